Background: an optimization exercise with open tools, aiming at small area, a short achievable clock period and few clock cycles per item. Do not read the settings as production practice. In this exercise RTL edits were held to simulation tests only and were not proved equivalent to the original. Order is by start time. A run may have started before the one above it ended, and the first run may already hold edits. The series may have gaps, and a smaller design here may also do less where the tests do not look.

## flow/design.v

```verilog
module neuro (input clk, input rst, input load, input [24:0] din, input start,
              output [24:0] state, output ready);
  reg [24:0] neuros;
  wire signed [7:0] links[624:0];
  reg signed [7:0] sum;
assign links[0] = 8'sd0;
assign links[1] = 8'sd0;
assign links[2] = 8'sd0;
assign links[3] = 8'sd0;
assign links[4] = 8'sd0;
assign links[5] = -8'sd2;
assign links[6] = 8'sd2;
assign links[7] = -8'sd2;
assign links[8] = 8'sd2;
assign links[9] = 8'sd2;
assign links[10] = -8'sd2;
assign links[11] = 8'sd0;
assign links[12] = 8'sd0;
assign links[13] = 8'sd0;
assign links[14] = 8'sd2;
assign links[15] = 8'sd0;
assign links[16] = 8'sd0;
assign links[17] = -8'sd2;
assign links[18] = 8'sd0;
assign links[19] = 8'sd2;
assign links[20] = 8'sd2;
assign links[21] = 8'sd0;
assign links[22] = 8'sd0;
assign links[23] = -8'sd2;
assign links[24] = -8'sd2;
assign links[25] = 8'sd0;
assign links[26] = 8'sd0;
assign links[27] = 8'sd4;
assign links[28] = 8'sd4;
assign links[29] = 8'sd0;
assign links[30] = -8'sd2;
assign links[31] = -8'sd2;
assign links[32] = -8'sd2;
assign links[33] = -8'sd2;
assign links[34] = -8'sd2;
assign links[35] = -8'sd2;
assign links[36] = 8'sd0;
assign links[37] = -8'sd4;
assign links[38] = 8'sd0;
assign links[39] = -8'sd2;
assign links[40] = 8'sd0;
assign links[41] = 8'sd0;
assign links[42] = -8'sd2;
assign links[43] = 8'sd0;
assign links[44] = -8'sd2;
assign links[45] = -8'sd2;
assign links[46] = 8'sd4;
assign links[47] = 8'sd4;
assign links[48] = 8'sd2;
assign links[49] = -8'sd2;
assign links[50] = 8'sd0;
assign links[51] = 8'sd4;
assign links[52] = 8'sd0;
assign links[53] = 8'sd4;
assign links[54] = 8'sd0;
assign links[55] = -8'sd2;
assign links[56] = -8'sd2;
assign links[57] = -8'sd2;
assign links[58] = -8'sd2;
assign links[59] = -8'sd2;
assign links[60] = -8'sd2;
assign links[61] = 8'sd0;
assign links[62] = -8'sd4;
assign links[63] = 8'sd0;
assign links[64] = -8'sd2;
assign links[65] = 8'sd0;
assign links[66] = 8'sd0;
assign links[67] = -8'sd2;
assign links[68] = 8'sd0;
assign links[69] = -8'sd2;
assign links[70] = -8'sd2;
assign links[71] = 8'sd4;
assign links[72] = 8'sd4;
assign links[73] = 8'sd2;
assign links[74] = -8'sd2;
assign links[75] = 8'sd0;
assign links[76] = 8'sd4;
assign links[77] = 8'sd4;
assign links[78] = 8'sd0;
assign links[79] = 8'sd0;
assign links[80] = -8'sd2;
assign links[81] = -8'sd2;
assign links[82] = -8'sd2;
assign links[83] = -8'sd2;
assign links[84] = -8'sd2;
assign links[85] = -8'sd2;
assign links[86] = 8'sd0;
assign links[87] = -8'sd4;
assign links[88] = 8'sd0;
assign links[89] = -8'sd2;
assign links[90] = 8'sd0;
assign links[91] = 8'sd0;
assign links[92] = -8'sd2;
assign links[93] = 8'sd0;
assign links[94] = -8'sd2;
assign links[95] = -8'sd2;
assign links[96] = 8'sd4;
assign links[97] = 8'sd4;
assign links[98] = 8'sd2;
assign links[99] = -8'sd2;
assign links[100] = 8'sd0;
assign links[101] = 8'sd0;
assign links[102] = 8'sd0;
assign links[103] = 8'sd0;
assign links[104] = 8'sd0;
assign links[105] = 8'sd2;
assign links[106] = -8'sd2;
assign links[107] = -8'sd2;
assign links[108] = 8'sd2;
assign links[109] = -8'sd2;
assign links[110] = 8'sd2;
assign links[111] = -8'sd4;
assign links[112] = 8'sd0;
assign links[113] = 8'sd0;
assign links[114] = -8'sd2;
assign links[115] = 8'sd4;
assign links[116] = -8'sd4;
assign links[117] = -8'sd2;
assign links[118] = 8'sd0;
assign links[119] = -8'sd2;
assign links[120] = 8'sd2;
assign links[121] = 8'sd0;
assign links[122] = 8'sd0;
assign links[123] = -8'sd2;
assign links[124] = 8'sd2;
assign links[125] = -8'sd2;
assign links[126] = -8'sd2;
assign links[127] = -8'sd2;
assign links[128] = -8'sd2;
assign links[129] = 8'sd2;
assign links[130] = 8'sd0;
assign links[131] = 8'sd0;
assign links[132] = 8'sd0;
assign links[133] = 8'sd0;
assign links[134] = 8'sd0;
assign links[135] = 8'sd4;
assign links[136] = -8'sd2;
assign links[137] = 8'sd2;
assign links[138] = -8'sd2;
assign links[139] = 8'sd0;
assign links[140] = 8'sd2;
assign links[141] = -8'sd2;
assign links[142] = 8'sd0;
assign links[143] = -8'sd2;
assign links[144] = 8'sd0;
assign links[145] = 8'sd0;
assign links[146] = -8'sd2;
assign links[147] = -8'sd2;
assign links[148] = 8'sd0;
assign links[149] = 8'sd4;
assign links[150] = 8'sd2;
assign links[151] = -8'sd2;
assign links[152] = -8'sd2;
assign links[153] = -8'sd2;
assign links[154] = -8'sd2;
assign links[155] = 8'sd0;
assign links[156] = 8'sd0;
assign links[157] = 8'sd0;
assign links[158] = 8'sd0;
assign links[159] = 8'sd4;
assign links[160] = 8'sd0;
assign links[161] = 8'sd2;
assign links[162] = 8'sd2;
assign links[163] = -8'sd2;
assign links[164] = 8'sd4;
assign links[165] = -8'sd2;
assign links[166] = 8'sd2;
assign links[167] = 8'sd0;
assign links[168] = -8'sd2;
assign links[169] = 8'sd4;
assign links[170] = 8'sd0;
assign links[171] = -8'sd2;
assign links[172] = -8'sd2;
assign links[173] = 8'sd0;
assign links[174] = 8'sd0;
assign links[175] = -8'sd2;
assign links[176] = -8'sd2;
assign links[177] = -8'sd2;
assign links[178] = -8'sd2;
assign links[179] = -8'sd2;
assign links[180] = 8'sd0;
assign links[181] = 8'sd0;
assign links[182] = 8'sd0;
assign links[183] = 8'sd0;
assign links[184] = 8'sd0;
assign links[185] = 8'sd0;
assign links[186] = 8'sd2;
assign links[187] = 8'sd2;
assign links[188] = 8'sd2;
assign links[189] = 8'sd0;
assign links[190] = -8'sd2;
assign links[191] = 8'sd2;
assign links[192] = 8'sd4;
assign links[193] = 8'sd2;
assign links[194] = 8'sd0;
assign links[195] = 8'sd0;
assign links[196] = -8'sd2;
assign links[197] = -8'sd2;
assign links[198] = 8'sd0;
assign links[199] = 8'sd0;
assign links[200] = 8'sd2;
assign links[201] = -8'sd2;
assign links[202] = -8'sd2;
assign links[203] = -8'sd2;
assign links[204] = 8'sd2;
assign links[205] = 8'sd0;
assign links[206] = 8'sd0;
assign links[207] = 8'sd0;
assign links[208] = 8'sd0;
assign links[209] = 8'sd0;
assign links[210] = 8'sd0;
assign links[211] = -8'sd2;
assign links[212] = 8'sd2;
assign links[213] = 8'sd2;
assign links[214] = 8'sd0;
assign links[215] = 8'sd2;
assign links[216] = -8'sd2;
assign links[217] = 8'sd0;
assign links[218] = 8'sd2;
assign links[219] = 8'sd0;
assign links[220] = 8'sd4;
assign links[221] = -8'sd2;
assign links[222] = -8'sd2;
assign links[223] = -8'sd4;
assign links[224] = 8'sd0;
assign links[225] = 8'sd2;
assign links[226] = -8'sd2;
assign links[227] = -8'sd2;
assign links[228] = -8'sd2;
assign links[229] = -8'sd2;
assign links[230] = 8'sd0;
assign links[231] = 8'sd4;
assign links[232] = 8'sd0;
assign links[233] = 8'sd0;
assign links[234] = 8'sd0;
assign links[235] = 8'sd0;
assign links[236] = 8'sd2;
assign links[237] = 8'sd2;
assign links[238] = -8'sd2;
assign links[239] = 8'sd4;
assign links[240] = -8'sd2;
assign links[241] = 8'sd2;
assign links[242] = 8'sd0;
assign links[243] = -8'sd2;
assign links[244] = 8'sd4;
assign links[245] = 8'sd0;
assign links[246] = -8'sd2;
assign links[247] = -8'sd2;
assign links[248] = 8'sd0;
assign links[249] = 8'sd0;
assign links[250] = -8'sd2;
assign links[251] = -8'sd2;
assign links[252] = -8'sd2;
assign links[253] = -8'sd2;
assign links[254] = 8'sd2;
assign links[255] = 8'sd4;
assign links[256] = 8'sd0;
assign links[257] = 8'sd0;
assign links[258] = 8'sd0;
assign links[259] = 8'sd0;
assign links[260] = 8'sd0;
assign links[261] = -8'sd2;
assign links[262] = 8'sd2;
assign links[263] = -8'sd2;
assign links[264] = 8'sd0;
assign links[265] = 8'sd2;
assign links[266] = -8'sd2;
assign links[267] = 8'sd0;
assign links[268] = -8'sd2;
assign links[269] = 8'sd0;
assign links[270] = 8'sd0;
assign links[271] = -8'sd2;
assign links[272] = -8'sd2;
assign links[273] = 8'sd0;
assign links[274] = 8'sd4;
assign links[275] = 8'sd0;
assign links[276] = 8'sd0;
assign links[277] = 8'sd0;
assign links[278] = 8'sd0;
assign links[279] = -8'sd4;
assign links[280] = -8'sd2;
assign links[281] = 8'sd2;
assign links[282] = 8'sd2;
assign links[283] = -8'sd2;
assign links[284] = 8'sd2;
assign links[285] = -8'sd2;
assign links[286] = 8'sd0;
assign links[287] = 8'sd0;
assign links[288] = 8'sd0;
assign links[289] = 8'sd2;
assign links[290] = -8'sd4;
assign links[291] = 8'sd4;
assign links[292] = 8'sd2;
assign links[293] = 8'sd0;
assign links[294] = 8'sd2;
assign links[295] = -8'sd2;
assign links[296] = 8'sd0;
assign links[297] = 8'sd0;
assign links[298] = 8'sd2;
assign links[299] = -8'sd2;
assign links[300] = 8'sd0;
assign links[301] = -8'sd4;
assign links[302] = -8'sd4;
assign links[303] = -8'sd4;
assign links[304] = 8'sd0;
assign links[305] = 8'sd2;
assign links[306] = 8'sd2;
assign links[307] = 8'sd2;
assign links[308] = 8'sd2;
assign links[309] = 8'sd2;
assign links[310] = 8'sd2;
assign links[311] = 8'sd0;
assign links[312] = 8'sd0;
assign links[313] = 8'sd0;
assign links[314] = 8'sd2;
assign links[315] = 8'sd0;
assign links[316] = 8'sd0;
assign links[317] = 8'sd2;
assign links[318] = 8'sd0;
assign links[319] = 8'sd2;
assign links[320] = 8'sd2;
assign links[321] = -8'sd4;
assign links[322] = -8'sd4;
assign links[323] = -8'sd2;
assign links[324] = 8'sd2;
assign links[325] = 8'sd0;
assign links[326] = 8'sd0;
assign links[327] = 8'sd0;
assign links[328] = 8'sd0;
assign links[329] = 8'sd0;
assign links[330] = -8'sd2;
assign links[331] = -8'sd2;
assign links[332] = 8'sd2;
assign links[333] = 8'sd2;
assign links[334] = -8'sd2;
assign links[335] = -8'sd2;
assign links[336] = 8'sd0;
assign links[337] = 8'sd0;
assign links[338] = 8'sd0;
assign links[339] = -8'sd2;
assign links[340] = 8'sd0;
assign links[341] = 8'sd0;
assign links[342] = 8'sd2;
assign links[343] = 8'sd4;
assign links[344] = -8'sd2;
assign links[345] = 8'sd2;
assign links[346] = 8'sd0;
assign links[347] = 8'sd0;
assign links[348] = -8'sd2;
assign links[349] = -8'sd2;
assign links[350] = 8'sd2;
assign links[351] = -8'sd2;
assign links[352] = -8'sd2;
assign links[353] = -8'sd2;
assign links[354] = -8'sd2;
assign links[355] = 8'sd0;
assign links[356] = 8'sd4;
assign links[357] = 8'sd0;
assign links[358] = 8'sd0;
assign links[359] = 8'sd4;
assign links[360] = 8'sd0;
assign links[361] = 8'sd2;
assign links[362] = 8'sd2;
assign links[363] = -8'sd2;
assign links[364] = 8'sd0;
assign links[365] = -8'sd2;
assign links[366] = 8'sd2;
assign links[367] = 8'sd0;
assign links[368] = -8'sd2;
assign links[369] = 8'sd4;
assign links[370] = 8'sd0;
assign links[371] = -8'sd2;
assign links[372] = -8'sd2;
assign links[373] = 8'sd0;
assign links[374] = 8'sd0;
assign links[375] = 8'sd0;
assign links[376] = 8'sd0;
assign links[377] = 8'sd0;
assign links[378] = 8'sd0;
assign links[379] = 8'sd4;
assign links[380] = 8'sd2;
assign links[381] = -8'sd2;
assign links[382] = -8'sd2;
assign links[383] = 8'sd2;
assign links[384] = -8'sd2;
assign links[385] = 8'sd2;
assign links[386] = -8'sd4;
assign links[387] = 8'sd0;
assign links[388] = 8'sd0;
assign links[389] = -8'sd2;
assign links[390] = 8'sd0;
assign links[391] = -8'sd4;
assign links[392] = -8'sd2;
assign links[393] = 8'sd0;
assign links[394] = -8'sd2;
assign links[395] = 8'sd2;
assign links[396] = 8'sd0;
assign links[397] = 8'sd0;
assign links[398] = -8'sd2;
assign links[399] = 8'sd2;
assign links[400] = 8'sd0;
assign links[401] = 8'sd0;
assign links[402] = 8'sd0;
assign links[403] = 8'sd0;
assign links[404] = -8'sd4;
assign links[405] = -8'sd2;
assign links[406] = 8'sd2;
assign links[407] = 8'sd2;
assign links[408] = -8'sd2;
assign links[409] = 8'sd2;
assign links[410] = -8'sd2;
assign links[411] = 8'sd4;
assign links[412] = 8'sd0;
assign links[413] = 8'sd0;
assign links[414] = 8'sd2;
assign links[415] = -8'sd4;
assign links[416] = 8'sd0;
assign links[417] = 8'sd2;
assign links[418] = 8'sd0;
assign links[419] = 8'sd2;
assign links[420] = -8'sd2;
assign links[421] = 8'sd0;
assign links[422] = 8'sd0;
assign links[423] = 8'sd2;
assign links[424] = -8'sd2;
assign links[425] = -8'sd2;
assign links[426] = -8'sd2;
assign links[427] = -8'sd2;
assign links[428] = -8'sd2;
assign links[429] = -8'sd2;
assign links[430] = 8'sd0;
assign links[431] = 8'sd0;
assign links[432] = 8'sd4;
assign links[433] = 8'sd0;
assign links[434] = 8'sd0;
assign links[435] = 8'sd0;
assign links[436] = 8'sd2;
assign links[437] = 8'sd2;
assign links[438] = 8'sd2;
assign links[439] = 8'sd0;
assign links[440] = -8'sd2;
assign links[441] = 8'sd2;
assign links[442] = 8'sd0;
assign links[443] = 8'sd2;
assign links[444] = 8'sd0;
assign links[445] = 8'sd0;
assign links[446] = -8'sd2;
assign links[447] = -8'sd2;
assign links[448] = 8'sd0;
assign links[449] = 8'sd0;
assign links[450] = 8'sd0;
assign links[451] = 8'sd0;
assign links[452] = 8'sd0;
assign links[453] = 8'sd0;
assign links[454] = 8'sd0;
assign links[455] = -8'sd2;
assign links[456] = -8'sd2;
assign links[457] = 8'sd2;
assign links[458] = 8'sd2;
assign links[459] = -8'sd2;
assign links[460] = -8'sd2;
assign links[461] = 8'sd0;
assign links[462] = 8'sd0;
assign links[463] = 8'sd4;
assign links[464] = -8'sd2;
assign links[465] = 8'sd0;
assign links[466] = 8'sd0;
assign links[467] = 8'sd2;
assign links[468] = 8'sd0;
assign links[469] = -8'sd2;
assign links[470] = 8'sd2;
assign links[471] = 8'sd0;
assign links[472] = 8'sd0;
assign links[473] = -8'sd2;
assign links[474] = -8'sd2;
assign links[475] = 8'sd2;
assign links[476] = -8'sd2;
assign links[477] = -8'sd2;
assign links[478] = -8'sd2;
assign links[479] = -8'sd2;
assign links[480] = 8'sd0;
assign links[481] = 8'sd4;
assign links[482] = 8'sd0;
assign links[483] = 8'sd0;
assign links[484] = 8'sd4;
assign links[485] = 8'sd0;
assign links[486] = 8'sd2;
assign links[487] = 8'sd2;
assign links[488] = -8'sd2;
assign links[489] = 8'sd4;
assign links[490] = -8'sd2;
assign links[491] = 8'sd2;
assign links[492] = 8'sd0;
assign links[493] = -8'sd2;
assign links[494] = 8'sd0;
assign links[495] = 8'sd0;
assign links[496] = -8'sd2;
assign links[497] = -8'sd2;
assign links[498] = 8'sd0;
assign links[499] = 8'sd0;
assign links[500] = 8'sd2;
assign links[501] = -8'sd2;
assign links[502] = -8'sd2;
assign links[503] = -8'sd2;
assign links[504] = 8'sd2;
assign links[505] = 8'sd0;
assign links[506] = 8'sd0;
assign links[507] = 8'sd0;
assign links[508] = 8'sd4;
assign links[509] = 8'sd0;
assign links[510] = 8'sd0;
assign links[511] = -8'sd2;
assign links[512] = 8'sd2;
assign links[513] = 8'sd2;
assign links[514] = 8'sd0;
assign links[515] = 8'sd2;
assign links[516] = -8'sd2;
assign links[517] = 8'sd0;
assign links[518] = 8'sd2;
assign links[519] = 8'sd0;
assign links[520] = 8'sd0;
assign links[521] = -8'sd2;
assign links[522] = -8'sd2;
assign links[523] = -8'sd4;
assign links[524] = 8'sd0;
assign links[525] = 8'sd0;
assign links[526] = 8'sd4;
assign links[527] = 8'sd4;
assign links[528] = 8'sd4;
assign links[529] = 8'sd0;
assign links[530] = -8'sd2;
assign links[531] = -8'sd2;
assign links[532] = -8'sd2;
assign links[533] = -8'sd2;
assign links[534] = -8'sd2;
assign links[535] = -8'sd2;
assign links[536] = 8'sd0;
assign links[537] = -8'sd4;
assign links[538] = 8'sd0;
assign links[539] = -8'sd2;
assign links[540] = 8'sd0;
assign links[541] = 8'sd0;
assign links[542] = -8'sd2;
assign links[543] = 8'sd0;
assign links[544] = -8'sd2;
assign links[545] = -8'sd2;
assign links[546] = 8'sd0;
assign links[547] = 8'sd4;
assign links[548] = 8'sd2;
assign links[549] = -8'sd2;
assign links[550] = 8'sd0;
assign links[551] = 8'sd4;
assign links[552] = 8'sd4;
assign links[553] = 8'sd4;
assign links[554] = 8'sd0;
assign links[555] = -8'sd2;
assign links[556] = -8'sd2;
assign links[557] = -8'sd2;
assign links[558] = -8'sd2;
assign links[559] = -8'sd2;
assign links[560] = -8'sd2;
assign links[561] = 8'sd0;
assign links[562] = -8'sd4;
assign links[563] = 8'sd0;
assign links[564] = -8'sd2;
assign links[565] = 8'sd0;
assign links[566] = 8'sd0;
assign links[567] = -8'sd2;
assign links[568] = 8'sd0;
assign links[569] = -8'sd2;
assign links[570] = -8'sd2;
assign links[571] = 8'sd4;
assign links[572] = 8'sd0;
assign links[573] = 8'sd2;
assign links[574] = -8'sd2;
assign links[575] = -8'sd2;
assign links[576] = 8'sd2;
assign links[577] = 8'sd2;
assign links[578] = 8'sd2;
assign links[579] = -8'sd2;
assign links[580] = 8'sd0;
assign links[581] = 8'sd0;
assign links[582] = 8'sd0;
assign links[583] = -8'sd4;
assign links[584] = 8'sd0;
assign links[585] = 8'sd0;
assign links[586] = 8'sd2;
assign links[587] = -8'sd2;
assign links[588] = -8'sd2;
assign links[589] = 8'sd0;
assign links[590] = -8'sd2;
assign links[591] = 8'sd2;
assign links[592] = 8'sd0;
assign links[593] = -8'sd2;
assign links[594] = 8'sd0;
assign links[595] = -8'sd4;
assign links[596] = 8'sd2;
assign links[597] = 8'sd2;
assign links[598] = 8'sd0;
assign links[599] = 8'sd0;
assign links[600] = -8'sd2;
assign links[601] = -8'sd2;
assign links[602] = -8'sd2;
assign links[603] = -8'sd2;
assign links[604] = 8'sd2;
assign links[605] = 8'sd4;
assign links[606] = 8'sd0;
assign links[607] = 8'sd0;
assign links[608] = 8'sd0;
assign links[609] = 8'sd0;
assign links[610] = 8'sd4;
assign links[611] = -8'sd2;
assign links[612] = 8'sd2;
assign links[613] = -8'sd2;
assign links[614] = 8'sd0;
assign links[615] = 8'sd2;
assign links[616] = -8'sd2;
assign links[617] = 8'sd0;
assign links[618] = -8'sd2;
assign links[619] = 8'sd0;
assign links[620] = 8'sd0;
assign links[621] = -8'sd2;
assign links[622] = -8'sd2;
assign links[623] = 8'sd0;
assign links[624] = 8'sd0;
  assign state = neuros;
  assign ready = 1'b1;
  integer k,m;
  always @(posedge(clk))begin
	if (rst==0) neuros = 25'b0111010011100100001001110;
	else if (load) neuros = din;
	else if (start) begin
        for (k=0;k<25;k=k+1) begin
            sum=0;
            for (m=0;m<25;m=m+1)
                sum = sum + ((neuros[m]==1)?links[(k<<4)+(k<<3)+k+m]:(-links[(k<<4)+(k<<3)+k+m]));
        neuros[k]=(sum>0)?1:0;
        end
	end
  end
endmodule
```

## flow/run.sh

```bash
#!/bin/bash
# synth_recipe.tcl (not shown) runs the flow's synth.tcl, then flattens the netlist and writes it again
# the make line also repeats each setting of config.mk as NAME=value (left out here)
make -C /OpenROAD-flow-scripts/flow DESIGN_CONFIG=/design/flow/config.mk WORK_HOME=/design/flow/orfs CLKGATE_MAP_FILE= SYNTH_SCRIPT=/design/flow/synth_recipe.tcl finish
```

## flow/config.mk

```make
export PLATFORM = sky130hd
export DESIGN_NAME = neuro
export DESIGN_NICKNAME = neuro
export VERILOG_FILES = /design/flow/design.v
export SDC_FILE = /design/flow/constraint.sdc
export NUM_CORES = 4
export LEC_CHECK = 0
export CAP_MARGIN = 20
export CORE_MARGIN = 2
export CORE_UTILIZATION = 40
export PLACE_DENSITY = 0.6
export SLEW_MARGIN = 20
```

## flow/constraint.sdc

```tcl
create_clock -name core_clock -period 90.0 [get_ports {clk}]
set_input_delay 18.0000 -clock core_clock [delete_from_list [all_inputs] [get_ports {clk}]]
set_output_delay 18.0000 -clock core_clock [all_outputs]
set_load 0.01 [all_outputs]
```

==> results.sh, run 1 <==
export IMPL_synthSimpleGateAreaFrac_pct=2.14
export IMPL_initial_core_util_pct=40.5
export IMPL_syn_area_per_cell_um2=10.5
export IMPL_synth_warnings=1
export IMPL_synth_xor_area_share_pct=11.5
export IMPL_cts_root_buffer="clkbuf_16"
export IMPL_fin_crit_sh_pct=83.8
export IMPL_synthDistinctLibCells=56
export IMPL_crit_arrival_ps=75590
export IMPL_synthTopCellsByCount="inv_1 (875), fa_1 (708), ha_1 (360)"
export IMPL_crit_required_ps=90180
export IMPL_netlist_area_um2=27300
export IMPL_crit_path_max_fanout=17
export IMPL_cts_tree="done"
export IMPL_antenna_found_initial=2
export IMPL_fillers=6330
export IMPL_place_port_buffers=53
export IMPL_postCtsSetupBuffers=0
export IMPL_ios=55
export IMPL_start_kind="flip-flop"
export IMPL_synth_fp_nets=3691
export IMPL_die_area_um2=70400
export IMPL_clock_sinks=25
export IMPL_holdCritPathClass="flip-flop to flip-flop"
export IMPL_max_cap_violations=0
export IMPL_cts_resized=0
export IMPL_rows=95
export IMPL_h_tree_depth=1
export IMPL_synth_top_area_share_pct=51.9
export IMPL_layout_setup_ws_ps=14600
export IMPL_drt_iter0_markers=819
export IMPL_insertion_delay_ps=310
export IMPL_status="timing/DRC/antenna clean"
export IMPL_area_growth_pct=7.44
export IMPL_yosysSeqAreaShare_pct=1.83
export IMPL_rsz0062_at_grt="false"
export IMPL_r2r_setup_slack_ps=14600
export IMPL_cts_hold_buf=0
export IMPL_synthMuxAreaShare_pct=0.339
export IMPL_dieWidth_um=265
export IMPL_vias_per_cell=4.78
export IMPL_antennaDiodeCount=0
export IMPL_netlist_instances=2594
export IMPL_grt_first_pass_wirelength_mm=117
export IMPL_worstSetupEndpointType="flip-flop"
export IMPL_tns_ps=0
export IMPL_clk_pin_slew_ps=100
export IMPL_yosysMostFrequentCell="inv_1"
export IMPL_ys_flop_type="dfxtp_1"
export IMPL_critPathKind="flip-flop to flip-flop"
export IMPL_largest_reg_flops=25
export IMPL_final_net_count=3778
export IMPL_clock_fmax_ghz=0.0133
export IMPL_gp_congestion=0.942
export IMPL_synth_top_family_by_area="adder cells"
export IMPL_first_pass_iters=5
export IMPL_routed_wl_mm=73.8
export IMPL_synth_seq_cells=25
export IMPL_synth_edf_count=0
export IMPL_grt_max_degree=42
export IMPL_synth_compound_area_share_pct=3.44
export IMPL_finalSetupViolCount=0
export IMPL_synth_async_sr_flop_share_pct=0
export IMPL_via_count=17000
export IMPL_drive_gt1_share_pct=3.21
export IMPL_clk_path_buf_depth=2
export IMPL_slew_headroom_pct=32.9
export IMPL_drc=0
export IMPL_grt_overflow=0
export IMPL_fp_coreArea_um2=67400
export IMPL_cp_slowest_stage_delay_ps=800
export IMPL_ant_nets=0
export IMPL_fin_skew_ps=19.7
export IMPL_critPathMostFrequentCell="fa_1"
export IMPL_period_minus_slack_ps=75400
export IMPL_maxSlewViolCount=0
export IMPL_cts_buffers=3
export IMPL_synthTopCellsByArea="fa_1 (52%), ha_1 (16%), inv_1 (12%), xnor2_1 (8.6%), dfxtp_1 (1.8%)"
export IMPL_place_worst_setup_slack_ps=14550
export IMPL_place_hpwl_mm=64.7
export IMPL_critPathSlowestCell="a31oi_4"
export IMPL_die_y_um=265
export IMPL_yosys_area_top_type="fa_1"
export IMPL_grt_use_total_pct=22.3
export IMPL_hold_viol=0
export IMPL_synth_fa_ha_area_share_pct=68.4
export IMPL_wire_per_inst_um=20.8
export IMPL_tightest_slew_ps=1010
export IMPL_grt_pass1_vias=19700
cells by family (layout without fill, tap and decap cells):
| group | after synthesis | in the layout |
|---|---|---|
| buf+inv | 896 | 982 |
| flops | 25 | 25 |
| fa+ha+maj | 1068 | 1068 |
| other cells | 1 | 1 |
| xor+xnor | 332 | 332 |
| simple gates | 119 | 119 |
| mux | 9 | 9 |
| compound gates | 144 | 144 |
critical path, delay by kind of cell, from the launching register on:
kind | cells | cell delay [ps]
multiplexers | 1 | 220
adder cells (fa/ha/maj) | 113 | 49020
AND/OR/NAND/NOR | 16 | 3220
flip-flops | 1 | 330
AO/OA/AOI/OAI | 27 | 5870
XOR/XNOR | 49 | 9130
buffers and inverters | 74 | 7300
final timing paths:
| kind | start | to | cells past startpoint |
|---|---|---|---|
| worst max-delay path | neuros[20] | neuros[23] | 280 |
| worst max register to register | neuros[20] | neuros[23] | 280 |
| worst min register to register | neuros[0] | neuros[0] | 2 |
| worst min-delay path | neuros[0] | neuros[0] | 2 |
layer usage:
metal	wire [um]	up-vias	GRT usage, %
li1	-	7619	-
met4	2470	0	5.83
met3	4940	94	4.58
met2	35200	409	37.0
met1	31200	8857	29.8
met5	0	-	0
final cells by class:
cell class                      instances  area [um2]  share of cell area [%]
Multi-Input combinational cell       1673       23500                    80.0
Inverter                              878        3300                    11.2
Timing Repair Buffer                  100         878                    2.99
Clock buffer                            3        75.1                   0.256
Clock inverter                          1        7.51                  0.0256
Sequential cell                        25         507                    1.73
Tap cell                              873        1090                    3.72
cells in the final DEF, fill, tap and decap left out, drive strengths merged, types with 2 or more instances in the layout:
cell	instances
buf	48
mux2	2
nand3	3
mux2i	7
nand2b	2
a21oi	50
nor2	57
nor3	2
a211o	5
and2	2
a21o	28
or2	10
xor3	2
clkdlybuf4s50	52
o21bai	8
nor4bb	2
inv	877
xnor2	273
xnor3	11
a31oi	4
a211oi	14
a41oi	4
nor2b	7
nand4b	3
xor2	46
nor4	7
o21ai	20
ha	360
o41a	2
fa	708
nand2	18
nor4b	3
clkbuf	3
dfxtp	25
through the flow:
step           cells  instance area [um2]  hold slack, ps  utilization [%]
6_report        3553                29300             568             43.5
5_1_grt         3553                29300             612             43.5
4_1_cts         3553                29300             576             43.5
3_5_place_dp    3549                29300             550             43.4
3_3_place_gp    3549                29300             555             43.4
2_1_floorplan   2594                27300             566                -
Testbench counts, summed over its fixed seeds: cycles 3,649, sweeps 2,449.
Power of run 1 is not shown: default switching activity piles up to over one toggle a cycle in this logic, so the estimate is an artifact.
==> inputs of run 2 (changes only) <==
==> flow/design.v (replaced) <==
module neuro (input clk, input rst, input load, input [24:0] din, input start,
              output [24:0] state, output ready);
  reg [24:0] x;
  wire [24:0] nx;
  assign state = x;
  assign ready = 1'b1;
  sweepc u_sweep (.x(x), .nx(nx));
  always @(posedge clk) begin
    if (!rst) x <= 25'd15321166;
    else if (load) x <= din;
    else if (start) x <= nx;
  end
endmodule
module sweepc(x, nx);
  input [24:0] x;
  wire [24:0] x;
  output [24:0] nx;
  wire [24:0] nx;
  wire _0000_;
  wire _0001_;
  wire _0002_;
  wire _0003_;
  wire _0004_;
  wire _0005_;
  wire _0006_;
  wire _0007_;
  wire _0008_;
  wire _0009_;
  wire _0010_;
  wire _0011_;
  wire _0012_;
  wire _0013_;
  wire _0014_;
  wire _0015_;
  wire _0016_;
  wire _0017_;
  wire _0018_;
  wire _0019_;
  wire _0020_;
  wire _0021_;
  wire _0022_;
  wire _0023_;
  wire _0024_;
  wire _0025_;
  wire _0026_;
  wire _0027_;
  wire _0028_;
  wire _0029_;
  wire _0030_;
  wire _0031_;
  wire _0032_;
  wire _0033_;
  wire _0034_;
  wire _0035_;
  wire _0036_;
  wire _0037_;
  wire _0038_;
  wire _0039_;
  wire _0040_;
  wire _0041_;
  wire _0042_;
  wire _0043_;
  wire _0044_;
  wire _0045_;
  wire _0046_;
  wire _0047_;
  wire _0048_;
  wire _0049_;
  wire _0050_;
  wire _0051_;
  wire _0052_;
  wire _0053_;
  wire _0054_;
  wire _0055_;
  wire _0056_;
  wire _0057_;
  wire _0058_;
  wire _0059_;
  wire _0060_;
  wire _0061_;
  wire _0062_;
  wire _0063_;
  wire _0064_;
  wire _0065_;
  wire _0066_;
  wire _0067_;
  wire _0068_;
  wire _0069_;
  wire _0070_;
  wire _0071_;
  wire _0072_;
  wire _0073_;
  wire _0074_;
  wire _0075_;
  wire _0076_;
  wire _0077_;
  wire _0078_;
  wire _0079_;
  wire _0080_;
  wire _0081_;
  wire _0082_;
  wire _0083_;
  wire _0084_;
  wire _0085_;
  wire _0086_;
  wire _0087_;
  wire _0088_;
  wire _0089_;
  wire _0090_;
  wire _0091_;
  wire _0092_;
  wire _0093_;
  wire _0094_;
  wire _0095_;
  wire _0096_;
  wire _0097_;
  wire _0098_;
  wire _0099_;
  wire _0100_;
  wire _0101_;
  wire _0102_;
  wire _0103_;
  wire _0104_;
  wire _0105_;
  wire _0106_;
  wire _0107_;
  wire _0108_;
  wire _0109_;
  wire _0110_;
  wire _0111_;
  wire _0112_;
  wire _0113_;
  wire _0114_;
  wire _0115_;
  wire _0116_;
  wire _0117_;
  wire _0118_;
  wire _0119_;
  wire _0120_;
  wire _0121_;
  wire _0122_;
  wire _0123_;
  wire _0124_;
  wire _0125_;
  wire _0126_;
  wire _0127_;
  wire _0128_;
  wire _0129_;
  wire _0130_;
  wire _0131_;
  wire _0132_;
  wire _0133_;
  wire _0134_;
  wire _0135_;
  wire _0136_;
  wire _0137_;
  wire _0138_;
  wire _0139_;
  wire _0140_;
  wire _0141_;
  wire _0142_;
  wire _0143_;
  wire _0144_;
  wire _0145_;
  wire _0146_;
  wire _0147_;
  wire _0148_;
  wire _0149_;
  wire _0150_;
  wire _0151_;
  wire _0152_;
  wire _0153_;
  wire _0154_;
  wire _0155_;
  wire _0156_;
  wire _0157_;
  wire _0158_;
  wire _0159_;
  wire _0160_;
  wire _0161_;
  wire _0162_;
  wire _0163_;
  wire _0164_;
  wire _0165_;
  wire _0166_;
  wire _0167_;
  wire _0168_;
  wire _0169_;
  wire _0170_;
  wire _0171_;
  wire _0172_;
  wire _0173_;
  wire _0174_;
  wire _0175_;
  wire _0176_;
  wire _0177_;
  wire _0178_;
  wire _0179_;
  wire _0180_;
  wire _0181_;
  wire _0182_;
  wire _0183_;
  wire _0184_;
  wire _0185_;
  wire _0186_;
  wire _0187_;
  wire _0188_;
  wire _0189_;
  wire _0190_;
  wire _0191_;
  wire _0192_;
  wire _0193_;
  wire _0194_;
  wire _0195_;
  wire _0196_;
  wire _0197_;
  wire _0198_;
  wire _0199_;
  wire _0200_;
  wire _0201_;
  wire _0202_;
  wire _0203_;
  wire _0204_;
  wire _0205_;
  wire _0206_;
  wire _0207_;
  wire _0208_;
  wire _0209_;
  wire _0210_;
  wire _0211_;
  wire _0212_;
  wire _0213_;
  wire _0214_;
  wire _0215_;
  wire _0216_;
  wire _0217_;
  wire _0218_;
  wire _0219_;
  wire _0220_;
  wire _0221_;
  wire _0222_;
  wire _0223_;
  wire _0224_;
  wire _0225_;
  wire _0226_;
  wire _0227_;
  wire _0228_;
  wire _0229_;
  wire _0230_;
  wire _0231_;
  wire _0232_;
  wire _0233_;
  wire _0234_;
  wire _0235_;
  wire _0236_;
  wire _0237_;
  wire _0238_;
  wire _0239_;
  wire _0240_;
  wire _0241_;
  wire _0242_;
  wire _0243_;
  wire _0244_;
  wire _0245_;
  wire _0246_;
  wire _0247_;
  wire _0248_;
  wire _0249_;
  wire _0250_;
  wire _0251_;
  wire _0252_;
  wire _0253_;
  wire _0254_;
  wire _0255_;
  wire _0256_;
  wire _0257_;
  wire _0258_;
  wire _0259_;
  wire _0260_;
  wire _0261_;
  wire _0262_;
  wire _0263_;
  wire _0264_;
  wire _0265_;
  wire _0266_;
  wire _0267_;
  wire _0268_;
  wire _0269_;
  wire _0270_;
  wire _0271_;
  wire _0272_;
  wire _0273_;
  wire _0274_;
  wire _0275_;
  wire _0276_;
  wire _0277_;
  wire _0278_;
  wire _0279_;
  wire _0280_;
  wire _0281_;
  wire _0282_;
  wire _0283_;
  wire _0284_;
  wire _0285_;
  wire _0286_;
  wire _0287_;
  wire _0288_;
  wire _0289_;
  wire _0290_;
  wire _0291_;
  wire _0292_;
  wire _0293_;
  wire _0294_;
  wire _0295_;
  wire _0296_;
  wire _0297_;
  wire _0298_;
  wire _0299_;
  wire _0300_;
  wire _0301_;
  wire _0302_;
  wire _0303_;
  wire _0304_;
  wire _0305_;
  wire _0306_;
  wire _0307_;
  wire _0308_;
  wire _0309_;
  wire _0310_;
  wire _0311_;
  wire _0312_;
  wire _0313_;
  wire _0314_;
  wire _0315_;
  wire _0316_;
  wire _0317_;
  wire _0318_;
  wire _0319_;
  wire _0320_;
  wire _0321_;
  wire _0322_;
  wire _0323_;
  wire _0324_;
  wire _0325_;
  wire _0326_;
  wire _0327_;
  wire _0328_;
  wire _0329_;
  wire _0330_;
  wire _0331_;
  wire _0332_;
  wire _0333_;
  wire _0334_;
  wire _0335_;
  wire _0336_;
  wire _0337_;
  wire _0338_;
  wire _0339_;
  wire _0340_;
  wire _0341_;
  wire _0342_;
  wire _0343_;
  wire _0344_;
  wire _0345_;
  wire _0346_;
  wire _0347_;
  wire _0348_;
  wire _0349_;
  wire _0350_;
  wire _0351_;
  wire _0352_;
  wire _0353_;
  wire _0354_;
  wire _0355_;
  wire _0356_;
  wire _0357_;
  wire _0358_;
  wire _0359_;
  wire _0360_;
  wire _0361_;
  wire _0362_;
  wire _0363_;
  wire _0364_;
  wire _0365_;
  wire _0366_;
  wire _0367_;
  wire _0368_;
  wire _0369_;
  wire _0370_;
  wire _0371_;
  wire _0372_;
  wire _0373_;
  wire _0374_;
  wire _0375_;
  wire _0376_;
  wire _0377_;
  wire _0378_;
  wire _0379_;
  wire _0380_;
  wire _0381_;
  wire _0382_;
  wire _0383_;
  wire _0384_;
  wire _0385_;
  wire _0386_;
  wire _0387_;
  wire _0388_;
  wire _0389_;
  wire _0390_;
  wire _0391_;
  wire _0392_;
  wire _0393_;
  wire _0394_;
  wire _0395_;
  wire _0396_;
  wire _0397_;
  wire _0398_;
  wire _0399_;
  wire _0400_;
  wire _0401_;
  wire _0402_;
  wire _0403_;
  wire _0404_;
  wire _0405_;
  wire _0406_;
  wire _0407_;
  wire _0408_;
  wire _0409_;
  wire _0410_;
  wire _0411_;
  wire _0412_;
  wire _0413_;
  wire _0414_;
  wire _0415_;
  wire _0416_;
  wire _0417_;
  wire _0418_;
  wire _0419_;
  wire _0420_;
  wire _0421_;
  wire _0422_;
  wire _0423_;
  wire _0424_;
  wire _0425_;
  wire _0426_;
  wire _0427_;
  wire _0428_;
  wire _0429_;
  wire _0430_;
  wire _0431_;
  wire _0432_;
  wire _0433_;
  wire _0434_;
  wire _0435_;
  wire _0436_;
  wire _0437_;
  wire _0438_;
  wire _0439_;
  wire _0440_;
  wire _0441_;
  wire _0442_;
  wire _0443_;
  wire _0444_;
  wire _0445_;
  wire _0446_;
  wire _0447_;
  wire _0448_;
  wire _0449_;
  wire _0450_;
  wire _0451_;
  wire _0452_;
  wire _0453_;
  wire _0454_;
  wire _0455_;
  wire _0456_;
  wire _0457_;
  wire _0458_;
  wire _0459_;
  wire _0460_;
  wire _0461_;
  wire _0462_;
  wire _0463_;
  wire _0464_;
  wire _0465_;
  wire _0466_;
  wire _0467_;
  wire _0468_;
  wire _0469_;
  wire _0470_;
  wire _0471_;
  wire _0472_;
  wire _0473_;
  wire _0474_;
  wire _0475_;
  wire _0476_;
  wire _0477_;
  wire _0478_;
  wire _0479_;
  wire _0480_;
  wire _0481_;
  wire _0482_;
  wire _0483_;
  wire _0484_;
  wire _0485_;
  wire _0486_;
  wire _0487_;
  wire _0488_;
  wire _0489_;
  wire _0490_;
  wire _0491_;
  wire _0492_;
  wire _0493_;
  wire _0494_;
  wire _0495_;
  wire _0496_;
  wire _0497_;
  wire _0498_;
  wire _0499_;
  wire _0500_;
  wire _0501_;
  wire _0502_;
  wire _0503_;
  wire _0504_;
  wire _0505_;
  wire _0506_;
  wire _0507_;
  wire _0508_;
  wire _0509_;
  wire _0510_;
  wire _0511_;
  wire _0512_;
  wire _0513_;
  wire _0514_;
  wire _0515_;
  wire _0516_;
  wire _0517_;
  wire _0518_;
  wire _0519_;
  wire _0520_;
  wire _0521_;
  wire _0522_;
  wire _0523_;
  wire _0524_;
  wire _0525_;
  wire _0526_;
  wire _0527_;
  wire _0528_;
  wire _0529_;
  wire _0530_;
  wire _0531_;
  wire _0532_;
  wire _0533_;
  wire _0534_;
  wire _0535_;
  wire _0536_;
  wire _0537_;
  wire _0538_;
  wire _0539_;
  wire _0540_;
  wire _0541_;
  wire _0542_;
  wire _0543_;
  wire _0544_;
  wire _0545_;
  wire _0546_;
  wire _0547_;
  wire _0548_;
  wire _0549_;
  wire _0550_;
  wire _0551_;
  wire _0552_;
  wire _0553_;
  wire _0554_;
  wire _0555_;
  wire _0556_;
  wire _0557_;
  wire _0558_;
  wire _0559_;
  wire _0560_;
  wire _0561_;
  wire _0562_;
  wire _0563_;
  wire _0564_;
  wire _0565_;
  wire _0566_;
  wire _0567_;
  wire _0568_;
  wire _0569_;
  wire _0570_;
  wire _0571_;
  wire _0572_;
  wire _0573_;
  wire _0574_;
  wire _0575_;
  wire _0576_;
  wire _0577_;
  wire _0578_;
  wire _0579_;
  wire _0580_;
  wire _0581_;
  wire _0582_;
  wire _0583_;
  wire _0584_;
  wire _0585_;
  wire _0586_;
  wire _0587_;
  wire _0588_;
  wire _0589_;
  wire _0590_;
  wire _0591_;
  wire _0592_;
  wire _0593_;
  wire _0594_;
  wire _0595_;
  wire _0596_;
  wire _0597_;
  wire _0598_;
  wire _0599_;
  wire _0600_;
  wire _0601_;
  wire _0602_;
  wire _0603_;
  wire _0604_;
  wire _0605_;
  wire _0606_;
  wire _0607_;
  wire _0608_;
  wire _0609_;
  wire _0610_;
  wire _0611_;
  wire _0612_;
  wire _0613_;
  wire _0614_;
  wire _0615_;
  wire _0616_;
  wire _0617_;
  wire _0618_;
  wire _0619_;
  wire _0620_;
  wire _0621_;
  wire _0622_;
  wire _0623_;
  wire _0624_;
  wire _0625_;
  wire _0626_;
  wire _0627_;
  wire _0628_;
  wire _0629_;
  wire _0630_;
  wire _0631_;
  wire _0632_;
  wire _0633_;
  wire _0634_;
  wire _0635_;
  wire _0636_;
  wire _0637_;
  wire _0638_;
  wire _0639_;
  wire _0640_;
  wire _0641_;
  wire _0642_;
  wire _0643_;
  wire _0644_;
  wire _0645_;
  wire _0646_;
  wire _0647_;
  wire _0648_;
  wire _0649_;
  wire _0650_;
  wire _0651_;
  wire _0652_;
  wire _0653_;
  wire _0654_;
  wire _0655_;
  wire _0656_;
  wire _0657_;
  wire _0658_;
  wire _0659_;
  wire _0660_;
  wire _0661_;
  wire _0662_;
  wire _0663_;
  wire _0664_;
  wire _0665_;
  wire _0666_;
  wire _0667_;
  wire _0668_;
  wire _0669_;
  wire _0670_;
  wire _0671_;
  wire _0672_;
  wire _0673_;
  wire _0674_;
  wire _0675_;
  wire _0676_;
  wire _0677_;
  wire _0678_;
  wire _0679_;
  wire _0680_;
  wire _0681_;
  wire _0682_;
  wire _0683_;
  wire _0684_;
  wire _0685_;
  wire _0686_;
  wire _0687_;
  wire _0688_;
  wire _0689_;
  wire _0690_;
  wire _0691_;
  wire _0692_;
  wire _0693_;
  wire _0694_;
  wire _0695_;
  wire _0696_;
  wire _0697_;
  wire _0698_;
  wire _0699_;
  wire _0700_;
  wire _0701_;
  wire _0702_;
  wire _0703_;
  wire _0704_;
  wire _0705_;
  wire _0706_;
  wire _0707_;
  wire _0708_;
  wire _0709_;
  wire _0710_;
  wire _0711_;
  wire _0712_;
  wire _0713_;
  wire _0714_;
  wire _0715_;
  wire _0716_;
  wire _0717_;
  wire _0718_;
  wire _0719_;
  wire _0720_;
  wire _0721_;
  wire _0722_;
  wire _0723_;
  wire _0724_;
  wire _0725_;
  wire _0726_;
  wire _0727_;
  wire _0728_;
  wire _0729_;
  wire _0730_;
  wire _0731_;
  wire _0732_;
  wire _0733_;
  wire _0734_;
  wire _0735_;
  wire _0736_;
  wire _0737_;
  wire _0738_;
  wire _0739_;
  wire _0740_;
  wire _0741_;
  wire _0742_;
  wire _0743_;
  wire _0744_;
  wire _0745_;
  wire _0746_;
  wire _0747_;
  wire _0748_;
  wire _0749_;
  wire _0750_;
  wire _0751_;
  wire _0752_;
  wire _0753_;
  wire _0754_;
  wire _0755_;
  wire _0756_;
  wire _0757_;
  wire _0758_;
  wire _0759_;
  wire _0760_;
  wire _0761_;
  wire _0762_;
  wire _0763_;
  wire _0764_;
  wire _0765_;
  wire _0766_;
  wire _0767_;
  wire _0768_;
  wire _0769_;
  wire _0770_;
  wire _0771_;
  wire _0772_;
  wire _0773_;
  wire _0774_;
  wire _0775_;
  wire _0776_;
  wire _0777_;
  wire _0778_;
  wire _0779_;
  wire _0780_;
  wire _0781_;
  wire _0782_;
  wire _0783_;
  wire _0784_;
  wire _0785_;
  wire _0786_;
  wire _0787_;
  wire _0788_;
  wire _0789_;
  wire _0790_;
  wire _0791_;
  wire _0792_;
  wire _0793_;
  wire _0794_;
  wire _0795_;
  wire _0796_;
  wire _0797_;
  wire _0798_;
  wire _0799_;
  wire _0800_;
  wire _0801_;
  wire _0802_;
  wire _0803_;
  wire _0804_;
  wire _0805_;
  wire _0806_;
  wire _0807_;
  wire _0808_;
  wire _0809_;
  wire _0810_;
  wire _0811_;
  wire _0812_;
  wire _0813_;
  wire _0814_;
  wire _0815_;
  wire _0816_;
  wire _0817_;
  wire _0818_;
  wire _0819_;
  wire _0820_;
  wire _0821_;
  wire _0822_;
  wire _0823_;
  wire _0824_;
  wire _0825_;
  wire _0826_;
  wire _0827_;
  wire _0828_;
  wire _0829_;
  wire _0830_;
  wire _0831_;
  wire _0832_;
  wire _0833_;
  wire _0834_;
  wire _0835_;
  wire _0836_;
  wire _0837_;
  wire _0838_;
  wire _0839_;
  wire _0840_;
  wire _0841_;
  wire _0842_;
  wire _0843_;
  wire _0844_;
  wire _0845_;
  wire _0846_;
  wire _0847_;
  wire _0848_;
  wire _0849_;
  wire _0850_;
  wire _0851_;
  wire _0852_;
  wire _0853_;
  wire _0854_;
  wire _0855_;
  wire _0856_;
  wire _0857_;
  wire _0858_;
  wire _0859_;
  wire _0860_;
  wire _0861_;
  wire _0862_;
  wire _0863_;
  wire _0864_;
  wire _0865_;
  wire _0866_;
  wire _0867_;
  wire _0868_;
  wire _0869_;
  wire _0870_;
  wire _0871_;
  wire _0872_;
  wire _0873_;
  wire _0874_;
  wire _0875_;
  wire _0876_;
  wire _0877_;
  wire _0878_;
  wire _0879_;
  wire _0880_;
  wire _0881_;
  wire _0882_;
  wire _0883_;
  wire _0884_;
  wire _0885_;
  wire _0886_;
  wire _0887_;
  wire _0888_;
  wire _0889_;
  wire _0890_;
  wire _0891_;
  wire _0892_;
  wire _0893_;
  wire _0894_;
  wire _0895_;
  wire _0896_;
  wire _0897_;
  wire _0898_;
  wire _0899_;
  wire _0900_;
  wire _0901_;
  wire _0902_;
  wire _0903_;
  wire _0904_;
  wire _0905_;
  wire _0906_;
  wire _0907_;
  wire _0908_;
  wire _0909_;
  wire _0910_;
  wire _0911_;
  wire _0912_;
  wire _0913_;
  wire _0914_;
  wire _0915_;
  wire _0916_;
  wire _0917_;
  wire _0918_;
  wire _0919_;
  wire _0920_;
  wire _0921_;
  wire _0922_;
  wire _0923_;
  wire _0924_;
  wire _0925_;
  wire _0926_;
  wire _0927_;
  wire _0928_;
  wire _0929_;
  wire _0930_;
  wire _0931_;
  wire _0932_;
  wire _0933_;
  wire _0934_;
  wire _0935_;
  wire _0936_;
  wire _0937_;
  wire _0938_;
  wire _0939_;
  wire _0940_;
  wire _0941_;
  wire _0942_;
  wire _0943_;
  wire _0944_;
  wire _0945_;
  wire _0946_;
  wire _0947_;
  wire _0948_;
  wire _0949_;
  wire _0950_;
  wire _0951_;
  wire _0952_;
  wire _0953_;
  wire _0954_;
  wire _0955_;
  wire _0956_;
  wire _0957_;
  wire _0958_;
  wire _0959_;
  wire _0960_;
  wire _0961_;
  wire _0962_;
  wire _0963_;
  wire _0964_;
  wire _0965_;
  wire _0966_;
  wire _0967_;
  wire _0968_;
  wire _0969_;
  wire _0970_;
  wire _0971_;
  wire _0972_;
  wire _0973_;
  wire _0974_;
  wire _0975_;
  wire _0976_;
  wire _0977_;
  wire _0978_;
  wire _0979_;
  wire _0980_;
  wire _0981_;
  wire _0982_;
  wire _0983_;
  wire _0984_;
  wire _0985_;
  wire _0986_;
  wire _0987_;
  wire _0988_;
  wire _0989_;
  wire _0990_;
  wire _0991_;
  wire _0992_;
  wire _0993_;
  wire _0994_;
  wire _0995_;
  wire _0996_;
  wire _0997_;
  wire _0998_;
  wire _0999_;
  wire _1000_;
  wire _1001_;
  wire _1002_;
  wire _1003_;
  wire _1004_;
  wire _1005_;
  wire _1006_;
  wire _1007_;
  wire _1008_;
  wire _1009_;
  wire _1010_;
  wire _1011_;
  wire _1012_;
  wire _1013_;
  wire _1014_;
  wire _1015_;
  wire _1016_;
  wire _1017_;
  wire _1018_;
  wire _1019_;
  wire _1020_;
  wire _1021_;
  wire _1022_;
  wire _1023_;
  wire _1024_;
  wire _1025_;
  wire _1026_;
  wire _1027_;
  wire _1028_;
  wire _1029_;
  wire _1030_;
  wire _1031_;
  wire _1032_;
  wire _1033_;
  wire _1034_;
  wire _1035_;
  wire _1036_;
  wire _1037_;
  wire _1038_;
  wire _1039_;
  wire _1040_;
  wire _1041_;
  wire _1042_;
  wire _1043_;
  wire _1044_;
  wire _1045_;
  wire _1046_;
  wire _1047_;
  wire _1048_;
  wire _1049_;
  wire _1050_;
  wire _1051_;
  wire _1052_;
  wire _1053_;
  wire _1054_;
  wire _1055_;
  wire _1056_;
  wire _1057_;
  wire _1058_;
  wire _1059_;
  wire _1060_;
  wire _1061_;
  wire _1062_;
  wire _1063_;
  wire _1064_;
  wire _1065_;
  wire _1066_;
  wire _1067_;
  wire _1068_;
  wire _1069_;
  wire _1070_;
  wire _1071_;
  wire _1072_;
  wire _1073_;
  wire _1074_;
  wire _1075_;
  wire _1076_;
  wire _1077_;
  wire _1078_;
  wire _1079_;
  wire _1080_;
  wire _1081_;
  wire _1082_;
  wire _1083_;
  wire _1084_;
  wire _1085_;
  wire _1086_;
  wire _1087_;
  wire _1088_;
  wire _1089_;
  wire _1090_;
  wire _1091_;
  wire _1092_;
  wire _1093_;
  wire _1094_;
  wire _1095_;
  wire _1096_;
  wire _1097_;
  wire _1098_;
  wire _1099_;
  wire _1100_;
  wire _1101_;
  wire _1102_;
  wire _1103_;
  wire _1104_;
  wire _1105_;
  wire _1106_;
  wire _1107_;
  wire _1108_;
  wire _1109_;
  wire _1110_;
  wire _1111_;
  wire _1112_;
  wire _1113_;
  wire _1114_;
  wire _1115_;
  wire _1116_;
  wire _1117_;
  wire _1118_;
  wire _1119_;
  wire _1120_;
  wire _1121_;
  wire _1122_;
  wire _1123_;
  wire _1124_;
  wire _1125_;
  wire _1126_;
  wire _1127_;
  wire _1128_;
  wire _1129_;
  wire _1130_;
  wire _1131_;
  wire _1132_;
  wire _1133_;
  wire _1134_;
  wire _1135_;
  wire _1136_;
  wire _1137_;
  wire _1138_;
  wire _1139_;
  wire _1140_;
  wire _1141_;
  wire _1142_;
  wire _1143_;
  wire _1144_;
  wire _1145_;
  wire _1146_;
  wire _1147_;
  wire _1148_;
  wire _1149_;
  wire _1150_;
  wire _1151_;
  wire _1152_;
  wire _1153_;
  wire _1154_;
  wire _1155_;
  wire _1156_;
  wire _1157_;
  wire _1158_;
  wire _1159_;
  wire _1160_;
  wire _1161_;
  wire _1162_;
  wire _1163_;
  wire _1164_;
  wire _1165_;
  wire _1166_;
  wire _1167_;
  wire _1168_;
  wire _1169_;
  wire _1170_;
  wire _1171_;
  wire _1172_;
  wire _1173_;
  wire _1174_;
  wire _1175_;
  wire _1176_;
  wire _1177_;
  wire _1178_;
  wire _1179_;
  wire _1180_;
  wire _1181_;
  wire _1182_;
  wire _1183_;
  wire _1184_;
  wire _1185_;
  wire _1186_;
  wire _1187_;
  wire _1188_;
  wire _1189_;
  wire _1190_;
  wire _1191_;
  wire _1192_;
  wire _1193_;
  wire _1194_;
  wire _1195_;
  wire _1196_;
  wire _1197_;
  wire _1198_;
  wire _1199_;
  wire _1200_;
  wire _1201_;
  wire _1202_;
  wire _1203_;
  wire _1204_;
  wire _1205_;
  wire _1206_;
  wire _1207_;
  wire _1208_;
  wire _1209_;
  wire _1210_;
  wire _1211_;
  wire _1212_;
  wire _1213_;
  wire _1214_;
  wire _1215_;
  wire _1216_;
  wire _1217_;
  wire _1218_;
  wire _1219_;
  wire _1220_;
  wire _1221_;
  wire _1222_;
  wire _1223_;
  wire _1224_;
  wire _1225_;
  wire _1226_;
  wire _1227_;
  wire _1228_;
  wire _1229_;
  wire _1230_;
  wire _1231_;
  wire _1232_;
  wire _1233_;
  wire _1234_;
  wire _1235_;
  wire _1236_;
  wire _1237_;
  wire _1238_;
  wire _1239_;
  wire _1240_;
  wire _1241_;
  wire _1242_;
  wire _1243_;
  wire _1244_;
  wire _1245_;
  wire _1246_;
  wire _1247_;
  wire _1248_;
  wire _1249_;
  wire _1250_;
  wire _1251_;
  wire _1252_;
  wire _1253_;
  wire _1254_;
  wire _1255_;
  wire _1256_;
  wire _1257_;
  wire _1258_;
  wire _1259_;
  wire _1260_;
  wire _1261_;
  wire _1262_;
  wire _1263_;
  assign _0205_ = ~(_0182_ | _0179_);
  assign _0206_ = _0185_ & _0183_;
  assign _0207_ = ~(_0206_ | _0205_);
  assign _0208_ = _0207_ & ~(_0204_);
  assign _0209_ = _0201_ & ~(_0202_);
  assign _0210_ = _0207_ & ~(_0209_);
  assign _0212_ = _0204_ & ~(_0210_);
  assign _0213_ = _0199_ & ~(_0209_);
  assign _0214_ = _0213_ | _0212_;
  assign _0215_ = _0214_ | _0208_;
  assign _0216_ = ~(_0215_ | _0187_);
  assign _0217_ = _0198_ & _0193_;
  assign _0218_ = _0212_ | _0217_;
  assign _0219_ = ~(_0218_ | _0216_);
  assign _0220_ = _0157_ | ~(_0183_);
  assign _0221_ = _0220_ | _0215_;
  assign _0223_ = ~x[22];
  assign _0224_ = _0218_ | _0223_;
  assign _0225_ = _0221_ & ~(_0224_);
  assign _1245_ = ~(_0225_ | _0219_);
  assign _1262_ = ~_0544_;
  assign _1248_ = _0049_ & ~(_0057_);
  assign _0226_ = _0223_ & ~(_0219_);
  assign _0227_ = _0226_ | _0225_;
  assign _0228_ = ~(_0184_ & x[22]);
  assign _0229_ = _0184_ | x[22];
  assign _0231_ = _0182_ ? _0228_ : _0229_;
  assign _0232_ = _0227_ & ~(_0231_);
  assign _0233_ = _0202_ ^ _0182_;
  assign _0234_ = _0232_ & ~(_0233_);
  assign _0235_ = _0234_ ^ _0193_;
  assign _0236_ = _1201_ | _0252_;
  assign _0237_ = ~(_1201_ & _0252_);
  assign _0238_ = _1196_ ? _0236_ : _0237_;
  assign _0239_ = ~(_0238_ | _0016_);
  assign _0240_ = _0239_ & _1222_;
  assign _0242_ = ~(_0240_ ^ _1224_);
  assign _0243_ = ~_0242_;
  assign _0244_ = ~(_0243_ & _0235_);
  assign _0245_ = _0232_ ^ _0202_;
  assign _0246_ = _0239_ ^ _1229_;
  assign _0247_ = _0246_ ^ _0245_;
  assign _0248_ = ~(_0016_ ^ _1201_);
  assign _0249_ = ~(_0227_ ^ _0184_);
  assign _0250_ = ~(_0249_ | _0248_);
  assign _0251_ = _0237_ & _0236_;
  assign _0253_ = ~(_0251_ | _0016_);
  assign _0254_ = _0253_ ^ _1196_;
  assign _0255_ = ~(_0254_ | _0250_);
  assign _0256_ = _0254_ ^ _0250_;
  assign _0257_ = _0229_ & _0228_;
  assign _0258_ = _0227_ & ~(_0257_);
  assign _0259_ = _0258_ ^ _0182_;
  assign _0260_ = _0256_ & ~(_0259_);
  assign _0261_ = ~(_0260_ | _0255_);
  assign _0262_ = _0247_ | ~(_0261_);
  assign _0264_ = _0245_ & ~(_0246_);
  assign _0265_ = _0264_ ^ _0243_;
  assign _0266_ = ~(_0265_ | _0235_);
  assign _0267_ = _0266_ | _0264_;
  assign _0268_ = _0262_ & ~(_0267_);
  assign _0269_ = _0244_ & ~(_0268_);
  assign _0270_ = _0380_ & ~(_0266_);
  assign _0271_ = ~(_0259_ ^ _0256_);
  assign _0272_ = _0265_ & _0235_;
  assign _0273_ = _0272_ | _0271_;
  assign _0275_ = _0270_ & ~(_0273_);
  assign _0276_ = _0261_ ^ _0247_;
  assign _0277_ = _0275_ & ~(_0276_);
  assign _1243_ = _0277_ | _0269_;
  assign _1263_ = ~(_0489_ | _0493_);
  assign _0278_ = _0173_ ^ _0124_;
  assign _0279_ = _0278_ ^ _0223_;
  assign _0280_ = _0227_ & ~(_0279_);
  assign _0281_ = _0179_ | x[22];
  assign _0282_ = ~(_0179_ & x[22]);
  assign _0284_ = _0201_ ? _0281_ : _0282_;
  assign _0285_ = _0280_ & ~(_0284_);
  assign _0286_ = _0285_ ^ _0198_;
  assign _0287_ = x[20] & ~(_0109_);
  assign _0288_ = _0090_ ? _0287_ : _0169_;
  assign _0289_ = ~(_0086_ & _0807_);
  assign _0290_ = _0086_ | _0807_;
  assign _0291_ = _0082_ ? _0290_ : _0289_;
  assign _0292_ = _0288_ & ~(_0291_);
  assign _0293_ = _0292_ ^ _0073_;
  assign _0295_ = _0286_ | ~(_0293_);
  assign _0296_ = _0282_ & _0281_;
  assign _0297_ = _0280_ & ~(_0296_);
  assign _0298_ = ~(_0297_ ^ _0201_);
  assign _0299_ = _0290_ & _0289_;
  assign _0300_ = _0299_ | ~(_0288_);
  assign _0301_ = _0300_ ^ _0082_;
  assign _0302_ = _0301_ ^ _0298_;
  assign _0303_ = ~(_0288_ ^ _0086_);
  assign _0304_ = ~(_0280_ ^ _0179_);
  assign _0306_ = ~(_0304_ & _0303_);
  assign _0307_ = _0304_ ^ _0303_;
  assign _0308_ = _0110_ ^ _0090_;
  assign _0309_ = _0278_ ^ _0227_;
  assign _0310_ = _0308_ | ~(_0309_);
  assign _0311_ = _0307_ & ~(_0310_);
  assign _0312_ = _0306_ & ~(_0311_);
  assign _0313_ = _0312_ | ~(_0302_);
  assign _0314_ = ~(_0301_ | _0298_);
  assign _0315_ = _0286_ & ~(_0293_);
  assign _0317_ = _0315_ | _0314_;
  assign _0318_ = _0313_ & ~(_0317_);
  assign _0319_ = _0295_ & ~(_0318_);
  assign _0320_ = _0308_ & ~(_0309_);
  assign _0321_ = _0433_ & ~(_0320_);
  assign _0322_ = _0321_ | _0307_;
  assign _0323_ = _0320_ & ~(_0433_);
  assign _0324_ = _0323_ | _0311_;
  assign _0325_ = _0322_ & ~(_0324_);
  assign _0326_ = _0315_ | ~(_0295_);
  assign _0328_ = _0326_ ^ _0314_;
  assign _0329_ = _0325_ & ~(_0328_);
  assign _0330_ = _0312_ ^ _0302_;
  assign _0331_ = _0329_ & ~(_0330_);
  assign _1244_ = _0331_ | _0319_;
  assign _0708_ = x[14] & x[6];
  assign _0719_ = ~(x[14] | x[6]);
  assign _0730_ = ~(_0719_ | _0708_);
  assign _0741_ = _0730_ ^ x[9];
  assign _0752_ = x[19] & ~(x[8]);
  assign _0763_ = x[19] | ~(x[8]);
  assign _0774_ = _0752_ | ~(_0763_);
  assign _0785_ = _0774_ ^ x[4];
  assign _0796_ = ~(_0785_ | _0741_);
  assign _0807_ = ~x[20];
  assign _0818_ = _0785_ ^ _0741_;
  assign _0829_ = _0818_ & ~(_0807_);
  assign _0840_ = _0829_ | _0796_;
  assign _0851_ = x[13] | x[15];
  assign _0862_ = ~(x[13] & x[15]);
  assign _0872_ = _0818_ ^ x[20];
  assign _0883_ = _0862_ & ~(_0872_);
  assign _0894_ = _0851_ & ~(_0883_);
  assign _0905_ = ~(_0894_ | _0840_);
  assign _0916_ = ~x[9];
  assign _0927_ = _0730_ & ~(_0916_);
  assign _0937_ = _0927_ | _0708_;
  assign _0948_ = x[4] & ~(_0752_);
  assign _0959_ = _0763_ & ~(_0948_);
  assign _0970_ = ~(_0959_ & _0937_);
  assign _0981_ = _0905_ & ~(_0970_);
  assign _0991_ = _0959_ | _0937_;
  assign _1002_ = _0991_ & _0970_;
  assign _1013_ = _0894_ ^ _0840_;
  assign _1024_ = _1002_ & ~(_1013_);
  assign _1035_ = _0991_ & ~(_1024_);
  assign _1046_ = _0905_ ? _0970_ : _1035_;
  assign _1057_ = _1013_ ^ _1002_;
  assign _1068_ = x[23] | ~(x[18]);
  assign _1079_ = ~(x[23] ^ x[18]);
  assign _1090_ = ~(_0862_ & _0851_);
  assign _1100_ = _1090_ ^ _0872_;
  assign _1111_ = _1079_ & ~(_1100_);
  assign _1122_ = _1068_ & ~(_1111_);
  assign _1133_ = _1122_ | _1057_;
  assign _1144_ = _1122_ ^ _1057_;
  assign _1155_ = ~(x[16] & x[11]);
  assign _1166_ = _1100_ ^ _1079_;
  assign _1177_ = x[16] ^ x[11];
  assign _1188_ = _1177_ & _1166_;
  assign _1199_ = _1155_ & ~(_1188_);
  assign _1210_ = _1199_ & _1144_;
  assign _1221_ = _1133_ & ~(_1210_);
  assign _1232_ = _1221_ & _1046_;
  assign _0000_ = ~(_1232_ | _0981_);
  assign _0008_ = ~_0000_;
  assign _0019_ = x[5] & x[4];
  assign _0030_ = ~x[15];
  assign _0041_ = x[5] ^ x[4];
  assign _0052_ = _0041_ & ~(_0030_);
  assign _0063_ = ~(_0052_ | _0019_);
  assign _0074_ = ~(x[13] & x[11]);
  assign _0085_ = ~x[7];
  assign _0096_ = x[13] ^ x[11];
  assign _0107_ = _0096_ & ~(_0085_);
  assign _0118_ = _0074_ & ~(_0107_);
  assign _0129_ = _0063_ & ~(_0118_);
  assign _0140_ = ~(_0118_ ^ _0063_);
  assign _0151_ = _0096_ ^ x[7];
  assign _0162_ = _0041_ ^ x[15];
  assign _0170_ = _0151_ | ~(_0162_);
  assign _0178_ = ~(_0162_ ^ _0151_);
  assign _0189_ = _0178_ & ~(x[18]);
  assign _0200_ = _0170_ & ~(_0189_);
  assign _0211_ = _0200_ & _0140_;
  assign _0222_ = _0211_ | _0129_;
  assign _0230_ = _0200_ ^ _0140_;
  assign _0241_ = ~(x[17] | x[16]);
  assign _0252_ = ~x[18];
  assign _0263_ = _0178_ ^ _0252_;
  assign _0274_ = x[17] ^ x[16];
  assign _0283_ = _0274_ & _0263_;
  assign _0294_ = ~(_0283_ | _0241_);
  assign _0305_ = ~(_0294_ & _0230_);
  assign _0316_ = ~(x[10] | x[24]);
  assign _0327_ = ~(_0274_ ^ _0263_);
  assign _0332_ = x[10] ^ x[24];
  assign _0333_ = _0332_ & _0327_;
  assign _0334_ = _0333_ | _0316_;
  assign _0335_ = _0294_ ^ _0230_;
  assign _0336_ = _0335_ & _0334_;
  assign _0337_ = _0305_ & ~(_0336_);
  assign _0338_ = _0222_ & ~(_0337_);
  assign _0339_ = _1221_ ^ _1046_;
  assign _0340_ = _0222_ | ~(_0337_);
  assign _0341_ = _0340_ & ~(_0338_);
  assign _0342_ = _0341_ & _0339_;
  assign _0343_ = ~(_0342_ | _0338_);
  assign _0344_ = _0343_ & ~(_0008_);
  assign _0345_ = _0343_ | _0000_;
  assign _0346_ = _1177_ ^ _1166_;
  assign _0347_ = _0332_ ^ _0327_;
  assign _0348_ = ~(_0347_ | _0346_);
  assign _0349_ = _0335_ ^ _0334_;
  assign _0350_ = _0348_ & ~(_0349_);
  assign _0351_ = _1199_ ^ _1144_;
  assign _0352_ = ~(_0349_ ^ _0348_);
  assign _0353_ = ~_0352_;
  assign _0354_ = _0353_ & ~(_0351_);
  assign _0355_ = _0354_ | x[4];
  assign _0356_ = _0355_ | ~(_0350_);
  assign _0357_ = ~(_0341_ ^ _0339_);
  assign _0358_ = _0356_ & ~(_0357_);
  assign _0359_ = _0351_ & ~(_0353_);
  assign _0360_ = _0359_ | _0350_;
  assign _0361_ = _0355_ & ~(_0360_);
  assign _0362_ = _0361_ | _0358_;
  assign _0363_ = _0345_ & ~(_0362_);
  assign _0364_ = ~(_0363_ | _0344_);
  assign _1261_ = ~_0364_;
  assign _0365_ = ~x[1];
  assign _0366_ = x[2] ^ x[21];
  assign _0367_ = x[3] ^ x[0];
  assign _0368_ = _0367_ ^ x[1];
  assign _0369_ = ~x[17];
  assign _0370_ = ~x[10];
  assign _0371_ = x[22] & ~(x[12]);
  assign _0372_ = x[22] | ~(x[12]);
  assign _0373_ = _0372_ & ~(_0371_);
  assign _0374_ = _0373_ ^ _0370_;
  assign _0375_ = _0374_ ^ _0369_;
  assign _0376_ = _0375_ ^ _0368_;
  assign _0377_ = x[5] ^ x[7];
  assign _0378_ = ~(_0377_ ^ _0376_);
  assign _0379_ = _0378_ | x[24];
  assign _0380_ = ~x[24];
  assign _0381_ = _0378_ & ~(_0380_);
  assign _0382_ = _0381_ | ~(_0379_);
  assign _0383_ = _0382_ ^ _0366_;
  assign _0384_ = x[3] & x[0];
  assign _0385_ = _0367_ & ~(_0365_);
  assign _0386_ = ~(_0385_ | _0384_);
  assign _0387_ = ~_0386_;
  assign _0388_ = _0374_ & ~(x[17]);
  assign _0389_ = ~(_0375_ & _0368_);
  assign _0390_ = _0389_ & ~(_0388_);
  assign _0391_ = _0387_ & ~(_0390_);
  assign _0392_ = _0383_ & x[2];
  assign _0393_ = x[21] & ~(_0381_);
  assign _0394_ = _0379_ & ~(_0393_);
  assign _0395_ = _0392_ | ~(_0394_);
  assign _0396_ = ~(_0394_ ^ _0392_);
  assign _0397_ = x[5] & x[7];
  assign _0398_ = _0377_ & ~(_0376_);
  assign _0399_ = ~(_0398_ | _0397_);
  assign _0400_ = _0390_ ^ _0387_;
  assign _0401_ = x[10] & ~(_0371_);
  assign _0402_ = _0372_ & ~(_0401_);
  assign _0403_ = _0400_ & ~(_0402_);
  assign _0404_ = _0402_ & ~(_0400_);
  assign _0405_ = ~(_0404_ | _0403_);
  assign _0406_ = _0405_ ^ _0399_;
  assign _0407_ = _0396_ & ~(_0406_);
  assign _0408_ = _0395_ & ~(_0407_);
  assign _0409_ = ~_0391_;
  assign _0410_ = _0399_ & ~(_0403_);
  assign _0411_ = _0410_ | _0409_;
  assign _0412_ = ~(_0410_ & _0409_);
  assign _0413_ = _0404_ | ~(_0412_);
  assign _0414_ = _0411_ & ~(_0413_);
  assign _0415_ = _0414_ ? _0391_ : _0408_;
  assign _0416_ = x[12] & x[19];
  assign _0417_ = x[12] ^ x[19];
  assign _0418_ = _0417_ & ~(_0807_);
  assign _0419_ = ~(_0418_ | _0416_);
  assign _0420_ = _0417_ ^ x[20];
  assign _0421_ = _0916_ & ~(_0420_);
  assign _0422_ = ~(_0420_ & x[9]);
  assign _0423_ = _0366_ ^ x[1];
  assign _0424_ = _0730_ ^ x[23];
  assign _0425_ = _0424_ ^ _0423_;
  assign _0426_ = _0425_ ^ x[8];
  assign _0427_ = _0422_ & ~(_0426_);
  assign _0428_ = ~(_0427_ | _0421_);
  assign _0429_ = _0428_ & ~(_0419_);
  assign _0430_ = x[2] & x[21];
  assign _0431_ = _0366_ & ~(_0365_);
  assign _0432_ = ~(_0431_ | _0430_);
  assign _0433_ = ~x[23];
  assign _0434_ = _0730_ & ~(_0433_);
  assign _0435_ = ~(_0434_ | _0719_);
  assign _0436_ = _0435_ ^ _0432_;
  assign _0437_ = _0424_ | _0423_;
  assign _0438_ = ~x[8];
  assign _0439_ = _0425_ & ~(_0438_);
  assign _0440_ = _0437_ & ~(_0439_);
  assign _0441_ = ~(_0440_ ^ _0436_);
  assign _0442_ = ~(_0428_ ^ _0419_);
  assign _0443_ = _0442_ & _0441_;
  assign _0444_ = ~(_0443_ | _0429_);
  assign _0445_ = _0435_ & _0432_;
  assign _0446_ = _0436_ & ~(_0440_);
  assign _0447_ = ~(_0446_ | _0445_);
  assign _0448_ = _0447_ & _0444_;
  assign _0449_ = _0442_ ^ _0441_;
  assign _0450_ = x[0] & ~(x[22]);
  assign _0451_ = ~(x[22] ^ x[0]);
  assign _0452_ = _0421_ | ~(_0422_);
  assign _0453_ = _0452_ ^ _0426_;
  assign _0454_ = _0451_ & ~(_0453_);
  assign _0455_ = ~(_0454_ | _0450_);
  assign _0456_ = _0455_ & ~(_0449_);
  assign _0457_ = ~(_0453_ ^ _0451_);
  assign _0458_ = x[3] & ~(_0457_);
  assign _0459_ = ~(_0455_ ^ _0449_);
  assign _0460_ = _0459_ & _0458_;
  assign _0461_ = ~(_0460_ | _0456_);
  assign _0462_ = _0447_ ^ _0444_;
  assign _0463_ = _0462_ & ~(_0461_);
  assign _0464_ = ~(_0463_ | _0448_);
  assign _0465_ = _0464_ | _0415_;
  assign _0466_ = ~(_0464_ & _0415_);
  assign _0467_ = _0414_ ^ _0408_;
  assign _0468_ = ~_0467_;
  assign _0469_ = _0459_ ^ _0458_;
  assign _0470_ = ~(_0406_ ^ _0396_);
  assign _0471_ = ~(_0470_ & _0469_);
  assign _0472_ = ~(_0457_ ^ x[3]);
  assign _0473_ = _0472_ | _0383_;
  assign _0474_ = _0470_ ^ _0469_;
  assign _0475_ = _0474_ & _0473_;
  assign _0476_ = _0471_ & ~(_0475_);
  assign _0477_ = _0476_ | _0468_;
  assign _0478_ = _0476_ ^ _0468_;
  assign _0479_ = ~(_0462_ ^ _0461_);
  assign _0480_ = _0479_ & _0478_;
  assign _0481_ = _0477_ & ~(_0480_);
  assign _0482_ = _0466_ & ~(_0481_);
  assign _0483_ = _0465_ & ~(_0482_);
  assign _0484_ = _0481_ | _0465_;
  assign _0485_ = _0474_ ^ _0473_;
  assign _0486_ = _0479_ ^ _0478_;
  assign _0487_ = _0486_ | _0485_;
  assign _0488_ = _0484_ & ~(_0487_);
  assign _0489_ = ~(_0488_ | _0483_);
  assign _0490_ = x[0] ? _0483_ : _0489_;
  assign _0491_ = _0490_ ^ _0383_;
  assign _0492_ = _0491_ ^ _0365_;
  assign _0493_ = x[0] & ~(_0483_);
  assign _0494_ = ~_0493_;
  assign _0495_ = ~x[0];
  assign _0496_ = _0495_ & ~(_0489_);
  assign _0497_ = ~_0496_;
  assign _0498_ = _0383_ ? _0494_ : _0497_;
  assign _0499_ = _0470_ ^ _0495_;
  assign _0500_ = _0499_ & ~(_0498_);
  assign _0501_ = _0470_ ^ _0467_;
  assign _0502_ = _0500_ & ~(_0501_);
  assign _0503_ = _0502_ ^ _0415_;
  assign _0504_ = _0472_ ? _0494_ : _0497_;
  assign _0505_ = ~(_0469_ & x[0]);
  assign _0506_ = _0469_ | x[0];
  assign _0507_ = _0479_ ? _0505_ : _0506_;
  assign _0508_ = ~(_0507_ | _0504_);
  assign _0509_ = ~(_0508_ ^ _0464_);
  assign _0510_ = ~_0509_;
  assign _0511_ = _0510_ & ~(_0503_);
  assign _0512_ = ~(_0506_ & _0505_);
  assign _0513_ = _0512_ & ~(_0504_);
  assign _0514_ = _0513_ ^ _0479_;
  assign _0515_ = _0500_ ^ _0467_;
  assign _0516_ = _0515_ & ~(_0514_);
  assign _0517_ = ~(_0504_ ^ _0469_);
  assign _0518_ = _0498_ ^ _0470_;
  assign _0519_ = ~(_0518_ & _0517_);
  assign _0520_ = _0518_ ^ _0517_;
  assign _0521_ = ~(_0490_ ^ _0472_);
  assign _0522_ = _0521_ & _0491_;
  assign _0523_ = _0522_ & _0520_;
  assign _0524_ = _0519_ & ~(_0523_);
  assign _0525_ = _0524_ | _0516_;
  assign _0526_ = _0510_ ^ _0503_;
  assign _0527_ = _0514_ & ~(_0515_);
  assign _0528_ = _0527_ | _0526_;
  assign _0529_ = _0525_ & ~(_0528_);
  assign _0530_ = _0529_ | _0511_;
  assign _0531_ = _0527_ & _0526_;
  assign _0532_ = _0531_ | _0529_;
  assign _0533_ = ~(_0527_ | _0516_);
  assign _0534_ = _0524_ & ~(_0533_);
  assign _0535_ = ~(_0521_ | _0491_);
  assign _0536_ = _0520_ ? _0522_ : _0535_;
  assign _0537_ = _0536_ | _0534_;
  assign _0538_ = _0532_ & ~(_0537_);
  assign _0539_ = _0530_ & ~(_0538_);
  assign _0540_ = _0365_ & ~(_0539_);
  assign _0541_ = _0520_ & ~(_0535_);
  assign _0542_ = _0530_ & ~(_0541_);
  assign _0543_ = ~(_0542_ | _0539_);
  assign _0544_ = ~(_0543_ | _0540_);
  assign _0545_ = _0544_ ^ x[2];
  assign _0546_ = _0492_ & ~(_0545_);
  assign _0547_ = _0365_ ? _0539_ : _0543_;
  assign _0548_ = ~(_0547_ | _0492_);
  assign _0549_ = ~(_0548_ ^ _0518_);
  assign _0550_ = x[2] & ~(_0549_);
  assign _0551_ = _0550_ | ~(_0546_);
  assign _0552_ = _0549_ & ~(x[2]);
  assign _0553_ = ~(_0552_ | _0551_);
  assign _0554_ = _0546_ ? _0518_ : _0549_;
  assign _0555_ = _0544_ | x[3];
  assign _0556_ = _0492_ ^ x[2];
  assign _0557_ = _0556_ | _0555_;
  assign _0558_ = ~(_0557_ | _0554_);
  assign _0559_ = ~(_0544_ & x[3]);
  assign _0560_ = _0559_ | ~(_0556_);
  assign _0561_ = _0554_ & ~(_0560_);
  assign _0562_ = _0561_ | _0558_;
  assign _0563_ = ~(_0562_ | _0553_);
  assign _0564_ = _0518_ ^ _0365_;
  assign _0565_ = _0548_ & ~(_0564_);
  assign _0566_ = _0565_ ^ _0515_;
  assign _0567_ = _0566_ ^ _0563_;
  assign _0568_ = _0559_ & _0555_;
  assign _0569_ = ~(_0568_ ^ _0556_);
  assign _0570_ = ~_0569_;
  assign _0571_ = _0515_ ^ x[1];
  assign _0572_ = _0565_ & ~(_0571_);
  assign _0573_ = _0572_ ^ _0503_;
  assign _0574_ = _0573_ | _0553_;
  assign _0575_ = x[2] & ~(_0551_);
  assign _0576_ = _0575_ | _0561_;
  assign _0577_ = _0574_ & ~(_0576_);
  assign _0578_ = ~(_0577_ | _0558_);
  assign _0579_ = ~(_0364_ & x[4]);
  assign _0580_ = _0579_ | ~(_0347_);
  assign _0581_ = _0349_ & ~(_0580_);
  assign _0582_ = _0364_ | x[4];
  assign _0583_ = _0582_ | _0347_;
  assign _0584_ = _0349_ ? _0580_ : _0583_;
  assign _0585_ = _0341_ & ~(_0584_);
  assign _0586_ = _0340_ & ~(_0585_);
  assign _0587_ = ~(_0586_ | _0581_);
  assign _0588_ = _0587_ | _0578_;
  assign _0589_ = ~(_0587_ & _0578_);
  assign _0590_ = ~(_0584_ ^ _0341_);
  assign _0591_ = _0590_ & ~(_0567_);
  assign _0592_ = _0556_ ? _0559_ : _0555_;
  assign _0593_ = _0592_ ^ _0554_;
  assign _0594_ = _0582_ & _0579_;
  assign _0595_ = ~(_0594_ ^ _0347_);
  assign _0596_ = _0569_ & ~(_0595_);
  assign _0597_ = _0347_ ? _0579_ : _0582_;
  assign _0598_ = ~(_0597_ ^ _0349_);
  assign _0599_ = _0596_ & ~(_0598_);
  assign _0600_ = _0593_ & ~(_0599_);
  assign _0601_ = _0598_ & ~(_0596_);
  assign _0602_ = ~_0590_;
  assign _0603_ = _0602_ ^ _0567_;
  assign _0604_ = _0603_ & ~(_0601_);
  assign _0605_ = _0604_ & ~(_0600_);
  assign _0606_ = _0605_ | _0591_;
  assign _0607_ = _0589_ & ~(_0606_);
  assign _0608_ = _0588_ & ~(_0607_);
  assign _0609_ = x[5] & ~(_0608_);
  assign _0610_ = _0606_ | _0588_;
  assign _0611_ = _0603_ | _0599_;
  assign _0612_ = ~_0593_;
  assign _0613_ = _0604_ ? _0600_ : _0612_;
  assign _0614_ = ~(_0613_ & _0611_);
  assign _0615_ = _0610_ & ~(_0614_);
  assign _0616_ = ~(_0615_ | _0608_);
  assign _0617_ = ~(_0616_ | x[5]);
  assign _0618_ = _0570_ ? _0609_ : _0617_;
  assign _0619_ = _0593_ ^ x[5];
  assign _0620_ = _0618_ & ~(_0619_);
  assign _0621_ = ~(_0620_ ^ _0567_);
  assign _0622_ = _0618_ ^ _0593_;
  assign _0623_ = _0622_ ^ _0621_;
  assign _0624_ = _0623_ & _0620_;
  assign _0625_ = ~(_0624_ ^ _0578_);
  assign _0626_ = _0595_ ? _0609_ : _0617_;
  assign _0627_ = _0598_ | x[5];
  assign _0628_ = ~(_0598_ & x[5]);
  assign _0629_ = _0590_ ? _0627_ : _0628_;
  assign _0630_ = _0626_ & ~(_0629_);
  assign _0631_ = ~(_0630_ ^ _0587_);
  assign _0632_ = _0631_ & ~(_0625_);
  assign _0633_ = _0625_ & ~(_0631_);
  assign _0634_ = ~(_0633_ | _0632_);
  assign _0635_ = ~_0621_;
  assign _0636_ = x[5] ? _0608_ : _0616_;
  assign _0637_ = _0636_ ^ _0570_;
  assign _0638_ = ~(_0626_ ^ _0598_);
  assign _0639_ = ~(_0636_ ^ _0595_);
  assign _0640_ = _0639_ ^ _0638_;
  assign _0641_ = _0637_ ? _0640_ : _0638_;
  assign _0642_ = ~(_0641_ | _0622_);
  assign _0643_ = _0638_ | ~(_0639_);
  assign _0644_ = _0637_ & ~(_0643_);
  assign _0645_ = ~(_0644_ | _0642_);
  assign _0646_ = _0628_ & _0627_;
  assign _0647_ = _0626_ & ~(_0646_);
  assign _0648_ = _0647_ ^ _0602_;
  assign _0649_ = _0645_ & ~(_0648_);
  assign _0650_ = _0648_ & ~(_0645_);
  assign _0651_ = _0635_ ? _0649_ : _0650_;
  assign _0652_ = _0651_ ^ _0634_;
  assign _0653_ = ~(_0652_ & x[7]);
  assign _0654_ = ~(_0641_ ^ _0622_);
  assign _0655_ = ~(_0654_ & _0652_);
  assign _0656_ = _0649_ | _0635_;
  assign _0657_ = _0650_ | _0632_;
  assign _0658_ = _0656_ & ~(_0657_);
  assign _0659_ = _0633_ | x[7];
  assign _0660_ = _0659_ | _0658_;
  assign _0661_ = _0655_ & ~(_0660_);
  assign _0662_ = _0653_ & ~(_0661_);
  assign _0663_ = _0637_ ^ _0085_;
  assign _0664_ = ~(_0663_ | _0662_);
  assign _0665_ = _0622_ ^ x[7];
  assign _0666_ = _0664_ & ~(_0665_);
  assign _0667_ = _0666_ ^ _0621_;
  assign _0668_ = _0666_ & _0623_;
  assign _0669_ = ~(_0668_ ^ _0625_);
  assign _0670_ = ~(_0664_ ^ _0622_);
  assign _1257_ = ~(_0616_ | _0609_);
  assign _0671_ = _1257_ | _0370_;
  assign _0672_ = _0662_ ^ _0637_;
  assign _0673_ = _0671_ | ~(_0672_);
  assign _0674_ = _0673_ | _0670_;
  assign _0675_ = _0669_ ? x[10] : _0674_;
  assign _0676_ = ~(_0675_ | _0667_);
  assign _0677_ = ~(_1257_ & _0370_);
  assign _0678_ = _0677_ | _0672_;
  assign _0679_ = _0670_ ? _0678_ : _0673_;
  assign _0680_ = _0679_ | _0667_;
  assign _0681_ = _0678_ | ~(_0670_);
  assign _0682_ = _0681_ & ~(_0669_);
  assign _0683_ = _0680_ & ~(_0682_);
  assign _0684_ = ~(_0683_ | _0676_);
  assign _0685_ = _0521_ ^ _0365_;
  assign _0686_ = ~(_0685_ | _0547_);
  assign _0687_ = _0517_ ^ _0365_;
  assign _0688_ = _0686_ & ~(_0687_);
  assign _0689_ = _0685_ & ~(_0545_);
  assign _0690_ = ~(_0686_ ^ _0517_);
  assign _0691_ = _0690_ ^ x[2];
  assign _0692_ = _0691_ | ~(_0689_);
  assign _0693_ = _0689_ ? _0517_ : _0690_;
  assign _0694_ = _0685_ ^ x[2];
  assign _0695_ = _0694_ & ~(_0559_);
  assign _0696_ = ~_0694_;
  assign _0697_ = _0696_ & ~(_0555_);
  assign _0698_ = _0693_ ? _0695_ : _0697_;
  assign _0699_ = _0692_ & ~(_0698_);
  assign _0700_ = _0699_ ^ _0514_;
  assign _0701_ = _0688_ ? _0514_ : _0700_;
  assign _0702_ = _0696_ ^ _0568_;
  assign _0703_ = ~_0702_;
  assign _0704_ = _0695_ & _0693_;
  assign _0705_ = _0692_ | x[2];
  assign _0706_ = _0510_ & ~(_0688_);
  assign _0707_ = _0517_ | ~(_0686_);
  assign _0709_ = x[1] & ~(_0707_);
  assign _0710_ = _0709_ | _0706_;
  assign _0711_ = _0692_ & ~(_0710_);
  assign _0712_ = _0711_ | _0698_;
  assign _0713_ = _0705_ & ~(_0712_);
  assign _0714_ = ~(_0713_ | _0704_);
  assign _0715_ = ~(_0582_ | _0346_);
  assign _0716_ = _0346_ & ~(_0579_);
  assign _0717_ = _0351_ ? _0715_ : _0716_;
  assign _0718_ = _0346_ ? _0579_ : _0582_;
  assign _0720_ = _0718_ ^ _0351_;
  assign _0721_ = ~_0720_;
  assign _0722_ = _0717_ ^ _0339_;
  assign _0723_ = _0722_ ^ _0721_;
  assign _0724_ = _0723_ & _0717_;
  assign _0725_ = _0724_ ^ _0008_;
  assign _0726_ = ~_0725_;
  assign _0727_ = ~(_0726_ & _0714_);
  assign _0728_ = _0726_ | _0714_;
  assign _0729_ = ~_0722_;
  assign _0731_ = _0729_ & ~(_0701_);
  assign _0732_ = _0701_ & ~(_0729_);
  assign _0733_ = _0594_ ^ _0346_;
  assign _0734_ = _0702_ & ~(_0733_);
  assign _0735_ = _0721_ & ~(_0734_);
  assign _0736_ = _0735_ & ~(_0732_);
  assign _0737_ = _0736_ | _0731_;
  assign _0738_ = ~(_0737_ & _0728_);
  assign _0739_ = ~(_0738_ & _0727_);
  assign _0740_ = _0696_ ? _0555_ : _0559_;
  assign _0742_ = ~(_0740_ ^ _0693_);
  assign _0743_ = _0734_ & ~(_0721_);
  assign _0744_ = _0743_ | _0742_;
  assign _0745_ = _0744_ | _0732_;
  assign _0746_ = _0728_ & ~(_0745_);
  assign _0747_ = ~(_0746_ | _0739_);
  assign _0748_ = x[6] & ~(_0747_);
  assign _0749_ = ~x[6];
  assign _0750_ = _0743_ & _0732_;
  assign _0751_ = _0750_ | _0727_;
  assign _0753_ = _0743_ | ~(_0731_);
  assign _0754_ = ~(_0753_ & _0742_);
  assign _0755_ = _0751_ & ~(_0754_);
  assign _0756_ = _0739_ & ~(_0755_);
  assign _0757_ = _0749_ & ~(_0756_);
  assign _0758_ = _0703_ ? _0748_ : _0757_;
  assign _0759_ = _0742_ ^ _0749_;
  assign _0760_ = _0758_ & ~(_0759_);
  assign _0761_ = _0760_ ^ _0701_;
  assign _0762_ = ~_0761_;
  assign _0764_ = x[6] ? _0747_ : _0756_;
  assign _0765_ = _0764_ ^ _0703_;
  assign _0766_ = _0758_ ^ _0742_;
  assign _0767_ = ~_0766_;
  assign _0768_ = _0767_ ^ _0761_;
  assign _0769_ = _0768_ & _0760_;
  assign _0770_ = _0769_ ^ _0714_;
  assign _0771_ = _0733_ ? _0748_ : _0757_;
  assign _0772_ = _0720_ ^ _0749_;
  assign _0773_ = _0771_ & ~(_0772_);
  assign _0775_ = _0773_ & _0723_;
  assign _0776_ = _0775_ ^ _0725_;
  assign _0777_ = _0776_ & _0770_;
  assign _0778_ = _0776_ | _0770_;
  assign _0779_ = _0771_ ^ _0721_;
  assign _0780_ = ~(_0779_ | _0766_);
  assign _0781_ = _0764_ ^ _0733_;
  assign _0782_ = _0765_ & ~(_0781_);
  assign _0783_ = _0779_ ^ _0766_;
  assign _0784_ = _0783_ & ~(_0782_);
  assign _0786_ = ~(_0784_ | _0780_);
  assign _0787_ = _0786_ & ~(_0762_);
  assign _0788_ = _0786_ ^ _0761_;
  assign _0789_ = _0773_ ^ _0722_;
  assign _0790_ = _0788_ & ~(_0789_);
  assign _0791_ = ~(_0790_ | _0787_);
  assign _0792_ = _0791_ & _0778_;
  assign _0793_ = _0792_ | _0777_;
  assign _0794_ = _0438_ & ~(_0793_);
  assign _0795_ = ~_0794_;
  assign _0797_ = _0791_ | _0778_;
  assign _0798_ = ~_0789_;
  assign _0799_ = _0798_ ^ _0788_;
  assign _0800_ = _0783_ ^ _0782_;
  assign _0801_ = _0800_ | _0799_;
  assign _0802_ = _0797_ & ~(_0801_);
  assign _0803_ = ~(_0802_ | _0793_);
  assign _0804_ = x[8] & ~(_0803_);
  assign _0805_ = ~_0804_;
  assign _0806_ = _0765_ ? _0795_ : _0805_;
  assign _0808_ = _0766_ ^ _0438_;
  assign _0809_ = ~(_0808_ | _0806_);
  assign _0810_ = _0809_ ^ _0762_;
  assign _0811_ = x[9] & ~(_0810_);
  assign _0812_ = _0806_ ^ _0767_;
  assign _0813_ = ~(_0757_ | _0747_);
  assign _0814_ = ~(_0813_ & x[9]);
  assign _0815_ = _0438_ ? _0793_ : _0803_;
  assign _0816_ = _0815_ ^ _0765_;
  assign _0817_ = _0814_ | ~(_0816_);
  assign _0819_ = _0817_ | _0812_;
  assign _0820_ = _0813_ | x[9];
  assign _0821_ = _0820_ | _0816_;
  assign _0822_ = _0812_ ? _0821_ : _0817_;
  assign _0823_ = ~(_0822_ | _0810_);
  assign _0824_ = _0819_ & ~(_0823_);
  assign _0825_ = ~(_0824_ | _0811_);
  assign _0826_ = _0809_ & _0768_;
  assign _0827_ = _0826_ ^ _0770_;
  assign _0828_ = _0827_ ^ _0825_;
  assign _0830_ = _0828_ | _0684_;
  assign _0831_ = _0672_ ? _0671_ : _0677_;
  assign _0832_ = ~(_0831_ ^ _0670_);
  assign _0833_ = _0816_ ? _0814_ : _0820_;
  assign _0834_ = ~(_0833_ ^ _0812_);
  assign _0835_ = _0834_ & _0832_;
  assign _0836_ = ~_0835_;
  assign _0837_ = _0679_ ^ _0667_;
  assign _0838_ = _0822_ ^ _0810_;
  assign _0839_ = ~(_0838_ ^ _0837_);
  assign _0841_ = _0839_ ^ _0836_;
  assign _0842_ = _0834_ | _0832_;
  assign _0843_ = ~x[12];
  assign _0844_ = _0677_ & _0671_;
  assign _0845_ = _0844_ ^ _0672_;
  assign _0846_ = _0820_ & _0814_;
  assign _0847_ = _0846_ ^ _0816_;
  assign _0848_ = ~(_0847_ | _0845_);
  assign _0849_ = _0848_ & ~(_0843_);
  assign _0850_ = _0849_ | _0835_;
  assign _0852_ = _0842_ & ~(_0850_);
  assign _0853_ = _0843_ & ~(_0848_);
  assign _0854_ = _0853_ | _0852_;
  assign _0855_ = _0841_ & ~(_0854_);
  assign _0856_ = ~(_0855_ | _0830_);
  assign _0857_ = _0838_ & ~(_0837_);
  assign _0858_ = _0839_ & ~(_0836_);
  assign _0859_ = _0858_ | _0857_;
  assign _0860_ = _0859_ | _0856_;
  assign _0861_ = _0828_ & _0684_;
  assign _0863_ = ~(_0861_ | _0855_);
  assign _0864_ = _0830_ & ~(_0863_);
  assign _1255_ = _0860_ & ~(_0864_);
  assign _0865_ = ~x[11];
  assign _0866_ = _0781_ ? _0805_ : _0795_;
  assign _0867_ = _0779_ ^ x[8];
  assign _0868_ = _0867_ & ~(_0866_);
  assign _0869_ = _0868_ ^ _0798_;
  assign _0870_ = x[9] & ~(_0869_);
  assign _0871_ = _0815_ ^ _0781_;
  assign _0873_ = _0814_ | ~(_0871_);
  assign _0874_ = ~(_0866_ ^ _0779_);
  assign _0875_ = _0873_ | ~(_0874_);
  assign _0876_ = _0871_ | _0820_;
  assign _0877_ = _0874_ ? _0873_ : _0876_;
  assign _0878_ = ~(_0877_ | _0869_);
  assign _0879_ = _0875_ & ~(_0878_);
  assign _0880_ = ~(_0879_ | _0870_);
  assign _0881_ = _0789_ ^ x[8];
  assign _0882_ = _0868_ & ~(_0881_);
  assign _0884_ = _0882_ ^ _0776_;
  assign _0885_ = _0884_ ^ _0880_;
  assign _0886_ = _0639_ ^ _0085_;
  assign _0887_ = ~(_0886_ | _0662_);
  assign _0888_ = _0887_ & _0640_;
  assign _0889_ = _0648_ ^ _0085_;
  assign _0890_ = _0888_ & ~(_0889_);
  assign _0891_ = _0890_ ^ _0631_;
  assign _0892_ = _0887_ ^ _0638_;
  assign _0893_ = ~(_0662_ ^ _0639_);
  assign _0895_ = ~(_0893_ | _0677_);
  assign _0896_ = _0893_ & ~(_0671_);
  assign _0897_ = _0892_ ? _0895_ : _0896_;
  assign _0898_ = ~(_0888_ ^ _0648_);
  assign _0899_ = _0898_ ^ _0370_;
  assign _0900_ = _0897_ & ~(_0899_);
  assign _0901_ = ~(_0900_ ^ _0891_);
  assign _0902_ = _0885_ & ~(_0901_);
  assign _0903_ = _0885_ | ~(_0901_);
  assign _0904_ = _0877_ ^ _0869_;
  assign _0906_ = ~(_0898_ ^ _0897_);
  assign _0907_ = ~(_0906_ & _0904_);
  assign _0908_ = _0906_ | _0904_;
  assign _0909_ = _0871_ ? _0814_ : _0820_;
  assign _0910_ = _0909_ ^ _0874_;
  assign _0911_ = _0893_ ? _0671_ : _0677_;
  assign _0912_ = ~(_0911_ ^ _0892_);
  assign _0913_ = _0910_ & ~(_0912_);
  assign _0914_ = _0912_ & ~(_0910_);
  assign _0915_ = ~(_0871_ ^ _0846_);
  assign _0917_ = ~_0915_;
  assign _0918_ = _0893_ ^ _0844_;
  assign _0919_ = _0917_ & ~(_0918_);
  assign _0920_ = _0919_ & ~(_0914_);
  assign _0921_ = ~(_0920_ | _0913_);
  assign _0922_ = _0908_ & ~(_0921_);
  assign _0923_ = _0907_ & ~(_0922_);
  assign _0924_ = _0923_ | ~(_0903_);
  assign _0925_ = _0924_ & ~(_0902_);
  assign _0926_ = _0865_ & ~(_0925_);
  assign _0928_ = _0902_ & ~(_0923_);
  assign _0929_ = _0908_ & _0907_;
  assign _0930_ = ~_0919_;
  assign _0931_ = _0913_ ? _0930_ : _0920_;
  assign _0932_ = _0914_ & ~(_0919_);
  assign _0933_ = _0929_ ? _0931_ : _0932_;
  assign _0934_ = ~(_0933_ | _0925_);
  assign _0935_ = _0934_ | _0928_;
  assign _1256_ = _0935_ | _0926_;
  assign _0936_ = x[11] & ~(_0935_);
  assign _0938_ = _0917_ ? _0926_ : _0936_;
  assign _0939_ = ~(_0910_ & _0865_);
  assign _0940_ = _0910_ | _0865_;
  assign _0941_ = _0940_ & _0939_;
  assign _0942_ = _0938_ & ~(_0941_);
  assign _0943_ = ~(_0942_ ^ _0904_);
  assign _0944_ = _0865_ ? _0925_ : _0935_;
  assign _0945_ = _0944_ ^ _0917_;
  assign _0946_ = ~(_0918_ & x[11]);
  assign _0947_ = _0918_ | x[11];
  assign _0949_ = _0912_ ? _0946_ : _0947_;
  assign _0950_ = ~(_0949_ | _0944_);
  assign _0951_ = _0906_ ^ _0865_;
  assign _0952_ = _0950_ & ~(_0951_);
  assign _0953_ = _0952_ ^ _0901_;
  assign _0954_ = _0904_ ? _0939_ : _0940_;
  assign _0955_ = _0938_ & ~(_0954_);
  assign _0956_ = ~(_0955_ ^ _0885_);
  assign _0957_ = _0953_ | ~(_0956_);
  assign _0958_ = _0947_ & _0946_;
  assign _0960_ = ~(_0958_ | _0944_);
  assign _0961_ = _0960_ ^ _0912_;
  assign _0962_ = _0938_ ^ _0910_;
  assign _0963_ = _0962_ & _0961_;
  assign _0964_ = _0944_ ^ _0918_;
  assign _0965_ = ~(_0964_ & _0945_);
  assign _0966_ = _0962_ ^ _0961_;
  assign _0967_ = _0966_ & _0965_;
  assign _0968_ = ~(_0967_ | _0963_);
  assign _0969_ = _0968_ ^ _0943_;
  assign _0971_ = _0950_ ^ _0906_;
  assign _0972_ = ~_0971_;
  assign _0973_ = _0972_ ^ _0969_;
  assign _0974_ = ~x[13];
  assign _0975_ = _0966_ ^ _0965_;
  assign _0976_ = _0974_ & ~(_0975_);
  assign _0977_ = _0973_ & ~(_0976_);
  assign _0978_ = ~(_0977_ | _0957_);
  assign _0979_ = _0968_ & _0943_;
  assign _0980_ = _0969_ & ~(_0972_);
  assign _0982_ = _0980_ | _0979_;
  assign _0983_ = _0982_ | _0978_;
  assign _0984_ = _0953_ & ~(_0956_);
  assign _0985_ = ~(_0984_ | _0977_);
  assign _0986_ = _0957_ & ~(_0985_);
  assign _1254_ = _0983_ & ~(_0986_);
  assign _0987_ = _1254_ & ~(x[13]);
  assign _0988_ = ~_0987_;
  assign _0989_ = x[13] & ~(_1254_);
  assign _0990_ = ~_0989_;
  assign _0992_ = _0945_ ? _0988_ : _0990_;
  assign _0993_ = ~(_0962_ & x[13]);
  assign _0994_ = _0962_ | x[13];
  assign _0995_ = ~(_0994_ & _0993_);
  assign _0996_ = _0995_ & ~(_0992_);
  assign _0997_ = _0996_ ^ _0943_;
  assign _0998_ = ~(_0989_ | _0987_);
  assign _0999_ = ~(_0998_ ^ _0945_);
  assign _1000_ = _0943_ ? _0994_ : _0993_;
  assign _1001_ = ~(_1000_ | _0992_);
  assign _1003_ = _1001_ ^ _0956_;
  assign _1004_ = x[12] & ~(_1255_);
  assign _1005_ = _1255_ & ~(x[12]);
  assign _1006_ = _0847_ ? _1005_ : _1004_;
  assign _1007_ = ~(_0834_ & _0843_);
  assign _1008_ = _0834_ | _0843_;
  assign _1009_ = _0838_ ? _1007_ : _1008_;
  assign _1010_ = _1006_ & ~(_1009_);
  assign _1011_ = _1010_ ^ _0828_;
  assign _1012_ = ~(_1011_ & _1003_);
  assign _1014_ = _1011_ | _1003_;
  assign _1015_ = ~_0838_;
  assign _1016_ = _1008_ & _1007_;
  assign _1017_ = _1006_ & ~(_1016_);
  assign _1018_ = _1017_ ^ _1015_;
  assign _1019_ = ~(_1018_ | _0997_);
  assign _1020_ = ~(_1018_ & _0997_);
  assign _1021_ = ~(_1005_ | _1004_);
  assign _1022_ = _1021_ ^ _0847_;
  assign _1023_ = _1022_ | _0999_;
  assign _1025_ = _0992_ ^ _0962_;
  assign _1026_ = ~_0834_;
  assign _1027_ = _1006_ ^ _1026_;
  assign _1028_ = ~_1027_;
  assign _1029_ = _1025_ & ~(_1028_);
  assign _1030_ = ~(_1029_ | _1023_);
  assign _1031_ = _1028_ & ~(_1025_);
  assign _1032_ = ~_1031_;
  assign _1033_ = _1032_ & ~(_1030_);
  assign _1034_ = _1020_ & ~(_1033_);
  assign _1036_ = _1034_ | _1019_;
  assign _1037_ = _1014_ & ~(_1036_);
  assign _1038_ = _1012_ & ~(_1037_);
  assign _1039_ = x[14] & ~(_1038_);
  assign _1040_ = ~_1039_;
  assign _1041_ = ~x[14];
  assign _1042_ = _1036_ | _1012_;
  assign _1043_ = ~(_1031_ | _1029_);
  assign _1044_ = _1023_ & ~(_1043_);
  assign _1045_ = _1020_ & ~(_1019_);
  assign _1047_ = _1045_ ? _1030_ : _1032_;
  assign _1048_ = _1047_ | _1044_;
  assign _1049_ = _1042_ & ~(_1048_);
  assign _1050_ = ~(_1049_ | _1038_);
  assign _1051_ = _1041_ & ~(_1050_);
  assign _1052_ = ~_1051_;
  assign _1053_ = _0999_ ? _1040_ : _1052_;
  assign _1054_ = ~(_1053_ ^ _1025_);
  assign _1055_ = x[14] ? _1038_ : _1050_;
  assign _1056_ = ~(_1055_ ^ _0999_);
  assign _1058_ = _1056_ ^ _1054_;
  assign _1059_ = ~(_1058_ | _1053_);
  assign _1060_ = ~(_1059_ ^ _0997_);
  assign _1061_ = _0974_ & ~(_0964_);
  assign _1062_ = ~(_1061_ | _0998_);
  assign _1063_ = _0961_ ? _0964_ : x[13];
  assign _1064_ = _1062_ & ~(_1063_);
  assign _1065_ = _1064_ ^ _0972_;
  assign _1066_ = ~_1065_;
  assign _1067_ = ~(_1066_ & _1060_);
  assign _1069_ = _0971_ ^ _0974_;
  assign _1070_ = _1064_ & ~(_1069_);
  assign _1071_ = _1070_ ^ _0953_;
  assign _1072_ = ~(_1060_ ^ _1054_);
  assign _1073_ = _1059_ & ~(_1072_);
  assign _1074_ = ~(_1073_ ^ _1003_);
  assign _1075_ = _1074_ & ~(_1071_);
  assign _1076_ = _1067_ & ~(_1075_);
  assign _1077_ = _1066_ | _1060_;
  assign _1078_ = ~(_0998_ ^ _0964_);
  assign _1080_ = _1056_ & ~(_1078_);
  assign _1081_ = _0964_ ? _0988_ : _0990_;
  assign _1082_ = _1081_ ^ _0961_;
  assign _1083_ = _1082_ & ~(_1054_);
  assign _1084_ = _1080_ & ~(_1083_);
  assign _1085_ = _1054_ & ~(_1082_);
  assign _1086_ = _1085_ | _1084_;
  assign _1087_ = _1077_ & ~(_1086_);
  assign _1088_ = _1087_ | ~(_1076_);
  assign _1089_ = _1071_ & ~(_1074_);
  assign _1091_ = _1089_ | _0030_;
  assign _1092_ = _1088_ & ~(_1091_);
  assign _1252_ = ~(_1092_ | _1256_);
  assign _1093_ = ~_1082_;
  assign _1094_ = _0030_ & ~(_1256_);
  assign _1095_ = _1078_ ? _1092_ : _1094_;
  assign _1096_ = _1095_ ^ _1093_;
  assign _1097_ = ~x[16];
  assign _1098_ = ~(_1094_ | _1092_);
  assign _1099_ = _1056_ ^ _0030_;
  assign _1101_ = ~(_1099_ | _1098_);
  assign _1102_ = _1101_ & ~(_1058_);
  assign _1103_ = _1102_ & ~(_1072_);
  assign _1104_ = _1103_ ^ _1074_;
  assign _1105_ = _1082_ | x[15];
  assign _1106_ = ~(_1082_ & x[15]);
  assign _1107_ = _1065_ ? _1105_ : _1106_;
  assign _1108_ = _1095_ & ~(_1107_);
  assign _1109_ = ~(_1108_ ^ _1071_);
  assign _1110_ = ~(_1109_ | _1104_);
  assign _1112_ = _1106_ & _1105_;
  assign _1113_ = _1095_ & ~(_1112_);
  assign _1114_ = _1113_ ^ _1066_;
  assign _1115_ = ~(_1102_ ^ _1060_);
  assign _1116_ = _1114_ & ~(_1115_);
  assign _1117_ = _1252_ & ~(_1116_);
  assign _1118_ = _1117_ | _1110_;
  assign _1119_ = _1097_ & ~(_1118_);
  assign _1120_ = ~_1119_;
  assign _1121_ = ~(_1098_ ^ _1078_);
  assign _1123_ = ~(_1109_ & _1104_);
  assign _1124_ = _1115_ & ~(_1114_);
  assign _1125_ = _1124_ | _1252_;
  assign _1126_ = _1125_ & ~(_1116_);
  assign _1127_ = _1126_ | _1123_;
  assign _1128_ = _1101_ ^ _1054_;
  assign _1129_ = _1128_ | ~(_1076_);
  assign _1130_ = _1129_ & ~(_1096_);
  assign _1131_ = _1098_ ^ _1056_;
  assign _1132_ = _1131_ & _1121_;
  assign _1134_ = _1096_ & ~(_1128_);
  assign _1135_ = _1134_ | _1132_;
  assign _1136_ = _1135_ | _1130_;
  assign _1137_ = _1127_ & ~(_1136_);
  assign _1138_ = ~(_1137_ | _1118_);
  assign _1139_ = x[16] & ~(_1138_);
  assign _1140_ = ~_1139_;
  assign _1141_ = _1121_ ? _1120_ : _1140_;
  assign _1142_ = _1141_ ^ _1096_;
  assign _1143_ = _1097_ ? _1118_ : _1138_;
  assign _1145_ = ~(_1143_ ^ _1121_);
  assign _1146_ = ~(_1145_ & _0369_);
  assign _1147_ = _1145_ | _0369_;
  assign _1148_ = ~(_1147_ & _1146_);
  assign _1149_ = _1097_ & ~(_1096_);
  assign _1150_ = _1096_ & ~(_1097_);
  assign _1151_ = _1114_ ? _1149_ : _1150_;
  assign _1152_ = _1151_ & ~(_1141_);
  assign _1153_ = _1152_ ^ _1109_;
  assign _1154_ = ~_0845_;
  assign _1156_ = _1154_ ? _1004_ : _1005_;
  assign _1157_ = ~(_0832_ & _0843_);
  assign _1158_ = _0832_ | _0843_;
  assign _1159_ = _0837_ ? _1158_ : _1157_;
  assign _1160_ = _1156_ & ~(_1159_);
  assign _1161_ = _1160_ ^ _0684_;
  assign _1162_ = _1153_ & ~(_1161_);
  assign _1163_ = _1150_ | _1149_;
  assign _1164_ = _1163_ & ~(_1141_);
  assign _1165_ = _1164_ ^ _1114_;
  assign _1167_ = _1158_ & _1157_;
  assign _1168_ = _1156_ & ~(_1167_);
  assign _1169_ = _1168_ ^ _0837_;
  assign _1170_ = _1165_ & ~(_1169_);
  assign _1171_ = _1156_ ^ _0832_;
  assign _1172_ = _1171_ | _1142_;
  assign _1173_ = _1021_ ^ _1154_;
  assign _1174_ = ~(_1173_ & _1145_);
  assign _1175_ = _1171_ ^ _1142_;
  assign _1176_ = _1175_ & _1174_;
  assign _1178_ = _1172_ & ~(_1176_);
  assign _1179_ = ~_1169_;
  assign _1180_ = _1179_ ^ _1165_;
  assign _1181_ = _1180_ & _1178_;
  assign _1182_ = ~(_1181_ | _1170_);
  assign _1183_ = _1162_ & ~(_1182_);
  assign _1184_ = _1162_ | ~(_1182_);
  assign _1185_ = _1175_ ^ _1174_;
  assign _1186_ = _1185_ | x[17];
  assign _1187_ = _1180_ ^ _1178_;
  assign _1189_ = _1186_ & ~(_1187_);
  assign _1190_ = _1161_ & ~(_1153_);
  assign _1191_ = _1190_ | _1189_;
  assign _1192_ = _1184_ & ~(_1191_);
  assign _1193_ = ~(_1192_ | _1183_);
  assign _1194_ = _1193_ ^ _0369_;
  assign _1195_ = _1194_ & _1148_;
  assign _1196_ = ~(_1195_ ^ _1142_);
  assign _1197_ = _1131_ ? _1120_ : _1140_;
  assign _1198_ = _1197_ ^ _1128_;
  assign _1200_ = ~(_1198_ | _1196_);
  assign _1201_ = _1194_ ^ _1145_;
  assign _1202_ = _1143_ ^ _1131_;
  assign _1203_ = ~_1202_;
  assign _1204_ = _1201_ & ~(_1203_);
  assign _1205_ = _1198_ ^ _1196_;
  assign _1206_ = _1205_ & _1204_;
  assign _1207_ = ~(_1206_ | _1200_);
  assign _1208_ = _1128_ | x[16];
  assign _1209_ = ~(_1128_ & x[16]);
  assign _1211_ = ~(_1209_ & _1208_);
  assign _1212_ = _1197_ | ~(_1211_);
  assign _1213_ = _1212_ ^ _1115_;
  assign _1214_ = ~(_1213_ & _1207_);
  assign _1215_ = _1115_ ? _1209_ : _1208_;
  assign _1216_ = ~(_1215_ | _1197_);
  assign _1217_ = _1216_ ^ _1104_;
  assign _1218_ = _1142_ ? _1146_ : _1147_;
  assign _1219_ = _1194_ & ~(_1218_);
  assign _1220_ = ~(_1219_ ^ _1165_);
  assign _1222_ = ~(_1220_ ^ _1196_);
  assign _1223_ = _1222_ & _1219_;
  assign _1224_ = _1223_ ^ _1153_;
  assign _1225_ = _1217_ & ~(_1224_);
  assign _1226_ = _1217_ | ~(_1224_);
  assign _1227_ = _1226_ & ~(_1225_);
  assign _1228_ = _1214_ & ~(_1227_);
  assign _1229_ = ~_1220_;
  assign _1230_ = ~(_1213_ | _1207_);
  assign _1231_ = _1214_ & ~(_1230_);
  assign _1233_ = _1229_ & ~(_1231_);
  assign _1234_ = _1220_ & ~(_1230_);
  assign _1235_ = _1234_ & _1227_;
  assign _1236_ = _1235_ | _1233_;
  assign _1237_ = _1236_ | _1228_;
  assign _1238_ = _1214_ & ~(_1234_);
  assign _1239_ = _1226_ & ~(_1238_);
  assign _1240_ = _1239_ | _1225_;
  assign _1241_ = _1237_ & ~(_1240_);
  assign _1242_ = _1205_ ^ _1204_;
  assign _0001_ = _1242_ | _1237_;
  assign _0002_ = _1240_ | x[18];
  assign _0003_ = _0001_ & ~(_0002_);
  assign _1249_ = _0003_ | _1241_;
  assign _1253_ = ~(_1050_ | _1039_);
  assign _1251_ = _1138_ | _1119_;
  assign _0004_ = _1022_ ? _1040_ : _1052_;
  assign _0005_ = _0004_ ^ _1027_;
  assign _0006_ = ~(_1055_ ^ _1022_);
  assign _0007_ = ~x[19];
  assign _0009_ = _1027_ & ~(_1041_);
  assign _0010_ = _1041_ & ~(_1027_);
  assign _0011_ = _1018_ ? _0009_ : _0010_;
  assign _0012_ = _0011_ & ~(_0004_);
  assign _0013_ = _0012_ ^ _1011_;
  assign _0014_ = ~_0013_;
  assign _0015_ = x[18] & ~(_1241_);
  assign _0016_ = ~(_0015_ | _0003_);
  assign _0017_ = ~(_1202_ & _0252_);
  assign _0018_ = _1202_ | _0252_;
  assign _0020_ = _1198_ ? _0018_ : _0017_;
  assign _0021_ = ~(_0020_ | _0016_);
  assign _0022_ = _1213_ ^ x[18];
  assign _0023_ = _0021_ & ~(_0022_);
  assign _0024_ = _0023_ ^ _1217_;
  assign _0025_ = _0024_ | _0014_;
  assign _0026_ = _0010_ | _0009_;
  assign _0027_ = _0026_ & ~(_0004_);
  assign _0028_ = _0027_ ^ _1018_;
  assign _0029_ = ~_0028_;
  assign _0031_ = ~(_0021_ ^ _1213_);
  assign _0032_ = _0031_ & ~(_0029_);
  assign _0033_ = _0018_ & _0017_;
  assign _0034_ = ~(_0033_ | _0016_);
  assign _0035_ = _0034_ ^ _1198_;
  assign _0036_ = ~(_0035_ & _0005_);
  assign _0037_ = _0031_ ^ _0029_;
  assign _0038_ = _0016_ ^ _1203_;
  assign _0039_ = ~(_0038_ | _0006_);
  assign _0040_ = ~(_0035_ | _0005_);
  assign _0042_ = _0039_ & ~(_0040_);
  assign _0043_ = _0042_ | _0037_;
  assign _0044_ = _0036_ & ~(_0043_);
  assign _0045_ = ~(_0044_ | _0032_);
  assign _0046_ = ~(_0024_ & _0014_);
  assign _0047_ = _0046_ & ~(_0045_);
  assign _0048_ = _0025_ & ~(_0047_);
  assign _0049_ = _0048_ | _0007_;
  assign _0050_ = _0045_ | _0025_;
  assign _0051_ = _0040_ | ~(_0036_);
  assign _0053_ = _0051_ & ~(_0039_);
  assign _0054_ = _0037_ ? _0036_ : _0042_;
  assign _0055_ = _0054_ | _0053_;
  assign _0056_ = _0050_ & ~(_0055_);
  assign _0057_ = ~(_0056_ | _0048_);
  assign _0058_ = _0007_ & ~(_0057_);
  assign _0059_ = ~_0058_;
  assign _0060_ = _0006_ ? _0049_ : _0059_;
  assign _0061_ = _0060_ ^ _0005_;
  assign _0062_ = ~(_0005_ & _0007_);
  assign _0064_ = _0005_ | _0007_;
  assign _0065_ = _0028_ ? _0064_ : _0062_;
  assign _0066_ = ~(_0065_ | _0060_);
  assign _0067_ = _0066_ ^ _0013_;
  assign _0068_ = _0038_ ? _0049_ : _0059_;
  assign _0069_ = _0035_ | _0007_;
  assign _0070_ = ~(_0035_ & _0007_);
  assign _0071_ = _0031_ ? _0069_ : _0070_;
  assign _0072_ = ~(_0071_ | _0068_);
  assign _0073_ = ~(_0072_ ^ _0024_);
  assign _0075_ = _0067_ & ~(_0073_);
  assign _0076_ = _0067_ | ~(_0073_);
  assign _0077_ = _0064_ & _0062_;
  assign _0078_ = ~(_0077_ | _0060_);
  assign _0079_ = _0078_ ^ _0028_;
  assign _0080_ = _0070_ & _0069_;
  assign _0081_ = ~(_0080_ | _0068_);
  assign _0082_ = ~(_0081_ ^ _0031_);
  assign _0083_ = _0082_ | _0079_;
  assign _0084_ = ~(_0082_ & _0079_);
  assign _0086_ = _0068_ ^ _0035_;
  assign _0087_ = _0061_ | ~(_0086_);
  assign _0088_ = _0086_ | ~(_0061_);
  assign _0089_ = x[19] ? _0048_ : _0057_;
  assign _0090_ = _0089_ ^ _0038_;
  assign _0091_ = _0089_ ^ _0006_;
  assign _0092_ = _0090_ | ~(_0091_);
  assign _0093_ = _0088_ & ~(_0092_);
  assign _0094_ = _0087_ & ~(_0093_);
  assign _0095_ = _0084_ & ~(_0094_);
  assign _0097_ = _0083_ & ~(_0095_);
  assign _0098_ = _0097_ & _0076_;
  assign _0099_ = _0098_ | _0075_;
  assign _0100_ = ~(_0097_ | _0076_);
  assign _0101_ = ~(_0084_ & _0083_);
  assign _0102_ = _0101_ | _0094_;
  assign _0103_ = _0087_ & ~(_0102_);
  assign _0104_ = _0101_ ? _0088_ : _0094_;
  assign _0105_ = _0092_ & ~(_0104_);
  assign _0106_ = _0105_ | _0103_;
  assign _0108_ = ~(_0106_ | _0099_);
  assign _0109_ = _0108_ | _0100_;
  assign _0110_ = _0807_ ? _0099_ : _0109_;
  assign _0111_ = ~(_0091_ & _0807_);
  assign _0112_ = _0091_ | _0807_;
  assign _0113_ = _0112_ & _0111_;
  assign _0114_ = ~(_0113_ | _0110_);
  assign _0115_ = _0114_ ^ _0061_;
  assign _0116_ = _1173_ | _0369_;
  assign _0117_ = ~(_1173_ & _0369_);
  assign _0119_ = _0117_ & _0116_;
  assign _0120_ = _1194_ & ~(_0119_);
  assign _0121_ = _0120_ ^ _1171_;
  assign _0122_ = _0115_ & ~(_0121_);
  assign _0123_ = ~(_0121_ ^ _0115_);
  assign _0124_ = ~(_0110_ ^ _0091_);
  assign _0125_ = _0119_ ^ _1193_;
  assign _0126_ = ~(_0125_ | _0124_);
  assign _0127_ = _0126_ & _0123_;
  assign _0128_ = ~(_0127_ | _0122_);
  assign _0130_ = _1171_ ? _0117_ : _0116_;
  assign _0131_ = _1194_ & ~(_0130_);
  assign _0132_ = _0131_ ^ _1179_;
  assign _0133_ = ~_0132_;
  assign _0134_ = _0128_ & ~(_0133_);
  assign _0135_ = _0061_ ? _0112_ : _0111_;
  assign _0136_ = ~(_0135_ | _0110_);
  assign _0137_ = ~(_0136_ ^ _0079_);
  assign _0138_ = _0137_ | _0134_;
  assign _0139_ = _0079_ ^ x[20];
  assign _0141_ = _0136_ & ~(_0139_);
  assign _0142_ = _0141_ ^ _0067_;
  assign _0143_ = _1169_ ^ x[17];
  assign _0144_ = _0131_ & ~(_0143_);
  assign _0145_ = _0144_ ^ _1161_;
  assign _0146_ = _0145_ ^ _0142_;
  assign _0147_ = _0133_ & ~(_0128_);
  assign _0148_ = _0147_ | ~(_0146_);
  assign _0149_ = _0138_ & ~(_0148_);
  assign _0150_ = _0137_ & _0134_;
  assign _0152_ = _0149_ & ~(_0150_);
  assign _0153_ = _0146_ | _0137_;
  assign _0154_ = _0147_ & ~(_0153_);
  assign _0155_ = _0154_ | _0152_;
  assign _0156_ = _0125_ & _0124_;
  assign _0157_ = _0156_ | _0126_;
  assign _0158_ = _0157_ | ~(_0123_);
  assign _0159_ = _0155_ & ~(_0158_);
  assign _0160_ = ~x[21];
  assign _0161_ = ~(_0145_ | _0142_);
  assign _0163_ = ~(_0149_ | _0161_);
  assign _0164_ = _0163_ | _0160_;
  assign _0165_ = _0164_ | _0159_;
  assign _0166_ = _0123_ ? _0126_ : _0156_;
  assign _0167_ = _0166_ | ~(_0155_);
  assign _0168_ = _0167_ & ~(_0163_);
  assign _1246_ = _0165_ & ~(_0168_);
  assign _1260_ = ~_0813_;
  assign _1258_ = _0803_ | _0794_;
  assign _0169_ = _0807_ & ~(_0099_);
  assign _1247_ = _0169_ | _0109_;
  assign _1250_ = ~_1193_;
  assign _0171_ = x[7] & ~(_0652_);
  assign _1259_ = _0171_ | _0661_;
  assign _0172_ = _0160_ & ~(_0168_);
  assign _0173_ = _0165_ & ~(_0172_);
  assign _0174_ = _0124_ | x[21];
  assign _0175_ = ~(_0124_ & x[21]);
  assign _0176_ = ~(_0175_ & _0174_);
  assign _0177_ = _0176_ & ~(_0173_);
  assign _0179_ = ~(_0177_ ^ _0115_);
  assign _0180_ = _0125_ ^ _0160_;
  assign _0181_ = _0180_ & ~(_0173_);
  assign _0182_ = _0181_ ^ _0121_;
  assign _0183_ = _0182_ ^ _0179_;
  assign _0184_ = ~(_0173_ ^ _0125_);
  assign _0185_ = _0157_ & ~(_0184_);
  assign _0186_ = _0185_ ^ _0183_;
  assign _0187_ = _0157_ & ~(_0186_);
  assign _0188_ = _0121_ ^ x[21];
  assign _0190_ = _0181_ & ~(_0188_);
  assign _0191_ = _0132_ ^ _0121_;
  assign _0192_ = _0190_ & ~(_0191_);
  assign _0193_ = _0192_ ^ _0145_;
  assign _0194_ = _0115_ ? _0174_ : _0175_;
  assign _0195_ = ~(_0194_ | _0173_);
  assign _0196_ = _0137_ ^ x[21];
  assign _0197_ = _0195_ & ~(_0196_);
  assign _0198_ = _0197_ ^ _0142_;
  assign _0199_ = ~(_0198_ ^ _0193_);
  assign _0201_ = ~(_0195_ ^ _0137_);
  assign _0202_ = _0190_ ^ _0132_;
  assign _0203_ = _0202_ & ~(_0201_);
  assign _0204_ = ~(_0203_ | _0199_);
  assign nx = { _1243_, _1244_, _1245_, _1246_, _1247_, _1248_, _1249_, _1250_, _1251_, _1252_, _1253_, _1254_, _1255_, _1256_, _1257_, _1260_, _1258_, _1259_, _1260_, _1257_, _1261_, _1262_, _1262_, _1262_, _1263_ };
endmodule
--- a/flow/config.mk
+++ b/flow/config.mk
@@ -5,6 +5,7 @@
 export SDC_FILE = /design/flow/constraint.sdc
 export NUM_CORES = 4
 export LEC_CHECK = 0
+export ABC_AREA = 1
 export CAP_MARGIN = 20
 export CORE_MARGIN = 2
 export CORE_UTILIZATION = 40
==> results.sh, run 2 <==
export IMPL_dieWidth_um=161
export IMPL_clk_path_buf_depth=2
export IMPL_vias_per_cell=4.95
export IMPL_grt_use_total_pct=21.4
export IMPL_crit_arrival_ps=30590
export IMPL_synthTopCellsByArea="nand2_1 (17%), ha_1 (14%), inv_1 (10%), xor2_1 (9.1%), fa_1 (9.0%)"
export IMPL_synth_seq_cells=25
export IMPL_ios=55
export IMPL_tns_ps=0
export IMPL_grt_pass1_vias=9169
export IMPL_multiInputGateArea_um2=8190
export IMPL_antenna_found_initial=0
export IMPL_drc=0
export IMPL_fp_coreArea_um2=24200
export IMPL_yosys_area_top_type="nand2_1"
export IMPL_final_net_count=1818
export IMPL_drive_gt1_share_pct=10.5
export IMPL_fin_crit_sh_pct=33.8
export IMPL_clk_pin_slew_ps=90
export IMPL_h_tree_depth=1
export IMPL_grt_first_pass_wirelength_mm=45.4
export IMPL_cts_tree="done"
export IMPL_critPathKind="flip-flop to flip-flop"
export IMPL_hold_viol=0
export IMPL_placed_cells=1956
export IMPL_first_pass_iters=5
export IMPL_die_area_um2=25800
export IMPL_rows=57
export IMPL_period_minus_slack_ps=30410
export IMPL_cts_hold_buf=0
export IMPL_cts_resized=0
export IMPL_final_cell_mix="nand2_1 (436), inv_1 (270), nand3_1 (175)"
export IMPL_holdCritPathClass="flip-flop to flip-flop"
export IMPL_synth_top_area_share_pct=16.6
export IMPL_max_cap_violations=0
export IMPL_tightest_slew_ps=1070
export IMPL_status="timing/DRC/antenna clean"
export IMPL_regArea_um2=500
export IMPL_ant_nets=0
export IMPL_cp_slowest_stage_delay_ps=560
export IMPL_yosysSeqAreaShare_pct=5.09
export IMPL_netlist_area_um2=9830
export IMPL_via_count=9696
export IMPL_synth_fp_nets=1768
export IMPL_place_hpwl_mm=22.9
export IMPL_cts_buffers=3
export IMPL_slew_headroom_pct=28.5
export IMPL_initial_core_util_pct=40.5
export IMPL_ys_flop_type="dfxtp_1"
export IMPL_maxSlewViolCount=0
export IMPL_start_kind="flip-flop"
export IMPL_synth_warnings=1
export IMPL_worstSetupEndpointType="flip-flop"
export IMPL_synthDistinctLibCells=44
export IMPL_synthTopCellsByCount="nand2_1 (436), inv_1 (270), nand3_1 (175)"
export IMPL_place_port_buffers=53
export IMPL_yosysMostFrequentCell="nand2_1"
export IMPL_finalSetupViolCount=0
export IMPL_drt_iter0_markers=649
export IMPL_postLayoutCellArea_um2=10800
export IMPL_critPathMostFrequentCell="nand2_1"
export IMPL_postCtsSetupBuffers=0
export IMPL_grt_overflow=0
export IMPL_mostFrequentLayoutCell="nand2_1"
export IMPL_gp_congestion=0.879
export IMPL_largest_reg_flops=25
export IMPL_critical_path_top_delay_family="simple AND/OR/NAND/NOR gates"
export IMPL_synth_edf_count=0
export IMPL_syn_area_per_cell_um2=6.19
export IMPL_routed_wl_mm=27.5
export IMPL_crit_path_max_fanout=12
export IMPL_place_area_um2=10700
export IMPL_cts_root_buffer="clkbuf_16"
export IMPL_synth_async_sr_flop_share_pct=0
export IMPL_area_growth_pct=9.98
export IMPL_grt_max_degree=27
export IMPL_critPathSlowestCell="fa_1"
export IMPL_path_buf_inv=29
export IMPL_clock_fmax_ghz=0.0329
export IMPL_place_worst_setup_slack_ps=59710
export IMPL_netlist_instances=1587
export IMPL_rsz0062_at_grt="false"
export IMPL_final_cells=1960
export IMPL_layout_setup_ws_ps=59590
export IMPL_crit_required_ps=90180
export IMPL_r2r_setup_slack_ps=59590
export IMPL_insertion_delay_ps=280
export IMPL_die_y_um=161
export IMPL_fillers=2649
export IMPL_fin_skew_ps=2.86
export IMPL_clock_sinks=25
export IMPL_wire_per_inst_um=14.0
export IMPL_antennaDiodeCount=0
## run 2: worst paths after layout
kind                            startpoint     to  cells past startpoint
worst max register to register       x[22]  x[23]                    202
worst min register to register        x[0]   x[0]                      2
worst min-delay path                  x[0]   x[0]                      2
worst max-delay path                 x[22]  x[23]                    202
## run 2: per-stage QoR
step | hold WS (ps) | util (%)
after floorplan | 572 | -
after global placement | 643 | 44.3
after detailed placement | 647 | 44.3
after CTS | 660 | 44.6
after global routing | 686 | 44.6
final | 666 | 44.6
## run 2: kinds of logic (layout without fill, tap and decap cells)
group	after synthesis	after routing	synth area share, %
fa+ha+maj	152	152	22.7
other cells	1	1	0.0381
simple gates	851	851	40.5
buf+inv	300	349	11.6
flops	25	25	5.09
mux	7	7	0.764
compound gates	124	124	7.74
xor+xnor	127	127	11.5
## run 2: layout make-up
| class | count | share of cell area [%] |
|---|---|---|
| tap | 324 | 3.75 |
| multi-input combinational | 1262 | 75.7 |
| inverter | 289 | 10.0 |
| sequential | 25 | 4.63 |
| clock buffer | 3 | 0.694 |
| timing repair buffer | 56 | 5.12 |
| clock inverter | 1 | 0.0463 |
## run 2: metal layers
layer / up-vias / GRT usage, % / routed length (um)
met3: 32 / 1.83 / 870
met4: 0 / 4.55 / 538
met2: 146 / 37.3 / 12900
met1: 4434 / 28.9 / 13200
li1: 5084 / - / -
met5: - / 0 / 0
## run 2: worst reg2reg max path, delay by kind of cell (launching register included)
family                   cells  cell delay [ps]
AO/OA/AOI/OAI                6              930
XOR/XNOR                    19             5800
adder cells (fa/ha/maj)     24             8350
buffers and inverters       29             2640
flip-flops                   1              510
AND/OR/NAND/NOR            124            12190
Testbench counts for the RTL of run 2, summed over its fixed seeds: cycles 3,649, sweeps 2,449.
Power of run 2 is left out for the same reason.
==> inputs of run 3 (changes only) <==
==> flow/design.v (replaced) <==
module neuro (input clk, input rst, input load, input [24:0] din, input start,
              output [24:0] state, output ready);
  reg [24:0] x;
  wire [24:0] nx;
  assign state = x;
  assign ready = 1'b1;
  sweepc u_sweep (.x(x), .nx(nx));
  always @(posedge clk) begin
    if (!rst) x <= 25'd15321166;
    else if (load) x <= din;
    else if (start) x <= nx;
  end
endmodule
module sweepc(x, nx);
  input [24:0] x;
  wire [24:0] x;
  output [24:0] nx;
  wire [24:0] nx;
  wire _0000_;
  wire _0001_;
  wire _0002_;
  wire _0003_;
  wire _0004_;
  wire _0005_;
  wire _0006_;
  wire _0007_;
  wire _0008_;
  wire _0009_;
  wire _0010_;
  wire _0011_;
  wire _0012_;
  wire _0013_;
  wire _0014_;
  wire _0015_;
  wire _0016_;
  wire _0017_;
  wire _0018_;
  wire _0019_;
  wire _0020_;
  wire _0021_;
  wire _0022_;
  wire _0023_;
  wire _0024_;
  wire _0025_;
  wire _0026_;
  wire _0027_;
  wire _0028_;
  wire _0029_;
  wire _0030_;
  wire _0031_;
  wire _0032_;
  wire _0033_;
  wire _0034_;
  wire _0035_;
  wire _0036_;
  wire _0037_;
  wire _0038_;
  wire _0039_;
  wire _0040_;
  wire _0041_;
  wire _0042_;
  wire _0043_;
  wire _0044_;
  wire _0045_;
  wire _0046_;
  wire _0047_;
  wire _0048_;
  wire _0049_;
  wire _0050_;
  wire _0051_;
  wire _0052_;
  wire _0053_;
  wire _0054_;
  wire _0055_;
  wire _0056_;
  wire _0057_;
  wire _0058_;
  wire _0059_;
  wire _0060_;
  wire _0061_;
  wire _0062_;
  wire _0063_;
  wire _0064_;
  wire _0065_;
  wire _0066_;
  wire _0067_;
  wire _0068_;
  wire _0069_;
  wire _0070_;
  wire _0071_;
  wire _0072_;
  wire _0073_;
  wire _0074_;
  wire _0075_;
  wire _0076_;
  wire _0077_;
  wire _0078_;
  wire _0079_;
  wire _0080_;
  wire _0081_;
  wire _0082_;
  wire _0083_;
  wire _0084_;
  wire _0085_;
  wire _0086_;
  wire _0087_;
  wire _0088_;
  wire _0089_;
  wire _0090_;
  wire _0091_;
  wire _0092_;
  wire _0093_;
  wire _0094_;
  wire _0095_;
  wire _0096_;
  wire _0097_;
  wire _0098_;
  wire _0099_;
  wire _0100_;
  wire _0101_;
  wire _0102_;
  wire _0103_;
  wire _0104_;
  wire _0105_;
  wire _0106_;
  wire _0107_;
  wire _0108_;
  wire _0109_;
  wire _0110_;
  wire _0111_;
  wire _0112_;
  wire _0113_;
  wire _0114_;
  wire _0115_;
  wire _0116_;
  wire _0117_;
  wire _0118_;
  wire _0119_;
  wire _0120_;
  wire _0121_;
  wire _0122_;
  wire _0123_;
  wire _0124_;
  wire _0125_;
  wire _0126_;
  wire _0127_;
  wire _0128_;
  wire _0129_;
  wire _0130_;
  wire _0131_;
  wire _0132_;
  wire _0133_;
  wire _0134_;
  wire _0135_;
  wire _0136_;
  wire _0137_;
  wire _0138_;
  wire _0139_;
  wire _0140_;
  wire _0141_;
  wire _0142_;
  wire _0143_;
  wire _0144_;
  wire _0145_;
  wire _0146_;
  wire _0147_;
  wire _0148_;
  wire _0149_;
  wire _0150_;
  wire _0151_;
  wire _0152_;
  wire _0153_;
  wire _0154_;
  wire _0155_;
  wire _0156_;
  wire _0157_;
  wire _0158_;
  wire _0159_;
  wire _0160_;
  wire _0161_;
  wire _0162_;
  wire _0163_;
  wire _0164_;
  wire _0165_;
  wire _0166_;
  wire _0167_;
  wire _0168_;
  wire _0169_;
  wire _0170_;
  wire _0171_;
  wire _0172_;
  wire _0173_;
  wire _0174_;
  wire _0175_;
  wire _0176_;
  wire _0177_;
  wire _0178_;
  wire _0179_;
  wire _0180_;
  wire _0181_;
  wire _0182_;
  wire _0183_;
  wire _0184_;
  wire _0185_;
  wire _0186_;
  wire _0187_;
  wire _0188_;
  wire _0189_;
  wire _0190_;
  wire _0191_;
  wire _0192_;
  wire _0193_;
  wire _0194_;
  wire _0195_;
  wire _0196_;
  wire _0197_;
  wire _0198_;
  wire _0199_;
  wire _0200_;
  wire _0201_;
  wire _0202_;
  wire _0203_;
  wire _0204_;
  wire _0205_;
  wire _0206_;
  wire _0207_;
  wire _0208_;
  wire _0209_;
  wire _0210_;
  wire _0211_;
  wire _0212_;
  wire _0213_;
  wire _0214_;
  wire _0215_;
  wire _0216_;
  wire _0217_;
  wire _0218_;
  wire _0219_;
  wire _0220_;
  wire _0221_;
  wire _0222_;
  wire _0223_;
  wire _0224_;
  wire _0225_;
  wire _0226_;
  wire _0227_;
  wire _0228_;
  wire _0229_;
  wire _0230_;
  wire _0231_;
  wire _0232_;
  wire _0233_;
  wire _0234_;
  wire _0235_;
  wire _0236_;
  wire _0237_;
  wire _0238_;
  wire _0239_;
  wire _0240_;
  wire _0241_;
  wire _0242_;
  wire _0243_;
  wire _0244_;
  wire _0245_;
  wire _0246_;
  wire _0247_;
  wire _0248_;
  wire _0249_;
  wire _0250_;
  wire _0251_;
  wire _0252_;
  wire _0253_;
  wire _0254_;
  wire _0255_;
  wire _0256_;
  wire _0257_;
  wire _0258_;
  wire _0259_;
  wire _0260_;
  wire _0261_;
  wire _0262_;
  wire _0263_;
  wire _0264_;
  wire _0265_;
  wire _0266_;
  wire _0267_;
  wire _0268_;
  wire _0269_;
  wire _0270_;
  wire _0271_;
  wire _0272_;
  wire _0273_;
  wire _0274_;
  wire _0275_;
  wire _0276_;
  wire _0277_;
  wire _0278_;
  wire _0279_;
  wire _0280_;
  wire _0281_;
  wire _0282_;
  wire _0283_;
  wire _0284_;
  wire _0285_;
  wire _0286_;
  wire _0287_;
  wire _0288_;
  wire _0289_;
  wire _0290_;
  wire _0291_;
  wire _0292_;
  wire _0293_;
  wire _0294_;
  wire _0295_;
  wire _0296_;
  wire _0297_;
  wire _0298_;
  wire _0299_;
  wire _0300_;
  wire _0301_;
  wire _0302_;
  wire _0303_;
  wire _0304_;
  wire _0305_;
  wire _0306_;
  wire _0307_;
  wire _0308_;
  wire _0309_;
  wire _0310_;
  wire _0311_;
  wire _0312_;
  wire _0313_;
  wire _0314_;
  wire _0315_;
  wire _0316_;
  wire _0317_;
  wire _0318_;
  wire _0319_;
  wire _0320_;
  wire _0321_;
  wire _0322_;
  wire _0323_;
  wire _0324_;
  wire _0325_;
  wire _0326_;
  wire _0327_;
  wire _0328_;
  wire _0329_;
  wire _0330_;
  wire _0331_;
  wire _0332_;
  wire _0333_;
  wire _0334_;
  wire _0335_;
  wire _0336_;
  wire _0337_;
  wire _0338_;
  wire _0339_;
  wire _0340_;
  wire _0341_;
  wire _0342_;
  wire _0343_;
  wire _0344_;
  wire _0345_;
  wire _0346_;
  wire _0347_;
  wire _0348_;
  wire _0349_;
  wire _0350_;
  wire _0351_;
  wire _0352_;
  wire _0353_;
  wire _0354_;
  wire _0355_;
  wire _0356_;
  wire _0357_;
  wire _0358_;
  wire _0359_;
  wire _0360_;
  wire _0361_;
  wire _0362_;
  wire _0363_;
  wire _0364_;
  wire _0365_;
  wire _0366_;
  wire _0367_;
  wire _0368_;
  wire _0369_;
  wire _0370_;
  wire _0371_;
  wire _0372_;
  wire _0373_;
  wire _0374_;
  wire _0375_;
  wire _0376_;
  wire _0377_;
  wire _0378_;
  wire _0379_;
  wire _0380_;
  wire _0381_;
  wire _0382_;
  wire _0383_;
  wire _0384_;
  wire _0385_;
  wire _0386_;
  wire _0387_;
  wire _0388_;
  wire _0389_;
  wire _0390_;
  wire _0391_;
  wire _0392_;
  wire _0393_;
  wire _0394_;
  wire _0395_;
  wire _0396_;
  wire _0397_;
  wire _0398_;
  wire _0399_;
  wire _0400_;
  wire _0401_;
  wire _0402_;
  wire _0403_;
  wire _0404_;
  wire _0405_;
  wire _0406_;
  wire _0407_;
  wire _0408_;
  wire _0409_;
  wire _0410_;
  wire _0411_;
  wire _0412_;
  wire _0413_;
  wire _0414_;
  wire _0415_;
  wire _0416_;
  wire _0417_;
  wire _0418_;
  wire _0419_;
  wire _0420_;
  wire _0421_;
  wire _0422_;
  wire _0423_;
  wire _0424_;
  wire _0425_;
  wire _0426_;
  wire _0427_;
  wire _0428_;
  wire _0429_;
  wire _0430_;
  wire _0431_;
  wire _0432_;
  wire _0433_;
  wire _0434_;
  wire _0435_;
  wire _0436_;
  wire _0437_;
  wire _0438_;
  wire _0439_;
  wire _0440_;
  wire _0441_;
  wire _0442_;
  wire _0443_;
  wire _0444_;
  wire _0445_;
  wire _0446_;
  wire _0447_;
  wire _0448_;
  wire _0449_;
  wire _0450_;
  wire _0451_;
  wire _0452_;
  wire _0453_;
  wire _0454_;
  wire _0455_;
  wire _0456_;
  wire _0457_;
  wire _0458_;
  wire _0459_;
  wire _0460_;
  wire _0461_;
  wire _0462_;
  wire _0463_;
  wire _0464_;
  wire _0465_;
  wire _0466_;
  wire _0467_;
  wire _0468_;
  wire _0469_;
  wire _0470_;
  wire _0471_;
  wire _0472_;
  wire _0473_;
  wire _0474_;
  wire _0475_;
  wire _0476_;
  wire _0477_;
  wire _0478_;
  wire _0479_;
  wire _0480_;
  wire _0481_;
  wire _0482_;
  wire _0483_;
  wire _0484_;
  wire _0485_;
  wire _0486_;
  wire _0487_;
  wire _0488_;
  wire _0489_;
  wire _0490_;
  wire _0491_;
  wire _0492_;
  wire _0493_;
  wire _0494_;
  wire _0495_;
  wire _0496_;
  wire _0497_;
  wire _0498_;
  wire _0499_;
  wire _0500_;
  wire _0501_;
  wire _0502_;
  wire _0503_;
  wire _0504_;
  wire _0505_;
  wire _0506_;
  wire _0507_;
  wire _0508_;
  wire _0509_;
  wire _0510_;
  wire _0511_;
  wire _0512_;
  wire _0513_;
  wire _0514_;
  wire _0515_;
  wire _0516_;
  wire _0517_;
  wire _0518_;
  wire _0519_;
  wire _0520_;
  wire _0521_;
  wire _0522_;
  wire _0523_;
  wire _0524_;
  wire _0525_;
  wire _0526_;
  wire _0527_;
  wire _0528_;
  wire _0529_;
  wire _0530_;
  wire _0531_;
  wire _0532_;
  wire _0533_;
  wire _0534_;
  wire _0535_;
  wire _0536_;
  wire _0537_;
  wire _0538_;
  wire _0539_;
  wire _0540_;
  wire _0541_;
  wire _0542_;
  wire _0543_;
  wire _0544_;
  wire _0545_;
  wire _0546_;
  wire _0547_;
  wire _0548_;
  wire _0549_;
  wire _0550_;
  wire _0551_;
  wire _0552_;
  wire _0553_;
  wire _0554_;
  wire _0555_;
  wire _0556_;
  wire _0557_;
  wire _0558_;
  wire _0559_;
  wire _0560_;
  wire _0561_;
  wire _0562_;
  wire _0563_;
  wire _0564_;
  wire _0565_;
  wire _0566_;
  wire _0567_;
  wire _0568_;
  wire _0569_;
  wire _0570_;
  wire _0571_;
  wire _0572_;
  wire _0573_;
  wire _0574_;
  wire _0575_;
  wire _0576_;
  wire _0577_;
  wire _0578_;
  wire _0579_;
  wire _0580_;
  wire _0581_;
  wire _0582_;
  wire _0583_;
  wire _0584_;
  wire _0585_;
  wire _0586_;
  wire _0587_;
  wire _0588_;
  wire _0589_;
  wire _0590_;
  wire _0591_;
  wire _0592_;
  wire _0593_;
  wire _0594_;
  wire _0595_;
  wire _0596_;
  wire _0597_;
  wire _0598_;
  wire _0599_;
  wire _0600_;
  wire _0601_;
  wire _0602_;
  wire _0603_;
  wire _0604_;
  wire _0605_;
  wire _0606_;
  wire _0607_;
  wire _0608_;
  wire _0609_;
  wire _0610_;
  wire _0611_;
  wire _0612_;
  wire _0613_;
  wire _0614_;
  wire _0615_;
  wire _0616_;
  wire _0617_;
  wire _0618_;
  wire _0619_;
  wire _0620_;
  wire _0621_;
  wire _0622_;
  wire _0623_;
  wire _0624_;
  wire _0625_;
  wire _0626_;
  wire _0627_;
  wire _0628_;
  wire _0629_;
  wire _0630_;
  wire _0631_;
  wire _0632_;
  wire _0633_;
  wire _0634_;
  wire _0635_;
  wire _0636_;
  wire _0637_;
  wire _0638_;
  wire _0639_;
  wire _0640_;
  wire _0641_;
  wire _0642_;
  wire _0643_;
  wire _0644_;
  wire _0645_;
  wire _0646_;
  wire _0647_;
  wire _0648_;
  wire _0649_;
  wire _0650_;
  wire _0651_;
  wire _0652_;
  wire _0653_;
  wire _0654_;
  wire _0655_;
  wire _0656_;
  wire _0657_;
  wire _0658_;
  wire _0659_;
  wire _0660_;
  wire _0661_;
  wire _0662_;
  wire _0663_;
  wire _0664_;
  wire _0665_;
  wire _0666_;
  wire _0667_;
  wire _0668_;
  wire _0669_;
  wire _0670_;
  wire _0671_;
  wire _0672_;
  wire _0673_;
  wire _0674_;
  wire _0675_;
  wire _0676_;
  wire _0677_;
  wire _0678_;
  wire _0679_;
  wire _0680_;
  wire _0681_;
  wire _0682_;
  wire _0683_;
  wire _0684_;
  wire _0685_;
  wire _0686_;
  wire _0687_;
  wire _0688_;
  wire _0689_;
  wire _0690_;
  wire _0691_;
  wire _0692_;
  wire _0693_;
  wire _0694_;
  wire _0695_;
  wire _0696_;
  wire _0697_;
  wire _0698_;
  wire _0699_;
  wire _0700_;
  wire _0701_;
  wire _0702_;
  wire _0703_;
  wire _0704_;
  wire _0705_;
  wire _0706_;
  wire _0707_;
  wire _0708_;
  wire _0709_;
  wire _0710_;
  wire _0711_;
  wire _0712_;
  wire _0713_;
  wire _0714_;
  wire _0715_;
  wire _0716_;
  wire _0717_;
  wire _0718_;
  wire _0719_;
  wire _0720_;
  wire _0721_;
  wire _0722_;
  wire _0723_;
  wire _0724_;
  wire _0725_;
  wire _0726_;
  wire _0727_;
  wire _0728_;
  wire _0729_;
  wire _0730_;
  wire _0731_;
  wire _0732_;
  wire _0733_;
  wire _0734_;
  wire _0735_;
  wire _0736_;
  wire _0737_;
  wire _0738_;
  wire _0739_;
  wire _0740_;
  wire _0741_;
  wire _0742_;
  wire _0743_;
  wire _0744_;
  wire _0745_;
  wire _0746_;
  wire _0747_;
  wire _0748_;
  wire _0749_;
  wire _0750_;
  wire _0751_;
  wire _0752_;
  wire _0753_;
  wire _0754_;
  wire _0755_;
  wire _0756_;
  wire _0757_;
  wire _0758_;
  wire _0759_;
  wire _0760_;
  wire _0761_;
  wire _0762_;
  wire _0763_;
  wire _0764_;
  wire _0765_;
  wire _0766_;
  wire _0767_;
  wire _0768_;
  wire _0769_;
  wire _0770_;
  wire _0771_;
  wire _0772_;
  wire _0773_;
  wire _0774_;
  wire _0775_;
  wire _0776_;
  wire _0777_;
  wire _0778_;
  wire _0779_;
  wire _0780_;
  wire _0781_;
  wire _0782_;
  wire _0783_;
  wire _0784_;
  wire _0785_;
  wire _0786_;
  wire _0787_;
  wire _0788_;
  wire _0789_;
  wire _0790_;
  wire _0791_;
  wire _0792_;
  wire _0793_;
  wire _0794_;
  wire _0795_;
  wire _0796_;
  wire _0797_;
  wire _0798_;
  wire _0799_;
  wire _0800_;
  wire _0801_;
  wire _0802_;
  wire _0803_;
  wire _0804_;
  wire _0805_;
  wire _0806_;
  wire _0807_;
  wire _0808_;
  wire _0809_;
  wire _0810_;
  wire _0811_;
  wire _0812_;
  wire _0813_;
  wire _0814_;
  wire _0815_;
  wire _0816_;
  wire _0817_;
  wire _0818_;
  wire _0819_;
  wire _0820_;
  wire _0821_;
  wire _0822_;
  wire _0823_;
  wire _0824_;
  wire _0825_;
  wire _0826_;
  wire _0827_;
  wire _0828_;
  wire _0829_;
  wire _0830_;
  wire _0831_;
  wire _0832_;
  wire _0833_;
  wire _0834_;
  wire _0835_;
  wire _0836_;
  wire _0837_;
  wire _0838_;
  wire _0839_;
  wire _0840_;
  wire _0841_;
  wire _0842_;
  wire _0843_;
  wire _0844_;
  wire _0845_;
  wire _0846_;
  wire _0847_;
  wire _0848_;
  wire _0849_;
  wire _0850_;
  wire _0851_;
  wire _0852_;
  wire _0853_;
  wire _0854_;
  wire _0855_;
  wire _0856_;
  wire _0857_;
  wire _0858_;
  wire _0859_;
  wire _0860_;
  wire _0861_;
  wire _0862_;
  wire _0863_;
  wire _0864_;
  wire _0865_;
  wire _0866_;
  wire _0867_;
  wire _0868_;
  wire _0869_;
  wire _0870_;
  wire _0871_;
  wire _0872_;
  wire _0873_;
  wire _0874_;
  wire _0875_;
  wire _0876_;
  wire _0877_;
  wire _0878_;
  wire _0879_;
  wire _0880_;
  wire _0881_;
  wire _0882_;
  wire _0883_;
  wire _0884_;
  wire _0885_;
  wire _0886_;
  wire _0887_;
  wire _0888_;
  wire _0889_;
  wire _0890_;
  wire _0891_;
  wire _0892_;
  wire _0893_;
  wire _0894_;
  wire _0895_;
  wire _0896_;
  wire _0897_;
  wire _0898_;
  wire _0899_;
  wire _0900_;
  wire _0901_;
  wire _0902_;
  wire _0903_;
  wire _0904_;
  wire _0905_;
  wire _0906_;
  wire _0907_;
  wire _0908_;
  wire _0909_;
  wire _0910_;
  wire _0911_;
  wire _0912_;
  wire _0913_;
  wire _0914_;
  wire _0915_;
  wire _0916_;
  wire _0917_;
  wire _0918_;
  wire _0919_;
  wire _0920_;
  wire _0921_;
  wire _0922_;
  wire _0923_;
  wire _0924_;
  wire _0925_;
  wire _0926_;
  wire _0927_;
  wire _0928_;
  wire _0929_;
  wire _0930_;
  wire _0931_;
  wire _0932_;
  wire _0933_;
  wire _0934_;
  wire _0935_;
  wire _0936_;
  wire _0937_;
  wire _0938_;
  wire _0939_;
  wire _0940_;
  wire _0941_;
  wire _0942_;
  wire _0943_;
  wire _0944_;
  wire _0945_;
  wire _0946_;
  wire _0947_;
  wire _0948_;
  wire _0949_;
  wire _0950_;
  wire _0951_;
  wire _0952_;
  wire _0953_;
  wire _0954_;
  wire _0955_;
  wire _0956_;
  wire _0957_;
  wire _0958_;
  wire _0959_;
  wire _0960_;
  wire _0961_;
  wire _0962_;
  wire _0963_;
  wire _0964_;
  wire _0965_;
  wire _0966_;
  wire _0967_;
  wire _0968_;
  wire _0969_;
  wire _0970_;
  wire _0971_;
  wire _0972_;
  wire _0973_;
  wire _0974_;
  wire _0975_;
  wire _0976_;
  wire _0977_;
  wire _0978_;
  wire _0979_;
  wire _0980_;
  wire _0981_;
  wire _0982_;
  wire _0983_;
  wire _0984_;
  wire _0985_;
  wire _0986_;
  wire _0987_;
  wire _0988_;
  wire _0989_;
  wire _0990_;
  wire _0991_;
  wire _0992_;
  wire _0993_;
  wire _0994_;
  wire _0995_;
  wire _0996_;
  wire _0997_;
  wire _0998_;
  wire _0999_;
  wire _1000_;
  wire _1001_;
  wire _1002_;
  wire _1003_;
  wire _1004_;
  wire _1005_;
  wire _1006_;
  wire _1007_;
  wire _1008_;
  wire _1009_;
  wire _1010_;
  wire _1011_;
  wire _1012_;
  wire _1013_;
  wire _1014_;
  wire _1015_;
  wire _1016_;
  wire _1017_;
  wire _1018_;
  wire _1019_;
  wire _1020_;
  wire _1021_;
  wire _1022_;
  wire _1023_;
  wire _1024_;
  wire _1025_;
  wire _1026_;
  wire _1027_;
  wire _1028_;
  wire _1029_;
  wire _1030_;
  wire _1031_;
  wire _1032_;
  wire _1033_;
  wire _1034_;
  wire _1035_;
  wire _1036_;
  wire _1037_;
  wire _1038_;
  wire _1039_;
  wire _1040_;
  wire _1041_;
  wire _1042_;
  wire _1043_;
  wire _1044_;
  wire _1045_;
  wire _1046_;
  wire _1047_;
  wire _1048_;
  wire _1049_;
  wire _1050_;
  wire _1051_;
  wire _1052_;
  wire _1053_;
  wire _1054_;
  wire _1055_;
  wire _1056_;
  wire _1057_;
  wire _1058_;
  wire _1059_;
  wire _1060_;
  wire _1061_;
  wire _1062_;
  wire _1063_;
  wire _1064_;
  wire _1065_;
  wire _1066_;
  wire _1067_;
  wire _1068_;
  wire _1069_;
  wire _1070_;
  wire _1071_;
  wire _1072_;
  wire _1073_;
  wire _1074_;
  wire _1075_;
  wire _1076_;
  wire _1077_;
  wire _1078_;
  wire _1079_;
  wire _1080_;
  wire _1081_;
  wire _1082_;
  wire _1083_;
  wire _1084_;
  wire _1085_;
  wire _1086_;
  wire _1087_;
  wire _1088_;
  wire _1089_;
  wire _1090_;
  wire _1091_;
  wire _1092_;
  wire _1093_;
  wire _1094_;
  wire _1095_;
  wire _1096_;
  wire _1097_;
  wire _1098_;
  wire _1099_;
  wire _1100_;
  wire _1101_;
  wire _1102_;
  wire _1103_;
  wire _1104_;
  wire _1105_;
  wire _1106_;
  wire _1107_;
  wire _1108_;
  wire _1109_;
  wire _1110_;
  wire _1111_;
  wire _1112_;
  wire _1113_;
  wire _1114_;
  wire _1115_;
  wire _1116_;
  wire _1117_;
  wire _1118_;
  wire _1119_;
  wire _1120_;
  wire _1121_;
  wire _1122_;
  wire _1123_;
  wire _1124_;
  wire _1125_;
  wire _1126_;
  wire _1127_;
  wire _1128_;
  wire _1129_;
  wire _1130_;
  wire _1131_;
  wire _1132_;
  wire _1133_;
  wire _1134_;
  wire _1135_;
  wire _1136_;
  wire _1137_;
  wire _1138_;
  wire _1139_;
  wire _1140_;
  wire _1141_;
  wire _1142_;
  wire _1143_;
  wire _1144_;
  wire _1145_;
  wire _1146_;
  wire _1147_;
  wire _1148_;
  wire _1149_;
  wire _1150_;
  wire _1151_;
  wire _1152_;
  wire _1153_;
  wire _1154_;
  wire _1155_;
  wire _1156_;
  wire _1157_;
  wire _1158_;
  wire _1159_;
  wire _1160_;
  wire _1161_;
  wire _1162_;
  wire _1163_;
  wire _1164_;
  wire _1165_;
  wire _1166_;
  wire _1167_;
  wire _1168_;
  wire _1169_;
  wire _1170_;
  wire _1171_;
  wire _1172_;
  wire _1173_;
  wire _1174_;
  wire _1175_;
  wire _1176_;
  wire _1177_;
  wire _1178_;
  wire _1179_;
  wire _1180_;
  wire _1181_;
  wire _1182_;
  wire _1183_;
  wire _1184_;
  wire _1185_;
  wire _1186_;
  wire _1187_;
  wire _1188_;
  wire _1189_;
  assign _0637_ = ~(x[8] | x[4]);
  assign _0648_ = ~x[19];
  assign _0659_ = x[8] ^ x[4];
  assign _0670_ = _0659_ & ~(_0648_);
  assign _0680_ = ~(_0670_ | _0637_);
  assign _0691_ = ~(x[14] & x[6]);
  assign _0702_ = ~x[9];
  assign _0713_ = x[14] ^ x[6];
  assign _0724_ = _0713_ & ~(_0702_);
  assign _0735_ = _0691_ & ~(_0724_);
  assign _0746_ = ~(_0735_ | _0680_);
  assign _0757_ = ~_0746_;
  assign _0768_ = x[13] | x[15];
  assign _0778_ = _0713_ ^ x[9];
  assign _0789_ = ~x[20];
  assign _0800_ = _0659_ ^ x[19];
  assign _0811_ = _0800_ ^ _0789_;
  assign _0821_ = _0811_ ^ _0778_;
  assign _0832_ = x[13] ^ x[15];
  assign _0843_ = _0832_ & _0821_;
  assign _0854_ = _0768_ & ~(_0843_);
  assign _0865_ = _0800_ & ~(x[20]);
  assign _0876_ = ~(_0811_ & _0778_);
  assign _0886_ = _0876_ & ~(_0865_);
  assign _0897_ = ~(_0886_ | _0854_);
  assign _0908_ = _0897_ & ~(_0757_);
  assign _0919_ = ~(_0735_ & _0680_);
  assign _0930_ = _0919_ & ~(_0746_);
  assign _0941_ = _0886_ ^ _0854_;
  assign _0952_ = _0930_ & ~(_0941_);
  assign _0963_ = _0919_ & ~(_0952_);
  assign _0974_ = _0897_ ? _0757_ : _0963_;
  assign _0985_ = _0941_ ^ _0930_;
  assign _0995_ = x[23] | ~(x[18]);
  assign _1006_ = _0832_ ^ _0821_;
  assign _1017_ = ~(x[18] ^ x[23]);
  assign _1028_ = _1017_ & ~(_1006_);
  assign _1039_ = _0995_ & ~(_1028_);
  assign _1050_ = _1039_ | _0985_;
  assign _1061_ = _1039_ ^ _0985_;
  assign _1072_ = x[11] | x[16];
  assign _1082_ = ~(_1017_ ^ _1006_);
  assign _1093_ = x[11] ^ x[16];
  assign _1104_ = _1093_ & _1082_;
  assign _1115_ = _1072_ & ~(_1104_);
  assign _1126_ = _1061_ & ~(_1115_);
  assign _1136_ = _1050_ & ~(_1126_);
  assign _1147_ = _1136_ & _0974_;
  assign _1158_ = ~(_1147_ | _0908_);
  assign _0000_ = _1093_ ^ _1082_;
  assign _0010_ = x[5] & x[15];
  assign _0021_ = ~x[4];
  assign _0032_ = x[5] ^ x[15];
  assign _0043_ = _0032_ & ~(_0021_);
  assign _0054_ = ~(_0043_ | _0010_);
  assign _0065_ = ~(x[7] & x[11]);
  assign _0076_ = ~x[13];
  assign _0087_ = x[7] ^ x[11];
  assign _0098_ = _0087_ & ~(_0076_);
  assign _0108_ = _0065_ & ~(_0098_);
  assign _0119_ = _0054_ & ~(_0108_);
  assign _0130_ = ~(_0108_ ^ _0054_);
  assign _0141_ = _0032_ ^ _0021_;
  assign _0152_ = _0087_ ^ x[13];
  assign _0163_ = _0152_ | _0141_;
  assign _0174_ = _0152_ ^ _0141_;
  assign _0185_ = _0174_ & ~(x[18]);
  assign _0196_ = _0163_ & ~(_0185_);
  assign _0207_ = _0196_ & _0130_;
  assign _0214_ = _0207_ | _0119_;
  assign _0225_ = _0196_ ^ _0130_;
  assign _0236_ = ~(x[17] | x[16]);
  assign _0247_ = ~x[18];
  assign _0254_ = _0174_ ^ _0247_;
  assign _0255_ = x[17] ^ x[16];
  assign _0256_ = _0255_ & _0254_;
  assign _0257_ = ~(_0256_ | _0236_);
  assign _0258_ = ~(_0257_ & _0225_);
  assign _0259_ = _0257_ ^ _0225_;
  assign _0260_ = x[10] | x[24];
  assign _0261_ = ~(_0255_ ^ _0254_);
  assign _0262_ = x[10] ^ x[24];
  assign _0263_ = _0262_ & _0261_;
  assign _0264_ = _0260_ & ~(_0263_);
  assign _0265_ = _0259_ & ~(_0264_);
  assign _0266_ = _0258_ & ~(_0265_);
  assign _0267_ = _0266_ & ~(_0214_);
  assign _0268_ = _1136_ ^ _0974_;
  assign _0269_ = _0214_ & ~(_0266_);
  assign _0270_ = ~(_0269_ | _0267_);
  assign _0271_ = ~_0270_;
  assign _0272_ = _0271_ | _0268_;
  assign _0273_ = _0272_ & ~(_0267_);
  assign _0274_ = _1158_ & ~(_0273_);
  assign _0275_ = ~(_1115_ ^ _1061_);
  assign _0276_ = _0262_ ^ _0261_;
  assign _0277_ = _0000_ & ~(_0276_);
  assign _0278_ = ~(_0277_ & _0275_);
  assign _0279_ = ~(_0264_ ^ _0259_);
  assign _0280_ = _0279_ & ~(_0021_);
  assign _0281_ = ~(_0280_ & _0278_);
  assign _0282_ = _0021_ & ~(_0279_);
  assign _0283_ = _0282_ & ~(_0278_);
  assign _0284_ = _0271_ ^ _0268_;
  assign _0285_ = ~(_0284_ | _0283_);
  assign _0286_ = _0281_ & ~(_0285_);
  assign _0287_ = ~_1158_;
  assign _0288_ = ~(_0273_ & _0287_);
  assign _0289_ = _0282_ | _0277_;
  assign _0290_ = _0289_ | _0275_;
  assign _0291_ = ~(_0290_ & _0288_);
  assign _0292_ = _0286_ & ~(_0291_);
  assign _1187_ = _0292_ | _0274_;
  assign _0293_ = _1187_ & ~(x[4]);
  assign _0294_ = ~_0293_;
  assign _0295_ = x[4] & ~(_1187_);
  assign _0296_ = ~_0295_;
  assign _0297_ = _0000_ ? _0294_ : _0296_;
  assign _0298_ = _0275_ ^ x[4];
  assign _0299_ = _0298_ & ~(_0297_);
  assign _0300_ = _0268_ ^ x[4];
  assign _0301_ = _0299_ & ~(_0300_);
  assign _0302_ = _0301_ ^ _1158_;
  assign _0303_ = ~_0302_;
  assign _0304_ = ~(_0295_ | _0293_);
  assign _0305_ = _0304_ ^ _0000_;
  assign _0306_ = ~x[6];
  assign _0307_ = x[21] & x[2];
  assign _0308_ = ~x[1];
  assign _0309_ = x[21] ^ x[2];
  assign _0310_ = _0309_ & ~(_0308_);
  assign _0311_ = ~(_0310_ | _0307_);
  assign _0312_ = _0713_ & ~(x[23]);
  assign _0313_ = _0691_ & ~(_0312_);
  assign _0314_ = _0311_ & ~(_0313_);
  assign _0315_ = ~(_0313_ ^ _0311_);
  assign _0316_ = ~x[8];
  assign _0317_ = _0309_ ^ x[1];
  assign _0318_ = ~(_0317_ & _0316_);
  assign _0319_ = ~(_0713_ ^ x[23]);
  assign _0320_ = _0317_ ^ _0316_;
  assign _0321_ = _0320_ & ~(_0319_);
  assign _0322_ = _0318_ & ~(_0321_);
  assign _0323_ = _0322_ & _0315_;
  assign _0324_ = ~(_0323_ | _0314_);
  assign _0325_ = x[12] ^ x[19];
  assign _0326_ = _0325_ ^ x[20];
  assign _0327_ = _0702_ & ~(_0326_);
  assign _0328_ = _0326_ ^ x[9];
  assign _0329_ = ~_0328_;
  assign _0330_ = ~(_0320_ ^ _0319_);
  assign _0331_ = _0330_ & ~(_0329_);
  assign _0332_ = _0331_ | _0327_;
  assign _0333_ = ~(x[12] & x[19]);
  assign _0334_ = _0325_ & ~(_0789_);
  assign _0335_ = _0333_ & ~(_0334_);
  assign _0336_ = _0335_ | _0332_;
  assign _0337_ = _0322_ ^ _0315_;
  assign _0338_ = _0335_ ^ _0332_;
  assign _0339_ = _0338_ & _0337_;
  assign _0340_ = _0336_ & ~(_0339_);
  assign _0341_ = _0340_ ^ _0324_;
  assign _0342_ = _0338_ ^ _0337_;
  assign _0343_ = x[0] & ~(x[22]);
  assign _0344_ = _0330_ ^ _0329_;
  assign _0345_ = ~(x[0] ^ x[22]);
  assign _0346_ = _0345_ & _0344_;
  assign _0347_ = ~(_0346_ | _0343_);
  assign _0348_ = _0342_ | ~(_0347_);
  assign _0349_ = _0345_ ^ _0344_;
  assign _0350_ = x[3] & ~(_0349_);
  assign _0351_ = ~(_0347_ ^ _0342_);
  assign _0352_ = _0351_ & _0350_;
  assign _0353_ = _0348_ & ~(_0352_);
  assign _0354_ = _0353_ ^ _0341_;
  assign _0355_ = x[3] & x[0];
  assign _0356_ = x[3] ^ x[0];
  assign _0357_ = _0356_ & ~(_0308_);
  assign _0358_ = ~(_0357_ | _0355_);
  assign _0359_ = ~x[17];
  assign _0360_ = ~x[10];
  assign _0361_ = x[22] & ~(x[12]);
  assign _0362_ = x[22] | ~(x[12]);
  assign _0363_ = _0362_ & ~(_0361_);
  assign _0364_ = _0363_ ^ _0360_;
  assign _0365_ = ~(_0364_ & _0359_);
  assign _0366_ = _0364_ ^ _0359_;
  assign _0367_ = _0356_ ^ x[1];
  assign _0368_ = _0367_ & _0366_;
  assign _0369_ = _0365_ & ~(_0368_);
  assign _0370_ = _0369_ ^ _0358_;
  assign _0371_ = x[10] & ~(_0361_);
  assign _0372_ = _0362_ & ~(_0371_);
  assign _0373_ = _0372_ ^ _0370_;
  assign _0374_ = x[7] | x[5];
  assign _0375_ = _0367_ ^ _0366_;
  assign _0376_ = x[7] ^ x[5];
  assign _0377_ = _0376_ & _0375_;
  assign _0378_ = _0374_ & ~(_0377_);
  assign _0379_ = ~(_0378_ ^ _0373_);
  assign _0380_ = x[21] | ~(x[24]);
  assign _0381_ = _0376_ ^ _0375_;
  assign _0382_ = ~(x[21] ^ x[24]);
  assign _0383_ = _0382_ & ~(_0381_);
  assign _0384_ = _0380_ & ~(_0383_);
  assign _0385_ = ~(_0384_ | _0379_);
  assign _0386_ = _0384_ ^ _0379_;
  assign _0387_ = ~(_0382_ ^ _0381_);
  assign _0388_ = x[2] & ~(_0387_);
  assign _0389_ = _0386_ & ~(_0388_);
  assign _0390_ = _0389_ | _0385_;
  assign _0391_ = ~(_0369_ | _0358_);
  assign _0392_ = ~_0391_;
  assign _0393_ = _0373_ & ~(_0378_);
  assign _0394_ = _0372_ & _0370_;
  assign _0395_ = _0394_ | _0391_;
  assign _0396_ = _0393_ ? _0392_ : _0395_;
  assign _0397_ = _0396_ ^ _0390_;
  assign _0398_ = _0354_ & ~(_0397_);
  assign _0399_ = ~(_0340_ | _0324_);
  assign _0400_ = _0353_ & _0341_;
  assign _0401_ = ~(_0400_ | _0399_);
  assign _0402_ = ~(_0395_ | _0393_);
  assign _0403_ = _0396_ & _0390_;
  assign _0404_ = ~(_0403_ | _0402_);
  assign _0405_ = _0401_ & ~(_0404_);
  assign _0406_ = _0398_ & ~(_0405_);
  assign _0407_ = _0398_ | ~(_0405_);
  assign _0408_ = ~x[0];
  assign _0409_ = _0351_ ^ _0350_;
  assign _0410_ = _0409_ & ~(_0408_);
  assign _0411_ = ~(_0388_ ^ _0386_);
  assign _0412_ = ~x[3];
  assign _0413_ = _0349_ ^ _0412_;
  assign _0414_ = _0381_ ^ x[24];
  assign _0415_ = _0414_ ^ _0309_;
  assign _0416_ = ~(_0415_ | _0413_);
  assign _0417_ = _0411_ & ~(_0416_);
  assign _0418_ = _0417_ | _0410_;
  assign _0419_ = _0408_ & ~(_0409_);
  assign _0420_ = _0416_ & _0386_;
  assign _0421_ = _0420_ | _0419_;
  assign _0422_ = _0418_ & ~(_0421_);
  assign _0423_ = _0397_ ^ _0354_;
  assign _0424_ = _0423_ | _0422_;
  assign _0425_ = _0404_ & ~(_0401_);
  assign _0426_ = _0420_ & _0419_;
  assign _0427_ = _0426_ | _0425_;
  assign _0428_ = _0424_ & ~(_0427_);
  assign _0429_ = _0407_ & ~(_0428_);
  assign _1189_ = _0429_ | _0406_;
  assign _0430_ = _0356_ ^ _0349_;
  assign _0431_ = _0430_ ^ _1189_;
  assign _0432_ = _1189_ ^ x[0];
  assign _0433_ = _0415_ ^ x[0];
  assign _0434_ = _0432_ & ~(_0433_);
  assign _0435_ = ~(_0434_ ^ _0411_);
  assign _0436_ = x[1] & ~(_0435_);
  assign _0437_ = _0432_ & _0430_;
  assign _0438_ = ~(_0419_ | _0410_);
  assign _0439_ = _0437_ & ~(_0438_);
  assign _0440_ = _0439_ ^ _0354_;
  assign _0441_ = _0411_ ^ x[0];
  assign _0442_ = _0434_ & ~(_0441_);
  assign _0443_ = ~(_0442_ ^ _0397_);
  assign _0444_ = _0443_ ^ _0440_;
  assign _0445_ = _0435_ & ~(x[1]);
  assign _0446_ = _0437_ ^ _0409_;
  assign _0447_ = ~(_0433_ ^ _1189_);
  assign _0448_ = _0431_ & ~(_0447_);
  assign _0449_ = _0448_ & ~(_0446_);
  assign _0450_ = _0449_ & ~(_0445_);
  assign _0451_ = _0450_ | _0444_;
  assign _0452_ = ~(_0451_ | _0436_);
  assign _0453_ = _0446_ & ~(_0448_);
  assign _0454_ = _0444_ & ~(_0445_);
  assign _0455_ = _0453_ & ~(_0454_);
  assign _0456_ = ~(_0455_ | _0452_);
  assign _0457_ = _0440_ | ~(_0443_);
  assign _0458_ = _0354_ ? _0419_ : _0410_;
  assign _0459_ = _0458_ & _0437_;
  assign _0460_ = ~(_0459_ ^ _0401_);
  assign _0461_ = _0397_ ^ x[0];
  assign _0462_ = _0442_ & ~(_0461_);
  assign _0463_ = ~(_0462_ ^ _0404_);
  assign _0464_ = ~(_0463_ & _0460_);
  assign _0465_ = _0457_ & ~(_0464_);
  assign _0466_ = ~(_0465_ | _0456_);
  assign _0467_ = ~(_0463_ | _0460_);
  assign _0468_ = _0457_ & ~(_0467_);
  assign _0469_ = _0464_ & ~(_0468_);
  assign _0470_ = ~(_0469_ | _0466_);
  assign _0471_ = ~(_0470_ & x[2]);
  assign _0472_ = _0470_ | x[2];
  assign _0473_ = _0472_ & _0471_;
  assign _0474_ = _0473_ ^ x[1];
  assign _0475_ = _0474_ ^ _0431_;
  assign _0476_ = _0470_ | x[3];
  assign _0477_ = ~_0446_;
  assign _0478_ = _0431_ & ~(_0308_);
  assign _0479_ = _0308_ & ~(_0431_);
  assign _0480_ = _0470_ ? _0478_ : _0479_;
  assign _0481_ = _0480_ ^ _0477_;
  assign _0482_ = ~(_0470_ & x[3]);
  assign _0483_ = _0481_ ? _0482_ : _0476_;
  assign _0484_ = ~(_0483_ | _0475_);
  assign _0485_ = _0470_ & ~(_0478_);
  assign _0486_ = _0477_ ? _0470_ : _0479_;
  assign _0487_ = _0486_ & ~(_0485_);
  assign _0488_ = ~(_0487_ | _0484_);
  assign _0489_ = _0481_ ? _0471_ : _0472_;
  assign _0490_ = _0489_ | ~(_0475_);
  assign _0491_ = _0490_ ^ _0440_;
  assign _0492_ = _0491_ ^ _0488_;
  assign _0493_ = _0299_ ^ _0268_;
  assign _0494_ = ~_0493_;
  assign _0495_ = _0492_ & ~(_0494_);
  assign _0496_ = ~_0495_;
  assign _0497_ = _0481_ | _0472_;
  assign _0498_ = _0475_ & ~(_0497_);
  assign _0499_ = _0487_ | _0460_;
  assign _0500_ = ~(_0479_ & _0446_);
  assign _0501_ = ~(_0500_ | _0470_);
  assign _0502_ = _0499_ & ~(_0501_);
  assign _0503_ = _0490_ & ~(_0502_);
  assign _0504_ = ~(_0503_ | _0498_);
  assign _0505_ = _0484_ ? x[3] : _0504_;
  assign _0506_ = _0505_ | _0303_;
  assign _0507_ = _0496_ & ~(_0506_);
  assign _0508_ = _0494_ ^ _0492_;
  assign _0509_ = ~(_0297_ ^ _0275_);
  assign _0510_ = _0306_ & ~(_0509_);
  assign _0511_ = ~_0473_;
  assign _0512_ = _0482_ & _0476_;
  assign _0513_ = ~_0512_;
  assign _0514_ = _0475_ ? _0511_ : _0513_;
  assign _0515_ = _0514_ ^ _0481_;
  assign _0516_ = ~_0305_;
  assign _0517_ = _0475_ ^ _0412_;
  assign _0518_ = _0517_ & ~(_0516_);
  assign _0519_ = ~(_0518_ & _0515_);
  assign _0520_ = _0510_ & ~(_0519_);
  assign _0521_ = _0508_ & ~(_0520_);
  assign _0522_ = ~(_0509_ & x[6]);
  assign _0523_ = _0519_ & ~(_0522_);
  assign _0524_ = ~(_0518_ | _0510_);
  assign _0525_ = _0524_ & ~(_0515_);
  assign _0526_ = _0525_ | _0523_;
  assign _0527_ = _0526_ | _0521_;
  assign _0528_ = ~(_0527_ | _0507_);
  assign _0529_ = _0505_ & ~(_0302_);
  assign _0530_ = _0496_ & ~(_0529_);
  assign _0531_ = _0506_ & ~(_0530_);
  assign _0532_ = ~(_0531_ | _0528_);
  assign _0533_ = _0306_ & ~(_0532_);
  assign _0534_ = _0532_ & ~(_0306_);
  assign _0535_ = _0305_ ? _0533_ : _0534_;
  assign _0536_ = _0522_ & ~(_0510_);
  assign _0537_ = _0535_ & ~(_0536_);
  assign _0538_ = _0493_ ^ _0306_;
  assign _0539_ = _0537_ & ~(_0538_);
  assign _0540_ = _0539_ ^ _0303_;
  assign _0541_ = ~_0540_;
  assign _0542_ = ~(_0534_ | _0533_);
  assign _0543_ = _0517_ ^ x[6];
  assign _0544_ = _0543_ & ~(_0542_);
  assign _0545_ = _0515_ ^ _0306_;
  assign _0546_ = _0544_ & ~(_0545_);
  assign _0547_ = _0546_ ^ _0492_;
  assign _0548_ = _0544_ ^ _0515_;
  assign _0549_ = _0548_ ^ _0547_;
  assign _0550_ = _0546_ & ~(_0549_);
  assign _0551_ = ~(_0550_ ^ _0505_);
  assign _0552_ = _0541_ & ~(_0551_);
  assign _0553_ = ~(_0551_ & _0540_);
  assign _0554_ = _0537_ ^ _0494_;
  assign _0555_ = ~(_0554_ & _0547_);
  assign _0556_ = ~(_0554_ | _0547_);
  assign _0557_ = _0542_ ^ _0516_;
  assign _0558_ = _0543_ ^ _0532_;
  assign _0559_ = ~(_0558_ | _0557_);
  assign _0560_ = _0535_ ^ _0509_;
  assign _0561_ = ~_0560_;
  assign _0562_ = _0561_ & ~(_0559_);
  assign _0563_ = ~_0548_;
  assign _0564_ = _0559_ & ~(_0561_);
  assign _0565_ = _0563_ & ~(_0564_);
  assign _0566_ = ~(_0565_ | _0562_);
  assign _0567_ = _0566_ & ~(_0556_);
  assign _0568_ = _0555_ & ~(_0567_);
  assign _0569_ = _0553_ & ~(_0568_);
  assign _0570_ = ~(_0569_ | _0552_);
  assign _0571_ = _0553_ & ~(_0552_);
  assign _0572_ = _0571_ | _0556_;
  assign _0573_ = ~(_0562_ & _0563_);
  assign _0574_ = ~(_0564_ & _0548_);
  assign _0575_ = _0556_ | ~(_0555_);
  assign _0576_ = _0574_ & ~(_0575_);
  assign _0577_ = _0573_ & ~(_0576_);
  assign _0578_ = _0577_ | _0316_;
  assign _0579_ = _0572_ & ~(_0578_);
  assign _0580_ = _0579_ | _0570_;
  assign _1184_ = ~_0580_;
  assign _0581_ = ~(_0474_ ^ _0447_);
  assign _0582_ = _0581_ ? _0511_ : _0513_;
  assign _0583_ = x[1] & ~(_0447_);
  assign _0584_ = _0447_ & ~(x[1]);
  assign _0585_ = _0470_ ? _0583_ : _0584_;
  assign _0586_ = ~(_0585_ ^ _0435_);
  assign _0587_ = _0586_ ^ _0470_;
  assign _0588_ = _0582_ & ~(_0587_);
  assign _0589_ = ~(_0445_ | _0436_);
  assign _0590_ = _0585_ & ~(_0589_);
  assign _0591_ = _0590_ ^ _0443_;
  assign _0592_ = ~(_0591_ ^ _0588_);
  assign _0593_ = _0581_ ^ _0412_;
  assign _0594_ = ~_0593_;
  assign _0595_ = ~x[5];
  assign _0596_ = ~_0276_;
  assign _0597_ = _0596_ ? _0294_ : _0296_;
  assign _0598_ = ~(_0282_ | _0280_);
  assign _0599_ = ~(_0598_ | _0597_);
  assign _0600_ = _0021_ & ~(_0269_);
  assign _0601_ = _0599_ ? _0600_ : _0267_;
  assign _0602_ = ~_0601_;
  assign _0603_ = _0590_ | _0588_;
  assign _0604_ = ~(_0591_ ^ _0586_);
  assign _0605_ = _0603_ & ~(_0604_);
  assign _0606_ = _0605_ ^ _0463_;
  assign _0607_ = _0602_ & ~(_0606_);
  assign _0608_ = _0599_ ^ _0270_;
  assign _0609_ = ~_0608_;
  assign _0610_ = _0592_ & ~(_0609_);
  assign _0611_ = _0607_ & ~(_0610_);
  assign _0612_ = _0609_ ^ _0592_;
  assign _0613_ = ~(_0597_ ^ _0279_);
  assign _0614_ = _0595_ & ~(_0613_);
  assign _0615_ = ~(_0586_ ^ _0582_);
  assign _0616_ = _0304_ ^ _0596_;
  assign _0617_ = _0593_ & ~(_0616_);
  assign _0618_ = _0615_ | ~(_0617_);
  assign _0619_ = _0614_ & ~(_0618_);
  assign _0620_ = _0612_ & ~(_0619_);
  assign _0621_ = _0617_ | _0614_;
  assign _0622_ = _0615_ & ~(_0621_);
  assign _0623_ = ~(_0613_ & x[5]);
  assign _0624_ = _0618_ & ~(_0623_);
  assign _0625_ = _0624_ | _0622_;
  assign _0626_ = _0625_ | _0620_;
  assign _0627_ = ~(_0626_ | _0611_);
  assign _0628_ = _0606_ & ~(_0602_);
  assign _0629_ = _0610_ & ~(_0607_);
  assign _0630_ = _0629_ | _0628_;
  assign _0631_ = ~(_0630_ | _0627_);
  assign _0632_ = _0595_ & ~(_0631_);
  assign _0633_ = ~(_0632_ | _0594_);
  assign _0634_ = _0631_ & ~(_0595_);
  assign _0635_ = _0615_ ? _0634_ : _0593_;
  assign _0636_ = _0635_ & ~(_0633_);
  assign _0638_ = _0636_ ^ _0592_;
  assign _0639_ = ~(_0634_ | _0632_);
  assign _0640_ = _0616_ ^ x[5];
  assign _0641_ = ~(_0640_ | _0639_);
  assign _0642_ = _0623_ & ~(_0614_);
  assign _0643_ = _0641_ & ~(_0642_);
  assign _0644_ = _0643_ ^ _0608_;
  assign _0645_ = _0644_ | ~(_0638_);
  assign _0646_ = _0644_ & ~(_0638_);
  assign _0647_ = _0593_ ? _0632_ : _0634_;
  assign _0649_ = _0647_ ^ _0615_;
  assign _0650_ = ~(_0649_ | x[7]);
  assign _0651_ = _0641_ ^ _0613_;
  assign _0652_ = _0639_ ^ _0594_;
  assign _0653_ = _0640_ ^ _0631_;
  assign _0654_ = _0652_ & ~(_0653_);
  assign _0655_ = ~(_0654_ & _0651_);
  assign _0656_ = _0650_ & ~(_0655_);
  assign _0657_ = _0656_ | _0646_;
  assign _0658_ = _0645_ & ~(_0657_);
  assign _0660_ = ~(_0654_ | _0651_);
  assign _0661_ = _0660_ & ~(_0650_);
  assign _0662_ = ~(_0649_ & x[7]);
  assign _0663_ = _0655_ & ~(_0662_);
  assign _0664_ = _0663_ | _0661_;
  assign _0665_ = _0664_ | _0658_;
  assign _0666_ = ~(_0649_ ^ _0638_);
  assign _0667_ = _0636_ & ~(_0666_);
  assign _0668_ = _0667_ ^ _0606_;
  assign _0669_ = _0668_ | ~(_0665_);
  assign _0671_ = _0665_ | ~(_0668_);
  assign _0672_ = _0608_ ^ _0595_;
  assign _0673_ = _0643_ & ~(_0672_);
  assign _0674_ = _0673_ ^ _0601_;
  assign _0675_ = ~(_0674_ | _0646_);
  assign _0676_ = _0671_ & ~(_0675_);
  assign _1185_ = _0669_ & ~(_0676_);
  assign _0677_ = _0580_ ^ x[8];
  assign _0678_ = _0557_ ^ x[8];
  assign _0679_ = _0678_ | _0677_;
  assign _0681_ = _0560_ ^ x[8];
  assign _0682_ = _0681_ & ~(_0679_);
  assign _0683_ = _0682_ ^ _0554_;
  assign _0684_ = x[9] & ~(_0683_);
  assign _0685_ = _0532_ & ~(_0702_);
  assign _0686_ = _0677_ ^ _0557_;
  assign _0687_ = ~(_0686_ & _0685_);
  assign _0688_ = _0679_ ^ _0560_;
  assign _0689_ = _0688_ | _0687_;
  assign _0690_ = _0702_ & ~(_0532_);
  assign _0692_ = ~_0690_;
  assign _0693_ = _0692_ | _0686_;
  assign _0694_ = _0688_ ? _0693_ : _0687_;
  assign _0695_ = ~(_0694_ | _0683_);
  assign _0696_ = _0689_ & ~(_0695_);
  assign _0697_ = ~(_0696_ | _0684_);
  assign _0698_ = _0554_ ^ _0316_;
  assign _0699_ = _0682_ & ~(_0698_);
  assign _0700_ = _0699_ ^ _0541_;
  assign _0701_ = ~(_0700_ ^ _0697_);
  assign _0703_ = ~(_0690_ | _0685_);
  assign _0704_ = ~_0703_;
  assign _0705_ = _0704_ ^ _0686_;
  assign _0706_ = ~_0705_;
  assign _0707_ = ~x[11];
  assign _0708_ = _1185_ & ~(x[7]);
  assign _0709_ = x[7] & ~(_1185_);
  assign _0710_ = _0653_ ? _0709_ : _0708_;
  assign _0711_ = ~(_0710_ ^ _0651_);
  assign _0712_ = ~(_0709_ | _0708_);
  assign _0714_ = ~(_0712_ ^ _0653_);
  assign _0715_ = _0631_ | x[10];
  assign _0716_ = _0714_ & ~(_0715_);
  assign _0717_ = ~(_0631_ & x[10]);
  assign _0718_ = ~(_0717_ | _0714_);
  assign _0719_ = _0711_ ? _0716_ : _0718_;
  assign _0720_ = _0708_ | _0653_;
  assign _0721_ = ~_0709_;
  assign _0722_ = _0651_ ? _0653_ : _0721_;
  assign _0723_ = _0720_ & ~(_0722_);
  assign _0725_ = ~(_0723_ ^ _0644_);
  assign _0726_ = ~(_0725_ ^ _0719_);
  assign _0727_ = _0714_ ? _0715_ : _0717_;
  assign _0728_ = ~(_0727_ ^ _0711_);
  assign _0729_ = ~_0728_;
  assign _0730_ = _0729_ ^ _0726_;
  assign _0731_ = _0730_ & _0719_;
  assign _0732_ = _0644_ ^ x[7];
  assign _0733_ = _0732_ | ~(_0723_);
  assign _0734_ = _0733_ ^ _0674_;
  assign _0736_ = _0734_ ^ _0731_;
  assign _0737_ = ~(_0736_ & _0701_);
  assign _0738_ = _0736_ | _0701_;
  assign _0739_ = _0694_ ^ _0683_;
  assign _0740_ = ~_0739_;
  assign _0741_ = _0740_ | _0726_;
  assign _0742_ = _0726_ & ~(_0739_);
  assign _0743_ = _0717_ & _0715_;
  assign _0744_ = ~(_0743_ ^ _0714_);
  assign _0745_ = _0706_ & ~(_0744_);
  assign _0747_ = _0745_ & ~(_0728_);
  assign _0748_ = ~_0685_;
  assign _0749_ = _0686_ ? _0748_ : _0692_;
  assign _0750_ = ~(_0749_ ^ _0688_);
  assign _0751_ = _0728_ & ~(_0745_);
  assign _0752_ = _0750_ & ~(_0751_);
  assign _0753_ = _0752_ | _0747_;
  assign _0754_ = _0753_ & ~(_0742_);
  assign _0755_ = _0741_ & ~(_0754_);
  assign _0756_ = _0738_ & ~(_0755_);
  assign _0758_ = _0737_ & ~(_0756_);
  assign _0759_ = _0707_ & ~(_0758_);
  assign _0760_ = ~_0759_;
  assign _0761_ = _0738_ & _0737_;
  assign _0762_ = _0761_ | _0742_;
  assign _0763_ = ~_0750_;
  assign _0764_ = ~(_0751_ & _0763_);
  assign _0765_ = _0741_ & ~(_0742_);
  assign _0766_ = _0764_ & ~(_0765_);
  assign _0767_ = _0747_ & ~(_0763_);
  assign _0769_ = _0767_ | _0707_;
  assign _0770_ = _0769_ | _0766_;
  assign _0771_ = _0762_ & ~(_0770_);
  assign _1182_ = ~(_0771_ | _0758_);
  assign _0772_ = x[11] & ~(_1182_);
  assign _0773_ = ~_0772_;
  assign _0774_ = _0706_ ? _0760_ : _0773_;
  assign _0775_ = _0750_ ^ x[11];
  assign _0776_ = _0775_ & ~(_0774_);
  assign _0777_ = _0750_ ^ _0739_;
  assign _0779_ = _0776_ & ~(_0777_);
  assign _0780_ = ~(_0779_ ^ _0701_);
  assign _0781_ = _0744_ ? _0773_ : _0760_;
  assign _0782_ = _0728_ ^ x[11];
  assign _0783_ = ~(_0782_ | _0781_);
  assign _0784_ = _0783_ & _0730_;
  assign _0785_ = ~(_0784_ ^ _0736_);
  assign _0786_ = _0780_ & ~(_0785_);
  assign _0787_ = _0776_ ^ _0740_;
  assign _0788_ = ~(_0783_ ^ _0726_);
  assign _0790_ = ~(_0788_ | _0787_);
  assign _0791_ = _0780_ | ~(_0785_);
  assign _0792_ = _0791_ & ~(_0790_);
  assign _0793_ = ~(_0792_ | _0786_);
  assign _0794_ = _0790_ | ~(_0786_);
  assign _0795_ = _0707_ ? _0758_ : _1182_;
  assign _0796_ = _0795_ ^ _0706_;
  assign _0797_ = _0795_ ^ _0744_;
  assign _0798_ = ~(_0797_ & _0796_);
  assign _0799_ = _0076_ & ~(_0798_);
  assign _0801_ = _0781_ ^ _0729_;
  assign _0802_ = _0774_ ^ _0763_;
  assign _0803_ = _0802_ | _0801_;
  assign _0804_ = _0799_ & ~(_0803_);
  assign _0805_ = ~(_0788_ ^ _0787_);
  assign _0806_ = _0805_ | _0804_;
  assign _0807_ = _0802_ & _0801_;
  assign _0808_ = _0807_ & ~(_0799_);
  assign _0809_ = ~(_0798_ & x[13]);
  assign _0810_ = _0803_ & ~(_0809_);
  assign _0812_ = _0810_ | _0808_;
  assign _0813_ = _0806_ & ~(_0812_);
  assign _0814_ = _0794_ & ~(_0813_);
  assign _0815_ = _0814_ | _0793_;
  assign _1180_ = ~_0815_;
  assign _0816_ = _0662_ & ~(_0650_);
  assign _0817_ = ~_0708_;
  assign _0818_ = _0652_ ? _0817_ : _0721_;
  assign _0819_ = ~(_0818_ | _0816_);
  assign _0820_ = _0819_ ^ _0638_;
  assign _0822_ = _0360_ & ~(_0820_);
  assign _0823_ = ~(_0712_ ^ _0652_);
  assign _0824_ = _0715_ | ~(_0823_);
  assign _0825_ = _0818_ ^ _0649_;
  assign _0826_ = _0824_ | ~(_0825_);
  assign _0827_ = _0823_ | _0717_;
  assign _0828_ = _0825_ ? _0824_ : _0827_;
  assign _0829_ = ~(_0828_ | _0820_);
  assign _0830_ = _0826_ & ~(_0829_);
  assign _0831_ = ~(_0830_ | _0822_);
  assign _0833_ = _0819_ & ~(_0666_);
  assign _0834_ = ~(_0833_ ^ _0668_);
  assign _0835_ = _0834_ ^ _0831_;
  assign _0836_ = _0558_ ^ x[8];
  assign _0837_ = _0836_ ^ _0580_;
  assign _0838_ = _0837_ & ~(_0690_);
  assign _0839_ = ~(_0836_ | _0677_);
  assign _0840_ = _0839_ ^ _0548_;
  assign _0841_ = _0840_ ? _0837_ : _0685_;
  assign _0842_ = _0841_ & ~(_0838_);
  assign _0844_ = _0548_ ^ _0316_;
  assign _0845_ = _0839_ & ~(_0844_);
  assign _0846_ = ~(_0845_ ^ _0547_);
  assign _0847_ = ~(_0846_ ^ _0840_);
  assign _0848_ = _0842_ & ~(_0847_);
  assign _0849_ = _0845_ & ~(_0549_);
  assign _0850_ = ~(_0849_ ^ _0551_);
  assign _0851_ = _0850_ ^ _0848_;
  assign _0852_ = ~_0851_;
  assign _0853_ = ~(_0852_ & _0835_);
  assign _0855_ = _0828_ ^ _0820_;
  assign _0856_ = _0846_ ^ _0842_;
  assign _0857_ = _0856_ & _0855_;
  assign _0858_ = _0852_ ^ _0835_;
  assign _0859_ = ~x[12];
  assign _0860_ = _0837_ ? _0690_ : _0685_;
  assign _0861_ = ~(_0860_ ^ _0840_);
  assign _0862_ = _0859_ & ~(_0861_);
  assign _0863_ = _0837_ ^ _0704_;
  assign _0864_ = ~_0863_;
  assign _0866_ = ~(_0823_ ^ _0743_);
  assign _0867_ = _0864_ & ~(_0866_);
  assign _0868_ = _0823_ ? _0715_ : _0717_;
  assign _0869_ = ~(_0868_ ^ _0825_);
  assign _0870_ = _0867_ | ~(_0869_);
  assign _0871_ = _0862_ & ~(_0870_);
  assign _0872_ = _0858_ & ~(_0871_);
  assign _0873_ = _0872_ | _0857_;
  assign _0874_ = _0856_ | _0855_;
  assign _0875_ = ~(_0874_ & _0858_);
  assign _0877_ = ~(_0861_ & x[12]);
  assign _0878_ = _0870_ & ~(_0877_);
  assign _0879_ = ~_0862_;
  assign _0880_ = _0869_ | ~(_0867_);
  assign _0881_ = _0879_ & ~(_0880_);
  assign _0882_ = _0881_ | _0878_;
  assign _0883_ = _0875_ & ~(_0882_);
  assign _0884_ = _0873_ & ~(_0883_);
  assign _1181_ = _0853_ & ~(_0884_);
  assign _0885_ = _0076_ & ~(_0815_);
  assign _0887_ = ~_0885_;
  assign _0888_ = _0815_ & ~(_0076_);
  assign _0889_ = ~_0888_;
  assign _0890_ = _0797_ ? _0887_ : _0889_;
  assign _0891_ = _0890_ ^ _0801_;
  assign _0892_ = ~(_0888_ | _0885_);
  assign _0893_ = ~(_0892_ ^ _0797_);
  assign _0894_ = ~(_0893_ & x[15]);
  assign _0895_ = _0801_ ^ _0076_;
  assign _0896_ = _0895_ & ~(_0890_);
  assign _0898_ = ~(_0896_ ^ _0788_);
  assign _0899_ = _0796_ ? _0887_ : _0889_;
  assign _0900_ = _0802_ ^ _0076_;
  assign _0901_ = _0900_ & ~(_0899_);
  assign _0902_ = ~(_0901_ ^ _0787_);
  assign _0903_ = ~x[14];
  assign _0904_ = _0899_ ^ _0802_;
  assign _0905_ = _0903_ & ~(_0904_);
  assign _0906_ = _0904_ & ~(_0903_);
  assign _0907_ = ~(_0906_ | _0905_);
  assign _0909_ = ~_0856_;
  assign _0910_ = _0877_ & ~(_0862_);
  assign _0911_ = x[12] & ~(_1181_);
  assign _0912_ = _1181_ & ~(x[12]);
  assign _0913_ = _0864_ ? _0911_ : _0912_;
  assign _0914_ = _0913_ & ~(_0910_);
  assign _0915_ = _0914_ ^ _0909_;
  assign _0916_ = ~_0915_;
  assign _0917_ = _0902_ & ~(_0916_);
  assign _0918_ = _0856_ ? _0877_ : _0879_;
  assign _0920_ = _0913_ & ~(_0918_);
  assign _0921_ = _0920_ ^ _0851_;
  assign _0922_ = _0921_ | _0917_;
  assign _0923_ = _0915_ ^ _0902_;
  assign _0924_ = _0892_ ^ _0796_;
  assign _0925_ = ~(_0912_ | _0911_);
  assign _0926_ = ~(_0925_ ^ _0864_);
  assign _0927_ = _0924_ & ~(_0926_);
  assign _0928_ = _0913_ ^ _0861_;
  assign _0929_ = _0927_ & ~(_0928_);
  assign _0931_ = _0929_ & _0905_;
  assign _0932_ = _0931_ | _0923_;
  assign _0933_ = _0906_ & ~(_0929_);
  assign _0934_ = _0928_ & ~(_0927_);
  assign _0935_ = _0934_ & ~(_0905_);
  assign _0936_ = _0935_ | _0933_;
  assign _0937_ = _0932_ & ~(_0936_);
  assign _0938_ = ~(_0937_ | _0922_);
  assign _0939_ = _0904_ ^ _0902_;
  assign _0940_ = _0939_ & _0901_;
  assign _0942_ = ~(_0940_ ^ _0780_);
  assign _0943_ = _0942_ & ~(_0938_);
  assign _0944_ = _0921_ & _0917_;
  assign _0945_ = ~(_0944_ | _0937_);
  assign _0946_ = _0922_ & ~(_0945_);
  assign _0947_ = ~(_0946_ | _0943_);
  assign _0948_ = _0947_ & ~(_0903_);
  assign _0949_ = _0903_ & ~(_0947_);
  assign _0950_ = ~(_0949_ | _0948_);
  assign _0951_ = _0924_ ^ x[14];
  assign _0953_ = _0950_ | ~(_0951_);
  assign _0954_ = ~(_0953_ | _0907_);
  assign _0955_ = _0954_ ^ _0902_;
  assign _0956_ = _0898_ & ~(_0955_);
  assign _0957_ = _0898_ ^ _0891_;
  assign _0958_ = _0957_ & _0896_;
  assign _0959_ = ~(_0958_ ^ _0785_);
  assign _0960_ = _0954_ & _0939_;
  assign _0961_ = ~(_0960_ ^ _0942_);
  assign _0962_ = _0961_ | ~(_0959_);
  assign _0964_ = _1182_ | x[15];
  assign _0965_ = ~(_0955_ ^ _0898_);
  assign _0966_ = _0964_ & ~(_0965_);
  assign _0967_ = _0953_ ^ _0904_;
  assign _0968_ = ~x[15];
  assign _0969_ = _0891_ & ~(_0968_);
  assign _0970_ = _0969_ & _0967_;
  assign _0971_ = _0969_ | _0967_;
  assign _0972_ = _0951_ ^ _0947_;
  assign _0973_ = _0972_ & ~(_0893_);
  assign _0975_ = _0968_ & ~(_0891_);
  assign _0976_ = _0975_ | _0973_;
  assign _0977_ = _0971_ & ~(_0976_);
  assign _0978_ = _0977_ | _0970_;
  assign _0979_ = _0978_ | _0966_;
  assign _0980_ = _0979_ & ~(_0962_);
  assign _0981_ = _0956_ & ~(_0980_);
  assign _0982_ = _0961_ & ~(_0959_);
  assign _0983_ = _0979_ & ~(_0982_);
  assign _0984_ = _0962_ & ~(_0983_);
  assign _0986_ = ~(_0984_ | _0981_);
  assign _0987_ = _0893_ | x[15];
  assign _0988_ = _0986_ ? _0894_ : _0987_;
  assign _0989_ = ~(_0988_ ^ _0891_);
  assign _0990_ = _0986_ & ~(x[16]);
  assign _0991_ = ~(_0987_ & _0894_);
  assign _0992_ = _0991_ ^ _0986_;
  assign _1178_ = ~_0986_;
  assign _0993_ = ~(_0975_ | _0969_);
  assign _0994_ = ~(_0993_ | _0988_);
  assign _0996_ = _0994_ & _0957_;
  assign _0997_ = _0996_ ^ _0959_;
  assign _0998_ = _0967_ | x[15];
  assign _0999_ = ~(_0967_ & x[15]);
  assign _1000_ = ~(_0999_ & _0998_);
  assign _1001_ = _0972_ & ~(x[15]);
  assign _1002_ = x[15] & ~(_0972_);
  assign _1003_ = _0986_ ? _1002_ : _1001_;
  assign _1004_ = _1003_ & _1000_;
  assign _1005_ = _1004_ ^ _0955_;
  assign _1007_ = _0994_ ^ _0898_;
  assign _1008_ = _1007_ & ~(_1005_);
  assign _1009_ = _0955_ ? _0999_ : _0998_;
  assign _1010_ = _1003_ & ~(_1009_);
  assign _1011_ = _1010_ ^ _0961_;
  assign _1012_ = ~(_1011_ | _1008_);
  assign _1013_ = ~(_1012_ & _0997_);
  assign _1014_ = _1007_ ^ _1005_;
  assign _1015_ = _1003_ ^ _0967_;
  assign _1016_ = ~(_1015_ | _0989_);
  assign _1018_ = _1014_ & ~(_1016_);
  assign _1019_ = ~(_1002_ | _1001_);
  assign _1020_ = _1019_ ^ _0986_;
  assign _1021_ = _0992_ & ~(_1020_);
  assign _1022_ = _1021_ | _1018_;
  assign _1023_ = _1013_ & ~(_1022_);
  assign _1024_ = ~(_1023_ | _1178_);
  assign _1025_ = x[16] & ~(_1024_);
  assign _1026_ = _0992_ ? _0990_ : _1025_;
  assign _1027_ = _1026_ ^ _0989_;
  assign _1029_ = _1027_ & ~(x[17]);
  assign _1030_ = ~_0869_;
  assign _1031_ = _0866_ ? _0912_ : _0911_;
  assign _1032_ = _1031_ ^ _1030_;
  assign _1033_ = ~(_0925_ ^ _0866_);
  assign _1034_ = ~x[16];
  assign _1035_ = _1034_ ? _1178_ : _1024_;
  assign _1036_ = ~(_1035_ ^ _0992_);
  assign _1037_ = ~(_1036_ & _1033_);
  assign _1038_ = _1037_ & _1032_;
  assign _1040_ = _1038_ & ~(_1029_);
  assign _1041_ = _1037_ | _1032_;
  assign _1042_ = _1027_ | _0359_;
  assign _1043_ = _1041_ & ~(_1042_);
  assign _1044_ = _1043_ | _1040_;
  assign _1045_ = _0911_ & ~(_0866_);
  assign _1046_ = _0912_ & _0866_;
  assign _1047_ = _1030_ ? _1045_ : _1046_;
  assign _1048_ = _0855_ ^ x[12];
  assign _1049_ = _1047_ & ~(_1048_);
  assign _1051_ = ~(_1049_ ^ _0835_);
  assign _1052_ = ~_1051_;
  assign _1053_ = ~(_1052_ | _1044_);
  assign _1054_ = _0989_ | _1034_;
  assign _1055_ = ~(_0989_ & _1034_);
  assign _1056_ = _1055_ & _1054_;
  assign _1057_ = _1026_ & ~(_1056_);
  assign _1058_ = ~(_1057_ ^ _1007_);
  assign _1059_ = _1047_ ^ _0855_;
  assign _1060_ = _1058_ | ~(_1059_);
  assign _1062_ = _1060_ | _1053_;
  assign _1063_ = _1059_ | ~(_1058_);
  assign _1064_ = _1063_ | _1044_;
  assign _1065_ = _1007_ ? _1054_ : _1055_;
  assign _1066_ = _1026_ & ~(_1065_);
  assign _1067_ = _1066_ ^ _0997_;
  assign _1068_ = _1067_ & ~(_1052_);
  assign _1069_ = _1029_ & ~(_1041_);
  assign _1070_ = _1069_ | _1068_;
  assign _1071_ = _1064_ & ~(_1070_);
  assign _1073_ = _1052_ & ~(_1067_);
  assign _1074_ = _1073_ | _1071_;
  assign _1176_ = _1062_ & ~(_1074_);
  assign _1075_ = _1029_ | ~(_1042_);
  assign _1076_ = _1176_ & ~(x[17]);
  assign _1077_ = ~_1076_;
  assign _1078_ = x[17] & ~(_1176_);
  assign _1079_ = ~_1078_;
  assign _1080_ = _1036_ ? _1077_ : _1079_;
  assign _1081_ = _1075_ & ~(_1080_);
  assign _1083_ = ~(_1081_ ^ _1058_);
  assign _1084_ = _1020_ | x[16];
  assign _1085_ = ~(_1020_ & x[16]);
  assign _1086_ = _1015_ ? _1084_ : _1085_;
  assign _1087_ = ~(_1086_ | _1035_);
  assign _1088_ = ~(_1087_ ^ _1005_);
  assign _1089_ = _1083_ & ~(_1088_);
  assign _1090_ = ~_1029_;
  assign _1091_ = _1058_ ? _1090_ : _1042_;
  assign _1092_ = ~(_1091_ | _1080_);
  assign _1094_ = ~(_1092_ ^ _1067_);
  assign _1095_ = _1005_ ^ _1034_;
  assign _1096_ = _1087_ & ~(_1095_);
  assign _1097_ = _1096_ ^ _1011_;
  assign _1098_ = _1097_ & ~(_1094_);
  assign _1099_ = _1098_ & ~(_1089_);
  assign _1100_ = _1085_ & _1084_;
  assign _1101_ = ~(_1100_ | _1035_);
  assign _1102_ = ~(_1101_ ^ _1015_);
  assign _1103_ = _1102_ & ~(x[18]);
  assign _1105_ = ~(_1078_ | _1076_);
  assign _1106_ = _1105_ ^ _1036_;
  assign _1107_ = _1035_ ^ _1020_;
  assign _1108_ = ~(_1107_ | _1106_);
  assign _1109_ = _1080_ ^ _1027_;
  assign _1110_ = _1109_ | ~(_1108_);
  assign _1111_ = _1103_ & ~(_1110_);
  assign _1112_ = _1088_ ^ _1083_;
  assign _1113_ = _1112_ | _1111_;
  assign _1114_ = _1089_ & ~(_1098_);
  assign _1116_ = _1108_ | _1103_;
  assign _1117_ = _1109_ & ~(_1116_);
  assign _1118_ = _1102_ | _0247_;
  assign _1119_ = _1110_ & ~(_1118_);
  assign _1120_ = _1094_ & ~(_1097_);
  assign _1121_ = _1120_ | _1119_;
  assign _1122_ = _1121_ | _1117_;
  assign _1123_ = _1122_ | _1114_;
  assign _1124_ = _1113_ & ~(_1123_);
  assign _1125_ = ~(_1124_ | _1099_);
  assign _1175_ = ~_1125_;
  assign _1127_ = _0926_ ? _0948_ : _0949_;
  assign _1128_ = ~(_0928_ & x[14]);
  assign _1129_ = _0928_ | x[14];
  assign _1130_ = _0915_ ? _1129_ : _1128_;
  assign _1131_ = _1127_ & ~(_1130_);
  assign _1132_ = _1131_ ^ _0921_;
  assign _1133_ = _0950_ ^ _0926_;
  assign _1134_ = _1129_ & _1128_;
  assign _1135_ = _1127_ & ~(_1134_);
  assign _1137_ = _1135_ ^ _0916_;
  assign _1138_ = _1103_ | ~(_1118_);
  assign _1139_ = _1125_ & ~(_0247_);
  assign _1140_ = _0247_ & ~(_1125_);
  assign _1141_ = _1107_ ? _1139_ : _1140_;
  assign _1142_ = _1141_ & _1138_;
  assign _1143_ = ~(_1142_ ^ _1088_);
  assign _1144_ = _1143_ & ~(_1137_);
  assign _1145_ = ~_1103_;
  assign _1146_ = _1088_ ? _1145_ : _1118_;
  assign _1148_ = _1141_ & ~(_1146_);
  assign _1149_ = _1148_ ^ _1097_;
  assign _1150_ = _1149_ & ~(_1132_);
  assign _1151_ = _1144_ | ~(_1150_);
  assign _1152_ = _1143_ ^ _1137_;
  assign _1153_ = ~(_1140_ | _1139_);
  assign _1154_ = _1153_ ^ _1107_;
  assign _1155_ = _1133_ & ~(_1154_);
  assign _1156_ = ~(_1127_ ^ _0928_);
  assign _1157_ = ~_1156_;
  assign _1159_ = _1155_ & ~(_1157_);
  assign _1160_ = _1141_ ^ _1102_;
  assign _1161_ = _1160_ | x[19];
  assign _1162_ = _1159_ & ~(_1161_);
  assign _1163_ = _1152_ & ~(_1162_);
  assign _1164_ = _1160_ & ~(_0648_);
  assign _1165_ = _1164_ & ~(_1159_);
  assign _1166_ = _1156_ | _1155_;
  assign _1167_ = _1161_ & ~(_1166_);
  assign _1168_ = _1167_ | _1165_;
  assign _0001_ = _1168_ | _1163_;
  assign _0002_ = _1132_ & ~(_1149_);
  assign _0003_ = _1144_ & ~(_1150_);
  assign _0004_ = _0003_ | _0002_;
  assign _0005_ = _0001_ & ~(_0004_);
  assign _1174_ = _1151_ & ~(_0005_);
  assign _0006_ = ~(_1174_ & _0648_);
  assign _0007_ = _1174_ | _0648_;
  assign _0008_ = _1133_ ? _0006_ : _0007_;
  assign _0009_ = ~(_1156_ & _0648_);
  assign _0011_ = _1156_ | _0648_;
  assign _0012_ = _1137_ ? _0011_ : _0009_;
  assign _0013_ = ~(_0012_ | _0008_);
  assign _0014_ = _0013_ ^ _1132_;
  assign _0015_ = _1164_ | ~(_1161_);
  assign _0016_ = _1154_ ? _0007_ : _0006_;
  assign _0017_ = _0015_ & ~(_0016_);
  assign _0018_ = _0017_ ^ _1143_;
  assign _0019_ = _0016_ ^ _1160_;
  assign _0020_ = ~(_0019_ ^ _0018_);
  assign _0022_ = _0020_ & _0017_;
  assign _0023_ = ~(_0022_ ^ _1149_);
  assign _0024_ = _0023_ & ~(_0014_);
  assign _0025_ = _0023_ | ~(_0014_);
  assign _0026_ = _0011_ & _0009_;
  assign _0027_ = ~(_0026_ | _0008_);
  assign _0028_ = _0027_ ^ _1137_;
  assign _0029_ = ~(_0028_ | _0018_);
  assign _0030_ = _0025_ & ~(_0029_);
  assign _0031_ = _0007_ & _0006_;
  assign _0033_ = ~(_0031_ ^ _1133_);
  assign _0034_ = ~(_0031_ ^ _1154_);
  assign _0035_ = _0034_ & _0033_;
  assign _0036_ = _0008_ ^ _1157_;
  assign _0037_ = _0019_ & ~(_0036_);
  assign _0038_ = _0037_ & ~(_0035_);
  assign _0039_ = _0038_ | _0030_;
  assign _0040_ = _0028_ & _0018_;
  assign _0041_ = _0036_ & ~(_0019_);
  assign _0042_ = _0041_ & _0035_;
  assign _0044_ = _0042_ | ~(_0025_);
  assign _0045_ = _0044_ & ~(_0040_);
  assign _0046_ = _0045_ | ~(_0039_);
  assign _0047_ = _0046_ & ~(_0024_);
  assign _0048_ = x[20] & ~(_0047_);
  assign _0049_ = _0041_ | _0035_;
  assign _0050_ = _0040_ | _0037_;
  assign _0051_ = _0050_ | ~(_0049_);
  assign _0052_ = ~(_0051_ & _0030_);
  assign _0053_ = _0024_ | x[20];
  assign _0055_ = _0052_ & ~(_0053_);
  assign _0056_ = ~(_0055_ | _0048_);
  assign _0057_ = _0033_ & ~(x[20]);
  assign _0058_ = x[20] & ~(_0033_);
  assign _0059_ = _0036_ ? _0057_ : _0058_;
  assign _0060_ = _0059_ & ~(_0056_);
  assign _0061_ = _0028_ ^ x[20];
  assign _0062_ = _0060_ & ~(_0061_);
  assign _0063_ = _0062_ ^ _0014_;
  assign _0064_ = ~(_0056_ ^ _0033_);
  assign _0066_ = ~(_1032_ & x[17]);
  assign _0067_ = _1032_ | x[17];
  assign _0068_ = ~(_0067_ & _0066_);
  assign _0069_ = _1033_ ? _1076_ : _1078_;
  assign _0070_ = _0069_ & _0068_;
  assign _0071_ = _0070_ ^ _1059_;
  assign _0072_ = ~(_0060_ ^ _0028_);
  assign _0073_ = _0071_ & ~(_0072_);
  assign _0074_ = _1059_ ? _0066_ : _0067_;
  assign _0075_ = _0069_ & ~(_0074_);
  assign _0077_ = _0075_ ^ _1052_;
  assign _0078_ = _0063_ & ~(_0077_);
  assign _0079_ = _0073_ | ~(_0078_);
  assign _0080_ = _0072_ ^ _0071_;
  assign _0081_ = ~x[21];
  assign _0082_ = _0058_ | _0057_;
  assign _0083_ = _0082_ & ~(_0056_);
  assign _0084_ = _0083_ ^ _0036_;
  assign _0085_ = _0081_ & ~(_0084_);
  assign _0086_ = ~(_0069_ ^ _1032_);
  assign _0088_ = ~(_1105_ ^ _1033_);
  assign _0089_ = _0088_ & _0064_;
  assign _0090_ = _0089_ | _0086_;
  assign _0091_ = _0085_ & ~(_0090_);
  assign _0092_ = _0080_ & ~(_0091_);
  assign _0093_ = _0089_ & _0086_;
  assign _0094_ = _0093_ & ~(_0085_);
  assign _0095_ = ~(_0084_ & x[21]);
  assign _0096_ = _0090_ & ~(_0095_);
  assign _0097_ = _0096_ | _0094_;
  assign _0099_ = _0097_ | _0092_;
  assign _0100_ = _0077_ & ~(_0063_);
  assign _0101_ = _0073_ & ~(_0078_);
  assign _0102_ = _0101_ | _0100_;
  assign _0103_ = _0099_ & ~(_0102_);
  assign _1172_ = _0079_ & ~(_0103_);
  assign _0104_ = x[21] & ~(_1172_);
  assign _0105_ = _1172_ & ~(x[21]);
  assign _0106_ = _0064_ ? _0104_ : _0105_;
  assign _0107_ = ~_0085_;
  assign _0109_ = _0072_ ? _0095_ : _0107_;
  assign _0110_ = _0106_ & ~(_0109_);
  assign _0111_ = _0110_ ^ _0063_;
  assign _0112_ = ~(_0106_ ^ _0084_);
  assign _0113_ = ~(_0105_ | _0104_);
  assign _0114_ = _0113_ ^ _0064_;
  assign _0115_ = ~_0114_;
  assign _0116_ = _0095_ & ~(_0085_);
  assign _0117_ = _0106_ & ~(_0116_);
  assign _0118_ = ~(_0117_ ^ _0072_);
  assign _0120_ = _0088_ ? _0104_ : _0105_;
  assign _0121_ = ~(_0086_ & x[21]);
  assign _0122_ = _0086_ | x[21];
  assign _0123_ = _0122_ & _0121_;
  assign _0124_ = _0123_ | ~(_0120_);
  assign _0125_ = _0124_ ^ _0071_;
  assign _0126_ = ~(_0125_ ^ _0118_);
  assign _0127_ = _0120_ ^ _0086_;
  assign _0128_ = _0127_ & ~(_0112_);
  assign _0129_ = _0126_ & ~(_0128_);
  assign _0131_ = _0112_ & ~(_0127_);
  assign _0132_ = _0131_ | _0126_;
  assign _0133_ = _0113_ ^ _0088_;
  assign _0134_ = ~(_0133_ | _0114_);
  assign _0135_ = _0134_ | x[22];
  assign _0136_ = _0132_ & ~(_0135_);
  assign _0137_ = ~(_0136_ | _0129_);
  assign _0138_ = _0118_ & ~(_0125_);
  assign _0139_ = _0071_ ? _0122_ : _0121_;
  assign _0140_ = _0120_ & ~(_0139_);
  assign _0142_ = _0140_ ^ _0077_;
  assign _0143_ = _0111_ & ~(_0142_);
  assign _0144_ = _0143_ & ~(_0138_);
  assign _0145_ = ~x[22];
  assign _0146_ = _0134_ & ~(_0145_);
  assign _0147_ = _0146_ & ~(_0131_);
  assign _0148_ = _0147_ | _0144_;
  assign _0149_ = ~(_0148_ | _0137_);
  assign _0150_ = _0142_ & ~(_0111_);
  assign _0151_ = _0138_ & ~(_0143_);
  assign _0153_ = _0151_ | _0150_;
  assign _0154_ = ~(_0153_ | _0149_);
  assign _0155_ = _0154_ | x[22];
  assign _0156_ = _0155_ | _0115_;
  assign _0157_ = ~(_0154_ & x[22]);
  assign _0158_ = _0115_ & ~(_0157_);
  assign _0159_ = ~_0158_;
  assign _0160_ = _0112_ ? _0156_ : _0159_;
  assign _0161_ = _0118_ ^ _0145_;
  assign _0162_ = _0161_ | _0160_;
  assign _0164_ = _0162_ ^ _0111_;
  assign _0165_ = ~(_0034_ & _0789_);
  assign _0166_ = _0034_ | _0789_;
  assign _0167_ = _0019_ ? _0166_ : _0165_;
  assign _0168_ = ~(_0167_ | _0056_);
  assign _0169_ = _0168_ & _0020_;
  assign _0170_ = _0169_ ^ _0023_;
  assign _0171_ = ~(_0170_ | _0164_);
  assign _0172_ = ~(_0160_ ^ _0118_);
  assign _0173_ = ~(_0168_ ^ _0018_);
  assign _0175_ = _0172_ & ~(_0173_);
  assign _0176_ = _0170_ & _0164_;
  assign _0177_ = _0176_ | _0175_;
  assign _0178_ = _0177_ & ~(_0171_);
  assign _0179_ = ~(_0173_ ^ _0172_);
  assign _0180_ = ~(_0166_ & _0165_);
  assign _0181_ = _0180_ & ~(_0056_);
  assign _0182_ = ~(_0181_ ^ _0019_);
  assign _0183_ = _0114_ ? _0155_ : _0157_;
  assign _0184_ = _0183_ ^ _0112_;
  assign _0186_ = _0184_ & _0182_;
  assign _0187_ = _0157_ & _0155_;
  assign _0188_ = _0187_ & ~(_0115_);
  assign _0189_ = _0115_ & ~(_0187_);
  assign _0190_ = _0056_ ^ _0034_;
  assign _0191_ = _0190_ | _0189_;
  assign _0192_ = _0191_ | _0188_;
  assign _0193_ = _0186_ & ~(_0192_);
  assign _0194_ = _0179_ & ~(_0193_);
  assign _0195_ = _0184_ | _0182_;
  assign _0197_ = _0192_ & ~(_0195_);
  assign _0198_ = _0197_ | x[23];
  assign _0199_ = _0198_ | _0194_;
  assign _0200_ = _0171_ & ~(_0175_);
  assign _0201_ = _0195_ & ~(_0192_);
  assign _0202_ = _0201_ | _0186_;
  assign _0203_ = _0179_ & ~(_0202_);
  assign _0204_ = x[23] & ~(_0203_);
  assign _0205_ = _0204_ | _0200_;
  assign _0206_ = _0199_ & ~(_0205_);
  assign _1170_ = _0206_ | _0178_;
  assign _1186_ = ~_0532_;
  assign _1171_ = ~_0154_;
  assign _1183_ = ~_0631_;
  assign _0208_ = _0133_ ? _0155_ : _0157_;
  assign _0209_ = _0208_ ^ _0127_;
  assign _0210_ = _1106_ ? _1139_ : _1140_;
  assign _0211_ = _0210_ ^ _1109_;
  assign _0212_ = _0209_ & ~(_0211_);
  assign _0213_ = ~(_1153_ ^ _1106_);
  assign _0215_ = ~(_0187_ ^ _0133_);
  assign _0216_ = _0213_ & ~(_0215_);
  assign _0217_ = _0216_ | ~(_0212_);
  assign _0218_ = ~(_1109_ & x[18]);
  assign _0219_ = _1109_ | x[18];
  assign _0220_ = _0219_ & _0218_;
  assign _0221_ = _0210_ & ~(_0220_);
  assign _0222_ = _0221_ ^ _1083_;
  assign _0223_ = ~(_0157_ | _0133_);
  assign _0224_ = _0133_ & ~(_0155_);
  assign _0226_ = _0127_ ? _0223_ : _0224_;
  assign _0227_ = ~(_0226_ ^ _0125_);
  assign _0228_ = ~(_0227_ ^ _0222_);
  assign _0229_ = _0209_ | ~(_0211_);
  assign _0230_ = _0229_ | ~(_0216_);
  assign _0231_ = _0230_ & ~(_0228_);
  assign _0232_ = _0217_ & ~(_0231_);
  assign _0233_ = _0232_ | x[24];
  assign _0234_ = _0222_ & ~(_0227_);
  assign _0235_ = _0125_ ^ x[22];
  assign _0237_ = _0226_ & ~(_0235_);
  assign _0238_ = ~(_0237_ ^ _0142_);
  assign _0239_ = _1083_ ? _0218_ : _0219_;
  assign _0240_ = _0210_ & ~(_0239_);
  assign _0241_ = _0240_ ^ _1094_;
  assign _0242_ = ~(_0241_ | _0238_);
  assign _0243_ = _0242_ & ~(_0234_);
  assign _0244_ = _0229_ & ~(_0216_);
  assign _0245_ = _0244_ | _0212_;
  assign _0246_ = _0228_ & ~(_0245_);
  assign _0248_ = x[24] & ~(_0246_);
  assign _0249_ = _0248_ | _0243_;
  assign _0250_ = _0233_ & ~(_0249_);
  assign _0251_ = _0241_ & _0238_;
  assign _0252_ = _0234_ & ~(_0242_);
  assign _0253_ = _0252_ | _0251_;
  assign _1169_ = _0253_ | _0250_;
  assign _1179_ = ~_0947_;
  assign _1188_ = ~_0470_;
  assign _1177_ = _1024_ | _0990_;
  assign _1173_ = _0055_ | _0047_;
  assign nx = { _1169_, _1170_, _1171_, _1172_, _1173_, _1174_, _1175_, _1176_, _1177_, _1178_, _1179_, _1180_, _1181_, _1182_, _1183_, _1186_, _1184_, _1185_, _1186_, _1183_, _1187_, _1188_, _1188_, _1188_, _1189_ };
endmodule
==> flow/flow/run.sh (new file) <==
#!/bin/bash
# Own flow: the standard ORFS layout, with one change in synthesis: ABC maps the logic
# with an area-oriented script (flow/abc_my.script) and Yosys's full/half-adder extraction is
# skipped. Registers, flattening and renaming are exactly as in synth_recipe.tcl.
set -euo pipefail
W=$(pwd)
{
  echo 'proc abc {args} {'
  echo '  set i [lsearch -exact $args -script]'
  echo "  if { \$i >= 0 } { set args [lreplace \$args \$i [expr {\$i+1}] -script $W/flow/abc_my.script] }"
  echo '  yosys abc {*}$args'
  echo '}'
  echo 'proc extract_fa {args} {}'
  cat "$W/synth_recipe.tcl"
} > "$W/my_synth.tcl"
sed "s#SYNTH_SCRIPT=[^ ]*#SYNTH_SCRIPT=$W/my_synth.tcl#" "$W/standard.sh" > "$W/my_standard.sh"
grep -q "SYNTH_SCRIPT=$W/my_synth.tcl" "$W/my_standard.sh"
bash "$W/my_standard.sh" finish > "$W/flow_make.log" 2>&1
==> flow/flow/abc_my.script (new file) <==
strash
&get -n
&deepsyn -T 20
&put
dch -f
map -a
topo
stime -c
==> flow/standard.sh (new file) <==
#!/bin/bash
# synth_recipe.tcl (not shown) runs the flow's synth.tcl, then flattens the netlist and writes it again
# the make line also repeats each setting of config.mk as NAME=value (left out here)
make -C /OpenROAD-flow-scripts/flow DESIGN_CONFIG=/design/flow/config.mk WORK_HOME=/design/flow/orfs CLKGATE_MAP_FILE= SYNTH_SCRIPT=/design/flow/synth_recipe.tcl "${@:-finish}"
removed: flow/run.sh
==> results.sh, run 3 <==
export IMPL_netlist_instances=1329
export IMPL_rows=48
export IMPL_area_growth_pct=12.7
export IMPL_critPathMostFrequentCell="nand2_1"
export IMPL_holdCritPathClass="flip-flop to flip-flop"
export IMPL_finalSetupViolCount=0
export IMPL_start_kind="flip-flop"
export IMPL_clock_fmax_ghz=0.0327
export IMPL_final_util_pct=46.4
export IMPL_drive_gt1_share_pct=3.96
export IMPL_final_cells=1613
export IMPL_grt_first_pass_wirelength_mm=35.2
export IMPL_routed_wl_mm=22.0
export IMPL_fin_crit_sh_pct=34.0
export IMPL_slew_headroom_pct=52.6
export IMPL_clk_path_buf_depth=2
export IMPL_place_hpwl_mm=17.9
export IMPL_synth_warnings=1
export IMPL_first_pass_iters=5
export IMPL_largest_reg_flops=25
export IMPL_fin_skew_ps=6.24
export IMPL_period_minus_slack_ps=30620
export IMPL_ant_nets=0
export IMPL_crit_path_max_fanout=9
export IMPL_multiInputGateArea_um2=5960
export IMPL_cts_tree="done"
export IMPL_final_net_count=1418
export IMPL_final_cell_mix="nand2_1 (355), nor2_1 (208), clkinv_1 (188)"
export IMPL_fp_coreArea_um2=17400
export IMPL_yosysSeqAreaShare_pct=6.97
export IMPL_grt_max_degree=18
export IMPL_fillers=1915
export IMPL_r2r_setup_slack_ps=59380
export IMPL_gp_congestion=0.873
export IMPL_crit_arrival_ps=30820
export IMPL_postLayoutCellArea_um2=8090
export IMPL_via_count=8132
export IMPL_die_area_um2=19000
export IMPL_wire_per_inst_um=13.6
export IMPL_synth_top_area_share_pct=18.7
export IMPL_maxSlewViolCount=0
export IMPL_h_tree_depth=1
export IMPL_insertion_delay_ps=300
export IMPL_die_y_um=138
export IMPL_netlist_area_um2=7180
export IMPL_hold_viol=0
export IMPL_place_port_buffers=53
export IMPL_grt_pass1_vias=7072
export IMPL_initial_core_util_pct=41.2
export IMPL_synth_async_sr_flop_share_pct=0
export IMPL_dieWidth_um=138
export IMPL_antenna_found_initial=0
export IMPL_drt_iter0_markers=470
export IMPL_tightest_slew_ps=707
export IMPL_drc=0
export IMPL_cts_root_buffer="clkbuf_16"
export IMPL_critPathKind="flip-flop to flip-flop"
export IMPL_critPathSlowestCell="dfxtp_1"
export IMPL_vias_per_cell=5.04
export IMPL_postCtsSetupBuffers=0
export IMPL_synthTopCellsByCount="nand2_1 (355), nor2_1 (208), clkinv_1 (188)"
export IMPL_grt_use_total_pct=23.4
export IMPL_cp_slowest_stage_delay_ps=520
export IMPL_regArea_um2=500
export IMPL_tns_ps=0
export IMPL_cts_hold_buf=0
export IMPL_yosys_area_top_type="xor2_1"
export IMPL_placed_cells=1609
export IMPL_syn_area_per_cell_um2=5.40
export IMPL_status="timing/DRC/antenna clean"
export IMPL_synth_fp_nets=1358
export IMPL_mostFrequentLayoutCell="nand2_1"
export IMPL_antennaDiodeCount=0
export IMPL_cts_buffers=3
export IMPL_grt_overflow=0
export IMPL_rsz0062_at_grt="false"
export IMPL_cts_resized=0
export IMPL_place_area_um2=8010
export IMPL_synthDistinctLibCells=40
export IMPL_yosysMostFrequentCell="nand2_1"
export IMPL_crit_required_ps=90200
export IMPL_synthTopCellsByArea="xor2_1 (19%), nand2_1 (19%), nor2_1 (11%), clkinv_1 (9.8%), o21ai_0 (7.8%)"
export IMPL_synth_edf_count=0
export IMPL_clock_sinks=25
export IMPL_ys_flop_type="dfxtp_1"
export IMPL_max_cap_violations=0
export IMPL_synth_seq_cells=25
export IMPL_worstSetupEndpointType="flip-flop"
export IMPL_clk_pin_slew_ps=100
export IMPL_ios=55
==> run 3: cell count changes after synthesis, moves of 83 or more <==
cell / change
nor2_1: +139
ha_1: -108
inv_1: -270
o21ai_0: +83
clkinv_1: +185
nand3_1: -134
nand2_2: -88
==> run 3: cell type report <==
class	instances	share of cell area [%]
inverter	188	8.73
sequential	25	6.19
clock buffer	3	0.928
clock inverter	1	0.0928
multi-input combinational	1115	73.7
tap	225	3.48
timing repair buffer	56	6.84
==> run 3: critical path: cells and delay by family (launching register included) <==
family                     cells  cell delay [ps]
and+or+nand+nor               77            10030
buffers and inverters         25             3070
adders and majority gates      3             1070
DFF                            1              520
xor gates and xnor gates      26             6650
AOI/OAI and AO/OA             53             9190
==> run 3: logic make-up after synthesis <==
logic type	count (synthesis)	share of synthesized area, %
DFF	25	6.97
xor gates and xnor gates	200	24.4
AOI/OAI and AO/OA	245	20.5
other	1	0.0522
muxes	2	0.314
adders and majority gates	3	0.418
and+or+nand+nor	664	37.4
buffers and inverters	189	9.94
==> run 3: final timing paths <==
kind / startpoint / endpoint / cells after the start
min reg2reg: x[14] / x[14] / 2
max reg2reg: x[1] / x[24] / 184
max: x[1] / x[24] / 184
min: x[14] / x[14] / 2
==> run 3: through the flow <==
| step | hold slack (ps) | setup slack (ps) |
|---|---|---|
| 3_5_place_dp | 623 | 59670 |
| 5_1_grt | 684 | 55610 |
| 2_1_floorplan | 558 | 63770 |
| 3_3_place_gp | 618 | 59960 |
| 6_report | 647 | 59380 |
| 4_1_cts | 642 | 59520 |
==> run 3: layer usage <==
metal / vias up / routed length [um] / GRT usage (%)
li1: 4409 / - / -
met1: 3555 / 11100 / 33.1
met2: 151 / 9830 / 39.2
met3: 17 / 762 / 1.39
met4: 0 / 359 / 4.99
met5: - / 0 / 0
Testbench counts for the RTL of run 3, summed over its fixed seeds: cycles 3,649, sweeps 2,449.
Power of run 3 is left out for the same reason.
==> inputs of run 4 (changes only) <==
==> flow/flow/abc_my.script (replaced) <==
strash
&get -n
&deepsyn -T 20
&put
dch -f
map -a
buffer -p
upsize -D 18000
dnsize -D 18000
topo
stime -c
==> results.sh, run 4 <==
export IMPL_place_area_um2=8290
export IMPL_final_net_count=1419
export IMPL_synthTopCellsByArea="xor2_1 (17%), nand2_1 (17%), nor2_1 (10%), inv_1 (7.7%), dfxtp_1 (6.7%)"
export IMPL_min_from="x[14]"
export IMPL_ios=55
export IMPL_fp_coreArea_um2=18600
export IMPL_hold_end="x[14]"
export IMPL_synthDistinctLibCells=62
export IMPL_r2r_setup_slack_ps=63970
export IMPL_crit_required_ps=90220
export IMPL_drive_gt1_share_pct=8.57
export IMPL_cts_hold_buf=0
export IMPL_critPathKind="flip-flop to flip-flop"
export IMPL_status="timing/DRC/antenna clean"
export IMPL_synth_edf_count=0
export IMPL_antennaDiodeCount=0
export IMPL_ys_flop_type="dfxtp_1"
export IMPL_grt_use_total_pct=22.6
export IMPL_period_minus_slack_ps=26030
export IMPL_start_kind="flip-flop"
export IMPL_routed_wl_mm=22.9
export IMPL_crit_path_max_fanout=8
export IMPL_postCtsSetupBuffers=0
export IMPL_netlist_instances=1344
export IMPL_largest_reg_flops=25
export IMPL_place_port_buffers=53
export IMPL_wire_per_inst_um=14.1
export IMPL_holdCritPathClass="flip-flop to flip-flop"
export IMPL_fin_crit_sh_pct=28.9
export IMPL_grt_overflow=0
export IMPL_synth_async_sr_flop_share_pct=0
export IMPL_maxSlewViolCount=0
export IMPL_clock_fmax_ghz=0.0384
export IMPL_tightest_slew_ps=852
export IMPL_grt_max_degree=19
export IMPL_mostFrequentLayoutCell="nand2_1"
export IMPL_final_util_pct=45.0
export IMPL_yosys_area_top_type="xor2_1"
export IMPL_synthTopCellsByCount="nand2_1 (337), nor2_1 (200), inv_1 (155)"
export IMPL_critPathSlowestCell="dfxtp_1"
export IMPL_drt_iter0_markers=520
export IMPL_worstSetupEndpointType="flip-flop"
export IMPL_crit_arrival_ps=26240
export IMPL_rsz0062_at_grt="false"
export IMPL_cts_buffers=3
export IMPL_die_area_um2=19900
export IMPL_antenna_found_initial=0
export IMPL_ff2ff_path_depth=175
export IMPL_cts_tree="done"
export IMPL_cts_resized=0
export IMPL_hold_viol=0
export IMPL_yosysSeqAreaShare_pct=6.66
export IMPL_synth_fp_nets=1373
export IMPL_ant_nets=0
export IMPL_fin_skew_ps=5.09
export IMPL_max_cap_violations=0
export IMPL_via_count=8240
export IMPL_h_tree_depth=1
export IMPL_reg2reg_from="x[3]"
export IMPL_clk_path_buf_depth=2
export IMPL_cp_slowest_stage_delay_ps=540
export IMPL_area_growth_pct=11.4
export IMPL_syn_area_per_cell_um2=5.59
export IMPL_slew_headroom_pct=43.1
export IMPL_grt_first_pass_wirelength_mm=36.6
export IMPL_rows=50
export IMPL_yosysMostFrequentCell="nand2_1"
export IMPL_die_y_um=141
export IMPL_final_cells=1623
export IMPL_initial_core_util_pct=40.4
export IMPL_synth_seq_cells=25
export IMPL_gp_congestion=0.877
export IMPL_dieWidth_um=141
export IMPL_finalSetupViolCount=0
export IMPL_final_cell_mix="nand2_1 (337), nor2_1 (200), inv_1 (155)"
export IMPL_postLayoutCellArea_um2=8370
export IMPL_drc=0
export IMPL_whs_path_depth=2
export IMPL_clk_pin_slew_ps=100
export IMPL_synth_warnings=1
export IMPL_first_pass_iters=5
export IMPL_place_hpwl_mm=18.4
export IMPL_critPathMostFrequentCell="nand2_1"
export IMPL_netlist_area_um2=7510
export IMPL_synth_top_area_share_pct=16.9
export IMPL_tns_ps=0
export IMPL_worst_r2r_endpoint="x[24]"
export IMPL_cts_root_buffer="clkbuf_16"
export IMPL_vias_per_cell=5.08
export IMPL_insertion_delay_ps=290
export IMPL_grt_pass1_vias=7327
export IMPL_placed_cells=1619
export IMPL_clock_sinks=25
-- run 4: cell count changes after synthesis, sizes merged --
cell	previous run	this run
buf	1	7
inv	0	182
clkinv	188	6
clkbuf	0	9
-- run 4: cell families (layout without fill, tap and decap cells) --
family,count (synthesis),after routing,share of synthesized area [%]
fa+ha+maj,3,3,0.450
xor+xnor,200,200,24.5
compound gates,245,245,20.8
other cells,1,1,0.0499
flops,25,25,6.66
simple gates,664,664,36.8
mux,2,2,0.300
buf+inv,204,249,10.5
-- run 4: worst max path at each step --
stage / startpoint / end / slack [ps] / cells after the start
after global placement: x[3] / x[24] / 64550 / 177
after CTS: x[3] / x[24] / 64060 / 180
after floorplan: x[6] / x[24] / 67550 / 175
after global routing: x[3] / x[24] / 60900 / 185
final: x[3] / x[24] / 63970 / 175
after detailed placement: x[3] / x[24] / 64140 / 178
-- run 4: critical path, delay by kind of cell, from the launching register on --
family                     cells  cell delay, ps
DFF                            1             540
AOI/OAI and AO/OA             47            6780
adders and majority gates      3             860
xor gates and xnor gates      28            7200
and+or+nand+nor               80            9020
buffers and inverters         17            1510
-- run 4: cell type report --
class	instances	area, um2
Fill cell	2024	10200
Multi-Input combinational cell	1115	6230
Inverter	188	706
Timing Repair Buffer	57	561
Sequential cell	25	500
Tap cell	234	293
Clock buffer	3	75.1
Clock inverter	1	5.00
-- run 4: metrics by stage --
stage,hold slack (ps),setup slack [ps]
6_report,695,63970
5_1_grt,734,60900
4_1_cts,679,64060
3_5_place_dp,658,64140
3_3_place_gp,665,64550
2_1_floorplan,583,67550
-- run 4: layer usage --
layer	track usage, %	vias up	part of all wire, %
li1	-	4385	-
met1	31.4	3669	49
met2	38.6	161	45
met3	1.43	25	4.2
met4	5.16	0	1.9
met5	0	-	0
Power of run 4 is left out for the same reason.
==> inputs of run 5 (changes only) <==
--- a/flow/config.mk
+++ b/flow/config.mk
@@ -8,6 +8,6 @@
 export ABC_AREA = 1
 export CAP_MARGIN = 20
 export CORE_MARGIN = 2
-export CORE_UTILIZATION = 40
-export PLACE_DENSITY = 0.6
+export CORE_UTILIZATION = 65
+export PLACE_DENSITY = 0.75
 export SLEW_MARGIN = 20
==> results.sh, run 5 <==
export IMPL_yosysMostFrequentCell="nand2_1"
export IMPL_via_count=8528
export IMPL_final_net_count=1417
export IMPL_hold_end="x[3]"
export IMPL_synthTopCellsByCount="nand2_1 (337), nor2_1 (200), inv_1 (155)"
export IMPL_finalHoldWorstSlack_ps=699
export IMPL_final_cells=1530
export IMPL_ff2ff_path_depth=173
export IMPL_clk_pin_slew_ps=90
export IMPL_crit_path_max_fanout=7
export IMPL_die_y_um=112
export IMPL_ys_flop_type="dfxtp_1"
export IMPL_synth_async_sr_flop_share_pct=0
export IMPL_tightest_slew_ps=786
export IMPL_routed_wl_mm=21.3
export IMPL_critPathSlowestCell="dfxtp_1"
export IMPL_cts_buffers=3
export IMPL_wire_per_inst_um=13.9
export IMPL_synth_seq_cells=25
export IMPL_ant_nets=0
export IMPL_clock_fmax_ghz=0.0383
export IMPL_yosysSeqAreaShare_pct=6.66
export IMPL_synth_top_area_share_pct=16.9
export IMPL_place_port_buffers=53
export IMPL_crit_arrival_ps=26300
export IMPL_postLayoutCellArea_um2=8240
export IMPL_synthTopCellsByArea="xor2_1 (17%), nand2_1 (17%), nor2_1 (10%), inv_1 (7.7%), dfxtp_1 (6.7%)"
export IMPL_whs_path_depth=2
export IMPL_cts_tree="done"
export IMPL_met3_length_mm=1.32
export IMPL_first_pass_iters=5
export IMPL_m1WireLength_mm=9.70
export IMPL_cp_slowest_stage_delay_ps=470
export IMPL_synth_edf_count=0
export IMPL_h_tree_depth=1
export IMPL_drc=0
export IMPL_antennaDiodeCount=0
export IMPL_crit_required_ps=90190
export IMPL_drt_iter0_markers=593
export IMPL_die_area_um2=12400
export IMPL_postCtsSetupBuffers=0
export IMPL_start_kind="flip-flop"
export IMPL_insertion_delay_ps=290
export IMPL_final_cell_mix="nand2_1 (337), nor2_1 (200), inv_1 (155)"
export IMPL_antenna_found_initial=0
export IMPL_synth_warnings=1
export IMPL_grt_first_pass_wirelength_mm=35.3
export IMPL_vias_per_cell=5.57
export IMPL_initial_core_util_pct=66.1
export IMPL_fin_crit_sh_pct=29.0
export IMPL_place_hpwl_mm=17.1
export IMPL_maxSlewViolCount=0
export IMPL_rsz0062_at_grt="false"
export IMPL_max_cap_violations=0
export IMPL_rows=39
export IMPL_cts_hold_buf=0
export IMPL_worstSetupEndpointType="flip-flop"
export IMPL_holdCritPathClass="flip-flop to flip-flop"
export IMPL_grt_max_degree=19
export IMPL_placed_cells=1526
export IMPL_clock_sinks=25
export IMPL_reg2reg_from="x[14]"
export IMPL_grt_pass1_vias=7597
export IMPL_top_layer="met4"
export IMPL_fp_coreArea_um2=11400
export IMPL_ios=55
export IMPL_area_growth_pct=9.63
export IMPL_cp_num_cells=173
export IMPL_syn_area_per_cell_um2=5.59
export IMPL_clk_path_buf_depth=2
export IMPL_grt_overflow=0
export IMPL_wl_met2_mm=9.66
export IMPL_place_area_um2=8160
export IMPL_tns_ps=0
export IMPL_path_buf_inv=18
export IMPL_worst_r2r_endpoint="x[24]"
export IMPL_synth_fp_nets=1373
export IMPL_gp_congestion=0.937
export IMPL_fin_skew_ps=11.8
export IMPL_netlist_instances=1344
export IMPL_grt_use_total_pct=33.8
export IMPL_period_minus_slack_ps=26100
export IMPL_finalSetupViolCount=0
export IMPL_status="timing/DRC/antenna clean"
export IMPL_hold_viol=0
export IMPL_critical_path_top_delay_family="simple AND/OR/NAND/NOR gates"
export IMPL_largest_reg_flops=25
export IMPL_cts_resized=0
export IMPL_min_from="x[3]"
export IMPL_slew_headroom_pct=47.5
export IMPL_critPathMostFrequentCell="nand2_1"
export IMPL_mostFrequentLayoutCell="nand2_1"
export IMPL_cts_root_buffer="clkbuf_16"
export IMPL_dieWidth_um=112
export IMPL_critPathKind="flip-flop to flip-flop"
export IMPL_synthDistinctLibCells=62
export IMPL_netlist_area_um2=7510
export IMPL_yosys_area_top_type="xor2_1"
export IMPL_r2r_setup_slack_ps=63900
export IMPL_drive_gt1_share_pct=8.36
[run 5: cell types whose count changed in the layout (fill, tap and decap cells not counted)]
cell	before	now
buf_4	4	2
clkbuf_1	0	1
clkinv_2	1	0
[run 5: worst max-delay path by stage]
stage	startpoint	to	slack [ps]
global route	x[1]	x[24]	60830
global placement	x[6]	x[24]	64870
finish	x[14]	x[24]	63900
CTS	x[14]	x[24]	64260
detailed placement	x[1]	x[24]	64400
floorplan	x[6]	x[24]	67550
[run 5: kinds of logic after synthesis]
logic type,synth area share (%)
buffers and inverters,10.5
adders and majority gates,0.450
other,0.0499
xor gates and xnor gates,24.5
DFF,6.66
muxes,0.300
AOI/OAI and AO/OA,20.8
and+or+nand+nor,36.8
[run 5: layout make-up]
class,count,area [um2]
Tap cell,143,179
Timing Repair Buffer,55,546
Clock buffer,4,78.8
Fill cell,1073,3130
Sequential cell,25,500
Multi-Input combinational cell,1115,6230
Inverter,188,706
[run 5: metrics by stage]
| stage | setup slack, ps | utilization (%) |
|---|---|---|
| 3_5_place_dp | 64400 | 71.8 |
| 3_3_place_gp | 64870 | 71.8 |
| 4_1_cts | 64260 | 72.4 |
| 2_1_floorplan | 67550 | - |
| 5_1_grt | 60830 | 72.4 |
| 6_report | 63900 | 72.4 |
[run 5: layer usage]
layer  track usage [%]  vias up
met5                 0        -
met4              10.3        0
met3              2.78       46
met2              58.3      265
met1              45.0     3838
li1                  -     4379
[run 5: tightest hold or removal path, delay by kind of cell, from the launching register on]
kind	cells	cell delay, ps
AND/OR/NAND/NOR	1	50
flip-flops	1	400
AO/OA/AOI/OAI	1	210
Power of run 5 is left out for the same reason.
==> inputs of run 6 (changes only) <==
--- a/flow/flow/run.sh
+++ b/flow/flow/run.sh
@@ -1,7 +1,7 @@
 #!/bin/bash
 # Own flow: the standard ORFS layout, with one change in synthesis: ABC maps the logic
 # with an area-oriented script (flow/abc_my.script) and Yosys's full/half-adder extraction is
-# skipped. Registers, flattening and renaming are exactly as in synth_recipe.tcl.
+# skipped. The resizer aims for setup slack of 64 ns (a path of 90-64 ns). Registers, flattening and renaming are exactly as in synth_recipe.tcl.
 set -euo pipefail
 W=$(pwd)
 {
@@ -15,4 +15,4 @@
 } > "$W/my_synth.tcl"
 sed "s#SYNTH_SCRIPT=[^ ]*#SYNTH_SCRIPT=$W/my_synth.tcl#" "$W/standard.sh" > "$W/my_standard.sh"
 grep -q "SYNTH_SCRIPT=$W/my_synth.tcl" "$W/my_standard.sh"
-bash "$W/my_standard.sh" finish > "$W/flow_make.log" 2>&1
+bash "$W/my_standard.sh" finish SETUP_SLACK_MARGIN=64 > "$W/flow_make.log" 2>&1
--- a/flow/config.mk
+++ b/flow/config.mk
@@ -8,6 +8,6 @@
 export ABC_AREA = 1
 export CAP_MARGIN = 20
 export CORE_MARGIN = 2
-export CORE_UTILIZATION = 65
-export PLACE_DENSITY = 0.75
+export CORE_UTILIZATION = 40
+export PLACE_DENSITY = 0.6
 export SLEW_MARGIN = 20
==> results.sh, run 6 <==
export IMPL_status="timing/DRC/antenna clean"
export IMPL_grt_first_pass_wirelength_mm=36.6
export IMPL_clock_sinks=25
export IMPL_slew_headroom_pct=38.8
export IMPL_yosysMostFrequentCell="nand2_1"
export IMPL_synth_async_sr_flop_share_pct=0
export IMPL_netlist_area_um2=7510
export IMPL_die_area_um2=19900
export IMPL_final_net_count=1516
export IMPL_grt_max_degree=19
export IMPL_place_port_buffers=53
export IMPL_fin_skew_ps=7.40
export IMPL_place_hpwl_mm=18.4
export IMPL_wire_per_inst_um=14.6
export IMPL_grt_use_total_pct=22.6
export IMPL_crit_path_max_fanout=7
export IMPL_cts_tree="done"
export IMPL_hold_viol=0
export IMPL_synth_fp_nets=1373
export IMPL_tns_ps=0
export IMPL_fillers=1817
export IMPL_cts_root_buffer="clkbuf_16"
export IMPL_critPathSlowestCell="dfxtp_1"
export IMPL_synthTopCellsByArea="xor2_1 (17%), nand2_1 (17%), nor2_1 (10%), inv_1 (7.7%), dfxtp_1 (6.7%)"
export IMPL_crit_arrival_ps=25140
export IMPL_critPathMostFrequentCell="nand2_2"
export IMPL_synth_edf_count=0
export IMPL_drc=0
export IMPL_dieWidth_um=141
export IMPL_final_cell_mix="nand2_1 (294), nor2_1 (164), inv_1 (145)"
export IMPL_regArea_um2=539
export IMPL_mostFrequentLayoutCell="nand2_1"
export IMPL_finalSetupViolCount=0
export IMPL_ys_flop_type="dfxtp_1"
export IMPL_yosysSeqAreaShare_pct=6.66
export IMPL_die_y_um=141
export IMPL_cts_buffers=3
export IMPL_antenna_found_initial=0
export IMPL_multiInputGateArea_um2=7350
export IMPL_initial_core_util_pct=40.4
export IMPL_grt_overflow=0
export IMPL_synth_top_area_share_pct=16.9
export IMPL_grt_pass1_vias=7327
export IMPL_via_count=8846
export IMPL_synth_seq_cells=25
export IMPL_clk_pin_slew_ps=100
export IMPL_ios=55
export IMPL_clk_path_buf_depth=2
export IMPL_fp_coreArea_um2=18600
export IMPL_rows=50
export IMPL_clock_fmax_ghz=0.0401
export IMPL_h_tree_depth=1
export IMPL_crit_required_ps=90220
export IMPL_max_cap_violations=0
export IMPL_ant_nets=0
export IMPL_maxSlewViolCount=0
export IMPL_synthTopCellsByCount="nand2_1 (337), nor2_1 (200), inv_1 (155)"
export IMPL_vias_per_cell=5.14
export IMPL_period_minus_slack_ps=24920
export IMPL_synth_warnings=1
export IMPL_netlist_instances=1344
export IMPL_first_pass_iters=5
export IMPL_drive_gt1_share_pct=27.2
export IMPL_tightest_slew_ps=916
export IMPL_routed_wl_mm=25.1
export IMPL_start_kind="flip-flop"
export IMPL_holdCritPathClass="flip-flop to flip-flop"
export IMPL_cp_slowest_stage_delay_ps=600
export IMPL_synthDistinctLibCells=62
export IMPL_worstSetupEndpointType="flip-flop"
export IMPL_rsz0062_at_grt="true"
export IMPL_fin_crit_sh_pct=27.7
export IMPL_critPathKind="flip-flop to flip-flop"
export IMPL_syn_area_per_cell_um2=5.59
export IMPL_insertion_delay_ps=300
export IMPL_gp_congestion=0.877
export IMPL_yosys_area_top_type="xor2_1"
export IMPL_antennaDiodeCount=0
export IMPL_drt_iter0_markers=589
export IMPL_area_growth_pct=37.0
export IMPL_largest_reg_flops=25
==> run 6: cell counts after synthesis <==
No cell type changed its count.
==> run 6: per-stage QoR <==
| stage | cells | hold slack, ps | cell area [um2] | util, % | setup slack (ps) |
|---|---|---|---|---|---|
| after floorplan | 1344 | 583 | 7510 | - | 67550 |
| after global placement | 1619 | 665 | 8290 | 44.6 | 64550 |
| after detailed placement | 1619 | 658 | 8290 | 44.6 | 64140 |
| after CTS | 1623 | 679 | 8370 | 45.0 | 64060 |
| after global routing | 1720 | 671 | 10300 | 55.4 | 63330 |
| final | 1720 | 624 | 10300 | 55.4 | 65080 |
==> run 6: cell families after synthesis <==
kind of cell             count (synthesis)  share of synthesized area (%)
AO/OA/AOI/OAI                          245                           20.8
XOR/XNOR                               200                           24.5
adder cells (fa/ha/maj)                  3                          0.450
buffers and inverters                  204                           10.5
flip-flops                              25                           6.66
multiplexers                             2                          0.300
other                                    1                         0.0499
AND/OR/NAND/NOR                        664                           36.8
==> run 6: layer usage <==
layer | global-route usage, % | part of all wire, %
met1 | 31.4 | 46
met2 | 38.6 | 48
met3 | 1.43 | 3.8
met4 | 5.16 | 1.9
met5 | 0 | 0
==> run 6: what timing repair did <==
action	4_1_cts	5_1_grt
buffers inserted	0	97
resized for setup	0	275
hold buffers	0	0
endpoints found under the setup margin	0	4
==> run 6: worst max-delay path, delay by kind of cell (launching register included) <==
family,cells,cell delay (ps)
compound gates,48,6630
fa+ha+maj,3,1020
simple gates,73,8900
buf+inv,21,1700
flops,1,600
xor+xnor,30,5860
==> run 6: final timing paths <==
path | start | endpoint | slack [ps] | depth (start not counted)
hold / removal | x[12] | x[12] | 620 | 2
hold reg to reg | x[12] | x[12] | 620 | 2
setup reg to reg | x[23] | x[24] | 65080 | 175
setup / recovery | x[23] | x[24] | 65080 | 175
==> run 6: area by class of cell <==
type | count | share of cell area [%]
Clock inverter | 1 | 0.0486
Clock buffer | 3 | 0.729
Sequential cell | 25 | 5.24
Multi-Input combinational cell | 1115 | 71.4
Inverter | 188 | 7.19
Tap cell | 234 | 2.84
Timing Repair Buffer | 154 | 12.6
Power of run 6 is left out for the same reason.
==> inputs of run 7 (changes only) <==
==> flow/flow/run.sh (replaced) <==
#!/bin/bash
# Own flow: the standard ORFS layout, with one change in synthesis: ABC maps the logic
# with an area-oriented script (flow/abc_my.script) and Yosys's full/half-adder extraction is
# skipped. The resizer aims for setup slack of 70 ns (a path of 90-70 ns). Registers, flattening and renaming are exactly as in synth_recipe.tcl.
set -euo pipefail
W=$(pwd)
{
  echo 'proc abc {args} {'
  echo '  set i [lsearch -exact $args -script]'
  echo "  if { \$i >= 0 } { set args [lreplace \$args \$i [expr {\$i+1}] -script $W/flow/abc_my.script] }"
  echo '  yosys abc {*}$args'
  echo '}'
  echo 'proc extract_fa {args} {}'
  cat "$W/synth_recipe.tcl"
} > "$W/my_synth.tcl"
sed "s#SYNTH_SCRIPT=[^ ]*#SYNTH_SCRIPT=$W/my_synth.tcl#" "$W/standard.sh" > "$W/my_standard.sh"
grep -q "SYNTH_SCRIPT=$W/my_synth.tcl" "$W/my_standard.sh"
bash "$W/my_standard.sh" finish SETUP_SLACK_MARGIN=70 > "$W/flow_make.log" 2>&1
==> results.sh, run 7 <==
export IMPL_status="timing/DRC/antenna clean"
export IMPL_netlist_instances=1344
export IMPL_tightest_slew_ps=869
export IMPL_ys_flop_type="dfxtp_1"
export IMPL_clk_pin_slew_ps=100
export IMPL_h_tree_depth=1
export IMPL_synth_warnings=1
export IMPL_met2_usage_pct=45.1
export IMPL_maxSlewViolCount=0
export IMPL_critPathMostFrequentCell="nand2_2"
export IMPL_cts_tree="done"
export IMPL_initial_core_util_pct=40.4
export IMPL_met1_usage_pct=32.3
export IMPL_critPathKind="flip-flop to flip-flop"
export IMPL_synth_fp_nets=1373
export IMPL_clock_sinks=25
export IMPL_grt_use_total_pct=25.4
export IMPL_period_minus_slack_ps=24400
export IMPL_synth_seq_cells=25
export IMPL_synth_top_area_share_pct=16.9
export IMPL_rows=50
export IMPL_fin_skew_ps=3.70
export IMPL_wire_per_inst_um=15.4
export IMPL_yosysMostFrequentCell="nand2_1"
export IMPL_mostFrequentLayoutCell="nand2_1"
export IMPL_worstSetupEndpointType="flip-flop"
export IMPL_synth_compound_area_share_pct=20.8
export IMPL_synth_edf_count=0
export IMPL_dieWidth_um=141
export IMPL_gp_congestion=0.906
export IMPL_largest_reg_flops=25
export IMPL_crit_arrival_ps=24620
export IMPL_cts_root_buffer="clkbuf_16"
export IMPL_synth_fa_ha_area_share_pct=0.450
export IMPL_grt_overflow=0
export IMPL_synth_top_family_by_area="simple AND/OR/NAND/NOR gates"
export IMPL_synth_xor_area_share_pct=24.5
export IMPL_drt_iter0_markers=553
export IMPL_synthSimpleGateAreaFrac_pct=36.8
export IMPL_slew_headroom_pct=42.0
export IMPL_holdCritPathClass="flip-flop to flip-flop"
export IMPL_antenna_found_initial=0
export IMPL_antennaDiodeCount=0
export IMPL_cts_hold_buf=0
export IMPL_crit_path_max_fanout=5
export IMPL_grtUsageMet3_pct=1.46
export IMPL_ios=55
export IMPL_rsz0062_at_grt="true"
export IMPL_via_count=9506
export IMPL_start_kind="flip-flop"
export IMPL_synth_async_sr_flop_share_pct=0
export IMPL_first_pass_iters=5
export IMPL_clk_path_buf_depth=2
export IMPL_synthMuxAreaShare_pct=0.300
export IMPL_syn_area_per_cell_um2=5.59
export IMPL_vias_per_cell=5.20
export IMPL_yosys_area_top_type="xor2_1"
export IMPL_clock_fmax_ghz=0.0410
export IMPL_routed_wl_mm=28.1
export IMPL_netlist_area_um2=7510
export IMPL_grt_first_pass_wirelength_mm=41.0
export IMPL_final_cell_mix="nand2_1 (279), buf_4 (205), nor2_1 (157)"
export IMPL_max_cap_violations=0
export IMPL_ant_nets=0
export IMPL_grt_max_degree=19
export IMPL_critPathSlowestCell="dfxtp_4"
export IMPL_final_net_count=1623
export IMPL_cp_slowest_stage_delay_ps=410
export IMPL_die_y_um=141
export IMPL_place_hpwl_mm=18.5
export IMPL_tns_ps=0
export IMPL_die_area_um2=19900
export IMPL_finalHoldWorstSlack_ps=626
export IMPL_place_port_buffers=53
export IMPL_synthTopCellsByArea="xor2_1 (17%), nand2_1 (17%), nor2_1 (10%), inv_1 (7.7%), dfxtp_1 (6.7%)"
export IMPL_fin_crit_sh_pct=27.1
export IMPL_insertion_delay_ps=290
export IMPL_synthDistinctLibCells=62
export IMPL_cts_buffers=3
export IMPL_yosysSeqAreaShare_pct=6.66
export IMPL_grt_pass1_vias=8538
export IMPL_finalSetupViolCount=0
export IMPL_drive_gt1_share_pct=36.0
export IMPL_area_growth_pct=52.9
export IMPL_fp_coreArea_um2=18600
export IMPL_drc=0
export IMPL_hold_viol=0
export IMPL_top_usage_layer="met2"
export IMPL_synthTopCellsByCount="nand2_1 (337), nor2_1 (200), inv_1 (155)"
export IMPL_crit_required_ps=90220
[run 7: cell types whose count changed in the layout (fill, tap and decap cells not counted), sizes merged]
cell,delta
buf,+107
clkinvlp,+3
inv,-1
clkinv,-2
[run 7: routing by layer]
| layer | vias up | part of all wire, % | wire length, um |
|---|---|---|---|
| met1 | 4413 | 42 | 11900 |
| met2 | 262 | 49 | 13700 |
| li1 | 4753 | - | - |
| met4 | 0 | 4.3 | 1210 |
| met5 | - | 0 | 0 |
| met3 | 78 | 4.7 | 1330 |
[run 7: path summary, 6_finish.rpt]
| path | depth (start not counted) | endpoint | start | slack, ps |
|---|---|---|---|---|
| worst min-delay path | 2 | x[2] | x[2] | 630 |
| worst max-delay path | 179 | x[24] | x[14] | 65600 |
| worst max register to register | 179 | x[24] | x[14] | 65600 |
| worst min register to register | 2 | x[2] | x[2] | 630 |
[run 7: metrics by stage]
| step | utilization, % | setup WS, ps | instance area, um2 | instances |
|---|---|---|---|---|
| detailed placement | 45.4 | 64880 | 8430 | 1618 |
| floorplan | - | 67870 | 7670 | 1344 |
| finish | 61.8 | 65600 | 11500 | 1827 |
| CTS | 55.7 | 66200 | 10300 | 1766 |
| global placement | 45.4 | 65250 | 8430 | 1618 |
| global route | 61.8 | 63920 | 11500 | 1827 |
[run 7: layout make-up]
class | count | area [um2]
multi-input combinational | 1115 | 7710
fill | 1649 | 7090
timing repair buffer | 261 | 2110
inverter | 188 | 751
sequential | 25 | 542
tap | 234 | 293
clock buffer | 3 | 75.1
clock inverter | 1 | 5.00
[run 7: timing repair]
item | in CTS | in global routing
hold endpoints to repair | 0 | 0
gates cloned | 0 | 0
pin swaps | 115 | 158
setup endpoints to repair | 19 | 15
buffers inserted | 144 | 61
gates resized for setup | 151 | 169
[run 7: cell families (layout without fill, tap and decap cells)]
group           after synthesis  count (layout)
simple gates                664             664
compound gates              245             245
buf+inv                     204             453
xor+xnor                    200             200
flops                        25              25
fa+ha+maj                     3               3
mux                           2               2
other cells                   1               1
[run 7: worst max-delay path: cells and delay by family (launching register included)]
kind | cells | cell delay [ps]
AO/OA/AOI/OAI | 49 | 7330
XOR/XNOR | 27 | 4940
adder cells (fa/ha/maj) | 2 | 580
buffers and inverters | 28 | 2620
flip-flops | 1 | 410
AND/OR/NAND/NOR | 73 | 8470
Power of run 7 is left out for the same reason.
==> inputs of run 8 (changes only) <==
==> flow/flow/run.sh (replaced) <==
#!/bin/bash
# Own flow: the standard ORFS layout, with one change in synthesis: ABC maps the logic
# with an area-oriented script (flow/abc_my.script) and Yosys's full/half-adder extraction is
# skipped, and the port buffers are buf_1 cells. Registers, flattening and renaming are exactly as in synth_recipe.tcl.
set -euo pipefail
W=$(pwd)
{
  echo 'proc abc {args} {'
  echo '  set i [lsearch -exact $args -script]'
  echo "  if { \$i >= 0 } { set args [lreplace \$args \$i [expr {\$i+1}] -script $W/flow/abc_my.script] }"
  echo '  yosys abc {*}$args'
  echo '}'
  echo 'proc extract_fa {args} {}'
  cat "$W/synth_recipe.tcl"
} > "$W/my_synth.tcl"
sed "s#SYNTH_SCRIPT=[^ ]*#SYNTH_SCRIPT=$W/my_synth.tcl#" "$W/standard.sh" > "$W/my_standard.sh"
grep -q "SYNTH_SCRIPT=$W/my_synth.tcl" "$W/my_standard.sh"
bash "$W/my_standard.sh" finish "BUFFER_PORTS_ARGS=-buffer_cell sky130_fd_sc_hd__buf_1" > "$W/flow_make.log" 2>&1
==> results.sh, run 8 <==
export IMPL_status="timing/DRC/antenna clean"
export IMPL_routed_wl_mm=22.6
export IMPL_grt_max_degree=19
export IMPL_clock_sinks=25
export IMPL_yosys_area_top_type="xor2_1"
export IMPL_place_port_buffers=53
export IMPL_place_hpwl_mm=18.5
export IMPL_worstSetupEndpointType="flip-flop"
export IMPL_clk_path_buf_depth=2
export IMPL_netlist_instances=1344
export IMPL_tns_ps=0
export IMPL_clock_fmax_ghz=0.0379
export IMPL_ant_nets=0
export IMPL_synth_top_area_share_pct=16.9
export IMPL_syn_area_per_cell_um2=5.59
export IMPL_final_util_pct=43.3
export IMPL_grt_use_total_pct=22.4
export IMPL_synth_warnings=1
export IMPL_cts_root_buffer="clkbuf_16"
export IMPL_tightest_slew_ps=854
export IMPL_clk_pin_slew_ps=90
export IMPL_synth_async_sr_flop_share_pct=0
export IMPL_cts_hold_buf=0
export IMPL_synth_edf_count=0
export IMPL_grt_overflow=0
export IMPL_h_tree_depth=1
export IMPL_synthDistinctLibCells=62
export IMPL_hold_viol=0
export IMPL_crit_arrival_ps=26570
export IMPL_first_pass_iters=5
export IMPL_ios=55
export IMPL_synth_seq_cells=25
export IMPL_dieWidth_um=141
export IMPL_initial_core_util_pct=40.4
export IMPL_finalSetupViolCount=0
export IMPL_critPathKind="flip-flop to flip-flop"
export IMPL_fin_crit_sh_pct=29.3
export IMPL_critPathSlowestCell="dfxtp_1"
export IMPL_final_cell_mix="nand2_1 (337), nor2_1 (199), inv_1 (155)"
export IMPL_slew_headroom_pct=43.0
export IMPL_period_minus_slack_ps=26360
export IMPL_crit_path_max_fanout=9
export IMPL_fp_coreArea_um2=18600
export IMPL_cts_buffers=3
export IMPL_rsz0062_at_grt="false"
export IMPL_die_y_um=141
export IMPL_yosysMostFrequentCell="nand2_1"
export IMPL_drt_iter0_markers=443
export IMPL_critPathMostFrequentCell="nand2_1"
export IMPL_final_net_count=1419
export IMPL_antenna_found_initial=0
export IMPL_cts_resized=0
export IMPL_wire_per_inst_um=13.9
export IMPL_insertion_delay_ps=290
export IMPL_maxSlewViolCount=0
export IMPL_gp_congestion=0.912
export IMPL_synth_fp_nets=1373
export IMPL_cts_tree="done"
export IMPL_ys_flop_type="dfxtp_1"
export IMPL_grt_pass1_vias=7401
export IMPL_drc=0
export IMPL_drive_gt1_share_pct=8.64
export IMPL_synthTopCellsByCount="nand2_1 (337), nor2_1 (200), inv_1 (155)"
export IMPL_synthTopCellsByArea="xor2_1 (17%), nand2_1 (17%), nor2_1 (10%), inv_1 (7.7%), dfxtp_1 (6.7%)"
export IMPL_die_area_um2=19900
export IMPL_via_count=8293
export IMPL_start_kind="flip-flop"
export IMPL_yosysSeqAreaShare_pct=6.66
export IMPL_largest_reg_flops=25
export IMPL_holdCritPathClass="flip-flop to flip-flop"
export IMPL_fin_skew_ps=5.59
export IMPL_mostFrequentLayoutCell="nand2_1"
export IMPL_rows=50
export IMPL_max_cap_violations=0
export IMPL_crit_required_ps=90210
export IMPL_vias_per_cell=5.11
export IMPL_antennaDiodeCount=0
export IMPL_postCtsSetupBuffers=0
export IMPL_cp_slowest_stage_delay_ps=560
export IMPL_grt_first_pass_wirelength_mm=36.3
export IMPL_netlist_area_um2=7510
export IMPL_area_growth_pct=6.98
==> run 8: changes by cell type in the layout (fill, tap and decap cells not counted), sizes merged <==
cell and change:
clkdlybuf4s50 -53, clkinvlp -3, clkinv +3, buf -151
==> run 8: worst paths after layout <==
| path | slack, ps | cells after the start | startpoint | to |
|---|---|---|---|---|
| max | 63640 | 176 | x[1] | x[24] |
| min | 680 | 2 | x[14] | x[14] |
| max reg2reg | 63640 | 176 | x[1] | x[24] |
| min reg2reg | 680 | 2 | x[14] | x[14] |
==> run 8: routing by layer <==
metal  vias up  wire length [um]  GRT usage [%]
met1      3760             11200           30.8
met2       125             10500           39.3
met5         -                 0              0
met3        19               558           1.26
met4         0               310           4.21
li1       4389                 -              -
==> run 8: layout make-up <==
class	count	area (um2)
repair buffers	57	229
multi-input cells	1115	6230
inverters	188	706
clock inverters	1	5.00
flip-flops and latches	25	500
fillers	2069	10500
clock buffers	3	75.1
well taps	234	293
==> run 8: kinds of logic (layout without fill, tap and decap cells) <==
logic type / Yosys count / count (layout) / share of synthesized area (%)
simple gates: 664 / 664 / 36.8
compound gates: 245 / 245 / 20.8
xor+xnor: 200 / 200 / 24.5
buf+inv: 204 / 249 / 10.5
mux: 2 / 2 / 0.300
fa+ha+maj: 3 / 3 / 0.450
flops: 25 / 25 / 6.66
other cells: 1 / 1 / 0.0499
==> run 8: critical path, delay by kind of cell, from the launching register on <==
| kind | cells | cell delay (ps) |
|---|---|---|
| buffers and inverters | 18 | 1650 |
| flip-flops | 1 | 560 |
| AND/OR/NAND/NOR | 87 | 9710 |
| XOR/XNOR | 28 | 7500 |
| AO/OA/AOI/OAI | 41 | 6230 |
| adder cells (fa/ha/maj) | 2 | 560 |
==> run 8: per-stage QoR <==
stage               instance area [um2]  worst slack, ps  hold WS, ps  cells
floorplan                          7510            67550          583   1344
global placement                   7960            64040          639   1619
detailed placement                 7960            63830          638   1619
CTS                                8040            63710          664   1623
global route                       8040            60550          720   1623
finish                             8040            63640          680   1623
Power of run 8 is left out for the same reason.
==> run 9: too many edits to list; what changed since run 8 <==
flow/design.v: 2400 -> 3022 lines; modules unchanged: 1
  sweepc: edited, 2387 -> 3009 lines, shown in part
==> module sweepc as of run 9, first 118 of 3009 lines <==
module sweepc(x, nx);
  input [24:0] x;
  wire [24:0] x;
  output [24:0] nx;
  wire [24:0] nx;
  wire _0000_;
  wire _0001_;
  wire _0002_;
  wire _0003_;
  wire _0004_;
  wire _0005_;
  wire _0006_;
  wire _0007_;
  wire _0008_;
  wire _0009_;
  wire _0010_;
  wire _0011_;
  wire _0012_;
  wire _0013_;
  wire _0014_;
  wire _0015_;
  wire _0016_;
  wire _0017_;
  wire _0018_;
  wire _0019_;
  wire _0020_;
  wire _0021_;
  wire _0022_;
  wire _0023_;
  wire _0024_;
  wire _0025_;
  wire _0026_;
  wire _0027_;
  wire _0028_;
  wire _0029_;
  wire _0030_;
  wire _0031_;
  wire _0032_;
  wire _0033_;
  wire _0034_;
  wire _0035_;
  wire _0036_;
  wire _0037_;
  wire _0038_;
  wire _0039_;
  wire _0040_;
  wire _0041_;
  wire _0042_;
  wire _0043_;
  wire _0044_;
  wire _0045_;
  wire _0046_;
  wire _0047_;
  wire _0048_;
  wire _0049_;
  wire _0050_;
  wire _0051_;
  wire _0052_;
  wire _0053_;
  wire _0054_;
  wire _0055_;
  wire _0056_;
  wire _0057_;
  wire _0058_;
  wire _0059_;
  wire _0060_;
  wire _0061_;
  wire _0062_;
  wire _0063_;
  wire _0064_;
  wire _0065_;
  wire _0066_;
  wire _0067_;
  wire _0068_;
  wire _0069_;
  wire _0070_;
  wire _0071_;
  wire _0072_;
  wire _0073_;
  wire _0074_;
  wire _0075_;
  wire _0076_;
  wire _0077_;
  wire _0078_;
  wire _0079_;
  wire _0080_;
  wire _0081_;
  wire _0082_;
  wire _0083_;
  wire _0084_;
  wire _0085_;
  wire _0086_;
  wire _0087_;
  wire _0088_;
  wire _0089_;
  wire _0090_;
  wire _0091_;
  wire _0092_;
  wire _0093_;
  wire _0094_;
  wire _0095_;
  wire _0096_;
  wire _0097_;
  wire _0098_;
  wire _0099_;
  wire _0100_;
  wire _0101_;
  wire _0102_;
  wire _0103_;
  wire _0104_;
  wire _0105_;
  wire _0106_;
  wire _0107_;
  wire _0108_;
  wire _0109_;
  wire _0110_;
  wire _0111_;
  wire _0112_;
==> results.sh, run 9 <==
export IMPL_fin_skew_ps=6.40
export IMPL_critPathSlowestCell="dfxtp_1"
export IMPL_clock_sinks=25
export IMPL_synthTopCellsByCount="nand2_1 (411), nor2_1 (270), inv_1 (246)"
export IMPL_via_count=10300
export IMPL_status="timing/DRC/antenna clean"
export IMPL_antenna_found_initial=0
export IMPL_rsz0062_at_grt="false"
export IMPL_syn_area_per_cell_um2=5.24
export IMPL_grt_use_total_pct=24.1
export IMPL_clk_pin_slew_ps=80
export IMPL_grt_first_pass_wirelength_mm=44.8
export IMPL_finalHoldWorstSlack_ps=739
export IMPL_ff2ff_path_depth=155
export IMPL_cts_root_buffer="clkbuf_16"
export IMPL_cts_buffers=3
export IMPL_clock_fmax_ghz=0.0444
export IMPL_crit_path_max_fanout=11
export IMPL_r2r_setup_slack_ps=67490
export IMPL_synth_edf_count=0
export IMPL_synth_fp_nets=1686
export IMPL_critPathMostFrequentCell="nand2_1"
export IMPL_worst_r2r_endpoint="x[23]"
export IMPL_dieWidth_um=151
export IMPL_holdCritPathClass="flip-flop to flip-flop"
export IMPL_hold_viol=0
export IMPL_slew_headroom_pct=41.1
export IMPL_initial_core_util_pct=41.1
export IMPL_grt_overflow=0
export IMPL_worstSetupEndpointType="flip-flop"
export IMPL_finalSetupViolCount=0
export IMPL_place_port_buffers=53
export IMPL_routed_wl_mm=27.8
export IMPL_yosysMostFrequentCell="nand2_1"
export IMPL_clk_path_buf_depth=2
export IMPL_ant_nets=0
export IMPL_cts_resized=0
export IMPL_fillers=2325
export IMPL_postCtsSetupBuffers=0
export IMPL_maxSlewViolCount=0
export IMPL_netlist_area_um2=8690
export IMPL_tns_ps=0
export IMPL_ys_flop_type="dfxtp_1"
export IMPL_drc=0
export IMPL_grt_max_degree=22
export IMPL_fin_crit_sh_pct=25.0
export IMPL_die_area_um2=22900
export IMPL_fp_coreArea_um2=21200
export IMPL_first_pass_iters=5
export IMPL_ios=55
export IMPL_period_minus_slack_ps=22510
export IMPL_netlist_instances=1657
export IMPL_yosys_area_top_type="nand2_1"
export IMPL_start_kind="flip-flop"
export IMPL_synthDistinctLibCells=55
export IMPL_vias_per_cell=5.24
export IMPL_rows=53
export IMPL_crit_arrival_ps=22630
export IMPL_final_net_count=1719
export IMPL_grt_pass1_vias=9224
export IMPL_cts_tree="done"
export IMPL_synthTopCellsByArea="nand2_1 (18%), xor2_1 (17%), nor2_1 (12%), inv_1 (11%), o21ai_0 (6.3%)"
export IMPL_drive_gt1_share_pct=3.20
export IMPL_crit_required_ps=90120
export IMPL_synth_top_area_share_pct=17.8
export IMPL_whs_path_depth=2
export IMPL_min_from="x[0]"
export IMPL_largest_reg_flops=25
export IMPL_critPathKind="flip-flop to flip-flop"
export IMPL_cts_hold_buf=0
export IMPL_hold_end="x[0]"
export IMPL_tightest_slew_ps=880
export IMPL_die_y_um=151
export IMPL_synth_async_sr_flop_share_pct=0
export IMPL_reg2reg_from="x[22]"
export IMPL_synth_warnings=1
export IMPL_drt_iter0_markers=573
export IMPL_insertion_delay_ps=280
export IMPL_final_cell_mix="nand2_1 (411), nor2_1 (270), inv_1 (246)"
export IMPL_h_tree_depth=1
export IMPL_gp_congestion=0.927
export IMPL_place_hpwl_mm=22.9
export IMPL_yosysSeqAreaShare_pct=5.76
export IMPL_cp_slowest_stage_delay_ps=590
export IMPL_max_cap_violations=0
export IMPL_area_growth_pct=6.02
export IMPL_wire_per_inst_um=14.1
export IMPL_synth_seq_cells=25
export IMPL_antennaDiodeCount=0
export IMPL_mostFrequentLayoutCell="nand2_1"
run 9: worst max path at each step:
stage	startpoint	endpoint	cells after the start
2_1_floorplan	load	x[1]	5
3_3_place_gp	x[22]	x[23]	155
3_5_place_dp	x[22]	x[23]	155
4_1_cts	x[22]	x[23]	155
5_1_grt	x[22]	x[23]	155
6_report	x[22]	x[23]	155
run 9: logic make-up (layout without fill, tap and decap cells):
logic type      count (synthesis)  after routing  synth area share [%]
xor+xnor                      213            213                  21.5
compound gates                325            325                  22.2
other cells                     1              1                0.0432
flops                          25             25                  5.76
fa+ha+maj                       5              5                 0.576
buf+inv                       289            321                  12.7
simple gates                  796            796                  36.8
mux                             3              3                 0.375
run 9: per-layer routing:
layer / up-vias / global-route usage (%) / routed length [um]
li1: 5338 / - / -
met1: 4615 / 32.4 / 12900
met2: 297 / 41.1 / 12600
met3: 51 / 0.813 / 1360
met4: 0 / 8.74 / 901
met5: - / 0 / 0
run 9: through the flow:
stage / util [%] / cells / cell area, um2 / setup slack [ps]
after detailed placement: 43.1 / 1960 / 9130 / 67850
after global placement: 43.1 / 1960 / 9130 / 68250
after floorplan: - / 1657 / 8690 / 71100
after global routing: 43.5 / 1964 / 9210 / 64400
after CTS: 43.5 / 1964 / 9210 / 67760
final: 43.5 / 1964 / 9210 / 67490
run 9: cell type report:
| class | instances | area [um2] | share of cell area [%] |
|---|---|---|---|
| Multi-Input combinational cell | 1343 | 7080 | 76.9 |
| Inverter | 261 | 980 | 10.6 |
| Sequential cell | 25 | 500 | 5.43 |
| Tap cell | 275 | 344 | 3.74 |
| Timing Repair Buffer | 56 | 221 | 2.40 |
| Clock buffer | 3 | 75.1 | 0.815 |
| Clock inverter | 1 | 7.51 | 0.0815 |
run 9: worst max-delay path, delay by kind of cell (launching register included):
family	cells	cell delay [ps]
xor+xnor	16	4180
mux	1	180
compound gates	33	5340
fa+ha+maj	2	800
flops	1	590
simple gates	73	8090
buf+inv	30	3180
Testbench counts for the RTL of run 9, summed over its fixed seeds: cycles 3,649, sweeps 2,449.
Power of run 9 is left out for the same reason.
==> inputs of run 10 (changes only) <==
==> flow/design.v (replaced) <==
module neuro (input clk, input rst, input load, input [24:0] din, input start,
              output [24:0] state, output ready);
  reg [24:0] x;
  wire [24:0] nx;
  assign state = x;
  assign ready = 1'b1;
  sweepc u_sweep (.x(x), .nx(nx));
  always @(posedge clk) begin
    if (!rst) x <= 25'd15321166;
    else if (load) x <= din;
    else if (start) x <= nx;
  end
endmodule
module sweepc(x, nx);
  input [24:0] x;
  wire [24:0] x;
  output [24:0] nx;
  wire [24:0] nx;
  wire _0000_;
  wire _0001_;
  wire _0002_;
  wire _0003_;
  wire _0004_;
  wire _0005_;
  wire _0006_;
  wire _0007_;
  wire _0008_;
  wire _0009_;
  wire _0010_;
  wire _0011_;
  wire _0012_;
  wire _0013_;
  wire _0014_;
  wire _0015_;
  wire _0016_;
  wire _0017_;
  wire _0018_;
  wire _0019_;
  wire _0020_;
  wire _0021_;
  wire _0022_;
  wire _0023_;
  wire _0024_;
  wire _0025_;
  wire _0026_;
  wire _0027_;
  wire _0028_;
  wire _0029_;
  wire _0030_;
  wire _0031_;
  wire _0032_;
  wire _0033_;
  wire _0034_;
  wire _0035_;
  wire _0036_;
  wire _0037_;
  wire _0038_;
  wire _0039_;
  wire _0040_;
  wire _0041_;
  wire _0042_;
  wire _0043_;
  wire _0044_;
  wire _0045_;
  wire _0046_;
  wire _0047_;
  wire _0048_;
  wire _0049_;
  wire _0050_;
  wire _0051_;
  wire _0052_;
  wire _0053_;
  wire _0054_;
  wire _0055_;
  wire _0056_;
  wire _0057_;
  wire _0058_;
  wire _0059_;
  wire _0060_;
  wire _0061_;
  wire _0062_;
  wire _0063_;
  wire _0064_;
  wire _0065_;
  wire _0066_;
  wire _0067_;
  wire _0068_;
  wire _0069_;
  wire _0070_;
  wire _0071_;
  wire _0072_;
  wire _0073_;
  wire _0074_;
  wire _0075_;
  wire _0076_;
  wire _0077_;
  wire _0078_;
  wire _0079_;
  wire _0080_;
  wire _0081_;
  wire _0082_;
  wire _0083_;
  wire _0084_;
  wire _0085_;
  wire _0086_;
  wire _0087_;
  wire _0088_;
  wire _0089_;
  wire _0090_;
  wire _0091_;
  wire _0092_;
  wire _0093_;
  wire _0094_;
  wire _0095_;
  wire _0096_;
  wire _0097_;
  wire _0098_;
  wire _0099_;
  wire _0100_;
  wire _0101_;
  wire _0102_;
  wire _0103_;
  wire _0104_;
  wire _0105_;
  wire _0106_;
  wire _0107_;
  wire _0108_;
  wire _0109_;
  wire _0110_;
  wire _0111_;
  wire _0112_;
  wire _0113_;
  wire _0114_;
  wire _0115_;
  wire _0116_;
  wire _0117_;
  wire _0118_;
  wire _0119_;
  wire _0120_;
  wire _0121_;
  wire _0122_;
  wire _0123_;
  wire _0124_;
  wire _0125_;
  wire _0126_;
  wire _0127_;
  wire _0128_;
  wire _0129_;
  wire _0130_;
  wire _0131_;
  wire _0132_;
  wire _0133_;
  wire _0134_;
  wire _0135_;
  wire _0136_;
  wire _0137_;
  wire _0138_;
  wire _0139_;
  wire _0140_;
  wire _0141_;
  wire _0142_;
  wire _0143_;
  wire _0144_;
  wire _0145_;
  wire _0146_;
  wire _0147_;
  wire _0148_;
  wire _0149_;
  wire _0150_;
  wire _0151_;
  wire _0152_;
  wire _0153_;
  wire _0154_;
  wire _0155_;
  wire _0156_;
  wire _0157_;
  wire _0158_;
  wire _0159_;
  wire _0160_;
  wire _0161_;
  wire _0162_;
  wire _0163_;
  wire _0164_;
  wire _0165_;
  wire _0166_;
  wire _0167_;
  wire _0168_;
  wire _0169_;
  wire _0170_;
  wire _0171_;
  wire _0172_;
  wire _0173_;
  wire _0174_;
  wire _0175_;
  wire _0176_;
  wire _0177_;
  wire _0178_;
  wire _0179_;
  wire _0180_;
  wire _0181_;
  wire _0182_;
  wire _0183_;
  wire _0184_;
  wire _0185_;
  wire _0186_;
  wire _0187_;
  wire _0188_;
  wire _0189_;
  wire _0190_;
  wire _0191_;
  wire _0192_;
  wire _0193_;
  wire _0194_;
  wire _0195_;
  wire _0196_;
  wire _0197_;
  wire _0198_;
  wire _0199_;
  wire _0200_;
  wire _0201_;
  wire _0202_;
  wire _0203_;
  wire _0204_;
  wire _0205_;
  wire _0206_;
  wire _0207_;
  wire _0208_;
  wire _0209_;
  wire _0210_;
  wire _0211_;
  wire _0212_;
  wire _0213_;
  wire _0214_;
  wire _0215_;
  wire _0216_;
  wire _0217_;
  wire _0218_;
  wire _0219_;
  wire _0220_;
  wire _0221_;
  wire _0222_;
  wire _0223_;
  wire _0224_;
  wire _0225_;
  wire _0226_;
  wire _0227_;
  wire _0228_;
  wire _0229_;
  wire _0230_;
  wire _0231_;
  wire _0232_;
  wire _0233_;
  wire _0234_;
  wire _0235_;
  wire _0236_;
  wire _0237_;
  wire _0238_;
  wire _0239_;
  wire _0240_;
  wire _0241_;
  wire _0242_;
  wire _0243_;
  wire _0244_;
  wire _0245_;
  wire _0246_;
  wire _0247_;
  wire _0248_;
  wire _0249_;
  wire _0250_;
  wire _0251_;
  wire _0252_;
  wire _0253_;
  wire _0254_;
  wire _0255_;
  wire _0256_;
  wire _0257_;
  wire _0258_;
  wire _0259_;
  wire _0260_;
  wire _0261_;
  wire _0262_;
  wire _0263_;
  wire _0264_;
  wire _0265_;
  wire _0266_;
  wire _0267_;
  wire _0268_;
  wire _0269_;
  wire _0270_;
  wire _0271_;
  wire _0272_;
  wire _0273_;
  wire _0274_;
  wire _0275_;
  wire _0276_;
  wire _0277_;
  wire _0278_;
  wire _0279_;
  wire _0280_;
  wire _0281_;
  wire _0282_;
  wire _0283_;
  wire _0284_;
  wire _0285_;
  wire _0286_;
  wire _0287_;
  wire _0288_;
  wire _0289_;
  wire _0290_;
  wire _0291_;
  wire _0292_;
  wire _0293_;
  wire _0294_;
  wire _0295_;
  wire _0296_;
  wire _0297_;
  wire _0298_;
  wire _0299_;
  wire _0300_;
  wire _0301_;
  wire _0302_;
  wire _0303_;
  wire _0304_;
  wire _0305_;
  wire _0306_;
  wire _0307_;
  wire _0308_;
  wire _0309_;
  wire _0310_;
  wire _0311_;
  wire _0312_;
  wire _0313_;
  wire _0314_;
  wire _0315_;
  wire _0316_;
  wire _0317_;
  wire _0318_;
  wire _0319_;
  wire _0320_;
  wire _0321_;
  wire _0322_;
  wire _0323_;
  wire _0324_;
  wire _0325_;
  wire _0326_;
  wire _0327_;
  wire _0328_;
  wire _0329_;
  wire _0330_;
  wire _0331_;
  wire _0332_;
  wire _0333_;
  wire _0334_;
  wire _0335_;
  wire _0336_;
  wire _0337_;
  wire _0338_;
  wire _0339_;
  wire _0340_;
  wire _0341_;
  wire _0342_;
  wire _0343_;
  wire _0344_;
  wire _0345_;
  wire _0346_;
  wire _0347_;
  wire _0348_;
  wire _0349_;
  wire _0350_;
  wire _0351_;
  wire _0352_;
  wire _0353_;
  wire _0354_;
  wire _0355_;
  wire _0356_;
  wire _0357_;
  wire _0358_;
  wire _0359_;
  wire _0360_;
  wire _0361_;
  wire _0362_;
  wire _0363_;
  wire _0364_;
  wire _0365_;
  wire _0366_;
  wire _0367_;
  wire _0368_;
  wire _0369_;
  wire _0370_;
  wire _0371_;
  wire _0372_;
  wire _0373_;
  wire _0374_;
  wire _0375_;
  wire _0376_;
  wire _0377_;
  wire _0378_;
  wire _0379_;
  wire _0380_;
  wire _0381_;
  wire _0382_;
  wire _0383_;
  wire _0384_;
  wire _0385_;
  wire _0386_;
  wire _0387_;
  wire _0388_;
  wire _0389_;
  wire _0390_;
  wire _0391_;
  wire _0392_;
  wire _0393_;
  wire _0394_;
  wire _0395_;
  wire _0396_;
  wire _0397_;
  wire _0398_;
  wire _0399_;
  wire _0400_;
  wire _0401_;
  wire _0402_;
  wire _0403_;
  wire _0404_;
  wire _0405_;
  wire _0406_;
  wire _0407_;
  wire _0408_;
  wire _0409_;
  wire _0410_;
  wire _0411_;
  wire _0412_;
  wire _0413_;
  wire _0414_;
  wire _0415_;
  wire _0416_;
  wire _0417_;
  wire _0418_;
  wire _0419_;
  wire _0420_;
  wire _0421_;
  wire _0422_;
  wire _0423_;
  wire _0424_;
  wire _0425_;
  wire _0426_;
  wire _0427_;
  wire _0428_;
  wire _0429_;
  wire _0430_;
  wire _0431_;
  wire _0432_;
  wire _0433_;
  wire _0434_;
  wire _0435_;
  wire _0436_;
  wire _0437_;
  wire _0438_;
  wire _0439_;
  wire _0440_;
  wire _0441_;
  wire _0442_;
  wire _0443_;
  wire _0444_;
  wire _0445_;
  wire _0446_;
  wire _0447_;
  wire _0448_;
  wire _0449_;
  wire _0450_;
  wire _0451_;
  wire _0452_;
  wire _0453_;
  wire _0454_;
  wire _0455_;
  wire _0456_;
  wire _0457_;
  wire _0458_;
  wire _0459_;
  wire _0460_;
  wire _0461_;
  wire _0462_;
  wire _0463_;
  wire _0464_;
  wire _0465_;
  wire _0466_;
  wire _0467_;
  wire _0468_;
  wire _0469_;
  wire _0470_;
  wire _0471_;
  wire _0472_;
  wire _0473_;
  wire _0474_;
  wire _0475_;
  wire _0476_;
  wire _0477_;
  wire _0478_;
  wire _0479_;
  wire _0480_;
  wire _0481_;
  wire _0482_;
  wire _0483_;
  wire _0484_;
  wire _0485_;
  wire _0486_;
  wire _0487_;
  wire _0488_;
  wire _0489_;
  wire _0490_;
  wire _0491_;
  wire _0492_;
  wire _0493_;
  wire _0494_;
  wire _0495_;
  wire _0496_;
  wire _0497_;
  wire _0498_;
  wire _0499_;
  wire _0500_;
  wire _0501_;
  wire _0502_;
  wire _0503_;
  wire _0504_;
  wire _0505_;
  wire _0506_;
  wire _0507_;
  wire _0508_;
  wire _0509_;
  wire _0510_;
  wire _0511_;
  wire _0512_;
  wire _0513_;
  wire _0514_;
  wire _0515_;
  wire _0516_;
  wire _0517_;
  wire _0518_;
  wire _0519_;
  wire _0520_;
  wire _0521_;
  wire _0522_;
  wire _0523_;
  wire _0524_;
  wire _0525_;
  wire _0526_;
  wire _0527_;
  wire _0528_;
  wire _0529_;
  wire _0530_;
  wire _0531_;
  wire _0532_;
  wire _0533_;
  wire _0534_;
  wire _0535_;
  wire _0536_;
  wire _0537_;
  wire _0538_;
  wire _0539_;
  wire _0540_;
  wire _0541_;
  wire _0542_;
  wire _0543_;
  wire _0544_;
  wire _0545_;
  wire _0546_;
  wire _0547_;
  wire _0548_;
  wire _0549_;
  wire _0550_;
  wire _0551_;
  wire _0552_;
  wire _0553_;
  wire _0554_;
  wire _0555_;
  wire _0556_;
  wire _0557_;
  wire _0558_;
  wire _0559_;
  wire _0560_;
  wire _0561_;
  wire _0562_;
  wire _0563_;
  wire _0564_;
  wire _0565_;
  wire _0566_;
  wire _0567_;
  wire _0568_;
  wire _0569_;
  wire _0570_;
  wire _0571_;
  wire _0572_;
  wire _0573_;
  wire _0574_;
  wire _0575_;
  wire _0576_;
  wire _0577_;
  wire _0578_;
  wire _0579_;
  wire _0580_;
  wire _0581_;
  wire _0582_;
  wire _0583_;
  wire _0584_;
  wire _0585_;
  wire _0586_;
  wire _0587_;
  wire _0588_;
  wire _0589_;
  wire _0590_;
  wire _0591_;
  wire _0592_;
  wire _0593_;
  wire _0594_;
  wire _0595_;
  wire _0596_;
  wire _0597_;
  wire _0598_;
  wire _0599_;
  wire _0600_;
  wire _0601_;
  wire _0602_;
  wire _0603_;
  wire _0604_;
  wire _0605_;
  wire _0606_;
  wire _0607_;
  wire _0608_;
  wire _0609_;
  wire _0610_;
  wire _0611_;
  wire _0612_;
  wire _0613_;
  wire _0614_;
  wire _0615_;
  wire _0616_;
  wire _0617_;
  wire _0618_;
  wire _0619_;
  wire _0620_;
  wire _0621_;
  wire _0622_;
  wire _0623_;
  wire _0624_;
  wire _0625_;
  wire _0626_;
  wire _0627_;
  wire _0628_;
  wire _0629_;
  wire _0630_;
  wire _0631_;
  wire _0632_;
  wire _0633_;
  wire _0634_;
  wire _0635_;
  wire _0636_;
  wire _0637_;
  wire _0638_;
  wire _0639_;
  wire _0640_;
  wire _0641_;
  wire _0642_;
  wire _0643_;
  wire _0644_;
  wire _0645_;
  wire _0646_;
  wire _0647_;
  wire _0648_;
  wire _0649_;
  wire _0650_;
  wire _0651_;
  wire _0652_;
  wire _0653_;
  wire _0654_;
  wire _0655_;
  wire _0656_;
  wire _0657_;
  wire _0658_;
  wire _0659_;
  wire _0660_;
  wire _0661_;
  wire _0662_;
  wire _0663_;
  wire _0664_;
  wire _0665_;
  wire _0666_;
  wire _0667_;
  wire _0668_;
  wire _0669_;
  wire _0670_;
  wire _0671_;
  wire _0672_;
  wire _0673_;
  wire _0674_;
  wire _0675_;
  wire _0676_;
  wire _0677_;
  wire _0678_;
  wire _0679_;
  wire _0680_;
  wire _0681_;
  wire _0682_;
  wire _0683_;
  wire _0684_;
  wire _0685_;
  wire _0686_;
  wire _0687_;
  wire _0688_;
  wire _0689_;
  wire _0690_;
  wire _0691_;
  wire _0692_;
  wire _0693_;
  wire _0694_;
  wire _0695_;
  wire _0696_;
  wire _0697_;
  wire _0698_;
  wire _0699_;
  wire _0700_;
  wire _0701_;
  wire _0702_;
  wire _0703_;
  wire _0704_;
  wire _0705_;
  wire _0706_;
  wire _0707_;
  wire _0708_;
  wire _0709_;
  wire _0710_;
  wire _0711_;
  wire _0712_;
  wire _0713_;
  wire _0714_;
  wire _0715_;
  wire _0716_;
  wire _0717_;
  wire _0718_;
  wire _0719_;
  wire _0720_;
  wire _0721_;
  wire _0722_;
  wire _0723_;
  wire _0724_;
  wire _0725_;
  wire _0726_;
  wire _0727_;
  wire _0728_;
  wire _0729_;
  wire _0730_;
  wire _0731_;
  wire _0732_;
  wire _0733_;
  wire _0734_;
  wire _0735_;
  wire _0736_;
  wire _0737_;
  wire _0738_;
  wire _0739_;
  wire _0740_;
  wire _0741_;
  wire _0742_;
  wire _0743_;
  wire _0744_;
  wire _0745_;
  wire _0746_;
  wire _0747_;
  wire _0748_;
  wire _0749_;
  wire _0750_;
  wire _0751_;
  wire _0752_;
  wire _0753_;
  wire _0754_;
  wire _0755_;
  wire _0756_;
  wire _0757_;
  wire _0758_;
  wire _0759_;
  wire _0760_;
  wire _0761_;
  wire _0762_;
  wire _0763_;
  wire _0764_;
  wire _0765_;
  wire _0766_;
  wire _0767_;
  wire _0768_;
  wire _0769_;
  wire _0770_;
  wire _0771_;
  wire _0772_;
  wire _0773_;
  wire _0774_;
  wire _0775_;
  wire _0776_;
  wire _0777_;
  wire _0778_;
  wire _0779_;
  wire _0780_;
  wire _0781_;
  wire _0782_;
  wire _0783_;
  wire _0784_;
  wire _0785_;
  wire _0786_;
  wire _0787_;
  wire _0788_;
  wire _0789_;
  wire _0790_;
  wire _0791_;
  wire _0792_;
  wire _0793_;
  wire _0794_;
  wire _0795_;
  wire _0796_;
  wire _0797_;
  wire _0798_;
  wire _0799_;
  wire _0800_;
  wire _0801_;
  wire _0802_;
  wire _0803_;
  wire _0804_;
  wire _0805_;
  wire _0806_;
  wire _0807_;
  wire _0808_;
  wire _0809_;
  wire _0810_;
  wire _0811_;
  wire _0812_;
  wire _0813_;
  wire _0814_;
  wire _0815_;
  wire _0816_;
  wire _0817_;
  wire _0818_;
  wire _0819_;
  wire _0820_;
  wire _0821_;
  wire _0822_;
  wire _0823_;
  wire _0824_;
  wire _0825_;
  wire _0826_;
  wire _0827_;
  wire _0828_;
  wire _0829_;
  wire _0830_;
  wire _0831_;
  wire _0832_;
  wire _0833_;
  wire _0834_;
  wire _0835_;
  wire _0836_;
  wire _0837_;
  wire _0838_;
  wire _0839_;
  wire _0840_;
  wire _0841_;
  wire _0842_;
  wire _0843_;
  wire _0844_;
  wire _0845_;
  wire _0846_;
  wire _0847_;
  wire _0848_;
  wire _0849_;
  wire _0850_;
  wire _0851_;
  wire _0852_;
  wire _0853_;
  wire _0854_;
  wire _0855_;
  wire _0856_;
  wire _0857_;
  wire _0858_;
  wire _0859_;
  wire _0860_;
  wire _0861_;
  wire _0862_;
  wire _0863_;
  wire _0864_;
  wire _0865_;
  wire _0866_;
  wire _0867_;
  wire _0868_;
  wire _0869_;
  wire _0870_;
  wire _0871_;
  wire _0872_;
  wire _0873_;
  wire _0874_;
  wire _0875_;
  wire _0876_;
  wire _0877_;
  wire _0878_;
  wire _0879_;
  wire _0880_;
  wire _0881_;
  wire _0882_;
  wire _0883_;
  wire _0884_;
  wire _0885_;
  wire _0886_;
  wire _0887_;
  wire _0888_;
  wire _0889_;
  wire _0890_;
  wire _0891_;
  wire _0892_;
  wire _0893_;
  wire _0894_;
  wire _0895_;
  wire _0896_;
  wire _0897_;
  wire _0898_;
  wire _0899_;
  wire _0900_;
  wire _0901_;
  wire _0902_;
  wire _0903_;
  wire _0904_;
  wire _0905_;
  wire _0906_;
  wire _0907_;
  wire _0908_;
  wire _0909_;
  wire _0910_;
  wire _0911_;
  wire _0912_;
  wire _0913_;
  wire _0914_;
  wire _0915_;
  wire _0916_;
  wire _0917_;
  wire _0918_;
  wire _0919_;
  wire _0920_;
  wire _0921_;
  wire _0922_;
  wire _0923_;
  wire _0924_;
  wire _0925_;
  wire _0926_;
  wire _0927_;
  wire _0928_;
  wire _0929_;
  wire _0930_;
  wire _0931_;
  wire _0932_;
  wire _0933_;
  wire _0934_;
  wire _0935_;
  wire _0936_;
  wire _0937_;
  wire _0938_;
  wire _0939_;
  wire _0940_;
  wire _0941_;
  wire _0942_;
  wire _0943_;
  wire _0944_;
  wire _0945_;
  wire _0946_;
  wire _0947_;
  wire _0948_;
  wire _0949_;
  wire _0950_;
  wire _0951_;
  wire _0952_;
  wire _0953_;
  wire _0954_;
  wire _0955_;
  wire _0956_;
  wire _0957_;
  wire _0958_;
  wire _0959_;
  wire _0960_;
  wire _0961_;
  wire _0962_;
  wire _0963_;
  wire _0964_;
  wire _0965_;
  wire _0966_;
  wire _0967_;
  wire _0968_;
  wire _0969_;
  wire _0970_;
  wire _0971_;
  wire _0972_;
  wire _0973_;
  wire _0974_;
  wire _0975_;
  wire _0976_;
  wire _0977_;
  wire _0978_;
  wire _0979_;
  wire _0980_;
  wire _0981_;
  wire _0982_;
  wire _0983_;
  wire _0984_;
  wire _0985_;
  wire _0986_;
  wire _0987_;
  wire _0988_;
  wire _0989_;
  wire _0990_;
  wire _0991_;
  wire _0992_;
  wire _0993_;
  wire _0994_;
  wire _0995_;
  wire _0996_;
  wire _0997_;
  wire _0998_;
  wire _0999_;
  wire _1000_;
  wire _1001_;
  wire _1002_;
  wire _1003_;
  wire _1004_;
  wire _1005_;
  wire _1006_;
  wire _1007_;
  wire _1008_;
  wire _1009_;
  wire _1010_;
  wire _1011_;
  wire _1012_;
  wire _1013_;
  wire _1014_;
  wire _1015_;
  wire _1016_;
  wire _1017_;
  wire _1018_;
  wire _1019_;
  wire _1020_;
  wire _1021_;
  wire _1022_;
  wire _1023_;
  wire _1024_;
  wire _1025_;
  wire _1026_;
  wire _1027_;
  wire _1028_;
  wire _1029_;
  wire _1030_;
  wire _1031_;
  wire _1032_;
  wire _1033_;
  wire _1034_;
  wire _1035_;
  wire _1036_;
  wire _1037_;
  wire _1038_;
  wire _1039_;
  wire _1040_;
  wire _1041_;
  wire _1042_;
  wire _1043_;
  wire _1044_;
  wire _1045_;
  wire _1046_;
  wire _1047_;
  wire _1048_;
  wire _1049_;
  wire _1050_;
  wire _1051_;
  wire _1052_;
  wire _1053_;
  wire _1054_;
  wire _1055_;
  wire _1056_;
  wire _1057_;
  wire _1058_;
  wire _1059_;
  wire _1060_;
  wire _1061_;
  wire _1062_;
  wire _1063_;
  wire _1064_;
  wire _1065_;
  wire _1066_;
  wire _1067_;
  wire _1068_;
  wire _1069_;
  wire _1070_;
  wire _1071_;
  wire _1072_;
  wire _1073_;
  wire _1074_;
  wire _1075_;
  wire _1076_;
  wire _1077_;
  wire _1078_;
  wire _1079_;
  wire _1080_;
  wire _1081_;
  wire _1082_;
  wire _1083_;
  wire _1084_;
  wire _1085_;
  wire _1086_;
  wire _1087_;
  wire _1088_;
  wire _1089_;
  wire _1090_;
  wire _1091_;
  wire _1092_;
  wire _1093_;
  wire _1094_;
  wire _1095_;
  wire _1096_;
  wire _1097_;
  wire _1098_;
  wire _1099_;
  wire _1100_;
  wire _1101_;
  wire _1102_;
  wire _1103_;
  wire _1104_;
  wire _1105_;
  wire _1106_;
  wire _1107_;
  wire _1108_;
  wire _1109_;
  wire _1110_;
  wire _1111_;
  wire _1112_;
  wire _1113_;
  wire _1114_;
  wire _1115_;
  wire _1116_;
  wire _1117_;
  wire _1118_;
  wire _1119_;
  wire _1120_;
  wire _1121_;
  wire _1122_;
  wire _1123_;
  wire _1124_;
  wire _1125_;
  wire _1126_;
  wire _1127_;
  wire _1128_;
  wire _1129_;
  wire _1130_;
  wire _1131_;
  wire _1132_;
  wire _1133_;
  wire _1134_;
  wire _1135_;
  wire _1136_;
  wire _1137_;
  wire _1138_;
  wire _1139_;
  wire _1140_;
  wire _1141_;
  wire _1142_;
  wire _1143_;
  wire _1144_;
  wire _1145_;
  wire _1146_;
  wire _1147_;
  wire _1148_;
  wire _1149_;
  wire _1150_;
  wire _1151_;
  wire _1152_;
  wire _1153_;
  wire _1154_;
  wire _1155_;
  wire _1156_;
  assign _0305_ = ~(_0304_ & x[3]);
  assign _0306_ = ~x[5];
  assign _0307_ = _0304_ | x[3];
  assign _0308_ = ~(_0307_ & _0305_);
  assign _0309_ = _0306_ & ~(_0308_);
  assign _0310_ = _0305_ & ~(_0309_);
  assign _0311_ = ~(_0310_ ^ _0303_);
  assign _0312_ = _0308_ ^ x[5];
  assign _0313_ = x[15] & x[4];
  assign _0314_ = x[15] ^ x[4];
  assign _0315_ = _0314_ & ~(_0306_);
  assign _0316_ = ~(_0315_ | _0313_);
  assign _0317_ = ~(x[11] & x[13]);
  assign _0318_ = x[11] ^ x[13];
  assign _0319_ = _0318_ & ~(_0108_);
  assign _0320_ = _0317_ & ~(_0319_);
  assign _0321_ = ~(_0320_ ^ _0316_);
  assign _0322_ = _0314_ ^ x[5];
  assign _0323_ = _0318_ ^ x[7];
  assign _0324_ = _0322_ | ~(_0323_);
  assign _0325_ = ~x[16];
  assign _0326_ = ~(_0323_ ^ _0322_);
  assign _0327_ = _0326_ & ~(_0325_);
  assign _0328_ = _0324_ & ~(_0327_);
  assign _0329_ = ~(_0328_ ^ _0321_);
  assign _0330_ = ~(x[18] & x[17]);
  assign _0331_ = _0326_ ^ x[16];
  assign _0332_ = x[18] ^ x[17];
  assign _0333_ = _0332_ & _0331_;
  assign _0334_ = _0330_ & ~(_0333_);
  assign _0335_ = ~(_0334_ ^ _0329_);
  assign _0336_ = _0332_ ^ _0331_;
  assign _0337_ = _0336_ & _1050_;
  assign _0338_ = _1039_ & ~(_0337_);
  assign _0339_ = _0338_ ^ _0335_;
  assign _0340_ = ~x[4];
  assign _0341_ = _0336_ ^ _1050_;
  assign _0342_ = _0341_ & ~(_0340_);
  assign _0343_ = _0342_ & ~(_0339_);
  assign _0344_ = ~_0343_;
  assign _0345_ = _0316_ & ~(_0320_);
  assign _0346_ = _0321_ & ~(_0328_);
  assign _0347_ = ~(_0346_ | _0345_);
  assign _0348_ = _0329_ & ~(_0334_);
  assign _0349_ = _0335_ & ~(_0338_);
  assign _0350_ = ~(_0349_ | _0348_);
  assign _0351_ = ~(_0350_ & _0347_);
  assign _0352_ = _0344_ & ~(_0351_);
  assign _0353_ = ~(_0342_ ^ _0339_);
  assign _0354_ = ~_0353_;
  assign _0355_ = ~(x[15] | x[8]);
  assign _0356_ = x[15] ^ x[8];
  assign _0357_ = x[13] ^ x[4];
  assign _0358_ = _0357_ ^ x[19];
  assign _0359_ = ~_0358_;
  assign _0360_ = _0726_ ^ _0639_;
  assign _0361_ = _0360_ ^ _0359_;
  assign _0362_ = _0361_ & _0356_;
  assign _0363_ = ~(_0362_ | _0355_);
  assign _0364_ = _0360_ ? x[20] : _0359_;
  assign _0365_ = ~(_0364_ ^ _0363_);
  assign _0366_ = ~(x[13] | x[4]);
  assign _0367_ = _0357_ & ~(_0770_);
  assign _0368_ = ~(_0367_ | _0366_);
  assign _0369_ = ~x[9];
  assign _0370_ = _0369_ & ~(_0619_);
  assign _0371_ = ~(_0370_ | _0629_);
  assign _0372_ = ~(_0371_ ^ _0368_);
  assign _0373_ = ~(_0372_ ^ _0365_);
  assign _0374_ = x[23] | ~(x[18]);
  assign _0375_ = _0361_ ^ _0356_;
  assign _0376_ = ~(x[18] ^ x[23]);
  assign _0377_ = _0376_ & ~(_0375_);
  assign _0378_ = _0374_ & ~(_0377_);
  assign _0379_ = _0378_ ^ _0373_;
  assign _0380_ = ~(x[11] & x[16]);
  assign _0381_ = x[11] | x[16];
  assign _0382_ = ~(_0376_ ^ _0375_);
  assign _0383_ = _0381_ & ~(_0382_);
  assign _0384_ = _0380_ & ~(_0383_);
  assign _0385_ = _0384_ ^ _0379_;
  assign _0386_ = _0381_ & _0380_;
  assign _0387_ = _0386_ ^ _0340_;
  assign _0388_ = ~(_0387_ ^ _0382_);
  assign _0389_ = _0388_ & ~(x[4]);
  assign _0390_ = _0389_ & _0385_;
  assign _0391_ = ~(_0378_ | _0373_);
  assign _0392_ = _0384_ & _0379_;
  assign _0393_ = ~(_0392_ | _0391_);
  assign _0394_ = _0365_ | ~(_0372_);
  assign _0395_ = ~(_0364_ | _0363_);
  assign _0396_ = _0371_ & ~(_0368_);
  assign _0397_ = _0396_ ^ _0395_;
  assign _0398_ = _0394_ & ~(_0397_);
  assign _0399_ = ~(_0398_ ^ _0393_);
  assign _0400_ = _0390_ & ~(_0399_);
  assign _0401_ = ~(_0396_ & _0395_);
  assign _0402_ = _0393_ & ~(_0398_);
  assign _0403_ = _0401_ & ~(_0402_);
  assign _0404_ = ~(_0403_ | _0400_);
  assign _0405_ = _0352_ & ~(_0404_);
  assign _0406_ = _0352_ | ~(_0404_);
  assign _0407_ = _0399_ ^ _0390_;
  assign _0408_ = _0350_ ^ _0347_;
  assign _0409_ = _0408_ ^ _0344_;
  assign _0410_ = _0409_ | _0407_;
  assign _0411_ = _0389_ ^ _0385_;
  assign _0412_ = _0411_ & _0339_;
  assign _0413_ = _0411_ | _0354_;
  assign _0414_ = _0341_ ^ x[4];
  assign _0415_ = _0414_ & _0388_;
  assign _0416_ = _0413_ & ~(_0415_);
  assign _0417_ = _0416_ | _0412_;
  assign _0418_ = ~_0409_;
  assign _0419_ = _0407_ & ~(_0418_);
  assign _0420_ = _0417_ & ~(_0419_);
  assign _0421_ = _0410_ & ~(_0420_);
  assign _0422_ = _0406_ & ~(_0421_);
  assign _1154_ = _0422_ | _0405_;
  assign _0423_ = _0414_ | x[5];
  assign _0424_ = _1154_ & ~(_0423_);
  assign _0425_ = ~(_0414_ & x[5]);
  assign _0426_ = ~(_0425_ | _1154_);
  assign _0427_ = _0354_ ? _0424_ : _0426_;
  assign _0428_ = _0352_ & ~(_0427_);
  assign _0429_ = ~(_0424_ & _0354_);
  assign _0430_ = _0418_ & ~(_0429_);
  assign _0431_ = _0430_ | _0428_;
  assign _0432_ = _0308_ | ~(_0301_);
  assign _0433_ = ~_0278_;
  assign _0434_ = _0275_ | ~(_0296_);
  assign _0435_ = _0295_ & _0274_;
  assign _0436_ = _0434_ & ~(_0435_);
  assign _0437_ = _0436_ ^ _0433_;
  assign _0438_ = _0307_ | ~(_0301_);
  assign _0439_ = _0302_ & ~(_0305_);
  assign _0440_ = _0438_ & ~(_0439_);
  assign _0441_ = _0440_ ^ _0437_;
  assign _0442_ = ~(_0441_ ^ _0432_);
  assign _0443_ = _0303_ | ~(_0309_);
  assign _0444_ = ~(_0443_ | _0442_);
  assign _0445_ = _0432_ | ~(_0441_);
  assign _0446_ = _0437_ | x[3];
  assign _0447_ = _0301_ & ~(_0446_);
  assign _0448_ = ~(_0435_ | _0281_);
  assign _0449_ = _0448_ | _0433_;
  assign _0450_ = x[3] & ~(_1155_);
  assign _0451_ = ~(_0450_ | _0433_);
  assign _0452_ = _0434_ & ~(_0451_);
  assign _0453_ = _0449_ & ~(_0452_);
  assign _0454_ = _0453_ | _0447_;
  assign _0455_ = _0445_ & ~(_0454_);
  assign _0456_ = ~(_0455_ | _0444_);
  assign _0457_ = _0431_ & ~(_0456_);
  assign _0458_ = _0431_ | ~(_0456_);
  assign _0459_ = ~(_0443_ ^ _0442_);
  assign _0460_ = _0427_ ^ _0409_;
  assign _0461_ = _0460_ | _0459_;
  assign _0462_ = _1154_ ? _0423_ : _0425_;
  assign _0463_ = _0462_ ^ _0353_;
  assign _0464_ = ~_0463_;
  assign _0465_ = ~(_0464_ & _0311_);
  assign _0466_ = _0464_ | _0311_;
  assign _0467_ = _0425_ & _0423_;
  assign _0468_ = ~(_0467_ ^ _1154_);
  assign _0469_ = _0468_ | _0312_;
  assign _0470_ = _0466_ & ~(_0469_);
  assign _0471_ = _0465_ & ~(_0470_);
  assign _0472_ = ~_0460_;
  assign _0473_ = _0459_ & ~(_0472_);
  assign _0474_ = _0471_ & ~(_0473_);
  assign _0475_ = _0461_ & ~(_0474_);
  assign _0476_ = _0458_ & ~(_0475_);
  assign _0477_ = ~(_0476_ | _0457_);
  assign _0478_ = _0477_ & ~(_0312_);
  assign _0479_ = _0478_ ^ _0311_;
  assign _0480_ = ~(_0477_ ^ _0312_);
  assign _0481_ = _0108_ & ~(_0480_);
  assign _0482_ = _0481_ & ~(_0479_);
  assign _0483_ = _0478_ & _0311_;
  assign _0484_ = _0483_ ^ _0459_;
  assign _0485_ = ~(_0484_ ^ _0482_);
  assign _0486_ = _0468_ & ~(_0477_);
  assign _0487_ = ~(_0477_ ^ _0468_);
  assign _0488_ = _0108_ & ~(_0487_);
  assign _0489_ = _0488_ | _0464_;
  assign _0490_ = ~(_0488_ & _0464_);
  assign _0491_ = _0486_ ? _0489_ : _0490_;
  assign _0492_ = _0491_ ^ _0460_;
  assign _0493_ = _0492_ ^ _0485_;
  assign _0494_ = _0489_ | ~(_0486_);
  assign _0495_ = _0472_ & ~(_0494_);
  assign _0496_ = ~(_0495_ | _0431_);
  assign _0497_ = _0482_ & ~(_0484_);
  assign _0498_ = ~(_0483_ & _0459_);
  assign _0499_ = _0498_ & ~(_0456_);
  assign _0500_ = ~(_0499_ | _0497_);
  assign _0501_ = _0500_ & ~(_0496_);
  assign _0502_ = _0480_ ^ _0108_;
  assign _0503_ = _0487_ ^ _0108_;
  assign _0504_ = _0503_ | _0502_;
  assign _0505_ = _0504_ | _0479_;
  assign _0506_ = _0490_ & _0489_;
  assign _0507_ = _0506_ ^ _0486_;
  assign _0508_ = ~(_0481_ ^ _0479_);
  assign _0509_ = _0504_ & ~(_0508_);
  assign _0510_ = _0507_ & ~(_0509_);
  assign _0511_ = _0505_ & ~(_0510_);
  assign _0512_ = _0511_ | _0501_;
  assign _0513_ = _0493_ & ~(_0512_);
  assign _0514_ = _0485_ | ~(_0492_);
  assign _0515_ = _0500_ | ~(_0496_);
  assign _0516_ = _0514_ & ~(_0515_);
  assign _1152_ = _0516_ | _0513_;
  assign _1150_ = ~_0477_;
  assign _0517_ = ~x[6];
  assign _0518_ = ~(_1154_ ^ _0388_);
  assign _0519_ = _0518_ ^ _0517_;
  assign _0520_ = x[6] & ~(_0518_);
  assign _0521_ = _0388_ & ~(_1154_);
  assign _0522_ = ~(_0521_ ^ _0411_);
  assign _0523_ = _0520_ & ~(_0522_);
  assign _0524_ = _0521_ & ~(_0411_);
  assign _0525_ = _0524_ ^ _0407_;
  assign _0526_ = _0523_ & ~(_0525_);
  assign _0527_ = ~(_0524_ & _0407_);
  assign _0528_ = _0527_ & ~(_0404_);
  assign _0529_ = ~(_0528_ | _0526_);
  assign _0530_ = ~_0529_;
  assign _0531_ = ~x[3];
  assign _0532_ = ~(_0297_ ^ _0286_);
  assign _0533_ = _0532_ & ~(_0531_);
  assign _0534_ = _0531_ & ~(_0532_);
  assign _0535_ = _0534_ | _0533_;
  assign _0536_ = _0517_ & ~(_0535_);
  assign _0537_ = _0286_ ? _0295_ : _0296_;
  assign _0538_ = ~(_0537_ ^ _0285_);
  assign _0539_ = _1155_ | ~(_0538_);
  assign _0540_ = _0539_ | ~(_0536_);
  assign _0541_ = x[6] & ~(_0535_);
  assign _0542_ = _0538_ | ~(_1155_);
  assign _0543_ = _0541_ & ~(_0542_);
  assign _0544_ = _0286_ | ~(_0296_);
  assign _0545_ = _0285_ & ~(_0544_);
  assign _0546_ = _0542_ & _0539_;
  assign _0547_ = _0546_ & _0537_;
  assign _0548_ = _0265_ & ~(_0547_);
  assign _0549_ = _0548_ | _0545_;
  assign _0550_ = _0547_ ^ _0267_;
  assign _0551_ = _0534_ & ~(_0542_);
  assign _0552_ = _0533_ & ~(_0539_);
  assign _0553_ = _0550_ ? _0552_ : _0551_;
  assign _0554_ = ~(_0553_ ^ _0549_);
  assign _0555_ = _0554_ & ~(_0543_);
  assign _0556_ = _0555_ | ~(_0540_);
  assign _0557_ = _0530_ & ~(_0556_);
  assign _0558_ = ~_0519_;
  assign _0559_ = _0535_ ^ x[6];
  assign _0560_ = _0559_ | _0558_;
  assign _0561_ = ~(_0560_ | _0522_);
  assign _0562_ = ~(_0536_ | _0533_);
  assign _0563_ = _0562_ ^ _0546_;
  assign _0564_ = ~(_0522_ ^ _0520_);
  assign _0565_ = ~_0564_;
  assign _0566_ = ~(_0565_ & _0560_);
  assign _0567_ = _0566_ & ~(_0563_);
  assign _0568_ = _0567_ | _0561_;
  assign _0569_ = ~(_0525_ ^ _0523_);
  assign _0570_ = ~_0569_;
  assign _0571_ = _0540_ & ~(_0551_);
  assign _0572_ = _0552_ | _0543_;
  assign _0573_ = _0571_ & ~(_0572_);
  assign _0574_ = _0573_ ^ _0550_;
  assign _0575_ = _0574_ & ~(_0570_);
  assign _0576_ = _0575_ | _0568_;
  assign _0577_ = _0570_ & ~(_0574_);
  assign _0578_ = _0576_ & ~(_0577_);
  assign _0579_ = _0556_ & ~(_0530_);
  assign _0580_ = _0578_ & ~(_0579_);
  assign _0581_ = _0580_ | _0557_;
  assign _0582_ = _0581_ ^ _0519_;
  assign _0583_ = _0582_ | x[8];
  assign _0584_ = _0558_ & ~(_0581_);
  assign _0585_ = _0584_ ^ _0565_;
  assign _0586_ = ~(_0585_ | _0583_);
  assign _0587_ = _0584_ & ~(_0564_);
  assign _0588_ = _0587_ ^ _0570_;
  assign _0589_ = ~(_0588_ ^ _0586_);
  assign _0590_ = ~(_0581_ ^ _0559_);
  assign _0591_ = ~(_0590_ | x[8]);
  assign _0592_ = _0581_ & ~(_0559_);
  assign _0593_ = ~(_0592_ ^ _0563_);
  assign _0594_ = _0591_ & ~(_0593_);
  assign _0595_ = _0592_ & ~(_0563_);
  assign _0596_ = _0595_ ^ _0574_;
  assign _0598_ = ~(_0596_ ^ _0594_);
  assign _0599_ = _0598_ | _0589_;
  assign _0600_ = _0586_ & ~(_0588_);
  assign _0601_ = _0587_ & ~(_0569_);
  assign _0602_ = _0530_ & ~(_0601_);
  assign _0603_ = ~(_0602_ | _0600_);
  assign _0604_ = _0594_ & ~(_0596_);
  assign _0605_ = _0595_ & _0574_;
  assign _0606_ = _0556_ & ~(_0605_);
  assign _0607_ = ~(_0606_ | _0604_);
  assign _0609_ = ~(_0607_ | _0603_);
  assign _0610_ = _0590_ ^ x[8];
  assign _0611_ = _0610_ & ~(_0593_);
  assign _0612_ = _0582_ ^ x[8];
  assign _0613_ = _0612_ & ~(_0585_);
  assign _0614_ = _0613_ & _0611_;
  assign _0615_ = ~(_0598_ ^ _0589_);
  assign _0616_ = ~(_0593_ ^ _0591_);
  assign _0617_ = _0585_ ^ _0583_;
  assign _0618_ = _0612_ & _0610_;
  assign _0620_ = ~(_0618_ | _0617_);
  assign _0621_ = _0620_ & ~(_0616_);
  assign _0622_ = _0615_ & ~(_0621_);
  assign _0623_ = ~(_0622_ | _0614_);
  assign _0624_ = _0609_ & ~(_0623_);
  assign _0625_ = _0624_ | _0599_;
  assign _0626_ = _0607_ & _0603_;
  assign _0627_ = _0626_ | _0623_;
  assign _0628_ = _0627_ & ~(_0609_);
  assign _1151_ = _0625_ & ~(_0628_);
  assign _0630_ = ~x[12];
  assign _0631_ = _1151_ & ~(_0369_);
  assign _0632_ = _0369_ & ~(_1151_);
  assign _0633_ = ~(_0632_ | _0631_);
  assign _0634_ = _0559_ ^ x[8];
  assign _0635_ = _0634_ ^ _0633_;
  assign _0636_ = _0630_ & ~(_0635_);
  assign _1153_ = ~_0581_;
  assign _0637_ = _0635_ | _1153_;
  assign _0638_ = _0610_ ^ _0369_;
  assign _0640_ = _0633_ & ~(_0638_);
  assign _0641_ = _0640_ ^ _0616_;
  assign _0642_ = _0641_ ^ _0637_;
  assign _0643_ = _0636_ & ~(_0642_);
  assign _0644_ = ~(_0641_ | _0637_);
  assign _0645_ = _0641_ & ~(_0369_);
  assign _0646_ = _0645_ | _0611_;
  assign _0647_ = _1151_ ? x[9] : _0611_;
  assign _0648_ = _0646_ & ~(_0647_);
  assign _0649_ = ~(_0648_ ^ _0598_);
  assign _0651_ = _0649_ ^ _0644_;
  assign _0652_ = _0643_ & ~(_0651_);
  assign _0653_ = ~(_0649_ & _0644_);
  assign _0654_ = _0598_ ^ _0369_;
  assign _0655_ = _0648_ & ~(_0654_);
  assign _0656_ = _0655_ ^ _0607_;
  assign _0657_ = _0653_ & ~(_0656_);
  assign _0658_ = _0657_ | _0652_;
  assign _0659_ = ~(_1152_ ^ _0502_);
  assign _0660_ = _0659_ ^ x[10];
  assign _0662_ = _0660_ ^ _1150_;
  assign _0663_ = _0630_ & ~(_0662_);
  assign _0664_ = _0660_ | _1150_;
  assign _0665_ = ~x[10];
  assign _0666_ = _0665_ & ~(_0659_);
  assign _0667_ = _0502_ & ~(_1152_);
  assign _0668_ = _0667_ & ~(_0508_);
  assign _0669_ = _0508_ & ~(_0667_);
  assign _0670_ = _0669_ | _0668_;
  assign _0671_ = _0670_ ^ _0666_;
  assign _0673_ = _0671_ ^ _0664_;
  assign _0674_ = _0663_ & ~(_0673_);
  assign _0675_ = ~(_0671_ | _0664_);
  assign _0676_ = _0668_ | _0666_;
  assign _0677_ = _0665_ & ~(_0669_);
  assign _0678_ = _0676_ & ~(_0677_);
  assign _0679_ = _0678_ ^ _0485_;
  assign _0680_ = _0679_ ^ _0675_;
  assign _0681_ = ~(_0680_ & _0674_);
  assign _0682_ = ~(_0508_ | _0485_);
  assign _0684_ = _0682_ | _0500_;
  assign _0685_ = _0679_ ? _0684_ : _0675_;
  assign _0686_ = ~(_0685_ & _0681_);
  assign _0687_ = _0686_ | _0658_;
  assign _0688_ = _0642_ ^ _0636_;
  assign _0689_ = ~(_0673_ ^ _0663_);
  assign _0690_ = _0688_ | ~(_0689_);
  assign _0691_ = _0662_ ^ x[12];
  assign _0692_ = _0635_ ^ x[12];
  assign _0693_ = _0692_ | _0691_;
  assign _0695_ = _0690_ & ~(_0693_);
  assign _0696_ = _0688_ & ~(_0689_);
  assign _0697_ = _0696_ | _0695_;
  assign _0698_ = _0687_ & ~(_0697_);
  assign _0699_ = ~(_0680_ ^ _0674_);
  assign _0700_ = _0651_ ^ _0643_;
  assign _0701_ = ~(_0700_ & _0699_);
  assign _0702_ = _0701_ | _0698_;
  assign _0703_ = ~(_0686_ & _0658_);
  assign _0704_ = _0702_ & ~(_0703_);
  assign _0706_ = _0700_ | _0699_;
  assign _0707_ = _0698_ & ~(_0706_);
  assign _1148_ = _0707_ | _0704_;
  assign _0708_ = _0633_ ^ _0612_;
  assign _0709_ = _0708_ ^ _1153_;
  assign _0710_ = x[11] & ~(_0709_);
  assign _0711_ = ~(_0708_ & _1153_);
  assign _0712_ = _0612_ ? _0631_ : _0632_;
  assign _0713_ = _0712_ ^ _0617_;
  assign _0714_ = _0713_ ^ _0711_;
  assign _0716_ = _0710_ & ~(_0714_);
  assign _0717_ = _0713_ | _0711_;
  assign _0718_ = _0631_ & _0613_;
  assign _0719_ = _0613_ | ~(_0632_);
  assign _0720_ = _0713_ & ~(_0719_);
  assign _0721_ = ~(_0720_ | _0718_);
  assign _0722_ = ~(_0721_ ^ _0589_);
  assign _0723_ = _0722_ ^ _0717_;
  assign _0724_ = _0716_ & ~(_0723_);
  assign _0725_ = _0722_ | _0717_;
  assign _0727_ = _0589_ ^ _0369_;
  assign _0728_ = _0727_ & ~(_0721_);
  assign _0729_ = _0728_ ^ _0603_;
  assign _0730_ = _0725_ & ~(_0729_);
  assign _0731_ = _0730_ | _0724_;
  assign _0732_ = _0723_ ^ _0716_;
  assign _0733_ = ~(_1152_ ^ _0503_);
  assign _0734_ = x[10] & ~(_0733_);
  assign _0735_ = _0503_ & ~(_1152_);
  assign _0736_ = ~(_0735_ ^ _0507_);
  assign _0738_ = ~(_0736_ ^ _0734_);
  assign _0739_ = _0733_ ^ x[10];
  assign _0740_ = ~x[11];
  assign _0741_ = _0477_ | _0740_;
  assign _0742_ = _0739_ & ~(_0741_);
  assign _0743_ = _0742_ & ~(_0738_);
  assign _0744_ = ~(_0477_ & _0740_);
  assign _0745_ = _0744_ | _0739_;
  assign _0746_ = ~(_0745_ | _0736_);
  assign _0747_ = _0746_ | _0743_;
  assign _0749_ = _0736_ | ~(_0734_);
  assign _0750_ = _0735_ & ~(_0507_);
  assign _0751_ = _0750_ ^ _0492_;
  assign _0752_ = _0751_ ^ _0749_;
  assign _0753_ = _0752_ ^ _0747_;
  assign _0754_ = ~(_0753_ | _0732_);
  assign _0755_ = _0750_ & _0492_;
  assign _0756_ = _0496_ & ~(_0755_);
  assign _0757_ = _0749_ & ~(_0756_);
  assign _0758_ = _0752_ ^ _0740_;
  assign _0760_ = _0747_ & ~(_0758_);
  assign _0761_ = _0760_ ^ _0757_;
  assign _0762_ = _0761_ | _0754_;
  assign _0763_ = ~(_0762_ | _0731_);
  assign _0764_ = ~(_0714_ ^ _0710_);
  assign _0765_ = ~_0764_;
  assign _0766_ = _0709_ ^ _0740_;
  assign _0767_ = _0744_ & _0741_;
  assign _0768_ = _0767_ ^ _0739_;
  assign _0769_ = _0766_ & ~(_0768_);
  assign _0771_ = _0739_ ? _0741_ : _0744_;
  assign _0772_ = ~(_0771_ ^ _0738_);
  assign _0773_ = _0769_ | ~(_0772_);
  assign _0774_ = _0765_ & ~(_0773_);
  assign _0775_ = ~(_0753_ ^ _0732_);
  assign _0776_ = _0775_ | _0774_;
  assign _0777_ = _0772_ | ~(_0769_);
  assign _0778_ = _0764_ & ~(_0777_);
  assign _0779_ = _0776_ & ~(_0778_);
  assign _0780_ = _0762_ & _0731_;
  assign _0782_ = _0779_ & ~(_0780_);
  assign _0783_ = ~(_0782_ | _0763_);
  assign _1149_ = ~_0783_;
  assign _0784_ = _0783_ & ~(_0768_);
  assign _0785_ = _0772_ | ~(_0784_);
  assign _0786_ = _0784_ ^ _0772_;
  assign _0787_ = ~x[13];
  assign _0788_ = ~(_0783_ ^ _0768_);
  assign _0789_ = _0787_ & ~(_0788_);
  assign _0790_ = _0789_ & _0786_;
  assign _0792_ = _0790_ ^ _0753_;
  assign _0793_ = _0792_ ^ _0785_;
  assign _0794_ = _0783_ ^ _0766_;
  assign _0795_ = _0787_ & ~(_0794_);
  assign _0796_ = ~(_0783_ | _0766_);
  assign _0797_ = _0796_ ^ _0765_;
  assign _0798_ = _0795_ & ~(_0797_);
  assign _0799_ = _0796_ & ~(_0764_);
  assign _0800_ = _0799_ ^ _0732_;
  assign _0801_ = ~(_0800_ ^ _0798_);
  assign _0803_ = ~_0801_;
  assign _0804_ = _0797_ ^ _0795_;
  assign _0805_ = ~(_0789_ ^ _0786_);
  assign _0806_ = ~(_0805_ | _0804_);
  assign _0807_ = _0786_ | ~(_0797_);
  assign _0808_ = _0788_ ^ _0787_;
  assign _0809_ = _0794_ ^ x[13];
  assign _0810_ = _0808_ | ~(_0809_);
  assign _0811_ = _0807_ & ~(_0810_);
  assign _0812_ = ~(_0811_ | _0806_);
  assign _0814_ = ~(_0812_ & _0803_);
  assign _0815_ = _0814_ | ~(_0793_);
  assign _0816_ = _0792_ | _0785_;
  assign _0817_ = x[13] & ~(_0816_);
  assign _0818_ = ~(_0817_ | _0761_);
  assign _0819_ = _0798_ & ~(_0800_);
  assign _0820_ = _0799_ & _0732_;
  assign _0821_ = _0731_ & ~(_0820_);
  assign _0822_ = ~(_0821_ | _0819_);
  assign _0823_ = ~_0822_;
  assign _0825_ = ~(_0823_ & _0818_);
  assign _0826_ = _0815_ & ~(_0825_);
  assign _0827_ = _0821_ | _0818_;
  assign _0828_ = _0812_ | _0803_;
  assign _0829_ = _0828_ | _0793_;
  assign _0830_ = _0827_ & ~(_0829_);
  assign _1147_ = _0830_ | _0826_;
  assign _0831_ = _1148_ ^ _0692_;
  assign _0832_ = ~(_0831_ | x[14]);
  assign _0833_ = _1148_ | _0692_;
  assign _0835_ = ~(_0833_ ^ _0688_);
  assign _0836_ = _0832_ & ~(_0835_);
  assign _0837_ = _0688_ & ~(_0833_);
  assign _0838_ = _0837_ ^ _0700_;
  assign _0839_ = _0836_ & ~(_0838_);
  assign _0840_ = _0837_ & _0700_;
  assign _0841_ = _0658_ & ~(_0840_);
  assign _0842_ = _0841_ | _0839_;
  assign _0843_ = ~(_0809_ & x[14]);
  assign _0844_ = _0843_ | ~(_1147_);
  assign _0846_ = ~(_0844_ | _0797_);
  assign _0847_ = _0809_ | x[14];
  assign _0848_ = ~(_0847_ | _1147_);
  assign _0849_ = _0848_ & _0804_;
  assign _0850_ = _0801_ ? _0846_ : _0849_;
  assign _0851_ = _0850_ ^ _0823_;
  assign _0852_ = _0842_ & ~(_0851_);
  assign _0853_ = _0842_ | ~(_0851_);
  assign _0854_ = _0838_ ^ _0836_;
  assign _0855_ = ~(_0849_ | _0846_);
  assign _0857_ = _0855_ ^ _0801_;
  assign _0858_ = _0854_ | ~(_0857_);
  assign _0859_ = _0857_ | ~(_0854_);
  assign _0860_ = _0835_ ^ _0832_;
  assign _0861_ = _1147_ ? _0843_ : _0847_;
  assign _0862_ = _0861_ ^ _0804_;
  assign _0863_ = _0862_ | _0860_;
  assign _0864_ = _0847_ & _0843_;
  assign _0865_ = _0864_ ^ _1147_;
  assign _0866_ = _0831_ ^ x[14];
  assign _0868_ = _0866_ | _0865_;
  assign _0869_ = _0862_ & _0860_;
  assign _0870_ = _0868_ & ~(_0869_);
  assign _0871_ = _0863_ & ~(_0870_);
  assign _0872_ = _0859_ & ~(_0871_);
  assign _0873_ = _0858_ & ~(_0872_);
  assign _0874_ = _0853_ & ~(_0873_);
  assign _0875_ = ~(_0874_ | _0852_);
  assign _1146_ = ~_0875_;
  assign _0876_ = ~(_1147_ ^ _0808_);
  assign _0878_ = x[15] & ~(_0876_);
  assign _0879_ = _0808_ & ~(_1147_);
  assign _0880_ = _0879_ ^ _0805_;
  assign _0881_ = _0878_ & ~(_0880_);
  assign _0882_ = _0879_ & _0805_;
  assign _0883_ = _0882_ & _0793_;
  assign _0884_ = _0883_ | ~(_0818_);
  assign _0885_ = _0884_ & ~(_0881_);
  assign _0886_ = ~_0885_;
  assign _0887_ = _0865_ | x[15];
  assign _0889_ = _0875_ & ~(_0887_);
  assign _0890_ = ~x[15];
  assign _0891_ = _0865_ & ~(_0890_);
  assign _0892_ = _0891_ & ~(_0875_);
  assign _0893_ = _0862_ ? _0889_ : _0892_;
  assign _0894_ = _0857_ ^ x[15];
  assign _0895_ = _0893_ & ~(_0894_);
  assign _0896_ = _0895_ ^ _0851_;
  assign _0897_ = _0896_ & ~(_0886_);
  assign _0898_ = _0882_ ^ _0793_;
  assign _0900_ = ~(_0898_ ^ _0881_);
  assign _0901_ = _0893_ ^ _0857_;
  assign _0902_ = _0901_ | _0900_;
  assign _0903_ = _0880_ ^ _0878_;
  assign _0904_ = _0876_ ^ _0890_;
  assign _0905_ = _0887_ & ~(_0891_);
  assign _0906_ = _0905_ ^ _0875_;
  assign _0907_ = _0906_ & _0904_;
  assign _0908_ = _0903_ & ~(_0907_);
  assign _0909_ = ~(_0892_ | _0889_);
  assign _0911_ = _0909_ ^ _0862_;
  assign _0912_ = _0903_ | ~(_0907_);
  assign _0913_ = _0912_ & ~(_0911_);
  assign _0914_ = _0913_ | _0908_;
  assign _0915_ = _0914_ | ~(_0902_);
  assign _0916_ = _0886_ & ~(_0896_);
  assign _0917_ = ~(_0901_ & _0900_);
  assign _0918_ = _0916_ | ~(_0917_);
  assign _0919_ = _0915_ & ~(_0918_);
  assign _1145_ = _0919_ | _0897_;
  assign _0921_ = _1145_ | x[16];
  assign _0922_ = _0921_ | ~(_0906_);
  assign _0923_ = ~(_1145_ & x[16]);
  assign _0924_ = _0923_ | _0906_;
  assign _0925_ = _0911_ ? _0922_ : _0924_;
  assign _0926_ = ~(_0925_ ^ _0901_);
  assign _0927_ = _0923_ | _0904_;
  assign _0928_ = _0927_ | ~(_0903_);
  assign _0929_ = _0921_ | ~(_0904_);
  assign _0930_ = ~(_0929_ | _0880_);
  assign _0932_ = _0928_ & ~(_0930_);
  assign _0933_ = ~(_0932_ ^ _0900_);
  assign _0934_ = ~(_0933_ | _0926_);
  assign _0935_ = _0911_ & ~(_0922_);
  assign _0936_ = ~(_0924_ | _0911_);
  assign _0937_ = _0901_ ? _0935_ : _0936_;
  assign _0938_ = ~(_0937_ ^ _0896_);
  assign _0939_ = ~_0938_;
  assign _0940_ = _0900_ ^ _0325_;
  assign _0941_ = ~(_0940_ | _0932_);
  assign _0943_ = _0941_ ^ _0886_;
  assign _0944_ = _0943_ & ~(_0939_);
  assign _0945_ = _0934_ & ~(_0944_);
  assign _0946_ = _0944_ & ~(_0934_);
  assign _0947_ = _0933_ ^ _0926_;
  assign _0948_ = _0906_ ? _0921_ : _0923_;
  assign _0949_ = ~(_0948_ ^ _0911_);
  assign _0950_ = _0904_ ? _0921_ : _0923_;
  assign _0951_ = ~(_0950_ ^ _0903_);
  assign _0952_ = _0949_ | ~(_0951_);
  assign _0954_ = _0952_ & ~(_0947_);
  assign _0955_ = _0923_ & _0921_;
  assign _0956_ = ~(_0955_ ^ _0904_);
  assign _0957_ = _0956_ | _0906_;
  assign _0958_ = _0957_ | _0954_;
  assign _0959_ = _0939_ & ~(_0943_);
  assign _0960_ = _0949_ & ~(_0951_);
  assign _0961_ = _0947_ & ~(_0960_);
  assign _0962_ = _0961_ | _0959_;
  assign _0963_ = _0962_ | ~(_0958_);
  assign _0965_ = _0963_ & ~(_0946_);
  assign _0966_ = _0965_ | _0945_;
  assign _1144_ = ~_0966_;
  assign _0967_ = _1148_ ^ _0691_;
  assign _0968_ = _0967_ ^ x[17];
  assign _0969_ = _0956_ ^ x[17];
  assign _0970_ = _0969_ ^ _0966_;
  assign _0971_ = _0968_ & ~(_0970_);
  assign _0972_ = ~_0951_;
  assign _0973_ = ~x[17];
  assign _0975_ = _0966_ | _0973_;
  assign _0976_ = _0956_ ? _0966_ : _0973_;
  assign _0977_ = _0975_ & ~(_0976_);
  assign _0978_ = _0977_ ^ _0972_;
  assign _0979_ = _0973_ & ~(_0967_);
  assign _0980_ = ~(_1148_ | _0691_);
  assign _0981_ = ~(_0980_ ^ _0689_);
  assign _0982_ = _0981_ ^ _0979_;
  assign _0983_ = _0978_ & ~(_0982_);
  assign _0984_ = _0983_ | _0971_;
  assign _0986_ = _0981_ & ~(_0978_);
  assign _0987_ = _0984_ & ~(_0986_);
  assign _0988_ = _0979_ & ~(_0981_);
  assign _0989_ = _0980_ & ~(_0689_);
  assign _0990_ = _0989_ ^ _0699_;
  assign _0991_ = _0988_ & ~(_0990_);
  assign _0992_ = _0989_ & _0699_;
  assign _0993_ = _0686_ & ~(_0992_);
  assign _0994_ = _0993_ | _0991_;
  assign _0995_ = _0972_ ? _0973_ : _0966_;
  assign _0997_ = _0995_ & ~(_0976_);
  assign _0998_ = _0933_ ^ _0973_;
  assign _0999_ = _0997_ & ~(_0998_);
  assign _1000_ = _0999_ ^ _0943_;
  assign _1001_ = _1000_ & _0994_;
  assign _1002_ = _0990_ ^ _0988_;
  assign _1003_ = _0997_ ^ _0933_;
  assign _1004_ = _1002_ & ~(_1003_);
  assign _1005_ = _1001_ & ~(_1004_);
  assign _1006_ = _1005_ | _0987_;
  assign _1008_ = ~(_1000_ | _0994_);
  assign _1009_ = _1002_ | ~(_1003_);
  assign _1010_ = _1009_ & ~(_1001_);
  assign _1011_ = _1010_ | _1008_;
  assign _1143_ = _1006_ & ~(_1011_);
  assign _1012_ = ~x[18];
  assign _1013_ = ~(_0955_ ^ _0906_);
  assign _1014_ = ~(_1013_ ^ _0966_);
  assign _1015_ = _1012_ & ~(_1014_);
  assign _1016_ = _1013_ & ~(_0966_);
  assign _1018_ = _1016_ ^ _0949_;
  assign _1019_ = _1015_ & ~(_1018_);
  assign _1020_ = _1016_ & _0949_;
  assign _1021_ = _1020_ ^ _0926_;
  assign _1022_ = _1019_ & ~(_1021_);
  assign _1023_ = _1020_ & _0926_;
  assign _1024_ = _0939_ & ~(_1023_);
  assign _1025_ = ~(_1024_ | _1022_);
  assign _1026_ = ~(_1021_ ^ _1019_);
  assign _1027_ = ~_1026_;
  assign _1029_ = _0970_ | ~(_1143_);
  assign _1030_ = _1029_ | x[18];
  assign _1031_ = _1143_ | ~(_0970_);
  assign _1032_ = _1031_ | _1012_;
  assign _1033_ = _0978_ ? _1030_ : _1032_;
  assign _1034_ = ~(_1033_ ^ _1003_);
  assign _1035_ = _1027_ & ~(_1034_);
  assign _1036_ = _0978_ & ~(_1030_);
  assign _1037_ = ~(_1032_ | _0978_);
  assign _1038_ = _1003_ ? _1036_ : _1037_;
  assign _1040_ = ~(_1038_ ^ _1000_);
  assign _1041_ = ~(_1040_ | _1035_);
  assign _1042_ = _1041_ & ~(_1025_);
  assign _1043_ = _1034_ ^ _1027_;
  assign _1044_ = ~(_1018_ ^ _1015_);
  assign _1045_ = _1012_ ? _1029_ : _1031_;
  assign _1046_ = _1045_ ^ _0978_;
  assign _1047_ = _1046_ & ~(_1044_);
  assign _1048_ = _1031_ & _1029_;
  assign _1049_ = _1048_ ^ _1012_;
  assign _1051_ = _1013_ ^ _1012_;
  assign _1052_ = ~(_1051_ ^ _0966_);
  assign _1053_ = _1052_ | _1049_;
  assign _1054_ = _1044_ & ~(_1046_);
  assign _1055_ = _1053_ & ~(_1054_);
  assign _1056_ = _1055_ | _1047_;
  assign _1057_ = _1043_ & ~(_1056_);
  assign _1058_ = _1025_ & ~(_1041_);
  assign _1059_ = _1057_ & ~(_1058_);
  assign _1060_ = ~(_1059_ | _1042_);
  assign _1142_ = ~_1060_;
  assign _1062_ = _1052_ | _0770_;
  assign _1063_ = ~(_1062_ | _1060_);
  assign _1064_ = ~(_1052_ & _0770_);
  assign _1065_ = _1060_ & ~(_1064_);
  assign _1066_ = _1044_ ? _1063_ : _1065_;
  assign _1067_ = _1066_ ^ _1026_;
  assign _1068_ = _1060_ ? _1064_ : _1062_;
  assign _1069_ = _1068_ ^ _1044_;
  assign _1070_ = _1069_ | x[20];
  assign _1072_ = ~(_1069_ & x[20]);
  assign _1073_ = ~(_1072_ & _1070_);
  assign _1074_ = _1064_ & _1062_;
  assign _1075_ = ~(_1074_ ^ _1060_);
  assign _1076_ = ~_1075_;
  assign _1077_ = ~(_0875_ ^ _0866_);
  assign _1078_ = _0770_ & ~(_1077_);
  assign _1079_ = _0866_ | ~(_0875_);
  assign _1080_ = ~(_1079_ ^ _0860_);
  assign _1081_ = _1078_ & ~(_1080_);
  assign _1083_ = _0860_ & ~(_1079_);
  assign _1084_ = _1083_ ^ _0854_;
  assign _1085_ = _1081_ & ~(_1084_);
  assign _1086_ = _1083_ & _0854_;
  assign _1087_ = _0842_ & ~(_1086_);
  assign _1088_ = ~(_1087_ | _1085_);
  assign _1089_ = _1026_ ^ x[19];
  assign _1090_ = _1066_ & ~(_1089_);
  assign _1091_ = ~(_1090_ ^ _1025_);
  assign _1092_ = ~(_1091_ & _1088_);
  assign _1094_ = _1091_ | _1088_;
  assign _1095_ = ~(_1084_ ^ _1081_);
  assign _1096_ = ~_1095_;
  assign _1097_ = ~(_1096_ & _1067_);
  assign _1098_ = _1096_ | _1067_;
  assign _1099_ = ~(_1080_ ^ _1078_);
  assign _1100_ = _1099_ & _1069_;
  assign _1101_ = _1077_ ^ x[19];
  assign _1102_ = _1101_ | _1075_;
  assign _1103_ = ~(_1099_ | _1069_);
  assign _1105_ = _1102_ & ~(_1103_);
  assign _1106_ = _1105_ | _1100_;
  assign _1107_ = _1098_ & ~(_1106_);
  assign _1108_ = _1097_ & ~(_1107_);
  assign _1109_ = _1094_ & ~(_1108_);
  assign _1141_ = _1092_ & ~(_1109_);
  assign _1110_ = _1141_ | x[20];
  assign _1111_ = ~(_1141_ & x[20]);
  assign _1112_ = _1076_ ? _1110_ : _1111_;
  assign _1113_ = _1073_ & ~(_1112_);
  assign _1115_ = ~(_1113_ ^ _1067_);
  assign _1116_ = ~_1115_;
  assign _1117_ = _1111_ & _1110_;
  assign _1118_ = ~x[20];
  assign _1119_ = _1101_ ^ _1118_;
  assign _1120_ = _1117_ & ~(_1119_);
  assign _1121_ = ~(_1099_ & _1118_);
  assign _1122_ = _1099_ | _1118_;
  assign _1123_ = _1122_ & _1121_;
  assign _1124_ = _1120_ & ~(_1123_);
  assign _1126_ = _1124_ ^ _1096_;
  assign _1127_ = _1126_ & ~(_1116_);
  assign _1128_ = _1067_ ? _1070_ : _1072_;
  assign _1129_ = ~(_1128_ | _1112_);
  assign _1130_ = _1129_ ^ _1091_;
  assign _1131_ = ~_1130_;
  assign _1132_ = _1095_ ? _1121_ : _1122_;
  assign _1133_ = _1120_ & ~(_1132_);
  assign _1134_ = ~(_1133_ ^ _1088_);
  assign _1135_ = _1134_ & ~(_1131_);
  assign _0001_ = _1135_ & ~(_1127_);
  assign _0002_ = _1126_ ^ _1115_;
  assign _0003_ = _1117_ ^ _1101_;
  assign _0004_ = _1117_ ^ _1076_;
  assign _0005_ = _0003_ & ~(_0004_);
  assign _0006_ = ~(_1120_ ^ _1099_);
  assign _0007_ = _0005_ | ~(_0006_);
  assign _0008_ = _0007_ & ~(_0002_);
  assign _0009_ = _1112_ ^ _1069_;
  assign _0010_ = _0009_ | _0008_;
  assign _0012_ = _0005_ & ~(_0006_);
  assign _0013_ = _0002_ & ~(_0012_);
  assign _0014_ = _1127_ & ~(_1135_);
  assign _0015_ = _1131_ & ~(_1134_);
  assign _0016_ = _0015_ | _0014_;
  assign _0017_ = _0016_ | _0013_;
  assign _0018_ = _0010_ & ~(_0017_);
  assign _0019_ = ~(_0018_ | _0001_);
  assign _1140_ = ~_0019_;
  assign _0020_ = ~(_1143_ | _0968_);
  assign _0022_ = _0020_ ^ _0982_;
  assign _0023_ = _1143_ ^ _0968_;
  assign _0024_ = x[21] & ~(_0023_);
  assign _0025_ = _0022_ | ~(_0024_);
  assign _0026_ = _0020_ & _0982_;
  assign _0027_ = _0026_ ^ _1002_;
  assign _0028_ = _0027_ ^ _0025_;
  assign _0029_ = ~_1126_;
  assign _0030_ = ~(_0003_ & x[21]);
  assign _0031_ = _0030_ | _0019_;
  assign _0033_ = _0031_ | _0006_;
  assign _0034_ = ~_0006_;
  assign _0035_ = _0003_ | x[21];
  assign _0036_ = _0019_ & ~(_0035_);
  assign _0037_ = _0036_ & ~(_0034_);
  assign _0038_ = _0033_ & ~(_0037_);
  assign _0039_ = _0038_ ^ _0029_;
  assign _0040_ = _0028_ | ~(_0039_);
  assign _0041_ = _0027_ | _0025_;
  assign _0042_ = _0026_ & _1002_;
  assign _0044_ = _0994_ & ~(_0042_);
  assign _0045_ = _0041_ & ~(_0044_);
  assign _0046_ = ~_0037_;
  assign _0047_ = _0029_ ? _0033_ : _0046_;
  assign _0048_ = ~(_0047_ ^ _1134_);
  assign _0049_ = _0045_ | ~(_0048_);
  assign _0050_ = _0040_ & ~(_0049_);
  assign _0051_ = _0039_ ^ _0028_;
  assign _0052_ = _0019_ ? _0035_ : _0030_;
  assign _0053_ = ~(_0052_ ^ _0034_);
  assign _0055_ = _0035_ & _0030_;
  assign _0056_ = ~(_0055_ ^ _0019_);
  assign _0057_ = ~(_0023_ ^ x[21]);
  assign _0058_ = _0057_ & ~(_0056_);
  assign _0059_ = ~(_0024_ ^ _0022_);
  assign _0060_ = ~_0059_;
  assign _0061_ = _0060_ & ~(_0058_);
  assign _0062_ = _0061_ & ~(_0053_);
  assign _0063_ = _0051_ & ~(_0062_);
  assign _0064_ = _0022_ | ~(_0057_);
  assign _0066_ = _0064_ | _0056_;
  assign _0067_ = _0053_ & ~(_0066_);
  assign _0068_ = _0067_ | _0063_;
  assign _0069_ = ~(_0068_ | _0050_);
  assign _0070_ = _0045_ & ~(_0048_);
  assign _0071_ = _0040_ & ~(_0070_);
  assign _0072_ = _0049_ & ~(_0071_);
  assign _0073_ = ~(_0072_ | _0069_);
  assign _1139_ = ~_0073_;
  assign _0074_ = _0073_ ^ _1061_;
  assign _0076_ = _0064_ | ~(_0073_);
  assign _0077_ = _0073_ | _0057_;
  assign _0078_ = _0060_ & ~(_0077_);
  assign _0079_ = _0076_ & ~(_0078_);
  assign _0080_ = _0074_ & ~(_0079_);
  assign _0081_ = ~(_0080_ ^ _0028_);
  assign _0082_ = _0073_ | _0056_;
  assign _0083_ = x[22] ? _0056_ : _0073_;
  assign _0084_ = _0082_ & ~(_0083_);
  assign _0085_ = _0073_ ^ _0053_;
  assign _0087_ = _0084_ & ~(_0085_);
  assign _0088_ = _0087_ ^ _0039_;
  assign _0089_ = _0088_ | _0081_;
  assign _0090_ = _0073_ | _1061_;
  assign _0091_ = _0057_ ? _1061_ : _0073_;
  assign _0092_ = _0090_ & ~(_0091_);
  assign _0093_ = _0092_ ^ _0059_;
  assign _0094_ = ~(_0084_ ^ _0053_);
  assign _0095_ = ~(_0074_ ^ _0057_);
  assign _0096_ = _0074_ ^ _0056_;
  assign _0098_ = ~(_0096_ | _0095_);
  assign _0099_ = _0094_ | ~(_0098_);
  assign _0100_ = _0093_ & ~(_0099_);
  assign _0101_ = _0089_ & ~(_0100_);
  assign _0102_ = _0027_ | _1061_;
  assign _0103_ = _0102_ | _0076_;
  assign _0104_ = _0028_ | x[22];
  assign _0105_ = _0078_ & ~(_0104_);
  assign _0106_ = _0103_ & ~(_0105_);
  assign _0107_ = _0106_ ^ _0045_;
  assign _0109_ = _0087_ ? x[22] : _0048_;
  assign _0110_ = ~_0109_;
  assign _0111_ = _0110_ & ~(_0107_);
  assign _0112_ = ~_0093_;
  assign _0113_ = _0098_ | ~(_0094_);
  assign _0114_ = _0112_ & ~(_0113_);
  assign _0115_ = _0088_ & _0081_;
  assign _0116_ = _0115_ | _0114_;
  assign _0117_ = _0116_ | _0111_;
  assign _0118_ = _0117_ | _0101_;
  assign _0120_ = ~(_0115_ & _0114_);
  assign _0121_ = ~(_0109_ & _0107_);
  assign _0122_ = _0120_ & ~(_0121_);
  assign _1138_ = _0118_ & ~(_0122_);
  assign _1156_ = ~_0255_;
  assign _0123_ = _0019_ & _0004_;
  assign _0124_ = _0123_ & ~(_0009_);
  assign _0125_ = _0019_ ^ _0004_;
  assign _0126_ = x[23] & ~(_0125_);
  assign _0127_ = _0019_ ^ x[23];
  assign _0129_ = _0127_ & ~(_0125_);
  assign _0130_ = _0129_ ^ _0009_;
  assign _0131_ = _0126_ & ~(_0130_);
  assign _0132_ = _0131_ ^ _1116_;
  assign _0133_ = ~(_0132_ ^ _0124_);
  assign _0134_ = ~(_1138_ & _0096_);
  assign _0135_ = _0134_ | x[23];
  assign _0136_ = ~(_1138_ | _0096_);
  assign _0137_ = ~(_0136_ & x[23]);
  assign _0138_ = _0094_ ? _0135_ : _0137_;
  assign _0140_ = _0088_ & ~(_0138_);
  assign _0141_ = _0094_ & ~(_0135_);
  assign _0142_ = ~_0094_;
  assign _0143_ = _0142_ & ~(_0137_);
  assign _0144_ = ~(_0143_ | _0088_);
  assign _0145_ = _0144_ & ~(_0141_);
  assign _0146_ = ~(_0145_ | _0140_);
  assign _0147_ = _0146_ ^ _0133_;
  assign _0148_ = _0137_ & _0135_;
  assign _0149_ = _0148_ ^ _0142_;
  assign _0151_ = ~_0125_;
  assign _0152_ = _0134_ & ~(_0136_);
  assign _0153_ = _0152_ | _0151_;
  assign _0154_ = x[23] ? _0151_ : _0152_;
  assign _0155_ = _0153_ & ~(_0154_);
  assign _0156_ = _0155_ | _0130_;
  assign _0157_ = _0149_ & ~(_0156_);
  assign _0158_ = ~(_0157_ | _0147_);
  assign _0159_ = _0155_ & _0130_;
  assign _0160_ = _0159_ & ~(_0149_);
  assign _0162_ = ~(_0160_ | _0158_);
  assign _0163_ = _0146_ & _0133_;
  assign _0164_ = _0088_ ? _0141_ : _0143_;
  assign _0165_ = _0164_ ^ _0110_;
  assign _0166_ = ~(_0131_ & _1116_);
  assign _0167_ = _0124_ & ~(_0132_);
  assign _0168_ = _0166_ & ~(_0167_);
  assign _0169_ = _0127_ & ~(_0168_);
  assign _0170_ = _0169_ ^ _1130_;
  assign _0171_ = _0165_ & ~(_0170_);
  assign _0173_ = _0171_ | _0163_;
  assign _0174_ = _0173_ | _0162_;
  assign _0175_ = ~(_0162_ & _0163_);
  assign _0176_ = _0165_ | ~(_0170_);
  assign _0177_ = _0175_ & ~(_0176_);
  assign _1137_ = _0174_ & ~(_0177_);
  assign _0178_ = ~x[24];
  assign _0179_ = _1138_ ^ _0095_;
  assign _0180_ = _0178_ & ~(_0179_);
  assign _0181_ = ~(_1138_ & _0095_);
  assign _0183_ = _0181_ ^ _0093_;
  assign _0184_ = _0180_ & ~(_0183_);
  assign _0185_ = _0112_ & ~(_0181_);
  assign _0186_ = _0185_ ^ _0081_;
  assign _0187_ = _0186_ ^ _0184_;
  assign _0188_ = _1060_ ^ _1049_;
  assign _0189_ = x[24] & ~(_0188_);
  assign _0190_ = _1060_ & _1049_;
  assign _0191_ = _0190_ ^ _1046_;
  assign _0192_ = _0189_ & ~(_0191_);
  assign _0194_ = _0190_ & _1046_;
  assign _0195_ = ~(_0194_ ^ _1034_);
  assign _0196_ = ~(_0195_ ^ _0192_);
  assign _0197_ = ~_0196_;
  assign _0198_ = _0197_ & ~(_0187_);
  assign _0199_ = _0194_ & ~(_1034_);
  assign _0200_ = _0199_ | _1040_;
  assign _0201_ = _0200_ & ~(_0192_);
  assign _0202_ = _0201_ | _0198_;
  assign _0203_ = _0185_ & _0081_;
  assign _0205_ = _0203_ ^ _0107_;
  assign _0206_ = ~(_0205_ | _0187_);
  assign _0207_ = _0202_ & ~(_0206_);
  assign _0208_ = _0201_ | ~(_0206_);
  assign _0209_ = _0183_ ^ _0180_;
  assign _0210_ = _0179_ ? _0178_ : _0188_;
  assign _0211_ = ~(_0210_ | _0189_);
  assign _0212_ = _0211_ & _0209_;
  assign _0213_ = _0212_ | _0198_;
  assign _0214_ = _0187_ & ~(_0197_);
  assign _0216_ = _0211_ | _0209_;
  assign _0217_ = _0191_ ^ _0189_;
  assign _0218_ = _0216_ & ~(_0217_);
  assign _0219_ = _0218_ | _0214_;
  assign _0220_ = _0219_ | _0213_;
  assign _0221_ = _0208_ & ~(_0220_);
  assign _1136_ = _0221_ | _0207_;
  assign _0597_ = x[12] | ~(x[23]);
  assign _0608_ = ~(x[23] ^ x[12]);
  assign _0619_ = x[14] & x[6];
  assign _0629_ = ~(x[14] | x[6]);
  assign _0639_ = ~(_0629_ | _0619_);
  assign _0650_ = _0639_ ^ x[8];
  assign _0661_ = x[2] ^ x[3];
  assign _0672_ = _0661_ ^ x[1];
  assign _0683_ = x[21] ^ x[22];
  assign _0694_ = ~(_0683_ ^ _0672_);
  assign _0705_ = _0694_ ^ x[19];
  assign _0715_ = _0705_ ^ _0650_;
  assign _0726_ = x[9] ^ x[20];
  assign _0737_ = ~(_0726_ ^ _0715_);
  assign _0748_ = _0737_ & _0608_;
  assign _0759_ = _0597_ & ~(_0748_);
  assign _0770_ = ~x[19];
  assign _0781_ = _0694_ & ~(_0770_);
  assign _0791_ = _0705_ & _0650_;
  assign _0802_ = ~(_0791_ | _0781_);
  assign _0813_ = ~_0802_;
  assign _0824_ = ~(x[21] | x[22]);
  assign _0834_ = _0683_ & ~(_0672_);
  assign _0845_ = _0834_ | _0824_;
  assign _0856_ = x[2] & x[3];
  assign _0867_ = ~x[1];
  assign _0877_ = _0661_ & ~(_0867_);
  assign _0888_ = ~(_0877_ | _0856_);
  assign _0899_ = ~(_0639_ & x[8]);
  assign _0910_ = _0899_ & ~(_0619_);
  assign _0920_ = _0910_ & ~(_0888_);
  assign _0931_ = _0888_ & ~(_0910_);
  assign _0942_ = ~(_0931_ | _0920_);
  assign _0953_ = _0942_ ^ _0845_;
  assign _0964_ = _0953_ ^ _0813_;
  assign _0974_ = ~(x[9] | x[20]);
  assign _0985_ = _0726_ & ~(_0715_);
  assign _0996_ = ~(_0985_ | _0974_);
  assign _1007_ = ~(_0996_ ^ _0964_);
  assign _1017_ = _1007_ ^ _0759_;
  assign _1028_ = _0737_ ^ _0608_;
  assign _1039_ = x[10] | x[24];
  assign _1050_ = x[10] ^ x[24];
  assign _1061_ = ~x[22];
  assign _1071_ = x[21] & ~(x[5]);
  assign _1082_ = x[21] | ~(x[5]);
  assign _1093_ = _1082_ & ~(_1071_);
  assign _1104_ = _1093_ ^ _1061_;
  assign _1114_ = _1050_ & ~(_1104_);
  assign _1125_ = _1039_ & ~(_1114_);
  assign _0000_ = _1061_ & ~(_1071_);
  assign _0011_ = _1082_ & ~(_0000_);
  assign _0021_ = ~(_0011_ ^ _0888_);
  assign _0032_ = ~(_0021_ ^ _1125_);
  assign _0043_ = ~(x[17] & x[12]);
  assign _0054_ = _1104_ ^ _1050_;
  assign _0065_ = x[17] ^ x[12];
  assign _0075_ = _0065_ & _0054_;
  assign _0086_ = _0043_ & ~(_0075_);
  assign _0097_ = _0086_ | _0032_;
  assign _0108_ = ~x[7];
  assign _0119_ = ~(_0672_ & _0108_);
  assign _0128_ = ~(_0065_ ^ _0054_);
  assign _0139_ = _0672_ ^ _0108_;
  assign _0150_ = _0139_ & _0128_;
  assign _0161_ = _0119_ & ~(_0150_);
  assign _0172_ = _0086_ ^ _0032_;
  assign _0182_ = _0172_ & _0161_;
  assign _0193_ = _0097_ & ~(_0182_);
  assign _0204_ = _0011_ | ~(_0888_);
  assign _0215_ = _0021_ & _1125_;
  assign _0222_ = _0204_ & ~(_0215_);
  assign _0223_ = _0222_ & _0193_;
  assign _0224_ = _0953_ | _0813_;
  assign _0225_ = _0920_ & ~(_0224_);
  assign _0226_ = _0964_ | ~(_0996_);
  assign _0227_ = _1007_ & _0759_;
  assign _0228_ = _0226_ & ~(_0227_);
  assign _0229_ = _0942_ & _0845_;
  assign _0230_ = _0229_ | _0931_;
  assign _0231_ = _0931_ & _0845_;
  assign _0232_ = _0802_ & ~(_0231_);
  assign _0233_ = _0232_ | ~(_0230_);
  assign _0234_ = _0233_ & ~(_0225_);
  assign _0235_ = _0234_ & _0228_;
  assign _0236_ = ~(_0235_ | _0225_);
  assign _0237_ = _0236_ & _0223_;
  assign _0238_ = _0172_ ^ _0161_;
  assign _0239_ = _0139_ ^ _0128_;
  assign _0240_ = _1028_ & ~(_0239_);
  assign _0241_ = _0240_ | _0238_;
  assign _0242_ = _0240_ & _0238_;
  assign _0243_ = _1017_ & ~(_0242_);
  assign _0244_ = _0241_ & ~(_0243_);
  assign _0245_ = _0234_ ^ _0228_;
  assign _0246_ = _0222_ | _0193_;
  assign _0247_ = _0246_ & ~(_0223_);
  assign _0248_ = ~_0247_;
  assign _0249_ = _0248_ | _0245_;
  assign _0250_ = ~(_0249_ & _0244_);
  assign _0251_ = _0236_ | _0223_;
  assign _0252_ = ~(_0248_ & _0245_);
  assign _0253_ = ~(_0252_ & _0251_);
  assign _0254_ = _0250_ & ~(_0253_);
  assign _0255_ = ~(_0254_ | _0237_);
  assign _0256_ = _0255_ | _0867_;
  assign _0257_ = _0256_ | _1028_;
  assign _0258_ = _1017_ & ~(_0257_);
  assign _0259_ = ~(_0255_ & _0867_);
  assign _0260_ = _1028_ & ~(_0259_);
  assign _0261_ = ~_0260_;
  assign _0262_ = _1017_ ? _0257_ : _0261_;
  assign _0263_ = _0245_ & ~(_0262_);
  assign _0264_ = _0236_ & ~(_0263_);
  assign _0265_ = ~(_0264_ | _0258_);
  assign _0266_ = ~(_0262_ ^ _0245_);
  assign _0267_ = ~_0266_;
  assign _0268_ = _0239_ ^ _0867_;
  assign _0269_ = _0259_ & _0256_;
  assign _0270_ = _0269_ & ~(_0268_);
  assign _0271_ = ~(_0268_ ^ _0255_);
  assign _0272_ = ~_0271_;
  assign _0273_ = _0270_ ^ _0238_;
  assign _0274_ = _0273_ & ~(_0272_);
  assign _0275_ = _0273_ | _0271_;
  assign _0276_ = _0275_ & ~(_0274_);
  assign _0277_ = _0270_ & ~(_0276_);
  assign _0278_ = _0277_ ^ _0248_;
  assign _0279_ = _0238_ | ~(_0239_);
  assign _0280_ = _0246_ & ~(_0279_);
  assign _0281_ = ~(_0280_ | _0223_);
  assign _0282_ = _0278_ ? _0281_ : _0267_;
  assign _0283_ = _0265_ & ~(_0282_);
  assign _0284_ = _1028_ ? _0259_ : _0256_;
  assign _0285_ = _0284_ ^ _1017_;
  assign _0286_ = _0269_ ^ _1028_;
  assign _0287_ = _0286_ & ~(_0285_);
  assign _0288_ = ~(_0287_ & _0274_);
  assign _0289_ = _0275_ | ~(_0285_);
  assign _0290_ = _0278_ ^ _0267_;
  assign _0291_ = _0289_ & ~(_0290_);
  assign _0292_ = _0288_ & ~(_0291_);
  assign _0293_ = _0282_ & ~(_0265_);
  assign _0294_ = _0292_ & ~(_0293_);
  assign _1155_ = _0294_ | _0283_;
  assign _0295_ = x[2] & ~(_1155_);
  assign _0296_ = _1155_ & ~(x[2]);
  assign _0297_ = ~(_0296_ | _0295_);
  assign _0298_ = ~(_0297_ & _0272_);
  assign _0299_ = _0298_ & ~(_0295_);
  assign _0300_ = _0299_ ^ _0276_;
  assign _0301_ = _1155_ & ~(_0300_);
  assign _0302_ = _0300_ & ~(_1155_);
  assign _0303_ = ~(_0302_ | _0301_);
  assign _0304_ = _0297_ ^ _0272_;
  assign nx = { _1136_, _1137_, _1138_, _1139_, _1140_, _1141_, _1142_, _1143_, _1144_, _1145_, _1146_, _1147_, _1148_, _1149_, _1150_, _1153_, _1151_, _1152_, _1153_, _1150_, _1154_, _1155_, _1155_, _1155_, _1156_ };
endmodule
==> results.sh, run 10 <==
export IMPL_netlist_instances=1285
export IMPL_met2_usage_pct=38.9
export IMPL_synth_compound_area_share_pct=18.1
export IMPL_synth_xor_area_share_pct=22.2
export IMPL_synthTopCellsByCount="nand2_1 (277), nor2_1 (249), inv_1 (155)"
export IMPL_regArea_um2=500
export IMPL_rsz0062_at_grt="false"
export IMPL_synth_edf_count=0
export IMPL_fin_skew_ps=18.1
export IMPL_synthSimpleGateAreaFrac_pct=39.4
export IMPL_critPathSlowestCell="dfxtp_1"
export IMPL_grt_use_total_pct=22.9
export IMPL_drt_iter0_markers=385
export IMPL_syn_area_per_cell_um2=5.41
export IMPL_ant_nets=0
export IMPL_drc=0
export IMPL_critPathMostFrequentCell="nand2_1"
export IMPL_via_count=7828
export IMPL_start_kind="flip-flop"
export IMPL_cts_resized=0
export IMPL_ios=55
export IMPL_drive_gt1_share_pct=8.14
export IMPL_finalSetupViolCount=0
export IMPL_tightest_slew_ps=834
export IMPL_grt_overflow=0
export IMPL_final_cells=1551
export IMPL_clock_fmax_ghz=0.0425
export IMPL_rows=48
export IMPL_synth_top_area_share_pct=15.0
export IMPL_slew_headroom_pct=44.4
export IMPL_ff2ff_path_depth=167
export IMPL_hold_end="x[0]"
export IMPL_crit_arrival_ps=23680
export IMPL_r2r_setup_slack_ps=66470
export IMPL_hold_viol=0
export IMPL_cts_root_buffer="clkbuf_16"
export IMPL_cp_slowest_stage_delay_ps=410
export IMPL_wire_per_inst_um=13.6
export IMPL_multiInputGateArea_um2=5650
export IMPL_antenna_found_initial=0
export IMPL_initial_core_util_pct=40.5
export IMPL_synth_fp_nets=1314
export IMPL_crit_path_max_fanout=7
export IMPL_synthDistinctLibCells=58
export IMPL_place_port_buffers=53
export IMPL_worstSetupEndpointType="flip-flop"
export IMPL_gp_congestion=0.904
export IMPL_yosysSeqAreaShare_pct=7.19
export IMPL_final_net_count=1356
export IMPL_synth_fa_ha_area_share_pct=1.24
export IMPL_ys_flop_type="dfxtp_1"
export IMPL_placed_cells=1547
export IMPL_synthMuxAreaShare_pct=0.162
export IMPL_synthTopCellsByArea="xor2_1 (15%), nand2_1 (15%), nor2_1 (13%), inv_1 (8.4%), dfxtp_1 (7.2%)"
export IMPL_netlist_area_um2=6960
export IMPL_fin_crit_sh_pct=26.1
export IMPL_synth_top_family_by_area="simple AND/OR/NAND/NOR gates"
export IMPL_clock_sinks=25
export IMPL_clk_path_buf_depth=2
export IMPL_mostFrequentLayoutCell="nand2_1"
export IMPL_insertion_delay_ps=290
export IMPL_antennaDiodeCount=0
export IMPL_synth_warnings=1
export IMPL_yosys_area_top_type="xor2_1"
export IMPL_dieWidth_um=136
export IMPL_whs_path_depth=2
export IMPL_routed_wl_mm=21.0
export IMPL_die_area_um2=18500
export IMPL_met1_usage_pct=30.8
export IMPL_max_cap_violations=0
export IMPL_crit_required_ps=90150
export IMPL_maxSlewViolCount=0
export IMPL_first_pass_iters=5
export IMPL_status="timing/DRC/antenna clean"
export IMPL_grtUsageMet3_pct=2.54
export IMPL_cts_hold_buf=0
export IMPL_period_minus_slack_ps=23530
export IMPL_final_cell_mix="nand2_1 (277), nor2_1 (249), inv_1 (155)"
export IMPL_min_from="x[0]"
export IMPL_critPathKind="flip-flop to flip-flop"
export IMPL_fillers=1987
export IMPL_synth_seq_cells=25
export IMPL_reg2reg_from="x[3]"
export IMPL_postCtsSetupBuffers=0
export IMPL_die_y_um=136
export IMPL_h_tree_depth=1
export IMPL_place_hpwl_mm=17.2
export IMPL_grt_max_degree=19
export IMPL_tns_ps=0
export IMPL_grt_pass1_vias=7003
export IMPL_clk_pin_slew_ps=90
export IMPL_holdCritPathClass="flip-flop to flip-flop"
export IMPL_top_usage_layer="met2"
export IMPL_area_growth_pct=7.25
export IMPL_yosysMostFrequentCell="nand2_1"
export IMPL_worst_r2r_endpoint="x[23]"
export IMPL_vias_per_cell=5.05
export IMPL_cts_tree="done"
export IMPL_fp_coreArea_um2=17200
export IMPL_synth_async_sr_flop_share_pct=0
export IMPL_grt_first_pass_wirelength_mm=33.9
export IMPL_cts_buffers=3
export IMPL_largest_reg_flops=25
-- run 10: layout make-up --
| type | instances | share of cell area (%) |
|---|---|---|
| Inverter | 194 | 9.79 |
| Multi-Input combinational cell | 1047 | 75.7 |
| Clock buffer | 3 | 1.01 |
| Timing Repair Buffer | 56 | 2.97 |
| Sequential cell | 25 | 6.71 |
| Clock inverter | 1 | 0.0671 |
| Tap cell | 225 | 3.77 |
-- run 10: per-layer routing --
metal | vias up | part of all wire, % | wire length, um
met2 | 176 | 45 | 9460
met4 | 0 | 2.8 | 586
met3 | 36 | 4.9 | 1030
li1 | 4154 | - | -
met5 | - | 0 | 0
met1 | 3462 | 47 | 9940
-- run 10: worst max path at each step --
stage                     cells past startpoint  endpoint  slack, ps  start
after floorplan                             174     x[23]      69800   x[2]
after global placement                      164     x[23]      67260   x[3]
after detailed placement                    169     x[23]      66710   x[3]
after CTS                                   167     x[23]      66640   x[3]
after global routing                        173     x[23]      63670   x[3]
final                                       167     x[23]      66470   x[3]
-- run 10: logic make-up after synthesis --
family                     Yosys count
DFF                                 25
AOI/OAI and AO/OA                  210
other                                1
and+or+nand+nor                    657
buffers and inverters              213
muxes                                1
adders and majority gates            8
xor gates and xnor gates           170
-- run 10: stage by stage --
step                setup WS (ps)  instance area (um2)  hold WS [ps]  utilization (%)
finish                      66470                 7460           565             43.4
global route                63670                 7460           575             43.4
CTS                         66640                 7460           567             43.4
floorplan                   69800                 6960           588                -
global placement            67260                 7380           539             43.0
detailed placement          66710                 7380           550             43.0
-- run 10: worst max-delay path: cells and delay by family (launching register included) --
kind | cells | cell delay (ps)
AND/OR/NAND/NOR | 80 | 9040
AO/OA/AOI/OAI | 33 | 5250
XOR/XNOR | 20 | 4690
buffers and inverters | 30 | 2590
adder cells (fa/ha/maj) | 4 | 1320
flip-flops | 1 | 410
Testbench counts for the RTL of run 10, summed over its fixed seeds: cycles 3,649, sweeps 2,449.
Power of run 10 is left out for the same reason.
--- run 11: outline of the changes from run 10 ---
flow/design.v: 2334 -> 2594 lines; modules unchanged: 1
  sweepc: edited, 2321 -> 2581 lines, shown in part
==> module sweepc as of run 11, first 118 of 2581 lines <==
module sweepc(x, nx);
  input [24:0] x;
  wire [24:0] x;
  output [24:0] nx;
  wire [24:0] nx;
  wire _0000_;
  wire _0001_;
  wire _0002_;
  wire _0003_;
  wire _0004_;
  wire _0005_;
  wire _0006_;
  wire _0007_;
  wire _0008_;
  wire _0009_;
  wire _0010_;
  wire _0011_;
  wire _0012_;
  wire _0013_;
  wire _0014_;
  wire _0015_;
  wire _0016_;
  wire _0017_;
  wire _0018_;
  wire _0019_;
  wire _0020_;
  wire _0021_;
  wire _0022_;
  wire _0023_;
  wire _0024_;
  wire _0025_;
  wire _0026_;
  wire _0027_;
  wire _0028_;
  wire _0029_;
  wire _0030_;
  wire _0031_;
  wire _0032_;
  wire _0033_;
  wire _0034_;
  wire _0035_;
  wire _0036_;
  wire _0037_;
  wire _0038_;
  wire _0039_;
  wire _0040_;
  wire _0041_;
  wire _0042_;
  wire _0043_;
  wire _0044_;
  wire _0045_;
  wire _0046_;
  wire _0047_;
  wire _0048_;
  wire _0049_;
  wire _0050_;
  wire _0051_;
  wire _0052_;
  wire _0053_;
  wire _0054_;
  wire _0055_;
  wire _0056_;
  wire _0057_;
  wire _0058_;
  wire _0059_;
  wire _0060_;
  wire _0061_;
  wire _0062_;
  wire _0063_;
  wire _0064_;
  wire _0065_;
  wire _0066_;
  wire _0067_;
  wire _0068_;
  wire _0069_;
  wire _0070_;
  wire _0071_;
  wire _0072_;
  wire _0073_;
  wire _0074_;
  wire _0075_;
  wire _0076_;
  wire _0077_;
  wire _0078_;
  wire _0079_;
  wire _0080_;
  wire _0081_;
  wire _0082_;
  wire _0083_;
  wire _0084_;
  wire _0085_;
  wire _0086_;
  wire _0087_;
  wire _0088_;
  wire _0089_;
  wire _0090_;
  wire _0091_;
  wire _0092_;
  wire _0093_;
  wire _0094_;
  wire _0095_;
  wire _0096_;
  wire _0097_;
  wire _0098_;
  wire _0099_;
  wire _0100_;
  wire _0101_;
  wire _0102_;
  wire _0103_;
  wire _0104_;
  wire _0105_;
  wire _0106_;
  wire _0107_;
  wire _0108_;
  wire _0109_;
  wire _0110_;
  wire _0111_;
  wire _0112_;
==> results.sh, run 11 <==
export IMPL_status="timing/DRC/antenna clean"
export IMPL_antenna_found_initial=0
export IMPL_critPathSlowestCell="dfxtp_1"
export IMPL_insertion_delay_ps=270
export IMPL_clock_sinks=25
export IMPL_met2_usage_pct=38.2
export IMPL_cts_tree="done"
export IMPL_ys_flop_type="dfxtp_1"
export IMPL_yosysSeqAreaShare_pct=6.96
export IMPL_gp_congestion=0.930
export IMPL_synthMuxAreaShare_pct=0
export IMPL_hold_viol=0
export IMPL_cts_hold_buf=0
export IMPL_initial_core_util_pct=40.5
export IMPL_clk_path_buf_depth=2
export IMPL_fin_crit_sh_pct=24.0
export IMPL_yosysMostFrequentCell="nor2_1"
export IMPL_critPathKind="flip-flop to flip-flop"
export IMPL_cts_resized=0
export IMPL_grt_pass1_vias=7658
export IMPL_h_tree_depth=1
export IMPL_cts_buffers=3
export IMPL_synth_seq_cells=25
export IMPL_ios=55
export IMPL_mostFrequentLayoutCell="nor2_1"
export IMPL_grt_use_total_pct=22.6
export IMPL_vias_per_cell=5.14
export IMPL_maxSlewViolCount=0
export IMPL_synth_top_area_share_pct=18.0
export IMPL_cts_root_buffer="clkbuf_16"
export IMPL_synth_async_sr_flop_share_pct=0
export IMPL_netlist_area_um2=7190
export IMPL_top_usage_layer="met2"
export IMPL_fp_coreArea_um2=17800
export IMPL_place_port_buffers=53
export IMPL_rows=49
export IMPL_final_cell_mix="nor2_1 (345), nand2_1 (305), inv_1 (217)"
export IMPL_cp_slowest_stage_delay_ps=490
export IMPL_area_growth_pct=7.50
export IMPL_wire_per_inst_um=13.3
export IMPL_synth_warnings=1
export IMPL_synthTopCellsByArea="nor2_1 (18%), nand2_1 (16%), xor2_1 (12%), inv_1 (11%), dfxtp_1 (7.0%)"
export IMPL_synthTopCellsByCount="nor2_1 (345), nand2_1 (305), inv_1 (217)"
export IMPL_drc=0
export IMPL_crit_arrival_ps=21720
export IMPL_synth_xor_area_share_pct=17.5
export IMPL_via_count=8667
export IMPL_die_y_um=138
export IMPL_grtUsageMet3_pct=1.18
export IMPL_grt_max_degree=19
export IMPL_drt_iter0_markers=672
export IMPL_syn_area_per_cell_um2=5.10
export IMPL_max_cap_violations=0
export IMPL_finalSetupViolCount=0
export IMPL_fin_skew_ps=6.00
export IMPL_synth_top_family_by_area="simple AND/OR/NAND/NOR gates"
export IMPL_crit_required_ps=90140
export IMPL_holdCritPathClass="flip-flop to flip-flop"
export IMPL_period_minus_slack_ps=21570
export IMPL_dieWidth_um=138
export IMPL_tightest_slew_ps=1010
export IMPL_ant_nets=0
export IMPL_final_net_count=1488
export IMPL_synth_fp_nets=1439
export IMPL_netlist_instances=1410
export IMPL_grt_overflow=0
export IMPL_postCtsSetupBuffers=0
export IMPL_grt_first_pass_wirelength_mm=36.6
export IMPL_synthSimpleGateAreaFrac_pct=41.8
export IMPL_antennaDiodeCount=0
export IMPL_synth_edf_count=0
export IMPL_place_hpwl_mm=18.8
export IMPL_die_area_um2=19100
export IMPL_worstSetupEndpointType="flip-flop"
export IMPL_rsz0062_at_grt="false"
export IMPL_clk_pin_slew_ps=80
export IMPL_met1_usage_pct=32.4
export IMPL_start_kind="flip-flop"
export IMPL_yosys_area_top_type="nor2_1"
export IMPL_first_pass_iters=6
export IMPL_slew_headroom_pct=32.9
export IMPL_clock_fmax_ghz=0.0464
export IMPL_drive_gt1_share_pct=1.71
export IMPL_synth_compound_area_share_pct=21.1
export IMPL_largest_reg_flops=25
export IMPL_routed_wl_mm=22.5
export IMPL_tns_ps=0
export IMPL_synthDistinctLibCells=48
export IMPL_crit_path_max_fanout=9
export IMPL_synth_fa_ha_area_share_pct=0.278
==> run 11: cell count changes in the layout (fill, tap and decap cells not counted), sizes merged, moves of 4 or more <==
cell,before,now
clkinv,9,2
a211oi,0,6
maj3,8,2
inv,186,221
nor2,268,345
a21oi,60,74
or2,17,21
nand3,49,44
xor2,124,98
nor3,20,26
nand2,294,305
a221oi,0,5
==> run 11: final cells by class <==
cell class              instances  area (um2)
multi-input cells            1151        5810
fillers                      2017       10000
clock inverters                 1        5.00
clock buffers                   3        75.1
inverters                     222         833
repair buffers                 56         221
flip-flops and latches         25         500
well taps                     229         287
==> run 11: logic make-up (layout without fill, tap and decap cells) <==
group,count (synthesis),in the layout
simple gates,755,755
flops,25,25
other cells,1,1
xor+xnor,144,144
compound gates,249,249
fa+ha+maj,2,2
buf+inv,234,282
==> run 11: layer usage <==
metal  up-vias  routed length (um)
met2       237               10100
met3        22                1190
met1      3814               10900
met5         -                   0
li1       4594                   -
met4         0                 295
==> run 11: metrics by stage <==
stage | util [%] | worst slack, ps | hold slack, ps | area (um2) | instances
2_1_floorplan | - | 70860 | 556 | 7190 | 1410
3_3_place_gp | 43.0 | 69110 | 539 | 7650 | 1683
3_5_place_dp | 43.0 | 68750 | 538 | 7650 | 1683
4_1_cts | 43.5 | 68690 | 558 | 7730 | 1687
5_1_grt | 43.5 | 65270 | 621 | 7730 | 1687
6_report | 43.5 | 68430 | 558 | 7730 | 1687
==> run 11: critical path, delay by kind of cell, from the launching register on <==
family,cells,cell delay [ps]
compound gates,36,5340
xor+xnor,15,3220
buf+inv,29,2930
flops,1,490
simple gates,73,9400
==> run 11: final timing paths <==
kind	endpoint	cells past startpoint	slack, ps	from
min	x[0]	2	560	x[0]
max	x[23]	153	68430	x[22]
min reg2reg	x[0]	2	560	x[0]
max reg2reg	x[23]	153	68430	x[22]
Testbench counts for the RTL of run 11, summed over its fixed seeds: cycles 3,649, sweeps 2,449.
Power of run 11 is left out for the same reason.
==> inputs of run 12 (changes only) <==
--- a/flow/flow/run.sh
+++ b/flow/flow/run.sh
@@ -1,7 +1,4 @@
 #!/bin/bash
-# Own flow: the standard ORFS layout, with one change in synthesis: ABC maps the logic
-# with an area-oriented script (flow/abc_my.script) and Yosys's full/half-adder extraction is
-# skipped, and the port buffers are buf_1 cells. Registers, flattening and renaming are exactly as in synth_recipe.tcl.
 set -euo pipefail
 W=$(pwd)
 {
==> flow/flow/abc_my.script (replaced) <==
strash
&get -n
&deepsyn -T 20
&put
dch -f
amap
buffer -p
upsize -D 18000
dnsize -D 18000
topo
stime -c
==> results.sh, run 12 <==
export IMPL_status="timing/DRC/antenna clean"
export IMPL_rsz0062_at_grt="false"
export IMPL_synth_warnings=1
export IMPL_die_area_um2=17800
export IMPL_grt_use_total_pct=23.7
export IMPL_largest_reg_flops=25
export IMPL_postCtsSetupBuffers=0
export IMPL_die_y_um=133
export IMPL_final_cell_mix="nor2_1 (252), nand2_1 (189), o21ai_0 (154)"
export IMPL_synth_top_area_share_pct=14.1
export IMPL_fin_crit_sh_pct=24.3
export IMPL_fin_skew_ps=5.26
export IMPL_clock_sinks=25
export IMPL_critPathMostFrequentCell="nor2_1"
export IMPL_synth_edf_count=0
export IMPL_synth_async_sr_flop_share_pct=0
export IMPL_antenna_found_initial=0
export IMPL_grt_max_degree=18
export IMPL_ant_nets=0
export IMPL_routed_wl_mm=21.9
export IMPL_clk_path_buf_depth=2
export IMPL_synth_seq_cells=25
export IMPL_drc=0
export IMPL_clk_pin_slew_ps=80
export IMPL_cts_tree="done"
export IMPL_tightest_slew_ps=730
export IMPL_rows=47
export IMPL_netlist_area_um2=6690
export IMPL_cp_slowest_stage_delay_ps=530
export IMPL_synthDistinctLibCells=68
export IMPL_vias_per_cell=5.58
export IMPL_wire_per_inst_um=14.5
export IMPL_netlist_instances=1243
export IMPL_clock_fmax_ghz=0.0458
export IMPL_ys_flop_type="dfxtp_1"
export IMPL_crit_required_ps=90220
export IMPL_fp_coreArea_um2=16500
export IMPL_grt_overflow=0
export IMPL_cts_resized=0
export IMPL_mostFrequentLayoutCell="nor2_1"
export IMPL_synth_fp_nets=1272
export IMPL_antennaDiodeCount=0
export IMPL_grt_first_pass_wirelength_mm=34.9
export IMPL_place_port_buffers=53
export IMPL_cts_hold_buf=0
export IMPL_synthTopCellsByArea="nor2_1 (14%), o21ai_0 (12%), nand2_1 (11%), a21oi_1 (8.2%), inv_1 (7.7%)"
export IMPL_syn_area_per_cell_um2=5.38
export IMPL_period_minus_slack_ps=21830
export IMPL_initial_core_util_pct=40.6
export IMPL_worstSetupEndpointType="flip-flop"
export IMPL_ios=55
export IMPL_first_pass_iters=6
export IMPL_area_growth_pct=6.49
export IMPL_tns_ps=0
export IMPL_yosysMostFrequentCell="nor2_1"
export IMPL_cts_root_buffer="clkbuf_16"
export IMPL_final_net_count=1316
export IMPL_drive_gt1_share_pct=8.32
export IMPL_crit_arrival_ps=22050
export IMPL_r2r_setup_slack_ps=68170
export IMPL_start_kind="flip-flop"
export IMPL_maxSlewViolCount=0
export IMPL_critPathKind="flip-flop to flip-flop"
export IMPL_via_count=8397
export IMPL_crit_path_max_fanout=11
export IMPL_place_hpwl_mm=18.0
export IMPL_cts_buffers=3
export IMPL_critPathSlowestCell="dfxtp_1"
export IMPL_finalSetupViolCount=0
export IMPL_h_tree_depth=1
export IMPL_max_cap_violations=0
export IMPL_synthTopCellsByCount="nor2_1 (252), nand2_1 (189), o21ai_0 (154)"
export IMPL_dieWidth_um=133
export IMPL_hold_viol=0
export IMPL_insertion_delay_ps=270
export IMPL_grt_pass1_vias=7166
export IMPL_gp_congestion=0.929
export IMPL_holdCritPathClass="flip-flop to flip-flop"
export IMPL_drt_iter0_markers=668
export IMPL_yosys_area_top_type="nor2_1"
export IMPL_yosysSeqAreaShare_pct=7.49
export IMPL_slew_headroom_pct=51.3
## run 12: cell types whose count changed after synthesis, sizes merged, moves of 29 or more
cell   previous run  this run
nand2           305       192
xor2             98         2
xnor2            46         2
a21oi            74       120
o21a              3        32
o22ai            23        58
o21ai            69       190
nor2            345       268
nand3            44         9
inv             221       168
## run 12: final timing paths
check         from     to  cells past startpoint
max          x[14]  x[23]                    144
min           x[0]   x[0]                      2
max reg2reg  x[14]  x[23]                    144
min reg2reg   x[0]   x[0]                      2
## run 12: stage by stage
stage / worst slack [ps] / utilization, % / area (um2) / cells / hold WS [ps]
3_5_place_dp: 68180 / 42.7 / 7030 / 1502 / 513
6_report: 68170 / 43.2 / 7120 / 1506 / 537
4_1_cts: 68090 / 43.2 / 7110 / 1506 / 531
2_1_floorplan: 71000 / - / 6690 / 1243 / 555
5_1_grt: 65500 / 43.2 / 7120 / 1506 / 581
3_3_place_gp: 68600 / 42.7 / 7030 / 1502 / 512
## run 12: critical path: cells and delay by family (launching register included)
family                 cells  cell delay (ps)
AND/OR/NAND/NOR           53             5890
AO/OA/AOI/OAI             72            13190
flip-flops                 1              530
buffers and inverters     19             2200
## run 12: area by class of cell
| class | instances | area [um2] |
|---|---|---|
| fill | 1841 | 9350 |
| multi-input combinational | 1031 | 5410 |
| inverter | 171 | 642 |
| sequential | 25 | 500 |
| tap | 220 | 275 |
| timing repair buffer | 55 | 214 |
| clock buffer | 3 | 75.1 |
| clock inverter | 1 | 5.00 |
## run 12: logic make-up (layout without fill, tap and decap cells)
logic type      Yosys count  after routing  synth area share (%)
buf+inv                 187            230                  11.7
compound gates          507            507                  48.3
xor+xnor                  4              4                 0.524
simple gates            519            519                  31.9
flops                    25             25                  7.49
other cells               1              1                0.0561
## run 12: metal layers
layer	GRT usage (%)	up-vias	part of all wire, %
met2	40.5	233	46
met1	32.2	3643	47
met3	1.71	33	5.5
met4	6.38	0	2.2
li1	-	4488	-
met5	0	-	0
Power of run 12 is left out for the same reason.
==> inputs of run 13 (changes only) <==
--- a/flow/flow/run.sh
+++ b/flow/flow/run.sh
@@ -1,4 +1,7 @@
 #!/bin/bash
+# Own flow: the standard ORFS layout, with one change in synthesis: ABC maps the logic
+# with an area-oriented script (flow/abc_my.script) and Yosys's full/half-adder extraction is
+# skipped, and the port buffers are buf_1 cells. Registers, flattening and renaming are exactly as in synth_recipe.tcl.
 set -euo pipefail
 W=$(pwd)
 {
==> flow/flow/abc_my.script (replaced) <==
strash
&get -n
&deepsyn -T 20
&put
dch -f
map -a
buffer -p
upsize -D 14000
dnsize -D 14000
topo
stime -c
==> results.sh, run 13 <==
export IMPL_status="timing/DRC/antenna clean"
export IMPL_antennaDiodeCount=0
export IMPL_critPathKind="primary input to flip-flop"
export IMPL_synth_async_sr_flop_share_pct=0
export IMPL_layout_setup_ws_ps=69980
export IMPL_synthTopCellsByArea="nor2_1 (16%), nand2_1 (14%), xor2_1 (11%), inv_1 (8.2%), dfxtp_1 (6.6%)"
export IMPL_dieWidth_um=142
export IMPL_grt_overflow=0
export IMPL_fillers=2101
export IMPL_tns_ps=0
export IMPL_grt_max_degree=19
export IMPL_final_cell_mix="nor2_1 (316), nand2_1 (288), inv_1 (165)"
export IMPL_whs_path_depth=2
export IMPL_grt_use_total_pct=22.4
export IMPL_area_growth_pct=6.59
export IMPL_tightest_slew_ps=1130
export IMPL_regArea_um2=500
export IMPL_cts_root_buffer="clkbuf_16"
export IMPL_slew_headroom_pct=24.1
export IMPL_clock_fmax_ghz=0.0500
export IMPL_place_hpwl_mm=19.3
export IMPL_cts_resized=0
export IMPL_fp_coreArea_um2=18600
export IMPL_postCtsSetupBuffers=0
export IMPL_rows=50
export IMPL_netlist_area_um2=7590
export IMPL_drive_gt1_share_pct=10.1
export IMPL_crit_arrival_ps=20130
export IMPL_yosysSeqAreaShare_pct=6.59
export IMPL_period_minus_slack_ps=20020
export IMPL_insertion_delay_ps=260
export IMPL_fin_crit_sh_pct=22.2
export IMPL_worstSetupEndpointType="flip-flop"
export IMPL_initial_core_util_pct=40.7
export IMPL_holdCritPathClass="flip-flop to flip-flop"
export IMPL_drt_iter0_markers=512
export IMPL_ff2ff_path_depth=140
export IMPL_crit_path_max_fanout=18
export IMPL_via_count=8657
export IMPL_ant_nets=0
export IMPL_finalSetupViolCount=0
export IMPL_cts_buffers=3
export IMPL_mostFrequentLayoutCell="nor2_1"
export IMPL_ys_flop_type="dfxtp_1"
export IMPL_h_tree_depth=1
export IMPL_vias_per_cell=5.13
export IMPL_place_port_buffers=53
export IMPL_die_y_um=142
export IMPL_hold_viol=0
export IMPL_maxSlewViolCount=0
export IMPL_synth_fp_nets=1439
export IMPL_place_worst_setup_slack_ps=69820
export IMPL_crit_required_ps=90110
export IMPL_synthTopCellsByCount="nor2_1 (317), nand2_1 (288), inv_1 (165)"
export IMPL_largest_reg_flops=25
export IMPL_synth_edf_count=0
export IMPL_syn_area_per_cell_um2=5.38
export IMPL_die_area_um2=20100
export IMPL_drc=0
export IMPL_grt_first_pass_wirelength_mm=37.1
export IMPL_synthDistinctLibCells=69
export IMPL_final_net_count=1485
export IMPL_clock_sinks=25
export IMPL_max_cap_violations=0
export IMPL_synth_top_area_share_pct=15.7
export IMPL_clk_path_buf_depth=2
export IMPL_synth_seq_cells=25
export IMPL_ios=55
export IMPL_clk_pin_slew_ps=70
export IMPL_synth_warnings=1
export IMPL_cts_hold_buf=0
export IMPL_multiInputGateArea_um2=6170
export IMPL_wire_per_inst_um=13.5
export IMPL_yosys_area_top_type="nor2_1"
export IMPL_gp_congestion=0.925
export IMPL_routed_wl_mm=22.8
export IMPL_netlist_instances=1410
export IMPL_first_pass_iters=5
export IMPL_yosysMostFrequentCell="nor2_1"
export IMPL_grt_pass1_vias=7795
export IMPL_rsz0062_at_grt="false"
export IMPL_start_kind="primary input"
export IMPL_cts_tree="done"
export IMPL_fin_skew_ps=1.56
export IMPL_antenna_found_initial=0
==> run 13: changes by cell type in the layout (fill, tap and decap cells not counted), sizes merged, moves of 44 or more <==
cell   before  now
a21oi     120   74
inv       168  218
nand2     192  305
nor2      268  345
o21ai     190   69
xnor2       2   46
xor2        2   98
==> run 13: worst paths after layout <==
kind / endpoint / slack (ps) / start
worst max-delay path: x[1] / 69980 / load
worst min-delay path: x[0] / 560 / x[0]
worst max register to register: x[23] / 70270 / x[10]
worst min register to register: x[0] / 560 / x[0]
==> run 13: cell families (layout without fill, tap and decap cells) <==
family	count (synthesis)	after routing	share of synthesized area [%]
DFF	25	25	6.59
other	1	1	0.0494
buffers and inverters	234	279	12.1
xor gates and xnor gates	144	144	17.6
AOI/OAI and AO/OA	249	249	21.2
and+or+nand+nor	755	755	42.2
adders and majority gates	2	2	0.280
==> run 13: per-layer routing <==
metal  track usage, %  share of wire (%)  up-vias
li1                 -                  -     4589
met1             30.9                 49     3861
met2             38.1                 45      185
met3             1.62                4.4       22
met4             4.95                1.7        0
met5                0                  0        -
==> run 13: final cells by class <==
class	instances	share of cell area, %
repair buffers	53	2.46
clock buffers	3	0.928
multi-input cells	1151	76.3
clock inverters	1	0.108
flip-flops and latches	25	6.19
inverters	222	10.4
well taps	234	3.62
==> run 13: worst max-delay path: stages <==
cell and delay (ps):
buf_1 360, nor2_1 1000, inv_1 400, nor2_1 250, o21ai_0 100
==> run 13: metrics by stage <==
step | hold WS, ps | area, um2 | utilization (%) | instances
2_1_floorplan | 546 | 7590 | - | 1410
3_3_place_gp | 543 | 8000 | 42.9 | 1685
3_5_place_dp | 547 | 8010 | 42.9 | 1685
4_1_cts | 565 | 8090 | 43.4 | 1689
5_1_grt | 592 | 8090 | 43.4 | 1689
6_report | 559 | 8090 | 43.4 | 1689
Power of run 13 is left out for the same reason.
==> inputs of run 14 (changes only) <==
--- a/flow/flow/run.sh
+++ b/flow/flow/run.sh
@@ -1,7 +1,4 @@
 #!/bin/bash
-# Own flow: the standard ORFS layout, with one change in synthesis: ABC maps the logic
-# with an area-oriented script (flow/abc_my.script) and Yosys's full/half-adder extraction is
-# skipped, and the port buffers are buf_1 cells. Registers, flattening and renaming are exactly as in synth_recipe.tcl.
 set -euo pipefail
 W=$(pwd)
 {
==> flow/flow/abc_my.script (replaced) <==
strash
&get -n
&deepsyn -T 20
&put
dch -f
amap
buffer -p
upsize -D 18000
dnsize -D 18000
topo
stime -c
--- a/flow/config.mk
+++ b/flow/config.mk
@@ -9,5 +9,6 @@
 export CAP_MARGIN = 20
 export CORE_MARGIN = 2
 export CORE_UTILIZATION = 40
+export GPL_TIMING_DRIVEN = 1
 export PLACE_DENSITY = 0.6
 export SLEW_MARGIN = 20
==> results.sh, run 14 <==
export IMPL_maxSlewViolCount=0
export IMPL_dieWidth_um=133
export IMPL_drc=0
export IMPL_netlist_area_um2=6690
export IMPL_antenna_found_initial=0
export IMPL_place_port_buffers=53
export IMPL_grt_overflow=0
export IMPL_synth_seq_cells=25
export IMPL_cts_root_buffer="clkbuf_16"
export IMPL_synth_edf_count=0
export IMPL_yosysSeqAreaShare_pct=7.49
export IMPL_vias_per_cell=5.58
export IMPL_cts_hold_buf=0
export IMPL_crit_required_ps=90220
export IMPL_cts_tree="done"
export IMPL_final_cell_mix="nor2_1 (252), nand2_1 (189), o21ai_0 (154)"
export IMPL_fin_skew_ps=5.26
export IMPL_antennaDiodeCount=0
export IMPL_hold_viol=0
export IMPL_grt_use_total_pct=23.7
export IMPL_grt_pass1_vias=7166
export IMPL_clock_sinks=25
export IMPL_routed_wl_mm=21.9
export IMPL_largest_reg_flops=25
export IMPL_clock_fmax_ghz=0.0458
export IMPL_synthTopCellsByArea="nor2_1 (14%), o21ai_0 (12%), nand2_1 (11%), a21oi_1 (8.2%), inv_1 (7.7%)"
export IMPL_grt_first_pass_wirelength_mm=34.9
export IMPL_placed_cells=1502
export IMPL_tns_ps=0
export IMPL_via_count=8397
export IMPL_ios=55
export IMPL_place_hpwl_mm=18.0
export IMPL_tightest_slew_ps=730
export IMPL_die_area_um2=17800
export IMPL_start_kind="flip-flop"
export IMPL_status="timing/DRC/antenna clean"
export IMPL_clk_path_buf_depth=2
export IMPL_crit_path_start="x[14]"
export IMPL_die_y_um=133
export IMPL_fp_coreArea_um2=16500
export IMPL_worstSetupEndpointType="flip-flop"
export IMPL_cts_resized=0
export IMPL_reg2reg_from="x[14]"
export IMPL_critPathMostFrequentCell="nor2_1"
export IMPL_fin_crit_sh_pct=24.3
export IMPL_rsz0062_at_grt="false"
export IMPL_critPathSlowestCell="dfxtp_1"
export IMPL_h_tree_depth=1
export IMPL_finalSetupViolCount=0
export IMPL_slew_headroom_pct=51.3
export IMPL_ant_nets=0
export IMPL_crit_path_max_fanout=11
export IMPL_grt_max_degree=18
export IMPL_synth_fp_nets=1272
export IMPL_fillers=1841
export IMPL_clk_pin_slew_ps=80
export IMPL_initial_core_util_pct=40.6
export IMPL_min_from="x[0]"
export IMPL_mostFrequentLayoutCell="nor2_1"
export IMPL_synth_async_sr_flop_share_pct=0
export IMPL_crit_arrival_ps=22050
export IMPL_gp_congestion=0.929
export IMPL_cts_buffers=3
export IMPL_yosysMostFrequentCell="nor2_1"
export IMPL_netlist_instances=1243
export IMPL_final_net_count=1316
export IMPL_ys_flop_type="dfxtp_1"
export IMPL_period_minus_slack_ps=21830
export IMPL_cp_slowest_stage_delay_ps=530
export IMPL_rows=47
export IMPL_area_growth_pct=6.49
export IMPL_drt_iter0_markers=668
export IMPL_first_pass_iters=6
export IMPL_synthDistinctLibCells=68
export IMPL_insertion_delay_ps=270
export IMPL_synth_top_area_share_pct=14.1
export IMPL_postCtsSetupBuffers=0
export IMPL_wire_per_inst_um=14.5
export IMPL_yosys_area_top_type="nor2_1"
export IMPL_critPathKind="flip-flop to flip-flop"
export IMPL_drive_gt1_share_pct=8.32
export IMPL_synth_warnings=1
export IMPL_synthTopCellsByCount="nor2_1 (252), nand2_1 (189), o21ai_0 (154)"
export IMPL_holdCritPathClass="flip-flop to flip-flop"
export IMPL_max_cap_violations=0
export IMPL_final_cells=1506
export IMPL_syn_area_per_cell_um2=5.38
run 14: stage by stage:
stage	hold slack [ps]	area, um2	utilization [%]	setup slack (ps)
4_1_cts	531	7110	43.2	68090
5_1_grt	581	7120	43.2	65500
3_3_place_gp	512	7030	42.7	68600
6_report	537	7120	43.2	68170
3_5_place_dp	513	7030	42.7	68180
2_1_floorplan	555	6690	-	71000
run 14: logic make-up after synthesis:
kind of cell,Yosys count,share of synthesized area (%)
AND/OR/NAND/NOR,519,31.9
AO/OA/AOI/OAI,507,48.3
buffers and inverters,187,11.7
flip-flops,25,7.49
XOR/XNOR,4,0.524
other,1,0.0561
run 14: per-layer routing:
layer | share of wire (%) | wire length [um] | vias up | GRT usage (%)
li1 | - | - | 4488 | -
met1 | 47 | 10200 | 3643 | 32.2
met2 | 46 | 9950 | 233 | 40.5
met3 | 5.5 | 1210 | 33 | 1.71
met4 | 2.2 | 472 | 0 | 6.38
met5 | 0 | 0 | - | 0
run 14: final cells by class:
type                    count  area (um2)  area share [%]
multi-input cells        1031        5410            76.0
inverters                 171         642            9.01
flip-flops and latches     25         500            7.03
well taps                 220         275            3.87
repair buffers             55         214            3.00
clock buffers               3        75.1            1.05
clock inverters             1        5.00          0.0703
run 14: critical path: cells and delay by family, from the launching register on:
kind / cells / cell delay, ps
flops: 1 / 530
buf+inv: 19 / 2200
simple gates: 53 / 5890
compound gates: 72 / 13190
run 14: path summary, 6_finish.rpt:
kind / slack (ps) / cells after the start / endpoint
worst max register to register: 68170 / 144 / x[23]
worst min register to register: 540 / 2 / x[0]
worst max-delay path: 68170 / 144 / x[23]
worst min-delay path: 540 / 2 / x[0]
Power of run 14 is left out for the same reason.
==> inputs of run 15 (changes only) <==
--- a/flow/config.mk
+++ b/flow/config.mk
@@ -8,7 +8,7 @@
 export ABC_AREA = 1
 export CAP_MARGIN = 20
 export CORE_MARGIN = 2
-export CORE_UTILIZATION = 40
+export CORE_UTILIZATION = 60
 export GPL_TIMING_DRIVEN = 1
-export PLACE_DENSITY = 0.6
+export PLACE_DENSITY = 0.8
 export SLEW_MARGIN = 20
==> results.sh, run 15 <==
export IMPL_status="timing/DRC/antenna clean"
export IMPL_routed_wl_mm=20.2
export IMPL_drc=0
export IMPL_ant_nets=0
export IMPL_synthTopCellsByArea="nor2_1 (14%), o21ai_0 (12%), nand2_1 (11%), a21oi_1 (8.2%), inv_1 (7.7%)"
export IMPL_dieWidth_um=110
export IMPL_cts_root_buffer="clkbuf_8"
export IMPL_h_tree_depth=1
export IMPL_cts_tree="done"
export IMPL_antenna_found_initial=0
export IMPL_finalSetupViolCount=0
export IMPL_fillers=1072
export IMPL_gp_congestion=0.987
export IMPL_cts_resized=0
export IMPL_first_pass_iters=10
export IMPL_clk_pin_slew_ps=100
export IMPL_crit_path_max_fanout=11
export IMPL_holdCritPathClass="flip-flop to flip-flop"
export IMPL_start_kind="flip-flop"
export IMPL_tns_ps=0
export IMPL_grt_max_degree=18
export IMPL_crit_required_ps=90230
export IMPL_via_count=8587
export IMPL_synth_fp_nets=1272
export IMPL_ios=55
export IMPL_fp_coreArea_um2=10800
export IMPL_grt_use_total_pct=32.4
export IMPL_initial_core_util_pct=61.7
export IMPL_critPathKind="flip-flop to flip-flop"
export IMPL_drt_iter0_markers=810
export IMPL_grt_pass1_vias=7103
export IMPL_insertion_delay_ps=280
export IMPL_cp_slowest_stage_delay_ps=510
export IMPL_netlist_instances=1243
export IMPL_fin_skew_ps=7.12
export IMPL_final_cell_mix="nor2_1 (251), nand2_1 (189), o21ai_0 (154)"
export IMPL_multiInputGateArea_um2=5400
export IMPL_fin_crit_sh_pct=24.7
export IMPL_drive_gt1_share_pct=8.25
export IMPL_period_minus_slack_ps=22190
export IMPL_rsz0062_at_grt="false"
export IMPL_postCtsSetupBuffers=0
export IMPL_crit_arrival_ps=22420
export IMPL_regArea_um2=500
export IMPL_synth_top_area_share_pct=14.1
export IMPL_worstSetupEndpointType="flip-flop"
export IMPL_clk_path_buf_depth=2
export IMPL_ys_flop_type="dfxtp_1"
export IMPL_cts_buffers=3
export IMPL_synthDistinctLibCells=68
export IMPL_hold_viol=0
export IMPL_yosys_area_top_type="nor2_1"
export IMPL_yosysMostFrequentCell="nor2_1"
export IMPL_antennaDiodeCount=0
export IMPL_yosysSeqAreaShare_pct=7.49
export IMPL_place_port_buffers=53
export IMPL_finalHoldWorstSlack_ps=528
export IMPL_synth_warnings=1
export IMPL_final_net_count=1315
export IMPL_tightest_slew_ps=873
export IMPL_synthTopCellsByCount="nor2_1 (252), nand2_1 (189), o21ai_0 (154)"
export IMPL_area_growth_pct=4.36
export IMPL_grt_overflow=0
export IMPL_synth_seq_cells=25
export IMPL_maxSlewViolCount=0
export IMPL_largest_reg_flops=25
export IMPL_critPathSlowestCell="a222oi_1"
export IMPL_syn_area_per_cell_um2=5.38
export IMPL_mostFrequentLayoutCell="nor2_1"
export IMPL_cts_hold_buf=0
export IMPL_synth_async_sr_flop_share_pct=0
export IMPL_max_cap_violations=0
export IMPL_critPathMostFrequentCell="nor2_1"
export IMPL_clock_fmax_ghz=0.0451
export IMPL_grt_first_pass_wirelength_mm=31.9
export IMPL_slew_headroom_pct=41.8
export IMPL_rows=38
export IMPL_die_area_um2=12000
export IMPL_vias_per_cell=6.03
export IMPL_synth_edf_count=0
export IMPL_die_y_um=110
export IMPL_wire_per_inst_um=14.2
export IMPL_place_hpwl_mm=16.3
export IMPL_netlist_area_um2=6690
export IMPL_clock_sinks=25
[run 15: cell types whose count changed in the layout (fill, tap and decap cells not counted), sizes merged]
cell and change:
buf -1, inv +1, clkinv -1
[run 15: cell families after synthesis]
kind of cell,Yosys count,share of synthesized area [%]
buffers and inverters,187,11.7
flip-flops,25,7.49
AO/OA/AOI/OAI,507,48.3
AND/OR/NAND/NOR,519,31.9
XOR/XNOR,4,0.524
other,1,0.0561
[run 15: layer usage]
metal	wire length, um	track usage, %	vias to the layer above
li1	-	-	4486
met1	8710	41.5	3695
met2	9150	56.5	351
met3	1670	3.56	55
met4	635	10.6	0
met5	0	0	-
[run 15: metrics by stage]
step	cells	instance area [um2]	setup slack [ps]	util (%)
6_report	1425	6980	67810	64.4
3_3_place_gp	1421	6930	69000	63.9
2_1_floorplan	1243	6690	71000	-
5_1_grt	1425	6980	65290	64.4
4_1_cts	1425	6980	68320	64.3
3_5_place_dp	1421	6930	68380	63.9
[run 15: area by class of cell]
type | count | area share, %
flip-flops and latches | 25 | 7.17
repair buffers | 54 | 2.96
inverters | 171 | 9.20
clock inverters | 1 | 0.126
clock buffers | 3 | 0.592
multi-input cells | 1031 | 77.4
well taps | 140 | 2.51
[run 15: final timing paths]
path         from    end  slack, ps  cells past startpoint
max          x[2]  x[23]      67810                    150
min          x[0]   x[0]        530                      2
max reg2reg  x[2]  x[23]      67810                    150
min reg2reg  x[0]   x[0]        530                      2
[run 15: worst max-delay path, delay by kind of cell (launching register included)]
kind                   cells  cell delay, ps
buffers and inverters     23            2460
AND/OR/NAND/NOR           49            5320
flip-flops                 1             480
AO/OA/AOI/OAI             78           13900
Power of run 15 is left out for the same reason.
==> inputs of run 16 (changes only) <==
==> flow/flow/abc_my.script (replaced) <==
strash
&get -n
&deepsyn -T 20
&put
dch -f
amap
buffer -p
upsize -W 5 -R 30 -D 14000
dnsize -D 14000
topo
stime -c
--- a/flow/config.mk
+++ b/flow/config.mk
@@ -8,7 +8,6 @@
 export ABC_AREA = 1
 export CAP_MARGIN = 20
 export CORE_MARGIN = 2
-export CORE_UTILIZATION = 60
-export GPL_TIMING_DRIVEN = 1
-export PLACE_DENSITY = 0.8
+export CORE_UTILIZATION = 40
+export PLACE_DENSITY = 0.6
 export SLEW_MARGIN = 20
==> results.sh, run 16 <==
export IMPL_synth_warnings=1
export IMPL_ys_flop_type="dfxtp_1"
export IMPL_fin_crit_sh_pct=25.0
export IMPL_start_kind="flip-flop"
export IMPL_fp_coreArea_um2=15800
export IMPL_max_cap_violations=0
export IMPL_yosys_area_top_type="nor2_1"
export IMPL_area_growth_pct=7.87
export IMPL_grt_use_total_pct=23.5
export IMPL_grt_first_pass_wirelength_mm=34.4
export IMPL_cts_hold_buf=0
export IMPL_h_tree_depth=1
export IMPL_antenna_found_initial=0
export IMPL_rsz0062_at_grt="false"
export IMPL_antennaDiodeCount=0
export IMPL_holdCritPathClass="flip-flop to flip-flop"
export IMPL_drc=0
export IMPL_critPathSlowestCell="dfxtp_1"
export IMPL_tightest_slew_ps=659
export IMPL_cp_slowest_stage_delay_ps=530
export IMPL_crit_path_max_fanout=11
export IMPL_dieWidth_um=131
export IMPL_synthTopCellsByCount="nor2_1 (260), nand2_1 (191), o21ai_0 (129)"
export IMPL_synth_async_sr_flop_share_pct=0
export IMPL_place_port_buffers=53
export IMPL_clk_pin_slew_ps=80
export IMPL_place_hpwl_mm=17.3
export IMPL_synthTopCellsByArea="nor2_1 (15%), nand2_1 (11%), o21ai_0 (10%), a21oi_1 (9.0%), dfxtp_1 (7.7%)"
export IMPL_critPathKind="flip-flop to flip-flop"
export IMPL_status="timing/DRC/antenna clean"
export IMPL_drive_gt1_share_pct=6.45
export IMPL_cts_resized=0
export IMPL_die_y_um=131
export IMPL_final_net_count=1317
export IMPL_synth_fp_nets=1272
export IMPL_critPathMostFrequentCell="nor2_1"
export IMPL_synthDistinctLibCells=62
export IMPL_tns_ps=0
export IMPL_crit_required_ps=90220
export IMPL_clk_path_buf_depth=2
export IMPL_maxSlewViolCount=0
export IMPL_netlist_area_um2=6470
export IMPL_worstSetupEndpointType="flip-flop"
export IMPL_insertion_delay_ps=270
export IMPL_cts_tree="done"
export IMPL_postCtsSetupBuffers=0
export IMPL_fin_skew_ps=6.42
export IMPL_clock_fmax_ghz=0.0444
export IMPL_first_pass_iters=8
export IMPL_netlist_instances=1243
export IMPL_postLayoutCellArea_um2=6980
export IMPL_slew_headroom_pct=56.0
export IMPL_synth_edf_count=0
export IMPL_synth_top_area_share_pct=15.1
export IMPL_place_area_um2=6900
export IMPL_hold_viol=0
export IMPL_cts_buffers=3
export IMPL_synth_seq_cells=25
export IMPL_ios=55
export IMPL_grt_pass1_vias=7117
export IMPL_finalSetupViolCount=0
export IMPL_final_cell_mix="nor2_1 (260), nand2_1 (191), o21ai_0 (129)"
export IMPL_rows=46
export IMPL_vias_per_cell=5.54
export IMPL_cts_root_buffer="clkbuf_16"
export IMPL_layout_setup_ws_ps=67500
export IMPL_grt_overflow=0
export IMPL_via_count=8333
export IMPL_largest_reg_flops=25
export IMPL_drt_iter0_markers=640
export IMPL_initial_core_util_pct=40.9
export IMPL_yosysMostFrequentCell="nor2_1"
export IMPL_die_area_um2=17200
export IMPL_ant_nets=0
export IMPL_routed_wl_mm=21.2
export IMPL_grt_max_degree=18
export IMPL_syn_area_per_cell_um2=5.21
export IMPL_period_minus_slack_ps=22500
export IMPL_yosysSeqAreaShare_pct=7.73
export IMPL_gp_congestion=0.939
export IMPL_wire_per_inst_um=14.1
export IMPL_mostFrequentLayoutCell="nor2_1"
export IMPL_clock_sinks=25
export IMPL_crit_arrival_ps=22720
export IMPL_place_worst_setup_slack_ps=67970
run 16: metrics by stage:
| stage | cells | hold slack [ps] | utilization, % |
|---|---|---|---|
| 3_5_place_dp | 1499 | 507 | 43.6 |
| 5_1_grt | 1503 | 560 | 44.1 |
| 3_3_place_gp | 1499 | 491 | 43.6 |
| 2_1_floorplan | 1243 | 552 | - |
| 6_report | 1503 | 519 | 44.1 |
| 4_1_cts | 1503 | 524 | 44.1 |
run 16: worst paths after layout:
| path | startpoint | end | slack [ps] | cells past startpoint |
|---|---|---|---|---|
| worst max-delay path | x[14] | x[23] | 67500 | 152 |
| worst max register to register | x[14] | x[23] | 67500 | 152 |
| worst min register to register | x[0] | x[0] | 520 | 2 |
| worst min-delay path | x[0] | x[0] | 520 | 2 |
run 16: layer usage:
metal	part of all wire [%]	vias to the layer above	wire length (um)	global-route usage, %
met1	48	3561	10200	32.4
met4	1.5	0	317	5.01
met5	0	-	0	0
met3	5.3	25	1130	1.16
li1	-	4495	-	-
met2	45	252	9560	40.7
run 16: layout make-up:
class	instances	area, um2
Clock buffer	3	75.1
Inverter	171	642
Tap cell	216	270
Clock inverter	1	7.51
Timing Repair Buffer	56	221
Multi-Input combinational cell	1031	5260
Fill cell	1767	8850
Sequential cell	25	500
run 16: logic make-up (layout without fill, tap and decap cells):
group | Yosys count | count (layout) | share of synthesized area, %
compound gates | 507 | 507 | 48.4
simple gates | 519 | 519 | 32.4
xor+xnor | 4 | 4 | 0.541
flops | 25 | 25 | 7.73
buf+inv | 187 | 231 | 10.9
other cells | 1 | 1 | 0.0579
run 16: worst max-delay path, delay by kind of cell, from the launching register on:
family	cells	cell delay (ps)
AO/OA/AOI/OAI	78	13990
buffers and inverters	24	2610
flip-flops	1	530
AND/OR/NAND/NOR	50	5290
Power of run 16 is left out for the same reason.
==> inputs of run 17 (changes only) <==
--- a/flow/flow/run.sh
+++ b/flow/flow/run.sh
@@ -12,4 +12,6 @@
 } > "$W/my_synth.tcl"
 sed "s#SYNTH_SCRIPT=[^ ]*#SYNTH_SCRIPT=$W/my_synth.tcl#" "$W/standard.sh" > "$W/my_standard.sh"
 grep -q "SYNTH_SCRIPT=$W/my_synth.tcl" "$W/my_standard.sh"
-bash "$W/my_standard.sh" finish "BUFFER_PORTS_ARGS=-buffer_cell sky130_fd_sc_hd__buf_1" > "$W/flow_make.log" 2>&1
+bash "$W/my_standard.sh" cts "BUFFER_PORTS_ARGS=-buffer_cell sky130_fd_sc_hd__buf_1" > "$W/flow_make_cts.log" 2>&1
+# after global routing, the resizer aims for 68.5 ns of setup slack (paths of at most 21.5 ns)
+bash "$W/my_standard.sh" finish "BUFFER_PORTS_ARGS=-buffer_cell sky130_fd_sc_hd__buf_1" SETUP_SLACK_MARGIN=68.5 > "$W/flow_make.log" 2>&1
==> flow/flow/abc_my.script (replaced) <==
strash
&get -n
&deepsyn -T 20
&put
dch -f
amap
buffer -p
upsize -D 18000
dnsize -D 18000
topo
stime -c
==> results.sh, run 17 <==
export IMPL_clock_sinks=25
export IMPL_synth_top_area_share_pct=14.1
export IMPL_clk_pin_slew_ps=80
export IMPL_holdCritPathClass="flip-flop to flip-flop"
export IMPL_insertion_delay_ps=270
export IMPL_crit_path_max_fanout=8
export IMPL_drc=0
export IMPL_place_port_buffers=53
export IMPL_synthTopCellsByCount="nor2_1 (252), nand2_1 (189), o21ai_0 (154)"
export IMPL_grt_max_degree=18
export IMPL_worstSetupEndpointType="flip-flop"
export IMPL_ys_flop_type="dfxtp_1"
export IMPL_synth_warnings=1
export IMPL_final_cell_mix="nor2_1 (225), nand2_1 (179), inv_1 (131), o21ai_0 (131), a21oi_1 (86)"
export IMPL_synth_async_sr_flop_share_pct=0
export IMPL_cts_root_buffer="clkbuf_16"
export IMPL_grt_first_pass_wirelength_mm=34.9
export IMPL_hold_viol=0
export IMPL_rsz0062_at_grt="false"
export IMPL_syn_area_per_cell_um2=5.38
export IMPL_place_hpwl_mm=18.0
export IMPL_grt_use_total_pct=23.7
export IMPL_maxSlewViolCount=0
export IMPL_wire_per_inst_um=15.2
export IMPL_critPathKind="flip-flop to flip-flop"
export IMPL_cts_tree="done"
export IMPL_clock_fmax_ghz=0.0485
export IMPL_final_net_count=1385
export IMPL_finalSetupViolCount=0
export IMPL_netlist_instances=1243
export IMPL_crit_path_start="x[3]"
export IMPL_yosysMostFrequentCell="nor2_1"
export IMPL_gp_congestion=0.929
export IMPL_grt_overflow=0
export IMPL_mostFrequentLayoutCell="nor2_1"
export IMPL_fillers=1715
export IMPL_antennaDiodeCount=0
export IMPL_critPathSlowestCell="dfxtp_4"
export IMPL_dieWidth_um=133
export IMPL_die_y_um=133
export IMPL_fin_skew_ps=5.68
export IMPL_antenna_found_initial=0
export IMPL_synthDistinctLibCells=68
export IMPL_fin_crit_sh_pct=22.9
export IMPL_first_pass_iters=6
export IMPL_crit_arrival_ps=20780
export IMPL_cts_hold_buf=0
export IMPL_via_count=8902
export IMPL_synthTopCellsByArea="nor2_1 (14%), o21ai_0 (12%), nand2_1 (11%), a21oi_1 (8.2%), inv_1 (7.7%)"
export IMPL_drt_iter0_markers=666
export IMPL_rows=47
export IMPL_tightest_slew_ps=726
export IMPL_area_growth_pct=25.4
export IMPL_largest_reg_flops=25
export IMPL_fp_coreArea_um2=16500
export IMPL_vias_per_cell=5.65
export IMPL_final_util_pct=50.9
export IMPL_tns_ps=0
export IMPL_routed_wl_mm=23.9
export IMPL_synth_seq_cells=25
export IMPL_start_kind="flip-flop"
export IMPL_grt_pass1_vias=7166
export IMPL_yosys_area_top_type="nor2_1"
export IMPL_period_minus_slack_ps=20620
export IMPL_cp_slowest_stage_delay_ps=400
export IMPL_min_from="x[0]"
export IMPL_yosysSeqAreaShare_pct=7.49
export IMPL_max_cap_violations=0
export IMPL_drive_gt1_share_pct=23.2
export IMPL_clk_path_buf_depth=2
export IMPL_ios=55
export IMPL_synth_edf_count=0
export IMPL_reg2reg_from="x[3]"
export IMPL_die_area_um2=17800
export IMPL_netlist_area_um2=6690
export IMPL_status="timing/DRC/antenna clean"
export IMPL_critPathMostFrequentCell="nor2_2"
export IMPL_crit_required_ps=90170
export IMPL_ant_nets=0
export IMPL_slew_headroom_pct=51.5
export IMPL_cts_buffers=3
export IMPL_h_tree_depth=1
export IMPL_synth_fp_nets=1272
export IMPL_initial_core_util_pct=40.6
-- run 17: cell types whose count changed after synthesis, sizes merged --
cell    before  now
nand2b       1    0
clkbuf      14    8
or2b         0    1
buf          2    6
nor2b       10    8
bufbuf       0    2
and2b        0    2
-- run 17: routing by layer --
metal | GRT usage, % | share of wire (%) | vias to the layer above
met4 | 6.38 | 2.4 | 0
met2 | 40.5 | 48 | 271
met3 | 1.71 | 5.1 | 42
met1 | 32.2 | 45 | 3968
li1 | - | - | 4621
met5 | 0 | 0 | -
-- run 17: layout make-up --
class | count | area, um2 | area share [%]
inverters | 171 | 652 | 7.77
repair buffers | 124 | 752 | 8.97
clock inverters | 1 | 5.00 | 0.0597
well taps | 220 | 275 | 3.28
multi-input cells | 1031 | 6100 | 72.8
clock buffers | 3 | 75.1 | 0.895
flip-flops and latches | 25 | 524 | 6.25
-- run 17: metrics by stage --
| step | setup slack, ps | hold slack, ps | instances | cell area [um2] |
|---|---|---|---|---|
| after floorplan | 71000 | 555 | 1243 | 6690 |
| after global placement | 68600 | 512 | 1502 | 7030 |
| after detailed placement | 68180 | 513 | 1502 | 7030 |
| after CTS | 68090 | 531 | 1506 | 7110 |
| after global routing | 67950 | 577 | 1575 | 8390 |
| final | 69380 | 529 | 1575 | 8390 |
-- run 17: final timing paths --
check | slack [ps] | depth (start not counted) | endpoint
worst min-delay path | 530 | 2 | x[0]
worst max-delay path | 69380 | 156 | x[23]
worst min register to register | 530 | 2 | x[0]
worst max register to register | 69380 | 156 | x[23]
-- run 17: repair_timing --
item                       CTS  global route
buffers inserted             0            69
setup endpoints to repair    0             5
gates resized for setup      0           205
-- run 17: cell families after synthesis --
logic type | after synthesis | share of synthesized area [%]
DFF | 25 | 7.49
buffers and inverters | 187 | 11.7
xor gates and xnor gates | 4 | 0.524
other | 1 | 0.0561
AOI/OAI and AO/OA | 507 | 48.3
and+or+nand+nor | 519 | 31.9
-- run 17: worst max-delay path, delay by kind of cell, from the launching register on --
kind	cells	cell delay, ps
AOI/OAI and AO/OA	76	11630
buffers and inverters	28	2810
DFF	1	400
and+or+nand+nor	52	5650
Power of run 17 is left out for the same reason.
==> inputs of run 18 (changes only) <==
--- a/flow/flow/run.sh
+++ b/flow/flow/run.sh
@@ -13,5 +13,5 @@
 sed "s#SYNTH_SCRIPT=[^ ]*#SYNTH_SCRIPT=$W/my_synth.tcl#" "$W/standard.sh" > "$W/my_standard.sh"
 grep -q "SYNTH_SCRIPT=$W/my_synth.tcl" "$W/my_standard.sh"
 bash "$W/my_standard.sh" cts "BUFFER_PORTS_ARGS=-buffer_cell sky130_fd_sc_hd__buf_1" > "$W/flow_make_cts.log" 2>&1
-# after global routing, the resizer aims for 68.5 ns of setup slack (paths of at most 21.5 ns)
-bash "$W/my_standard.sh" finish "BUFFER_PORTS_ARGS=-buffer_cell sky130_fd_sc_hd__buf_1" SETUP_SLACK_MARGIN=68.5 > "$W/flow_make.log" 2>&1
+# after global routing, the resizer aims for 69.5 ns of setup slack (paths of at most 20.5 ns)
+bash "$W/my_standard.sh" finish "BUFFER_PORTS_ARGS=-buffer_cell sky130_fd_sc_hd__buf_1" SETUP_SLACK_MARGIN=69.5 > "$W/flow_make.log" 2>&1
==> results.sh, run 18 <==
export IMPL_ff2ff_path_depth=153
export IMPL_maxSlewViolCount=0
export IMPL_gp_congestion=0.929
export IMPL_critPathSlowestCell="dfxtp_4"
export IMPL_grt_max_degree=18
export IMPL_cp_slowest_stage_delay_ps=400
export IMPL_worstSetupEndpointType="flip-flop"
export IMPL_critical_path_top_delay_family="compound AO/OA/AOI/OAI gates"
export IMPL_slew_headroom_pct=50.3
export IMPL_rows=47
export IMPL_fp_coreArea_um2=16500
export IMPL_fillers=1642
export IMPL_cts_root_buffer="clkbuf_16"
export IMPL_status="timing/DRC/antenna clean"
export IMPL_crit_path_max_fanout=6
export IMPL_routed_wl_mm=25.0
export IMPL_syn_area_per_cell_um2=5.38
export IMPL_die_y_um=133
export IMPL_mostFrequentLayoutCell="nor2_1"
export IMPL_top_layer="met4"
export IMPL_grt_use_total_pct=23.7
export IMPL_place_port_buffers=53
export IMPL_synth_top_area_share_pct=14.1
export IMPL_synth_async_sr_flop_share_pct=0
export IMPL_layout_setup_ws_ps=69470
export IMPL_grt_first_pass_wirelength_mm=34.9
export IMPL_final_net_count=1415
export IMPL_dieWidth_um=133
export IMPL_ios=55
export IMPL_rsz0062_at_grt="true"
export IMPL_yosys_area_top_type="nor2_1"
export IMPL_clock_sinks=25
export IMPL_finalSetupViolCount=0
export IMPL_area_growth_pct=34.8
export IMPL_drc=0
export IMPL_wl_met2_mm=12.1
export IMPL_m1WireLength_mm=10.7
export IMPL_die_area_um2=17800
export IMPL_yosysMostFrequentCell="nor2_1"
export IMPL_drive_gt1_share_pct=28.4
export IMPL_period_minus_slack_ps=20530
export IMPL_place_worst_setup_slack_ps=68180
export IMPL_whs_path_depth=2
export IMPL_yosysSeqAreaShare_pct=7.49
export IMPL_grt_pass1_vias=7166
export IMPL_cts_tree="done"
export IMPL_netlist_area_um2=6690
export IMPL_cts_hold_buf=0
export IMPL_ys_flop_type="dfxtp_1"
export IMPL_grt_overflow=0
export IMPL_hold_viol=0
export IMPL_place_hpwl_mm=18.0
export IMPL_antenna_found_initial=0
export IMPL_synth_edf_count=0
export IMPL_regArea_um2=531
export IMPL_vias_per_cell=5.67
export IMPL_start_kind="flip-flop"
export IMPL_clk_pin_slew_ps=80
export IMPL_final_cell_mix="nor2_1 (216), nand2_1 (167), inv_1 (127)"
export IMPL_cts_buffers=3
export IMPL_synth_warnings=1
export IMPL_largest_reg_flops=25
export IMPL_clock_fmax_ghz=0.0487
export IMPL_finalHoldWorstSlack_ps=531
export IMPL_synthTopCellsByCount="nor2_1 (252), nand2_1 (189), o21ai_0 (154)"
export IMPL_met3_length_mm=1.50
export IMPL_fin_crit_sh_pct=22.8
export IMPL_first_pass_iters=6
export IMPL_ant_nets=0
export IMPL_via_count=9099
export IMPL_multiInputGateArea_um2=6460
export IMPL_drt_iter0_markers=682
export IMPL_h_tree_depth=1
export IMPL_netlist_instances=1243
export IMPL_path_buf_inv=27
export IMPL_fin_skew_ps=4.27
export IMPL_synthDistinctLibCells=68
export IMPL_clk_path_buf_depth=2
export IMPL_r2r_setup_slack_ps=69470
export IMPL_synth_fp_nets=1272
export IMPL_tns_ps=0
export IMPL_synthTopCellsByArea="nor2_1 (14%), o21ai_0 (12%), nand2_1 (11%), a21oi_1 (8.2%), inv_1 (7.7%)"
export IMPL_tightest_slew_ps=743
export IMPL_worst_r2r_endpoint="x[23]"
export IMPL_initial_core_util_pct=40.6
export IMPL_min_from="x[0]"
export IMPL_hold_end="x[0]"
export IMPL_crit_arrival_ps=20750
export IMPL_synth_seq_cells=25
export IMPL_max_cap_violations=0
export IMPL_critPathKind="flip-flop to flip-flop"
export IMPL_insertion_delay_ps=270
export IMPL_reg2reg_from="x[3]"
export IMPL_holdCritPathClass="flip-flop to flip-flop"
export IMPL_antennaDiodeCount=0
export IMPL_crit_required_ps=90220
export IMPL_wire_per_inst_um=15.6
[run 18: changes by cell type in the layout (fill, tap and decap cells not counted), sizes merged]
cell	change
buf	+30
clkinvlp	+1
inv	-1
[run 18: how the worst max path moves through the flow]
stage	start	to	slack, ps	cells after the start
4_1_cts	x[2]	x[23]	68090	150
3_3_place_gp	x[2]	x[23]	68600	148
6_report	x[3]	x[23]	69470	153
3_5_place_dp	x[2]	x[23]	68180	150
2_1_floorplan	load	x[2]	71000	6
5_1_grt	x[3]	x[23]	68200	160
[run 18: metal layers]
metal  up-vias  track usage, %
li1       4671               -
met1      4077            32.2
met2       297            40.5
met3        54            1.71
met4         0            6.38
met5         -               0
[run 18: cells by family (layout without fill, tap and decap cells)]
group	count (synthesis)	count (layout)	share of synthesized area [%]
AND/OR/NAND/NOR	519	519	31.9
AO/OA/AOI/OAI	507	507	48.3
buffers and inverters	187	329	11.7
flip-flops	25	25	7.49
XOR/XNOR	4	4	0.524
other	1	1	0.0561
[run 18: cell type report]
type                    instances  share of cell area [%]
multi-input cells            1031                    71.6
flip-flops and latches         25                    5.88
well taps                     220                    3.05
repair buffers                154                    11.0
inverters                     171                    7.55
clock inverters                 1                  0.0555
clock buffers                   3                   0.833
[run 18: timing repair]
item	4_1_cts	5_1_grt
endpoints found under the setup margin	0	6
resized for setup	0	312
setup buffers	0	99
[run 18: metrics by stage]
step | instances | instance area [um2] | util (%)
5_1_grt | 1605 | 9010 | 54.7
3_3_place_gp | 1502 | 7030 | 42.7
4_1_cts | 1506 | 7110 | 43.2
3_5_place_dp | 1502 | 7030 | 42.7
2_1_floorplan | 1243 | 6690 | -
6_report | 1605 | 9010 | 54.7
[run 18: worst reg2reg max path: cells and delay by family (launching register included)]
family,cells,cell delay [ps]
flops,1,400
compound gates,69,10940
buf+inv,27,2810
simple gates,57,6340
Power of run 18 is left out for the same reason.

afterwards: timing with drivers on the ports:
How much do the figures lean on ideal ports? The routed layouts below were timed once more, with nothing changed but the port constraints.
Step 1, drivers: a clkbuf_16 drives clk and a buf_2 each remaining input, both assumed.
Step 2, shift: input delay + t, output delay - t, t = (earliest + latest rising clock arrival at the registers) / 2. This alone moves slack from input paths to output paths.
Three values: ideal, step 1, step 2; two values: the first two.
run | shift t [ns] | slack for setup (ns) | hold slack, ns | clock arrival spread, ns | worst data-port slew with drivers (ns)
run 1 | 0.353 | 14.598 / 14.598 / 14.598 | 0.568 / 0.568 / 0.568 | 0.020 / 0.019 | 0.07
run 2 | 0.319 | 59.587 / 59.587 / 59.587 | 0.666 / 0.666 / 0.666 | 0.003 / 0.003 | 0.04
run 3 | 0.330 | 59.379 / 59.379 / 59.379 | 0.647 / 0.647 / 0.647 | 0.007 / 0.006 | 0.05
run 4 | 0.328 | 63.974 / 63.974 / 63.974 | 0.695 / 0.695 / 0.695 | 0.005 / 0.005 | 0.04
run 5 | 0.316 | 63.896 / 63.896 / 63.896 | 0.699 / 0.699 / 0.699 | 0.012 / 0.012 | 0.04
run 6 | 0.330 | 65.084 / 65.084 / 65.084 | 0.624 / 0.624 / 0.624 | 0.007 / 0.007 | 0.04
run 7 | 0.327 | 65.597 / 65.597 / 65.597 | 0.626 / 0.626 / 0.626 | 0.004 / 0.003 | 0.05
run 8 | 0.326 | 63.638 / 63.638 / 63.638 | 0.680 / 0.680 / 0.680 | 0.006 / 0.006 | 0.04
run 9 | 0.309 | 67.487 / 67.487 / 67.487 | 0.739 / 0.739 / 0.739 | 0.007 / 0.006 | 0.05
run 10 | 0.318 | 66.469 / 66.469 / 66.469 | 0.565 / 0.565 / 0.565 | 0.018 / 0.018 | 0.06
run 11 | 0.304 | 68.426 / 68.426 / 68.426 | 0.558 / 0.558 / 0.558 | 0.006 / 0.006 | 0.05
run 12 | 0.298 | 68.167 / 68.167 / 68.167 | 0.537 / 0.537 / 0.537 | 0.005 / 0.005 | 0.04
run 13 | 0.293 | 69.982 / 69.995 / 69.702 | 0.559 / 0.559 / 0.559 | 0.002 / 0.001 | 0.04
run 14 | 0.298 | 68.167 / 68.167 / 68.167 | 0.537 / 0.537 / 0.537 | 0.005 / 0.005 | 0.04
run 15 | 0.302 | 67.810 / 67.810 / 67.810 | 0.528 / 0.528 / 0.528 | 0.007 / 0.007 | 0.04
run 16 | 0.302 | 67.496 / 67.496 / 67.496 | 0.519 / 0.519 / 0.519 | 0.006 / 0.006 | 0.04
run 17 | 0.300 | 69.383 / 69.383 / 69.383 | 0.529 / 0.529 / 0.529 | 0.005 / 0.006 | 0.04
run 18 | 0.299 | 69.469 / 69.469 / 69.389 | 0.531 / 0.531 / 0.531 | 0.005 / 0.005 | 0.04
After both steps setup and hold are still met in every run listed. For run 13, which loses most, drivers alone change the setup slack by +0.013 ns; drivers and shift together by -0.280 ns.
